This design comes from an exercise in tuning for small area and a short achievable clock period on the open sky130 flow, not from production work. RTL that was checked went through simulation tests only; none was proved equivalent to the original. The runs stand in the order in which they began. Some may have run side by side, so a run need not build on the results above it, and the first need not be the original design. Some runs may be left out. An edit can pass the tests and still lose a function that they never use. Only the layout flow was run in runs 3 to 12, 14, 22 to 26, 29 to 31, 40, 41 and 43; the RTL was not checked for function there. In runs 31 to 55 the design's own scripts or RTL, not TritonCTS, make the clock network. The flow treats the clock pin as an ideal source. Dropping or thinning the clock tree relies on that and would not hold on a real chip. Power and IR drop assume default switching activity.

**flow/config.mk**
```make
export PLATFORM = sky130hd
export DESIGN_NAME = CPU
export DESIGN_NICKNAME = CPU
export VERILOG_FILES = /design/flow/design.v
export SDC_FILE = /design/flow/constraint.sdc
export NUM_CORES = 4
export LEC_CHECK = 0
export CAP_MARGIN = 20
export CORE_MARGIN = 2
export CORE_UTILIZATION = 40
export SLEW_MARGIN = 20
```
**flow/constraint.sdc**
```tcl
create_clock -name core_clock -period 6.0 [get_ports {clk}]
set_input_delay 1.2000 -clock core_clock [delete_from_list [all_inputs] [get_ports {clk}]]
set_output_delay 1.2000 -clock core_clock [all_outputs]
set_load 0.01 [all_outputs]
```
**flow/design.v**
```verilog
module TC_Splitter8 (in, out0, out1, out2, out3, out4, out5, out6, out7);
    parameter UUID = 0;
    parameter NAME = "";
    input [7:0] in;
    output out0;
    output out1;
    output out2;
    output out3;
    output out4;
    output out5;
    output out6;
    output out7;
    assign {out7, out6, out5, out4, out3, out2, out1, out0} = in;
endmodule
module TC_Decoder3 (dis, sel0, sel1, sel2, out0, out1, out2, out3, out4, out5, out6, out7);
    parameter UUID = 0;
    parameter NAME = "";
    input dis;
    input sel0;
    input sel1;
    input sel2;
    output reg out0;
    output reg out1;
    output reg out2;
    output reg out3;
    output reg out4;
    output reg out5;
    output reg out6;
    output reg out7;
    always @ (dis or sel2 or sel1 or sel0)
    begin
        case({dis, sel2, sel1, sel0})
        4'b0000 : {out7, out6, out5, out4, out3, out2, out1, out0} = 8'b0000_0001;
        4'b0001 : {out7, out6, out5, out4, out3, out2, out1, out0} = 8'b0000_0010;
        4'b0010 : {out7, out6, out5, out4, out3, out2, out1, out0} = 8'b0000_0100;
        4'b0011 : {out7, out6, out5, out4, out3, out2, out1, out0} = 8'b0000_1000;
        4'b0100 : {out7, out6, out5, out4, out3, out2, out1, out0} = 8'b0001_0000;
        4'b0101 : {out7, out6, out5, out4, out3, out2, out1, out0} = 8'b0010_0000;
        4'b0110 : {out7, out6, out5, out4, out3, out2, out1, out0} = 8'b0100_0000;
        4'b0111 : {out7, out6, out5, out4, out3, out2, out1, out0} = 8'b1000_0000;
        default : {out7, out6, out5, out4, out3, out2, out1, out0} = 8'b0000_0000;
        endcase
    end 
endmodule
module TC_Switch(en, in, out);
    parameter UUID = 0;
    parameter NAME = "";
    parameter BIT_WIDTH = 1;
    input en;
    input [BIT_WIDTH-1:0] in;
    output [BIT_WIDTH-1:0] out;
    reg [BIT_WIDTH-1:0] outval;
    always @ (en or in) begin
        case(en)
        1'b0 : outval = {BIT_WIDTH{1'b0}};
        1'b1 : outval = in;
        endcase
    end
    assign out = outval;
endmodule
module TC_Mux(sel, in0, in1, out);
    parameter UUID = 0;
    parameter NAME = "";
    parameter BIT_WIDTH = 1;
    input sel;
    input [BIT_WIDTH-1:0] in0;
    input [BIT_WIDTH-1:0] in1;
    output reg [BIT_WIDTH-1:0] out;
    always @ (sel or in0 or in1) begin
        case(sel)
        1'b0 : out = in0;
        1'b1 : out = in1;
        endcase
    end
endmodule
module TC_Counter (clk, rst, save, in, out);
    parameter UUID = 0;
    parameter NAME = "";
    parameter BIT_WIDTH = 8;
    parameter count = 1;
    input clk;
    input rst;
    input save;
    input [BIT_WIDTH-1:0] in;
    output reg [BIT_WIDTH-1:0] out;
    reg [BIT_WIDTH-1:0] value;
    always @ (posedge clk) begin
        if (rst) begin
            out <= {BIT_WIDTH{1'b0}};
            value <= {BIT_WIDTH{1'b0}};
        end else begin
            if (save) begin
                out <= in;
                value <= in + count;
            end else begin
                out <= value;
                value <= value + count;
            end
        end
    end
endmodule
module TC_Not(in, out);
    parameter UUID = 0;
    parameter NAME = "";
    parameter BIT_WIDTH = 1;
    input [BIT_WIDTH-1:0] in;
    output [BIT_WIDTH-1:0] out;
    assign out = ~in;
endmodule
module TC_Or(in0, in1, out);
    parameter UUID = 0;
    parameter NAME = "";
    parameter BIT_WIDTH = 1;
    input [BIT_WIDTH-1:0] in0;
    input [BIT_WIDTH-1:0] in1;
    output [BIT_WIDTH-1:0] out;
    assign out = in0 | in1;
endmodule
module TC_Or3(in0, in1, in2, out);
    parameter UUID = 0;
    parameter NAME = "";
    parameter BIT_WIDTH = 1;
    input [BIT_WIDTH-1:0] in0;
    input [BIT_WIDTH-1:0] in1;
    input [BIT_WIDTH-1:0] in2;
    output [BIT_WIDTH-1:0] out;
    assign out = in0 | in1 | in2;
endmodule
module TC_And(in0, in1, out);
    parameter UUID = 0;
    parameter NAME = "";
    parameter BIT_WIDTH = 1;
    input [BIT_WIDTH-1:0] in0;
    input [BIT_WIDTH-1:0] in1;
    output [BIT_WIDTH-1:0] out;
    assign out = in0 & in1;
endmodule
module TC_Nor(in0, in1, out);
    parameter UUID = 0;
    parameter NAME = "";
    parameter BIT_WIDTH = 1;
    input [BIT_WIDTH-1:0] in0;
    input [BIT_WIDTH-1:0] in1;
    output [BIT_WIDTH-1:0] out;
    assign out = ~(in0 | in1);
endmodule
module TC_Xor(in0, in1, out);
    parameter UUID = 0;
    parameter NAME = "";
    parameter BIT_WIDTH = 1;
    input [BIT_WIDTH-1:0] in0;
    input [BIT_WIDTH-1:0] in1;
    output [BIT_WIDTH-1:0] out;
    assign out = in0 ^ in1;
endmodule
module TC_Add (in0, in1, ci, out, co);
    parameter UUID = 0;
    parameter NAME = "";
    parameter BIT_WIDTH = 1;
    input [BIT_WIDTH-1:0] in0;
    input [BIT_WIDTH-1:0] in1;
    input ci;
    output [BIT_WIDTH-1:0] out;
    output co;
    assign {co, out} = in0 + in1 + ci;
endmodule
module TC_Neg (in, out);
    parameter UUID = 0;
    parameter NAME = "";
    parameter BIT_WIDTH = 1;
    input [BIT_WIDTH-1:0] in;
    output [BIT_WIDTH-1:0] out;
    assign out = {BIT_WIDTH{1'b0}} - in;
endmodule
module TC_Constant(out);
    parameter UUID = 0;
    parameter NAME = "";
    parameter BIT_WIDTH = 1;
    parameter value = {BIT_WIDTH{1'b0}};
    output [BIT_WIDTH-1:0] out;
    assign out = value;
endmodule
module TC_Register(clk, rst, load, save, in, out);
    parameter UUID = 0;
    parameter NAME = "";
    parameter BIT_WIDTH = 1;
    input clk;
    input rst;
    input load;
    input save;
    input [BIT_WIDTH-1:0] in;
    output [BIT_WIDTH-1:0] out;
    reg [BIT_WIDTH-1:0] value;
    always @(posedge clk) begin
        if (rst) begin
            value <= {BIT_WIDTH{1'b0}};
        end else if (save) begin
            value <= in;
        end
    end
    assign out = rst ? {BIT_WIDTH{1'b0}} : (load ? value : {BIT_WIDTH{1'b0}});
endmodule
module TC_SegmentDisplay (clk, rst, enable, value);
    parameter UUID = 0;
    parameter NAME = "";
    input clk;
    input rst;
    input enable;
    input [7:0] value;
endmodule
module DEC (clk, rst, opcode, imme, condition, cal, copy);
  parameter UUID = 0;
  parameter NAME = "";
  input wire clk;
  input wire rst;
  input  wire [7:0] opcode;
  output  wire [0:0] imme;
  output  wire [0:0] condition;
  output  wire [0:0] cal;
  output  wire [0:0] copy;
    wire [0:0] wire_0;
  wire [0:0] wire_1;
  wire [0:0] wire_2;
  assign imme = wire_2;
  wire [0:0] wire_3;
  assign condition = wire_3;
  wire [0:0] wire_4;
  wire [0:0] wire_5;
  assign cal = wire_5;
  wire [0:0] wire_6;
  assign copy = wire_6;
  wire [7:0] wire_7;
  assign wire_7 = opcode;
  wire [0:0] wire_8;
  TC_Splitter8 # (.UUID(64'd827310526666029203 ^ UUID)) Splitter8_0 (.in(wire_7), .out0(), .out1(), .out2(), .out3(), .out4(), .out5(), .out6(wire_1), .out7(wire_0));
  TC_Nor # (.UUID(64'd906105695261242525 ^ UUID), .BIT_WIDTH(64'd1)) Nor_1 (.in0(wire_1), .in1(wire_0), .out(wire_2));
  TC_And # (.UUID(64'd3789704926614815027 ^ UUID), .BIT_WIDTH(64'd1)) And_2 (.in0(wire_0), .in1(wire_1), .out(wire_3));
  TC_Xor # (.UUID(64'd856303867671499959 ^ UUID), .BIT_WIDTH(64'd1)) Xor_3 (.in0(wire_0), .in1(wire_1), .out(wire_4));
  TC_Xor # (.UUID(64'd3369899527930689728 ^ UUID), .BIT_WIDTH(64'd1)) Xor_4 (.in0(wire_0), .in1(wire_1), .out(wire_8));
  TC_And # (.UUID(64'd755252315778961311 ^ UUID), .BIT_WIDTH(64'd1)) And_5 (.in0(wire_1), .in1(wire_4), .out(wire_5));
  TC_And # (.UUID(64'd2053104498862861711 ^ UUID), .BIT_WIDTH(64'd1)) And_6 (.in0(wire_0), .in1(wire_8), .out(wire_6));
endmodule
module ALU (clk, rst, cmd, input1, input2, \output );
  parameter UUID = 0;
  parameter NAME = "";
  input wire clk;
  input wire rst;
  input  wire [7:0] cmd;
  input  wire [7:0] input1;
  input  wire [7:0] input2;
  output  wire [7:0] \output ;
    wire [0:0] wire_0;
  wire [7:0] wire_1;
  wire [7:0] wire_2;
  wire [7:0] wire_2_0;
  wire [7:0] wire_2_1;
  wire [7:0] wire_2_2;
  wire [7:0] wire_2_3;
  wire [7:0] wire_2_4;
  wire [7:0] wire_2_5;
  assign wire_2 = wire_2_0|wire_2_1|wire_2_2|wire_2_3|wire_2_4|wire_2_5;
  assign \output  = wire_2;
  wire [0:0] wire_3;
  wire [7:0] wire_4;
  assign wire_4 = input1;
  wire [0:0] wire_5;
  wire [0:0] wire_6;
  wire [0:0] wire_7;
  wire [0:0] wire_8;
  wire [7:0] wire_9;
  assign wire_9 = input2;
  wire [7:0] wire_10;
  wire [7:0] wire_11;
  wire [7:0] wire_12;
  wire [7:0] wire_13;
  wire [7:0] wire_14;
  wire [7:0] wire_15;
  wire [7:0] wire_16;
  wire [7:0] wire_17;
  wire [7:0] wire_18;
  wire [7:0] wire_19;
  wire [7:0] wire_20;
  wire [7:0] wire_21;
  wire [7:0] wire_22;
  wire [7:0] wire_23;
  wire [0:0] wire_24;
  wire [7:0] wire_25;
  wire [7:0] wire_26;
  wire [7:0] wire_27;
  wire [7:0] wire_28;
  wire [0:0] wire_29;
  wire [7:0] wire_30;
  wire [7:0] wire_31;
  wire [0:0] wire_32;
  wire [7:0] wire_33;
  wire [7:0] wire_34;
  wire [7:0] wire_35;
  assign wire_35 = cmd;
  wire [7:0] wire_36;
  wire [7:0] wire_37;
  TC_Or # (.UUID(64'd1029278905383820776 ^ UUID), .BIT_WIDTH(64'd8)) Or8_0 (.in0(wire_20), .in1(wire_31), .out(wire_16));
  TC_Not # (.UUID(64'd1855087917867058098 ^ UUID), .BIT_WIDTH(64'd8)) Not8_1 (.in(wire_18), .out(wire_20));
  TC_Not # (.UUID(64'd1120555654468192161 ^ UUID), .BIT_WIDTH(64'd8)) Not8_2 (.in(wire_14), .out(wire_31));
  TC_Or # (.UUID(64'd4087604044960771246 ^ UUID), .BIT_WIDTH(64'd8)) Or8_3 (.in0(wire_34), .in1(wire_22), .out(wire_21));
  TC_Not # (.UUID(64'd1605617921455847448 ^ UUID), .BIT_WIDTH(64'd8)) Not8_4 (.in(wire_21), .out(wire_30));
  TC_Or # (.UUID(64'd2585052386329273930 ^ UUID), .BIT_WIDTH(64'd8)) Or8_5 (.in0(wire_37), .in1(wire_17), .out(wire_36));
  TC_Not # (.UUID(64'd3425828984370853204 ^ UUID), .BIT_WIDTH(64'd8)) Not8_6 (.in(wire_36), .out(wire_25));
  TC_Not # (.UUID(64'd673144019471828146 ^ UUID), .BIT_WIDTH(64'd8)) Not8_7 (.in(wire_26), .out(wire_37));
  TC_Not # (.UUID(64'd3365265557724810005 ^ UUID), .BIT_WIDTH(64'd8)) Not8_8 (.in(wire_10), .out(wire_17));
  TC_Or # (.UUID(64'd3577820485719657908 ^ UUID), .BIT_WIDTH(64'd8)) Or8_9 (.in0(wire_19), .in1(wire_28), .out(wire_23));
  TC_Splitter8 # (.UUID(64'd2795288827045885747 ^ UUID)) Splitter8_10 (.in(wire_35), .out0(wire_32), .out1(wire_24), .out2(wire_29), .out3(), .out4(), .out5(), .out6(), .out7());
  TC_Switch # (.UUID(64'd4468983803232351222 ^ UUID), .BIT_WIDTH(64'd8)) Switch8_11 (.en(wire_0), .in(wire_4), .out(wire_18));
  TC_Switch # (.UUID(64'd395591505664693870 ^ UUID), .BIT_WIDTH(64'd8)) Switch8_12 (.en(wire_0), .in(wire_9), .out(wire_14));
  TC_Switch # (.UUID(64'd1601402203432394550 ^ UUID), .BIT_WIDTH(64'd8)) Switch8_13 (.en(wire_3), .in(wire_4), .out(wire_34));
  TC_Switch # (.UUID(64'd970195613402418433 ^ UUID), .BIT_WIDTH(64'd8)) Switch8_14 (.en(wire_3), .in(wire_9), .out(wire_22));
  TC_Switch # (.UUID(64'd1974079933648512979 ^ UUID), .BIT_WIDTH(64'd8)) Switch8_15 (.en(wire_8), .in(wire_4), .out(wire_26));
  TC_Switch # (.UUID(64'd2113715048216053677 ^ UUID), .BIT_WIDTH(64'd8)) Switch8_16 (.en(wire_8), .in(wire_9), .out(wire_10));
  TC_Switch # (.UUID(64'd1417111000291069272 ^ UUID), .BIT_WIDTH(64'd8)) Switch8_17 (.en(wire_7), .in(wire_4), .out(wire_19));
  TC_Switch # (.UUID(64'd2620733236984203592 ^ UUID), .BIT_WIDTH(64'd8)) Switch8_18 (.en(wire_7), .in(wire_9), .out(wire_28));
  TC_Decoder3 # (.UUID(64'd3431927245054413885 ^ UUID)) Decoder3_19 (.dis(1'd0), .sel0(wire_32), .sel1(wire_24), .sel2(wire_29), .out0(wire_7), .out1(wire_0), .out2(wire_3), .out3(wire_8), .out4(wire_6), .out5(wire_5), .out6(), .out7());
  TC_Switch # (.UUID(64'd888147644563154846 ^ UUID), .BIT_WIDTH(64'd8)) Switch8_20 (.en(wire_7), .in(wire_23), .out(wire_2_1));
  TC_Switch # (.UUID(64'd2228716300505859704 ^ UUID), .BIT_WIDTH(64'd8)) Switch8_21 (.en(wire_0), .in(wire_16), .out(wire_2_0));
  TC_Switch # (.UUID(64'd1607598335967245297 ^ UUID), .BIT_WIDTH(64'd8)) Switch8_22 (.en(wire_3), .in(wire_30), .out(wire_2_2));
  TC_Switch # (.UUID(64'd299260152923995108 ^ UUID), .BIT_WIDTH(64'd8)) Switch8_23 (.en(wire_8), .in(wire_25), .out(wire_2_3));
  TC_Add # (.UUID(64'd169074278508500186 ^ UUID), .BIT_WIDTH(64'd8)) Add8_24 (.in0(wire_1), .in1(wire_11), .ci(1'd0), .out(wire_15), .co());
  TC_Add # (.UUID(64'd2574134166858126510 ^ UUID), .BIT_WIDTH(64'd8)) Add8_25 (.in0(wire_27), .in1(wire_12), .ci(1'd0), .out(wire_33), .co());
  TC_Switch # (.UUID(64'd629117182162894566 ^ UUID), .BIT_WIDTH(64'd8)) Switch8_26 (.en(wire_6), .in(wire_4), .out(wire_1));
  TC_Switch # (.UUID(64'd4347130703739876119 ^ UUID), .BIT_WIDTH(64'd8)) Switch8_27 (.en(wire_6), .in(wire_9), .out(wire_11));
  TC_Switch # (.UUID(64'd2731706839471440459 ^ UUID), .BIT_WIDTH(64'd8)) Switch8_28 (.en(wire_6), .in(wire_15), .out(wire_2_4));
  TC_Neg # (.UUID(64'd1635506308924341396 ^ UUID), .BIT_WIDTH(64'd8)) Neg8_29 (.in(wire_13), .out(wire_12));
  TC_Switch # (.UUID(64'd2718341691260391934 ^ UUID), .BIT_WIDTH(64'd8)) Switch8_30 (.en(wire_5), .in(wire_4), .out(wire_27));
  TC_Switch # (.UUID(64'd1850747926098071791 ^ UUID), .BIT_WIDTH(64'd8)) Switch8_31 (.en(wire_5), .in(wire_9), .out(wire_13));
  TC_Switch # (.UUID(64'd1099209684752076663 ^ UUID), .BIT_WIDTH(64'd8)) Switch8_32 (.en(wire_5), .in(wire_33), .out(wire_2_5));
endmodule
module COND (clk, rst, condition, \input , \output );
  parameter UUID = 0;
  parameter NAME = "";
  input wire clk;
  input wire rst;
  input  wire [7:0] condition;
  input  wire [7:0] \input ;
  output  wire [0:0] \output ;
    wire [0:0] wire_0;
  wire [0:0] wire_1;
  wire [7:0] wire_2;
  assign wire_2 = \input ;
  wire [0:0] wire_3;
  wire [0:0] wire_4;
  wire [0:0] wire_5;
  wire [0:0] wire_6;
  wire [0:0] wire_7;
  wire [0:0] wire_8;
  wire [0:0] wire_8_0;
  wire [0:0] wire_8_1;
  wire [0:0] wire_8_2;
  wire [0:0] wire_8_3;
  wire [0:0] wire_8_4;
  wire [0:0] wire_8_5;
  wire [0:0] wire_8_6;
  wire [0:0] wire_8_7;
  assign wire_8 = wire_8_0|wire_8_1|wire_8_2|wire_8_3|wire_8_4|wire_8_5|wire_8_6|wire_8_7;
  assign \output  = wire_8;
  wire [0:0] wire_9;
  wire [0:0] wire_10;
  wire [0:0] wire_11;
  wire [0:0] wire_12;
  wire [0:0] wire_13;
  wire [0:0] wire_14;
  wire [0:0] wire_15;
  wire [0:0] wire_16;
  wire [0:0] wire_17;
  wire [0:0] wire_18;
  wire [0:0] wire_19;
  wire [0:0] wire_20;
  wire [0:0] wire_21;
  wire [0:0] wire_22;
  wire [0:0] wire_23;
  wire [0:0] wire_24;
  wire [0:0] wire_25;
  wire [0:0] wire_26;
  wire [0:0] wire_27;
  wire [7:0] wire_28;
  assign wire_28 = condition;
  wire [0:0] wire_29;
  wire [0:0] wire_30;
  wire [0:0] wire_31;
  wire [0:0] wire_32;
  TC_Splitter8 # (.UUID(64'd1626108248391372479 ^ UUID)) Splitter8_0 (.in(wire_28), .out0(wire_16), .out1(wire_23), .out2(wire_32), .out3(), .out4(), .out5(), .out6(), .out7());
  TC_Decoder3 # (.UUID(64'd664719945811842615 ^ UUID)) Decoder3_1 (.dis(1'd0), .sel0(wire_16), .sel1(wire_23), .sel2(wire_32), .out0(wire_5), .out1(wire_18), .out2(wire_15), .out3(wire_24), .out4(wire_17), .out5(wire_11), .out6(wire_31), .out7(wire_1));
  TC_Splitter8 # (.UUID(64'd3409271623388678653 ^ UUID)) Splitter8_2 (.in(wire_2), .out0(wire_12), .out1(wire_26), .out2(wire_9), .out3(wire_0), .out4(wire_27), .out5(wire_29), .out6(wire_14), .out7(wire_3));
  TC_Or3 # (.UUID(64'd4544219891533489094 ^ UUID), .BIT_WIDTH(64'd1)) Or3_3 (.in0(wire_12), .in1(wire_26), .in2(wire_9), .out(wire_6));
  TC_Or3 # (.UUID(64'd812029084129003057 ^ UUID), .BIT_WIDTH(64'd1)) Or3_4 (.in0(wire_0), .in1(wire_27), .in2(wire_29), .out(wire_21));
  TC_Or # (.UUID(64'd3906001498225346400 ^ UUID), .BIT_WIDTH(64'd1)) Or_5 (.in0(wire_14), .in1(wire_3), .out(wire_19));
  TC_Or3 # (.UUID(64'd2236180109743473341 ^ UUID), .BIT_WIDTH(64'd1)) Or3_6 (.in0(wire_6), .in1(wire_21), .in2(wire_19), .out(wire_7));
  TC_Not # (.UUID(64'd2732009158243364202 ^ UUID), .BIT_WIDTH(64'd1)) Not_7 (.in(wire_7), .out(wire_4));
  TC_Switch # (.UUID(64'd1355124367183916583 ^ UUID), .BIT_WIDTH(64'd1)) Switch1_8 (.en(wire_18), .in(wire_4), .out(wire_8_0));
  TC_Switch # (.UUID(64'd2343652008544335172 ^ UUID), .BIT_WIDTH(64'd1)) Switch1_9 (.en(wire_15), .in(wire_3), .out(wire_8_2));
  TC_Or # (.UUID(64'd3524322528432577362 ^ UUID), .BIT_WIDTH(64'd1)) Or_10 (.in0(wire_4), .in1(wire_3), .out(wire_20));
  TC_Switch # (.UUID(64'd1512187370760949314 ^ UUID), .BIT_WIDTH(64'd1)) Switch1_11 (.en(wire_24), .in(wire_20), .out(wire_8_1));
  TC_Switch # (.UUID(64'd1404402443833340378 ^ UUID), .BIT_WIDTH(64'd1)) Switch1_12 (.en(wire_17), .in(wire_30), .out(wire_8_6));
  TC_Constant # (.UUID(64'd4049127725879294253 ^ UUID), .BIT_WIDTH(64'd1), .value(1'd1)) On_13 (.out(wire_30));
  TC_Constant # (.UUID(64'd167062377107786211 ^ UUID), .BIT_WIDTH(64'd1), .value(1'd0)) Off_14 (.out(wire_22));
  TC_Switch # (.UUID(64'd3190015809445638485 ^ UUID), .BIT_WIDTH(64'd1)) Switch1_15 (.en(wire_5), .in(wire_22), .out(wire_8_7));
  TC_Switch # (.UUID(64'd1801256342584983417 ^ UUID), .BIT_WIDTH(64'd1)) Switch1_16 (.en(wire_11), .in(wire_7), .out(wire_8_3));
  TC_Or # (.UUID(64'd1019657907615878222 ^ UUID), .BIT_WIDTH(64'd1)) Or_17 (.in0(wire_4), .in1(wire_10), .out(wire_25));
  TC_Switch # (.UUID(64'd4479935552462623508 ^ UUID), .BIT_WIDTH(64'd1)) Switch1_18 (.en(wire_31), .in(wire_25), .out(wire_8_4));
  TC_Switch # (.UUID(64'd2638523907705458315 ^ UUID), .BIT_WIDTH(64'd1)) Switch1_19 (.en(wire_1), .in(wire_10), .out(wire_8_5));
  TC_And # (.UUID(64'd2181256102390187462 ^ UUID), .BIT_WIDTH(64'd1)) And_20 (.in0(wire_7), .in1(wire_13), .out(wire_10));
  TC_Not # (.UUID(64'd183784368915722352 ^ UUID), .BIT_WIDTH(64'd1)) Not_21 (.in(wire_3), .out(wire_13));
endmodule
module RegisterPlus (clk, rst, rd_en, \input , wr_en, output_always, Output);
  parameter UUID = 0;
  parameter NAME = "";
  input wire clk;
  input wire rst;
  input  wire [0:0] rd_en;
  input  wire [7:0] \input ;
  input  wire [0:0] wr_en;
  output  wire [7:0] output_always;
  output  wire [7:0] Output;
    wire [7:0] wire_0;
  assign wire_0 = \input ;
  wire [7:0] wire_1;
  assign output_always = wire_1;
  wire [0:0] wire_2;
  assign wire_2 = rd_en;
  wire [0:0] wire_3;
  wire [0:0] wire_4;
  assign wire_4 = wr_en;
  TC_Register # (.UUID(64'd1 ^ UUID), .BIT_WIDTH(64'd8)) Register8_0 (.clk(clk), .rst(rst), .load(wire_3), .save(wire_4), .in(wire_0), .out(wire_1));
  TC_Constant # (.UUID(64'd2 ^ UUID), .BIT_WIDTH(64'd1), .value(1'd1)) On_1 (.out(wire_3));
  TC_Switch # (.UUID(64'd3587491547824661070 ^ UUID), .BIT_WIDTH(64'd8)) Output8z_2 (.en(wire_2), .in(wire_1), .out(Output));
endmodule
module CPU (clk, input_8bit, output_8bit ,cmd_addr, cmd_8bit, rst);
  parameter UUID = 0;
  parameter NAME = "";
  input wire 		clk;
  input wire 		rst;
  input wire [7:0] 	input_8bit;
  input wire [7:0] 	cmd_8bit  ;
  output wire [7:0] output_8bit;
  output reg  [7:0] cmd_addr   ;
  wire [7:0] wire_0;
  wire [7:0] wire_0_0;
  wire [7:0] wire_0_1;
  wire [7:0] wire_0_2;
  wire [7:0] wire_0_3;
  wire [7:0] wire_0_4;
  wire [7:0] wire_0_5;
  wire [7:0] wire_0_6;
  wire [7:0] wire_0_7;
  wire [7:0] wire_0_8;
  assign wire_0 = wire_0_0|wire_0_1|wire_0_2|wire_0_3|wire_0_4|wire_0_5|wire_0_6|wire_0_7|wire_0_8;
  wire [0:0] wire_1;
  wire [0:0] wire_2;
  wire [0:0] wire_3;
  wire [0:0] wire_4;
  wire [7:0] wire_5;
  wire [7:0] wire_6;
  wire [7:0] wire_7;
  wire [0:0] wire_8;
  wire [0:0] wire_9;
  wire [0:0] wire_10;
  wire [0:0] wire_11;
  wire [7:0] wire_12;
  wire [0:0] wire_13;
  wire [0:0] wire_14;
  wire [0:0] wire_15;
  wire [7:0] wire_16;
  wire [0:0] wire_17;
  wire [0:0] wire_18;
  wire [7:0] wire_19;
  wire [0:0] wire_20;
  wire [7:0] wire_21;
  wire [7:0] wire_22;
  wire [0:0] wire_23;
  wire [0:0] wire_24;
  wire [0:0] wire_25;
  wire [7:0] wire_26;
  wire [7:0] wire_27;
  wire [0:0] wire_28;
  wire [0:0] wire_29;
  wire [0:0] wire_30;
  wire [0:0] wire_31;
  wire [0:0] wire_32;
  wire [0:0] wire_33;
  wire [0:0] wire_34;
  wire [0:0] wire_35;
  wire [0:0] wire_36;
  wire [7:0] wire_37;
  assign wire_0_4 = rst ? 8'b0 : (wire_8 ? input_8bit : 8'b0);   
  assign output_8bit = rst ? 8'b0 : (wire_25 ? wire_0 : 8'b0);   
  assign wire_16 = cmd_8bit;                                     
  TC_Splitter8 # (.UUID(64'd1740909036157118627 ^ UUID)) Splitter8_0 (.in(wire_16), .out0(wire_24), .out1(wire_10), .out2(wire_33), .out3(wire_29), .out4(wire_35), .out5(wire_2), .out6(), .out7());
  TC_Decoder3 # (.UUID(64'd3285532197686644414 ^ UUID)) Decoder3_1 (.dis(wire_20), .sel0(wire_24), .sel1(wire_10), .sel2(wire_33), .out0(wire_18), .out1(wire_9), .out2(wire_15), .out3(wire_13), .out4(wire_32), .out5(wire_31), .out6(wire_25), .out7());
  TC_Decoder3 # (.UUID(64'd2068417560946943622 ^ UUID)) Decoder3_2 (.dis(wire_20), .sel0(wire_29), .sel1(wire_35), .sel2(wire_2), .out0(wire_30), .out1(wire_36), .out2(wire_14), .out3(wire_23), .out4(wire_11), .out5(wire_34), .out6(wire_8), .out7());
  TC_Switch # (.UUID(64'd325150327384652478 ^ UUID), .BIT_WIDTH(64'd8)) Switch8_3 (.en(wire_4), .in(wire_22), .out(wire_0_7));
  TC_Mux # (.UUID(64'd723863209402855404 ^ UUID), .BIT_WIDTH(64'd8)) Mux8_4 (.sel(wire_4), .in0({{7{1'b0}}, wire_13 }), .in1({{7{1'b0}}, wire_4 }), .out(wire_37));
  TC_Counter # (.UUID(64'd2647770476147775263 ^ UUID), .BIT_WIDTH(64'd8), .count(8'd1)) Counter8_5 (.clk(clk), .rst(rst), .save(wire_1), .in(wire_5), .out(wire_6));
  TC_Mux # (.UUID(64'd4158782181600309462 ^ UUID), .BIT_WIDTH(64'd8)) Mux8_6 (.sel(wire_3), .in0({{7{1'b0}}, wire_18 }), .in1({{7{1'b0}}, wire_3 }), .out(wire_27));
  TC_Switch # (.UUID(64'd3888359016934678901 ^ UUID), .BIT_WIDTH(64'd8)) Switch8_7 (.en(wire_3), .in(wire_16), .out(wire_0_8));
  TC_Not # (.UUID(64'd3155310201563455113 ^ UUID), .BIT_WIDTH(64'd1)) Not_8 (.in(wire_17), .out(wire_20));
  TC_Switch # (.UUID(64'd347437319060339452 ^ UUID), .BIT_WIDTH(64'd8)) Switch8_9 (.en(wire_28), .in(wire_16), .out(wire_7));
  DEC # (.UUID(64'd561234129375555341 ^ UUID)) DEC_11 (.clk(clk), .rst(rst), .opcode(wire_16), .imme(wire_3), .condition(wire_28), .cal(wire_4), .copy(wire_17));
  ALU # (.UUID(64'd3203376692861713137 ^ UUID)) ALU_12 (.clk(clk), .rst(rst), .cmd(wire_16), .input1(wire_26), .input2(wire_12), .\output (wire_22));
  COND # (.UUID(64'd3319144537462594360 ^ UUID)) COND_13 (.clk(clk), .rst(rst), .condition(wire_7), .\input (wire_21), .\output (wire_1));
  RegisterPlus # (.UUID(64'd2013824320296903733 ^ UUID)) RegisterPlus_14 (.clk(clk), .rst(rst), .rd_en(wire_30), .\input (wire_0), .wr_en(wire_27[0:0]), .output_always(wire_5), .Output(wire_0_5));
  RegisterPlus # (.UUID(64'd4393917700000120423 ^ UUID)) RegisterPlus_15 (.clk(clk), .rst(rst), .rd_en(wire_36), .\input (wire_0), .wr_en(wire_9), .output_always(wire_26), .Output(wire_0_6));
  RegisterPlus # (.UUID(64'd898038243217137729 ^ UUID)) RegisterPlus_16 (.clk(clk), .rst(rst), .rd_en(wire_14), .\input (wire_0), .wr_en(wire_15), .output_always(wire_12), .Output(wire_0_3));
  RegisterPlus # (.UUID(64'd2922266585936576169 ^ UUID)) RegisterPlus_17 (.clk(clk), .rst(rst), .rd_en(wire_23), .\input (wire_0), .wr_en(wire_37[0:0]), .output_always(wire_21), .Output(wire_0_2));
  RegisterPlus # (.UUID(64'd2122138527428093258 ^ UUID)) RegisterPlus_18 (.clk(clk), .rst(rst), .rd_en(wire_11), .\input (wire_0), .wr_en(wire_32), .output_always(), .Output(wire_0_1));
  RegisterPlus # (.UUID(64'd4446153895860665334 ^ UUID)) RegisterPlus_19 (.clk(clk), .rst(rst), .rd_en(wire_34), .\input (wire_0), .wr_en(wire_31), .output_always(), .Output(wire_0_0));
  TC_SegmentDisplay # (.UUID(64'd4193781903170062915 ^ UUID)) SegmentDisplay_22 (.clk(clk), .rst(rst), .enable(wire_25), .value(wire_0));
  always@(posedge clk) begin  
	if(rst)
		cmd_addr <= 'b0;
	else
		cmd_addr <= wire_6;
  end
endmodule
```
**flow/run.sh**
```bash
#!/bin/bash
# synth_recipe.tcl (not shown) runs the flow's synth.tcl, then flattens the netlist and writes it again
# the make line also repeats each setting of config.mk as NAME=value (left out here)
make -C /OpenROAD-flow-scripts/flow DESIGN_CONFIG=/design/flow/config.mk WORK_HOME=/design/flow/orfs CLKGATE_MAP_FILE= SYNTH_SCRIPT=/design/flow/synth_recipe.tcl finish
```
==> summary.txt, run 1 <==
Synth
  • Syn Area/Cell: about 8.3 um2
  • Sequential cell area fraction in the yosys report: 30.8%
  • Multiplexer share of the synthesized area: about a tenth
  • Complex-gate fraction of the synthesized area: around 22%
  • Number of instances in the synthesized netlist: ~560
  • Count of yosys warnings during synthesis: a little under 50
  • Main combinational cell family by area after synthesis: compound AO/OA/AOI/OAI gates
  • Number of distinct library cells after synthesis: between 60 and 70
  • Netlist area before placement: roughly 0.0047 mm2
  • Total nets after synthesis: between 500 and 600
  • Flip-flop cell with the highest count after synthesis: dfxtp_1
  • Number of enable flip-flop cells after synthesis: 0
  • Post-Synth Adder-Cell Area: 4.60%
  • Area share of xor/xnor cells in the synthesized design: 4.49%
  • Post-synthesis share of cell area spent on and, or, nand and nor gates: between 20 and 25%
  • Register bit total from synthesis: between 70 and 80
  • Fraction of registers with async set or reset after synthesis: 0%

Run status
  • Outcome: timing/DRC/antenna clean

Critical path
  • Data arrival at the endpoint of the critical path: approximately 4.5 ns
  • Peak fanout along the critical path: 15
  • Crit-path max cell delay: approximately 0.50 ns
  • WP buf/inv: 3
  • Cell family with the largest share of critical-path delay: buffers and inverters
  • Slowest stage cell on the critical path: clkdlybuf4s50_1
  • Type of element launching the critical path: input port
  • Critical path data required time: about 4.8 ns
  • Setup crit end kind: output pin
  • CP cell instances: clkdlybuf4s50_1, nor2_1, and2_1, buf_4, and3_1, fa_1, a21oi_1, o211ai_1, a21oi_1, mux2i_1, o21a_1, nor2_1, clkdlybuf4s50_1
  • Start-to-end type of the worst setup path: in -> out

STA
  • Setup-failing EPs final: 0
  • Final worst clock skew: 0.00873 ns
  • Final hold vios: 0
  • Min Hold Slack: around 0.44 ns
  • RSZ-0062 raised after global routing: no
  • Final critical-path share of the clock period: 94.2%
  • Final total negative setup slack: 0 ns
  • Min cycle time layout: approximately 5.7 ns
  • Number of max-slew violations in the final report: 0
  • Fmax: between 150 and 200 MHz
  • Worst Max-Slew Pin Slew: just over 0.9 ns
  • Rel. slew slack: approximately 39%

Global routing
  • Via count of the first global-routing pass: ~4.2k
  • Global-route wire length before repair: roughly 22000 um
  • Initial antenna violation count: 0
  • Grt ovf: 0
  • Total global routing track utilization: between 20% and 30%
  • Pin count of the biggest net entering global routing: 44

Finish
  • Layout net count: 618
  • Ratio of cells with drive above 1 in the final layout: about 11%
  • Final Instance Area: approximately 0.0055 mm2
  • Diode insertion count for antenna repair: 0
  • Syn-to-layout area delta: 17.3%

Route
  • Number of antenna-violating nets in the routed design: 0
  • Via count: between 4k and 5k
  • First DRT Iteration DRCs: 335
  • Remaining DRCs: 0
  • Detailed-route wire length per cell: 18.1 um
  • Aggregate routed wire length: ~13000 um
  • Per-cell via count in the routed design: just under 6
  • DR pass1 iterations: 5

Placed design
  • Placed wire-length estimate after detailed placement: 9640 um
  • Gp weighted congestion: 0.878
  • Placement Cell Area: between 0.005 and 0.006 mm2
  • Quantity of I/O buffers inserted on ports: 33

Flow run
  • Number of maximum-capacitance constraint violations: 0

Power
  • Fraction of power consumed by combinational cells: 12.6%
  • Power density over cell area: between 200 and 250 mW/mm2
  • Leakage power summed over all cells: roughly 2 nW
  • Power share of the sequential group: between 40% and 50%
  • Highest ir drop seen on vdd: ~140 uV
  • Internal power: ~980 uW
  • Clock share of power: 47.3%
  • Sw frac: approximately a quarter
  • Psw: 318 uW

Die
  • Ports placed on the boundary: 34
  • Initial standard-cell utilization of the core: between 40% and 50%
  • Count of standard-cell rows: 39
  • Die Span Y: 112 um
  • Core ar.: between 0.01 and 0.015 mm2
  • Width of the chip: between 100 and 150 um
  • Die ar.: between 0.01 and 0.015 mm2

Clock network
  • Clock sink count: 72
  • CTS Hold Buffers Added: 0
  • Post-CTS clock slew at the launch and capture registers of the worst setup and hold paths: 0.06 ns
  • Buffer type at the clock tree root: clkbuf_16
  • Maximum buffer depth of the clock tree: 2
  • CTS tree: built
  • Post_cts resized: 0
  • Buffers inserted during post-CTS setup optimization: 0
  • Cts bufs inserted: 9
  • Maximum level of the CTS H-tree: 3
  • Latest clock arrival within the worst-skew pair: approximately 0.34 ns

Worst hold path
  • Tightest Hold Check Type: reg -> reg
cell usage after synthesis, drive strengths merged, types with 5 or more instances:
library cell	instances	share of area [%]
a21oi	19	2.0
nand2b	7	0.94
a22oi	5	0.80
and3	18	2.4
o21ba	5	1.1
o211ai	6	0.96
o22ai	8	1.1
xor2	14	2.6
ha	14	3.7
a211oi	32	6.0
xnor2	10	1.9
clkbuf	23	1.8
o21ai	22	2.4
nor3	12	1.3
nand2	37	3.0
nand3	9	0.96
inv	8	0.64
o221ai	5	0.94
mux2	5	1.2
buf	17	2.1
nor2	89	7.1
nor2b	21	2.8
mux2i	37	7.9
and2	10	1.3
dfxtp	72	31
per-layer routing:
metal	part of all wire [%]	up-vias	track usage, %
li1	-	2072	-
met1	47	2004	30.2
met2	45	155	33.7
met3	6.7	12	5.35
met4	0.96	0	4.63
met5	0	-	0
final timing paths:
path | start | end | slack (ns) | cells past startpoint
setup / recovery | cmd_8bit[0] | output_8bit[6] | 0.35 | 13
hold / removal | Counter8_5.out[0] | cmd_addr[0] | 0.44 | 1
setup reg to reg | RegisterPlus_15.Register8_0.value[0] | RegisterPlus_17.Register8_0.value[6] | 3.31 | 9
hold reg to reg | Counter8_5.out[0] | cmd_addr[0] | 0.44 | 1
cell families after synthesis:
group / Yosys count
xor+xnor: 24
simple gates: 217
flops: 72
fa+ha+maj: 16
compound gates: 139
buf+inv: 48
mux: 45
layout by cell type, fill, tap and decap left out, drive strengths merged, types with 14 or more instances in the layout:
cell type	Yosys	routed
o21ai	22	22
clkdlybuf4s50	0	32
nand2	37	37
ha	14	14
nor2b	21	21
and3	18	18
nor2	89	89
dfxtp	72	72
xor2	14	14
mux2i	37	37
a211oi	32	32
buf	17	20
a21oi	19	19
final cells by class:
class	instances	area (um2)
Tap cell	143	179
Fill cell	1110	5930
Clock inverter	7	118
Inverter	8	30.0
Multi-Input combinational cell	441	3030
Sequential cell	72	1440
Clock buffer	9	225
Timing Repair Buffer	52	468
sequential cells by signal, indices dropped and copies added, names as in the netlist:
signal,flops
Counter8_5.out,8
Counter8_5.value,8
RegisterPlus_14.Register8_0.value,8
RegisterPlus_15.Register8_0.value,8
RegisterPlus_16.Register8_0.value,8
RegisterPlus_17.Register8_0.value,8
RegisterPlus_18.Register8_0.value,8
RegisterPlus_19.Register8_0.value,8
cmd_addr,8
metrics by stage:
stage	std cells	total power [mW]	worst slack, ns	utilization, %
3_3_place_gp	716	0.685	0.518	45.0
2_1_floorplan	561	0.636	1.08	-
3_5_place_dp	716	0.689	0.450	45.0
6_report	732	1.29	0.348	48.1
5_1_grt	732	1.34	0.156	48.1
4_1_cts	732	1.30	0.420	48.0
power groups by stage:
stage,logic [mW],registers [mW],clock network [mW]
4_1_cts,0.162,0.518,0.621
2_1_floorplan,0.114,0.522,0
3_5_place_dp,0.161,0.528,0
6_report,0.164,0.518,0.613
5_1_grt,0.179,0.520,0.643
3_3_place_gp,0.158,0.527,0
==> run 2: changes to the inputs <==
==> flow/design.v (replaced) <==
module CPU (clk, input_8bit, output_8bit, cmd_addr, cmd_8bit, rst);
  input  wire       clk;
  input  wire       rst;
  input  wire [7:0] input_8bit;
  input  wire [7:0] cmd_8bit;
  output wire [7:0] output_8bit;
  output reg  [7:0] cmd_addr;
  reg [7:0] r0, r1, r2, r3, r4, r5;
  reg [7:0] f;
  reg       boot;
  wire [1:0] op = cmd_8bit[7:6];
  wire [2:0] s  = cmd_8bit[5:3];
  wire [2:0] d  = cmd_8bit[2:0];
  wire is_imm = (op == 2'b00);
  wire is_cal = (op == 2'b01);
  wire is_cpy = (op == 2'b10);
  wire is_cnd = (op == 2'b11);
  reg [7:0] src;
  always @* begin
    case (s)
      3'd0: src = r0;
      3'd1: src = r1;
      3'd2: src = r2;
      3'd3: src = r3;
      3'd4: src = r4;
      3'd5: src = r5;
      3'd6: src = input_8bit;
      default: src = 8'd0;
    endcase
  end
  assign output_8bit = (!rst && is_cpy && d == 3'd6) ? src : 8'd0;
  reg [7:0] alu;
  always @* begin
    case (d)
      3'd0: alu = r1 | r2;
      3'd1: alu = ~(r1 & r2);
      3'd2: alu = ~(r1 | r2);
      3'd3: alu = r1 & r2;
      3'd4: alu = r1 + r2;
      3'd5: alu = r1 - r2;
      default: alu = 8'd0;
    endcase
  end
  wire z = (r3 == 8'd0);
  wire n = r3[7];
  reg  t;
  always @* begin
    case (d)
      3'd0: t = 1'b0;
      3'd1: t = z;
      3'd2: t = n;
      3'd3: t = z | n;
      3'd4: t = 1'b1;
      3'd5: t = ~z;
      3'd6: t = ~n;
      default: t = ~z & ~n;
    endcase
  end
  wire jump = is_cnd & t;
  always @(posedge clk) begin
    if (rst) begin
      cmd_addr <= 8'd0;
      f        <= 8'd0;
      boot     <= 1'b1;
      r0 <= 8'd0; r1 <= 8'd0; r2 <= 8'd0;
      r3 <= 8'd0; r4 <= 8'd0; r5 <= 8'd0;
    end else begin
      cmd_addr <= f;
      f        <= jump ? r0 : f + {7'd0, ~boot};
      boot     <= 1'b0;
      if (is_imm)                  r0 <= cmd_8bit;
      else if (is_cpy && d == 3'd0) r0 <= src;
      if (is_cpy && d == 3'd1)     r1 <= src;
      if (is_cpy && d == 3'd2)     r2 <= src;
      if (is_cal)                  r3 <= alu;
      else if (is_cpy && d == 3'd3) r3 <= src;
      if (is_cpy && d == 3'd4)     r4 <= src;
      if (is_cpy && d == 3'd5)     r5 <= src;
    end
  end
endmodule
==> run 2 against run 1 <==
Effect of this change:
- still clean on timing, DRC and antenna
- critical path depth down 6
- final area down 15%
- final cell count down 10%
- critical path type unchanged
==> summary.txt, run 2 <==
Run status
  • Outcome: timing/DRC/antenna clean

STA
  • Min Hold Slack: 0.458 ns (+0.0211 ns)
  • Min cycle time layout: 5.13 ns (-0.526 ns)
  • Setup-failing EPs final: 0 (unchanged)
  • Final critical-path share of the clock period: 85.4% (-8.8 points)
  • Number of max-slew violations in the final report: 0 (unchanged)
  • Worst Max-Slew Pin Slew: 0.883 ns (-0.0295 ns)
  • Fmax: 195 MHz (+10%)
  • Final hold vios: 0 (unchanged)

Critical path
  • Start-to-end type of the worst setup path: in -> out
  • Type of element launching the critical path: input port
  • Peak fanout along the critical path: 16 (+1)
  • Critical path data required time: 4.80 ns (about the same)
  • Data arrival at the endpoint of the critical path: 3.93 ns (-0.52 ns)

Route
  • Aggregate routed wire length: 12000 um (-9.5%)
  • Via count: 3759 (-11%)
  • DR pass1 iterations: 5 (unchanged)
  • Detailed-route wire length per cell: 18.2 um (+0.85%)
  • Per-cell via count in the routed design: 5.72 (-1.3%)
  • Remaining DRCs: 0 (unchanged)
  • First DRT Iteration DRCs: 224 (-33%)
  • Number of antenna-violating nets in the routed design: 0 (unchanged)

Placed design
  • Quantity of I/O buffers inserted on ports: 33 (unchanged)
  • Placement Cell Area: 0.00446 mm2 (-13%)
  • Worst slack at placement: 0.958 ns (+0.507 ns)
  • Gp weighted congestion: 0.850 (-3.2%)
  • Placed wire-length estimate after detailed placement: 8460 um (-12%)
  • Number of instances in the placed design: 640 (-11%)

Power
  • Power density over cell area: 226 mW/mm2 (-4.2%)
  • Overall Power: 1.06 mW (-18%)
  • Highest ir drop seen on vdd: 119 uV (-14%)

Clock network
  • Maximum level of the CTS H-tree: 3 (unchanged)
  • Cts bufs inserted: 9 (unchanged)
  • Post_cts resized: 0 (unchanged)
  • Latest clock arrival within the worst-skew pair: 0.36 ns (+0.02 ns)
  • Post-CTS clock slew at the launch and capture registers of the worst setup and hold paths: 0.08 ns (+0.02 ns)

Finish
  • Core occupancy in the finished layout: 47.5% (-0.60 points)
  • Syn-to-layout area delta: 14.5%
  • Diode insertion count for antenna repair: 0 (unchanged)
  • Most frequent standard cell in the layout excluding fill and tap cells: nor2_1
  • Top library cells by usage in the layout, fill and taps aside: nor2_1 (66), dfxtp_1 (65), nand2_1 (37), a21oi_1 (33), clkdlybuf4s50_1 (32)
  • Layout net count: 550 (-11%)
  • Fill cell count: 994 (-10%)
  • Ratio of cells with drive above 1 in the final layout: 8.97% (-2.2 points)
  • Final Non-Filler Cells: 657 (-10%)

Synth
  • Area fraction of the dominant cell type after synthesis: 31.8% (+1.0 points)
  • Total nets after synthesis: 527 (-11%)
  • Number of distinct library cells after synthesis: 72 (+13%)
  • Number of instances in the synthesized netlist: 496 (-12%)
  • Top area cells in the synthesized netlist: dfxtp_1 (32%), mux2i_1 (6.1%), nor2_1 (6.1%)
  • Fraction of registers with async set or reset after synthesis: 0% (unchanged)
  • Number of enable flip-flop cells after synthesis: 0 (unchanged)
  • Sequential cell area fraction in the yosys report: 31.8% (+1.0 points)
  • Syn Area/Cell: 8.24 um2 (-1.1%)
  • Register bit total from synthesis: 65 (-9.7%)
  • Most common cell in the netlist: nor2_1
  • Top cells by instance count after synthesis: nor2_1 (66), dfxtp_1 (65), nand2_1 (37)
  • Netlist area before placement: 0.00409 mm2 (-13%)
  • Count of yosys warnings during synthesis: 1 (-98%)

Flow run
  • Number of maximum-capacitance constraint violations: 0 (unchanged)

Die
  • Width of the chip: 105 um (-6.3%)
  • Core ar.: 0.00986 mm2 (-14%)
  • Count of standard-cell rows: 36 (-7.7%)
  • Die ar.: 0.0110 mm2 (-12%)
  • Initial standard-cell utilization of the core: 41.5% (+0.48 points)
  • Ports placed on the boundary: 34 (unchanged)

Global routing
  • Global-route wire length before repair: 18900 um (-14%)
  • Grt ovf: 0 (unchanged)
  • Via count of the first global-routing pass: 3435 (-18%)
  • Total global routing track utilization: 22.0% (+0.48 points)

Worst hold path
  • Tightest Hold Check Type: reg -> reg
-- run 2: changes by cell type after synthesis, moves of 10 or more --
cell | previous run | this run
xor2_1 | 14 | 4
inv_1 | 8 | 21
and3_1 | 18 | 5
nor2_1 | 89 | 66
mux2i_1 | 37 | 25
o21ai_0 | 22 | 12
a21oi_1 | 19 | 33
-- run 2: final cells by class --
class	count	area, um2	share of cell area (%)
Clock buffer	9	124	2.64
Clock inverter	7	95.1	2.03
Inverter	21	78.8	1.68
Multi-Input combinational cell	376	2490	53.3
Sequential cell	65	1300	27.8
Tap cell	133	166	3.55
Timing Repair Buffer	46	423	9.03
-- run 2: logic make-up after synthesis --
kind of cell | synth area share [%]
compound gates | 19.2
fa+ha+maj | 4.16
flops | 31.8
simple gates | 25.0
xor+xnor | 3.64
mux | 8.97
buf+inv | 7.16
-- run 2: critical path: stages --
cell and delay [ns]:
clkdlybuf4s50_1 0.87, nor2b_1 0.20, buf_4 0.16, a22oi_1 0.09
o221ai_1 0.54, nor2b_1 0.28, clkdlybuf4s50_1 0.58
-- run 2: layer usage --
| metal | wire length, um | vias up | global-route usage (%) |
|---|---|---|---|
| li1 | - | 1821 | - |
| met5 | 0 | - | 0 |
| met3 | 663 | 14 | 4.37 |
| met1 | 5460 | 1816 | 29.6 |
| met4 | 136 | 0 | 5.81 |
| met2 | 5710 | 108 | 35.9 |
-- run 2: worst paths after layout --
check / from / end / slack [ns] / cells after the start
setup / recovery: cmd_8bit[3] / output_8bit[0] / 0.87 / 7
hold / removal: r4[7] / r4[7] / 0.46 / 2
setup reg to reg: r2[0] / r3[6] / 3.06 / 9
hold reg to reg: r4[7] / r4[7] / 0.46 / 2
-- run 2: power breakdown --
group	internal (mW)	switching, mW	total, mW
sequential	0.446	0.0156	0.462
clock	0.234	0.189	0.423
combinational	0.0743	0.0984	0.173
total	0.754	0.303	1.06
==> run 3: changes to the inputs <==
==> flow/design.v (replaced) <==
module CPU (clk, input_8bit, output_8bit, cmd_addr, cmd_8bit, rst);
  input  wire       clk;
  input  wire       rst;
  input  wire [7:0] input_8bit;
  input  wire [7:0] cmd_8bit;
  output wire [7:0] output_8bit;
  output reg  [7:0] cmd_addr;
  reg [7:0] r0, r1, r2, r3, r4, r5;
  reg [7:0] f;
  reg       boot;
  wire [1:0] op = cmd_8bit[7:6];
  wire [2:0] s  = cmd_8bit[5:3];
  wire [2:0] d  = cmd_8bit[2:0];
  wire is_imm = (op == 2'b00);
  wire is_cal = (op == 2'b01);
  wire is_cpy = (op == 2'b10);
  wire is_cnd = (op == 2'b11);
  wire cp = is_cpy & ~rst;
  wire [7:0] bus = ({8{cp & (s == 3'd0)}} & r0)
                 | ({8{cp & (s == 3'd1)}} & r1)
                 | ({8{cp & (s == 3'd2)}} & r2)
                 | ({8{cp & (s == 3'd3)}} & r3)
                 | ({8{cp & (s == 3'd4)}} & r4)
                 | ({8{cp & (s == 3'd5)}} & r5)
                 | ({8{cp & (s == 3'd6)}} & input_8bit);
  assign output_8bit = {8{d == 3'd6}} & bus;
  wire       sub = (d[2:0] == 3'd5);
  wire [7:0] b   = r2 ^ {8{sub}};
  wire [7:0] sum = r1 + b + {7'd0, sub};
  wire [7:0] g   = r1 & b;
  wire [7:0] o   = r1 | b;
  wire [7:0] lg  = (d[0] ? g : o) ^ {8{d[0] ^ d[1]}};
  wire [7:0] alu = d[2] ? (d[1] ? 8'd0 : sum) : lg;
  wire       cal = is_cal & ~rst;
  wire z = (r3 == 8'd0);
  wire n = r3[7];
  wire t = d[2] ^ (d[0] & z | d[1] & n);
  wire jump = is_cnd & t;
  wire [7:0] r0_in = bus | ({8{is_imm & ~rst}} & cmd_8bit);
  wire [7:0] r3_in = bus | ({8{cal}} & alu);
  wire we0 = rst | is_imm | (is_cpy & d == 3'd0);
  wire we1 = rst | (is_cpy & d == 3'd1);
  wire we2 = rst | (is_cpy & d == 3'd2);
  wire we3 = rst | is_cal | (is_cpy & d == 3'd3);
  wire we4 = rst | (is_cpy & d == 3'd4);
  wire we5 = rst | (is_cpy & d == 3'd5);
  always @(posedge clk) begin
    if (we0) r0 <= r0_in;
    if (we1) r1 <= bus;
    if (we2) r2 <= bus;
    if (we3) r3 <= r3_in;
    if (we4) r4 <= bus;
    if (we5) r5 <= bus;
  end
  always @(posedge clk) begin
    if (rst) begin
      cmd_addr <= 8'd0;
      f        <= 8'd0;
      boot     <= 1'b1;
    end else begin
      cmd_addr <= f;
      f        <= jump ? r0 : f + {7'd0, ~boot};
      boot     <= 1'b0;
    end
  end
endmodule
--- a/flow/config.mk
+++ b/flow/config.mk
@@ -8,4 +8,5 @@
 export CAP_MARGIN = 20
 export CORE_MARGIN = 2
 export CORE_UTILIZATION = 40
+export SETUP_SLACK_MARGIN = 3.0
 export SLEW_MARGIN = 20
==> run 3 against run 2 <==
Effect of this change:
- still clean on timing, DRC and antenna
- clock skew barely moved
- core utilization increased by 9.0 points
- clock-buffer cell count is the same
- setup slack better by 1.3 ns
- final cell count shrank 19%
- non-clock buffer count rose by 34
- maximum frequency grew 35%
- area after synthesis shrank 7.9%
- total power increased by 7.2%
- combinational power increased by 32%
- first-iteration DRC count shrank 0.45%
- die area fell by 7.6%
- critical path type unchanged
==> summary.txt, run 3 <==
Run status
  • Outcome: timing/DRC/antenna clean

Power
  • Psw: 316 uW (+4.2%)
  • Highest ir drop seen on vdd: 106 uV (-11%)
  • Power share of the sequential group: 47.5% (+3.8 points)
  • Clock share of power: 32.2% (-7.8 points)
  • Fraction of power consumed by combinational cells: 20.2% (+3.9 points)

Synth
  • Number of instances in the synthesized netlist: 343 (-31%)
  • Netlist area before placement: 0.00377 mm2 (-7.9%)
  • Syn Area/Cell: 11.0 um2 (+33%)
  • Multiplexer share of the synthesized area: 0.266% (-8.7 points)
  • Most common cell in the netlist: edfxtp_1
  • Post-Synth Adder-Cell Area: 7.17% (+3.0 points)
  • Sequential cell area fraction in the yosys report: 47.3% (+15 points)
  • Complex-gate fraction of the synthesized area: 16.6% (-2.6 points)
  • Number of enable flip-flop cells after synthesis: 48 (+48)
  • Post-synthesis share of cell area spent on and, or, nand and nor gates: 16.3% (-8.7 points)
  • Register bit total from synthesis: 65 (unchanged)
  • Number of distinct library cells after synthesis: 58 (-19%)
  • Area share of xor/xnor cells in the synthesized design: 6.71% (+3.1 points)
  • Area fraction of the dominant cell type after synthesis: 38.3% (+6.4 points)
  • Fraction of registers with async set or reset after synthesis: 0% (unchanged)
  • Top cells by instance count after synthesis: edfxtp_1 (48), inv_1 (35), nand2_1 (23)

Die
  • Initial standard-cell utilization of the core: 41.0% (-0.49 points)
  • Core ar.: 0.00920 mm2 (-6.8%)
  • Count of standard-cell rows: 35 (-2.8%)
  • Ports placed on the boundary: 34 (unchanged)
  • Die ar.: 0.0102 mm2 (-7.6%)
  • Width of the chip: 101 um (-3.9%)

Route
  • Per-cell via count in the routed design: 5.61 (-1.9%)
  • WL met1: 4380 um (-20%)
  • DR pass1 iterations: 5 (unchanged)
  • Via count: 2996 (-20%)
  • Detailed route wirelength on metal2: 5130 um (-10%)
  • Highest metal used: met4
  • Aggregate routed wire length: 10500 um (-13%)
  • Detailed-route wire length per cell: 19.6 um (+7.5%)
  • Met3 WL post-DR: 801 um (+21%)
  • Remaining DRCs: 0 (unchanged)
  • First DRT Iteration DRCs: 223 (-0.45%)

STA
  • Final critical-path share of the clock period: 63.1% (-22 points)
  • Setup-failing EPs final: 0 (unchanged)
  • Final hold vios: 0 (unchanged)
  • Number of max-slew violations in the final report: 0 (unchanged)
  • Worst Max-Slew Pin Slew: 1.11 ns (+0.229 ns)
  • Fmax: 264 MHz (+35%)

Finish
  • Total area of multi-input combinational cells: 0.00214 mm2 (-14%)
  • Fill cell count: 794 (-20%)
  • Most frequent standard cell in the layout excluding fill and tap cells: edfxtp_1
  • Diode insertion count for antenna repair: 0 (unchanged)
  • Top library cells by usage in the layout, fill and taps aside: edfxtp_1 (48), buf_4 (35), inv_1 (30), nand2_1 (20), dfxtp_1 (17)
  • Syn-to-layout area delta: 37.9%
  • Ratio of cells with drive above 1 in the final layout: 35.7% (+27 points)
  • Layout net count: 457 (-17%)
  • Register cell area after layout: 0.00178 mm2 (+37%)

Global routing
  • Total global routing track utilization: 21.5% (-0.48 points)
  • Global-route wire length before repair: 16300 um (-13%)
  • Grt ovf: 0 (unchanged)

Critical path
  • Peak fanout along the critical path: 8 (-8)
  • Cell family with the largest share of critical-path delay: simple AND/OR/NAND/NOR gates
  • Critical path data required time: 4.80 ns (about the same)
  • Start-to-end type of the worst setup path: in -> out
  • Data arrival at the endpoint of the critical path: 2.58 ns (-1.35 ns)
  • Crit-path max cell delay: 0.38 ns (-0.49 ns)

Clock network
  • Latest clock arrival within the worst-skew pair: 0.35 ns (about the same)
  • Post-CTS clock slew at the launch and capture registers of the worst setup and hold paths: 0.07 ns (about the same)
  • Cts bufs inserted: 9 (unchanged)

Placed design
  • Quantity of I/O buffers inserted on ports: 33 (unchanged)
  • Placement Cell Area: 0.00435 mm2 (-2.4%)
  • Worst slack at placement: 1.03 ns (+0.0689 ns)
  • Gp weighted congestion: 0.871 (+2.5%)
  • Placed wire-length estimate after detailed placement: 7070 um (-16%)
run 3: worst reg2reg max path: cells and delay by family (launching register included):
family	cells	cell delay [ns]
AOI/OAI and AO/OA	4	0.65
DFF	1	0.54
adders and majority gates	1	0.38
and+or+nand+nor	2	0.27
xor gates and xnor gates	1	0.20
run 3: power by group through the flow:
stage	Clock [mW]	Combinational [mW]	Sequential [mW]
after floorplan	0	0.123	0.537
after global placement	0	0.172	0.546
after detailed placement	0	0.174	0.547
after CTS	0.369	0.209	0.538
after global routing	0.392	0.250	0.541
final	0.365	0.229	0.539
run 3: kinds of logic (layout without fill, tap and decap cells):
logic type,after synthesis,after routing
adder cells (fa/ha/maj),21,21
AND/OR/NAND/NOR,95,95
XOR/XNOR,28,28
multiplexers,1,1
AO/OA/AOI/OAI,82,82
flip-flops,65,65
buffers and inverters,51,131
run 3: cell type report:
type | count | share of cell area, %
well taps | 111 | 2.67
clock buffers | 9 | 2.38
inverters | 35 | 2.91
repair buffers | 80 | 15.2
multi-input cells | 227 | 41.2
clock inverters | 7 | 1.35
flip-flops and latches | 65 | 34.3
run 3: path summary, 6_finish.rpt:
path                    endpoint  slack [ns]         from  cells after the start
hold / removal       cmd_addr[0]        0.47         f[0]                      1
hold reg to reg      cmd_addr[0]        0.47         f[0]                      1
setup / recovery  output_8bit[6]        2.22  cmd_8bit[7]                      8
setup reg to reg           r3[6]        3.71        r2[0]                      8
run 3: metrics by stage:
stage	util [%]	hold WS (ns)	total power, mW	cells
6_report	56.5	0.470	1.13	534
5_1_grt	56.5	0.495	1.18	534
4_1_cts	54.5	0.479	1.12	525
3_5_place_dp	47.3	0.464	0.720	474
3_3_place_gp	47.3	0.463	0.719	474
2_1_floorplan	-	0.445	0.661	343
run 3: layer usage:
layer  vias to the layer above  GRT usage (%)
met2                       130           34.5
li1                       1392              -
met1                      1457           29.2
met3                        17           5.27
met4                         0           5.61
met5                         -              0
run 3: what timing repair did:
action	CTS	global route
resized for setup	130	18
pin swaps	49	35
buffers inserted	35	9
endpoints found under the setup margin	87	20
==> run 4: changes to the inputs <==
--- a/flow/config.mk
+++ b/flow/config.mk
@@ -8,5 +8,5 @@
 export CAP_MARGIN = 20
 export CORE_MARGIN = 2
 export CORE_UTILIZATION = 40
-export SETUP_SLACK_MARGIN = 3.0
+export SETUP_SLACK_MARGIN = 2.0
 export SLEW_MARGIN = 20
==> run 4 against run 3 <==
Effect of this change:
- combinational power decreased by 24%
- routed wire length decreased by 4.8%
- highest routed layer unchanged
- largest cell class unchanged
- maximum frequency decreased by 3.3%
- clock power about the same
- sequential cell count unchanged
- hold slack got worse by 0.0018 ns
- via count decreased by 5.1%
- final area decreased by 11%
- sequential share of layout area increased by 4.2 points
==> summary.txt, run 4 <==
Run status
  • Outcome: timing/DRC/antenna clean

Route
  • WL met1: 4550 um (+3.7%)
  • Per-cell via count in the routed design: 5.57 (-0.80%)
  • Detailed route wirelength on metal2: 4800 um (-6.4%)
  • Via count: 2844 (-5.1%)
  • DR pass1 iterations: 5 (unchanged)
  • Aggregate routed wire length: 9960 um (-4.8%)
  • Number of antenna-violating nets in the routed design: 0
  • First DRT Iteration DRCs: 171 (-23%)
  • Met3 WL post-DR: 433 um (-46%)
  • Remaining DRCs: 0 (unchanged)
  • Highest metal used: met4
  • Detailed-route wire length per cell: 19.5 um (-0.48%)

Finish
  • Final Instance Area: roughly 0.0046 mm2
  • Most frequent standard cell in the layout excluding fill and tap cells: edfxtp_1
  • Syn-to-layout area delta: 22.7%
  • Top library cells by usage in the layout, fill and taps aside: edfxtp_1 (48), inv_1 (34), nand2_1 (21), ha_1 (19), buf_4 (18)
  • Ratio of cells with drive above 1 in the final layout: 24.5% (-11 points)
  • Diode insertion count for antenna repair: 0 (unchanged)
  • Layout net count: 434 (-5.0%)

Placed design
  • Gp weighted congestion: 0.915 (+5.0%)
  • Placed wire-length estimate after detailed placement: 7180 um (+1.6%)
  • Quantity of I/O buffers inserted on ports: 33 (unchanged)
  • Placement Cell Area: 0.00419 mm2 (-3.6%)

Synth
  • Post-synth top area cell: edfxtp_1
  • Number of instances in the synthesized netlist: 343 (unchanged)
  • Most common cell in the netlist: edfxtp_1
  • Number of distinct library cells after synthesis: 58 (unchanged)
  • Sequential cell area fraction in the yosys report: 47.3% (unchanged)
  • Top area cells in the synthesized netlist: edfxtp_1 (38%), dfxtp_1 (9.0%), ha_1 (6.6%)
  • Syn Area/Cell: 11.0 um2 (unchanged)
  • Register bit total from synthesis: 65 (unchanged)
  • Top cells by instance count after synthesis: edfxtp_1 (48), inv_1 (35), nand2_1 (23)
  • Fraction of registers with async set or reset after synthesis: 0% (unchanged)
  • Netlist area before placement: 0.00377 mm2 (unchanged)
  • Count of yosys warnings during synthesis: 1
  • Number of enable flip-flop cells after synthesis: 48 (unchanged)

Die
  • Ports placed on the boundary: 34 (unchanged)
  • Core ar.: 0.00920 mm2 (unchanged)
  • Initial standard-cell utilization of the core: 41.0% (unchanged)
  • Count of standard-cell rows: 35 (unchanged)
  • Die ar.: 0.0102 mm2 (unchanged)
  • Width of the chip: 101 um (unchanged)

Clock network
  • Cts bufs inserted: 9 (unchanged)
  • CTS Hold Buffers Added: 0
  • Post-CTS clock slew at the launch and capture registers of the worst setup and hold paths: 0.06 ns (about the same)
  • Latest clock arrival within the worst-skew pair: 0.35 ns (about the same)

STA
  • Final hold vios: 0 (unchanged)
  • Setup-failing EPs final: 0 (unchanged)
  • Worst Max-Slew Pin Slew: 1.06 ns (-0.0505 ns)
  • Fmax: 256 MHz (-3.3%)
  • Final critical-path share of the clock period: 65.2% (+2.1 points)
  • Number of max-slew violations in the final report: 0 (unchanged)

Power
  • Sequential power: 536 uW (about the same)
  • Highest ir drop seen on vdd: 109 uV (+2.1%)
  • Power share of the sequential group: 49.8% (+2.3 points)
  • Power consumed by combinational cells: 175 uW (-24%)
  • Clock share of power: 34.0% (+1.8 points)
  • Fraction of power consumed by combinational cells: 16.3% (-3.9 points)
  • Top power consumer group: registers
  • Psw: 290 uW (-8.1%)

Global routing
  • Grt ovf: 0 (unchanged)
  • Total global routing track utilization: 20.7% (-0.85 points)
  • Global-route wire length before repair: 15400 um (-5.4%)

Critical path
  • Peak fanout along the critical path: 7 (-1)
  • Cell family with the largest share of critical-path delay: simple AND/OR/NAND/NOR gates
  • Start-to-end type of the worst setup path: in -> out
  • Critical path data required time: 4.80 ns (about the same)
  • Data arrival at the endpoint of the critical path: 2.71 ns (+0.13 ns)
  • Crit-path max cell delay: 0.26 ns (-0.12 ns)
  • CP cell instances: dlygate4sd2_1, buf_6, nor3b_4, and2_4, buf_4, a22oi_1, and3_4, nor2_1, buf_2
-- run 4: cell counts after synthesis --
Identical to the previous run, type by type.
-- run 4: through the flow --
step	util [%]	total power, mW	instances	hold WS, ns	worst slack, ns
after floorplan	-	0.648	343	0.445	2.31
after global placement	45.6	0.704	476	0.448	0.965
after global routing	50.3	1.13	511	0.494	2.03
after detailed placement	45.6	0.706	476	0.462	0.937
after CTS	49.9	1.08	509	0.471	2.00
final	50.3	1.08	511	0.468	2.09
-- run 4: final timing paths --
path	startpoint	end	slack, ns	cells past startpoint
min	f[0]	cmd_addr[0]	0.47	1
max reg2reg	r2[4]	r3[7]	3.67	8
min reg2reg	f[0]	cmd_addr[0]	0.47	1
max	rst	output_8bit[5]	2.09	9
-- run 4: layout make-up --
cell class,instances,area (um2)
well taps,111,139
flip-flops and latches,65,1780
inverters,35,135
clock inverters,2,10.0
fillers,852,4570
repair buffers,57,474
clock buffers,14,184
multi-input cells,227,1900
-- run 4: repair_timing --
item | in CTS | in global routing
pin swaps | 11 | 1
setup endpoints to repair | 13 | 11
buffers inserted | 17 | 2
resized for setup | 77 | 13
endpoints found under the hold margin | 0 | 0
-- run 4: metal layers --
metal / vias to the layer above / GRT usage [%]
met4: 0 / 8.00
met5: - / 0
met3: 16 / 4.30
met1: 1397 / 27.0
li1: 1343 / -
met2: 88 / 33.6
-- run 4: worst reg2reg max path, cell delays in order, from the launching register on --
cell	delay, ns
edfxtp_1	0.47
xnor2_2	0.20
inv_1	0.06
ha_1	0.33
a21o_1	0.20
a21o_1	0.20
a221oi_2	0.30
xor2_1	0.17
o221ai_1	0.13
-- run 4: kinds of logic after synthesis --
group / share of synthesized area, %
AND/OR/NAND/NOR: 16.3
AO/OA/AOI/OAI: 16.6
flip-flops: 47.3
buffers and inverters: 5.61
XOR/XNOR: 6.71
adder cells (fa/ha/maj): 7.17
multiplexers: 0.266
==> run 5: changes to the inputs <==
==> flow/design.v (replaced) <==
module CPU (clk, input_8bit, output_8bit, cmd_addr, cmd_8bit, rst);
  input  wire       clk;
  input  wire       rst;
  input  wire [7:0] input_8bit;
  input  wire [7:0] cmd_8bit;
  output wire [7:0] output_8bit;
  output reg  [7:0] cmd_addr;
  reg [7:0] r0, r1, r2, r3, r4, r5;
  reg [7:0] f;
  reg       boot;
  wire [1:0] op = cmd_8bit[7:6];
  wire [2:0] s  = cmd_8bit[5:3];
  wire [2:0] d  = cmd_8bit[2:0];
  wire is_imm = (op == 2'b00);
  wire is_cal = (op == 2'b01);
  wire is_cpy = (op == 2'b10);
  wire is_cnd = (op == 2'b11);
  wire [7:0] bus = ({8{s == 3'd0}} & r0)
                 | ({8{s == 3'd1}} & r1)
                 | ({8{s == 3'd2}} & r2)
                 | ({8{s == 3'd3}} & r3)
                 | ({8{s == 3'd4}} & r4)
                 | ({8{s == 3'd5}} & r5)
                 | ({8{s == 3'd6}} & input_8bit);
  wire out_en = is_cpy & (d == 3'd6) & ~rst;
  assign output_8bit = {8{out_en}} & bus;
  wire [7:0] b   = r2 ^ {8{d[0]}};
  wire [7:0] sum = r1 + b + {7'd0, d[0]};
  wire [7:0] g   = r1 & r2;
  wire [7:0] o   = r1 | r2;
  wire [7:0] lg  = (d[0] ? g : o) ^ {8{d[0] ^ d[1]}};
  wire [7:0] alu = d[2] ? (d[1] ? 8'd0 : sum) : lg;
  wire z = (r3 == 8'd0);
  wire n = r3[7];
  wire t = d[2] ^ (d[0] & z | d[1] & n);
  wire jump = is_cnd & t;
  wire [7:0] r0_in = {8{~rst}} & (is_imm ? cmd_8bit : bus);
  wire [7:0] r3_in = {8{~rst}} & (is_cal ? alu : bus);
  wire [7:0] rx_in = {8{~rst}} & bus;
  wire we0 = rst | is_imm | (is_cpy & d == 3'd0);
  wire we1 = rst | (is_cpy & d == 3'd1);
  wire we2 = rst | (is_cpy & d == 3'd2);
  wire we3 = rst | is_cal | (is_cpy & d == 3'd3);
  wire we4 = rst | (is_cpy & d == 3'd4);
  wire we5 = rst | (is_cpy & d == 3'd5);
  always @(posedge clk) begin
    if (we0) r0 <= r0_in;
    if (we1) r1 <= rx_in;
    if (we2) r2 <= rx_in;
    if (we3) r3 <= r3_in;
    if (we4) r4 <= rx_in;
    if (we5) r5 <= rx_in;
  end
  always @(posedge clk) begin
    if (rst) begin
      cmd_addr <= 8'd0;
      f        <= 8'd0;
      boot     <= 1'b1;
    end else begin
      cmd_addr <= f;
      f        <= jump ? r0 : f + {7'd0, ~boot};
      boot     <= 1'b0;
    end
  end
endmodule
==> run 5 against run 4 <==
Effect of this change:
- critical endpoint is now output_8bit[7]
- non-clock buffer count is 5 lower
- sequential cell count unchanged
- combinational power grew 42%
- routed wire length down 2.4%
- sequential power rose by 5.0%
- critical path depth fell by 2
- maximum frequency is 1.2% higher
- core utilization fell by 1.7 points
- final cell count is 5.1% lower
- clock-buffer cell count is 4 lower
- synthesized cell count fell by 5.8%
- largest power group unchanged
==> summary.txt, run 5 <==
Synth
  • Register bit total from synthesis: 65 (unchanged)
  • Count of yosys warnings during synthesis: 1 (unchanged)
  • Top area cells in the synthesized netlist: edfxtp_1 (39%), dfxtp_1 (9.2%), ha_1 (4.1%)
  • Post-synth top area cell: edfxtp_1
  • Most common cell in the netlist: edfxtp_1
  • Area fraction of the dominant cell type after synthesis: 39.1%
  • Fraction of registers with async set or reset after synthesis: 0% (unchanged)
  • Top cells by instance count after synthesis: edfxtp_1 (48), nor2_1 (29), a21oi_1 (17), dfxtp_1 (17), xor2_1 (16)
  • Netlist area before placement: 0.00369 mm2 (-2.1%)
  • Sequential cell area fraction in the yosys report: 48.3% (+0.99 points)
  • Number of distinct library cells after synthesis: 56 (-3.4%)
  • Number of enable flip-flop cells after synthesis: 48 (unchanged)
  • Syn Area/Cell: 11.4 um2 (+4.0%)
  • Flip-flop cell with the highest count after synthesis: edfxtp_1
  • Number of instances in the synthesized netlist: 323 (-5.8%)

Finish
  • Total area of multi-input combinational cells: 0.00183 mm2 (-3.5%)
  • Syn-to-layout area delta: 19.9%
  • Final Instance Area: 0.00443 mm2 (-4.3%)
  • Diode insertion count for antenna repair: 0 (unchanged)
  • Ratio of cells with drive above 1 in the final layout: 19.5% (-5.0 points)
  • Layout net count: 400 (-7.8%)
  • Core occupancy in the finished layout: 48.6% (-1.7 points)
  • Fill cell count: 856 (+0.47%)
  • Top library cells by usage in the layout, fill and taps aside: edfxtp_1 (48), nor2_1 (28), clkdlybuf4s50_1 (20), a21oi_1 (17), dfxtp_1 (17)
  • Final Non-Filler Cells: 485 (-5.1%)
  • Register cell area after layout: 0.00178 mm2 (unchanged)
  • Most frequent standard cell in the layout excluding fill and tap cells: edfxtp_1

Clock network
  • Cts bufs inserted: 9 (unchanged)
  • CTS Hold Buffers Added: 0 (unchanged)
  • Latest clock arrival within the worst-skew pair: 0.35 ns (about the same)
  • Post-CTS clock slew at the launch and capture registers of the worst setup and hold paths: 0.06 ns (about the same)
  • CTS tree: built

Placed design
  • Placement Cell Area: 0.00414 mm2 (-1.4%)
  • Number of instances in the placed design: 459 (-3.6%)
  • Worst slack at placement: 0.995 ns (+0.0582 ns)
  • Gp weighted congestion: 0.907 (-0.90%)
  • Placed wire-length estimate after detailed placement: 7010 um (-2.4%)
  • Quantity of I/O buffers inserted on ports: 33 (unchanged)

Global routing
  • Global-route wire length before repair: 15200 um (-1.4%)
  • Grt ovf: 0 (unchanged)
  • Total global routing track utilization: 20.6% (-0.052 points)
  • Pin count of the biggest net entering global routing: 43

Critical path
  • Data arrival at the endpoint of the critical path: 2.67 ns (-0.04 ns)
  • Peak fanout along the critical path: 2 (-5)
  • Start-to-end type of the worst setup path: in -> out
  • Critical path data required time: 4.80 ns (about the same)

STA
  • Setup-failing EPs final: 0 (unchanged)
  • Fmax: 259 MHz (+1.2%)
  • Least setup slack across all paths after layout: 2.13 ns (+0.0461 ns)
  • Worst Max-Slew Pin Slew: 0.459 ns (-0.602 ns)
  • Min Hold Slack: 0.469 ns (+0.000940 ns)
  • Final hold vios: 0 (unchanged)
  • Number of max-slew violations in the final report: 0 (unchanged)

Route
  • First DRT Iteration DRCs: 237 (+39%)
  • Remaining DRCs: 0 (unchanged)
  • Per-cell via count in the routed design: 5.69 (+2.2%)
  • Via count: 2759 (-3.0%)
  • Aggregate routed wire length: 9720 um (-2.4%)
  • Number of antenna-violating nets in the routed design: 0 (unchanged)
  • Detailed-route wire length per cell: 20.0 um (+2.9%)
  • DR pass1 iterations: 5 (unchanged)

Die
  • Width of the chip: 100 um (-0.99%)
  • Ports placed on the boundary: 34 (unchanged)
  • Core ar.: 0.00911 mm2 (-0.95%)
  • Initial standard-cell utilization of the core: 40.5% (-0.46 points)

Power
  • Clock share of power: 31.4% (-2.6 points)
  • Psw: 351 uW (+21%)
  • Fraction of power consumed by combinational cells: 21.0% (+4.7 points)
  • Power share of the sequential group: 47.6% (-2.2 points)
  • Highest ir drop seen on vdd: 173 uV (+59%)

Run status
  • Outcome: timing/DRC/antenna clean
[run 5: cell families (layout without fill, tap and decap cells)]
group	after synthesis	in the layout	synth area share (%)
and+or+nand+nor	97	97	14.3
DFF	65	65	48.3
muxes	20	20	6.99
xor gates and xnor gates	30	30	7.83
buffers and inverters	21	72	2.85
AOI/OAI and AO/OA	69	69	12.9
adders and majority gates	21	21	6.78
[run 5: final timing paths]
kind / from / depth (start not counted) / endpoint / slack, ns
worst max register to register: r2[0] / 8 / r3[6] / 3.50
worst max-delay path: input_8bit[7] / 7 / output_8bit[7] / 2.13
worst min-delay path: f[0] / 1 / cmd_addr[0] / 0.47
worst min register to register: f[0] / 1 / cmd_addr[0] / 0.47
[run 5: timing repair]
item | 4_1_cts | 5_1_grt
buffers inserted | 10 | 0
setup endpoints to repair | 8 | 7
pin swaps | 6 | 1
gates resized for setup | 37 | 14
[run 5: cell type report]
type | count | share of cell area [%]
multi-input combinational | 237 | 41.4
clock buffer | 10 | 2.88
sequential | 65 | 40.3
clock inverter | 6 | 1.50
inverter | 4 | 0.452
timing repair buffer | 52 | 10.3
tap | 111 | 3.14
[run 5: per-layer routing]
layer / wire length [um] / vias to the layer above / track usage, % / part of all wire [%]
li1: - / 1299 / - / -
met4: 272 / 0 / 7.59 / 2.8
met5: 0 / - / 0 / 0
met2: 4660 / 120 / 33.7 / 48
met1: 4050 / 1319 / 26.7 / 42
met3: 744 / 21 / 5.01 / 7.7
[run 5: power by group through the flow]
| stage | Sequential [mW] | Clock [mW] | Combinational (mW) |
|---|---|---|---|
| after detailed placement | 0.572 | 0 | 0.232 |
| after CTS | 0.562 | 0.378 | 0.247 |
| final | 0.563 | 0.371 | 0.248 |
| after global placement | 0.572 | 0 | 0.230 |
| after floorplan | 0.556 | 0 | 0.165 |
| after global routing | 0.566 | 0.398 | 0.272 |
[run 5: critical path, stage by stage]
cell and delay, ns:
clkdlybuf4s50_1 0.42, mux2_2 0.28, a221oi_2 0.21, a21oi_1 0.08, nor2_2 0.14, nor2_1 0.05, dlygate4sd2_1 0.28
==> run 6: changes to the inputs <==
--- a/flow/config.mk
+++ b/flow/config.mk
@@ -8,5 +8,5 @@
 export CAP_MARGIN = 20
 export CORE_MARGIN = 2
 export CORE_UTILIZATION = 40
-export SETUP_SLACK_MARGIN = 2.0
+export SETUP_SLACK_MARGIN = 2.5
 export SLEW_MARGIN = 20
==> run 6 against run 5 <==
Effect of this change:
- core utilization up 3.9 points
- first-iteration DRC count grew 24%
- combinational power grew 18%
- largest cell class unchanged
- global-route usage increased by 1.7 points
- via count up 6.5%
- critical path type unchanged
- sequential power barely moved
==> summary.txt, run 6 <==
Power
  • Highest ir drop seen on vdd: 180 uV (+3.7%)

Clock network
  • CTS Hold Buffers Added: 0 (unchanged)
  • CTS tree: built
  • Cts bufs inserted: 9 (unchanged)
  • Post-CTS clock slew at the launch and capture registers of the worst setup and hold paths: 0.06 ns (about the same)
  • Latest clock arrival within the worst-skew pair: 0.35 ns (about the same)
  • Buffer type at the clock tree root: clkbuf_8

Global routing
  • Total global routing track utilization: 22.3% (+1.7 points)
  • Grt ovf: 0 (unchanged)
  • Pin count of the biggest net entering global routing: 22 (-49%)
  • Global-route wire length before repair: 16300 um (+7.0%)

Route
  • DR pass1 iterations: 5 (unchanged)
  • Detailed-route wire length per cell: 21.5 um (+7.1%)
  • Number of antenna-violating nets in the routed design: 0 (unchanged)
  • Remaining DRCs: 0 (unchanged)
  • First DRT Iteration DRCs: 294 (+24%)
  • Per-cell via count in the routed design: 5.81 (+2.1%)
  • Aggregate routed wire length: 10900 um (+12%)
  • Via count: 2939 (+6.5%)

Synth
  • Netlist area before placement: 0.00369 mm2 (unchanged)
  • Register bit total from synthesis: 65 (unchanged)
  • Sequential cell area fraction in the yosys report: 48.3% (unchanged)
  • Count of yosys warnings during synthesis: 1 (unchanged)
  • Number of instances in the synthesized netlist: 323 (unchanged)
  • Number of enable flip-flop cells after synthesis: 48 (unchanged)
  • Most common cell in the netlist: edfxtp_1
  • Post-Synth Adder-Cell Area: 6.78% (unchanged)
  • Main combinational cell family by area after synthesis: simple AND/OR/NAND/NOR gates
  • Complex-gate fraction of the synthesized area: 12.9% (unchanged)
  • Syn Area/Cell: 11.4 um2 (unchanged)
  • Area share of xor/xnor cells in the synthesized design: 7.83% (unchanged)
  • Post-synthesis share of cell area spent on and, or, nand and nor gates: 14.3% (unchanged)
  • Fraction of registers with async set or reset after synthesis: 0% (unchanged)
  • Area fraction of the dominant cell type after synthesis: 39.1% (unchanged)
  • Post-synth top area cell: edfxtp_1
  • Multiplexer share of the synthesized area: 6.99% (unchanged)

Die
  • Width of the chip: 100 um (unchanged)
  • Count of standard-cell rows: 35
  • Initial standard-cell utilization of the core: 40.5% (unchanged)
  • Ports placed on the boundary: 34 (unchanged)

Finish
  • Total area of multi-input combinational cells: 0.00194 mm2 (+5.7%)
  • Register cell area after layout: 0.00178 mm2 (unchanged)
  • Most frequent standard cell in the layout excluding fill and tap cells: edfxtp_1
  • Layout net count: 421 (+5.3%)
  • Diode insertion count for antenna repair: 0 (unchanged)
  • Ratio of cells with drive above 1 in the final layout: 31.1% (+12 points)
  • Syn-to-layout area delta: 29.6%
  • Final Instance Area: 0.00478 mm2 (+8.1%)
  • Fill cell count: 814 (-4.9%)
  • Top library cells by usage in the layout, fill and taps aside: edfxtp_1 (48), buf_4 (30), nor2_1 (25), a21oi_1 (17), dfxtp_1 (17)

Critical path
  • Critical register-to-register path startpoint: r2[0]
  • First element of the critical path: cmd_8bit[5]
  • Critical path data required time: 4.80 ns (about the same)
  • Crit Reg-Reg Endpoint: r3[6]
  • Data arrival at the endpoint of the critical path: 2.34 ns (-0.33 ns)
  • Setup slack of the most critical reg-to-reg path: 3.49 ns (about the same)
  • Peak fanout along the critical path: 7 (+5)
  • Worst R2R Path Depth: 8 (unchanged)
  • Start-to-end type of the worst setup path: in -> out
  • Type of element launching the critical path: input port

Placed design
  • Placed wire-length estimate after detailed placement: 7010 um (unchanged)
  • Placement Cell Area: 0.00414 mm2 (unchanged)
  • Gp weighted congestion: 0.907 (unchanged)
  • Quantity of I/O buffers inserted on ports: 33 (unchanged)

STA
  • Fmax: 283 MHz (+9.3%)
  • Number of max-slew violations in the final report: 0 (unchanged)
  • Setup-failing EPs final: 0 (unchanged)
  • Worst Max-Slew Pin Slew: 0.494 ns (+0.0357 ns)
  • Final critical-path share of the clock period: between 50% and 60%

Worst hold path
  • Tightest Hold Check Type: reg -> reg

Run status
  • Outcome: timing/DRC/antenna clean
-- run 6: how the worst min path moves through the flow --
stage                  end  depth (start not counted)  startpoint
2_1_floorplan  cmd_addr[0]                          1        f[0]
3_3_place_gp   cmd_addr[0]                          1        f[0]
3_5_place_dp   cmd_addr[0]                          1        f[0]
4_1_cts        cmd_addr[0]                          1        f[0]
5_1_grt        cmd_addr[0]                          1        f[0]
6_report       cmd_addr[0]                          1        f[0]
-- run 6: what timing repair did --
action                                  CTS  global route
pin swaps                                19             8
setup buffers                            24             3
gates cloned                              4             0
endpoints found under the setup margin    8             8
resized for setup                       130            22
-- run 6: cell type report --
class	instances	share of cell area (%)
Tap cell	111	2.90
Sequential cell	65	37.3
Multi-Input combinational cell	237	40.5
Timing Repair Buffer	73	14.8
Clock buffer	10	2.67
Clock inverter	6	1.39
Inverter	4	0.471
-- run 6: stage by stage --
stage | power (mW) | cells | util, % | worst slack [ns] | hold WS (ns)
after global placement | 0.802 | 459 | 45.4 | 1.07 | 0.456
after CTS | 1.22 | 503 | 52.0 | 2.47 | 0.471
after global routing | 1.28 | 506 | 52.5 | 2.42 | 0.480
final | 1.23 | 506 | 52.5 | 2.46 | 0.469
after floorplan | 0.721 | 323 | - | 2.53 | 0.445
after detailed placement | 0.804 | 459 | 45.4 | 0.995 | 0.463
-- run 6: where the power goes --
group	switching [mW]	leakage (nW)	internal (mW)	total (mW)
Clock	0.178	0.0889	0.192	0.371
Sequential	0.0372	0.638	0.528	0.566
Combinational	0.153	1.14	0.139	0.292
-- run 6: cells by family after synthesis --
group,count (synthesis)
DFF,65
and+or+nand+nor,97
buffers and inverters,21
AOI/OAI and AO/OA,69
xor gates and xnor gates,30
adders and majority gates,21
muxes,20
-- run 6: layer usage --
metal	vias to the layer above	routed length, um	global-route usage [%]
li1	1339	-	-
met1	1412	4380	27.8
met2	144	5140	36.3
met3	44	777	6.48
met4	0	565	9.80
met5	-	0	0
-- run 6: critical path: stages --
cell and delay, ns:
buf_16 0.11, mux2_2 0.34, a22oi_2 0.16, o22ai_2 0.11, a31oi_2 0.23, nor2_2 0.05, buf_2 0.14
==> run 7: changes to the inputs <==
==> flow/flow/run.sh (new file) <==
#!/bin/bash
# Own layout flow: the standard ORFS flow, with two changes:
#  - synthesis is the standard flow's synthesis script unchanged except for the abc script
#    (flow/abc.script, an area-oriented mapping); registers are mapped by the
#    same dfflibmap step before abc, so their names and cells are unchanged;
#  - port buffers are sky130_fd_sc_hd__buf_2 instead of buffer_ports' default.
# Every tool's output goes to a log file in the work folder (and ORFS's own
# per-step logs under orfs/logs).
set -euo pipefail
W=$(pwd)
sed 's#log_cmd abc {\*}\$abc_args#log_cmd abc -script '"$W"'/flow/abc.script {*}[lrange $abc_args 2 end]#' \
  "$FLOW_HOME/scripts/synth.tcl" > "$W/my_synth.tcl"
grep -q 'flow/abc.script' "$W/my_synth.tcl"
sed "s#source \$::env(SCRIPTS_DIR)/synth.tcl#source $W/my_synth.tcl#" "$W/synth_recipe.tcl" > "$W/my_synth_recipe.tcl"
grep -q 'my_synth.tcl' "$W/my_synth_recipe.tcl"
sed "s#SYNTH_SCRIPT=[^ ]*#SYNTH_SCRIPT=$W/my_synth_recipe.tcl#" "$W/standard.sh" > "$W/my_standard.sh"
grep -q 'my_synth_recipe.tcl' "$W/my_standard.sh"
bash "$W/my_standard.sh" "BUFFER_PORTS_ARGS=-buffer_cell sky130_fd_sc_hd__buf_2" finish > "$W/flow.log" 2>&1
==> flow/flow/abc.script (new file) <==
strash
&get -n
&dch
&nf -R 1000 -p
&put
==> flow/standard.sh (new file) <==
#!/bin/bash
# synth_recipe.tcl (not shown) runs the flow's synth.tcl, then flattens the netlist and writes it again
# the make line also repeats each setting of config.mk as NAME=value (left out here)
make -C /OpenROAD-flow-scripts/flow DESIGN_CONFIG=/design/flow/config.mk WORK_HOME=/design/flow/orfs CLKGATE_MAP_FILE= SYNTH_SCRIPT=/design/flow/synth_recipe.tcl "${@:-finish}"
removed: flow/run.sh
==> run 7 against run 6 <==
Effect of this change:
- largest cell class is now sequential cells
- combinational power is 26% lower
- hold slack improved by 0.0012 ns
- core utilization fell by 1.7 points
- die area fell by 11%
- sequential power fell by 2%
- final cell count shrank 7.9%
==> summary.txt, run 7 <==
Die
  • Count of standard-cell rows: 33 (-5.7%)
  • Initial standard-cell utilization of the core: 40.5% (about the same)
  • Width of the chip: 94.6 um (-5.5%)
  • Ports placed on the boundary: 34 (unchanged)

Finish
  • Total area of multi-input combinational cells: 0.00162 mm2 (-16%)
  • Top library cells by usage in the layout, fill and taps aside: edfxtp_1 (48), nor2_1 (34), buf_2 (29), nand2_1 (25), buf_4 (19)
  • Fill cell count: 756 (-7.1%)
  • Final Non-Filler Cells: 466 (-7.9%)
  • Layout net count: 387 (-8.1%)
  • Register cell area after layout: 0.00178 mm2 (unchanged)
  • Syn-to-layout area delta: 25.3%
  • Ratio of cells with drive above 1 in the final layout: 23.3% (-7.9 points)
  • Diode insertion count for antenna repair: 0 (unchanged)

Power
  • Highest ir drop seen on vdd: 144 uV (-20%)
  • Overall Power: 1.19 mW (-3.4%)

Global routing
  • Grt ovf: 0 (unchanged)
  • GR peak layer: met2
  • Total global routing track utilization: 22.3% (-0.061 points)
  • Met1 track demand over resource in global routing: 29.2% (+1.5 points)
  • Global-route track usage on met2: 35.7% (-0.62 points)
  • Routing usage on met3: 5.51% (-0.97 points)

STA
  • Number of max-slew violations in the final report: 0 (unchanged)
  • Worst Max-Slew Pin Slew: 0.760 ns (+0.266 ns)
  • Final total negative setup slack: 0 ns
  • Final critical-path share of the clock period: 62.5% (+3.5 points)
  • Fmax: 267 MHz (-5.6%)
  • Least setup slack across all paths after layout: 2.25 ns (-0.209 ns)
  • Min Hold Slack: 0.471 ns (+0.00120 ns)
  • RSZ-0062 raised after global routing: yes
  • Setup-failing EPs final: 0 (unchanged)

Synth
  • Number of enable flip-flop cells after synthesis: 48 (unchanged)
  • Netlist area before placement: 0.00328 mm2 (-11%)
  • Post-synth top area cell: edfxtp_1
  • Number of instances in the synthesized netlist: 294 (-9.0%)
  • Area fraction of the dominant cell type after synthesis: 43.9% (+4.9 points)
  • Sequential cell area fraction in the yosys report: 54.3% (+6.0 points)
  • Register bit total from synthesis: 65 (unchanged)
  • Count of yosys warnings during synthesis: 1 (unchanged)
  • Syn Area/Cell: 11.2 um2 (-2.3%)
  • Fraction of registers with async set or reset after synthesis: 0% (unchanged)
  • Most common cell in the netlist: edfxtp_1

Placed design
  • Number of instances in the placed design: 435 (-5.2%)
  • Placement Cell Area: 0.00360 mm2 (-13%)
  • Quantity of I/O buffers inserted on ports: 33 (unchanged)
  • Gp weighted congestion: 0.876 (-3.5%)
  • Worst slack at placement: 1.66 ns (+0.667 ns)

Critical path
  • CP cell instances: buf_12, nor3b_4, a222oi_1, nand3_1, a221oi_4, nor2_1, buf_2
  • Slowest stage cell on the critical path: a222oi_1
  • Worst R2R Path Depth: 10 (+2)
  • Cell family with the largest share of critical-path delay: compound AO/OA/AOI/OAI gates
  • Setup slack of the most critical reg-to-reg path: 3.59 ns (+0.10 ns)
  • Crit-path max cell delay: 0.32 ns (-0.02 ns)
  • Peak fanout along the critical path: 7 (unchanged)
  • Type of element launching the critical path: input port
  • Data arrival at the endpoint of the critical path: 2.55 ns (+0.21 ns)
  • Crit Reg-Reg Endpoint: r3[7]
  • WP buf/inv: 2 (unchanged)

Route
  • Number of antenna-violating nets in the routed design: 0 (unchanged)
  • Remaining DRCs: 0 (unchanged)
  • Aggregate routed wire length: 9410 um (-13%)
  • DR pass1 iterations: 5 (unchanged)
  • Detailed-route wire length per cell: 20.2 um (-5.9%)
  • Via count: 2716 (-7.6%)

Worst hold path
  • Tightest Hold Check Type: reg -> reg
  • Instance count along the most critical hold path: 1 (unchanged)
  • Hold wc startpoint: f[0]
  • WHS Endpoint: cmd_addr[0]

Clock network
  • CTS tree: built
  • Latest clock arrival within the worst-skew pair: 0.34 ns (about the same)
  • Buffer type at the clock tree root: clkbuf_8

Run status
  • Outcome: timing/DRC/antenna clean
## run 7: cell count changes in the layout (fill, tap and decap cells not counted), moves of 5 or more
cell             previous run  this run
buf_2                      15        29
nand2_1                    12        25
buf_4                      30        19
clkdlybuf4s50_1             9         0
nor2_1                     25        34
nor3_1                     11         2
a222oi_1                    0         8
o21ai_0                     7        15
a21o_1                      6         0
nand3_1                     8        14
nor3_2                      6         0
a211oi_1                    7        12
a31o_1                      0         5
mux2i_1                     7         2
## run 7: per-layer routing
layer | wire, um | up-vias
li1 | - | 1254
met1 | 3990 | 1291
met3 | 795 | 30
met4 | 284 | 0
met2 | 4340 | 141
met5 | 0 | -
## run 7: kinds of logic (layout without fill, tap and decap cells)
logic type / after synthesis / after routing / synth area share (%)
and+or+nand+nor: 106 / 106 / 15.2
AOI/OAI and AO/OA: 70 / 70 / 14.9
DFF: 65 / 65 / 54.3
xor gates and xnor gates: 27 / 27 / 7.21
adders and majority gates: 20 / 20 / 7.32
buffers and inverters: 4 / 71 / 0.458
muxes: 2 / 2 / 0.610
## run 7: layout make-up
class / instances / area share (%)
Inverter: 4 / 0.487
Multi-Input combinational cell: 225 / 39.4
Tap cell: 105 / 3.20
Sequential cell: 65 / 43.3
Clock inverter: 7 / 2.28
Timing Repair Buffer: 51 / 8.25
Clock buffer: 9 / 3.01
## run 7: power breakdown
group	internal (mW)	switching (mW)	total (mW)
sequential	0.528	0.0292	0.557
combinational	0.0943	0.121	0.215
clock	0.234	0.180	0.414
total	0.856	0.330	1.19
## run 7: timing repair
action | in CTS | in global routing
endpoints found under the setup margin | 8 | 8
setup buffers | 10 | 5
gates resized for setup | 39 | 1
pin swaps | 19 | 10
endpoints found under the hold margin | 0 | 0
## run 7: worst max-delay path by stage
stage / slack [ns] / end / start
2_1_floorplan: 2.50 / output_8bit[2] / cmd_8bit[3]
3_3_place_gp: 1.67 / output_8bit[5] / cmd_8bit[3]
3_5_place_dp: 1.66 / output_8bit[5] / cmd_8bit[3]
4_1_cts: 2.27 / output_8bit[3] / cmd_8bit[3]
5_1_grt: 2.18 / output_8bit[4] / cmd_8bit[3]
6_report: 2.25 / output_8bit[3] / cmd_8bit[3]
==> run 8: changes to the inputs <==
--- a/flow/flow/run.sh
+++ b/flow/flow/run.sh
@@ -3,7 +3,7 @@
 #  - synthesis is the standard flow's synthesis script unchanged except for the abc script
 #    (flow/abc.script, an area-oriented mapping); registers are mapped by the
 #    same dfflibmap step before abc, so their names and cells are unchanged;
-#  - port buffers are sky130_fd_sc_hd__buf_2 instead of buffer_ports' default.
+#  - port buffers are sky130_fd_sc_hd__buf_1 instead of buffer_ports' default.
 # Every tool's output goes to a log file in the work folder (and ORFS's own
 # per-step logs under orfs/logs).
 set -euo pipefail
--- a/flow/config.mk
+++ b/flow/config.mk
@@ -8,5 +8,6 @@
 export CAP_MARGIN = 20
 export CORE_MARGIN = 2
 export CORE_UTILIZATION = 40
+export CTS_BUF_LIST = sky130_fd_sc_hd__clkbuf_4
 export SETUP_SLACK_MARGIN = 2.5
 export SLEW_MARGIN = 20
==> run 8 against run 7 <==
Effect of this change:
- clock power is 18% lower
- combinational power is 4% higher
- final cell count is 1.5% higher
- sequential share of layout area is 0.39 points lower
- highest routed layer unchanged
- final area is 0.91% higher
- critical path depth stayed put
- critical path type unchanged
- largest power group unchanged
==> summary.txt, run 8 <==
Run status
  • Outcome: timing/DRC/antenna clean

Finish
  • Diode insertion count for antenna repair: 0 (unchanged)
  • Layout net count: 394 (+1.8%)
  • Final Non-Filler Cells: 473 (+1.5%)
  • Syn-to-layout area delta: 26.5%
  • Top library cells by usage in the layout, fill and taps aside: edfxtp_1 (48), nor2_1 (32), buf_4 (27), buf_2 (27), nand2_1 (24)
  • Ratio of cells with drive above 1 in the final layout: 25.8% (+2.5 points)

Placed design
  • Worst slack at placement: 1.66 ns (unchanged)
  • Gp weighted congestion: 0.876 (unchanged)
  • Placement Cell Area: 0.00360 mm2 (unchanged)
  • Quantity of I/O buffers inserted on ports: 33 (unchanged)
  • Number of instances in the placed design: 435 (unchanged)

Critical path
  • Setup slack of the most critical reg-to-reg path: 3.58 ns (about the same)
  • Data arrival at the endpoint of the critical path: 2.58 ns (+0.03 ns)
  • Type of element launching the critical path: input port
  • Cell family with the largest share of critical-path delay: compound AO/OA/AOI/OAI gates
  • First element of the critical path: cmd_8bit[3]
  • Worst R2R Path Depth: 10 (unchanged)
  • WP buf/inv: 2 (unchanged)
  • Crit Reg-Reg Endpoint: r3[7]
  • Worst Setup EP: output_8bit[3]
  • CP cell instances: buf_12, nor3b_4, a222oi_1, nand3_1, a221oi_4, nor2_1, buf_2
  • Peak fanout along the critical path: 8 (+1)
  • Crit-path max cell delay: 0.33 ns (about the same)
  • Slowest stage cell on the critical path: a222oi_1

Die
  • Width of the chip: 94.6 um (unchanged)
  • Count of standard-cell rows: 33 (unchanged)
  • Ports placed on the boundary: 34 (unchanged)
  • Initial standard-cell utilization of the core: 40.5% (unchanged)

Clock network
  • Buffer type at the clock tree root: clkbuf_4
  • Latest clock arrival within the worst-skew pair: 0.41 ns (+0.07 ns)
  • CTS tree: built
  • Clock sink count: 65
  • Cts bufs inserted: 9

Synth
  • Netlist area before placement: 0.00328 mm2 (unchanged)
  • Area fraction of the dominant cell type after synthesis: 43.9% (unchanged)
  • Syn Area/Cell: 11.2 um2 (unchanged)
  • Fraction of registers with async set or reset after synthesis: 0% (unchanged)
  • Sequential cell area fraction in the yosys report: 54.3% (unchanged)
  • Most common cell in the netlist: edfxtp_1
  • Number of enable flip-flop cells after synthesis: 48 (unchanged)
  • Count of yosys warnings during synthesis: 1 (unchanged)
  • Register bit total from synthesis: 65 (unchanged)
  • Post-synth top area cell: edfxtp_1
  • Number of instances in the synthesized netlist: 294 (unchanged)

STA
  • Final total negative setup slack: 0 ns (unchanged)
  • Setup-failing EPs final: 0 (unchanged)
  • Fmax: 264 MHz (-0.93%)
  • Final critical-path share of the clock period: 63.0% (+0.59 points)
  • Worst Max-Slew Pin Slew: 0.619 ns (-0.141 ns)
  • Least setup slack across all paths after layout: 2.22 ns (-0.0353 ns)
  • Min Hold Slack: 0.477 ns (+0.00599 ns)
  • Number of max-slew violations in the final report: 0 (unchanged)
  • RSZ-0062 raised after global routing: yes

Route
  • Detailed route wirelength on metal2: 4330 um (-0.25%)
  • Number of antenna-violating nets in the routed design: 0 (unchanged)
  • Via count: 2760 (+1.6%)
  • Aggregate routed wire length: 9660 um (+2.6%)
  • WL met1: 4070 um (+2.1%)
  • Met3 WL post-DR: 799 um (+0.50%)
  • Highest metal used: met4
  • DR pass1 iterations: 6 (+1)
  • Detailed-route wire length per cell: 20.4 um (+1.1%)
  • Remaining DRCs: 0 (unchanged)

Flow run
  • Number of maximum-capacitance constraint violations: 0

Power
  • Overall Power: 1.12 mW (-5.7%)
  • Highest ir drop seen on vdd: 138 uV (-4.3%)

Worst hold path
  • Tightest Hold Check Type: reg -> reg

Global routing
  • Total global routing track utilization: 22.3% (+0.030 points)
  • Global-route wire length before repair: 14400 um
  • Grt ovf: 0 (unchanged)
run 8: cell types whose count changed in the layout (fill, tap and decap cells not counted), moves of 2 or more:
cell      previous run  this run
and3b_2              2         0
and3b_4              0         2
buf_2               29        27
buf_4               19        27
clkbuf_4             0         9
clkbuf_8             9         0
nor2_1              34        32
run 8: area by class of cell:
type | instances | area, um2
clock buffers | 9 | 67.6
well taps | 105 | 131
fillers | 745 | 3940
repair buffers | 58 | 409
flip-flops and latches | 65 | 1780
multi-input cells | 225 | 1650
inverters | 4 | 20.0
clock inverters | 7 | 93.8
run 8: cell families (layout without fill, tap and decap cells):
family / after synthesis / in the layout / share of synthesized area (%)
flip-flops: 65 / 65 / 54.3
multiplexers: 2 / 2 / 0.610
AND/OR/NAND/NOR: 106 / 106 / 15.2
adder cells (fa/ha/maj): 20 / 20 / 7.32
buffers and inverters: 4 / 78 / 0.458
XOR/XNOR: 27 / 27 / 7.21
AO/OA/AOI/OAI: 70 / 70 / 14.9
run 8: power breakdown:
| group | switching, mW | total (mW) | leakage [nW] | internal [mW] |
|---|---|---|---|---|
| Combinational | 0.124 | 0.224 | 0.863 | 0.0996 |
| Sequential | 0.0299 | 0.557 | 0.639 | 0.527 |
| Clock | 0.169 | 0.338 | 0.0839 | 0.169 |
run 8: timing repair:
| action | 4_1_cts | 5_1_grt |
|---|---|---|
| setup buffers | 10 | 12 |
| endpoints found under the setup margin | 8 | 8 |
| pin swaps | 21 | 15 |
| resized for setup | 41 | 10 |
| hold endpoints to repair | 0 | 0 |
run 8: routing by layer:
metal	vias up	GRT usage [%]
met5	-	0
met2	157	34.4
met4	0	12.2
li1	1267	-
met3	35	5.43
met1	1301	28.9
run 8: worst min-delay path by stage:
stage          from     endpoint  slack [ns]  depth (start not counted)
5_1_grt        f[0]  cmd_addr[0]        0.50                          1
2_1_floorplan  f[0]  cmd_addr[0]        0.44                          1
3_5_place_dp   f[0]  cmd_addr[0]        0.47                          1
4_1_cts        f[0]  cmd_addr[0]        0.48                          1
3_3_place_gp   f[0]  cmd_addr[0]        0.45                          1
6_report       f[0]  cmd_addr[0]        0.48                          1
==> run 9: changes to the inputs <==
==> flow/design.v (replaced) <==
module CPU (clk, input_8bit, output_8bit, cmd_addr, cmd_8bit, rst);
  input  wire       clk;
  input  wire       rst;
  input  wire [7:0] input_8bit;
  input  wire [7:0] cmd_8bit;
  output wire [7:0] output_8bit;
  output reg  [7:0] cmd_addr;
  reg [7:0] r0, r1, r2, r3, r4, r5;
  reg [7:0] f;
  reg       boot;
  wire [1:0] op = cmd_8bit[7:6];
  wire [2:0] s  = cmd_8bit[5:3];
  wire [2:0] d  = cmd_8bit[2:0];
  wire is_imm = (op == 2'b00);
  wire is_cal = (op == 2'b01);
  wire is_cpy = (op == 2'b10);
  wire is_cnd = (op == 2'b11);
  wire cp = is_cpy & ~rst;
  wire [7:0] bus = ({8{cp & (s == 3'd0)}} & r0)
                 | ({8{cp & (s == 3'd1)}} & r1)
                 | ({8{cp & (s == 3'd2)}} & r2)
                 | ({8{cp & (s == 3'd3)}} & r3)
                 | ({8{cp & (s == 3'd4)}} & r4)
                 | ({8{cp & (s == 3'd5)}} & r5)
                 | ({8{cp & (s == 3'd6)}} & input_8bit);
  assign output_8bit = {8{d == 3'd6}} & bus;
  wire       ca  = is_cal & ~rst;
  wire [7:0] b   = r2 ^ {8{d[0]}};
  wire [7:0] sum = r1 + b + {7'd0, d[0]};
  wire [7:0] g   = r1 & r2;
  wire [7:0] o   = r1 | r2;
  wire [7:0] alu = ({8{ca & (d == 3'd0)}} & o)
                 | ({8{ca & (d == 3'd1)}} & ~g)
                 | ({8{ca & (d == 3'd2)}} & ~o)
                 | ({8{ca & (d == 3'd3)}} & g)
                 | ({8{ca & (d[2:1] == 2'b10)}} & sum);
  wire z = (r3 == 8'd0);
  wire n = r3[7];
  wire t = d[2] ^ (d[0] & z | d[1] & n);
  wire jump = is_cnd & t;
  wire [7:0] r0_in = bus | ({8{is_imm & ~rst}} & cmd_8bit);
  wire [7:0] r3_in = bus | alu;
  wire we0 = rst | is_imm | (is_cpy & d == 3'd0);
  wire we1 = rst | (is_cpy & d == 3'd1);
  wire we2 = rst | (is_cpy & d == 3'd2);
  wire we3 = rst | is_cal | (is_cpy & d == 3'd3);
  wire we4 = rst | (is_cpy & d == 3'd4);
  wire we5 = rst | (is_cpy & d == 3'd5);
  always @(posedge clk) begin
    if (we0) r0 <= r0_in;
    if (we1) r1 <= bus;
    if (we2) r2 <= bus;
    if (we3) r3 <= r3_in;
    if (we4) r4 <= bus;
    if (we5) r5 <= bus;
  end
  always @(posedge clk) begin
    if (rst) begin
      cmd_addr <= 8'd0;
      f        <= 8'd0;
      boot     <= 1'b1;
    end else begin
      cmd_addr <= f;
      f        <= jump ? r0 : f + {7'd0, ~boot};
      boot     <= 1'b0;
    end
  end
endmodule
--- a/flow/flow/run.sh
+++ b/flow/flow/run.sh
@@ -3,7 +3,7 @@
 #  - synthesis is the standard flow's synthesis script unchanged except for the abc script
 #    (flow/abc.script, an area-oriented mapping); registers are mapped by the
 #    same dfflibmap step before abc, so their names and cells are unchanged;
-#  - port buffers are sky130_fd_sc_hd__buf_1 instead of buffer_ports' default.
+#  - port buffers are sky130_fd_sc_hd__buf_2 instead of buffer_ports' default.
 # Every tool's output goes to a log file in the work folder (and ORFS's own
 # per-step logs under orfs/logs).
 set -euo pipefail
--- a/flow/config.mk
+++ b/flow/config.mk
@@ -8,6 +8,5 @@
 export CAP_MARGIN = 20
 export CORE_MARGIN = 2
 export CORE_UTILIZATION = 40
-export CTS_BUF_LIST = sky130_fd_sc_hd__clkbuf_4
 export SETUP_SLACK_MARGIN = 2.5
 export SLEW_MARGIN = 20
==> run 9 against run 8 <==
Effect of this change:
- still clean on timing, DRC and antenna
- final cell count grew 3.2%
- sequential power shrank 3%
- die area shrank 1.2%
- clock-buffer cell count grew 4
- global-route usage grew 0.084 points
- setup slack lost 0.26 ns
==> summary.txt, run 9 <==
STA
  • Worst Max-Slew Pin Slew: 1.08 ns (+0.461 ns)
  • Final critical-path share of the clock period: 67.3% (+4.3 points)
  • Setup-failing EPs final: 0 (unchanged)
  • Fmax: 248 MHz (-6.4%)
  • RSZ-0062 raised after global routing: yes
  • Number of max-slew violations in the final report: 0 (unchanged)
  • Final total negative setup slack: 0 ns (unchanged)
  • Min cycle time layout: ~4.0 ns

Global routing
  • Met1 track demand over resource in global routing: 26.5% (-2.4 points)
  • GR peak layer: met2
  • Total global routing track utilization: 22.4% (+0.084 points)
  • Global-route wire length before repair: 14300 um (-0.71%)
  • Global-route track usage on met2: 37.1% (+2.7 points)
  • Routing usage on met3: 7.46% (+2.0 points)
  • Grt ovf: 0 (unchanged)

Critical path
  • Crit Reg-Reg Endpoint: r3[6]
  • Worst R2R Path Depth: 9 (-1)
  • Peak fanout along the critical path: 5 (-3)
  • Type of element launching the critical path: input port
  • Data arrival at the endpoint of the critical path: 2.84 ns (+0.26 ns)
  • Setup slack of the most critical reg-to-reg path: 3.69 ns (+0.11 ns)

Placed design
  • Placement Cell Area: 0.00364 mm2 (+1.2%)
  • Number of instances in the placed design: 450 (+3.4%)
  • Gp weighted congestion: 0.851 (-2.8%)
  • Quantity of I/O buffers inserted on ports: 33 (unchanged)

Finish
  • Final Non-Filler Cells: 488 (+3.2%)
  • Ratio of cells with drive above 1 in the final layout: 24.1% (-1.7 points)
  • Top library cells by usage in the layout, fill and taps aside: nand2_1 (49), edfxtp_1 (48), buf_2 (29), nor2_1 (22), buf_4 (20)
  • Syn-to-layout area delta: 27.4%

Flow run
  • Number of maximum-capacitance constraint violations: 0 (unchanged)

Clock network
  • Cts bufs inserted: 9 (unchanged)
  • CTS Hold Buffers Added: 0
  • Latest clock arrival within the worst-skew pair: 0.34 ns (-0.07 ns)
  • Post_cts resized: 22 (-46%)
  • CTS tree: built
  • Clock sink count: 65 (unchanged)
  • Buffer type at the clock tree root: clkbuf_8

Die
  • Count of standard-cell rows: 32 (-3.0%)
  • Width of the chip: 94.0 um (-0.60%)
  • Ports placed on the boundary: 34 (unchanged)
  • Initial standard-cell utilization of the core: 41.7% (+1.2 points)

Route
  • DR pass1 iterations: 9 (+3)
  • Aggregate routed wire length: 9510 um (-1.6%)
  • Highest metal used: met4
  • Detailed route wirelength on metal2: 4700 um (+8.6%)
  • Number of antenna-violating nets in the routed design: 0 (unchanged)
  • WL met1: 3630 um (-11%)
  • Remaining DRCs: 0 (unchanged)
  • Via count: 2870 (+4.0%)
  • Met3 WL post-DR: 902 um (+13%)

Power
  • Psw: 262 uW (-19%)
  • Internal power: 730 uW (-8.3%)
  • Highest ir drop seen on vdd: 152 uV (+10%)
  • Overall Power: 992 uW (-11%)
  • Sw frac: 26.4% (-2.5 points)
  • Fraction of power consumed by combinational cells: 13.0% (-7.0 points)
  • Clock share of power: 32.4% (+2.2 points)

Synth
  • Total nets after synthesis: 341
  • Register bit total from synthesis: 65 (unchanged)
  • Sequential cell area fraction in the yosys report: 55.0% (+0.69 points)
  • Area fraction of the dominant cell type after synthesis: 44.5% (+0.56 points)
  • Fraction of registers with async set or reset after synthesis: 0% (unchanged)
  • Number of instances in the synthesized netlist: 314 (+6.8%)
  • Count of yosys warnings during synthesis: 1 (unchanged)
  • Netlist area before placement: 0.00324 mm2 (-1.3%)
  • Most common cell in the netlist: nand2_1

Worst hold path
  • Hold wc startpoint: f[0]
  • WHS Endpoint: cmd_addr[0]
  • Instance count along the most critical hold path: 1 (unchanged)
  • Tightest Hold Check Type: reg -> reg

Run status
  • Outcome: timing/DRC/antenna clean
-- run 9: changes by cell type after synthesis, sizes merged, moves of 5 or more --
cell	delta
nand4	+6
a31o	-5
a21oi	+7
nor2	-7
maj3	-7
xnor2	-8
a221oi	-5
a211oi	-5
clkinv	+8
o21ai	-6
nor3	+12
nand2	+25
-- run 9: area by class of cell --
class                           count  area (um2)
Sequential cell                    65        1780
Timing Repair Buffer               56         417
Clock inverter                      3        17.5
Clock buffer                       13         149
Fill cell                         702        3640
Tap cell                          102         128
Multi-Input combinational cell    237        1590
Inverter                           12        50.0
-- run 9: how the worst max path moves through the flow --
stage	from	endpoint	slack, ns	depth (start not counted)
floorplan	rst	output_8bit[6]	2.28	5
global placement	rst	output_8bit[4]	1.61	10
detailed placement	rst	output_8bit[1]	1.57	10
CTS	cmd_8bit[7]	output_8bit[1]	1.98	11
global route	rst	output_8bit[4]	1.88	10
finish	rst	output_8bit[1]	1.96	10
-- run 9: logic make-up after synthesis --
kind of cell / after synthesis / synth area share [%]
adders and majority gates: 9 / 3.71
DFF: 65 / 55.0
muxes: 2 / 0.618
xor gates and xnor gates: 20 / 5.41
AOI/OAI and AO/OA: 66 / 13.9
buffers and inverters: 12 / 1.39
and+or+nand+nor: 140 / 19.9
-- run 9: worst max-delay path, stage by stage --
cell      delay, ns
buf_16         0.11
or3_4          0.43
nand2b_4       0.19
nor3b_4        0.27
buf_6          0.16
nand2_2        0.04
nand4_1        0.15
a21oi_4        0.06
nor2_2         0.08
buf_2          0.15
-- run 9: metrics by stage --
| step | hold WS, ns | setup WS (ns) |
|---|---|---|
| final | 0.467 | 1.96 |
| after global placement | 0.455 | 1.61 |
| after global routing | 0.489 | 1.88 |
| after CTS | 0.468 | 1.98 |
| after floorplan | 0.445 | 2.28 |
| after detailed placement | 0.467 | 1.57 |
-- run 9: power by group through the flow --
stage / sequential, mW / combinational, mW / clock (mW)
global route: 0.544 / 0.142 / 0.355
floorplan: 0.541 / 0.0728 / 0
CTS: 0.540 / 0.122 / 0.331
global placement: 0.550 / 0.111 / 0
detailed placement: 0.550 / 0.112 / 0
finish: 0.542 / 0.129 / 0.321
==> run 10: changes to the inputs <==
==> flow/design.v (replaced) <==
module CPU (clk, input_8bit, output_8bit, cmd_addr, cmd_8bit, rst);
  input  wire       clk;
  input  wire       rst;
  input  wire [7:0] input_8bit;
  input  wire [7:0] cmd_8bit;
  output wire [7:0] output_8bit;
  output reg  [7:0] cmd_addr;
  reg [7:0] r0, r1, r2, r3, r4, r5;
  reg [7:0] f;
  reg       boot;
  wire [1:0] op = cmd_8bit[7:6];
  wire [2:0] s  = cmd_8bit[5:3];
  wire [2:0] d  = cmd_8bit[2:0];
  wire is_imm = (op == 2'b00);
  wire is_cal = (op == 2'b01);
  wire is_cpy = (op == 2'b10);
  wire is_cnd = (op == 2'b11);
  wire [7:0] bus = ({8{s == 3'd0}} & r0)
                 | ({8{s == 3'd1}} & r1)
                 | ({8{s == 3'd2}} & r2)
                 | ({8{s == 3'd3}} & r3)
                 | ({8{s == 3'd4}} & r4)
                 | ({8{s == 3'd5}} & r5)
                 | ({8{s == 3'd6}} & input_8bit);
  wire out_en = is_cpy & (d == 3'd6) & ~rst;
  assign output_8bit = {8{out_en}} & bus;
  wire [7:0] b   = r2 ^ {8{d[0]}};
  wire [7:0] sum = r1 + b + {7'd0, d[0]};
  wire [7:0] g   = r1 & r2;
  wire [7:0] o   = r1 | r2;
  wire [7:0] lg  = (d[0] ? g : o) ^ {8{d[0] ^ d[1]}};
  wire [7:0] alu = d[2] ? (d[1] ? 8'd0 : sum) : lg;
  wire z = (r3 == 8'd0);
  wire n = r3[7];
  wire t = d[2] ^ (d[0] & z | d[1] & n);
  wire jump = is_cnd & t;
  wire [7:0] r0_in = {8{~rst}} & (is_imm ? cmd_8bit : bus);
  wire [7:0] r3_in = {8{~rst}} & (is_cal ? alu : bus);
  wire [7:0] rx_in = {8{~rst}} & bus;
  wire we0 = rst | is_imm | (is_cpy & d == 3'd0);
  wire we1 = rst | (is_cpy & d == 3'd1);
  wire we2 = rst | (is_cpy & d == 3'd2);
  wire we3 = rst | is_cal | (is_cpy & d == 3'd3);
  wire we4 = rst | (is_cpy & d == 3'd4);
  wire we5 = rst | (is_cpy & d == 3'd5);
  always @(posedge clk) begin
    if (we0) r0 <= r0_in;
    if (we1) r1 <= rx_in;
    if (we2) r2 <= rx_in;
    if (we3) r3 <= r3_in;
    if (we4) r4 <= rx_in;
    if (we5) r5 <= rx_in;
  end
  always @(posedge clk) begin
    if (rst) begin
      cmd_addr <= 8'd0;
      f        <= 8'd0;
      boot     <= 1'b1;
    end else begin
      cmd_addr <= f;
      f        <= jump ? r0 : f + {7'd0, ~boot};
      boot     <= 1'b0;
    end
  end
endmodule
--- a/flow/config.mk
+++ b/flow/config.mk
@@ -7,6 +7,6 @@
 export LEC_CHECK = 0
 export CAP_MARGIN = 20
 export CORE_MARGIN = 2
-export CORE_UTILIZATION = 40
-export SETUP_SLACK_MARGIN = 2.5
+export CORE_UTILIZATION = 65
+export SETUP_SLACK_MARGIN = 2.3
 export SLEW_MARGIN = 20
==> run 10 against run 9 <==
Effect of this change:
- combinational power grew 59%
- non-clock buffer count shrank 12
- critical endpoint is now output_8bit[4]
- first-iteration DRC count grew 42%
- critical path type unchanged
- maximum frequency grew 5.0%
- final cell count shrank 14%
- synthesized cell count shrank 6.4%
- area after synthesis grew 1.3%
- sequential cell count is the same
- critical path depth shrank 3
- clock skew grew 0.0093 ns
- register-to-register slack lost 0.09 ns
- setup slack gained 0.19 ns
- largest power group unchanged
==> summary.txt, run 10 <==
Synth
  • Fraction of registers with async set or reset after synthesis: 0% (unchanged)
  • Flip-flop cell with the highest count after synthesis: edfxtp_1
  • Top cells by instance count after synthesis: edfxtp_1 (48), nor2_1 (37), nand2_1 (25)
  • Register bit total from synthesis: 65 (unchanged)
  • Count of yosys warnings during synthesis: 1 (unchanged)
  • Sequential cell area fraction in the yosys report: 54.3% (-0.69 points)
  • Most common cell in the netlist: edfxtp_1
  • Total nets after synthesis: 325 (-4.7%)
  • Area fraction of the dominant cell type after synthesis: 43.9% (-0.56 points)
  • Top area cells in the synthesized netlist: edfxtp_1 (44%), dfxtp_1 (10%), ha_1 (4.6%)
  • Number of instances in the synthesized netlist: 294 (-6.4%)
  • Netlist area before placement: 0.00328 mm2 (+1.3%)
  • Number of distinct library cells after synthesis: 36

STA
  • RSZ-0062 raised after global routing: yes
  • Min Hold Slack: 0.472 ns (+0.00483 ns)
  • Final hold vios: 0
  • Final total negative setup slack: 0 ns (unchanged)
  • Worst Max-Slew Pin Slew: 0.750 ns (-0.331 ns)
  • Final critical-path share of the clock period: 64.1% (-3.2 points)
  • Fmax: 260 MHz (+5.0%)
  • Min cycle time layout: 3.85 ns (-0.193 ns)
  • Rel. slew slack: roughly half
  • Number of max-slew violations in the final report: 0 (unchanged)
  • Setup-failing EPs final: 0 (unchanged)

Route
  • Number of antenna-violating nets in the routed design: 0 (unchanged)
  • Detailed route wirelength on metal2: 4030 um (-14%)
  • Per-cell via count in the routed design: roughly 6.5
  • Detailed-route wire length per cell: between 20 and 25 um
  • Via count: 2743 (-4.4%)
  • WL met1: 3330 um (-8.2%)
  • Aggregate routed wire length: 8600 um (-9.6%)
  • Highest metal used: met4
  • DR pass1 iterations: 8 (-1)
  • Remaining DRCs: 0 (unchanged)
  • Met3 WL post-DR: 989 um (+9.6%)

Die
  • Count of standard-cell rows: 25 (-22%)
  • Ports placed on the boundary: 34 (unchanged)
  • Initial standard-cell utilization of the core: 68.5% (+27 points)
  • Width of the chip: 75.0 um (-20%)

Critical path
  • Critical register-to-register path startpoint: r2[4]
  • Peak fanout along the critical path: 8 (+3)
  • Type of element launching the critical path: input port
  • Data arrival at the endpoint of the critical path: 2.65 ns (-0.19 ns)
  • First element of the critical path: cmd_8bit[3]

Finish
  • Fill cell count: 277 (-61%)
  • Top library cells by usage in the layout, fill and taps aside: edfxtp_1 (48), nor2_1 (36), buf_2 (29), nand2_1 (25), dfxtp_1 (17)
  • Syn-to-layout area delta: 20.7%
  • Final Non-Filler Cells: 421 (-14%)
  • Layout net count: 380
  • Ratio of cells with drive above 1 in the final layout: 20.3% (-3.8 points)

Placed design
  • Number of instances in the placed design: 394 (-12%)
  • Gp weighted congestion: 0.886 (+4.0%)
  • Quantity of I/O buffers inserted on ports: 33 (unchanged)

Clock network
  • Clock sink count: 65 (unchanged)
  • Cts bufs inserted: 9 (unchanged)
  • Maximum buffer depth of the clock tree: 2
  • Buffer type at the clock tree root: clkbuf_8
  • Latest clock arrival within the worst-skew pair: 0.34 ns (about the same)
  • CTS tree: built
  • CTS Hold Buffers Added: 0 (unchanged)

Power
  • Overall Power: 1.11 mW (+12%)
  • Highest ir drop seen on vdd: 213 uV (+41%)
  • Leakage power summed over all cells: ~1.5 nW

Global routing
  • Total global routing track utilization: 33.0% (+11 points)
  • Global-route wire length before repair: 13300 um (-7.3%)
  • Initial antenna violation count: 0
  • Grt ovf: 0 (unchanged)

Worst hold path
  • Tightest Hold Check Type: reg -> reg
  • Hold wc startpoint: f[0]

Flow run
  • Number of maximum-capacitance constraint violations: 0 (unchanged)

Run status
  • Outcome: timing/DRC/antenna clean
==> run 10: cell types whose count changed in the layout (fill, tap and decap cells not counted), sizes merged, moves of 7 or more <==
| cell | previous run | this run |
|---|---|---|
| maj3 | 0 | 7 |
| a21oi | 23 | 16 |
| xnor2 | 7 | 15 |
| nand2 | 50 | 25 |
| buf | 55 | 44 |
| nor3 | 15 | 3 |
| nor2 | 30 | 37 |
==> run 10: what timing repair did <==
item / CTS / global route
setup buffers: 5 / 6
setup endpoints to repair: 8 / 7
pin swaps: 0 / 12
resized for setup: 27 / 5
endpoints found under the hold margin: 0 / 0
==> run 10: worst paths after layout <==
path | to | cells after the start | slack [ns]
max reg2reg | r3[7] | 10 | 3.60
min | cmd_addr[0] | 1 | 0.47
min reg2reg | cmd_addr[0] | 1 | 0.47
max | output_8bit[4] | 7 | 2.15
==> run 10: kinds of logic after synthesis <==
| group | synth area share (%) |
|---|---|
| AO/OA/AOI/OAI | 14.9 |
| flip-flops | 54.3 |
| XOR/XNOR | 7.21 |
| multiplexers | 0.610 |
| AND/OR/NAND/NOR | 15.2 |
| buffers and inverters | 0.458 |
| adder cells (fa/ha/maj) | 7.32 |
==> run 10: through the flow <==
step                      utilization [%]  setup WS [ns]  instance area, um2
after global routing                 82.8           2.12                3960
after CTS                            81.4           2.31                3900
final                                82.8           2.15                3960
after floorplan                         -           2.50                3280
after detailed placement             73.8           1.88                3530
after global placement               73.8           1.79                3530
==> run 10: metal layers <==
metal	up-vias	GRT usage, %
met5	-	0
met4	0	13.7
met3	31	7.63
met2	208	52.0
met1	1264	44.3
li1	1240	-
==> run 10: worst max-delay path: stages <==
cell	delay [ns]
buf_12	0.11
nor3b_4	0.18
a222oi_1	0.45
nand3_1	0.20
a221oi_4	0.26
nor2_1	0.08
buf_2	0.15
==> run 10: area by class of cell <==
cell class	instances	area [um2]	area share (%)
inverter	4	16.3	0.411
clock buffer	13	170	4.30
tap	67	83.8	2.12
sequential	65	1780	45.0
multi-input combinational	225	1620	40.8
clock inverter	3	13.8	0.347
timing repair buffer	44	278	7.01
==> run 10: where the power goes <==
group,switching (mW),internal [mW]
registers,0.0295,0.528
clock network,0.166,0.184
logic,0.118,0.0869
==> run 11: changes to the inputs <==
--- a/flow/design.v
+++ b/flow/design.v
@@ -15,13 +15,18 @@
   wire is_cal = (op == 2'b01);
   wire is_cpy = (op == 2'b10);
   wire is_cnd = (op == 2'b11);
-  wire [7:0] bus = ({8{s == 3'd0}} & r0)
-                 | ({8{s == 3'd1}} & r1)
-                 | ({8{s == 3'd2}} & r2)
-                 | ({8{s == 3'd3}} & r3)
-                 | ({8{s == 3'd4}} & r4)
-                 | ({8{s == 3'd5}} & r5)
-                 | ({8{s == 3'd6}} & input_8bit);
+  wire [7:0] sel;
+  genvar k;
+  generate
+    for (k = 0; k < 8; k = k + 1) begin : dec
+      assign sel[k] = (s == k);
+    end
+  endgenerate
+  wire [7:0] x01 = ({8{sel[0]}} & r0) | ({8{sel[1]}} & r1);
+  wire [7:0] x23 = ({8{sel[2]}} & r2) | ({8{sel[3]}} & r3);
+  wire [7:0] x45 = ({8{sel[4]}} & r4) | ({8{sel[5]}} & r5);
+  wire [7:0] x6  = ({8{sel[6]}} & input_8bit);
+  wire [7:0] bus = x01 | x23 | x45 | x6;
   wire out_en = is_cpy & (d == 3'd6) & ~rst;
   assign output_8bit = {8{out_en}} & bus;
   wire [7:0] b   = r2 ^ {8{d[0]}};
--- a/flow/config.mk
+++ b/flow/config.mk
@@ -7,6 +7,6 @@
 export LEC_CHECK = 0
 export CAP_MARGIN = 20
 export CORE_MARGIN = 2
-export CORE_UTILIZATION = 65
-export SETUP_SLACK_MARGIN = 2.3
+export CORE_UTILIZATION = 40
+export SETUP_SLACK_MARGIN = 2.5
 export SLEW_MARGIN = 20
==> run 11 against run 10 <==
Effect of this change:
- still clean on timing, DRC and antenna
- final cell count grew 10%
- total power increased by 2.5%
- combinational power grew 4%
- final area increased by 5.3%
- sequential cell count is the same
- clock-buffer cell count down 2
- via count fell by 3.5%
- clock power rose by 6.3%
- sequential power about the same
- sequential share of layout area fell by 2.3 points
- non-clock buffer count rose by 6
- synthesized cell count down 0.68%
- critical path type unchanged
==> summary.txt, run 11 <==
Global routing
  • Via count of the first global-routing pass: roughly 2.6k
  • Initial antenna violation count: 0 (unchanged)
  • Grt ovf: 0 (unchanged)
  • Global-route wire length before repair: 13900 um (+4.4%)
  • Total global routing track utilization: 20.9% (-12 points)

Route
  • DR pass1 iterations: 6 (-2)
  • Aggregate routed wire length: 8750 um (+1.8%)
  • Via count: 2646 (-3.5%)
  • Remaining DRCs: 0 (unchanged)
  • Per-cell via count in the routed design: 5.71 (-12%)
  • Detailed-route wire length per cell: 18.9 um (-7.5%)
  • Number of antenna-violating nets in the routed design: 0 (unchanged)

Die
  • Width of the chip: 94.9 um (+26%)
  • Initial standard-cell utilization of the core: 40.8% (-28 points)
  • Count of standard-cell rows: 33 (+32%)
  • Ports placed on the boundary: 34 (unchanged)

Placed design
  • Quantity of I/O buffers inserted on ports: 33 (unchanged)
  • Gp weighted congestion: 0.869 (-1.8%)
  • Placed wire-length estimate after detailed placement: between 6000 and 7000 um

STA
  • Final hold vios: 0 (unchanged)
  • Worst Max-Slew Pin Slew: 0.652 ns (-0.0975 ns)
  • Rel. slew slack: 56.5% (+6.5 points)
  • Setup-failing EPs final: 0 (unchanged)
  • RSZ-0062 raised after global routing: yes
  • Final critical-path share of the clock period: 61.2% (-2.9 points)
  • Number of max-slew violations in the final report: 0 (unchanged)
  • Final worst clock skew: ~0.0095 ns
  • Fmax: 272 MHz (+4.8%)
  • Final total negative setup slack: 0 ns (unchanged)
  • Min cycle time layout: 3.67 ns (-0.176 ns)

Clock network
  • CTS tree: built
  • Clock sink count: 65 (unchanged)
  • Maximum buffer depth of the clock tree: 2 (unchanged)
  • Post-CTS clock slew at the launch and capture registers of the worst setup and hold paths: around 0.08 ns
  • Cts bufs inserted: 9 (unchanged)
  • Latest clock arrival within the worst-skew pair: 0.35 ns (about the same)
  • Buffer type at the clock tree root: clkbuf_8

Synth
  • Flip-flop cell with the highest count after synthesis: edfxtp_1
  • Sequential cell area fraction in the yosys report: 54.0% (-0.35 points)
  • Netlist area before placement: 0.00330 mm2 (+0.65%)
  • Fraction of registers with async set or reset after synthesis: 0% (unchanged)
  • Count of yosys warnings during synthesis: 1 (unchanged)
  • Top cells by instance count after synthesis: edfxtp_1 (48), nor2_1 (41), a211oi_1 (20)
  • Area fraction of the dominant cell type after synthesis: 43.7% (-0.28 points)
  • Top area cells in the synthesized netlist: edfxtp_1 (44%), dfxtp_1 (10%), nor2_1 (4.7%)
  • Most common cell in the netlist: edfxtp_1
  • Total nets after synthesis: 323 (-0.62%)
  • Number of distinct library cells after synthesis: 32 (-11%)
  • Register bit total from synthesis: 65 (unchanged)
  • Number of instances in the synthesized netlist: 292 (-0.68%)

Critical path
  • Peak fanout along the critical path: 8 (unchanged)
  • Type of element launching the critical path: input port
  • Data arrival at the endpoint of the critical path: 2.47 ns (-0.18 ns)
  • Critical register-to-register path startpoint: r2[4]
  • Critical path data required time: about 4.8 ns
  • First element of the critical path: cmd_8bit[3]

Power
  • Highest ir drop seen on vdd: 144 uV (-33%)
  • Power density over cell area: roughly 270 mW/mm2
  • Overall Power: 1.14 mW (+2.5%)
  • Leakage power summed over all cells: 1.58 nW (+3.7%)

Worst hold path
  • Tightest Hold Check Type: reg -> reg
  • Hold wc startpoint: f[0]

Flow run
  • Number of maximum-capacitance constraint violations: 0 (unchanged)

Finish
  • Total area of multi-input combinational cells: 0.00164 mm2 (+1.2%)
  • Layout net count: 384 (+1.1%)
  • Ratio of cells with drive above 1 in the final layout: 25.4% (+5.1 points)
  • Fill cell count: 727 (+160%)
  • Register cell area after layout: 0.00178 mm2 (unchanged)
  • Syn-to-layout area delta: 26.3%
  • Top library cells by usage in the layout, fill and taps aside: edfxtp_1 (48), nor2_1 (36), buf_2 (27), a211oi_1 (20)

Run status
  • Outcome: timing/DRC/antenna clean
## run 11: area by class of cell
| class | instances | share of cell area, % |
|---|---|---|
| clock buffers | 11 | 4.17 |
| clock inverters | 5 | 0.810 |
| inverters | 4 | 0.480 |
| multi-input cells | 223 | 39.2 |
| flip-flops and latches | 65 | 42.7 |
| well taps | 105 | 3.15 |
| repair buffers | 50 | 9.42 |
## run 11: cell families after synthesis
kind of cell	share of synthesized area, %
adders and majority gates	7.28
xor gates and xnor gates	7.43
AOI/OAI and AO/OA	16.0
and+or+nand+nor	14.3
buffers and inverters	0.455
muxes	0.606
DFF	54.0
## run 11: path summary, 6_finish.rpt
kind                                  endpoint  slack, ns  depth (start not counted)
worst max register to register           r3[7]       3.61                         10
worst min-delay path               cmd_addr[0]       0.47                          1
worst max-delay path            output_8bit[2]       2.33                          7
worst min register to register     cmd_addr[0]       0.47                          1
## run 11: stage by stage
stage	util [%]	setup WS (ns)	hold slack, ns	instances	area (um2)
after detailed placement	44.7	1.89	0.462	430	3610
final	51.5	2.33	0.469	463	4170
after floorplan	-	2.53	0.445	292	3320
after CTS	51.1	2.35	0.473	461	4130
after global placement	44.7	1.91	0.454	430	3610
after global routing	51.5	2.31	0.497	463	4170
## run 11: critical path, cell delays in order
cell      delay [ns]
buf_12          0.12
nor3b_4         0.15
buf_12          0.13
a222oi_1        0.42
and3_4          0.28
nor2_2          0.04
buf_2           0.13
## run 11: what timing repair did
item                                    4_1_cts  5_1_grt
hold buffers                                  0        0
setup buffers                                15        2
resized for setup                            45        3
pin swaps                                    20        6
endpoints found under the setup margin        8        8
## run 11: report_power, final
part | leakage (nW) | switching, mW | internal [mW]
Combinational | 0.833 | 0.117 | 0.0967
Clock | 0.110 | 0.173 | 0.200
Sequential | 0.639 | 0.0269 | 0.527
Total | 1.58 | 0.316 | 0.824
## run 11: layer usage
layer | routed length, um | part of all wire (%) | GRT usage, %
met1 | 3990 | 46 | 28.0
met2 | 4060 | 46 | 33.2
met3 | 484 | 5.5 | 4.23
met4 | 215 | 2.5 | 8.45
met5 | 0 | 0 | 0
==> run 12: changes to the inputs <==
--- a/flow/design.v
+++ b/flow/design.v
@@ -15,22 +15,14 @@
   wire is_cal = (op == 2'b01);
   wire is_cpy = (op == 2'b10);
   wire is_cnd = (op == 2'b11);
-  wire [7:0] sel;
-  genvar k;
-  generate
-    for (k = 0; k < 8; k = k + 1) begin : dec
-      assign sel[k] = (s == k);
-    end
-  endgenerate
-  wire [7:0] x01 = ({8{sel[0]}} & r0) | ({8{sel[1]}} & r1);
-  wire [7:0] x23 = ({8{sel[2]}} & r2) | ({8{sel[3]}} & r3);
-  wire [7:0] x45 = ({8{sel[4]}} & r4) | ({8{sel[5]}} & r5);
-  wire [7:0] x6  = ({8{sel[6]}} & input_8bit);
-  wire [7:0] bus = x01 | x23 | x45 | x6;
+  wire [7:0] m0  = s[1] ? (s[0] ? r3 : r2) : (s[0] ? r1 : r0);
+  wire [7:0] m1  = s[1] ? (s[0] ? 8'd0 : input_8bit) : (s[0] ? r5 : r4);
+  wire [7:0] bus = s[2] ? m1 : m0;
   wire out_en = is_cpy & (d == 3'd6) & ~rst;
   assign output_8bit = {8{out_en}} & bus;
-  wire [7:0] b   = r2 ^ {8{d[0]}};
-  wire [7:0] sum = r1 + b + {7'd0, d[0]};
+  wire [7:0] sa  = r1 + r2;
+  wire [7:0] ss  = r1 - r2;
+  wire [7:0] sum = d[0] ? ss : sa;
   wire [7:0] g   = r1 & r2;
   wire [7:0] o   = r1 | r2;
   wire [7:0] lg  = (d[0] ? g : o) ^ {8{d[0] ^ d[1]}};
==> run 12 against run 11 <==
Effect of this change:
- area after synthesis increased by 5.6%
- critical path type unchanged
- core utilization decreased by 2.2 points
- die area increased by 5.3%
- highest routed layer unchanged
- still clean
- register-to-register slack got worse by 0.64 ns
- critical path depth decreased by 2
- clock power decreased by 6.7%
- critical endpoint is now output_8bit[1]
- sequential share of layout area decreased by 0.73 points
- sequential power about the same
- clock skew decreased by 0.0053 ns
- combinational power increased by 12%
- maximum frequency increased by 5.7%
==> summary.txt, run 12 <==
Run status
  • Outcome: timing/DRC/antenna clean

Finish
  • Layout net count: 398 (+3.6%)
  • Core occupancy in the finished layout: 49.4% (-2.2 points)
  • Top library cells by usage in the layout, fill and taps aside: edfxtp_1 (48), nor2_1 (43), buf_2 (28), nand2_1 (20), xnor2_1 (19)
  • Final Non-Filler Cells: 476 (+2.8%)
  • Final Instance Area: 0.00424 mm2 (+1.7%)
  • Ratio of cells with drive above 1 in the final layout: 21.7% (-3.7 points)
  • Fill cell count: 790 (+8.7%)

Placed design
  • Gp weighted congestion: 0.859 (-1.2%)
  • Placement Cell Area: 0.00379 mm2 (+4.8%)
  • Placed wire-length estimate after detailed placement: 6160 um (+1.9%)
  • Worst slack at placement: 1.91 ns (+0.0163 ns)
  • Number of instances in the placed design: 449 (+4.4%)

Route
  • Number of antenna-violating nets in the routed design: 0 (unchanged)
  • DR pass1 iterations: 5 (-1)
  • Aggregate routed wire length: 8790 um (+0.48%)
  • Detailed-route wire length per cell: 18.5 um (-2.3%)
  • Via count: 2671 (+0.94%)
  • Per-cell via count in the routed design: 5.61 (-1.8%)

STA
  • Final total negative setup slack: 0 ns (unchanged)
  • Final critical-path share of the clock period: 57.9% (-3.3 points)
  • Worst Max-Slew Pin Slew: 0.638 ns (-0.0143 ns)
  • Final worst clock skew: 0.00428 ns (-0.00526 ns)
  • Final hold vios: 0 (unchanged)
  • Rel. slew slack: 57.5% (+0.96 points)
  • Fmax: 288 MHz (+5.7%)
  • RSZ-0062 raised after global routing: no
  • Setup-failing EPs final: 0 (unchanged)
  • Min Hold Slack: 0.468 ns (-0.000909 ns)
  • Least setup slack across all paths after layout: 2.53 ns (+0.199 ns)
  • Number of max-slew violations in the final report: 0 (unchanged)
  • Min cycle time layout: 3.47 ns (-0.199 ns)

Global routing
  • Total global routing track utilization: 19.2% (-1.7 points)
  • Global-route wire length before repair: 14000 um (+0.84%)
  • Grt ovf: 0 (unchanged)
  • Initial antenna violation count: 0 (unchanged)
  • Via count of the first global-routing pass: 2554 (-2.3%)

Synth
  • Number of distinct library cells after synthesis: 32 (unchanged)
  • Most common cell in the netlist: edfxtp_1
  • Top area cells in the synthesized netlist: edfxtp_1 (41%), dfxtp_1 (9.8%), ha_1 (5.7%)
  • Register bit total from synthesis: 65 (unchanged)
  • Top cells by instance count after synthesis: edfxtp_1 (48), nor2_1 (46), nand2_1 (20)
  • Number of instances in the synthesized netlist: 308 (+5.5%)
  • Netlist area before placement: 0.00349 mm2 (+5.6%)
  • Total nets after synthesis: 343 (+6.2%)
  • Count of yosys warnings during synthesis: 1 (unchanged)
  • Flip-flop cell with the highest count after synthesis: edfxtp_1
  • Area fraction of the dominant cell type after synthesis: 41.3% (-2.3 points)
  • Fraction of registers with async set or reset after synthesis: 0% (unchanged)
  • Sequential cell area fraction in the yosys report: 51.1% (-2.8 points)

Clock network
  • CTS Hold Buffers Added: 0 (unchanged)
  • Maximum buffer depth of the clock tree: 2 (unchanged)
  • Buffer type at the clock tree root: clkbuf_8
  • Latest clock arrival within the worst-skew pair: 0.34 ns (about the same)
  • Post-CTS clock slew at the launch and capture registers of the worst setup and hold paths: 0.07 ns (about the same)

Flow run
  • Number of maximum-capacitance constraint violations: 0 (unchanged)

Power
  • Power density over cell area: 269 mW/mm2 (-1.6%)
  • Leakage power summed over all cells: 1.62 nW (+2.7%)
  • Highest ir drop seen on vdd: 112 uV (-22%)
  • Overall Power: 1.14 mW (+0.13%)

Critical path
  • Peak fanout along the critical path: 18 (+10)
  • Data arrival at the endpoint of the critical path: 2.27 ns (-0.20 ns)
  • Critical path data required time: 4.80 ns (about the same)
  • Type of element launching the critical path: input port
  • First element of the critical path: cmd_8bit[4]

Die
  • Die ar.: 0.00948 mm2
  • Count of standard-cell rows: 34 (+3.0%)
  • Width of the chip: 97.4 um (+2.6%)
  • Initial standard-cell utilization of the core: 40.6% (-0.24 points)

Worst hold path
  • Hold wc startpoint: f[0]
  • Tightest Hold Check Type: reg -> reg
## run 12: path summary, 6_finish.rpt
path	slack [ns]	to	cells past startpoint
max	2.53	output_8bit[1]	5
min	0.47	cmd_addr[0]	1
max reg2reg	2.97	r3[7]	16
min reg2reg	0.47	cmd_addr[0]	1
## run 12: worst max-delay path: stages
cell and delay, ns:
buf_12 0.13, mux4_2 0.54, o21ai_4 0.19, nor2_1 0.07, buf_2 0.14
## run 12: logic make-up after synthesis
family          count (synthesis)  share of synthesized area, %
simple gates                   93                          11.7
compound gates                 73                          13.4
flops                          65                          51.1
xor+xnor                       27                          6.78
fa+ha+maj                      23                          8.04
mux                            18                          8.04
buf+inv                         9                         0.969
## run 12: layout make-up
cell class / instances / area (um2) / area share, %
inverter: 9 / 38.8 / 0.914
sequential: 65 / 1780 / 42.0
clock buffer: 14 / 174 / 4.10
clock inverter: 2 / 10.0 / 0.236
multi-input combinational: 234 / 1790 / 42.2
tap: 108 / 135 / 3.18
timing repair buffer: 44 / 314 / 7.40
## run 12: timing repair
action / in CTS / in global routing
pin swaps: 2 / 3
cloned: 0 / 1
gates resized for setup: 39 / 7
buffers inserted: 4 / 6
endpoints found under the setup margin: 9 / 8
## run 12: metal layers
metal  share of wire [%]  GRT usage (%)  vias up  wire length [um]
met4                 1.7           6.30        0               153
met2                  46           29.6      109              4030
met3                 8.2           4.68       20               720
met5                   0              0        -                 0
li1                    -              -     1265                 -
met1                  44           26.8     1277              3880
## run 12: power by group
part / internal, mW / switching [mW]
clock network: 0.186 / 0.163
logic: 0.107 / 0.132
registers: 0.528 / 0.0267
total: 0.821 / 0.321
==> run 13: changes to the inputs <==
--- a/flow/design.v
+++ b/flow/design.v
@@ -20,9 +20,8 @@
   wire [7:0] bus = s[2] ? m1 : m0;
   wire out_en = is_cpy & (d == 3'd6) & ~rst;
   assign output_8bit = {8{out_en}} & bus;
-  wire [7:0] sa  = r1 + r2;
-  wire [7:0] ss  = r1 - r2;
-  wire [7:0] sum = d[0] ? ss : sa;
+  wire [7:0] b   = r2 ^ {8{d[0]}};
+  wire [7:0] sum = r1 + b + {7'd0, d[0]};
   wire [7:0] g   = r1 & r2;
   wire [7:0] o   = r1 | r2;
   wire [7:0] lg  = (d[0] ? g : o) ^ {8{d[0] ^ d[1]}};
==> run 13 against run 12 <==
Effect of this change:
- maximum frequency hardly changed
- via count is 4.3% lower
- non-clock buffer count is 6 higher
- core utilization is 1.9 points higher
- largest power group unchanged
- routed wire length is 4.9% lower
- highest routed layer unchanged
- sequential share of layout area is 0.26 points higher
- area after synthesis is 2.5% lower
- largest cell class is now sequential cells
- sequential cell count stayed put
- critical path depth stayed put
- still clean on timing, DRC and antenna
- global-route usage is 0.10 points lower
==> summary.txt, run 13 <==
Route
  • Number of antenna-violating nets in the routed design: 0 (unchanged)
  • Via count: 2556 (-4.3%)
  • Per-cell via count in the routed design: 5.54 (-1.2%)

Finish
  • Fill cell count: 736 (-6.8%)
  • Core occupancy in the finished layout: 51.3% (+1.9 points)

STA
  • Min cycle time layout: 3.47 ns (+0.00190 ns)
  • Final critical-path share of the clock period: 57.9% (about the same)
  • Least setup slack across all paths after layout: 2.53 ns (-0.00190 ns)
  • Final worst clock skew: 0.00959 ns (+0.00530 ns)
  • Rel. slew slack: 55.5% (-2.0 points)
  • Final total negative setup slack: 0 ns (unchanged)
  • Fmax: 288 MHz (about the same)
  • Min Hold Slack: 0.469 ns (+0.00122 ns)

Synth
  • Complex-gate fraction of the synthesized area: 12.8% (-0.57 points)
  • Multiplexer share of the synthesized area: 8.25% (+0.21 points)
  • Most common cell in the netlist: edfxtp_1
  • Main combinational cell family by area after synthesis: compound AO/OA/AOI/OAI gates
  • Sequential cell area fraction in the yosys report: 52.4% (+1.3 points)
  • Netlist area before placement: 0.00340 mm2 (-2.5%)
  • Area share of xor/xnor cells in the synthesized design: 7.48% (+0.69 points)
  • Top cells by instance count after synthesis: edfxtp_1 (48), nor2_1 (44), a211oi_1 (19)
  • Number of instances in the synthesized netlist: 290 (-5.8%)
  • Total nets after synthesis: 321 (-6.4%)
  • Count of yosys warnings during synthesis: 1 (unchanged)
  • Register bit total from synthesis: 65 (unchanged)
  • Top area cells in the synthesized netlist: edfxtp_1 (42%), dfxtp_1 (10%), mux4_2 (5.3%)
  • Area fraction of the dominant cell type after synthesis: 42.4% (+1.1 points)

Placed design
  • Worst slack at placement: 1.81 ns (-0.0973 ns)
  • Gp weighted congestion: 0.888 (+3.4%)
  • Placement Cell Area: 0.00370 mm2 (-2.2%)

Global routing
  • Global-route wire length before repair: 12800 um (-8.7%)
  • Grt ovf: 0 (unchanged)
  • Via count of the first global-routing pass: 2363 (-7.5%)
  • Total global routing track utilization: 19.1% (-0.10 points)

Run status
  • Outcome: timing/DRC/antenna clean

Power
  • Psw: 316 uW (-1.8%)
  • Power density over cell area: 281 mW/mm2 (+4.5%)
  • Power share of the sequential group: 46.6% (-2.0 points)
  • Overall Power: 1.19 mW (+3.8%)
  • Highest ir drop seen on vdd: 152 uV (+36%)
  • Fraction of power consumed by combinational cells: 19.3% (-1.6 points)
  • Sw frac: 26.6% (-1.5 points)

Die
  • Die ar.: 0.00925 mm2 (-2.4%)
  • Initial standard-cell utilization of the core: 41.3% (+0.78 points)

Worst hold path
  • Tightest Hold Check Type: reg -> reg

Clock network
  • Post-CTS clock slew at the launch and capture registers of the worst setup and hold paths: 0.07 ns (about the same)
  • Maximum buffer depth of the clock tree: 2 (unchanged)
  • CTS Hold Buffers Added: 0 (unchanged)

Critical path
  • Data arrival at the endpoint of the critical path: 2.27 ns (about the same)
==> run 13: changes by cell type after synthesis, sizes merged, moves of 4 or more <==
| cell | delta |
|---|---|
| nand2 | -4 |
| clkinv | -5 |
| a211oi | +6 |
| xnor2 | -4 |
| ha | -4 |
| o21ai | -7 |
| xor2 | +6 |
==> run 13: critical path: stages <==
cell and delay, ns:
clkbuf_16 0.14, mux4_2 0.54, o21ai_4 0.19, nor2_1 0.06, buf_2 0.13
==> run 13: layout make-up <==
class	count	area share [%]
tap	105	3.12
timing repair buffer	50	8.66
clock buffer	12	4.18
inverter	4	0.534
multi-input combinational	221	40.1
clock inverter	4	1.10
sequential	65	42.3
==> run 13: per-layer routing <==
metal  global-route usage, %  wire length [um]  vias up
met3                    4.62               473       14
li1                        -                 -     1226
met4                    8.10               168        0
met2                    29.1              3850       81
met1                    25.9              3870     1235
met5                       0                 0        -
==> run 13: what timing repair did <==
| action | in CTS | in global routing |
|---|---|---|
| endpoints found under the setup margin | 10 | 9 |
| pin swaps | 2 | 5 |
| gates cloned | 0 | 1 |
| setup buffers | 3 | 12 |
| endpoints found under the hold margin | 0 | 0 |
| resized for setup | 35 | 9 |
==> run 13: cell families (layout without fill, tap and decap cells) <==
family,after synthesis,count (layout)
xor gates and xnor gates,29,29
DFF,65,65
AOI/OAI and AO/OA,66,66
and+or+nand+nor,88,88
muxes,18,18
adders and majority gates,20,20
buffers and inverters,4,70
==> run 13: worst max-delay path by stage <==
stage                           start  slack [ns]        endpoint  cells past startpoint
after floorplan           cmd_8bit[3]        2.71  output_8bit[6]                      3
after global routing      cmd_8bit[3]        2.49  output_8bit[4]                      5
after detailed placement  cmd_8bit[3]        1.81  output_8bit[4]                      5
after CTS                 cmd_8bit[3]        2.45  output_8bit[4]                      5
after global placement    cmd_8bit[3]        1.79  output_8bit[4]                      5
final                     cmd_8bit[3]        2.53  output_8bit[4]                      5
==> run 13: power by group through the flow <==
stage / clock network, mW / logic (mW) / registers [mW]
after detailed placement: 0 / 0.194 / 0.562
after global placement: 0 / 0.193 / 0.562
final: 0.404 / 0.229 / 0.553
after global routing: 0.434 / 0.251 / 0.557
after CTS: 0.414 / 0.211 / 0.552
after floorplan: 0 / 0.136 / 0.554
==> run 14: changes to the inputs <==
--- a/flow/design.v
+++ b/flow/design.v
@@ -15,9 +15,18 @@
   wire is_cal = (op == 2'b01);
   wire is_cpy = (op == 2'b10);
   wire is_cnd = (op == 2'b11);
-  wire [7:0] m0  = s[1] ? (s[0] ? r3 : r2) : (s[0] ? r1 : r0);
-  wire [7:0] m1  = s[1] ? (s[0] ? 8'd0 : input_8bit) : (s[0] ? r5 : r4);
-  wire [7:0] bus = s[2] ? m1 : m0;
+  wire [7:0] sel;
+  genvar k;
+  generate
+    for (k = 0; k < 8; k = k + 1) begin : dec
+      assign sel[k] = (s == k);
+    end
+  endgenerate
+  wire [7:0] x01 = ({8{sel[0]}} & r0) | ({8{sel[1]}} & r1);
+  wire [7:0] x23 = ({8{sel[2]}} & r2) | ({8{sel[3]}} & r3);
+  wire [7:0] x45 = ({8{sel[4]}} & r4) | ({8{sel[5]}} & r5);
+  wire [7:0] x6  = ({8{sel[6]}} & input_8bit);
+  wire [7:0] bus = x01 | x23 | x45 | x6;
   wire out_en = is_cpy & (d == 3'd6) & ~rst;
   assign output_8bit = {8{out_en}} & bus;
   wire [7:0] b   = r2 ^ {8{d[0]}};
==> flow/flow/run.sh (replaced) <==
#!/bin/bash
# Own layout flow: the standard ORFS flow (standard.sh), with these changes:
#  - synthesis is the standard flow's synthesis script unchanged except for the abc script
#    (flow/abc.script, an area-oriented mapping) and any extra abc options
#    in flow/abc_args (cells abc may not use); registers are mapped by the
#    same dfflibmap step before abc, so their names and cells are unchanged;
#  - extra ORFS make variables, one per line, from flow/make_args
#    (port buffer cell, clock tree options).
# Every tool's output goes to flow.log in the work folder, and ORFS writes its
# own per-step logs under orfs/logs.
set -euo pipefail
W=$(pwd)
extra=""
[[ -f "$W/flow/abc_args" ]] && extra=$(tr '\n' ' ' < "$W/flow/abc_args")
sed 's#log_cmd abc {\*}\$abc_args#log_cmd abc -script '"$W"'/flow/abc.script {*}[lrange $abc_args 2 end] '"$extra"'#' \
  "$FLOW_HOME/scripts/synth.tcl" > "$W/my_synth.tcl"
grep -q 'flow/abc.script' "$W/my_synth.tcl"
sed "s#source \$::env(SCRIPTS_DIR)/synth.tcl#source $W/my_synth.tcl#" "$W/synth_recipe.tcl" > "$W/my_synth_recipe.tcl"
grep -q 'my_synth.tcl' "$W/my_synth_recipe.tcl"
sed "s#SYNTH_SCRIPT=[^ ]*#SYNTH_SCRIPT=$W/my_synth_recipe.tcl#" "$W/standard.sh" > "$W/my_standard.sh"
grep -q 'my_synth_recipe.tcl' "$W/my_standard.sh"
args=()
if [[ -f "$W/flow/make_args" ]]; then
  while IFS= read -r line; do
    [[ -n "$line" && "$line" != \#* ]] && args+=("$line")
  done < "$W/flow/make_args"
fi
bash "$W/my_standard.sh" "${args[@]}" finish > "$W/flow.log" 2>&1
==> flow/flow/abc_args (new file) <==
-dont_use sky130_fd_sc_hd__a222oi_1
==> flow/flow/make_args (new file) <==
BUFFER_PORTS_ARGS=-buffer_cell sky130_fd_sc_hd__buf_2
==> run 14 against run 13 <==
Effect of this change:
- first-iteration DRC count is 50% higher
- clock-buffer cell count decreased by 3
- die area fell by 2.4%
- sequential power rose by 1%
- clock skew increased by 0.0022 ns
- still clean
- combinational power about the same
- sequential cell count did not move
- largest cell class unchanged
- core utilization grew 1.7 points
- clock power increased by 2%
- total power grew 1.4%
- routed wire length increased by 16%
- critical path depth rose by 2
==> summary.txt, run 14 <==
Route
  • Highest metal used: met4
  • Per-cell via count in the routed design: 5.88 (+6.1%)
  • Met3 WL post-DR: 739 um (+56%)
  • Remaining DRCs: 0
  • WL met1: 3920 um (+1.4%)
  • Via count: 2782 (+8.8%)
  • Detailed route wirelength on metal2: 4580 um (+19%)
  • Number of antenna-violating nets in the routed design: 0 (unchanged)
  • First DRT Iteration DRCs: between 300 and 400

Synth
  • Most common cell in the netlist: edfxtp_1
  • Register bit total from synthesis: 65 (unchanged)
  • Top area cells in the synthesized netlist: edfxtp_1 (44%), dfxtp_1 (10%), a22oi_1 (5.4%)
  • Area fraction of the dominant cell type after synthesis: 43.5% (+1.1 points)
  • Post-synth top area cell: edfxtp_1
  • Count of yosys warnings during synthesis: 1 (unchanged)
  • Number of instances in the synthesized netlist: 299 (+3.1%)
  • Number of enable flip-flop cells after synthesis: 48
  • Sequential cell area fraction in the yosys report: 53.8% (+1.3 points)
  • Netlist area before placement: 0.00331 mm2 (-2.5%)
  • Syn Area/Cell: 11.1 um2
  • Total nets after synthesis: 330 (+2.8%)
  • Top cells by instance count after synthesis: edfxtp_1 (48), nor2_1 (41), a22oi_1 (24)

Global routing
  • Pin count of the biggest net entering global routing: 49
  • Global-route wire length before repair: 15000 um (+17%)
  • Grt ovf: 0 (unchanged)
  • Total global routing track utilization: 23.1% (+4.0 points)
  • Via count of the first global-routing pass: 2680 (+13%)

Clock network
  • CTS tree: built
  • Maximum buffer depth of the clock tree: 2 (unchanged)
  • Maximum level of the CTS H-tree: 3
  • Clock sink count: 65
  • Buffer type at the clock tree root: clkbuf_8
  • CTS Hold Buffers Added: 0 (unchanged)
  • Post-CTS clock slew at the launch and capture registers of the worst setup and hold paths: 0.07 ns (about the same)

STA
  • Setup-failing EPs final: 0
  • Least setup slack across all paths after layout: 2.45 ns (-0.0717 ns)
  • Final worst clock skew: 0.0117 ns (+0.00216 ns)
  • Fmax: 282 MHz (-2.0%)
  • Final total negative setup slack: 0 ns (unchanged)
  • Min cycle time layout: 3.55 ns (+0.0717 ns)
  • Final hold vios: 0
  • Worst Max-Slew Pin Slew: 0.680 ns
  • Rel. slew slack: 54.7% (-0.83 points)
  • Number of max-slew violations in the final report: 0
  • Final critical-path share of the clock period: 59.1% (+1.2 points)

Die
  • Initial standard-cell utilization of the core: 40.7% (-0.63 points)
  • Ports placed on the boundary: 34
  • Count of standard-cell rows: 33
  • Die ar.: 0.00902 mm2 (-2.4%)

Worst hold path
  • Tightest Hold Check Type: reg -> reg
  • WHS Endpoint: cmd_addr[0]

Critical path
  • Peak fanout along the critical path: 8
  • First element of the critical path: cmd_8bit[5]
  • Worst Setup EP: output_8bit[5]
  • Setup slack of the most critical reg-to-reg path: between 3 and 4 ns
  • Worst R2R Path Depth: 10
  • Data arrival at the endpoint of the critical path: 2.35 ns (+0.08 ns)

Finish
  • Fill cell count: 705 (-4.2%)
  • Diode insertion count for antenna repair: 0
  • Final Instance Area: 0.00431 mm2
  • Final Non-Filler Cells: around 470
  • Top library cells by usage in the layout, fill and taps aside: edfxtp_1 (48), nor2_1 (39), buf_2 (28), a211oi_1 (20), buf_4 (19)

Placed design
  • Worst slack at placement: 1.82 ns (+0.00947 ns)
  • Gp weighted congestion: 0.927 (+4.4%)
  • Placement Cell Area: 0.00361 mm2 (-2.4%)
  • Number of instances in the placed design: between 400 and 500
  • Placed wire-length estimate after detailed placement: 6760 um

Power
  • Highest ir drop seen on vdd: 144 uV (-5.4%)
  • Overall Power: 1.20 mW (+1.4%)
  • Power density over cell area: 279 mW/mm2 (-0.82%)

Run status
  • Outcome: timing/DRC/antenna clean
==> run 14: cell count changes in the layout (fill, tap and decap cells not counted), moves of 4 or more <==
cell      delta
mux4_2       -8
o21ai_4      -4
a21oi_4      +5
buf_12       +4
a22oi_1      +6
o21ai_0      +4
nand3_2      +5
buf_4        +5
a22oi_2     +18
nand3_1      +5
o21ai_2      -4
o211ai_1     -8
mux2i_1      -7
==> run 14: what timing repair did <==
action | 4_1_cts | 5_1_grt
setup endpoints to repair | 10 | 8
buffers inserted | 16 | 4
gates resized for setup | 60 | 7
hold endpoints to repair | 0 | 0
pin swaps | 15 | 16
==> run 14: area by class of cell <==
class / count / share of cell area, %
Clock buffer: 9 / 2.87
Clock inverter: 7 / 2.20
Inverter: 4 / 0.464
Multi-Input combinational cell: 230 / 41.0
Sequential cell: 65 / 41.3
Tap cell: 105 / 3.05
Timing Repair Buffer: 53 / 9.14
==> run 14: report_power, final <==
part | internal [mW] | total (mW) | switching (mW)
logic | 0.101 | 0.231 | 0.130
registers | 0.528 | 0.560 | 0.0325
clock network | 0.233 | 0.412 | 0.179
==> run 14: worst max-delay path, cell delays in order <==
cell,delay [ns]
buf_12,0.12
and3b_2,0.29
a22oi_2,0.25
nand3_2,0.12
a21oi_4,0.17
nor2_1,0.06
buf_2,0.13
==> run 14: through the flow <==
stage          hold WS [ns]  util [%]
4_1_cts               0.473      52.1
5_1_grt               0.484      53.0
2_1_floorplan         0.445         -
3_5_place_dp          0.463      44.4
3_3_place_gp          0.453      44.4
6_report              0.471      53.0
==> run 14: layer usage <==
metal | up-vias | GRT usage (%)
li1 | 1268 | -
met1 | 1314 | 30.2
met2 | 160 | 36.8
met3 | 40 | 5.43
met4 | 0 | 10.0
met5 | - | 0
==> run 14: logic make-up (layout without fill, tap and decap cells) <==
kind of cell | after synthesis | after routing | synth area share [%]
buf+inv | 4 | 73 | 0.453
compound gates | 82 | 82 | 16.6
mux | 2 | 2 | 0.604
xor+xnor | 28 | 28 | 7.40
flops | 65 | 65 | 53.8
simple gates | 98 | 98 | 13.9
fa+ha+maj | 20 | 20 | 7.25
==> run 15: changes to the inputs <==
--- a/flow/design.v
+++ b/flow/design.v
@@ -15,18 +15,9 @@
   wire is_cal = (op == 2'b01);
   wire is_cpy = (op == 2'b10);
   wire is_cnd = (op == 2'b11);
-  wire [7:0] sel;
-  genvar k;
-  generate
-    for (k = 0; k < 8; k = k + 1) begin : dec
-      assign sel[k] = (s == k);
-    end
-  endgenerate
-  wire [7:0] x01 = ({8{sel[0]}} & r0) | ({8{sel[1]}} & r1);
-  wire [7:0] x23 = ({8{sel[2]}} & r2) | ({8{sel[3]}} & r3);
-  wire [7:0] x45 = ({8{sel[4]}} & r4) | ({8{sel[5]}} & r5);
-  wire [7:0] x6  = ({8{sel[6]}} & input_8bit);
-  wire [7:0] bus = x01 | x23 | x45 | x6;
+  wire [7:0] m0  = s[1] ? (s[0] ? r3 : r2) : (s[0] ? r1 : r0);
+  wire [7:0] m1  = s[1] ? (s[0] ? 8'd0 : input_8bit) : (s[0] ? r5 : r4);
+  wire [7:0] bus = s[2] ? m1 : m0;
   wire out_en = is_cpy & (d == 3'd6) & ~rst;
   assign output_8bit = {8{out_en}} & bus;
   wire [7:0] b   = r2 ^ {8{d[0]}};
--- a/flow/flow/run.sh
+++ b/flow/flow/run.sh
@@ -1,8 +1,7 @@
 #!/bin/bash
 # Own layout flow: the standard ORFS flow (standard.sh), with these changes:
 #  - synthesis is the standard flow's synthesis script unchanged except for the abc script
-#    (flow/abc.script, an area-oriented mapping) and any extra abc options
-#    in flow/abc_args (cells abc may not use); registers are mapped by the
+#    (flow/abc.script, an area-oriented mapping); registers are mapped by the
 #    same dfflibmap step before abc, so their names and cells are unchanged;
 #  - extra ORFS make variables, one per line, from flow/make_args
 #    (port buffer cell, clock tree options).
@@ -10,9 +9,7 @@
 # own per-step logs under orfs/logs.
 set -euo pipefail
 W=$(pwd)
-extra=""
-[[ -f "$W/flow/abc_args" ]] && extra=$(tr '\n' ' ' < "$W/flow/abc_args")
-sed 's#log_cmd abc {\*}\$abc_args#log_cmd abc -script '"$W"'/flow/abc.script {*}[lrange $abc_args 2 end] '"$extra"'#' \
+sed 's#log_cmd abc {\*}\$abc_args#log_cmd abc -script '"$W"'/flow/abc.script {*}[lrange $abc_args 2 end]#' \
   "$FLOW_HOME/scripts/synth.tcl" > "$W/my_synth.tcl"
 grep -q 'flow/abc.script' "$W/my_synth.tcl"
 sed "s#source \$::env(SCRIPTS_DIR)/synth.tcl#source $W/my_synth.tcl#" "$W/synth_recipe.tcl" > "$W/my_synth_recipe.tcl"
==> flow/flow/make_args (replaced) <==
BUFFER_PORTS_ARGS=-buffer_cell sky130_fd_sc_hd__buf_2
CTS_ARGS=-sink_clustering_enable -repair_clock_nets -dont_use_dummy_load -buf_list sky130_fd_sc_hd__clkbuf_8 -root_buf sky130_fd_sc_hd__clkbuf_8 -sink_clustering_size 65 -sink_clustering_max_diameter 400
removed: flow/flow/abc_args
==> run 15 against run 14 <==
Effect of this change:
- clock skew is 0.0064 ns higher
- clock-buffer cell count is the same
- setup slack better by 0.077 ns
- total power decreased by 12%
- largest cell class unchanged
- critical path depth shrank 2
- first-iteration DRC count decreased by 46%
- critical path type unchanged
- highest routed layer unchanged
- via count is 10% lower
- still clean on timing, DRC and antenna
==> summary.txt, run 15 <==
Run status
  • Outcome: timing/DRC/antenna clean

Placed design
  • Number of instances in the placed design: 429 (-1.8%)
  • Placement Cell Area: 0.00370 mm2 (+2.4%)
  • Quantity of I/O buffers inserted on ports: 33
  • Gp weighted congestion: 0.888 (-4.2%)
  • Placed wire-length estimate after detailed placement: 5890 um (-13%)
  • Worst slack at placement: 1.81 ns (-0.00947 ns)

Route
  • Per-cell via count in the routed design: 5.59 (-5.0%)
  • Number of antenna-violating nets in the routed design: 0 (unchanged)
  • Remaining DRCs: 0 (unchanged)
  • First DRT Iteration DRCs: 182 (-46%)
  • Via count: 2503 (-10%)

Die
  • Ports placed on the boundary: 34 (unchanged)
  • Count of standard-cell rows: 33 (unchanged)
  • Die ar.: 0.00925 mm2 (+2.5%)
  • Initial standard-cell utilization of the core: 41.3% (+0.63 points)

Clock network
  • CTS Hold Buffers Added: 0 (unchanged)
  • Post-CTS clock slew at the launch and capture registers of the worst setup and hold paths: 0.07 ns (about the same)
  • Maximum level of the CTS H-tree: 3 (unchanged)
  • Buffer type at the clock tree root: clkbuf_8
  • CTS tree: built
  • Maximum buffer depth of the clock tree: 2 (unchanged)
  • Clock sink count: 65 (unchanged)
  • Cts bufs inserted: 9

Power
  • Power density over cell area: 258 mW/mm2 (-7.4%)
  • Overall Power: 1.05 mW (-12%)
  • Highest ir drop seen on vdd: 145 uV (+0.58%)

Synth
  • Netlist area before placement: 0.00340 mm2 (+2.6%)
  • Number of instances in the synthesized netlist: 290 (-3.0%)
  • Sequential cell area fraction in the yosys report: 52.4% (-1.3 points)
  • Top area cells in the synthesized netlist: edfxtp_1 (42%), dfxtp_1 (10%), mux4_2 (5.3%)
  • Register bit total from synthesis: 65 (unchanged)
  • Post-synth top area cell: edfxtp_1
  • Top cells by instance count after synthesis: edfxtp_1 (48), nor2_1 (44), a211oi_1 (19)
  • Area fraction of the dominant cell type after synthesis: 42.4% (-1.1 points)
  • Most common cell in the netlist: edfxtp_1
  • Total nets after synthesis: 321 (-2.7%)
  • Syn Area/Cell: 11.7 um2 (+5.8%)
  • Number of enable flip-flop cells after synthesis: 48 (unchanged)

Global routing
  • Total global routing track utilization: 19.1% (-4.1 points)
  • Global-route wire length before repair: 12700 um (-15%)
  • Pin count of the biggest net entering global routing: 49 (unchanged)
  • Initial antenna violation count: 0
  • Grt ovf: 0 (unchanged)
  • Via count of the first global-routing pass: 2353 (-12%)

Finish
  • Core occupancy in the finished layout: 49.7% (-3.3 points)
  • Most frequent standard cell in the layout excluding fill and tap cells: edfxtp_1
  • Ratio of cells with drive above 1 in the final layout: 22.2%
  • Fill cell count: 748 (+6.1%)
  • Final Non-Filler Cells: 448 (-5.3%)
  • Final Instance Area: 0.00408 mm2 (-5.3%)
  • Top library cells by usage in the layout, fill and taps aside: edfxtp_1 (48), nor2_1 (41), buf_2 (30), a211oi_1 (19)
  • Diode insertion count for antenna repair: 0 (unchanged)

Critical path
  • Start-to-end type of the worst setup path: in -> out
  • Data arrival at the endpoint of the critical path: 2.27 ns (-0.08 ns)
  • Peak fanout along the critical path: 8 (unchanged)

STA
  • Worst Max-Slew Pin Slew: 0.642 ns (-0.0377 ns)
  • Fmax: 288 MHz (+2.2%)
  • Min Hold Slack: 0.469 ns (-0.00181 ns)
  • Min cycle time layout: 3.47 ns (-0.0769 ns)
  • Least setup slack across all paths after layout: 2.53 ns (+0.0769 ns)
  • Setup-failing EPs final: 0 (unchanged)
  • RSZ-0062 raised after global routing: yes
  • Final critical-path share of the clock period: 57.8% (-1.3 points)
  • Final hold vios: 0 (unchanged)
  • Rel. slew slack: 57.2% (+2.5 points)
  • Final total negative setup slack: 0 ns (unchanged)
  • Final worst clock skew: 0.0181 ns (+0.00638 ns)
  • Number of max-slew violations in the final report: 0 (unchanged)

Flow run
  • Number of maximum-capacitance constraint violations: 0

Worst hold path
  • Tightest Hold Check Type: reg -> reg
-- run 15: changes by cell type after synthesis, moves of 4 or more --
| cell | before | now |
|---|---|---|
| o211ai_1 | 0 | 8 |
| o21ai_0 | 8 | 12 |
| mux2i_1 | 2 | 10 |
| a21oi_1 | 23 | 17 |
| mux4_2 | 0 | 8 |
| nand3_1 | 18 | 8 |
| a22oi_1 | 24 | 0 |
-- run 15: logic make-up (layout without fill, tap and decap cells) --
kind of cell / after synthesis / after routing / share of synthesized area [%]
compound gates: 66 / 66 / 12.8
simple gates: 88 / 88 / 11.5
xor+xnor: 29 / 29 / 7.48
mux: 18 / 18 / 8.25
fa+ha+maj: 20 / 20 / 7.07
buf+inv: 4 / 57 / 0.442
flops: 65 / 65 / 52.4
-- run 15: worst max-delay path: stages --
cell and delay [ns]:
buf_16 0.11, mux4_2 0.51, o21ai_2 0.23, nor2_1 0.07, buf_2 0.14
-- run 15: routing by layer --
layer  track usage (%)  wire length [um]  up-vias
met5                 0                 0        -
met4              7.74               172        0
met3              4.62               405       15
met2              29.3              3800       76
met1              25.8              3790     1207
li1                  -                 -     1205
-- run 15: path summary, 6_finish.rpt --
kind	from	cells past startpoint	slack, ns	end
worst min register to register	f[0]	1	0.47	cmd_addr[0]
worst max register to register	r2[2]	10	3.17	r3[7]
worst min-delay path	f[0]	1	0.47	cmd_addr[0]
worst max-delay path	cmd_8bit[3]	5	2.53	output_8bit[3]
-- run 15: timing repair --
item	CTS	global route
hold endpoints to repair	0	0
setup endpoints to repair	10	9
gates resized for setup	37	5
cloned	0	1
pin swaps	4	3
setup buffers	5	4
-- run 15: power by group --
part           internal (mW)  switching (mW)  total, mW
Sequential             0.529          0.0248      0.553
Combinational          0.101           0.124      0.225
Clock                  0.133           0.143      0.276
-- run 15: final cells by class --
type / instances / area (um2) / area share (%)
inverters: 4 / 20.0 / 0.490
clock buffers: 9 / 124 / 3.03
flip-flops and latches: 65 / 1780 / 43.6
multi-input cells: 221 / 1700 / 41.6
well taps: 105 / 131 / 3.22
repair buffers: 44 / 329 / 8.06
==> run 16: changes to the inputs <==
==> flow/flow/make_args (replaced) <==
BUFFER_PORTS_ARGS=-buffer_cell sky130_fd_sc_hd__buf_2
CTS_ARGS=-sink_clustering_enable -repair_clock_nets -dont_use_dummy_load -sink_clustering_size 30 -sink_clustering_max_diameter 150
--- a/flow/config.mk
+++ b/flow/config.mk
@@ -7,6 +7,6 @@
 export LEC_CHECK = 0
 export CAP_MARGIN = 20
 export CORE_MARGIN = 2
-export CORE_UTILIZATION = 40
+export CORE_UTILIZATION = 55
 export SETUP_SLACK_MARGIN = 2.5
 export SLEW_MARGIN = 20
==> run 16 against run 15 <==
Effect of this change:
- critical path depth is the same
- routed wire length increased by 5.3%
- area after synthesis did not move
- setup slack worse by 0.019 ns
- total power is 0.46% higher
- via count grew 3.7%
- sequential power is essentially flat
- sequential share of layout area grew 0.36 points
- hold slack worse by 0.0050 ns
- first-iteration DRC count down 21%
==> summary.txt, run 16 <==
Die
  • Count of standard-cell rows: 28 (-15%)
  • Core ar.: around 0.0060 mm2
  • Die ar.: 0.00682 mm2 (-26%)
  • Initial standard-cell utilization of the core: 57.0% (+16 points)
  • Ports placed on the boundary: 34 (unchanged)

Route
  • Via count: 2596 (+3.7%)
  • Per-cell via count in the routed design: 6.18 (+11%)
  • First DRT Iteration DRCs: 144 (-21%)

Power
  • Fraction of power consumed by combinational cells: 21.4% (about the same)
  • Highest ir drop seen on vdd: 190 uV (+31%)
  • Power share of the sequential group: 52.4% (about the same)
  • Psw: 296 uW (+1.5%)
  • Overall Power: 1.06 mW (+0.46%)
  • Internal power: 763 uW (about the same)
  • Clock share of power: 26.2% (about the same)

STA
  • Rel. slew slack: 53.9% (-3.3 points)
  • Number of max-slew violations in the final report: 0 (unchanged)
  • Final hold vios: 0 (unchanged)
  • Setup-failing EPs final: 0 (unchanged)
  • Min cycle time layout: 3.49 ns (+0.0187 ns)
  • Worst Max-Slew Pin Slew: 0.692 ns (+0.0494 ns)
  • Final critical-path share of the clock period: 58.1% (+0.31 points)
  • RSZ-0062 raised after global routing: yes

Critical path
  • Crit Reg-Reg Endpoint: r3[7]
  • Data arrival at the endpoint of the critical path: 2.29 ns (+0.02 ns)
  • CP cell instances: clkbuf_16, mux4_2, o21ai_2, nor2_1, buf_2
  • First element of the critical path: cmd_8bit[3]
  • Logic depth of the worst path, buffers included: 5 (unchanged)
  • Worst R2R Path Depth: 10 (unchanged)
  • WP buf/inv: 2 (unchanged)
  • Worst Setup EP: output_8bit[2]
  • Crit-path max cell delay: 0.50 ns (about the same)
  • Start-to-end type of the worst setup path: in -> out
  • Setup slack of the most critical reg-to-reg path: 3.29 ns (+0.12 ns)
  • Cell family with the largest share of critical-path delay: multiplexers

Synth
  • Netlist area before placement: 0.00340 mm2 (unchanged)
  • Sequential cell area fraction in the yosys report: 52.4% (unchanged)
  • Top area cells in the synthesized netlist: edfxtp_1 (42%), dfxtp_1 (10%), mux4_2 (5.3%)
  • Most common cell in the netlist: edfxtp_1
  • Total nets after synthesis: 321 (unchanged)
  • Post-synth top area cell: edfxtp_1
  • Top cells by instance count after synthesis: edfxtp_1 (48), nor2_1 (44), a211oi_1 (19)
  • Syn Area/Cell: 11.7 um2 (unchanged)
  • Register bit total from synthesis: 65 (unchanged)
  • Number of enable flip-flop cells after synthesis: 48 (unchanged)
  • Area fraction of the dominant cell type after synthesis: 42.4% (unchanged)
  • Number of instances in the synthesized netlist: 290 (unchanged)

Clock network
  • Cts bufs inserted: 9 (unchanged)
  • Buffer type at the clock tree root: clkbuf_8
  • Post-CTS clock slew at the launch and capture registers of the worst setup and hold paths: 0.07 ns (about the same)
  • Clock sink count: 65 (unchanged)
  • CTS tree: built
  • Maximum buffer depth of the clock tree: 2 (unchanged)
  • Maximum level of the CTS H-tree: 3 (unchanged)

Flow run
  • Number of maximum-capacitance constraint violations: 0 (unchanged)

Placed design
  • Placed wire-length estimate after detailed placement: 5720 um (-2.9%)
  • Placement Cell Area: 0.00366 mm2 (-1.2%)
  • Quantity of I/O buffers inserted on ports: 33 (unchanged)
  • Gp weighted congestion: 0.827 (-6.9%)

Finish
  • Ratio of cells with drive above 1 in the final layout: 21.7% (-0.42 points)
  • Top library cells by usage in the layout, fill and taps aside: edfxtp_1 (48), nor2_1 (44), buf_2 (28), a211oi_1 (19)
  • Syn-to-layout area delta: 19.2%
  • Final Non-Filler Cells: 420 (-6.3%)
  • Diode insertion count for antenna repair: 0 (unchanged)
  • Most frequent standard cell in the layout excluding fill and tap cells: edfxtp_1

Global routing
  • Total global routing track utilization: 26.5% (+7.4 points)
  • Initial antenna violation count: 0 (unchanged)
  • Pin count of the biggest net entering global routing: 49 (unchanged)
  • Grt ovf: 0 (unchanged)

Worst hold path
  • Hold wc startpoint: f[7]

Run status
  • Outcome: timing/DRC/antenna clean
-- run 16: cell count changes in the layout (fill, tap and decap cells not counted), sizes merged --
cell    change
buf         +1
clkbuf      +1
-- run 16: timing repair --
item / 4_1_cts / 5_1_grt
gates cloned: 0 / 1
resized for setup: 33 / 11
hold buffers: 0 / 0
pin swaps: 3 / 5
setup endpoints to repair: 9 / 9
setup buffers: 9 / 3
-- run 16: per-stage QoR --
stage	utilization (%)	hold slack, ns	worst slack [ns]
detailed placement	61.4	0.466	1.74
global route	68.0	0.486	2.48
global placement	61.4	0.454	1.71
finish	68.0	0.464	2.51
CTS	66.3	0.469	2.48
floorplan	-	0.445	2.71
-- run 16: area by class of cell --
type | instances | area (um2)
Inverter | 4 | 20.0
Sequential cell | 65 | 1780
Timing Repair Buffer | 46 | 333
Tap cell | 75 | 93.8
Multi-Input combinational cell | 221 | 1700
Fill cell | 443 | 1910
Clock buffer | 9 | 124
-- run 16: cells by family after synthesis --
group	count (synthesis)	synth area share, %
buf+inv	4	0.442
mux	18	8.25
xor+xnor	29	7.48
flops	65	52.4
compound gates	66	12.8
simple gates	88	11.5
fa+ha+maj	20	7.07
-- run 16: worst min path at each step --
stage | to | slack (ns) | cells past startpoint
floorplan | cmd_addr[0] | 0.44 | 1
global placement | cmd_addr[0] | 0.45 | 1
detailed placement | cmd_addr[0] | 0.47 | 1
CTS | cmd_addr[7] | 0.47 | 1
global route | cmd_addr[7] | 0.49 | 1
finish | cmd_addr[7] | 0.46 | 1
-- run 16: power groups by stage --
| stage | logic, mW | clock network (mW) | registers (mW) |
|---|---|---|---|
| after floorplan | 0.136 | 0 | 0.554 |
| after global placement | 0.192 | 0 | 0.563 |
| after detailed placement | 0.194 | 0 | 0.563 |
| after CTS | 0.214 | 0.283 | 0.554 |
| after global routing | 0.248 | 0.299 | 0.558 |
| final | 0.227 | 0.277 | 0.555 |
-- run 16: routing by layer --
layer / part of all wire, % / GRT usage [%] / vias up / wire (um)
li1: - / - / 1210 / -
met1: 41 / 32.7 / 1254 / 3530
met2: 49 / 43.6 / 103 / 4220
met3: 6.2 / 6.74 / 29 / 535
met4: 3.7 / 12.1 / 0 / 316
met5: 0 / 0 / - / 0
==> run 17: changes to the inputs <==
--- a/flow/config.mk
+++ b/flow/config.mk
@@ -7,6 +7,6 @@
 export LEC_CHECK = 0
 export CAP_MARGIN = 20
 export CORE_MARGIN = 2
-export CORE_UTILIZATION = 55
+export CORE_UTILIZATION = 70
 export SETUP_SLACK_MARGIN = 2.5
 export SLEW_MARGIN = 20
==> run 17 against run 16 <==
Effect of this change:
- clock skew is 0.0023 ns lower
- area after synthesis stayed put
- total power up 1.3%
- final area decreased by 0.90%
- clock power about the same
- combinational power grew 6%
- critical path depth rose by 6
- critical endpoint is now r3[7]
- largest cell class unchanged
==> summary.txt, run 17 <==
STA
  • Min cycle time layout: 3.54 ns (+0.0494 ns)
  • Number of max-slew violations in the final report: 0 (unchanged)
  • Final worst clock skew: slightly above 0.02 ns
  • Final critical-path share of the clock period: 58.9% (+0.82 points)
  • Rel. slew slack: 53.7% (-0.16 points)
  • Setup-failing EPs final: 0 (unchanged)
  • Final hold vios: 0 (unchanged)
  • RSZ-0062 raised after global routing: yes
  • Worst Max-Slew Pin Slew: 0.694 ns (+0.00238 ns)

Die
  • Count of standard-cell rows: 25 (-11%)
  • Initial standard-cell utilization of the core: 72.4% (+15 points)
  • Ports placed on the boundary: 34 (unchanged)
  • Core ar.: 0.00469 mm2 (-21%)
  • Die ar.: 0.00543 mm2 (-20%)

Clock network
  • CTS tree: built
  • Cts bufs inserted: 9 (unchanged)
  • Clock sink count: 65 (unchanged)
  • Maximum buffer depth of the clock tree: 2 (unchanged)
  • CTS Hold Buffers Added: 0 (unchanged)
  • Maximum level of the CTS H-tree: 3 (unchanged)
  • Buffer type at the clock tree root: clkbuf_8
  • Post-CTS clock slew at the launch and capture registers of the worst setup and hold paths: 0.07 ns (about the same)
  • Latest clock arrival within the worst-skew pair: approximately 0.34 ns

Worst hold path
  • Instance count along the most critical hold path: 1 (unchanged)
  • Tightest Hold Check Type: reg -> reg
  • Hold wc startpoint: f[1]
  • WHS Endpoint: cmd_addr[1]

Critical path
  • Setup slack of the most critical reg-to-reg path: 3.05 ns (-0.24 ns)
  • Crit Reg-Reg Endpoint: r3[7]
  • CP cell instances: buf_6, xor2_1, ha_1, a21o_1, a31oi_1, nor3_1, a2111oi_2, xnor2_1, o21ai_0, a21oi_1, a211oi_1
  • Crit-path max cell delay: 0.46 ns (-0.04 ns)
  • Start-to-end type of the worst setup path: in -> reg
  • Data arrival at the endpoint of the critical path: 3.67 ns (+1.38 ns)
  • Worst R2R Path Depth: 10 (unchanged)

Synth
  • Post-synth top area cell: edfxtp_1
  • Netlist area before placement: 0.00340 mm2 (unchanged)
  • Top cells by instance count after synthesis: edfxtp_1 (48), nor2_1 (44), a211oi_1 (19)
  • Most common cell in the netlist: edfxtp_1
  • Syn Area/Cell: 11.7 um2 (unchanged)
  • Number of instances in the synthesized netlist: 290 (unchanged)
  • Total nets after synthesis: 321 (unchanged)
  • Number of enable flip-flop cells after synthesis: 48 (unchanged)
  • Top area cells in the synthesized netlist: edfxtp_1 (42%), dfxtp_1 (10%), mux4_2 (5.3%)
  • Register bit total from synthesis: 65 (unchanged)
  • Area fraction of the dominant cell type after synthesis: 42.4% (unchanged)

Power
  • Highest ir drop seen on vdd: 195 uV (+2.9%)
  • Leakage power summed over all cells: roughly 1.6 nW
  • Overall Power: 1.07 mW (+1.3%)

Finish
  • Final Non-Filler Cells: 398 (-5.2%)
  • Most frequent standard cell in the layout excluding fill and tap cells: edfxtp_1
  • Ratio of cells with drive above 1 in the final layout: 22.1% (+0.35 points)
  • Top library cells by usage in the layout, fill and taps aside: edfxtp_1 (48), nor2_1 (42), buf_2 (28), a211oi_1 (19)
  • Diode insertion count for antenna repair: 0 (unchanged)
  • Core occupancy in the finished layout: 85.5% (+18 points)
  • Syn-to-layout area delta: 18.1%

Route
  • Met3 WL post-DR: 1140 um (+110%)
  • Per-cell via count in the routed design: 7.20 (+17%)
  • WL met1: 3320 um (-6.1%)
  • Via count: 2867 (+10%)
  • Detailed route wirelength on metal2: 4390 um (+4.2%)
  • First DRT Iteration DRCs: 384 (+170%)
  • Highest metal used: met4

Placed design
  • Placement Cell Area: 0.00363 mm2 (-0.72%)
  • Gp weighted congestion: 0.897 (+8.5%)
  • Placed wire-length estimate after detailed placement: 5710 um (-0.22%)
  • Quantity of I/O buffers inserted on ports: 33 (unchanged)

Flow run
  • Number of maximum-capacitance constraint violations: 0 (unchanged)

Global routing
  • Pin count of the biggest net entering global routing: 49 (unchanged)
  • Grt ovf: 0 (unchanged)
  • Total global routing track utilization: 34.5% (+8.0 points)

Run status
  • Outcome: timing/DRC/antenna clean
==> run 17: worst max-delay path by stage <==
stage | start | to | slack, ns | cells after the start
2_1_floorplan | cmd_8bit[3] | output_8bit[6] | 2.71 | 3
3_3_place_gp | cmd_8bit[3] | output_8bit[5] | 1.80 | 5
3_5_place_dp | cmd_8bit[3] | output_8bit[6] | 1.83 | 5
4_1_cts | cmd_8bit[3] | output_8bit[6] | 2.47 | 5
5_1_grt | cmd_8bit[0] | r3[7] | 2.45 | 11
6_report | cmd_8bit[0] | r3[7] | 2.46 | 11
==> run 17: logic make-up after synthesis <==
family	share of synthesized area, %
compound gates	12.8
xor+xnor	7.48
fa+ha+maj	7.07
buf+inv	0.442
flops	52.4
mux	8.25
simple gates	11.5
==> run 17: layer usage <==
metal  track usage, %  vias to the layer above
li1                 -                     1205
met1             45.6                     1317
met2             52.6                      279
met3             7.96                       66
met4             19.6                        0
met5                0                        -
==> run 17: cell type report <==
cell class                      count  area [um2]
Clock buffer                        9         124
Fill cell                         249         679
Inverter                            4        20.0
Multi-Input combinational cell    221        1690
Sequential cell                    65        1780
Tap cell                           54        67.6
Timing Repair Buffer               45         325
==> run 17: critical path, delay by kind of cell <==
kind	cells	cell delay (ns)
xor+xnor	2	0.31
compound gates	6	1.54
simple gates	1	0.12
buf+inv	1	0.18
fa+ha+maj	1	0.31
==> run 17: metrics by stage <==
stage	setup slack, ns	hold slack, ns
CTS	2.47	0.484
global route	2.45	0.494
global placement	1.80	0.454
floorplan	2.71	0.445
detailed placement	1.83	0.475
finish	2.46	0.480
==> run 17: report_power, final <==
part           switching, mW  internal, mW  total [mW]  leakage [nW]
Clock                  0.141         0.133       0.274        0.0647
Combinational          0.139         0.102       0.241         0.862
Sequential            0.0286         0.529       0.557         0.635
Total                  0.308         0.764        1.07          1.56
==> run 17: timing repair <==
item	CTS	global route
hold endpoints to repair	0	0
cloned	0	1
setup endpoints to repair	10	9
pin swaps	1	8
setup buffers	6	5
gates resized for setup	32	13
==> run 18: changes to the inputs <==
==> flow/flow/make_args (replaced) <==
BUFFER_PORTS_ARGS=-buffer_cell sky130_fd_sc_hd__buf_1
CTS_ARGS=-sink_clustering_enable -repair_clock_nets -dont_use_dummy_load -sink_clustering_size 30 -sink_clustering_max_diameter 150
--- a/flow/config.mk
+++ b/flow/config.mk
@@ -7,6 +7,6 @@
 export LEC_CHECK = 0
 export CAP_MARGIN = 20
 export CORE_MARGIN = 2
-export CORE_UTILIZATION = 70
+export CORE_UTILIZATION = 40
 export SETUP_SLACK_MARGIN = 2.5
 export SLEW_MARGIN = 20
==> run 18 against run 17 <==
Effect of this change:
- maximum frequency down 0.42%
- area after synthesis unchanged
- clock-buffer cell count unchanged
- clock power about the same
- clock skew down 0.0025 ns
- synthesized cell count unchanged
- routed wire length down 9.4%
- hold slack worse by 0.018 ns
- still clean
- sequential power about the same
- sequential cell count unchanged
- non-clock buffer count up 14
- combinational power down 2%
==> summary.txt, run 18 <==
STA
  • Least setup slack across all paths after layout: 2.45 ns (-0.0150 ns)
  • Setup-failing EPs final: 0 (unchanged)
  • Final worst clock skew: 0.0183 ns (-0.00248 ns)
  • Min Hold Slack: 0.462 ns (-0.0181 ns)
  • RSZ-0062 raised after global routing: yes
  • Rel. slew slack: 54.5% (+0.74 points)
  • Worst Max-Slew Pin Slew: 0.683 ns (-0.0112 ns)
  • Min cycle time layout: 3.55 ns (+0.0150 ns)
  • Number of max-slew violations in the final report: 0 (unchanged)
  • Final critical-path share of the clock period: 59.2% (+0.25 points)
  • Final hold vios: 0 (unchanged)

Placed design
  • Placed wire-length estimate after detailed placement: 5880 um (+2.9%)
  • Placement Cell Area: 0.00369 mm2 (+1.7%)
  • Gp weighted congestion: 0.895 (-0.31%)
  • Quantity of I/O buffers inserted on ports: 33 (unchanged)

Die
  • Count of standard-cell rows: 33 (+32%)
  • Core ar.: 0.00822 mm2 (+75%)
  • Ports placed on the boundary: 34 (unchanged)
  • Initial standard-cell utilization of the core: 41.3% (-31 points)

Critical path
  • Cell family with the largest share of critical-path delay: simple AND/OR/NAND/NOR gates
  • First element of the critical path: cmd_8bit[3]
  • Crit-path max cell delay: 0.23 ns (-0.23 ns)
  • Critical register-to-register path startpoint: r2[2]
  • Crit Reg-Reg Endpoint: r3[7]
  • WP buf/inv: 3 (+2)
  • Start-to-end type of the worst setup path: in -> out
  • Setup slack of the most critical reg-to-reg path: 3.38 ns (+0.33 ns)
  • Worst R2R Path Depth: 10 (unchanged)
  • Data arrival at the endpoint of the critical path: 2.35 ns (-1.32 ns)

Power
  • Highest ir drop seen on vdd: 112 uV (-43%)
  • Psw: 297 uW (-3.7%)
  • Overall Power: 1.07 mW (-0.46%)
  • Fraction of power consumed by combinational cells: 22.2% (-0.2 points)
  • Sw frac: 27.8% (-0.95 points)
  • Internal power: 771 uW (+0.87%)
  • Leakage power summed over all cells: 1.56 nW (-0.15%)

Synth
  • Number of enable flip-flop cells after synthesis: 48 (unchanged)
  • Post-synth top area cell: edfxtp_1
  • Most common cell in the netlist: edfxtp_1
  • Register bit total from synthesis: 65 (unchanged)
  • Top area cells in the synthesized netlist: edfxtp_1 (42%), dfxtp_1 (10%), mux4_2 (5.3%)
  • Netlist area before placement: 0.00340 mm2 (unchanged)
  • Total nets after synthesis: 321 (unchanged)
  • Syn Area/Cell: 11.7 um2 (unchanged)
  • Top cells by instance count after synthesis: edfxtp_1 (48), nor2_1 (44), a211oi_1 (19)

Clock network
  • Maximum level of the CTS H-tree: 3 (unchanged)
  • Clock sink count: 65 (unchanged)
  • Post-CTS clock slew at the launch and capture registers of the worst setup and hold paths: 0.07 ns (about the same)
  • Buffer type at the clock tree root: clkbuf_8
  • Latest clock arrival within the worst-skew pair: 0.34 ns (about the same)
  • CTS tree: built

Global routing
  • Grt ovf: 0 (unchanged)
  • Pin count of the biggest net entering global routing: 49 (unchanged)
  • Global-route track usage on met2: 30.4% (-22 points)
  • Routing usage on met3: 4.54% (-3.4 points)
  • Met1 track demand over resource in global routing: 27.0% (-19 points)
  • GR peak layer: met2

Finish
  • Top library cells by usage in the layout, fill and taps aside: edfxtp_1 (48), nor2_1 (38), a211oi_1 (19), buf_1 (19), buf_4 (19)
  • Syn-to-layout area delta: 22.8%
  • Ratio of cells with drive above 1 in the final layout: 21.2% (-0.86 points)
  • Final Non-Filler Cells: 463 (+16%)
  • Most frequent standard cell in the layout excluding fill and tap cells: edfxtp_1
  • Layout net count: between 300 and 400
  • Core occupancy in the finished layout: 50.8% (-35 points)

Run status
  • Outcome: timing/DRC/antenna clean

Route
  • Per-cell via count in the routed design: 5.57 (-23%)
  • Via count: 2577 (-10%)
  • First DRT Iteration DRCs: 243 (-37%)

Worst hold path
  • Hold wc startpoint: f[0]
  • Tightest Hold Check Type: reg -> reg
  • Instance count along the most critical hold path: 1 (unchanged)
run 18: cell count changes in the layout (fill, tap and decap cells not counted), moves of 2 or more:
cell and delta:
buf_1 +19, buf_2 -19, buf_4 +8, buf_6 +2, clkbuf_2 +4, nor2_1 -4, nor2_2 +4
run 18: repair_timing:
action,CTS,global route
buffers inserted,9,11
pin swaps,7,9
hold endpoints to repair,0,0
resized for setup,46,23
cloned,1,0
endpoints found under the setup margin,9,9
hold buffers,0,0
run 18: per-layer routing:
| metal | wire, um | vias to the layer above | part of all wire, % |
|---|---|---|---|
| met1 | 3870 | 1236 | 45 |
| met2 | 3970 | 93 | 46 |
| li1 | - | 1233 | - |
| met5 | 0 | - | 0 |
| met3 | 535 | 15 | 6.3 |
| met4 | 169 | 0 | 2.0 |
run 18: final cells by class:
type | instances | area [um2]
clock buffer | 9 | 124
fill | 734 | 4050
inverter | 4 | 15.0
multi-input combinational | 221 | 1710
sequential | 65 | 1780
tap | 105 | 131
timing repair buffer | 59 | 407
run 18: power by group through the flow:
stage                     Sequential (mW)  Clock (mW)  Combinational, mW
final                               0.555       0.276              0.237
after global routing                0.559       0.301              0.261
after CTS                           0.554       0.284              0.219
after detailed placement            0.563           0              0.192
after global placement              0.562           0              0.190
after floorplan                     0.554           0              0.136
run 18: cell families (layout without fill, tap and decap cells):
logic type / Yosys count / count (layout) / share of synthesized area, %
AO/OA/AOI/OAI: 66 / 66 / 12.8
XOR/XNOR: 29 / 29 / 7.48
adder cells (fa/ha/maj): 20 / 20 / 7.07
buffers and inverters: 4 / 72 / 0.442
flip-flops: 65 / 65 / 52.4
multiplexers: 18 / 18 / 8.25
AND/OR/NAND/NOR: 88 / 88 / 11.5
run 18: how the worst max path moves through the flow:
stage	slack (ns)	endpoint	cells after the start
final	2.45	output_8bit[7]	8
after global routing	2.38	output_8bit[7]	8
after CTS	2.39	output_8bit[1]	8
after detailed placement	1.55	output_8bit[6]	6
after global placement	1.62	output_8bit[3]	6
after floorplan	2.71	output_8bit[6]	3
==> run 19: changes to the inputs <==
==> flow/flow/make_args (replaced) <==
BUFFER_PORTS_ARGS=-buffer_cell sky130_fd_sc_hd__buf_2
CTS_ARGS=-sink_clustering_enable -repair_clock_nets -dont_use_dummy_load -sink_clustering_size 30 -sink_clustering_max_diameter 150
--- a/flow/config.mk
+++ b/flow/config.mk
@@ -5,8 +5,8 @@
 export SDC_FILE = /design/flow/constraint.sdc
 export NUM_CORES = 4
 export LEC_CHECK = 0
-export CAP_MARGIN = 20
+export CAP_MARGIN = 0
 export CORE_MARGIN = 2
 export CORE_UTILIZATION = 40
 export SETUP_SLACK_MARGIN = 2.5
-export SLEW_MARGIN = 20
+export SLEW_MARGIN = 0
==> run 19 against run 18 <==
Effect of this change:
- global-route usage shrank 0.61 points
- non-clock buffer count shrank 15
- critical path type unchanged
- largest cell class unchanged
- hold slack better by 0.0068 ns
- combinational power decreased by 5%
- still clean on timing, DRC and antenna
==> summary.txt, run 19 <==
Run status
  • Outcome: timing/DRC/antenna clean

STA
  • Worst Max-Slew Pin Slew: 0.642 ns (-0.0406 ns)
  • Final hold vios: 0 (unchanged)
  • Min cycle time layout: 3.47 ns (-0.0831 ns)
  • Number of max-slew violations in the final report: 0 (unchanged)
  • RSZ-0062 raised after global routing: yes
  • Final critical-path share of the clock period: 57.8% (-1.4 points)
  • Final worst clock skew: 0.0181 ns (-0.000180 ns)
  • Setup-failing EPs final: 0 (unchanged)
  • Rel. slew slack: 57.2% (+2.7 points)
  • Least setup slack across all paths after layout: 2.53 ns (+0.0831 ns)

Clock network
  • Buffer type at the clock tree root: clkbuf_8
  • Maximum level of the CTS H-tree: 3 (unchanged)
  • Clock sink count: 65 (unchanged)
  • Buffers inserted during post-CTS setup optimization: 5 (-4)
  • Post_cts resized: 37 (-20%)
  • CTS tree: built
  • Latest clock arrival within the worst-skew pair: 0.35 ns (about the same)

Synth
  • Top cells by instance count after synthesis: edfxtp_1 (48), nor2_1 (44), a211oi_1 (19)
  • Register bit total from synthesis: 65 (unchanged)
  • Top area cells in the synthesized netlist: edfxtp_1 (42%), dfxtp_1 (10%), mux4_2 (5.3%)
  • Syn Area/Cell: 11.7 um2 (unchanged)
  • Number of instances in the synthesized netlist: between 200 and 300
  • Most common cell in the netlist: edfxtp_1
  • Post-synth top area cell: edfxtp_1
  • Netlist area before placement: 0.00340 mm2 (unchanged)
  • Number of enable flip-flop cells after synthesis: 48 (unchanged)

Power
  • Leakage power summed over all cells: 1.57 nW (+0.37%)
  • Fraction of power consumed by combinational cells: 21.4% (-0.8 points)
  • Sw frac: 27.7% (-0.14 points)
  • Psw: 292 uW (-1.7%)

Finish
  • Count of buffers not belonging to the clock network in the layout: 44 (-25%)
  • Fill cell count: 748 (+1.9%)
  • Fraction of standard cell area in multi-input logic: 41.6% (+0.50 points)
  • Layout net count: 376 (-3.8%)
  • Register fraction of the total cell area: 43.6% (+0.93 points)
  • Ratio of cells with drive above 1 in the final layout: 22.2% (+0.93 points)
  • Register cell area after layout: 0.00178 mm2 (unchanged)
  • Non-Clock Inverter Count: 4 (unchanged)
  • Most frequent standard cell in the layout excluding fill and tap cells: edfxtp_1
  • Syn-to-layout area delta: 20.2%
  • Top library cells by usage in the layout, fill and taps aside: edfxtp_1 (48), nor2_1 (41), buf_2 (30), a211oi_1 (19)
  • Clock network contribution to total cell area: 3.03% (+0.065 points)
  • Cell class ranked first by area: sequential cells
  • Count of multi-input combinational gates: 221 (unchanged)
  • Total area of multi-input combinational cells: 0.00170 mm2 (-0.95%)
  • Count of flip-flops and latches: 65 (unchanged)
  • Number of clock buffers in the layout: 9 (unchanged)

Critical path
  • Setup slack of the most critical reg-to-reg path: 3.17 ns (-0.21 ns)
  • Cell family with the largest share of critical-path delay: multiplexers
  • Critical register-to-register path startpoint: r2[2]
  • Worst R2R Path Depth: 10 (unchanged)
  • Crit-path max cell delay: 0.51 ns (+0.28 ns)
  • WP buf/inv: 2 (-1)
  • Crit Reg-Reg Endpoint: r3[7]
  • Start-to-end type of the worst setup path: in -> out
  • Data arrival at the endpoint of the critical path: 2.27 ns (-0.08 ns)

Placed design
  • Placement Cell Area: 0.00370 mm2 (+0.27%)
  • Gp weighted congestion: 0.888 (-0.72%)
  • Quantity of I/O buffers inserted on ports: 33 (unchanged)
  • Placed wire-length estimate after detailed placement: 5890 um (+0.29%)

Die
  • Tapcell Cnt: 105 (unchanged)
  • Initial standard-cell utilization of the core: 41.3% (unchanged)
  • Count of standard-cell rows: 33 (unchanged)

Worst hold path
  • Hold wc startpoint: f[0]
  • Tightest Hold Check Type: reg -> reg
  • Instance count along the most critical hold path: 1 (unchanged)

Route
  • Per-cell via count in the routed design: 5.59 (+0.38%)
  • Via count: 2503 (-2.9%)
  • First DRT Iteration DRCs: 182 (-25%)

Global routing
  • Pin count of the biggest net entering global routing: 49 (unchanged)
run 19: routing by layer:
| layer | share of wire (%) | track usage (%) | routed length, um | up-vias |
|---|---|---|---|---|
| met3 | 5.0 | 4.62 | 405 | 15 |
| li1 | - | - | - | 1205 |
| met5 | 0 | 0 | 0 | - |
| met1 | 46 | 25.8 | 3790 | 1207 |
| met2 | 46 | 29.3 | 3800 | 76 |
| met4 | 2.1 | 7.74 | 172 | 0 |
run 19: power groups by stage:
| stage | registers, mW | clock network [mW] | logic [mW] |
|---|---|---|---|
| 2_1_floorplan | 0.554 | 0 | 0.136 |
| 3_3_place_gp | 0.562 | 0 | 0.193 |
| 3_5_place_dp | 0.562 | 0 | 0.194 |
| 4_1_cts | 0.552 | 0.283 | 0.215 |
| 5_1_grt | 0.557 | 0.301 | 0.247 |
| 6_report | 0.553 | 0.276 | 0.225 |
run 19: metrics by stage:
stage / hold slack (ns) / util, % / power (mW) / cells
6_report: 0.469 / 49.7 / 1.05 / 448
3_5_place_dp: 0.463 / 45.0 / 0.756 / 429
2_1_floorplan: 0.445 / - / 0.690 / 290
4_1_cts: 0.473 / 48.6 / 1.05 / 443
3_3_place_gp: 0.450 / 45.0 / 0.754 / 429
5_1_grt: 0.491 / 49.7 / 1.11 / 448
run 19: logic make-up (layout without fill, tap and decap cells):
family          count (synthesis)  after routing  synth area share [%]
compound gates                 66             66                  12.8
xor+xnor                       29             29                  7.48
fa+ha+maj                      20             20                  7.07
buf+inv                         4             57                 0.442
flops                          65             65                  52.4
mux                            18             18                  8.25
simple gates                   88             88                  11.5
run 19: worst max-delay path by stage:
stage / from / endpoint / slack [ns] / cells past startpoint
after detailed placement: cmd_8bit[3] / output_8bit[4] / 1.81 / 5
after global placement: cmd_8bit[3] / output_8bit[4] / 1.79 / 5
after CTS: cmd_8bit[3] / output_8bit[6] / 2.48 / 5
after global routing: cmd_8bit[4] / output_8bit[1] / 2.48 / 7
final: cmd_8bit[3] / output_8bit[3] / 2.53 / 5
after floorplan: cmd_8bit[3] / output_8bit[6] / 2.71 / 3
==> run 20: changes to the inputs <==
==> flow/flow/make_args (replaced) <==
BUFFER_PORTS_ARGS=-buffer_cell sky130_fd_sc_hd__buf_2
CTS_ARGS=-sink_clustering_enable -repair_clock_nets -dont_use_dummy_load -buf_list sky130_fd_sc_hd__clkbuf_16 -sink_clustering_size 65 -sink_clustering_max_diameter 400 -sink_buffer_max_cap_derate 1.0
--- a/flow/config.mk
+++ b/flow/config.mk
@@ -5,8 +5,8 @@
 export SDC_FILE = /design/flow/constraint.sdc
 export NUM_CORES = 4
 export LEC_CHECK = 0
-export CAP_MARGIN = 0
+export CAP_MARGIN = 20
 export CORE_MARGIN = 2
 export CORE_UTILIZATION = 40
 export SETUP_SLACK_MARGIN = 2.5
-export SLEW_MARGIN = 0
+export SLEW_MARGIN = 20
==> run 20 against run 19 <==
Effect of this change:
- still clean
- synthesized cell count stayed put
- total power up 14%
- clock skew is 0.0053 ns lower
- global-route usage is essentially flat
- register-to-register slack improved by 0.16 ns
- critical path depth did not move
- hold slack got worse by 0.0027 ns
- sequential power barely moved
- core utilization grew 1.5 points
- final area rose by 3.1%
- largest power group unchanged
==> summary.txt, run 20 <==
Run status
  • Outcome: timing/DRC/antenna clean

Synth
  • Number of enable flip-flop cells after synthesis: 48 (unchanged)
  • Top cells by instance count after synthesis: edfxtp_1 (48), nor2_1 (44), a211oi_1 (19)
  • Fraction of registers with async set or reset after synthesis: 0%
  • Netlist area before placement: 0.00340 mm2 (unchanged)
  • Sequential cell area fraction in the yosys report: between 50 and 60%
  • Top area cells in the synthesized netlist: edfxtp_1 (42%), dfxtp_1 (10%), mux4_2 (5.3%)
  • Register bit total from synthesis: 65 (unchanged)
  • Post-synth top area cell: edfxtp_1
  • Count of yosys warnings during synthesis: 1
  • Number of distinct library cells after synthesis: 31
  • Number of instances in the synthesized netlist: 290 (unchanged)
  • Syn Area/Cell: 11.7 um2 (unchanged)
  • Total nets after synthesis: 321
  • Most common cell in the netlist: edfxtp_1

STA
  • Final critical-path share of the clock period: 57.5% (-0.33 points)
  • Fmax: 290 MHz
  • Number of max-slew violations in the final report: 0 (unchanged)
  • Min cycle time layout: 3.45 ns (-0.0198 ns)
  • Final hold vios: 0 (unchanged)
  • Worst Max-Slew Pin Slew: 0.653 ns (+0.0109 ns)
  • Setup-failing EPs final: 0 (unchanged)
  • Final worst clock skew: 0.0128 ns (-0.00529 ns)
  • Rel. slew slack: 56.4% (-0.73 points)
  • Final total negative setup slack: 0 ns
  • RSZ-0062 raised after global routing: yes

Critical path
  • Data arrival at the endpoint of the critical path: 2.25 ns (-0.02 ns)
  • Critical register-to-register path startpoint: r2[2]
  • Start-to-end type of the worst setup path: in -> out
  • Setup slack of the most critical reg-to-reg path: 3.33 ns (+0.16 ns)
  • First element of the critical path: cmd_8bit[3]

Worst hold path
  • Hold wc startpoint: f[0]
  • Tightest Hold Check Type: reg -> reg

Global routing
  • Met1 track demand over resource in global routing: 25.8% (-0.050 points)
  • Grt ovf: 0
  • Global-route track usage on met2: 29.3% (+0.058 points)
  • Initial antenna violation count: 0
  • Routing usage on met3: 4.62% (unchanged)
  • Pin count of the biggest net entering global routing: 49 (unchanged)
  • Global-route wire length before repair: around 13000 um
  • GR peak layer: met2

Finish
  • Layout net count: 377 (+0.27%)
  • Ratio of cells with drive above 1 in the final layout: 22.4% (+0.23 points)
  • Most frequent standard cell in the layout excluding fill and tap cells: edfxtp_1
  • Top library cells by usage in the layout, fill and taps aside: edfxtp_1 (48), nor2_1 (41), buf_2 (29), a211oi_1 (19)
  • Syn-to-layout area delta: 23.9%

Clock network
  • CTS tree: built
  • Maximum buffer depth of the clock tree: 2
  • Buffer type at the clock tree root: clkbuf_16
  • Clock sink count: 65 (unchanged)
  • Maximum level of the CTS H-tree: 3 (unchanged)
  • Latest clock arrival within the worst-skew pair: 0.32 ns (-0.03 ns)

Die
  • Width of the chip: ~96 um
  • Initial standard-cell utilization of the core: 41.3% (unchanged)
  • Count of standard-cell rows: 33 (unchanged)
  • Ports placed on the boundary: 34
  • Die Span Y: around 96 um
  • Die ar.: between 0.009 and 0.01 mm2

Power
  • Leakage power summed over all cells: 1.62 nW (+3.4%)
  • Overall Power: 1.20 mW (+14%)
  • Power density over cell area: 285 mW/mm2
  • Highest ir drop seen on vdd: ~160 uV

Route
  • Detailed-route wire length per cell: between 15 and 20 um
  • Via count: 2484 (-0.76%)
  • First DRT Iteration DRCs: 146 (-20%)
  • Per-cell via count in the routed design: 5.53 (-0.98%)
  • Number of antenna-violating nets in the routed design: 0
  • DR pass1 iterations: 4

Placed design
  • Quantity of I/O buffers inserted on ports: 33 (unchanged)
  • Gp weighted congestion: 0.888 (unchanged)
  • Placed wire-length estimate after detailed placement: 5890 um (unchanged)
==> run 20: changes by cell type in the layout (fill, tap and decap cells not counted), sizes merged <==
cell and change:
clkbuf +1
==> run 20: stage by stage <==
step / hold WS [ns] / worst slack (ns) / std cells / cell area (um2) / util [%]
after floorplan: 0.445 / 2.71 / 290 / 3400 / -
after CTS: 0.470 / 2.48 / 440 / 4060 / 49.5
after global placement: 0.450 / 1.79 / 429 / 3700 / 45.0
after global routing: 0.488 / 2.49 / 449 / 4210 / 51.2
after detailed placement: 0.463 / 1.81 / 429 / 3700 / 45.0
final: 0.466 / 2.55 / 449 / 4210 / 51.2
==> run 20: cell families after synthesis <==
logic type      share of synthesized area [%]
compound gates                           12.8
xor+xnor                                 7.48
fa+ha+maj                                7.07
buf+inv                                 0.442
flops                                    52.4
mux                                      8.25
simple gates                             11.5
==> run 20: layout make-up <==
type	count	area [um2]
Fill cell	733	4010
Sequential cell	65	1780
Tap cell	105	131
Timing Repair Buffer	45	330
Multi-Input combinational cell	221	1720
Inverter	4	20.0
Clock buffer	9	225
==> run 20: layer usage <==
layer | vias to the layer above | wire [um]
met5 | - | 0
met2 | 67 | 3880
met3 | 10 | 390
li1 | 1210 | -
met4 | 0 | 119
met1 | 1197 | 3820
==> run 20: path summary, 6_finish.rpt <==
kind / endpoint / cells past startpoint
worst min register to register: cmd_addr[0] / 1
worst max register to register: r3[7] / 10
worst max-delay path: output_8bit[3] / 5
worst min-delay path: cmd_addr[0] / 1
==> run 20: timing repair <==
item                                    4_1_cts  5_1_grt
resized for setup                            36       11
setup buffers                                 2        8
pin swaps                                     1        3
endpoints found under the setup margin       10        9
gates cloned                                  0        1
==> run 20: worst max-delay path, cell delays in order <==
cell and delay [ns]:
buf_16 0.12, mux4_2 0.54, o21ai_4 0.19, nor2_1 0.07, buf_2 0.14
==> run 20: power breakdown <==
| group | internal [mW] | switching, mW | total, mW |
|---|---|---|---|
| clock | 0.261 | 0.156 | 0.417 |
| combinational | 0.103 | 0.126 | 0.229 |
| sequential | 0.530 | 0.0248 | 0.554 |
==> run 21: changes to the inputs <==
==> flow/flow/make_args (replaced) <==
BUFFER_PORTS_ARGS=-buffer_cell sky130_fd_sc_hd__buf_2
CTS_ARGS=-repair_clock_nets -dont_use_dummy_load
==> run 21 against run 20 <==
Effect of this change:
- final cell count is 0.22% lower
- largest power group unchanged
- area after synthesis stayed put
- core utilization is 1.5 points lower
- final area is 3.0% lower
- sequential power hardly changed
- synthesized cell count stayed put
- combinational power is 2% lower
- still clean on timing, DRC and antenna
==> summary.txt, run 21 <==
Die
  • Die ar.: 0.00925 mm2 (unchanged)
  • Count of standard-cell rows: 33 (unchanged)
  • Die Span Y: 96.2 um (unchanged)

Critical path
  • Worst R2R Path Depth: 10 (unchanged)
  • Worst Setup EP: output_8bit[3]
  • Crit Reg-Reg Endpoint: r3[7]
  • Start-to-end type of the worst setup path: in -> out
  • Critical register-to-register path startpoint: r2[2]
  • Setup slack of the most critical reg-to-reg path: 3.17 ns (-0.16 ns)
  • First element of the critical path: cmd_8bit[3]

Power
  • Psw: 292 uW (-5.1%)
  • Internal power: 763 uW (-15%)
  • Clock share of power: 26.2% (-8.5 points)
  • Leakage power summed over all cells: 1.57 nW (-3.2%)
  • Power share of the sequential group: 52.5% (+6.3 points)
  • Power density over cell area: 258 mW/mm2 (-9.5%)
  • Fraction of power consumed by combinational cells: 21.4% (+2.3 points)
  • Sw frac: 27.7% (+2.1 points)

Route
  • Met3 WL post-DR: 405 um (+3.8%)
  • DR pass1 iterations: 4 (unchanged)
  • Number of antenna-violating nets in the routed design: 0 (unchanged)
  • First DRT Iteration DRCs: 182 (+25%)
  • WL met1: 3790 um (-0.84%)
  • Highest metal used: met4
  • Via count: 2503 (+0.76%)
  • Per-cell via count in the routed design: 5.59 (+0.99%)
  • Detailed-route wire length per cell: 18.2 um (-0.35%)

Synth
  • Register bit total from synthesis: 65 (unchanged)
  • Post-synth top area cell: edfxtp_1
  • Post-synthesis share of cell area spent on and, or, nand and nor gates: 11.5% (unchanged)
  • Fraction of registers with async set or reset after synthesis: 0% (unchanged)
  • Main combinational cell family by area after synthesis: compound AO/OA/AOI/OAI gates
  • Netlist area before placement: 0.00340 mm2 (unchanged)
  • Number of instances in the synthesized netlist: 290 (unchanged)
  • Total nets after synthesis: 321 (unchanged)
  • Count of yosys warnings during synthesis: 1 (unchanged)
  • Top area cells in the synthesized netlist: edfxtp_1 (42%), dfxtp_1 (10%), mux4_2 (5.3%)
  • Sequential cell area fraction in the yosys report: 52.4% (unchanged)
  • Complex-gate fraction of the synthesized area: 12.8% (unchanged)
  • Post-Synth Adder-Cell Area: 7.07% (unchanged)

Clock network
  • Latest clock arrival within the worst-skew pair: 0.35 ns (+0.03 ns)
  • Maximum buffer depth of the clock tree: 2 (unchanged)
  • Clock sink count: 65 (unchanged)
  • Buffer type at the clock tree root: clkbuf_8
  • CTS tree: built

Global routing
  • GR peak layer: met2
  • Grt ovf: 0 (unchanged)
  • Global-route wire length before repair: 12700 um (-0.16%)
  • Met1 track demand over resource in global routing: 25.8% (+0.050 points)
  • Pin count of the biggest net entering global routing: 49 (unchanged)
  • Routing usage on met3: 4.62% (unchanged)
  • Initial antenna violation count: 0 (unchanged)

STA
  • RSZ-0062 raised after global routing: yes
  • Final critical-path share of the clock period: 57.8% (+0.33 points)
  • Min Hold Slack: 0.469 ns (+0.00265 ns)
  • Final worst clock skew: 0.0181 ns (+0.00529 ns)
  • Final hold vios: 0 (unchanged)
  • Number of max-slew violations in the final report: 0 (unchanged)
  • Worst Max-Slew Pin Slew: 0.642 ns (-0.0109 ns)
  • Final total negative setup slack: 0 ns (unchanged)
  • Rel. slew slack: 57.2% (+0.73 points)
  • Fmax: 288 MHz (-0.57%)

Finish
  • Ratio of cells with drive above 1 in the final layout: 22.2% (-0.23 points)
  • Core occupancy in the finished layout: 49.7% (-1.5 points)
  • Layout net count: 376 (-0.27%)
  • Final Instance Area: 0.00408 mm2 (-3.0%)
  • Syn-to-layout area delta: 20.2%

Placed design
  • Gp weighted congestion: 0.888 (unchanged)
  • Placed wire-length estimate after detailed placement: 5890 um (unchanged)
  • Placement Cell Area: 0.00370 mm2 (unchanged)

Run status
  • Outcome: timing/DRC/antenna clean
run 21: changes by cell type in the layout (fill, tap and decap cells not counted), sizes merged:
cell	previous run	this run
clkbuf	11	10
run 21: worst min path at each step:
| stage | from | end | slack, ns | depth (start not counted) |
|---|---|---|---|---|
| 3_5_place_dp | f[0] | cmd_addr[0] | 0.46 | 1 |
| 2_1_floorplan | f[0] | cmd_addr[0] | 0.44 | 1 |
| 4_1_cts | f[0] | cmd_addr[0] | 0.47 | 1 |
| 5_1_grt | f[0] | cmd_addr[0] | 0.49 | 1 |
| 3_3_place_gp | f[0] | cmd_addr[0] | 0.45 | 1 |
| 6_report | f[0] | cmd_addr[0] | 0.47 | 1 |
run 21: final cells by class:
class	count	area, um2
Sequential cell	65	1780
Fill cell	748	4130
Timing Repair Buffer	44	329
Clock buffer	9	124
Tap cell	105	131
Multi-Input combinational cell	221	1700
Inverter	4	20.0
run 21: what timing repair did:
action	CTS	global route
setup endpoints to repair	10	9
buffers inserted	5	4
cloned	0	1
hold buffers	0	0
hold endpoints to repair	0	0
resized for setup	37	5
pin swaps	4	3
run 21: cell families (layout without fill, tap and decap cells):
kind of cell               Yosys count  count (layout)
buffers and inverters                4              57
xor gates and xnor gates            29              29
adders and majority gates           20              20
DFF                                 65              65
AOI/OAI and AO/OA                   66              66
muxes                               18              18
and+or+nand+nor                     88              88
run 21: power groups by stage:
stage                     Combinational (mW)  Sequential [mW]  Clock (mW)
after floorplan                        0.136            0.554           0
after CTS                              0.215            0.552       0.283
after global routing                   0.247            0.557       0.301
after detailed placement               0.194            0.562           0
after global placement                 0.193            0.562           0
final                                  0.225            0.553       0.276
run 21: critical path, cell delays in order:
cell,delay (ns)
buf_16,0.11
mux4_2,0.51
o21ai_2,0.23
nor2_1,0.07
buf_2,0.14
run 21: per-stage QoR:
step / instances / power [mW] / setup slack, ns
6_report: 448 / 1.05 / 2.53
5_1_grt: 448 / 1.11 / 2.48
4_1_cts: 443 / 1.05 / 2.48
3_5_place_dp: 429 / 0.756 / 1.81
3_3_place_gp: 429 / 0.754 / 1.79
2_1_floorplan: 290 / 0.690 / 2.71
==> run 22: changes to the inputs <==
--- a/flow/design.v
+++ b/flow/design.v
@@ -15,13 +15,30 @@
   wire is_cal = (op == 2'b01);
   wire is_cpy = (op == 2'b10);
   wire is_cnd = (op == 2'b11);
-  wire [7:0] m0  = s[1] ? (s[0] ? r3 : r2) : (s[0] ? r1 : r0);
-  wire [7:0] m1  = s[1] ? (s[0] ? 8'd0 : input_8bit) : (s[0] ? r5 : r4);
-  wire [7:0] bus = s[2] ? m1 : m0;
+  wire [6:0] q;
+  genvar k;
+  generate
+    for (k = 0; k < 7; k = k + 1) begin : dec
+      assign q[k] = (s == k);
+    end
+  endgenerate
   wire out_en = is_cpy & (d == 3'd6) & ~rst;
-  assign output_8bit = {8{out_en}} & bus;
-  wire [7:0] b   = r2 ^ {8{d[0]}};
-  wire [7:0] sum = r1 + b + {7'd0, d[0]};
+  wire [7:0] bus;
+  genvar i;
+  generate
+    for (i = 0; i < 8; i = i + 1) begin : src
+      wire x01, x23, x45;
+      wire x6 = ~(q[6] & input_8bit[i]);
+      OVT_AOI22 u01 (.a(q[0]), .b(r0[i]), .c(q[1]), .d(r1[i]), .y(x01));
+      OVT_AOI22 u23 (.a(q[2]), .b(r2[i]), .c(q[3]), .d(r3[i]), .y(x23));
+      OVT_AOI22 u45 (.a(q[4]), .b(r4[i]), .c(q[5]), .d(r5[i]), .y(x45));
+      OVT_NAND4 ub  (.a(x01), .b(x23), .c(x45), .d(x6), .y(bus[i]));
+      OVT_AOI41 uo  (.a(x01), .b(x23), .c(x45), .d(x6), .e(~out_en), .y(output_8bit[i]));
+    end
+  endgenerate
+  wire [7:0] sa  = r1 + r2;
+  wire [7:0] ss  = r1 - r2;
+  wire [7:0] sum = d[0] ? ss : sa;
   wire [7:0] g   = r1 & r2;
   wire [7:0] o   = r1 | r2;
   wire [7:0] lg  = (d[0] ? g : o) ^ {8{d[0] ^ d[1]}};
@@ -59,3 +76,18 @@
     end
   end
 endmodule
+module OVT_AOI22 (a, b, c, d, y);
+  input  wire a, b, c, d;
+  output wire y;
+  assign y = ~(a & b | c & d);
+endmodule
+module OVT_NAND4 (a, b, c, d, y);
+  input  wire a, b, c, d;
+  output wire y;
+  assign y = ~(a & b & c & d);
+endmodule
+module OVT_AOI41 (a, b, c, d, e, y);
+  input  wire a, b, c, d, e;
+  output wire y;
+  assign y = ~(a & b & c & d | e);
+endmodule
==> flow/flow/make_args (replaced) <==
BUFFER_PORTS_ARGS=-buffer_cell sky130_fd_sc_hd__buf_2
CTS_ARGS=-sink_clustering_enable -repair_clock_nets -dont_use_dummy_load -sink_clustering_size 30 -sink_clustering_max_diameter 150
SYNTH_KEEP_MODULES=OVT_AOI22 OVT_NAND4 OVT_AOI41
==> run 22 against run 21 <==
Effect of this change:
- sequential power grew 0.7%
- total power decreased by 1.0%
- critical path type unchanged
- clock power fell by 1%
- maximum frequency shrank 0.20%
- still clean on timing, DRC and antenna
- final cell count grew 5.1%
- critical path depth increased by 2
- non-clock buffer count up 3
- largest cell class unchanged
- routed wire length rose by 11%
==> summary.txt, run 22 <==
Placed design
  • Placed wire-length estimate after detailed placement: 6360 um (+7.9%)
  • Placement Cell Area: 0.00377 mm2 (+1.8%)
  • Gp weighted congestion: 0.909 (+2.3%)
  • Number of instances in the placed design: 449 (+4.7%)

Critical path
  • Cell family with the largest share of critical-path delay: buffers and inverters
  • Crit Reg-Reg Endpoint: r3[7]
  • Cell occurring most often along the worst timing path: buf_6
  • CP cell instances: buf_6, clkinv_8, ha_2, nand4b_1, buf_6, a41oi_1, buf_2
  • Start-to-end type of the worst setup path: in -> out
  • Worst R2R Path Depth: 16 (+6)
  • Slowest stage cell on the critical path: ha_2
  • Setup slack of the most critical reg-to-reg path: 2.95 ns (-0.22 ns)

Synth
  • Number of instances in the synthesized netlist: 310 (+6.9%)
  • Sequential cell area fraction in the yosys report: 51.5% (-0.97 points)
  • Post-synth top area cell: edfxtp_1
  • Total nets after synthesis: 345 (+7.5%)
  • Complex-gate fraction of the synthesized area: 19.0% (+6.2 points)
  • Top area cells in the synthesized netlist: edfxtp_1 (42%), dfxtp_1 (9.8%), ha_1 (5.8%)
  • Main combinational cell family by area after synthesis: compound AO/OA/AOI/OAI gates
  • Post-synthesis share of cell area spent on and, or, nand and nor gates: 13.6% (+2.0 points)
  • Area share of xor/xnor cells in the synthesized design: approximately 6.3%
  • Netlist area before placement: 0.00346 mm2 (+1.9%)
  • Register bit total from synthesis: 65 (unchanged)
  • Fraction of registers with async set or reset after synthesis: 0% (unchanged)
  • Post-Synth Adder-Cell Area: 8.10% (+1.0 points)
  • Count of yosys warnings during synthesis: 1 (unchanged)

STA
  • Worst Max-Slew Pin Slew: 0.783 ns (+0.141 ns)
  • Min Hold Slack: 0.461 ns (-0.00793 ns)
  • Fmax: 288 MHz (-0.20%)
  • Final critical-path share of the clock period: 57.9% (+0.12 points)
  • Final total negative setup slack: 0 ns (unchanged)
  • RSZ-0062 raised after global routing: yes
  • Least setup slack across all paths after layout: 2.52 ns (-0.00697 ns)

Global routing
  • Initial antenna violation count: 0 (unchanged)
  • Pin count of the biggest net entering global routing: 43 (-12%)
  • Global-route wire length before repair: 13800 um (+8.5%)
  • Grt ovf: 0 (unchanged)

Finish
  • Fill cell count: 760 (+1.6%)
  • Final Instance Area: 0.00423 mm2 (+3.7%)
  • Final Non-Filler Cells: 471 (+5.1%)
  • Ratio of cells with drive above 1 in the final layout: 20.8% (-1.4 points)
  • Core occupancy in the finished layout: 51.0% (+1.3 points)
  • Layout net count: 403 (+7.2%)
  • Syn-to-layout area delta: 22.3%

Route
  • Via count: 2752 (+9.9%)
  • First DRT Iteration DRCs: 238 (+31%)
  • Number of antenna-violating nets in the routed design: 0 (unchanged)
  • DR pass1 iterations: 5 (+1)
  • Detailed-route wire length per cell: 19.2 um (+5.4%)
  • Per-cell via count in the routed design: 5.84 (+4.6%)

Clock network
  • Maximum buffer depth of the clock tree: 2 (unchanged)
  • Latest clock arrival within the worst-skew pair: 0.34 ns (about the same)
  • CTS Hold Buffers Added: 0 (unchanged)
  • Clock sink count: 65 (unchanged)
  • CTS tree: built
  • Buffer type at the clock tree root: clkbuf_8

Power
  • Power share of the sequential group: 53.4% (+0.9 points)
  • Overall Power: 1.04 mW (-1.0%)
  • Clock share of power: 26.0% (-0.2 points)
  • Sw frac: 27.7% (+0.087 points)
  • Power density over cell area: 246 mW/mm2 (-4.6%)
  • Leakage power summed over all cells: 1.57 nW (+0.17%)
  • Internal power: 754 uW (-1.1%)
  • Psw: 289 uW (-0.71%)
  • Fraction of power consumed by combinational cells: 20.6% (-0.8 points)

Worst hold path
  • WHS Endpoint: cmd_addr[0]
  • Hold wc startpoint: f[0]
  • Instance count along the most critical hold path: 1 (unchanged)

Run status
  • Outcome: timing/DRC/antenna clean

Die
  • Count of standard-cell rows: 33 (unchanged)
  • Die ar.: 0.00941 mm2 (+1.8%)
==> run 22: timing repair <==
action,4_1_cts,5_1_grt
pin swaps,2,4
endpoints found under the setup margin,9,8
gates cloned,0,1
gates resized for setup,20,23
buffers inserted,6,6
==> run 22: power groups by stage <==
stage | clock [mW] | sequential [mW] | combinational [mW]
floorplan | 0 | 0.555 | 0.135
global placement | 0 | 0.565 | 0.189
detailed placement | 0 | 0.564 | 0.191
CTS | 0.282 | 0.555 | 0.203
global route | 0.301 | 0.560 | 0.236
finish | 0.272 | 0.557 | 0.215
==> run 22: worst max path at each step <==
stage | from | to | slack (ns) | cells after the start
finish | cmd_8bit[0] | output_8bit[0] | 2.52 | 7
global route | cmd_8bit[0] | output_8bit[3] | 2.47 | 7
CTS | cmd_8bit[4] | output_8bit[5] | 2.50 | 5
detailed placement | cmd_8bit[5] | output_8bit[5] | 1.81 | 5
global placement | cmd_8bit[5] | output_8bit[3] | 1.83 | 5
floorplan | cmd_8bit[4] | output_8bit[0] | 2.52 | 3
==> run 22: cells by family after synthesis <==
| kind of cell | count (synthesis) |
|---|---|
| AO/OA/AOI/OAI | 93 |
| AND/OR/NAND/NOR | 93 |
| flip-flops | 65 |
| XOR/XNOR | 25 |
| adder cells (fa/ha/maj) | 23 |
| buffers and inverters | 9 |
| multiplexers | 2 |
==> run 22: routing by layer <==
metal  vias to the layer above  GRT usage [%]  part of all wire, %
li1                       1318              -                    -
met1                      1330           25.9                   44
met2                        97           30.7                   48
met3                         7           4.26                  6.9
met4                         0           5.31                 0.91
met5                         -              0                    0
==> run 22: per-module statistics from Yosys, one instance, submodules excluded <==
| module | times used | flops+latches |
|---|---|---|
| CPU | 1 | 65 |
| OVT_AOI22 | 24 | 0 |
| OVT_NAND4 | 8 | 0 |
| OVT_AOI41 | 8 | 0 |
==> run 22: final cells by class <==
cell class | count | area [um2] | area share [%]
flip-flops and latches | 65 | 1780 | 42.1
clock buffers | 9 | 124 | 2.93
well taps | 105 | 131 | 3.10
multi-input cells | 236 | 1770 | 41.8
repair buffers | 47 | 380 | 8.98
inverters | 9 | 46.3 | 1.09
==> run 23: changes to the inputs <==
--- a/flow/config.mk
+++ b/flow/config.mk
@@ -8,5 +8,5 @@
 export CAP_MARGIN = 20
 export CORE_MARGIN = 2
 export CORE_UTILIZATION = 40
-export SETUP_SLACK_MARGIN = 2.5
+export SETUP_SLACK_MARGIN = 2.9
 export SLEW_MARGIN = 20
==> run 23 against run 22 <==
Effect of this change:
- clock-buffer cell count unchanged
- maximum frequency increased by 1.9%
- combinational power increased by 12%
- clock skew decreased by 0.0047 ns
- total power increased by 2.9%
- setup slack improved by 0.066 ns
- sequential power about the same
- final cell count increased by 2.1%
- area after synthesis unchanged
- still clean
- critical endpoint is now output_8bit[3]
==> summary.txt, run 23 <==
Critical path
  • Type of element launching the critical path: input port
  • Crit Reg-Reg Endpoint: r3[6]
  • Logic depth of the worst path, buffers included: 5 (-2)
  • Slowest stage cell on the critical path: and3b_4
  • First element of the critical path: cmd_8bit[4]
  • Peak fanout along the critical path: 8
  • Worst R2R Path Depth: 11 (-5)
  • Start-to-end type of the worst setup path: in -> out
  • Worst Setup EP: output_8bit[3]
  • Cell family with the largest share of critical-path delay: simple AND/OR/NAND/NOR gates
  • WP buf/inv: 2
  • Setup slack of the most critical reg-to-reg path: 3.05 ns (+0.10 ns)
  • CP cell instances: buf_12, and3b_4, a22oi_2, a41oi_2, buf_2

Synth
  • Fraction of registers with async set or reset after synthesis: 0% (unchanged)
  • Post-synth top area cell: edfxtp_1
  • Complex-gate fraction of the synthesized area: 19.0% (unchanged)
  • Area fraction of the dominant cell type after synthesis: 41.6%
  • Post-synthesis share of cell area spent on and, or, nand and nor gates: 13.6% (unchanged)
  • Number of instances in the synthesized netlist: 310 (unchanged)
  • Area share of xor/xnor cells in the synthesized design: 6.33% (unchanged)
  • Top area cells in the synthesized netlist: edfxtp_1 (42%), dfxtp_1 (9.8%), ha_1 (5.8%)
  • Main combinational cell family by area after synthesis: compound AO/OA/AOI/OAI gates
  • Register bit total from synthesis: 65 (unchanged)
  • Total nets after synthesis: 345 (unchanged)
  • Sequential cell area fraction in the yosys report: 51.5% (unchanged)
  • Netlist area before placement: 0.00346 mm2 (unchanged)
  • Post-Synth Adder-Cell Area: 8.10% (unchanged)
  • Count of yosys warnings during synthesis: 1 (unchanged)
  • Syn Area/Cell: roughly 11 um2

STA
  • Min cycle time layout: approximately 3.4 ns
  • RSZ-0062 raised after global routing: yes
  • Final total negative setup slack: 0 ns (unchanged)
  • Rel. slew slack: between 50% and 60%
  • Final critical-path share of the clock period: 56.8% (-1.1 points)
  • Worst Max-Slew Pin Slew: 0.733 ns (-0.0505 ns)
  • Fmax: 293 MHz (+1.9%)

Route
  • First DRT Iteration DRCs: 184 (-23%)
  • Via count: 2824 (+2.6%)
  • Number of antenna-violating nets in the routed design: 0 (unchanged)
  • Detailed-route wire length per cell: 19.6 um (+1.9%)
  • Per-cell via count in the routed design: 5.87 (+0.48%)

Placed design
  • Gp weighted congestion: 0.962 (+5.9%)
  • Placement Cell Area: 0.00387 mm2 (+2.7%)
  • Placed wire-length estimate after detailed placement: 6600 um (+3.9%)

Global routing
  • Pin count of the biggest net entering global routing: 43 (unchanged)
  • Grt ovf: 0 (unchanged)
  • Initial antenna violation count: 0 (unchanged)
  • Global-route wire length before repair: 14900 um (+8.3%)
  • Met1 track demand over resource in global routing: 26.4% (+0.55 points)
  • Global-route track usage on met2: 34.5% (+3.8 points)
  • Routing usage on met3: 5.56% (+1.3 points)
  • GR peak layer: met2

Clock network
  • Latest clock arrival within the worst-skew pair: 0.34 ns (about the same)
  • CTS tree: built
  • Buffer type at the clock tree root: clkbuf_8
  • Maximum buffer depth of the clock tree: 2 (unchanged)

Power
  • Power density over cell area: 238 mW/mm2 (-3.4%)
  • Leakage power summed over all cells: 1.64 nW (+4.7%)
  • Overall Power: 1.07 mW (+2.9%)

Finish
  • Final Instance Area: 0.00451 mm2 (+6.5%)
  • Ratio of cells with drive above 1 in the final layout: 31.1% (+10 points)
  • Syn-to-layout area delta: 30.3%
  • Layout net count: 413 (+2.5%)

Worst hold path
  • WHS Endpoint: cmd_addr[1]
  • Tightest Hold Check Type: reg -> reg
  • Instance count along the most critical hold path: 1 (unchanged)
  • Hold wc startpoint: f[1]

Die
  • Ports placed on the boundary: 34
  • Die ar.: 0.00941 mm2 (unchanged)
  • Count of standard-cell rows: 33 (unchanged)

Run status
  • Outcome: timing/DRC/antenna clean
-- run 23: changes by cell type in the layout (fill, tap and decap cells not counted), moves of 3 or more --
cell / change
a21oi_1: -3
a21oi_2: +3
a22oi_1: -17
a22oi_2: +17
a41oi_1: -3
a41oi_2: +3
buf_4: +10
nand2_1: -4
nand2_2: +4
o21ai_0: -5
o21ai_1: +3
-- run 23: cell type report --
| class | count | area [um2] |
|---|---|---|
| Clock buffer | 9 | 124 |
| Fill cell | 730 | 3790 |
| Inverter | 9 | 46.3 |
| Multi-Input combinational cell | 236 | 1940 |
| Sequential cell | 65 | 1780 |
| Tap cell | 105 | 131 |
| Timing Repair Buffer | 57 | 492 |
-- run 23: repair_timing --
item,in CTS,in global routing
gates resized for setup,46,29
setup buffers,14,9
endpoints found under the setup margin,11,10
hold buffers,0,0
pin swaps,13,25
-- run 23: where the power goes --
part / total, mW / switching [mW] / internal [mW]
Combinational: 0.241 / 0.133 / 0.108
Sequential: 0.560 / 0.0319 / 0.528
Clock: 0.272 / 0.139 / 0.133
-- run 23: cells by family (layout without fill, tap and decap cells) --
logic type | count (synthesis) | in the layout
buffers and inverters | 9 | 75
muxes | 2 | 2
DFF | 65 | 65
and+or+nand+nor | 93 | 93
adders and majority gates | 23 | 23
xor gates and xnor gates | 25 | 25
AOI/OAI and AO/OA | 93 | 93
-- run 23: per-layer routing --
metal | routed length, um | part of all wire [%]
met5 | 0 | 0
met4 | 95 | 1.0
met3 | 528 | 5.6
met2 | 4790 | 51
met1 | 4000 | 42
-- run 23: stage by stage --
| step | worst slack (ns) | utilization, % | hold WS (ns) | instances |
|---|---|---|---|---|
| 2_1_floorplan | 2.71 | - | 0.445 | 310 |
| 3_3_place_gp | 1.87 | 46.6 | 0.455 | 449 |
| 5_1_grt | 2.54 | 54.3 | 0.479 | 481 |
| 4_1_cts | 2.59 | 52.2 | 0.461 | 472 |
| 3_5_place_dp | 1.84 | 46.6 | 0.468 | 449 |
| 6_report | 2.59 | 54.3 | 0.462 | 481 |
-- run 23: modules after synthesis, one instance, submodules excluded --
module / area [um2] / copies in the design
OVT_AOI22: 7.51 / 24
OVT_NAND4: 6.26 / 8
CPU: 3160 / 1
OVT_AOI41: 8.76 / 8
==> run 24: changes to the inputs <==
--- a/flow/design.v
+++ b/flow/design.v
@@ -22,7 +22,8 @@
       assign q[k] = (s == k);
     end
   endgenerate
-  wire out_en = is_cpy & (d == 3'd6) & ~rst;
+  wire out_en_n;
+  OVT_NEN uen (.op(op), .rst(rst), .d(d), .y(out_en_n));
   wire [7:0] bus;
   genvar i;
   generate
@@ -33,7 +34,7 @@
       OVT_AOI22 u23 (.a(q[2]), .b(r2[i]), .c(q[3]), .d(r3[i]), .y(x23));
       OVT_AOI22 u45 (.a(q[4]), .b(r4[i]), .c(q[5]), .d(r5[i]), .y(x45));
       OVT_NAND4 ub  (.a(x01), .b(x23), .c(x45), .d(x6), .y(bus[i]));
-      OVT_AOI41 uo  (.a(x01), .b(x23), .c(x45), .d(x6), .e(~out_en), .y(output_8bit[i]));
+      OVT_AOI41 uo  (.a(x01), .b(x23), .c(x45), .d(x6), .e(out_en_n), .y(output_8bit[i]));
     end
   endgenerate
   wire [7:0] sa  = r1 + r2;
@@ -91,3 +92,10 @@
   output wire y;
   assign y = ~(a & b & c & d | e);
 endmodule
+module OVT_NEN (op, rst, d, y);
+  input  wire [1:0] op;
+  input  wire       rst;
+  input  wire [2:0] d;
+  output wire       y;
+  assign y = ~(op[1] & ~op[0] & ~rst & d[2] & d[1] & ~d[0]);
+endmodule
==> flow/flow/make_args (replaced) <==
BUFFER_PORTS_ARGS=-buffer_cell sky130_fd_sc_hd__buf_2
CTS_ARGS=-sink_clustering_enable -repair_clock_nets -dont_use_dummy_load -sink_clustering_size 30 -sink_clustering_max_diameter 150
SYNTH_KEEP_MODULES=OVT_AOI22 OVT_NAND4 OVT_AOI41 OVT_NEN
==> run 24 against run 23 <==
Effect of this change:
- largest cell class unchanged
- area after synthesis increased by 0.51%
- still clean
- final area increased by 0.42%
- sequential share of layout area down 0.16 points
- critical path depth increased by 1
==> summary.txt, run 24 <==
Run status
  • Outcome: timing/DRC/antenna clean

Global routing
  • Global-route wire length before repair: 14200 um (-4.9%)
  • Grt ovf: 0 (unchanged)
  • Total global routing track utilization: approximately 20%
  • Initial antenna violation count: 0 (unchanged)
  • Pin count of the biggest net entering global routing: 46 (+7.0%)

Synth
  • Netlist area before placement: 0.00348 mm2 (+0.51%)
  • Number of instances in the synthesized netlist: 321 (+3.5%)
  • Top area cells in the synthesized netlist: edfxtp_1 (41%), dfxtp_1 (9.8%), ha_1 (5.8%)
  • Sequential cell area fraction in the yosys report: 51.2% (-0.26 points)
  • Register bit total from synthesis: 65 (unchanged)
  • Area share of xor/xnor cells in the synthesized design: 5.54% (-0.79 points)
  • Main combinational cell family by area after synthesis: compound AO/OA/AOI/OAI gates
  • Syn Area/Cell: 10.8 um2 (-2.9%)
  • Fraction of registers with async set or reset after synthesis: 0% (unchanged)
  • Total nets after synthesis: 356 (+3.2%)
  • Post-Synth Adder-Cell Area: 8.06% (-0.041 points)
  • Post-synth top area cell: edfxtp_1
  • Count of yosys warnings during synthesis: 1 (unchanged)
  • Number of distinct library cells after synthesis: 36
  • Post-synthesis share of cell area spent on and, or, nand and nor gates: 15.6% (+2.1 points)
  • Complex-gate fraction of the synthesized area: 18.0% (-0.99 points)
  • Area fraction of the dominant cell type after synthesis: 41.4% (-0.21 points)

Die
  • Count of standard-cell rows: 34 (+3.0%)
  • Die ar.: 0.00946 mm2 (+0.49%)
  • Ports placed on the boundary: 34 (unchanged)

Power
  • Leakage power summed over all cells: 1.64 nW (+0.16%)
  • Sw frac: 28.1% (-0.27 points)
  • Psw: 298 uW (-2.0%)
  • Overall Power: 1.06 mW (-1.1%)
  • Power share of the sequential group: 52.7% (+0.5 points)
  • Fraction of power consumed by combinational cells: 21.7% (-0.8 points)
  • Internal power: 764 uW (-0.74%)
  • Power density over cell area: 234 mW/mm2 (-1.5%)
  • Clock share of power: 25.6% (+0.3 points)

Route
  • Per-cell via count in the routed design: 5.77 (-1.6%)
  • Detailed-route wire length per cell: 18.5 um (-5.3%)
  • First DRT Iteration DRCs: 187 (+1.6%)
  • Number of antenna-violating nets in the routed design: 0 (unchanged)
  • Via count: 2847 (+0.81%)

Critical path
  • CP cell instances: buf_12, and3b_2, buf_12, a22oi_2, a41oi_2, buf_2
  • Slowest stage cell on the critical path: and3b_2
  • First element of the critical path: cmd_8bit[3]
  • Start-to-end type of the worst setup path: in -> out
  • Type of element launching the critical path: input port
  • Cell family with the largest share of critical-path delay: buffers and inverters
  • Peak fanout along the critical path: 8 (unchanged)
  • WP buf/inv: 3 (+1)

Worst hold path
  • Tightest Hold Check Type: reg -> reg
  • Hold wc startpoint: f[7]

Placed design
  • Placed wire-length estimate after detailed placement: 6430 um (-2.6%)
  • Gp weighted congestion: 0.934 (-2.9%)

Finish
  • Syn-to-layout area delta: 30.2% (about the same)
  • Ratio of cells with drive above 1 in the final layout: 30.1% (-0.99 points)
  • Top library cells by usage in the layout, fill and taps aside: edfxtp_1 (48), nor2_1 (35), buf_2 (27), a22oi_2 (24), nor2b_1 (18)
  • Fill cell count: 758 (+3.8%)
  • Layout net count: 422 (+2.2%)

STA
  • Final total negative setup slack: 0 ns (unchanged)
  • Min cycle time layout: 3.35 ns (-0.0578 ns)
  • Final critical-path share of the clock period: 55.9% (-0.96 points)
  • Worst Max-Slew Pin Slew: 0.649 ns (-0.0833 ns)
  • RSZ-0062 raised after global routing: yes
  • Fmax: 298 MHz (+1.7%)
  • Rel. slew slack: 56.5% (+5.7 points)
  • Min Hold Slack: 0.474 ns (+0.0118 ns)

Clock network
  • Maximum buffer depth of the clock tree: 2 (unchanged)
  • Buffer type at the clock tree root: clkbuf_8
  • Clock sink count: 65
  • CTS tree: built
  • Latest clock arrival within the worst-skew pair: 0.33 ns (about the same)
  • Cts bufs inserted: 9
## run 24: cell count changes in the layout (fill, tap and decap cells not counted), sizes merged, moves of 2 or more
cell / before / now
nand2: 18 / 21
a211oi: 13 / 15
a22o: 3 / 0
o32a: 3 / 0
xnor2: 15 / 13
nor3: 3 / 6
nor2: 27 / 36
## run 24: per-stage QoR
stage                     cell area, um2  worst slack (ns)  utilization [%]  cells
final                               4530              2.65             52.7    493
after global routing                4530              2.60             52.7    493
after CTS                           4400              2.66             51.2    484
after detailed placement            3900              2.04             45.3    463
after global placement              3900              2.13             45.3    463
after floorplan                     3590              2.85                -    321
## run 24: final cells by class
type | count | area [um2] | area share (%)
multi-input cells | 247 | 1950 | 43.0
flip-flops and latches | 65 | 1780 | 39.3
repair buffers | 55 | 503 | 11.1
well taps | 108 | 135 | 2.98
clock buffers | 9 | 124 | 2.73
inverters | 9 | 38.8 | 0.856
## run 24: final timing paths
| kind | end | slack [ns] | cells after the start |
|---|---|---|---|
| max reg2reg | r3[7] | 3.15 | 16 |
| max | output_8bit[5] | 2.65 | 6 |
| min | cmd_addr[7] | 0.47 | 1 |
| min reg2reg | cmd_addr[7] | 0.47 | 1 |
## run 24: power by group through the flow
| stage | clock (mW) | sequential, mW | combinational, mW |
|---|---|---|---|
| floorplan | 0 | 0.554 | 0.136 |
| global placement | 0 | 0.563 | 0.192 |
| detailed placement | 0 | 0.564 | 0.194 |
| CTS | 0.282 | 0.559 | 0.216 |
| global route | 0.300 | 0.563 | 0.253 |
| finish | 0.271 | 0.560 | 0.230 |
## run 24: what timing repair did
item,4_1_cts,5_1_grt
pin swaps,20,7
endpoints found under the setup margin,11,9
hold buffers,0,0
setup buffers,12,9
gates cloned,0,0
resized for setup,53,17
## run 24: per-layer routing
| layer | track usage (%) | up-vias | share of wire [%] | wire length (um) |
|---|---|---|---|---|
| met4 | 5.88 | 0 | 0.85 | 78 |
| met1 | 24.9 | 1387 | 43 | 3970 |
| met3 | 4.39 | 8 | 6.5 | 598 |
| met5 | 0 | - | 0 | 0 |
| li1 | - | 1365 | - | - |
| met2 | 33.6 | 87 | 49 | 4490 |
==> run 25: changes to the inputs <==
--- a/flow/config.mk
+++ b/flow/config.mk
@@ -8,5 +8,5 @@
 export CAP_MARGIN = 20
 export CORE_MARGIN = 2
 export CORE_UTILIZATION = 40
-export SETUP_SLACK_MARGIN = 2.9
+export SETUP_SLACK_MARGIN = 2.3
 export SLEW_MARGIN = 20
==> run 25 against run 24 <==
Effect of this change:
- non-clock buffer count shrank 12
- maximum frequency down 6.6%
- die area unchanged
- clock skew grew 0.0013 ns
- total power fell by 2.9%
- critical endpoint is now output_8bit[1]
- largest power group unchanged
==> summary.txt, run 25 <==
Clock network
  • CTS tree: built
  • Clock sink count: 65 (unchanged)
  • Latest clock arrival within the worst-skew pair: 0.35 ns (+0.02 ns)
  • Cts bufs inserted: 9 (unchanged)
  • Buffer type at the clock tree root: clkbuf_8
  • Maximum buffer depth of the clock tree: 2 (unchanged)
  • CTS Hold Buffers Added: 0 (unchanged)

Placed design
  • Quantity of I/O buffers inserted on ports: 33
  • Placed wire-length estimate after detailed placement: 6420 um (-0.20%)
  • Gp weighted congestion: 0.867 (-7.1%)
  • Worst slack at placement: 2.03 ns (-0.0138 ns)

Critical path
  • Crit Reg-Reg Endpoint: r3[7]
  • Setup slack of the most critical reg-to-reg path: 3.06 ns (-0.09 ns)
  • Worst R2R Path Depth: 16 (unchanged)
  • Worst Setup EP: output_8bit[1]
  • Peak fanout along the critical path: 8 (unchanged)
  • Type of element launching the critical path: input port

Finish
  • Syn-to-layout area delta: 16.1%
  • Register cell area after layout: 0.00178 mm2 (unchanged)
  • Core occupancy in the finished layout: 47.0% (-5.7 points)
  • Ratio of cells with drive above 1 in the final layout: 16.1% (-14 points)
  • Layout net count: 410 (-2.8%)
  • Total area of multi-input combinational cells: 0.00170 mm2 (-13%)

Synth
  • Sequential cell area fraction in the yosys report: 51.2% (unchanged)
  • Register bit total from synthesis: 65 (unchanged)
  • Syn Area/Cell: 10.8 um2 (unchanged)
  • Post-synthesis share of cell area spent on and, or, nand and nor gates: 15.6% (unchanged)
  • Number of distinct library cells after synthesis: 36 (unchanged)
  • Complex-gate fraction of the synthesized area: 18.0% (unchanged)
  • Post-Synth Adder-Cell Area: 8.06% (unchanged)
  • Netlist area before placement: 0.00348 mm2 (unchanged)
  • Area fraction of the dominant cell type after synthesis: 41.4% (unchanged)
  • Main combinational cell family by area after synthesis: compound AO/OA/AOI/OAI gates
  • Top area cells in the synthesized netlist: edfxtp_1 (41%), dfxtp_1 (9.8%), ha_1 (5.8%)
  • Total nets after synthesis: 356 (unchanged)
  • Post-synth top area cell: edfxtp_1
  • Area share of xor/xnor cells in the synthesized design: 5.54% (unchanged)
  • Fraction of registers with async set or reset after synthesis: 0% (unchanged)

STA
  • RSZ-0062 raised after global routing: no
  • Least setup slack across all paths after layout: 2.41 ns (-0.236 ns)
  • Fmax: 279 MHz (-6.6%)
  • Final hold vios: 0
  • Final critical-path share of the clock period: 59.8% (+3.9 points)
  • Rel. slew slack: 57.1% (+0.61 points)
  • Worst Max-Slew Pin Slew: 0.643 ns (-0.00619 ns)
  • Min cycle time layout: 3.59 ns (+0.236 ns)
  • Final total negative setup slack: 0 ns (unchanged)

Route
  • Per-cell via count in the routed design: 5.84 (+1.2%)
  • Number of antenna-violating nets in the routed design: 0 (unchanged)
  • Via count: 2810 (-1.3%)
  • Detailed-route wire length per cell: 19.2 um (+3.3%)
  • First DRT Iteration DRCs: 266 (+42%)

Power
  • Sw frac: 28.1% (about the same)
  • Psw: 289 uW (-2.8%)
  • Overall Power: 1.03 mW (-2.9%)
  • Clock share of power: 26.9% (+1.3 points)
  • Internal power: 742 uW (-2.9%)
  • Power density over cell area: 255 mW/mm2 (+9.0%)
  • Leakage power summed over all cells: 1.50 nW (-8.7%)
  • Fraction of power consumed by combinational cells: 19.2% (-2.5 points)
  • Power share of the sequential group: 53.8% (+1.1 points)

Global routing
  • Initial antenna violation count: 0 (unchanged)
  • Global-route wire length before repair: 14400 um (+1.6%)
  • Grt ovf: 0 (unchanged)
  • Pin count of the biggest net entering global routing: 46 (unchanged)
  • Total global routing track utilization: 20.3% (+0.64 points)

Worst hold path
  • Hold wc startpoint: f[0]
  • Tightest Hold Check Type: reg -> reg

Die
  • Count of standard-cell rows: 34 (unchanged)
  • Die ar.: 0.00946 mm2 (unchanged)

Run status
  • Outcome: timing/DRC/antenna clean
[run 25: metal layers]
metal	global-route usage [%]	wire length [um]	vias to the layer above
met5	0	0	-
met4	7.16	249	0
met3	6.19	657	17
met2	32.0	4270	96
met1	26.5	4030	1352
li1	-	-	1345
[run 25: logic make-up (layout without fill, tap and decap cells)]
| family | Yosys count | in the layout |
|---|---|---|
| AOI/OAI and AO/OA | 90 | 90 |
| xor gates and xnor gates | 22 | 22 |
| adders and majority gates | 23 | 23 |
| buffers and inverters | 9 | 61 |
| DFF | 65 | 65 |
| muxes | 2 | 2 |
| and+or+nand+nor | 110 | 110 |
[run 25: final cells by class]
class | instances | share of cell area [%]
well taps | 108 | 3.35
flip-flops and latches | 65 | 44.1
inverters | 9 | 0.930
clock buffers | 9 | 3.07
multi-input cells | 247 | 42.1
repair buffers | 43 | 6.38
[run 25: how the worst min path moves through the flow]
| stage | end | cells after the start |
|---|---|---|
| 2_1_floorplan | cmd_addr[0] | 1 |
| 3_3_place_gp | cmd_addr[0] | 1 |
| 3_5_place_dp | cmd_addr[0] | 1 |
| 4_1_cts | cmd_addr[0] | 1 |
| 5_1_grt | cmd_addr[0] | 1 |
| 6_report | cmd_addr[0] | 1 |
[run 25: worst max-delay path, cell delays in order]
cell and delay (ns):
buf_2 0.16, nor3_4 0.45, a22oi_1 0.19, a41oi_1 0.21, buf_2 0.16
[run 25: power groups by stage]
stage	logic, mW	registers, mW	clock network [mW]
detailed placement	0.190	0.564	0
floorplan	0.133	0.554	0
global route	0.223	0.559	0.304
finish	0.198	0.555	0.278
CTS	0.192	0.555	0.286
global placement	0.186	0.563	0
[run 25: repair_timing]
action | CTS | global route
setup buffers | 1 | 5
pin swaps | 1 | 0
endpoints found under the setup margin | 8 | 10
resized for setup | 4 | 5
gates cloned | 0 | 0
[run 25: through the flow]
stage / cells / hold WS [ns] / instance area, um2
floorplan: 321 / 0.445 / 3480
finish: 481 / 0.453 / 4040
CTS: 476 / 0.453 / 3970
global placement: 466 / 0.454 / 3810
global route: 481 / 0.461 / 4040
detailed placement: 466 / 0.464 / 3820
==> run 26: changes to the inputs <==
--- a/flow/config.mk
+++ b/flow/config.mk
@@ -8,5 +8,5 @@
 export CAP_MARGIN = 20
 export CORE_MARGIN = 2
 export CORE_UTILIZATION = 40
-export SETUP_SLACK_MARGIN = 2.3
+export SETUP_SLACK_MARGIN = 2.55
 export SLEW_MARGIN = 20
==> run 26 against run 25 <==
Effect of this change:
- still clean
- maximum frequency rose by 3.7%
- clock-buffer cell count stayed put
- sequential share of layout area shrank 2.9 points
==> summary.txt, run 26 <==
Run status
  • Outcome: timing/DRC/antenna clean

Critical path
  • Type of element launching the critical path: input port
  • CP cell instances: buf_8, nor3b_4, buf_12, a22oi_1, a41oi_2, buf_2
  • Slowest stage cell on the critical path: a22oi_1
  • Peak fanout along the critical path: 8 (unchanged)
  • Cell family with the largest share of critical-path delay: compound AO/OA/AOI/OAI gates
  • Crit-path max cell delay: 0.30 ns (-0.15 ns)
  • Critical path data required time: 4.80 ns
  • WP buf/inv: 3 (+1)

Power
  • Power density over cell area: 242 mW/mm2 (-5.2%)
  • Overall Power: 1.05 mW (+1.5%)
  • Leakage power summed over all cells: 1.56 nW (+3.8%)

STA
  • Final total negative setup slack: 0 ns (unchanged)
  • Final critical-path share of the clock period: 57.6% (-2.2 points)
  • Final hold vios: 0 (unchanged)
  • Worst Max-Slew Pin Slew: 0.693 ns (+0.0500 ns)
  • Setup-failing EPs final: 0
  • Min cycle time layout: 3.46 ns (-0.129 ns)
  • RSZ-0062 raised after global routing: yes
  • Rel. slew slack: 53.8% (-3.3 points)
  • Fmax: 289 MHz (+3.7%)

Clock network
  • Post-CTS clock slew at the launch and capture registers of the worst setup and hold paths: approximately 0.070 ns
  • Clock sink count: 65 (unchanged)
  • Maximum level of the CTS H-tree: 3
  • Cts bufs inserted: 9 (unchanged)
  • CTS tree: built
  • Buffer type at the clock tree root: clkbuf_8
  • Latest clock arrival within the worst-skew pair: 0.34 ns (about the same)
  • Maximum buffer depth of the clock tree: 2 (unchanged)

Synth
  • Register bit total from synthesis: 65 (unchanged)
  • Number of distinct library cells after synthesis: 36 (unchanged)
  • Top area cells in the synthesized netlist: edfxtp_1 (41%), dfxtp_1 (9.8%), ha_1 (5.8%)
  • Syn Area/Cell: 10.8 um2 (unchanged)
  • Number of enable flip-flop cells after synthesis: 48
  • Area fraction of the dominant cell type after synthesis: 41.4% (unchanged)
  • Netlist area before placement: 0.00348 mm2 (unchanged)
  • Fraction of registers with async set or reset after synthesis: 0% (unchanged)
  • Sequential cell area fraction in the yosys report: 51.2% (unchanged)
  • Post-synth top area cell: edfxtp_1
  • Total nets after synthesis: 356 (unchanged)
  • Flip-flop cell with the highest count after synthesis: edfxtp_1

Finish
  • Most frequent standard cell in the layout excluding fill and tap cells: edfxtp_1
  • Syn-to-layout area delta: 24.3%
  • Layout net count: 410 (unchanged)
  • Ratio of cells with drive above 1 in the final layout: 23.6% (+7.5 points)

Die
  • Core ar.: around 0.0086 mm2
  • Die ar.: 0.00946 mm2 (unchanged)
  • Count of standard-cell rows: 34 (unchanged)
  • Die Span Y: roughly 100 um

Route
  • Detailed-route wire length per cell: 19.5 um (+1.6%)
  • Via count: 2802 (-0.28%)
  • Highest metal used: met4
  • Number of antenna-violating nets in the routed design: 0 (unchanged)
  • First DRT Iteration DRCs: 269 (+1.1%)
  • WL met1: 4140 um (+2.7%)
  • Met3 WL post-DR: 585 um (-11%)
  • Per-cell via count in the routed design: 5.83 (-0.28%)
  • Detailed route wirelength on metal2: 4550 um (+6.4%)

Global routing
  • Global-route wire length before repair: 14200 um (-1.4%)
  • Initial antenna violation count: 0 (unchanged)
  • GR peak layer: met2
  • Routing usage on met3: 4.60% (-1.6 points)
  • Grt ovf: 0 (unchanged)
  • Met1 track demand over resource in global routing: 27.1% (+0.53 points)
  • Total global routing track utilization: 19.5% (-0.73 points)
  • Global-route track usage on met2: 29.8% (-2.2 points)
  • Pin count of the biggest net entering global routing: 47 (+2.2%)

Placed design
  • Quantity of I/O buffers inserted on ports: 33 (unchanged)
  • Placed wire-length estimate after detailed placement: 6300 um (-1.9%)
  • Gp weighted congestion: 0.872 (+0.61%)

Worst hold path
  • Tightest Hold Check Type: reg -> reg
[run 26: cell counts after synthesis]
Identical to the previous run, type by type.
[run 26: area by class of cell]
type | instances | area, um2
Fill cell | 789 | 4270
Sequential cell | 65 | 1780
Tap cell | 108 | 135
Multi-Input combinational cell | 247 | 1870
Clock buffer | 9 | 124
Timing Repair Buffer | 43 | 370
Inverter | 9 | 38.8
[run 26: what timing repair did]
| action | CTS | global route |
|---|---|---|
| endpoints found under the hold margin | 0 | 0 |
| cloned | 0 | 0 |
| setup buffers | 7 | 1 |
| pin swaps | 4 | 13 |
| hold buffers | 0 | 0 |
| gates resized for setup | 23 | 38 |
| setup endpoints to repair | 9 | 8 |
[run 26: kinds of logic after synthesis]
logic type               share of synthesized area, %
adder cells (fa/ha/maj)                          8.06
XOR/XNOR                                         5.54
AND/OR/NAND/NOR                                  15.6
multiplexers                                    0.576
flip-flops                                       51.2
buffers and inverters                           0.971
AO/OA/AOI/OAI                                    18.0
[run 26: per-stage QoR]
step | instance area [um2] | worst slack, ns | cells | utilization, % | hold slack, ns
floorplan | 3480 | 2.58 | 321 | - | 0.445
global placement | 3800 | 1.76 | 464 | 44.2 | 0.453
detailed placement | 3800 | 1.86 | 464 | 44.3 | 0.468
CTS | 4130 | 2.56 | 480 | 48.0 | 0.477
global route | 4320 | 2.50 | 481 | 50.3 | 0.496
finish | 4320 | 2.54 | 481 | 50.3 | 0.472
[run 26: per-module statistics from Yosys (local to each module, per instance)]
module / flip-flops and latches / area, um2
CPU: 65 / 3160
OVT_NAND4: 0 / 6.26
OVT_NEN: 0 / 16.3
OVT_AOI41: 0 / 8.76
OVT_AOI22: 0 / 7.51
[run 26: path summary, 6_finish.rpt]
| path | slack (ns) | from | endpoint | depth (start not counted) |
|---|---|---|---|---|
| setup / recovery | 2.54 | cmd_8bit[4] | output_8bit[2] | 6 |
| hold / removal | 0.47 | f[0] | cmd_addr[0] | 1 |
| setup reg to reg | 2.88 | r2[0] | r3[7] | 16 |
| hold reg to reg | 0.47 | f[0] | cmd_addr[0] | 1 |
[run 26: report_power, final]
part,internal [mW],total (mW),switching [mW]
sequential,0.528,0.558,0.0305
clock,0.133,0.276,0.143
combinational,0.0908,0.213,0.122
==> run 27: changes to the inputs <==
==> flow/design.v (replaced) <==
module CPU (clk, input_8bit, output_8bit, cmd_addr, cmd_8bit, rst);
  input  wire       clk;
  input  wire       rst;
  input  wire [7:0] input_8bit;
  input  wire [7:0] cmd_8bit;
  output wire [7:0] output_8bit;
  output reg  [7:0] cmd_addr;
  reg [7:0] r0, r1, r2, r3, r4, r5;
  reg [7:0] f;
  reg       boot;
  wire [1:0] op = cmd_8bit[7:6];
  wire [2:0] s  = cmd_8bit[5:3];
  wire [2:0] d  = cmd_8bit[2:0];
  wire is_imm = (op == 2'b00);
  wire is_cal = (op == 2'b01);
  wire is_cpy = (op == 2'b10);
  wire is_cnd = (op == 2'b11);
  wire [7:0] m0  = s[1] ? (s[0] ? r3 : r2) : (s[0] ? r1 : r0);
  wire [7:0] m1  = s[1] ? (s[0] ? 8'd0 : input_8bit) : (s[0] ? r5 : r4);
  wire [7:0] bus = s[2] ? m1 : m0;
  wire out_en = is_cpy & (d == 3'd6) & ~rst;
  assign output_8bit = {8{out_en}} & bus;
  wire [7:0] b   = r2 ^ {8{d[0]}};
  wire [7:0] sum = r1 + b + {7'd0, d[0]};
  wire [7:0] g   = r1 & r2;
  wire [7:0] o   = r1 | r2;
  wire [7:0] lg  = (d[0] ? g : o) ^ {8{d[0] ^ d[1]}};
  wire [7:0] alu = d[2] ? (d[1] ? 8'd0 : sum) : lg;
  wire z = (r3 == 8'd0);
  wire n = r3[7];
  wire t = d[2] ^ (d[0] & z | d[1] & n);
  wire jump = is_cnd & t;
  wire [7:0] r0_in = {8{~rst}} & (is_imm ? cmd_8bit : bus);
  wire [7:0] r3_in = {8{~rst}} & (is_cal ? alu : bus);
  wire [7:0] rx_in = {8{~rst}} & bus;
  wire we0 = rst | is_imm | (is_cpy & d == 3'd0);
  wire we1 = rst | (is_cpy & d == 3'd1);
  wire we2 = rst | (is_cpy & d == 3'd2);
  wire we3 = rst | is_cal | (is_cpy & d == 3'd3);
  wire we4 = rst | (is_cpy & d == 3'd4);
  wire we5 = rst | (is_cpy & d == 3'd5);
  always @(posedge clk) begin
    if (we0) r0 <= r0_in;
    if (we1) r1 <= rx_in;
    if (we2) r2 <= rx_in;
    if (we3) r3 <= r3_in;
    if (we4) r4 <= rx_in;
    if (we5) r5 <= rx_in;
  end
  always @(posedge clk) begin
    if (rst) begin
      cmd_addr <= 8'd0;
      f        <= 8'd0;
      boot     <= 1'b1;
    end else begin
      cmd_addr <= f;
      f        <= jump ? r0 : f + {7'd0, ~boot};
      boot     <= 1'b0;
    end
  end
endmodule
==> flow/flow/make_args (replaced) <==
BUFFER_PORTS_ARGS=-buffer_cell sky130_fd_sc_hd__buf_2
CTS_ARGS=-sink_clustering_enable -repair_clock_nets -dont_use_dummy_load -sink_clustering_size 30 -sink_clustering_max_diameter 150
REMOVE_ABC_BUFFERS=1
RECOVER_POWER=100
--- a/flow/config.mk
+++ b/flow/config.mk
@@ -8,5 +8,5 @@
 export CAP_MARGIN = 20
 export CORE_MARGIN = 2
 export CORE_UTILIZATION = 40
-export SETUP_SLACK_MARGIN = 2.55
+export SETUP_SLACK_MARGIN = 2.5
 export SLEW_MARGIN = 20
==> run 27 against run 26 <==
Effect of this change:
- the layout now fails its checks (capacitance limit, slew limit)
- final cell count decreased by 6.9%
- sequential power fell by 0.9%
- area after synthesis down 2.3%
- maximum frequency decreased by 24%
- synthesized cell count fell by 9.7%
- hold slack got worse by 0.0031 ns
- register-to-register slack is essentially flat
- sequential cell count stayed put
- final area shrank 6.5%
- highest routed layer unchanged
==> summary.txt, run 27 <==
Critical path
  • Cell family with the largest share of critical-path delay: buffers and inverters
  • Setup crit end kind: output pin
  • Type of element launching the critical path: input port
  • Slowest stage cell on the critical path: clkbuf_1
  • Setup slack of the most critical reg-to-reg path: 2.87 ns (about the same)
  • Peak fanout along the critical path: 48 (+40)
  • Critical path data required time: 4.80 ns (about the same)
  • Crit-path max cell delay: 1.42 ns (+1.12 ns)
  • WP buf/inv: 4 (+1)

Clock network
  • Buffer type at the clock tree root: clkbuf_8
  • CTS Hold Buffers Added: 0 (unchanged)
  • Latest clock arrival within the worst-skew pair: 0.35 ns (about the same)
  • Maximum buffer depth of the clock tree: 2 (unchanged)
  • Cts bufs inserted: 9 (unchanged)
  • Clock sink count: 65 (unchanged)
  • Post-CTS clock slew at the launch and capture registers of the worst setup and hold paths: 0.07 ns (about the same)
  • Maximum level of the CTS H-tree: 3 (unchanged)
  • CTS tree: built

Synth
  • Fraction of registers with async set or reset after synthesis: 0% (unchanged)
  • Top area cells in the synthesized netlist: edfxtp_1 (42%), dfxtp_1 (10%), mux4_2 (5.3%)
  • Sequential cell area fraction in the yosys report: 52.4% (+1.2 points)
  • Netlist area before placement: 0.00340 mm2 (-2.3%)
  • Area fraction of the dominant cell type after synthesis: 42.4% (+0.99 points)
  • Syn Area/Cell: 11.7 um2 (+8.1%)
  • Flip-flop cell with the highest count after synthesis: edfxtp_1
  • Number of enable flip-flop cells after synthesis: 48 (unchanged)
  • Post-synth top area cell: edfxtp_1

Route
  • First DRT Iteration DRCs: 180 (-33%)
  • DR pass1 iterations: 4
  • Detailed-route wire length per cell: 18.2 um (-6.4%)
  • Per-cell via count in the routed design: 5.61 (-3.7%)

STA
  • Min Hold Slack: 0.469 ns (-0.00311 ns)
  • Final hold vios: 0 (unchanged)
  • Final total negative setup slack: 0 ns (unchanged)
  • Number of max-slew violations in the final report: between 40 and 50
  • Final critical-path share of the clock period: 75.5% (+18 points)
  • Setup-failing EPs final: 0 (unchanged)
  • Min cycle time layout: 4.53 ns (+1.07 ns)
  • RSZ-0062 raised after global routing: yes
  • Worst Max-Slew Pin Slew: 1.99 ns (+1.30 ns)
  • Fmax: 221 MHz (-24%)

Finish
  • Syn-to-layout area delta: 19.0%
  • Final Instance Area: 0.00404 mm2 (-6.5%)
  • Ratio of cells with drive above 1 in the final layout: 16.9% (-6.7 points)
  • Final Non-Filler Cells: 448 (-6.9%)
  • Fill cell count: 761 (-3.5%)
  • Layout net count: 376 (-8.3%)

Global routing
  • Grt ovf: 0 (unchanged)
  • Global-route wire length before repair: 12700 um (-11%)
  • Initial antenna violation count: 0 (unchanged)
  • Total global routing track utilization: 19.1% (-0.46 points)
  • Pin count of the biggest net entering global routing: 49 (+4.3%)

Placed design
  • Quantity of I/O buffers inserted on ports: 33 (unchanged)
  • Placed wire-length estimate after detailed placement: 5890 um (-6.4%)
  • Gp weighted congestion: 0.888 (+1.8%)
  • Number of instances in the placed design: 429 (-7.5%)
  • Placement Cell Area: 0.00370 mm2 (-2.7%)

Worst hold path
  • Tightest Hold Check Type: reg -> reg

Power
  • Power density over cell area: 260 mW/mm2 (+7.2%)
  • Power share of the sequential group: 52.7% (-0.6 points)
  • Internal power: 760 uW (+1.1%)
  • Clock share of power: 26.2% (-0.2 points)
  • Psw: 290 uW (-1.9%)
  • Leakage power summed over all cells: 1.49 nW (-4.3%)

Die
  • Count of standard-cell rows: 33 (-2.9%)
  • Core ar.: 0.00822 mm2 (-4.4%)
  • Die ar.: 0.00925 mm2 (-2.2%)
  • Die Span Y: 96.2 um (-1.1%)

Run status
  • Outcome: finished with violations
  • Blocking Checks: capacitance limit, slew limit

Flow run
  • Number of maximum-capacitance constraint violations: 1
[run 27: timing repair]
item | 4_1_cts | 5_1_grt
cloned | 0 | 1
pin swaps | 4 | 3
resized for setup | 37 | 5
setup endpoints to repair | 10 | 9
buffers inserted | 5 | 4
[run 27: logic make-up (layout without fill, tap and decap cells)]
logic type                 after synthesis  after routing  synth area share [%]
and+or+nand+nor                         88             88                  11.5
AOI/OAI and AO/OA                       66             66                  12.8
DFF                                     65             65                  52.4
xor gates and xnor gates                29             29                  7.48
adders and majority gates               20             20                  7.07
muxes                                   18             18                  8.25
buffers and inverters                    4             57                 0.442
[run 27: path summary, 6_finish.rpt]
path,to,depth (start not counted),startpoint
max reg2reg,r3[7],10,r2[2]
min,cmd_addr[0],1,f[0]
max,output_8bit[4],6,rst
min reg2reg,cmd_addr[0],1,f[0]
[run 27: stage by stage]
stage               setup slack (ns)  util [%]  power [mW]
floorplan                       2.71         -       0.690
global placement                1.79      45.0       0.754
detailed placement              1.81      45.0       0.756
CTS                             2.48      48.6        1.05
global route                    1.27      49.2        1.10
finish                          1.47      49.2        1.05
[run 27: worst reg2reg max path, cell delays in order (launching register included)]
cell	delay, ns
edfxtp_1	0.44
xor2_1	0.19
ha_1	0.38
a21o_1	0.19
a31oi_1	0.31
nor3_1	0.10
a2111oi_0	0.65
xnor2_1	0.17
o21ai_0	0.17
a21oi_1	0.08
a211oi_1	0.23
[run 27: layout make-up]
cell class | count | area, um2 | area share [%]
flip-flops and latches | 65 | 1780 | 44.1
multi-input cells | 221 | 1690 | 41.8
repair buffers | 44 | 295 | 7.30
well taps | 105 | 131 | 3.25
clock buffers | 9 | 124 | 3.06
inverters | 4 | 20.0 | 0.495
[run 27: power groups by stage]
stage / combinational (mW) / sequential, mW / clock (mW)
global placement: 0.193 / 0.562 / 0
detailed placement: 0.194 / 0.562 / 0
CTS: 0.215 / 0.552 / 0.283
floorplan: 0.136 / 0.554 / 0
global route: 0.244 / 0.558 / 0.301
finish: 0.222 / 0.553 / 0.275
[run 27: layer usage]
layer | share of wire (%) | track usage, %
met5 | 0 | 0
met4 | 1.7 | 7.74
met3 | 5.2 | 4.62
met2 | 47 | 29.3
met1 | 47 | 25.8
==> run 28: changes to the inputs <==
==> flow/flow/make_args (replaced) <==
BUFFER_PORTS_ARGS=-buffer_cell sky130_fd_sc_hd__buf_2
CTS_ARGS=-sink_clustering_enable -repair_clock_nets -dont_use_dummy_load -sink_clustering_size 30 -sink_clustering_max_diameter 150
==> run 28 against run 27 <==
Effect of this change:
- the run now finishes clean
- global-route usage unchanged
- die area unchanged
- sequential power barely moved
- final area increased by 0.99%
- via count shrank 0.44%
- total power increased by 0.41%
- register-to-register slack improved by 0.30 ns
- routed wire length is essentially flat
- sequential cell count is the same
- clock power about the same
- area after synthesis unchanged
- clock skew fell by 0.00077 ns
- critical endpoint is now output_8bit[3]
==> summary.txt, run 28 <==
Global routing
  • Grt ovf: 0 (unchanged)
  • Global-route wire length before repair: 12700 um (unchanged)
  • Total global routing track utilization: 19.1% (unchanged)
  • Initial antenna violation count: 0 (unchanged)
  • Pin count of the biggest net entering global routing: 49 (unchanged)

Synth
  • Top area cells in the synthesized netlist: edfxtp_1 (42%), dfxtp_1 (10%), mux4_2 (5.3%)
  • Number of enable flip-flop cells after synthesis: 48 (unchanged)
  • Netlist area before placement: 0.00340 mm2 (unchanged)
  • Post-Synth Adder-Cell Area: 7.07% (unchanged)
  • Fraction of registers with async set or reset after synthesis: 0% (unchanged)
  • Complex-gate fraction of the synthesized area: 12.8% (unchanged)
  • Area fraction of the dominant cell type after synthesis: 42.4% (unchanged)
  • Post-synthesis share of cell area spent on and, or, nand and nor gates: 11.5% (unchanged)
  • Sequential cell area fraction in the yosys report: 52.4% (unchanged)
  • Syn Area/Cell: 11.7 um2 (unchanged)
  • Number of distinct library cells after synthesis: 31
  • Flip-flop cell with the highest count after synthesis: edfxtp_1
  • Area share of xor/xnor cells in the synthesized design: 7.48% (unchanged)
  • Number of instances in the synthesized netlist: slightly below 300
  • Multiplexer share of the synthesized area: 8.25% (unchanged)
  • Register bit total from synthesis: 65
  • Post-synth top area cell: edfxtp_1
  • Main combinational cell family by area after synthesis: compound AO/OA/AOI/OAI gates

Clock network
  • Cts bufs inserted: 9 (unchanged)
  • Clock sink count: 65 (unchanged)
  • Maximum level of the CTS H-tree: 3 (unchanged)
  • Latest clock arrival within the worst-skew pair: 0.35 ns (about the same)
  • Post-CTS clock slew at the launch and capture registers of the worst setup and hold paths: 0.07 ns (about the same)
  • Buffer type at the clock tree root: clkbuf_8
  • Maximum buffer depth of the clock tree: 2 (unchanged)
  • CTS Hold Buffers Added: 0 (unchanged)
  • CTS tree: built

STA
  • Number of max-slew violations in the final report: 0 (-100%)
  • Fmax: 288 MHz (+31%)
  • Worst Max-Slew Pin Slew: 0.642 ns (-1.35 ns)
  • Final total negative setup slack: 0 ns (unchanged)
  • Final critical-path share of the clock period: 57.8% (-18 points)
  • Min cycle time layout: 3.47 ns (-1.06 ns)
  • RSZ-0062 raised after global routing: yes
  • Final hold vios: 0 (unchanged)

Power
  • Leakage power summed over all cells: 1.57 nW (+5.1%)
  • Power density over cell area: 258 mW/mm2 (-0.57%)
  • Highest ir drop seen on vdd: roughly 140 uV
  • Overall Power: 1.05 mW (+0.41%)

Critical path
  • Type of element launching the critical path: input port
  • Peak fanout along the critical path: 8 (-83%)
  • Critical path data required time: 4.80 ns (about the same)
  • Setup crit end kind: output pin

Route
  • Per-cell via count in the routed design: 5.59 (-0.44%)
  • First DRT Iteration DRCs: 182 (+1.1%)
  • Detailed-route wire length per cell: 18.2 um (about the same)
  • DR pass1 iterations: 4 (unchanged)

Finish
  • Fill cell count: 748 (-1.7%)
  • Top library cells by usage in the layout, fill and taps aside: edfxtp_1 (48), nor2_1 (41), buf_2 (30), a211oi_1 (19)
  • Ratio of cells with drive above 1 in the final layout: 22.2% (+5.2 points)
  • Most frequent standard cell in the layout excluding fill and tap cells: edfxtp_1
  • Core occupancy in the finished layout: 49.7% (+0.49 points)
  • Syn-to-layout area delta: 20.2%
  • Layout net count: 376 (unchanged)
  • Final Non-Filler Cells: 448 (unchanged)

Placed design
  • Placed wire-length estimate after detailed placement: 5890 um (unchanged)
  • Number of instances in the placed design: 429 (unchanged)
  • Quantity of I/O buffers inserted on ports: 33 (unchanged)
  • Gp weighted congestion: 0.888 (unchanged)

Die
  • Core ar.: 0.00822 mm2 (unchanged)
  • Die ar.: 0.00925 mm2 (unchanged)
  • Count of standard-cell rows: 33 (unchanged)
  • Die Span Y: 96.2 um (unchanged)

Flow run
  • Number of maximum-capacitance constraint violations: 0 (-1)

Run status
  • Outcome: timing/DRC/antenna clean

Worst hold path
  • Tightest Hold Check Type: reg -> reg
-- run 28: changes by cell type in the layout (fill, tap and decap cells not counted) --
cell,previous run,this run
a2111oi_0,1,0
buf_6,1,3
a2111oi_2,0,1
buf_2,15,30
clkbuf_1,17,0
-- run 28: path summary, 6_finish.rpt --
| check | startpoint | to | slack, ns | depth (start not counted) |
|---|---|---|---|---|
| worst min register to register | f[0] | cmd_addr[0] | 0.47 | 1 |
| worst min-delay path | f[0] | cmd_addr[0] | 0.47 | 1 |
| worst max-delay path | cmd_8bit[3] | output_8bit[3] | 2.53 | 5 |
| worst max register to register | r2[2] | r3[7] | 3.17 | 10 |
-- run 28: cells by family after synthesis --
family | Yosys count
DFF | 65
xor gates and xnor gates | 29
and+or+nand+nor | 88
buffers and inverters | 4
muxes | 18
AOI/OAI and AO/OA | 66
adders and majority gates | 20
-- run 28: power breakdown --
| part | switching (mW) | internal, mW |
|---|---|---|
| logic | 0.124 | 0.101 |
| clock network | 0.143 | 0.133 |
| registers | 0.0248 | 0.529 |
| total | 0.292 | 0.763 |
-- run 28: worst max-delay path, cell delays in order --
cell	delay [ns]
buf_16	0.11
mux4_2	0.51
o21ai_2	0.23
nor2_1	0.07
buf_2	0.14
-- run 28: what timing repair did --
action | in CTS | in global routing
gates resized for setup | 37 | 5
setup endpoints to repair | 10 | 9
gates cloned | 0 | 1
pin swaps | 4 | 3
buffers inserted | 5 | 4
-- run 28: final cells by class --
cell class	instances	area (um2)	area share, %
Tap cell	105	131	3.22
Timing Repair Buffer	44	329	8.06
Inverter	4	20.0	0.490
Clock buffer	9	124	3.03
Sequential cell	65	1780	43.6
Multi-Input combinational cell	221	1700	41.6
-- run 28: metal layers --
metal	up-vias	GRT usage, %	wire [um]
li1	1205	-	-
met5	-	0	0
met3	15	4.62	405
met4	0	7.74	172
met1	1207	25.8	3790
met2	76	29.3	3800
-- run 28: through the flow --
step,worst slack [ns],area (um2),hold slack [ns]
floorplan,2.71,3400,0.445
global placement,1.79,3700,0.450
detailed placement,1.81,3700,0.463
CTS,2.48,4000,0.473
global route,2.48,4080,0.491
finish,2.53,4080,0.469
==> run 29: changes to the inputs <==
--- a/flow/design.v
+++ b/flow/design.v
@@ -15,13 +15,31 @@
   wire is_cal = (op == 2'b01);
   wire is_cpy = (op == 2'b10);
   wire is_cnd = (op == 2'b11);
-  wire [7:0] m0  = s[1] ? (s[0] ? r3 : r2) : (s[0] ? r1 : r0);
-  wire [7:0] m1  = s[1] ? (s[0] ? 8'd0 : input_8bit) : (s[0] ? r5 : r4);
-  wire [7:0] bus = s[2] ? m1 : m0;
-  wire out_en = is_cpy & (d == 3'd6) & ~rst;
-  assign output_8bit = {8{out_en}} & bus;
-  wire [7:0] b   = r2 ^ {8{d[0]}};
-  wire [7:0] sum = r1 + b + {7'd0, d[0]};
+  wire [6:0] q;
+  genvar k;
+  generate
+    for (k = 0; k < 7; k = k + 1) begin : dec
+      assign q[k] = (s == k);
+    end
+  endgenerate
+  wire out_en_n;
+  OVT_NEN uen (.op(op), .rst(rst), .d(d), .y(out_en_n));
+  wire [7:0] bus;
+  genvar i;
+  generate
+    for (i = 0; i < 8; i = i + 1) begin : src
+      wire x01, x23, x45;
+      wire x6 = ~(q[6] & input_8bit[i]);
+      OVT_AOI22 u01 (.a(q[0]), .b(r0[i]), .c(q[1]), .d(r1[i]), .y(x01));
+      OVT_AOI22 u23 (.a(q[2]), .b(r2[i]), .c(q[3]), .d(r3[i]), .y(x23));
+      OVT_AOI22 u45 (.a(q[4]), .b(r4[i]), .c(q[5]), .d(r5[i]), .y(x45));
+      OVT_NAND4 ub  (.a(x01), .b(x23), .c(x45), .d(x6), .y(bus[i]));
+      OVT_AOI41 uo  (.a(x01), .b(x23), .c(x45), .d(x6), .e(out_en_n), .y(output_8bit[i]));
+    end
+  endgenerate
+  wire [7:0] sa  = r1 + r2;
+  wire [7:0] ss  = r1 - r2;
+  wire [7:0] sum = d[0] ? ss : sa;
   wire [7:0] g   = r1 & r2;
   wire [7:0] o   = r1 | r2;
   wire [7:0] lg  = (d[0] ? g : o) ^ {8{d[0] ^ d[1]}};
@@ -59,3 +77,25 @@
     end
   end
 endmodule
+module OVT_AOI22 (a, b, c, d, y);
+  input  wire a, b, c, d;
+  output wire y;
+  assign y = ~(a & b | c & d);
+endmodule
+module OVT_NAND4 (a, b, c, d, y);
+  input  wire a, b, c, d;
+  output wire y;
+  assign y = ~(a & b & c & d);
+endmodule
+module OVT_AOI41 (a, b, c, d, e, y);
+  input  wire a, b, c, d, e;
+  output wire y;
+  assign y = ~(a & b & c & d | e);
+endmodule
+module OVT_NEN (op, rst, d, y);
+  input  wire [1:0] op;
+  input  wire       rst;
+  input  wire [2:0] d;
+  output wire       y;
+  assign y = ~(op[1] & ~op[0] & ~rst & d[2] & d[1] & ~d[0]);
+endmodule
==> flow/flow/make_args (replaced) <==
BUFFER_PORTS_ARGS=-buffer_cell sky130_fd_sc_hd__buf_2
CTS_ARGS=-sink_clustering_enable -repair_clock_nets -dont_use_dummy_load -sink_clustering_size 30 -sink_clustering_max_diameter 150
SYNTH_KEEP_MODULES=OVT_AOI22 OVT_NAND4 OVT_AOI41 OVT_NEN
REMOVE_ABC_BUFFERS=1
--- a/flow/config.mk
+++ b/flow/config.mk
@@ -8,5 +8,5 @@
 export CAP_MARGIN = 20
 export CORE_MARGIN = 2
 export CORE_UTILIZATION = 40
-export SETUP_SLACK_MARGIN = 2.5
+export SETUP_SLACK_MARGIN = 2.4
 export SLEW_MARGIN = 20
==> run 29 against run 28 <==
Effect of this change:
- core utilization decreased by 2.2 points
- sequential cell count unchanged
- sequential power about the same
- clock power about the same
- sequential share of layout area about the same
- setup slack got worse by 0.034 ns
- via count increased by 11%
- die area increased by 2.3%
- total power decreased by 1.9%
- global-route usage increased by 1.2 points
==> summary.txt, run 29 <==
Run status
  • Outcome: timing/DRC/antenna clean

Critical path
  • WP buf/inv: 2 (unchanged)
  • Critical path data required time: 4.80 ns (about the same)
  • Logic depth of the worst path, buffers included: 5 (unchanged)
  • Worst R2R Path Depth: 16 (+6)
  • Crit-path max cell delay: 0.41 ns (-0.10 ns)
  • Peak fanout along the critical path: 8 (unchanged)
  • Cell occurring most often along the worst timing path: buf_2
  • Type of element launching the critical path: input port
  • Slowest stage cell on the critical path: and3b_4
  • Cell family with the largest share of critical-path delay: simple AND/OR/NAND/NOR gates

Synth
  • Post-synthesis share of cell area spent on and, or, nand and nor gates: 15.6% (+4.1 points)
  • Post-Synth Adder-Cell Area: 8.06% (+0.99 points)
  • Post-synth top area cell: edfxtp_1
  • Number of distinct library cells after synthesis: 36 (+16%)
  • Sequential cell area fraction in the yosys report: 51.2% (-1.2 points)
  • Number of enable flip-flop cells after synthesis: 48 (unchanged)
  • Flip-flop cell with the highest count after synthesis: edfxtp_1
  • Top area cells in the synthesized netlist: edfxtp_1 (41%), dfxtp_1 (9.8%), ha_1 (5.8%)
  • Syn Area/Cell: 10.8 um2 (-7.5%)
  • Netlist area before placement: 0.00348 mm2 (+2.4%)
  • Area fraction of the dominant cell type after synthesis: 41.4% (-0.99 points)
  • Multiplexer share of the synthesized area: 0.576% (-7.7 points)
  • Fraction of registers with async set or reset after synthesis: 0% (unchanged)
  • Complex-gate fraction of the synthesized area: 18.0% (+5.2 points)
  • Main combinational cell family by area after synthesis: compound AO/OA/AOI/OAI gates
  • Area share of xor/xnor cells in the synthesized design: 5.54% (-1.9 points)
  • Number of instances in the synthesized netlist: 321 (+11%)

Placed design
  • Gp weighted congestion: 0.867 (-2.4%)
  • Quantity of I/O buffers inserted on ports: 33 (unchanged)
  • Placement Cell Area: 0.00382 mm2 (+3.2%)
  • Worst slack at placement: 2.03 ns (+0.217 ns)
  • Number of instances in the placed design: 466 (+8.6%)

Power
  • Overall Power: 1.03 mW (-1.9%)
  • Power density over cell area: 253 mW/mm2 (-1.8%)
  • Highest ir drop seen on vdd: 137 uV (-5.4%)
  • Leakage power summed over all cells: 1.51 nW (-3.5%)

Clock network
  • Buffer type at the clock tree root: clkbuf_8
  • Post-CTS clock slew at the launch and capture registers of the worst setup and hold paths: 0.07 ns (about the same)
  • Maximum level of the CTS H-tree: 3 (unchanged)
  • Cts bufs inserted: 9 (unchanged)
  • Latest clock arrival within the worst-skew pair: 0.35 ns (about the same)
  • Maximum buffer depth of the clock tree: 2 (unchanged)

Worst hold path
  • Tightest Hold Check Type: reg -> reg

Finish
  • Core occupancy in the finished layout: 47.5% (-2.2 points)
  • Final Instance Area: 0.00408 mm2 (about the same)
  • Most frequent standard cell in the layout excluding fill and tap cells: edfxtp_1
  • Top library cells by usage in the layout, fill and taps aside: edfxtp_1 (48), nor2_1 (35), buf_2 (28), a22oi_1 (24), nand2_1 (21)
  • Ratio of cells with drive above 1 in the final layout: 16.6% (-5.6 points)
  • Final Non-Filler Cells: 482 (+7.6%)
  • Layout net count: 411 (+9.3%)

STA
  • Fmax: 286 MHz (-0.98%)
  • Final total negative setup slack: 0 ns (unchanged)
  • Min cycle time layout: 3.50 ns (+0.0342 ns)
  • Number of max-slew violations in the final report: 0 (unchanged)
  • RSZ-0062 raised after global routing: no
  • Final hold vios: 0 (unchanged)
  • Worst Max-Slew Pin Slew: 0.637 ns (-0.00583 ns)
  • Least setup slack across all paths after layout: 2.50 ns (-0.0342 ns)
  • Min Hold Slack: 0.454 ns (-0.0156 ns)

Flow run
  • Number of maximum-capacitance constraint violations: 0 (unchanged)

Route
  • DR pass1 iterations: 4 (unchanged)
  • Detailed-route wire length per cell: 19.1 um (+4.7%)
  • First DRT Iteration DRCs: 314 (+73%)
  • Per-cell via count in the routed design: 5.78 (+3.4%)

Global routing
  • Global-route wire length before repair: 14400 um (+14%)
  • Total global routing track utilization: 20.3% (+1.2 points)
  • Pin count of the biggest net entering global routing: 46 (-6.1%)

Die
  • Die ar.: 0.00946 mm2 (+2.3%)
  • Die Span Y: 97.3 um (+1.1%)
  • Count of standard-cell rows: 34 (+3.0%)
[run 29: cell count changes in the layout (fill, tap and decap cells not counted), sizes merged, moves of 5 or more]
cell and delta:
a22oi +24, nand4 +9, nor2b +9, a41oi +8, mux2i -8, mux4 -8
nor2 -8, o211ai -8, nand2 +5, xor2 -5
[run 29: layout make-up]
cell class	count	area, um2
clock buffer	9	124
fill	829	4510
inverter	9	37.5
multi-input combinational	247	1710
sequential	65	1780
tap	108	135
timing repair buffer	44	289
[run 29: worst paths after layout]
check | slack, ns | to | start
setup / recovery | 2.50 | output_8bit[1] | cmd_8bit[4]
hold / removal | 0.45 | cmd_addr[0] | f[0]
setup reg to reg | 3.16 | r3[7] | r2[0]
hold reg to reg | 0.45 | cmd_addr[0] | f[0]
[run 29: logic make-up (layout without fill, tap and decap cells)]
kind of cell	after synthesis	count (layout)
xor gates and xnor gates	22	22
buffers and inverters	9	62
and+or+nand+nor	110	110
DFF	65	65
muxes	2	2
adders and majority gates	23	23
AOI/OAI and AO/OA	90	90
[run 29: routing by layer]
layer	vias to the layer above	global-route usage [%]	part of all wire [%]
met2	87	32.0	46
li1	1348	-	-
met5	-	0	0
met4	0	7.16	1.4
met1	1340	26.5	45
met3	10	6.19	7.5
[run 29: report_power, final]
group	total [mW]	internal, mW	switching [mW]
Sequential	0.555	0.528	0.0278
Clock	0.278	0.133	0.145
Combinational	0.201	0.0833	0.118
[run 29: worst reg2reg max path: cells and delay by family, from the launching register on]
kind	cells	cell delay [ns]
compound gates	5	0.72
xor+xnor	2	0.23
fa+ha+maj	2	0.64
buf+inv	1	0.12
flops	1	0.43
simple gates	6	0.53
[run 29: Yosys stat by module (local to each module, per instance)]
module,cells,area (um2),copies in the design,flops+latches
OVT_AOI22,1,7.51,24,0
OVT_NEN,3,16.3,1,0
CPU,278,3160,1,65
OVT_NAND4,1,6.26,8,0
OVT_AOI41,1,8.76,8,0
[run 29: repair_timing]
item | 4_1_cts | 5_1_grt
resized for setup | 6 | 11
hold buffers | 0 | 0
endpoints found under the setup margin | 8 | 10
pin swaps | 1 | 2
buffers inserted | 1 | 6
==> run 30: changes to the inputs <==
--- a/flow/config.mk
+++ b/flow/config.mk
@@ -8,5 +8,5 @@
 export CAP_MARGIN = 20
 export CORE_MARGIN = 2
 export CORE_UTILIZATION = 40
-export SETUP_SLACK_MARGIN = 2.4
+export SETUP_SLACK_MARGIN = 2.5
 export SLEW_MARGIN = 20
==> run 30 against run 29 <==
Effect of this change:
- hold slack gained 0.0024 ns
- largest power group unchanged
- clock power is essentially flat
- register-to-register slack about the same
- critical endpoint is now output_8bit[7]
- die area unchanged
- combinational power about the same
- total power increased by 0.23%
- routed wire length increased by 1.4%
==> summary.txt, run 30 <==
Route
  • Aggregate routed wire length: around 9300 um
  • Per-cell via count in the routed design: 5.85 (+1.3%)
  • First DRT Iteration DRCs: 250 (-20%)
  • Number of antenna-violating nets in the routed design: 0
  • DR pass1 iterations: 5 (+1)
  • Detailed-route wire length per cell: 19.4 um (+1.6%)
  • Remaining DRCs: 0
  • Via count: between 2k and 3k

Run status
  • Outcome: timing/DRC/antenna clean

Critical path
  • Start-to-end type of the worst setup path: in -> out
  • Cell family with the largest share of critical-path delay: buffers and inverters
  • WP buf/inv: 3 (+1)
  • Peak fanout along the critical path: 8 (unchanged)
  • Data arrival at the endpoint of the critical path: around 2.3 ns
  • Crit-path max cell delay: 0.25 ns (-0.16 ns)
  • Type of element launching the critical path: input port
  • Slowest stage cell on the critical path: a41oi_1
  • Setup slack of the most critical reg-to-reg path: 3.17 ns (about the same)
  • Critical path data required time: 4.80 ns (about the same)

Finish
  • Syn-to-layout area delta: 19.1%
  • Layout net count: 410 (-0.24%)
  • Ratio of cells with drive above 1 in the final layout: 18.8% (+2.2 points)
  • Top library cells by usage in the layout, fill and taps aside: edfxtp_1 (48), nor2_1 (35), buf_2 (27), nand2_1 (21), nor2b_1 (19)
  • Most frequent standard cell in the layout excluding fill and tap cells: edfxtp_1

Clock network
  • Cts bufs inserted: 9 (unchanged)
  • Maximum buffer depth of the clock tree: 2 (unchanged)
  • Maximum level of the CTS H-tree: 3 (unchanged)
  • Buffer type at the clock tree root: clkbuf_8
  • CTS Hold Buffers Added: 0 (unchanged)
  • Post-CTS clock slew at the launch and capture registers of the worst setup and hold paths: 0.07 ns (about the same)
  • Latest clock arrival within the worst-skew pair: 0.35 ns (about the same)
  • CTS tree: built

Flow run
  • Number of maximum-capacitance constraint violations: 0 (unchanged)

Die
  • Ports placed on the boundary: 34
  • Die ar.: 0.00946 mm2 (unchanged)
  • Die Span Y: 97.3 um (unchanged)
  • Count of standard-cell rows: 34 (unchanged)
  • Width of the chip: ~100 um

Placed design
  • Quantity of I/O buffers inserted on ports: 33 (unchanged)
  • Gp weighted congestion: 0.867 (unchanged)

Synth
  • Top cells by instance count after synthesis: edfxtp_1 (48), nor2_1 (36), a22oi_1 (24)
  • Area fraction of the dominant cell type after synthesis: 41.4% (unchanged)
  • Post-synth top area cell: edfxtp_1
  • Number of enable flip-flop cells after synthesis: 48 (unchanged)
  • Sequential cell area fraction in the yosys report: 51.2% (unchanged)
  • Flip-flop cell with the highest count after synthesis: edfxtp_1
  • Number of instances in the synthesized netlist: 321 (unchanged)
  • Fraction of registers with async set or reset after synthesis: 0% (unchanged)
  • Netlist area before placement: 0.00348 mm2 (unchanged)
  • Most common cell in the netlist: edfxtp_1
  • Top area cells in the synthesized netlist: edfxtp_1 (41%), dfxtp_1 (9.8%), ha_1 (5.8%)
  • Number of distinct library cells after synthesis: 36 (unchanged)
  • Syn Area/Cell: 10.8 um2 (unchanged)

Global routing
  • Global-route wire length before repair: 14600 um (+1.3%)
  • Via count of the first global-routing pass: between 2k and 3k
  • Total global routing track utilization: 20.5% (+0.22 points)
  • Pin count of the biggest net entering global routing: 46 (unchanged)

STA
  • Min Hold Slack: 0.456 ns (+0.00243 ns)
  • Number of max-slew violations in the final report: 0 (unchanged)
  • Final worst clock skew: 0.0206 ns
  • Min cycle time layout: 3.53 ns (+0.0226 ns)
  • Fmax: 284 MHz (-0.64%)
  • RSZ-0062 raised after global routing: yes
  • Worst Max-Slew Pin Slew: 0.642 ns (+0.00538 ns)
  • Final hold vios: 0 (unchanged)
  • Final total negative setup slack: 0 ns (unchanged)
  • Final critical-path share of the clock period: roughly three fifths

Power
  • Leakage power summed over all cells: 1.53 nW (+1.0%)
  • Power density over cell area: 250 mW/mm2 (-1.2%)
  • Highest ir drop seen on vdd: 137 uV (+0.39%)

Worst hold path
  • Tightest Hold Check Type: reg -> reg
-- run 30: cell counts after synthesis --
Identical to the previous run, type by type.
-- run 30: path summary, 6_finish.rpt --
check | endpoint | depth (start not counted) | start
setup / recovery | output_8bit[7] | 6 | cmd_8bit[5]
hold / removal | cmd_addr[0] | 1 | f[0]
setup reg to reg | r3[7] | 16 | r2[0]
hold reg to reg | cmd_addr[0] | 1 | f[0]
-- run 30: layer usage --
metal  track usage (%)  vias up  routed length [um]
met5                 0        -                   0
met3              6.19       14                 698
met4              6.73        0                 259
li1                  -     1349                   -
met2              32.6      101                4400
met1              26.9     1351                3970
-- run 30: modules after synthesis (local to each module, per instance) --
module | area (um2) | cells
OVT_NEN | 16.3 | 3
OVT_AOI41 | 8.76 | 1
OVT_AOI22 | 7.51 | 1
OVT_NAND4 | 6.26 | 1
CPU | 3160 | 278
-- run 30: cells by family (layout without fill, tap and decap cells) --
group	count (synthesis)	in the layout	share of synthesized area (%)
XOR/XNOR	22	22	5.54
flip-flops	65	65	51.2
buffers and inverters	9	61	0.971
AND/OR/NAND/NOR	110	110	15.6
multiplexers	2	2	0.576
adder cells (fa/ha/maj)	23	23	8.06
AO/OA/AOI/OAI	90	90	18.0
-- run 30: area by class of cell --
class | instances | area, um2
fill | 824 | 4450
inverter | 9 | 36.3
tap | 108 | 135
sequential | 65 | 1780
multi-input combinational | 247 | 1770
clock buffer | 9 | 124
timing repair buffer | 43 | 299
-- run 30: power by group --
part	switching, mW	internal (mW)	leakage (nW)
clock network	0.144	0.133	0.0647
registers	0.0288	0.528	0.639
logic	0.119	0.0847	0.822
-- run 30: what timing repair did --
action,4_1_cts,5_1_grt
buffers inserted,5,1
gates resized for setup,14,19
endpoints found under the setup margin,9,10
pin swaps,3,1
-- run 30: metrics by stage --
step           worst slack, ns  instances  utilization (%)  cell area, um2  power, mW
2_1_floorplan             2.52        321                -            3480      0.687
3_3_place_gp              1.81        466             44.3            3810      0.750
3_5_place_dp              2.03        466             44.4            3820      0.754
4_1_cts                   2.50        480             47.2            4060       1.04
5_1_grt                   2.45        481             48.2            4140       1.09
6_report                  2.47        481             48.2            4140       1.04
==> run 31: changes to the inputs <==
==> flow/flow/run.sh (replaced) <==
#!/bin/bash
# Own layout flow: the standard ORFS flow (standard.sh), with these changes:
#  - synthesis is the standard flow's synthesis script unchanged except for the abc script
#    (flow/abc.script, an area-oriented mapping) and any extra abc options
#    in flow/abc_args (cells abc may not use); registers are mapped by the
#    same dfflibmap step before abc, so their names and cells are unchanged;
#  - extra ORFS make variables, one per line, from flow/make_args
#    (port buffer cell, clock tree options, kept modules); @W@ in a line
#    stands for the work folder.
# Every tool's output goes to flow.log in the work folder, and ORFS writes its
# own per-step logs under orfs/logs.
set -euo pipefail
W=$(pwd)
extra=""
[[ -f "$W/flow/abc_args" ]] && extra=$(tr '\n' ' ' < "$W/flow/abc_args")
sed 's#log_cmd abc {\*}\$abc_args#log_cmd abc -script '"$W"'/flow/abc.script {*}[lrange $abc_args 2 end] '"$extra"'#' \
  "$FLOW_HOME/scripts/synth.tcl" > "$W/my_synth.tcl"
grep -q 'flow/abc.script' "$W/my_synth.tcl"
sed "s#source \$::env(SCRIPTS_DIR)/synth.tcl#source $W/my_synth.tcl#" "$W/synth_recipe.tcl" > "$W/my_synth_recipe.tcl"
grep -q 'my_synth.tcl' "$W/my_synth_recipe.tcl"
sed "s#SYNTH_SCRIPT=[^ ]*#SYNTH_SCRIPT=$W/my_synth_recipe.tcl#" "$W/standard.sh" > "$W/my_standard.sh"
grep -q 'my_synth_recipe.tcl' "$W/my_standard.sh"
args=()
if [[ -f "$W/flow/make_args" ]]; then
  while IFS= read -r line; do
    [[ -n "$line" && "$line" != \#* ]] && args+=("${line//@W@/$W}")
  done < "$W/flow/make_args"
fi
bash "$W/my_standard.sh" "${args[@]}" finish > "$W/flow.log" 2>&1
==> flow/flow/make_args (replaced) <==
BUFFER_PORTS_ARGS=-buffer_cell sky130_fd_sc_hd__buf_2
PRE_CTS_TCL=@W@/flow/pre_cts.tcl
SYNTH_KEEP_MODULES=OVT_AOI22 OVT_NAND4 OVT_AOI41 OVT_NEN
REMOVE_ABC_BUFFERS=1
==> flow/flow/pre_cts.tcl (new file) <==
# Sourced by ORFS's cts.tcl before clock_tree_synthesis (PRE_CTS_TCL).
# The design has 65 flip-flops close together.  Instead of TritonCTS's
# H-tree, the flip-flops are split into four groups by location (halves in
# x, then halves in y) and the clock port drives one clock buffer per group,
# placed at the group's centroid; clock_tree_synthesis is then a no-op.
set pre_cts_buf [expr {[info exists ::env(PRE_CTS_BUF)] ? $::env(PRE_CTS_BUF) : "sky130_fd_sc_hd__clkbuf_8"}]
set block [ord::get_db_block]
set clk_master [[ord::get_db] findMaster $pre_cts_buf]
set clk_net [$block findNet clk]
set sinks {}
foreach it [$clk_net getITerms] {
  set box [[$it getInst] getBBox]
  lappend sinks [list $it [expr {([$box xMin] + [$box xMax]) / 2}] [expr {([$box yMin] + [$box yMax]) / 2}]]
}
proc pre_cts_halves { items idx } {
  set s [lsort -integer -index $idx $items]
  set h [expr {[llength $s] / 2}]
  return [list [lrange $s 0 [expr {$h - 1}]] [lrange $s $h end]]
}
set groups {}
foreach half [pre_cts_halves $sinks 1] {
  foreach quarter [pre_cts_halves $half 2] { lappend groups $quarter }
}
set g 0
foreach group $groups {
  set sx 0
  set sy 0
  foreach s $group {
    set sx [expr {$sx + [lindex $s 1]}]
    set sy [expr {$sy + [lindex $s 2]}]
  }
  set n [llength $group]
  set buf [odb::dbInst_create $block $clk_master clkbuf_g$g]
  set net [odb::dbNet_create $block clk_g$g]
  $net setSigType CLOCK
  foreach s $group {
    set it [lindex $s 0]
    $it disconnect
    $it connect $net
  }
  [$buf findITerm A] connect $clk_net
  [$buf findITerm X] connect $net
  $buf setLocation [expr {$sx / $n}] [expr {$sy / $n}]
  $buf setPlacementStatus PLACED
  puts "pre_cts.tcl: clkbuf_g$g ($pre_cts_buf) drives $n clock pins"
  incr g
}
proc clock_tree_synthesis { args } {
  puts "pre_cts.tcl: clock_tree_synthesis skipped (one clock buffer per flip-flop group)"
}
--- a/flow/config.mk
+++ b/flow/config.mk
@@ -8,5 +8,5 @@
 export CAP_MARGIN = 20
 export CORE_MARGIN = 2
 export CORE_UTILIZATION = 40
-export SETUP_SLACK_MARGIN = 2.5
+export SETUP_SLACK_MARGIN = 2.4
 export SLEW_MARGIN = 20
==> run 31 against run 30 <==
Effect of this change:
- final area is 3.8% lower
- synthesized cell count stayed put
- clock skew is 0.0034 ns lower
- setup slack worse by 0.0056 ns
- global-route usage is 1.5 points lower
- hold slack better by 0.020 ns
- die area stayed put
- clock power is 37% lower
- highest routed layer unchanged
==> summary.txt, run 31 <==
Run status
  • Outcome: timing/DRC/antenna clean

Critical path
  • Peak fanout along the critical path: 8 (unchanged)
  • Critical path data required time: 4.80 ns (about the same)
  • Crit-path max cell delay: 0.43 ns (+0.18 ns)
  • Start-to-end type of the worst setup path: in -> out
  • Cell family with the largest share of critical-path delay: simple AND/OR/NAND/NOR gates
  • Type of element launching the critical path: input port
  • Slowest stage cell on the critical path: and3b_4
  • Data arrival at the endpoint of the critical path: 2.33 ns (about the same)
  • WP buf/inv: 2 (-1)

Flow run
  • Number of maximum-capacitance constraint violations: 0 (unchanged)

Die
  • Die Span Y: 97.3 um (unchanged)
  • Count of standard-cell rows: 34 (unchanged)
  • Width of the chip: 97.3 um (unchanged)
  • Die ar.: 0.00946 mm2 (unchanged)

Finish
  • Final Instance Area: 0.00398 mm2 (-3.8%)
  • Top library cells by usage in the layout, fill and taps aside: edfxtp_1 (48), nor2_1 (35), buf_2 (28), a22oi_1 (24), nand2_1 (21)
  • Most frequent standard cell in the layout excluding fill and tap cells: edfxtp_1
  • Syn-to-layout area delta: 14.5%
  • Layout net count: 402 (-2.0%)
  • Ratio of cells with drive above 1 in the final layout: 14.5% (-4.2 points)

Synth
  • Fraction of registers with async set or reset after synthesis: 0% (unchanged)
  • Sequential cell area fraction in the yosys report: 51.2% (unchanged)
  • Most common cell in the netlist: edfxtp_1
  • Number of instances in the synthesized netlist: 321 (unchanged)
  • Top cells by instance count after synthesis: edfxtp_1 (48), nor2_1 (36), a22oi_1 (24)
  • Netlist area before placement: 0.00348 mm2 (unchanged)
  • Syn Area/Cell: 10.8 um2 (unchanged)
  • Number of distinct library cells after synthesis: 36 (unchanged)
  • Area fraction of the dominant cell type after synthesis: 41.4% (unchanged)
  • Flip-flop cell with the highest count after synthesis: edfxtp_1
  • Top area cells in the synthesized netlist: edfxtp_1 (41%), dfxtp_1 (9.8%), ha_1 (5.8%)
  • Post-synth top area cell: edfxtp_1

Route
  • First DRT Iteration DRCs: 188 (-25%)
  • Remaining DRCs: 0 (unchanged)
  • Aggregate routed wire length: 9110 um (-2.3%)
  • Via count: 2786 (-1.0%)
  • Number of antenna-violating nets in the routed design: 0 (unchanged)
  • Detailed-route wire length per cell: 19.3 um (-0.64%)
  • DR pass1 iterations: 5 (unchanged)
  • Per-cell via count in the routed design: 5.89 (+0.64%)

Power
  • Leakage power summed over all cells: 1.46 nW (-4.4%)
  • Power density over cell area: 233 mW/mm2 (-6.9%)
  • Highest ir drop seen on vdd: 120 uV (-12%)

Global routing
  • Global-route wire length before repair: 14300 um (-2.4%)
  • GR peak layer: met2
  • Pin count of the biggest net entering global routing: 46 (unchanged)
  • Met1 track demand over resource in global routing: 26.8% (-0.071 points)
  • Routing usage on met3: 1.58% (-4.6 points)
  • Total global routing track utilization: 19.0% (-1.5 points)
  • Via count of the first global-routing pass: 2709 (-2.9%)
  • Global-route track usage on met2: 31.1% (-1.5 points)

Placed design
  • Worst slack at placement: 2.03 ns (unchanged)
  • Quantity of I/O buffers inserted on ports: 33 (unchanged)
  • Gp weighted congestion: 0.867 (unchanged)
  • Placement Cell Area: 0.00382 mm2 (unchanged)

STA
  • Worst Max-Slew Pin Slew: 0.642 ns (-0.000338 ns)
  • Final critical-path share of the clock period: 58.8% (+0.093 points)
  • Min cycle time layout: 3.53 ns (+0.00560 ns)
  • Number of max-slew violations in the final report: 0 (unchanged)
  • Least setup slack across all paths after layout: 2.47 ns (-0.00560 ns)
  • Final worst clock skew: 0.0171 ns (-0.00345 ns)
  • Final hold vios: 0 (unchanged)
  • Final total negative setup slack: 0 ns (unchanged)
  • Fmax: 283 MHz (-0.16%)
  • Setup-failing EPs final: 0

Clock network
  • CTS Hold Buffers Added: 0 (unchanged)
  • Post_cts resized: 9 (-5)
  • Post-CTS clock slew at the launch and capture registers of the worst setup and hold paths: 0.10 ns (+0.03 ns)
  • Buffers inserted during post-CTS setup optimization: 1 (-4)

Worst hold path
  • Tightest Hold Check Type: reg -> reg
[run 31: stage by stage]
step | power (mW) | std cells | util [%] | hold slack (ns)
5_1_grt | 0.977 | 473 | 46.4 | 0.492
2_1_floorplan | 0.687 | 321 | - | 0.445
3_5_place_dp | 0.754 | 466 | 44.4 | 0.464
3_3_place_gp | 0.750 | 466 | 44.3 | 0.454
4_1_cts | 0.883 | 471 | 45.5 | 0.464
6_report | 0.929 | 473 | 46.4 | 0.476
[run 31: cells by family (layout without fill, tap and decap cells)]
logic type / after synthesis / after routing / synth area share, %
adder cells (fa/ha/maj): 23 / 23 / 8.06
flip-flops: 65 / 65 / 51.2
AO/OA/AOI/OAI: 90 / 90 / 18.0
multiplexers: 2 / 2 / 0.576
buffers and inverters: 9 / 53 / 0.971
XOR/XNOR: 22 / 22 / 5.54
AND/OR/NAND/NOR: 110 / 110 / 15.6
[run 31: per-module statistics from Yosys, one instance, submodules excluded]
module     cells inside  flip-flops and latches
CPU                 278                      65
OVT_NEN               3                       0
OVT_AOI41             1                       0
OVT_AOI22             1                       0
OVT_NAND4             1                       0
[run 31: path summary, 6_finish.rpt]
| kind | from | to | slack (ns) | depth (start not counted) |
|---|---|---|---|---|
| min | f[0] | cmd_addr[0] | 0.48 | 1 |
| max | cmd_8bit[4] | output_8bit[1] | 2.47 | 5 |
| min reg2reg | f[0] | cmd_addr[0] | 0.48 | 1 |
| max reg2reg | r2[0] | r3[7] | 3.17 | 16 |
[run 31: per-layer routing]
layer,vias to the layer above,share of wire [%]
li1,1329,-
met1,1334,43
met2,104,46
met3,19,7.3
met4,0,4.1
met5,-,0
[run 31: power by group]
group / total (mW) / internal (mW) / switching (mW)
combinational: 0.199 / 0.0818 / 0.117
clock: 0.175 / 0.0620 / 0.113
sequential: 0.555 / 0.527 / 0.0284
[run 31: cell type report]
class	count	area [um2]	share of cell area, %
Tap cell	108	135	3.39
Inverter	9	38.8	0.974
Multi-Input combinational cell	247	1710	43.0
Buffer	4	55.1	1.38
Sequential cell	65	1780	44.7
Timing Repair Buffer	40	259	6.50
==> run 32: changes to the inputs <==
==> flow/design.v (replaced) <==
module CPU (clk, input_8bit, output_8bit, cmd_addr, cmd_8bit, rst);
  input  wire       clk;
  input  wire       rst;
  input  wire [7:0] input_8bit;
  input  wire [7:0] cmd_8bit;
  output wire [7:0] output_8bit;
  output reg  [7:0] cmd_addr;
  reg [7:0] r0, r1, r2, r3, r4, r5;
  reg [7:0] f;
  reg       boot;
  wire [1:0] op = cmd_8bit[7:6];
  wire [2:0] s  = cmd_8bit[5:3];
  wire [2:0] d  = cmd_8bit[2:0];
  wire is_imm = (op == 2'b00);
  wire is_cal = (op == 2'b01);
  wire is_cpy = (op == 2'b10);
  wire is_cnd = (op == 2'b11);
  wire [7:0] m0  = s[1] ? (s[0] ? r3 : r2) : (s[0] ? r1 : r0);
  wire [7:0] m1  = s[1] ? (s[0] ? 8'd0 : input_8bit) : (s[0] ? r5 : r4);
  wire [7:0] bus = s[2] ? m1 : m0;
  wire out_en = is_cpy & (d == 3'd6) & ~rst;
  assign output_8bit = {8{out_en}} & bus;
  wire [7:0] b   = r2 ^ {8{d[0]}};
  wire [7:0] sum = r1 + b + {7'd0, d[0]};
  wire [7:0] g   = r1 & r2;
  wire [7:0] o   = r1 | r2;
  wire [7:0] lg  = (d[0] ? g : o) ^ {8{d[0] ^ d[1]}};
  wire [7:0] alu = d[2] ? (d[1] ? 8'd0 : sum) : lg;
  wire z = (r3 == 8'd0);
  wire n = r3[7];
  wire t = d[2] ^ (d[0] & z | d[1] & n);
  wire jump = is_cnd & t;
  wire [7:0] r0_in = {8{~rst}} & (is_imm ? cmd_8bit : bus);
  wire [7:0] r3_in = {8{~rst}} & (is_cal ? alu : bus);
  wire [7:0] rx_in = {8{~rst}} & bus;
  wire we0 = rst | is_imm | (is_cpy & d == 3'd0);
  wire we1 = rst | (is_cpy & d == 3'd1);
  wire we2 = rst | (is_cpy & d == 3'd2);
  wire we3 = rst | is_cal | (is_cpy & d == 3'd3);
  wire we4 = rst | (is_cpy & d == 3'd4);
  wire we5 = rst | (is_cpy & d == 3'd5);
  always @(posedge clk) begin
    if (we0) r0 <= r0_in;
    if (we1) r1 <= rx_in;
    if (we2) r2 <= rx_in;
    if (we3) r3 <= r3_in;
    if (we4) r4 <= rx_in;
    if (we5) r5 <= rx_in;
  end
  always @(posedge clk) begin
    if (rst) begin
      cmd_addr <= 8'd0;
      f        <= 8'd0;
      boot     <= 1'b1;
    end else begin
      cmd_addr <= f;
      f        <= jump ? r0 : f + {7'd0, ~boot};
      boot     <= 1'b0;
    end
  end
endmodule
==> flow/flow/make_args (replaced) <==
BUFFER_PORTS_ARGS=-buffer_cell sky130_fd_sc_hd__buf_2
PRE_CTS_TCL=@W@/flow/pre_cts.tcl
--- a/flow/config.mk
+++ b/flow/config.mk
@@ -8,5 +8,5 @@
 export CAP_MARGIN = 20
 export CORE_MARGIN = 2
 export CORE_UTILIZATION = 40
-export SETUP_SLACK_MARGIN = 2.4
+export SETUP_SLACK_MARGIN = 2.5
 export SLEW_MARGIN = 20
==> run 32 against run 31 <==
Effect of this change:
- maximum frequency grew 2.2%
- register-to-register slack improved by 0.24 ns
- clock skew down 0.0015 ns
- highest routed layer unchanged
- sequential cell count is the same
- total power grew 2.5%
- final area grew 1.5%
- still clean
- largest cell class unchanged
- hold slack worse by 0.0023 ns
- sequential share of layout area is 0.66 points lower
- first-iteration DRC count grew 12%
- setup slack better by 0.078 ns
- area after synthesis fell by 2.3%
==> summary.txt, run 32 <==
Route
  • Via count: 2459 (-12%)
  • Detailed-route wire length per cell: 18.3 um (-5.1%)
  • First DRT Iteration DRCs: 211 (+12%)
  • Aggregate routed wire length: 8120 um (-11%)
  • DR pass1 iterations: 4 (-1)
  • Remaining DRCs: 0 (unchanged)
  • Per-cell via count in the routed design: 5.54 (-6.0%)
  • Number of antenna-violating nets in the routed design: 0 (unchanged)

Power
  • Power share of the sequential group: 58.0% (-1.8 points)
  • Sw frac: 27.1% (-0.66 points)
  • Overall Power: 952 uW (+2.5%)
  • Leakage power summed over all cells: 1.54 nW (+5.2%)
  • Power density over cell area: 235 mW/mm2 (+0.95%)
  • Psw: 258 uW (about the same)
  • Internal power: 693 uW (+3.4%)
  • Fraction of power consumed by combinational cells: 24.3% (+2.9 points)
  • Highest ir drop seen on vdd: 134 uV (+11%)
  • Clock share of power: 17.7% (-1.1 points)

Critical path
  • Start-to-end type of the worst setup path: in -> out
  • Cell family with the largest share of critical-path delay: multiplexers
  • Slowest stage cell on the critical path: mux4_2
  • WP buf/inv: 2 (unchanged)
  • Crit-path max cell delay: 0.54 ns (+0.11 ns)
  • Peak fanout along the critical path: 9 (+1)
  • Critical path data required time: 4.80 ns (about the same)
  • Data arrival at the endpoint of the critical path: 2.25 ns (-0.08 ns)
  • Type of element launching the critical path: input port

Die
  • Die Span Y: 96.2 um (-1.1%)
  • Count of standard-cell rows: 33 (-2.9%)
  • Die ar.: 0.00925 mm2 (-2.2%)
  • Width of the chip: 96.2 um (-1.1%)

Placed design
  • Quantity of I/O buffers inserted on ports: 33 (unchanged)
  • Placement Cell Area: 0.00370 mm2 (-3.1%)
  • Gp weighted congestion: 0.888 (+2.5%)

STA
  • Number of max-slew violations in the final report: 0 (unchanged)
  • Worst Max-Slew Pin Slew: 0.669 ns (+0.0275 ns)
  • Setup-failing EPs final: 0 (unchanged)
  • Fmax: 290 MHz (+2.2%)
  • Final worst clock skew: 0.0156 ns (-0.00152 ns)
  • Final total negative setup slack: 0 ns (unchanged)
  • Final critical-path share of the clock period: 57.6% (-1.3 points)
  • Min Hold Slack: 0.473 ns (-0.00230 ns)
  • Final hold vios: 0 (unchanged)

Global routing
  • Via count of the first global-routing pass: 2276 (-16%)
  • Global-route wire length before repair: 12400 um (-13%)
  • Total global routing track utilization: 17.5% (-1.4 points)
  • Pin count of the biggest net entering global routing: 49 (+6.5%)

Worst hold path
  • Tightest Hold Check Type: reg -> reg

Synth
  • Top area cells in the synthesized netlist: edfxtp_1 (42%), dfxtp_1 (10%), mux4_2 (5.3%)
  • Most common cell in the netlist: edfxtp_1
  • Netlist area before placement: 0.00340 mm2 (-2.3%)
  • Area fraction of the dominant cell type after synthesis: 42.4% (+0.99 points)
  • Total nets after synthesis: between 300 and 400
  • Syn Area/Cell: 11.7 um2 (+8.1%)
  • Fraction of registers with async set or reset after synthesis: 0% (unchanged)
  • Flip-flop cell with the highest count after synthesis: edfxtp_1
  • Number of instances in the synthesized netlist: 290 (-9.7%)
  • Post-synth top area cell: edfxtp_1
  • Number of distinct library cells after synthesis: 31 (-14%)
  • Top cells by instance count after synthesis: edfxtp_1 (48), nor2_1 (44), a211oi_1 (19)
  • Sequential cell area fraction in the yosys report: 52.4% (+1.2 points)

Clock network
  • CTS Hold Buffers Added: 0 (unchanged)
  • Post-CTS clock slew at the launch and capture registers of the worst setup and hold paths: 0.10 ns (about the same)

Run status
  • Outcome: timing/DRC/antenna clean

Finish
  • Layout net count: 372 (-7.5%)
  • Ratio of cells with drive above 1 in the final layout: 21.5% (+7.0 points)
  • Syn-to-layout area delta: 19.0%
  • Most frequent standard cell in the layout excluding fill and tap cells: edfxtp_1
  • Top library cells by usage in the layout, fill and taps aside: edfxtp_1 (48), nor2_1 (41), buf_2 (29), a211oi_1 (19)
  • Final Instance Area: 0.00404 mm2 (+1.5%)

Flow run
  • Number of maximum-capacitance constraint violations: 0 (unchanged)
## run 32: changes by cell type after synthesis, sizes merged, moves of 5 or more
cell    change
o211ai      +8
a41oi       -8
a22oi      -24
nor2        +8
nand4       -9
mux4        +8
nor2b       -9
nand2       -5
mux2i       +8
xor2        +5
clkinv      -5
## run 32: power groups by stage
stage          combinational, mW  sequential [mW]  clock, mW
5_1_grt                    0.253            0.557      0.191
6_report                   0.231            0.552      0.169
3_3_place_gp               0.193            0.562          0
2_1_floorplan              0.136            0.554          0
3_5_place_dp               0.194            0.562          0
4_1_cts                    0.212            0.562      0.126
## run 32: area by class of cell
class                           instances  area (um2)
Inverter                                4        20.0
Buffer                                  4        55.1
Multi-Input combinational cell        221        1730
Tap cell                              105         131
Fill cell                             750        4170
Timing Repair Buffer                   45         330
Sequential cell                        65        1780
## run 32: metal layers
metal,track usage (%),wire (um),share of wire (%),up-vias
li1,-,-,-,1194
met1,26.1,3810,47,1201
met2,28.6,3790,47,57
met3,1.02,382,4.7,7
met4,2.86,136,1.7,0
met5,0,0,0,-
## run 32: stage by stage
| stage | std cells | worst slack [ns] |
|---|---|---|
| 3_5_place_dp | 429 | 1.81 |
| 2_1_floorplan | 290 | 2.71 |
| 4_1_cts | 435 | 2.48 |
| 6_report | 444 | 2.55 |
| 5_1_grt | 444 | 2.49 |
| 3_3_place_gp | 429 | 1.79 |
## run 32: what timing repair did
action,4_1_cts,5_1_grt
pin swaps,2,2
setup buffers,2,8
gates cloned,0,1
resized for setup,37,11
endpoints found under the setup margin,15,8
## run 32: path summary, 6_finish.rpt
| kind | startpoint | to | slack (ns) | cells past startpoint |
|---|---|---|---|---|
| worst max-delay path | cmd_8bit[3] | output_8bit[4] | 2.55 | 5 |
| worst min-delay path | f[0] | cmd_addr[0] | 0.47 | 1 |
| worst max register to register | r2[2] | r3[7] | 3.41 | 10 |
| worst min register to register | f[0] | cmd_addr[0] | 0.47 | 1 |
## run 32: kinds of logic after synthesis
kind of cell | count (synthesis) | synth area share, %
compound gates | 66 | 12.8
flops | 65 | 52.4
buf+inv | 4 | 0.442
fa+ha+maj | 20 | 7.07
mux | 18 | 8.25
simple gates | 88 | 11.5
xor+xnor | 29 | 7.48
==> run 33: changes to the inputs <==
--- a/flow/design.v
+++ b/flow/design.v
@@ -6,8 +6,8 @@
   output wire [7:0] output_8bit;
   output reg  [7:0] cmd_addr;
   reg [7:0] r0, r1, r2, r3, r4, r5;
-  reg [7:0] f;
-  reg       boot;
+  reg       j;
+  reg       b1, b2;
   wire [1:0] op = cmd_8bit[7:6];
   wire [2:0] s  = cmd_8bit[5:3];
   wire [2:0] d  = cmd_8bit[2:0];
@@ -47,15 +47,18 @@
     if (we4) r4 <= rx_in;
     if (we5) r5 <= rx_in;
   end
+  wire [7:0] f = j ? r0 : cmd_addr + {7'd0, ~(b1 | b2)};
   always @(posedge clk) begin
     if (rst) begin
       cmd_addr <= 8'd0;
-      f        <= 8'd0;
-      boot     <= 1'b1;
+      j        <= 1'b0;
+      b1       <= 1'b1;
+      b2       <= 1'b0;
     end else begin
       cmd_addr <= f;
-      f        <= jump ? r0 : f + {7'd0, ~boot};
-      boot     <= 1'b0;
+      j        <= jump;
+      b1       <= 1'b0;
+      b2       <= b1;
     end
   end
 endmodule
==> run 33 against run 32 <==
Effect of this change:
- hold slack got worse by 0.0069 ns
- die area shrank 4.2%
- total power decreased by 6.5%
- final cell count down 0.45%
- first-iteration DRC count shrank 23%
- via count up 0.94%
- sequential share of layout area down 1.7 points
==> summary.txt, run 33 <==
Run status
  • Outcome: timing/DRC/antenna clean

Die
  • Ports placed on the boundary: 34
  • Count of standard-cell rows: 32 (-3.0%)
  • Core ar.: between 0.007 and 0.008 mm2
  • Die Span Y: 94.1 um (-2.1%)
  • Die ar.: 0.00886 mm2 (-4.2%)
  • Initial standard-cell utilization of the core: a little over two fifths
  • Width of the chip: 94.1 um (-2.1%)

Placed design
  • Placed wire-length estimate after detailed placement: between 5000 and 6000 um
  • Gp weighted congestion: 0.867 (-2.4%)
  • Quantity of I/O buffers inserted on ports: 33 (unchanged)

STA
  • Min cycle time layout: around 3.5 ns
  • Rel. slew slack: 60.5%
  • Worst Max-Slew Pin Slew: 0.592 ns (-0.0768 ns)
  • Final worst clock skew: 0.0130 ns (-0.00256 ns)
  • Setup-failing EPs final: 0 (unchanged)
  • Final total negative setup slack: 0 ns (unchanged)
  • Number of max-slew violations in the final report: 0 (unchanged)
  • Fmax: 289 MHz (-0.20%)
  • Final hold vios: 0 (unchanged)
  • Final critical-path share of the clock period: 57.7% (+0.12 points)
  • RSZ-0062 raised after global routing: no

Synth
  • Flip-flop cell with the highest count after synthesis: edfxtp_1
  • Total nets after synthesis: 315 (-1.9%)
  • Syn Area/Cell: 11.4 um2 (-2.3%)
  • Number of instances in the synthesized netlist: 284 (-2.1%)
  • Top cells by instance count after synthesis: edfxtp_1 (48), nor2_1 (48), a21oi_1 (23)
  • Fraction of registers with async set or reset after synthesis: 0% (unchanged)
  • Post-synth top area cell: edfxtp_1
  • Register bit total from synthesis: 59
  • Number of enable flip-flop cells after synthesis: 48
  • Top area cells in the synthesized netlist: edfxtp_1 (44%), dfxtp_1 (6.8%), mux4_2 (5.5%)
  • Sequential cell area fraction in the yosys report: 51.1% (-1.3 points)
  • Netlist area before placement: 0.00325 mm2 (-4.3%)
  • Area fraction of the dominant cell type after synthesis: 44.4% (+1.9 points)
  • Number of distinct library cells after synthesis: 33 (+6.5%)
  • Count of yosys warnings during synthesis: 1

Global routing
  • Grt ovf: 0
  • Pin count of the biggest net entering global routing: 43 (-12%)
  • Total global routing track utilization: 18.5% (+1.0 points)
  • Via count of the first global-routing pass: 2379 (+4.5%)
  • Global-route wire length before repair: 12800 um (+2.4%)
  • Initial antenna violation count: 0

Power
  • Leakage power summed over all cells: 1.51 nW (-1.4%)
  • Power density over cell area: 227 mW/mm2 (-3.5%)
  • Overall Power: 890 uW (-6.5%)
  • Highest ir drop seen on vdd: 99.3 uV (-26%)

Clock network
  • Latest clock arrival within the worst-skew pair: around 0.15 ns
  • Post-CTS clock slew at the launch and capture registers of the worst setup and hold paths: 0.09 ns (about the same)
  • CTS Hold Buffers Added: 0 (unchanged)

Route
  • Remaining DRCs: 0 (unchanged)
  • Detailed-route wire length per cell: 18.8 um (+2.9%)
  • Per-cell via count in the routed design: 5.62 (+1.4%)
  • Via count: 2482 (+0.94%)
  • Number of antenna-violating nets in the routed design: 0 (unchanged)
  • DR pass1 iterations: 4 (unchanged)
  • Aggregate routed wire length: 8320 um (+2.4%)
  • First DRT Iteration DRCs: 162 (-23%)

Critical path
  • Setup crit end kind: output pin
  • Peak fanout along the critical path: 8 (-1)
  • Critical path data required time: 4.80 ns (about the same)
  • Type of element launching the critical path: input port
  • Start-to-end type of the worst setup path: in -> out
  • Data arrival at the endpoint of the critical path: 2.26 ns (about the same)

Finish
  • Most frequent standard cell in the layout excluding fill and tap cells: edfxtp_1
  • Syn-to-layout area delta: 20.6%
  • Layout net count: 373 (+0.27%)
  • Diode insertion count for antenna repair: 0
  • Top library cells by usage in the layout, fill and taps aside: edfxtp_1 (48), nor2_1 (47), buf_2 (29), a21oi_1 (23)
  • Ratio of cells with drive above 1 in the final layout: 22.6% (+1.1 points)

Flow run
  • Number of maximum-capacitance constraint violations: 0 (unchanged)

Worst hold path
  • Tightest Hold Check Type: reg -> reg
## run 33: what timing repair did
item,in CTS,in global routing
resized for setup,36,7
buffers inserted,13,5
pin swaps,5,1
cloned,0,1
endpoints found under the setup margin,14,8
## run 33: per-layer routing
layer  GRT usage (%)  up-vias  share of wire [%]
met5               0        -                  0
met4            5.31        0                3.8
met3            1.44       18                4.9
met2            28.9       67                 44
met1            27.7     1198                 47
li1                -     1199                  -
## run 33: logic make-up after synthesis
logic type / after synthesis / synth area share, %
AOI/OAI and AO/OA: 65 / 12.7
xor gates and xnor gates: 26 / 7.01
adders and majority gates: 20 / 7.39
buffers and inverters: 3 / 0.347
DFF: 59 / 51.1
muxes: 18 / 8.63
and+or+nand+nor: 93 / 12.8
## run 33: path summary, 6_finish.rpt
kind | startpoint | to | slack (ns) | depth (start not counted)
setup / recovery | cmd_8bit[3] | output_8bit[3] | 2.54 | 7
hold / removal | b1 | b2 | 0.47 | 1
setup reg to reg | r2[0] | r3[6] | 3.66 | 12
hold reg to reg | b1 | b2 | 0.47 | 1
## run 33: worst max-delay path: stages
cell	delay, ns
clkbuf_16	0.15
buf_4	0.14
mux2i_1	0.13
o211ai_1	0.23
o21ai_2	0.11
nor2_2	0.15
buf_2	0.15
## run 33: stage by stage
step	setup WS (ns)	instances	cell area [um2]	utilization [%]	hold WS, ns
CTS	2.52	436	3830	49.0	0.457
detailed placement	1.81	419	3540	45.4	0.457
global route	2.50	442	3920	50.2	0.501
global placement	1.81	419	3540	45.4	0.448
finish	2.54	442	3920	50.2	0.467
floorplan	2.71	284	3250	-	0.439
## run 33: power breakdown
part / internal, mW / switching [mW]
registers: 0.484 / 0.0242
clock network: 0.0615 / 0.0948
logic: 0.102 / 0.124
## run 33: area by class of cell
| cell class | instances | area [um2] |
|---|---|---|
| Sequential cell | 59 | 1660 |
| Tap cell | 102 | 128 |
| Buffer | 4 | 55.1 |
| Inverter | 3 | 18.8 |
| Timing Repair Buffer | 52 | 384 |
| Fill cell | 729 | 3890 |
| Multi-Input combinational cell | 222 | 1670 |
==> run 34: changes to the inputs <==
--- a/flow/design.v
+++ b/flow/design.v
@@ -15,11 +15,28 @@
   wire is_cal = (op == 2'b01);
   wire is_cpy = (op == 2'b10);
   wire is_cnd = (op == 2'b11);
-  wire [7:0] m0  = s[1] ? (s[0] ? r3 : r2) : (s[0] ? r1 : r0);
-  wire [7:0] m1  = s[1] ? (s[0] ? 8'd0 : input_8bit) : (s[0] ? r5 : r4);
-  wire [7:0] bus = s[2] ? m1 : m0;
-  wire out_en = is_cpy & (d == 3'd6) & ~rst;
-  assign output_8bit = {8{out_en}} & bus;
+  wire [6:0] q;
+  genvar k;
+  generate
+    for (k = 0; k < 7; k = k + 1) begin : dec
+      assign q[k] = (s == k);
+    end
+  endgenerate
+  wire out_en_n;
+  OVT_NEN uen (.op(op), .rst(rst), .d(d), .y(out_en_n));
+  wire [7:0] bus;
+  genvar i;
+  generate
+    for (i = 0; i < 8; i = i + 1) begin : src
+      wire x01, x23, x45;
+      wire x6 = ~(q[6] & input_8bit[i]);
+      OVT_AOI22 u01 (.a(q[0]), .b(r0[i]), .c(q[1]), .d(r1[i]), .y(x01));
+      OVT_AOI22 u23 (.a(q[2]), .b(r2[i]), .c(q[3]), .d(r3[i]), .y(x23));
+      OVT_AOI22 u45 (.a(q[4]), .b(r4[i]), .c(q[5]), .d(r5[i]), .y(x45));
+      OVT_NAND4 ub  (.a(x01), .b(x23), .c(x45), .d(x6), .y(bus[i]));
+      OVT_AOI41 uo  (.a(x01), .b(x23), .c(x45), .d(x6), .e(out_en_n), .y(output_8bit[i]));
+    end
+  endgenerate
   wire [7:0] b   = r2 ^ {8{d[0]}};
   wire [7:0] sum = r1 + b + {7'd0, d[0]};
   wire [7:0] g   = r1 & r2;
@@ -62,3 +79,25 @@
     end
   end
 endmodule
+module OVT_AOI22 (a, b, c, d, y);
+  input  wire a, b, c, d;
+  output wire y;
+  assign y = ~(a & b | c & d);
+endmodule
+module OVT_NAND4 (a, b, c, d, y);
+  input  wire a, b, c, d;
+  output wire y;
+  assign y = ~(a & b & c & d);
+endmodule
+module OVT_AOI41 (a, b, c, d, e, y);
+  input  wire a, b, c, d, e;
+  output wire y;
+  assign y = ~(a & b & c & d | e);
+endmodule
+module OVT_NEN (op, rst, d, y);
+  input  wire [1:0] op;
+  input  wire       rst;
+  input  wire [2:0] d;
+  output wire       y;
+  assign y = ~(op[1] & ~op[0] & ~rst & d[2] & d[1] & ~d[0]);
+endmodule
==> flow/flow/make_args (replaced) <==
BUFFER_PORTS_ARGS=-buffer_cell sky130_fd_sc_hd__buf_2
PRE_CTS_TCL=@W@/flow/pre_cts.tcl
SYNTH_KEEP_MODULES=OVT_AOI22 OVT_NAND4 OVT_AOI41 OVT_NEN
REMOVE_ABC_BUFFERS=1
==> run 34 against run 33 <==
Effect of this change:
- still clean
- via count rose by 8.3%
- synthesized cell count rose by 3.5%
- hold slack improved by 0.0019 ns
- largest cell class unchanged
==> summary.txt, run 34 <==
Critical path
  • Crit Reg-Reg Endpoint: r3[7]
  • Setup slack of the most critical reg-to-reg path: 3.59 ns (-0.07 ns)
  • Critical register-to-register path startpoint: r2[2]
  • Type of element launching the critical path: input port
  • Critical path data required time: 4.80 ns (about the same)

Clock network
  • Latest clock arrival within the worst-skew pair: 0.16 ns (about the same)

Power
  • Highest ir drop seen on vdd: 168 uV (+70%)
  • Top power consumer group: registers
  • Clk pwr: 162 uW (+4%)
  • Internal power: 626 uW (-3.3%)
  • Sw frac: 27.8% (+0.51 points)
  • Sequential power: 510 uW (about the same)
  • Power share of the sequential group: 58.9% (+1.8 points)
  • Power consumed by combinational cells: 195 uW (-14%)
  • Power density over cell area: 224 mW/mm2 (-1.2%)

Synth
  • Post-synth top area cell: edfxtp_1
  • Complex-gate fraction of the synthesized area: 18.4% (+5.7 points)
  • Register bit total from synthesis: 59 (unchanged)
  • Netlist area before placement: 0.00322 mm2 (-1.0%)
  • Count of yosys warnings during synthesis: 1 (unchanged)
  • Number of distinct library cells after synthesis: 36 (+9.1%)
  • Area fraction of the dominant cell type after synthesis: 44.8% (+0.45 points)
  • Top cells by instance count after synthesis: edfxtp_1 (48), nor2_1 (34), a22oi_1 (24)
  • Sequential cell area fraction in the yosys report: 51.7% (+0.52 points)
  • Flip-flop cell with the highest count after synthesis: edfxtp_1
  • Area share of xor/xnor cells in the synthesized design: 6.26% (-0.75 points)

Finish
  • Non-Clock Inverter Count: 3 (unchanged)
  • Ratio of cells with drive above 1 in the final layout: 21.7% (-0.97 points)
  • Register fraction of the total cell area: 43.0% (+0.62 points)
  • Layout net count: 379 (+1.6%)
  • Register cell area after layout: 0.00166 mm2 (unchanged)
  • Cell class ranked first by area: multi-input gates
  • Final Non-Filler Cells: 448 (+1.4%)
  • Most frequent standard cell in the layout excluding fill and tap cells: edfxtp_1
  • Diode insertion count for antenna repair: 0 (unchanged)
  • Fill cell count: 723 (-0.82%)
  • Count of multi-input combinational gates: 232 (+4.5%)

STA
  • Final total negative setup slack: 0 ns (unchanged)
  • Final hold vios: 0 (unchanged)
  • Min cycle time layout: 3.48 ns (+0.0152 ns)
  • Final worst clock skew: 0.00902 ns (-0.00402 ns)
  • Min Hold Slack: 0.468 ns (+0.00194 ns)
  • Rel. slew slack: 58.3% (-2.2 points)
  • Fmax: 288 MHz (-0.44%)
  • Number of max-slew violations in the final report: 0 (unchanged)
  • RSZ-0062 raised after global routing: yes
  • Final critical-path share of the clock period: 57.9% (+0.25 points)

Global routing
  • Pin count of the biggest net entering global routing: 41 (-4.7%)
  • Global-route wire length before repair: 13900 um (+8.7%)
  • Via count of the first global-routing pass: 2495 (+4.9%)
  • Total global routing track utilization: 20.7% (+2.2 points)
  • Grt ovf: 0 (unchanged)

Worst hold path
  • Hold wc startpoint: b1
  • Tightest Hold Check Type: reg -> reg
  • Instance count along the most critical hold path: 1 (unchanged)

Flow run
  • Number of maximum-capacitance constraint violations: 0 (unchanged)

Placed design
  • Number of instances in the placed design: 433 (+3.3%)
  • Gp weighted congestion: 0.882 (+1.7%)
  • Placed wire-length estimate after detailed placement: 6040 um (+3.5%)
  • Quantity of I/O buffers inserted on ports: 33 (unchanged)

Route
  • Remaining DRCs: 0 (unchanged)
  • Number of antenna-violating nets in the routed design: 0 (unchanged)
  • First DRT Iteration DRCs: 187 (+15%)
  • Detailed-route wire length per cell: 20.5 um (+8.9%)
  • DR pass1 iterations: 4 (unchanged)

Run status
  • Outcome: timing/DRC/antenna clean

Die
  • Tapcell Cnt: 102 (unchanged)
  • Core ar.: 0.00777 mm2 (-0.51%)
  • Width of the chip: 93.7 um (-0.48%)
  • Ports placed on the boundary: 34 (unchanged)
  • Initial standard-cell utilization of the core: 41.4% (-0.20 points)
-- run 34: cell count changes after synthesis, moves of 8 or more --
cell and delta:
mux2i_1 -8, mux4_2 -8, o211ai_1 -8, nor2b_1 +8
a22oi_1 +24, a41oi_1 +8, nor2_1 -14, nand4_1 +8
-- run 34: critical path, cell delays in order --
cell	delay, ns
buf_4	0.15
nor3_1	0.19
buf_4	0.24
a22oi_1	0.14
a41oi_1	0.20
buf_2	0.16
-- run 34: repair_timing --
action / 4_1_cts / 5_1_grt
endpoints found under the setup margin: 13 / 10
pin swaps: 2 / 8
hold buffers: 0 / 0
buffers inserted: 4 / 7
resized for setup: 12 / 32
-- run 34: logic make-up (layout without fill, tap and decap cells) --
kind of cell             Yosys count  count (layout)
AO/OA/AOI/OAI                     86              86
XOR/XNOR                          23              23
adder cells (fa/ha/maj)           20              20
AND/OR/NAND/NOR                  101             101
multiplexers                       2               2
flip-flops                        59              59
buffers and inverters              3              55
-- run 34: through the flow --
stage	power [mW]	setup slack, ns	util (%)	instance area (um2)
final	0.866	2.52	49.7	3860
after detailed placement	0.688	1.98	45.6	3540
after global placement	0.684	2.06	45.6	3540
after global routing	0.906	2.45	49.7	3860
after CTS	0.815	2.50	47.2	3670
after floorplan	0.625	2.52	-	3220
-- run 34: per-layer routing --
metal / up-vias / track usage (%) / share of wire (%)
met3: 21 / 1.36 / 5.8
met1: 1321 / 30.5 / 45
li1: 1253 / - / -
met4: 0 / 6.52 / 4.5
met5: - / 0 / 0
met2: 93 / 32.8 / 45
-- run 34: worst max-delay path by stage --
stage,from,end,slack (ns),cells after the start
2_1_floorplan,cmd_8bit[4],output_8bit[0],2.52,3
3_3_place_gp,cmd_8bit[5],output_8bit[4],2.06,5
3_5_place_dp,rst,output_8bit[6],1.98,5
4_1_cts,cmd_8bit[4],output_8bit[6],2.50,5
5_1_grt,cmd_8bit[4],output_8bit[6],2.45,6
6_report,cmd_8bit[4],output_8bit[1],2.52,6
==> run 35: changes to the inputs <==
--- a/flow/flow/run.sh
+++ b/flow/flow/run.sh
@@ -7,7 +7,9 @@
 #  - extra ORFS make variables, one per line, from flow/make_args
 #    (port buffer cell, clock tree options, kept modules); @W@ in a line
 #    stands for the work folder.
-# Every tool's output goes to flow.log in the work folder, and ORFS writes its
+#  - optionally (flow/late_margin) a different setup slack margin for the
+#    steps after clock tree synthesis.
+# Every tool's output goes to flow.log (and flow_finish.log) in the work folder, and ORFS writes its
 # own per-step logs under orfs/logs.
 set -euo pipefail
 W=$(pwd)
@@ -26,4 +28,11 @@
     [[ -n "$line" && "$line" != \#* ]] && args+=("${line//@W@/$W}")
   done < "$W/flow/make_args"
 fi
-bash "$W/my_standard.sh" "${args[@]}" finish > "$W/flow.log" 2>&1
+if [[ -f "$W/flow/late_margin" ]]; then
+  # up to clock tree synthesis with config.mk's SETUP_SLACK_MARGIN, the rest
+  # (global route's repair) with the margin in flow/late_margin
+  bash "$W/my_standard.sh" "${args[@]}" cts > "$W/flow.log" 2>&1
+  bash "$W/my_standard.sh" "${args[@]}" "SETUP_SLACK_MARGIN=$(tr -d ' \n' < "$W/flow/late_margin")" finish > "$W/flow_finish.log" 2>&1
+else
+  bash "$W/my_standard.sh" "${args[@]}" finish > "$W/flow.log" 2>&1
+fi
==> flow/flow/late_margin (new file) <==
2.3
==> run 35 against run 34 <==
Effect of this change:
- combinational power is 7% lower
- core utilization decreased by 2.5 points
- final cell count shrank 1.6%
- first-iteration DRC count increased by 1.6%
==> summary.txt, run 35 <==
Run status
  • Outcome: timing/DRC/antenna clean

Route
  • DR pass1 iterations: 5 (+1)
  • Per-cell via count in the routed design: between 6 and 7
  • Detailed-route wire length per cell: 20.4 um (-0.39%)
  • Number of antenna-violating nets in the routed design: 0 (unchanged)
  • Remaining DRCs: 0 (unchanged)
  • First DRT Iteration DRCs: 190 (+1.6%)

Die
  • Width of the chip: 93.7 um (unchanged)
  • Ports placed on the boundary: 34 (unchanged)
  • Initial standard-cell utilization of the core: 41.4% (unchanged)
  • Core ar.: 0.00777 mm2 (unchanged)

Finish
  • Ratio of cells with drive above 1 in the final layout: 15.3% (-6.3 points)
  • Final Instance Area: 0.00367 mm2 (-5.1%)
  • Diode insertion count for antenna repair: 0 (unchanged)
  • Core occupancy in the finished layout: 47.2% (-2.5 points)
  • Top library cells by usage in the layout, fill and taps aside: edfxtp_1 (48), nor2_1 (33), buf_2 (30), a22oi_1 (24), nand2_1 (20)
  • Layout net count: 372 (-1.8%)
  • Most frequent standard cell in the layout excluding fill and tap cells: edfxtp_1
  • Fill cell count: 745 (+3.0%)

Global routing
  • Via count of the first global-routing pass: 2495 (unchanged)
  • Grt ovf: 0 (unchanged)
  • Pin count of the biggest net entering global routing: 41 (unchanged)
  • Global-route track usage on met2: 32.8% (unchanged)
  • Routing usage on met3: 1.36% (unchanged)
  • Met1 track demand over resource in global routing: 30.5% (unchanged)
  • Global-route wire length before repair: 13900 um (unchanged)
  • GR peak layer: met2
  • Total global routing track utilization: 20.7% (unchanged)

Placed design
  • Placement Cell Area: 0.00354 mm2 (unchanged)
  • Placed wire-length estimate after detailed placement: 6040 um (unchanged)
  • Gp weighted congestion: 0.882 (unchanged)
  • Quantity of I/O buffers inserted on ports: 33 (unchanged)

STA
  • RSZ-0062 raised after global routing: no
  • Final worst clock skew: 0.0111 ns (+0.00207 ns)
  • Min cycle time layout: 3.54 ns (+0.0604 ns)
  • Number of max-slew violations in the final report: 0 (unchanged)
  • Final hold vios: 0 (unchanged)
  • Rel. slew slack: 60.1% (+1.8 points)
  • Min Hold Slack: 0.468 ns (-0.0000570 ns)
  • Fmax: 283 MHz (-1.7%)
  • Worst Max-Slew Pin Slew: 0.599 ns
  • Final critical-path share of the clock period: 58.9% (+1.0 points)
  • Final total negative setup slack: 0 ns (unchanged)

Critical path
  • Critical path data required time: 4.80 ns (about the same)
  • Type of element launching the critical path: input port
  • Setup crit end kind: output pin
  • Peak fanout along the critical path: 8

Synth
  • Number of instances in the synthesized netlist: 294
  • Post-synth top area cell: edfxtp_1
  • Most common cell in the netlist: edfxtp_1
  • Sequential cell area fraction in the yosys report: 51.7% (unchanged)
  • Count of yosys warnings during synthesis: 1 (unchanged)
  • Number of enable flip-flop cells after synthesis: 48
  • Top cells by instance count after synthesis: edfxtp_1 (48), nor2_1 (34), a22oi_1 (24)
  • Number of distinct library cells after synthesis: 36 (unchanged)
  • Netlist area before placement: 0.00322 mm2 (unchanged)
  • Flip-flop cell with the highest count after synthesis: edfxtp_1
  • Area fraction of the dominant cell type after synthesis: 44.8% (unchanged)
  • Register bit total from synthesis: 59 (unchanged)
  • Complex-gate fraction of the synthesized area: 18.4% (unchanged)
  • Area share of xor/xnor cells in the synthesized design: 6.26% (unchanged)

Power
  • Power density over cell area: 232 mW/mm2 (+3.2%)
  • Highest ir drop seen on vdd: 170 uV (+0.98%)
  • Sw frac: 27.5% (-0.28 points)
  • Internal power: 616 uW (-1.6%)
  • Clock share of power: 18.9%
  • Power share of the sequential group: 59.8% (+0.9 points)
  • Overall Power: 849 uW (-2.0%)

Clock network
  • Latest clock arrival within the worst-skew pair: 0.15 ns (about the same)

Flow run
  • Number of maximum-capacitance constraint violations: 0 (unchanged)

Worst hold path
  • Tightest Hold Check Type: reg -> reg
[run 35: cell count changes in the layout (fill, tap and decap cells not counted), moves of 2 or more]
cell     delta
a41oi_2     -3
a22oi_2    -10
buf_6       -7
nor3b_1     +2
a41oi_1     +3
buf_2       +4
a22oi_1    +10
buf_4       -2
[run 35: cell families (layout without fill, tap and decap cells)]
logic type,count (synthesis),count (layout)
compound gates,86,86
flops,59,59
mux,2,2
xor+xnor,23,23
fa+ha+maj,20,20
buf+inv,3,48
simple gates,101,101
[run 35: power by group through the flow]
stage / logic [mW] / clock network [mW] / registers (mW)
floorplan: 0.117 / 0 / 0.508
global placement: 0.169 / 0 / 0.515
detailed placement: 0.172 / 0 / 0.516
CTS: 0.179 / 0.119 / 0.516
global route: 0.202 / 0.176 / 0.511
finish: 0.181 / 0.160 / 0.508
[run 35: routing by layer]
layer | up-vias | wire length, um
met1 | 1290 | 3960
met3 | 24 | 659
met2 | 117 | 4040
met5 | - | 0
li1 | 1238 | -
met4 | 0 | 344
[run 35: through the flow]
| stage | cells | setup WS [ns] |
|---|---|---|
| final | 441 | 2.46 |
| after global routing | 441 | 2.33 |
| after CTS | 441 | 2.50 |
| after detailed placement | 433 | 1.98 |
| after global placement | 433 | 2.06 |
| after floorplan | 294 | 2.52 |
[run 35: path summary, 6_finish.rpt]
path,from,endpoint,slack (ns),cells after the start
hold reg to reg,b1,b2,0.47,1
setup reg to reg,r2[2],r3[7],3.52,10
setup / recovery,cmd_8bit[5],output_8bit[3],2.46,6
hold / removal,b1,b2,0.47,1
[run 35: layout make-up]
cell class	instances	area (um2)	share of cell area [%]
timing repair buffer	41	233	6.35
inverter	3	12.5	0.341
tap	102	128	3.48
buffer	4	55.1	1.50
sequential	59	1660	45.3
multi-input combinational	232	1580	43.0
[run 35: timing repair]
item                       CTS  global route
setup buffers                4             0
hold buffers                 0             0
gates resized for setup     12             0
hold endpoints to repair     0             0
setup endpoints to repair   13             0
[run 35: worst max-delay path, stage by stage]
cell and delay, ns:
buf_2 0.19, nor3b_4 0.25, buf_4 0.21, a22oi_1 0.11, a41oi_1 0.22, buf_2 0.16
==> run 36: changes to the inputs <==
--- a/flow/config.mk
+++ b/flow/config.mk
@@ -8,5 +8,5 @@
 export CAP_MARGIN = 20
 export CORE_MARGIN = 2
 export CORE_UTILIZATION = 40
-export SETUP_SLACK_MARGIN = 2.5
+export SETUP_SLACK_MARGIN = 2.3
 export SLEW_MARGIN = 20
removed: flow/flow/late_margin
==> run 36 against run 35 <==
Effect of this change:
- routed wire length is 0.88% lower
- first-iteration DRC count rose by 7.4%
- still clean
- final area fell by 0.17%
- critical path type unchanged
- largest power group unchanged
- clock skew fell by 0.0047 ns
- total power is 0.27% lower
==> summary.txt, run 36 <==
STA
  • Rel. slew slack: 58.4% (-1.7 points)
  • Min cycle time layout: 3.55 ns (+0.0114 ns)
  • Final critical-path share of the clock period: 59.1% (+0.19 points)
  • RSZ-0062 raised after global routing: no
  • Fmax: 282 MHz (-0.32%)
  • Final worst clock skew: 0.00644 ns (-0.00466 ns)
  • Final hold vios: 0 (unchanged)
  • Min Hold Slack: 0.469 ns (+0.000304 ns)
  • Worst Max-Slew Pin Slew: 0.624 ns (+0.0253 ns)

Finish
  • Fill cell count: 743 (-0.27%)
  • Diode insertion count for antenna repair: 0 (unchanged)
  • Layout net count: 372 (unchanged)
  • Most frequent standard cell in the layout excluding fill and tap cells: edfxtp_1
  • Ratio of cells with drive above 1 in the final layout: 15.0% (-0.29 points)
  • Top library cells by usage in the layout, fill and taps aside: edfxtp_1 (48), nor2_1 (33), buf_2 (30), a22oi_1 (24), nand2_1 (20)

Global routing
  • GR peak layer: met2
  • Via count of the first global-routing pass: 2498 (+0.12%)
  • Global-route track usage on met2: 32.0% (-0.84 points)
  • Pin count of the biggest net entering global routing: 41 (unchanged)
  • Total global routing track utilization: 20.6% (-0.14 points)
  • Grt ovf: 0 (unchanged)
  • Met1 track demand over resource in global routing: 30.2% (-0.31 points)
  • Routing usage on met3: 1.44% (+0.080 points)
  • Global-route wire length before repair: 13800 um (-0.80%)

Power
  • Internal power: 615 uW (-0.15%)
  • Power density over cell area: 231 mW/mm2 (about the same)
  • Power share of the sequential group: 60.0% (+0.2 points)
  • Highest ir drop seen on vdd: 168 uV (-1.2%)
  • Clock share of power: 19.0% (about the same)

Critical path
  • Logic depth of the worst path, buffers included: 6 (unchanged)
  • Peak fanout along the critical path: 8 (unchanged)
  • Slowest stage cell on the critical path: nor3b_4
  • Type of element launching the critical path: input port
  • CP cell instances: buf_2, nor3b_4, buf_4, a22oi_1, a41oi_1, buf_2
  • Setup crit end kind: output pin
  • Critical register-to-register path startpoint: r2[2]
  • Cell occurring most often along the worst timing path: buf_2
  • Setup slack of the most critical reg-to-reg path: 3.35 ns (-0.17 ns)
  • Crit-path max cell delay: 0.25 ns (about the same)
  • First element of the critical path: cmd_8bit[5]
  • WP buf/inv: 3 (unchanged)
  • Cell family with the largest share of critical-path delay: buffers and inverters
  • Crit Reg-Reg Endpoint: r3[7]
  • Worst R2R Path Depth: 10 (unchanged)

Clock network
  • Latest clock arrival within the worst-skew pair: 0.15 ns (about the same)

Synth
  • Number of instances in the synthesized netlist: 294 (unchanged)
  • Most common cell in the netlist: edfxtp_1
  • Netlist area before placement: 0.00322 mm2 (unchanged)
  • Number of enable flip-flop cells after synthesis: 48 (unchanged)
  • Number of distinct library cells after synthesis: 36 (unchanged)
  • Count of yosys warnings during synthesis: 1 (unchanged)
  • Area fraction of the dominant cell type after synthesis: 44.8% (unchanged)
  • Flip-flop cell with the highest count after synthesis: edfxtp_1
  • Top cells by instance count after synthesis: edfxtp_1 (48), nor2_1 (34), a22oi_1 (24)
  • Register bit total from synthesis: 59 (unchanged)

Flow run
  • Number of maximum-capacitance constraint violations: 0 (unchanged)

Die
  • Initial standard-cell utilization of the core: 41.4% (unchanged)
  • Width of the chip: 93.7 um (unchanged)
  • Ports placed on the boundary: 34 (unchanged)
  • Core ar.: 0.00777 mm2 (unchanged)

Placed design
  • Placed wire-length estimate after detailed placement: 6040 um (unchanged)
  • Quantity of I/O buffers inserted on ports: 33 (unchanged)
  • Gp weighted congestion: 0.882 (unchanged)

Route
  • Per-cell via count in the routed design: 5.98 (-1.1%)
  • Detailed-route wire length per cell: 20.2 um (-0.88%)
  • DR pass1 iterations: 4 (-1)
  • Remaining DRCs: 0 (unchanged)
  • Number of antenna-violating nets in the routed design: 0 (unchanged)
  • First DRT Iteration DRCs: 204 (+7.4%)

Worst hold path
  • Tightest Hold Check Type: reg -> reg

Run status
  • Outcome: timing/DRC/antenna clean
## run 36: routing by layer
metal | up-vias | routed length [um]
met5 | - | 0
met4 | 0 | 414
met3 | 24 | 762
met2 | 109 | 3880
met1 | 1264 | 3860
li1 | 1242 | -
## run 36: layout make-up
cell class	instances	area, um2	share of cell area, %
Sequential cell	59	1660	45.4
Timing Repair Buffer	41	233	6.36
Inverter	3	12.5	0.342
Multi-Input combinational cell	232	1570	42.9
Tap cell	102	128	3.49
Buffer	4	55.1	1.50
## run 36: worst min-delay path by stage
stage | depth (start not counted) | endpoint | from
floorplan | 1 | b2 | b1
global placement | 1 | b2 | b1
detailed placement | 1 | b2 | b1
CTS | 1 | b2 | b1
global route | 1 | b2 | b1
finish | 1 | b2 | b1
## run 36: Yosys stat by module (local to each module, per instance)
module	copies in the design	flops+latches
CPU	1	59
OVT_AOI22	24	0
OVT_AOI41	8	0
OVT_NAND4	8	0
OVT_NEN	1	0
## run 36: power by group through the flow
stage	sequential [mW]	combinational, mW	clock [mW]
final	0.508	0.179	0.161
after global routing	0.511	0.200	0.176
after CTS	0.516	0.177	0.119
after detailed placement	0.516	0.172	0
after global placement	0.515	0.169	0
after floorplan	0.508	0.117	0
## run 36: timing repair
action                                  CTS  global route
pin swaps                                 1             0
resized for setup                         6             6
endpoints found under the setup margin   10             9
hold endpoints to repair                  0             0
setup buffers                             4             0
hold buffers                              0             0
## run 36: cells by family (layout without fill, tap and decap cells)
family          Yosys count  count (layout)  share of synthesized area, %
flops                    59              59                          51.7
buf+inv                   3              48                         0.350
xor+xnor                 23              23                          6.26
fa+ha+maj                20              20                          7.47
simple gates            101             101                          15.3
mux                       2               2                         0.622
compound gates           86              86                          18.4
## run 36: metrics by stage
step	util [%]	area [um2]	instances	power, mW	setup WS, ns
4_1_cts	47.0	3650	441	0.813	2.32
3_5_place_dp	45.6	3540	433	0.688	1.98
5_1_grt	47.1	3660	441	0.887	2.30
6_report	47.1	3660	441	0.847	2.45
3_3_place_gp	45.6	3540	433	0.684	2.06
2_1_floorplan	-	3220	294	0.625	2.52
==> run 37: changes to the inputs <==
--- a/flow/flow/run.sh
+++ b/flow/flow/run.sh
@@ -7,9 +7,7 @@
 #  - extra ORFS make variables, one per line, from flow/make_args
 #    (port buffer cell, clock tree options, kept modules); @W@ in a line
 #    stands for the work folder.
-#  - optionally (flow/late_margin) a different setup slack margin for the
-#    steps after clock tree synthesis.
-# Every tool's output goes to flow.log (and flow_finish.log) in the work folder, and ORFS writes its
+# Every tool's output goes to flow.log in the work folder, and ORFS writes its
 # own per-step logs under orfs/logs.
 set -euo pipefail
 W=$(pwd)
@@ -28,11 +26,4 @@
     [[ -n "$line" && "$line" != \#* ]] && args+=("${line//@W@/$W}")
   done < "$W/flow/make_args"
 fi
-if [[ -f "$W/flow/late_margin" ]]; then
-  # up to clock tree synthesis with config.mk's SETUP_SLACK_MARGIN, the rest
-  # (global route's repair) with the margin in flow/late_margin
-  bash "$W/my_standard.sh" "${args[@]}" cts > "$W/flow.log" 2>&1
-  bash "$W/my_standard.sh" "${args[@]}" "SETUP_SLACK_MARGIN=$(tr -d ' \n' < "$W/flow/late_margin")" finish > "$W/flow_finish.log" 2>&1
-else
-  bash "$W/my_standard.sh" "${args[@]}" finish > "$W/flow.log" 2>&1
-fi
+bash "$W/my_standard.sh" "${args[@]}" finish > "$W/flow.log" 2>&1
--- a/flow/config.mk
+++ b/flow/config.mk
@@ -8,5 +8,5 @@
 export CAP_MARGIN = 20
 export CORE_MARGIN = 2
 export CORE_UTILIZATION = 40
-export SETUP_SLACK_MARGIN = 2.3
+export SETUP_SLACK_MARGIN = 2.4
 export SLEW_MARGIN = 20
==> run 37 against run 36 <==
Effect of this change:
- clock power hardly changed
- critical endpoint unchanged
- setup slack improved by 0.015 ns
- largest cell class unchanged
- hold slack is essentially flat
- final area is 1.5% higher
- largest power group unchanged
- synthesized cell count unchanged
- still clean
- first-iteration DRC count up 1.5%
==> summary.txt, run 37 <==
STA
  • Final total negative setup slack: 0 ns
  • Least setup slack across all paths after layout: 2.47 ns (+0.0147 ns)
  • Fmax: 283 MHz (+0.42%)
  • Final hold vios: 0 (unchanged)
  • Min cycle time layout: 3.53 ns (-0.0147 ns)
  • Final critical-path share of the clock period: 58.9% (-0.24 points)
  • Final worst clock skew: 0.00886 ns (+0.00242 ns)
  • Worst Max-Slew Pin Slew: 0.618 ns (-0.00618 ns)
  • RSZ-0062 raised after global routing: no
  • Rel. slew slack: 58.8% (+0.41 points)

Finish
  • Top library cells by usage in the layout, fill and taps aside: edfxtp_1 (48), nor2_1 (33), buf_2 (27), a22oi_1 (24), nand2_1 (20)
  • Ratio of cells with drive above 1 in the final layout: 16.4% (+1.4 points)
  • Layout net count: 374 (+0.54%)
  • Final Instance Area: 0.00372 mm2 (+1.5%)
  • Register cell area after layout: 0.00166 mm2 (unchanged)
  • Diode insertion count for antenna repair: 0 (unchanged)
  • Total area of multi-input combinational cells: 0.00159 mm2 (+1.0%)
  • Most frequent standard cell in the layout excluding fill and tap cells: edfxtp_1
  • Fill cell count: 738 (-0.67%)

Global routing
  • Global-route wire length before repair: 13800 um (+0.50%)
  • Grt ovf: 0 (unchanged)
  • Via count of the first global-routing pass: 2502 (+0.16%)
  • Total global routing track utilization: 20.7% (+0.10 points)

Worst hold path
  • Tightest Hold Check Type: reg -> reg
  • Instance count along the most critical hold path: 1 (unchanged)
  • Hold wc startpoint: b1

Critical path
  • Critical register-to-register path startpoint: r2[2]
  • Setup crit end kind: output pin
  • Peak fanout along the critical path: 8 (unchanged)
  • First element of the critical path: cmd_8bit[5]
  • WP buf/inv: 3 (unchanged)
  • CP cell instances: clkbuf_4, nor3b_4, buf_4, a22oi_1, a41oi_1, buf_2
  • Type of element launching the critical path: input port
  • Crit-path max cell delay: 0.24 ns (about the same)
  • Logic depth of the worst path, buffers included: 6 (unchanged)

Placed design
  • Placement Cell Area: 0.00354 mm2 (unchanged)
  • Quantity of I/O buffers inserted on ports: 33 (unchanged)
  • Gp weighted congestion: 0.882 (unchanged)
  • Worst slack at placement: 1.98 ns (unchanged)
  • Placed wire-length estimate after detailed placement: 6040 um (unchanged)
  • Number of instances in the placed design: 433 (unchanged)

Synth
  • Flip-flop cell with the highest count after synthesis: edfxtp_1
  • Netlist area before placement: 0.00322 mm2 (unchanged)
  • Count of yosys warnings during synthesis: 1 (unchanged)
  • Most common cell in the netlist: edfxtp_1
  • Top cells by instance count after synthesis: edfxtp_1 (48), nor2_1 (34), a22oi_1 (24)
  • Number of distinct library cells after synthesis: 36 (unchanged)
  • Number of instances in the synthesized netlist: 294 (unchanged)
  • Fraction of registers with async set or reset after synthesis: 0%
  • Number of enable flip-flop cells after synthesis: 48 (unchanged)
  • Area fraction of the dominant cell type after synthesis: 44.8% (unchanged)
  • Register bit total from synthesis: 59 (unchanged)

Power
  • Highest ir drop seen on vdd: 169 uV (+0.34%)
  • Power density over cell area: 230 mW/mm2 (-0.65%)

Die
  • Ports placed on the boundary: 34 (unchanged)
  • Width of the chip: 93.7 um (unchanged)
  • Die ar.: 0.00878 mm2
  • Core ar.: 0.00777 mm2 (unchanged)
  • Initial standard-cell utilization of the core: 41.4% (unchanged)

Run status
  • Outcome: timing/DRC/antenna clean

Flow run
  • Number of maximum-capacitance constraint violations: 0 (unchanged)

Route
  • DR pass1 iterations: 4 (unchanged)
  • Number of antenna-violating nets in the routed design: 0 (unchanged)
  • WL met1: 4070 um (+5.2%)
  • Met3 WL post-DR: 577 um (-24%)
  • Remaining DRCs: 0 (unchanged)
  • First DRT Iteration DRCs: 207 (+1.5%)
  • Detailed route wirelength on metal2: 4200 um (+8.1%)
  • Per-cell via count in the routed design: 5.93 (-0.90%)
  • Highest metal used: met4

Clock network
  • Latest clock arrival within the worst-skew pair: 0.16 ns (about the same)
run 37: cell families after synthesis:
group                    count (synthesis)  synth area share (%)
adder cells (fa/ha/maj)                 20                  7.47
AO/OA/AOI/OAI                           86                  18.4
XOR/XNOR                                23                  6.26
buffers and inverters                    3                 0.350
AND/OR/NAND/NOR                        101                  15.3
flip-flops                              59                  51.7
multiplexers                             2                 0.622
run 37: routing by layer:
layer  global-route usage (%)  up-vias
met4                     7.85        0
met1                     30.3     1287
met5                        0        -
li1                         -     1245
met3                     1.44       11
met2                     32.2       84
run 37: repair_timing:
action / 4_1_cts / 5_1_grt
pin swaps: 1 / 2
buffers inserted: 4 / 2
hold buffers: 0 / 0
gates resized for setup: 10 / 9
endpoints found under the setup margin: 12 / 9
endpoints found under the hold margin: 0 / 0
run 37: stage by stage:
| stage | hold slack [ns] | util [%] | power (mW) |
|---|---|---|---|
| global route | 0.499 | 47.8 | 0.893 |
| finish | 0.469 | 47.8 | 0.854 |
| global placement | 0.448 | 45.6 | 0.684 |
| floorplan | 0.439 | - | 0.625 |
| CTS | 0.458 | 47.1 | 0.814 |
| detailed placement | 0.456 | 45.6 | 0.688 |
run 37: layout make-up:
cell class                      count  area share [%]
Inverter                            3           0.337
Timing Repair Buffer               43            7.31
Buffer                              4            1.48
Tap cell                          102            3.43
Multi-Input combinational cell    232            42.7
Sequential cell                    59            44.7
run 37: power by group:
| group | switching, mW | internal [mW] |
|---|---|---|
| registers | 0.0253 | 0.483 |
| logic | 0.111 | 0.0736 |
| clock network | 0.100 | 0.0617 |
| total | 0.236 | 0.618 |
run 37: modules after synthesis (local to each module, per instance):
module | flops+latches | cells | copies in the design | area [um2]
CPU | 59 | 251 | 1 | 2900
OVT_AOI22 | 0 | 1 | 24 | 7.51
OVT_AOI41 | 0 | 1 | 8 | 8.76
OVT_NAND4 | 0 | 1 | 8 | 6.26
OVT_NEN | 0 | 3 | 1 | 16.3
run 37: worst paths after layout:
check	end	slack [ns]
hold / removal	b2	0.47
hold reg to reg	b2	0.47
setup reg to reg	r3[7]	3.53
setup / recovery	output_8bit[1]	2.47
==> run 38: changes to the inputs <==
--- a/flow/flow/run.sh
+++ b/flow/flow/run.sh
@@ -7,7 +7,9 @@
 #  - extra ORFS make variables, one per line, from flow/make_args
 #    (port buffer cell, clock tree options, kept modules); @W@ in a line
 #    stands for the work folder.
-# Every tool's output goes to flow.log in the work folder, and ORFS writes its
+#  - optionally (flow/late_margin) a different setup slack margin for the
+#    steps after clock tree synthesis.
+# Every tool's output goes to flow.log (and flow_finish.log) in the work folder, and ORFS writes its
 # own per-step logs under orfs/logs.
 set -euo pipefail
 W=$(pwd)
@@ -26,4 +28,11 @@
     [[ -n "$line" && "$line" != \#* ]] && args+=("${line//@W@/$W}")
   done < "$W/flow/make_args"
 fi
-bash "$W/my_standard.sh" "${args[@]}" finish > "$W/flow.log" 2>&1
+if [[ -f "$W/flow/late_margin" ]]; then
+  # up to clock tree synthesis with config.mk's SETUP_SLACK_MARGIN, the rest
+  # (global route's repair) with the margin in flow/late_margin
+  bash "$W/my_standard.sh" "${args[@]}" cts > "$W/flow.log" 2>&1
+  bash "$W/my_standard.sh" "${args[@]}" "SETUP_SLACK_MARGIN=$(tr -d ' \n' < "$W/flow/late_margin")" finish > "$W/flow_finish.log" 2>&1
+else
+  bash "$W/my_standard.sh" "${args[@]}" finish > "$W/flow.log" 2>&1
+fi
==> flow/flow/late_margin (new file) <==
2.1
==> run 38 against run 37 <==
Effect of this change:
- die area is the same
- clock power is essentially flat
- sequential share of layout area is 0.69 points higher
- critical path depth stayed put
- first-iteration DRC count decreased by 0.97%
- critical path type unchanged
- final cell count fell by 0.45%
- area after synthesis unchanged
- global-route usage unchanged
- maximum frequency down 1.4%
==> summary.txt, run 38 <==
Run status
  • Outcome: timing/DRC/antenna clean

Synth
  • Number of enable flip-flop cells after synthesis: 48 (unchanged)
  • Number of distinct library cells after synthesis: 36 (unchanged)
  • Top cells by instance count after synthesis: edfxtp_1 (48), nor2_1 (34), a22oi_1 (24)
  • Area fraction of the dominant cell type after synthesis: 44.8% (unchanged)
  • Post-synth top area cell: edfxtp_1
  • Fraction of registers with async set or reset after synthesis: 0% (unchanged)
  • Count of yosys warnings during synthesis: 1 (unchanged)
  • Flip-flop cell with the highest count after synthesis: edfxtp_1
  • Register bit total from synthesis: 59 (unchanged)
  • Number of instances in the synthesized netlist: 294 (unchanged)
  • Netlist area before placement: 0.00322 mm2 (unchanged)
  • Most common cell in the netlist: edfxtp_1

Route
  • DR pass1 iterations: 4 (unchanged)
  • Detailed route wirelength on metal2: 3940 um (-6.1%)
  • WL met1: 3970 um (-2.3%)
  • Highest metal used: met4
  • Number of antenna-violating nets in the routed design: 0 (unchanged)
  • Per-cell via count in the routed design: 6.03 (+1.7%)
  • Remaining DRCs: 0 (unchanged)
  • First DRT Iteration DRCs: 205 (-0.97%)

Flow run
  • Number of maximum-capacitance constraint violations: 0 (unchanged)

Critical path
  • Crit-path max cell delay: 0.38 ns (+0.14 ns)
  • Type of element launching the critical path: input port
  • Setup slack of the most critical reg-to-reg path: 3.40 ns (-0.13 ns)
  • Setup crit end kind: output pin
  • CP cell instances: buf_2, nand2_1, nor2_2, a22oi_1, a41oi_1, buf_2
  • Start-to-end type of the worst setup path: in -> out
  • Crit Reg-Reg Endpoint: r3[7]
  • Critical register-to-register path startpoint: r2[2]
  • Peak fanout along the critical path: 8 (unchanged)

Power
  • Highest ir drop seen on vdd: 170 uV (+0.82%)
  • Top power consumer group: registers
  • Sequential power: 508 uW (about the same)
  • Power consumed by combinational cells: 180 uW (-2%)
  • Clk pwr: 162 uW (about the same)
  • Internal power: 615 uW (-0.43%)
  • Sw frac: 27.7% (about the same)
  • Psw: 235 uW (-0.30%)
  • Clock share of power: 19.1% (+0.2 points)
  • Power share of the sequential group: 59.7% (+0.2 points)
  • Fraction of power consumed by combinational cells: 21.2% (-0.4 points)
  • Power density over cell area: 232 mW/mm2 (+1.1%)

Die
  • Width of the chip: 93.7 um (unchanged)
  • Die ar.: 0.00878 mm2 (unchanged)
  • Ports placed on the boundary: 34 (unchanged)
  • Initial standard-cell utilization of the core: 41.4% (unchanged)
  • Core ar.: 0.00777 mm2 (unchanged)

Clock network
  • Latest clock arrival within the worst-skew pair: 0.15 ns (about the same)

Global routing
  • Global-route wire length before repair: 13800 um (unchanged)
  • Grt ovf: 0 (unchanged)
  • Total global routing track utilization: 20.7% (unchanged)
  • Via count of the first global-routing pass: 2502 (unchanged)
  • Initial antenna violation count: 0

Placed design
  • Worst slack at placement: 1.98 ns (unchanged)
  • Gp weighted congestion: 0.882 (unchanged)
  • Placed wire-length estimate after detailed placement: 6040 um (unchanged)

STA
  • RSZ-0062 raised after global routing: no
  • Final total negative setup slack: 0 ns (unchanged)
  • Fmax: 279 MHz (-1.4%)
  • Rel. slew slack: 58.9% (+0.064 points)
  • Final worst clock skew: 0.00680 ns (-0.00206 ns)
  • Min cycle time layout: 3.58 ns (+0.0492 ns)
  • Final critical-path share of the clock period: 59.7% (+0.82 points)
  • Final hold vios: 0 (unchanged)

Worst hold path
  • WHS Endpoint: b2
  • Hold wc startpoint: b1

Finish
  • Top library cells by usage in the layout, fill and taps aside: edfxtp_1 (48), nor2_1 (33), buf_2 (31), a22oi_1 (24), nand2_1 (20)
  • Diode insertion count for antenna repair: 0 (unchanged)
  • Most frequent standard cell in the layout excluding fill and tap cells: edfxtp_1
  • Layout net count: 372 (-0.53%)
## run 38: cell count changes in the layout (fill, tap and decap cells not counted), sizes merged
cell / change
buf: +1
clkbuf: -3
## run 38: cells by family (layout without fill, tap and decap cells)
family | after synthesis | in the layout | synth area share [%]
AO/OA/AOI/OAI | 86 | 86 | 18.4
buffers and inverters | 3 | 48 | 0.350
adder cells (fa/ha/maj) | 20 | 20 | 7.47
AND/OR/NAND/NOR | 101 | 101 | 15.3
XOR/XNOR | 23 | 23 | 6.26
multiplexers | 2 | 2 | 0.622
flip-flops | 59 | 59 | 51.7
## run 38: per-module statistics from Yosys (local to each module, per instance)
module	flops+latches	times used	cells	cell area, um2
OVT_AOI41	0	8	1	8.76
OVT_AOI22	0	24	1	7.51
OVT_NEN	0	1	3	16.3
CPU	59	1	251	2900
OVT_NAND4	0	8	1	6.26
## run 38: through the flow
step	cells	hold slack (ns)	power (mW)	utilization, %	cell area, um2
after floorplan	294	0.439	0.625	-	3220
after global placement	433	0.448	0.684	45.6	3540
after detailed placement	433	0.456	0.688	45.6	3540
after CTS	441	0.458	0.814	47.1	3660
after global routing	441	0.499	0.889	47.1	3660
final	441	0.469	0.851	47.1	3660
## run 38: worst max path at each step
stage,from,to,slack [ns],cells past startpoint
finish,cmd_8bit[4],output_8bit[6],2.42,6
global route,cmd_8bit[3],output_8bit[3],2.21,6
CTS,cmd_8bit[0],r3[7],2.43,11
detailed placement,rst,output_8bit[6],1.98,5
global placement,cmd_8bit[5],output_8bit[4],2.06,5
floorplan,cmd_8bit[4],output_8bit[0],2.52,3
## run 38: area by class of cell
class                   instances  area [um2]
flip-flops and latches         59        1660
plain buffers                   4        55.1
inverters                       3        12.5
multi-input cells             232        1570
repair buffers                 41         230
well taps                     102         128
fillers                       748        4110
## run 38: repair_timing
action                     4_1_cts  5_1_grt
setup buffers                    4        0
gates resized for setup         10        0
hold buffers                     0        0
setup endpoints to repair       12        0
hold endpoints to repair         0        0
## run 38: routing by layer
| metal | vias up | track usage [%] |
|---|---|---|
| li1 | 1240 | - |
| met1 | 1290 | 30.3 |
| met2 | 103 | 32.2 |
| met3 | 26 | 1.44 |
| met4 | 0 | 7.85 |
| met5 | - | 0 |
==> run 39: changes to the inputs <==
==> flow/flow/late_margin (replaced) <==
2.2
--- a/flow/config.mk
+++ b/flow/config.mk
@@ -8,5 +8,5 @@
 export CAP_MARGIN = 20
 export CORE_MARGIN = 2
 export CORE_UTILIZATION = 40
-export SETUP_SLACK_MARGIN = 2.4
+export SETUP_SLACK_MARGIN = 2.6
 export SLEW_MARGIN = 20
==> run 39 against run 38 <==
Effect of this change:
- hold slack is essentially flat
- still clean on timing, DRC and antenna
- highest routed layer unchanged
- routed wire length rose by 0.83%
- sequential cell count unchanged
- largest power group unchanged
==> summary.txt, run 39 <==
Run status
  • Outcome: timing/DRC/antenna clean

Finish
  • Ratio of cells with drive above 1 in the final layout: about 20%
  • Register cell area after layout: 0.00166 mm2 (unchanged)
  • Core occupancy in the finished layout: 49.1% (+1.9 points)
  • Most frequent standard cell in the layout excluding fill and tap cells: edfxtp_1
  • Syn-to-layout area delta: 18.5%
  • Fill cell count: 728 (-2.7%)
  • Total area of multi-input combinational cells: 0.00164 mm2 (+4.1%)
  • Layout net count: 377 (+1.3%)
  • Diode insertion count for antenna repair: 0 (unchanged)
  • Top library cells by usage in the layout, fill and taps aside: edfxtp_1 (48), nor2_1 (33), buf_2 (26), nand2_1 (20)

Die
  • Core ar.: 0.00777 mm2 (unchanged)
  • Width of the chip: 93.7 um (unchanged)
  • Die ar.: 0.00878 mm2 (unchanged)
  • Initial standard-cell utilization of the core: 41.4% (unchanged)
  • Ports placed on the boundary: 34 (unchanged)
  • Count of standard-cell rows: 32

Route
  • Remaining DRCs: 0 (unchanged)
  • Per-cell via count in the routed design: 6.01 (-0.34%)
  • DR pass1 iterations: 5 (+1)
  • First DRT Iteration DRCs: 248 (+21%)
  • Number of antenna-violating nets in the routed design: 0 (unchanged)

Synth
  • Number of enable flip-flop cells after synthesis: 48 (unchanged)
  • Post-synthesis share of cell area spent on and, or, nand and nor gates: 15.3% (unchanged)
  • Main combinational cell family by area after synthesis: compound AO/OA/AOI/OAI gates
  • Most common cell in the netlist: edfxtp_1
  • Syn Area/Cell: around 11 um2
  • Fraction of registers with async set or reset after synthesis: 0% (unchanged)
  • Number of instances in the synthesized netlist: 294 (unchanged)
  • Register bit total from synthesis: 59 (unchanged)
  • Number of distinct library cells after synthesis: 36 (unchanged)
  • Count of yosys warnings during synthesis: 1 (unchanged)
  • Top area cells in the synthesized netlist: edfxtp_1 (45%), dfxtp_1 (6.8%), a22oi_1 (5.6%)
  • Area fraction of the dominant cell type after synthesis: 44.8% (unchanged)
  • Netlist area before placement: 0.00322 mm2 (unchanged)
  • Post-synth top area cell: edfxtp_1
  • Post-Synth Adder-Cell Area: 7.47% (unchanged)
  • Area share of xor/xnor cells in the synthesized design: 6.26% (unchanged)
  • Sequential cell area fraction in the yosys report: 51.7%
  • Complex-gate fraction of the synthesized area: 18.4% (unchanged)
  • Top cells by instance count after synthesis: edfxtp_1 (48), nor2_1 (34), a22oi_1 (24)
  • Multiplexer share of the synthesized area: 0.622% (unchanged)
  • Flip-flop cell with the highest count after synthesis: edfxtp_1

Critical path
  • Peak fanout along the critical path: 8 (unchanged)
  • Start-to-end type of the worst setup path: in -> out
  • Setup crit end kind: output pin
  • Type of element launching the critical path: input port
  • Critical path data required time: approximately 4.8 ns

Flow run
  • Number of maximum-capacitance constraint violations: 0 (unchanged)

Power
  • Power density over cell area: 226 mW/mm2 (-2.9%)
  • Highest ir drop seen on vdd: 168 uV (-1.1%)
  • Overall Power: 860 uW (+1.1%)

Clock network
  • Latest clock arrival within the worst-skew pair: 0.15 ns (about the same)
  • CTS Hold Buffers Added: 0 (unchanged)

Placed design
  • Quantity of I/O buffers inserted on ports: 33
  • Placed wire-length estimate after detailed placement: 6040 um (unchanged)
  • Gp weighted congestion: 0.882 (unchanged)

Global routing
  • Global-route wire length before repair: 13900 um (+0.90%)
  • Total global routing track utilization: 20.8% (+0.15 points)
  • Grt ovf: 0 (unchanged)
  • Via count of the first global-routing pass: 2536 (+1.4%)
  • Initial antenna violation count: 0 (unchanged)

STA
  • RSZ-0062 raised after global routing: no
  • Final worst clock skew: 0.00898 ns (+0.00217 ns)
  • Rel. slew slack: 58.2% (-0.66 points)
  • Min Hold Slack: 0.468 ns (-0.000389 ns)
  • Min cycle time layout: 3.52 ns (-0.0619 ns)
  • Fmax: 284 MHz (+1.8%)
  • Final critical-path share of the clock period: 58.7% (-1.0 points)
  • Final hold vios: 0 (unchanged)
  • Final total negative setup slack: 0 ns (unchanged)
## run 39: changes by cell type in the layout (fill, tap and decap cells not counted), sizes merged
| cell | delta |
|---|---|
| buf | +5 |
## run 39: worst max-delay path: stages
cell and delay [ns]:
buf_4 0.15, nor3b_1 0.24, buf_4 0.24, a22oi_1 0.12, a41oi_1 0.19, buf_2 0.16
## run 39: per-layer routing
metal	vias to the layer above	share of wire [%]	track usage [%]
li1	1252	-	-
met1	1298	44	30.2
met2	104	44	33.0
met3	26	7.0	1.36
met4	0	5.0	7.61
met5	-	0	0
## run 39: path summary, 6_finish.rpt
kind	start	to	slack, ns	cells past startpoint
worst max-delay path	cmd_8bit[5]	output_8bit[6]	2.48	6
worst min-delay path	b1	b2	0.47	1
worst max register to register	r2[2]	r3[7]	3.58	10
worst min register to register	b1	b2	0.47	1
## run 39: stage by stage
| step | cells | area [um2] | setup slack (ns) |
|---|---|---|---|
| 2_1_floorplan | 294 | 3220 | 2.52 |
| 3_3_place_gp | 433 | 3540 | 2.06 |
| 3_5_place_dp | 433 | 3540 | 1.98 |
| 4_1_cts | 446 | 3810 | 2.56 |
| 5_1_grt | 446 | 3810 | 2.40 |
| 6_report | 446 | 3810 | 2.48 |
## run 39: per-module statistics from Yosys, one instance, submodules excluded
module	flip-flops and latches	area, um2	cells
OVT_AOI22	0	7.51	1
OVT_NAND4	0	6.26	1
CPU	59	2900	251
OVT_NEN	0	16.3	3
OVT_AOI41	0	8.76	1
## run 39: layout make-up
class,count,share of cell area [%]
plain buffers,4,1.44
inverters,3,0.328
multi-input cells,232,43.0
flip-flops and latches,59,43.6
well taps,102,3.35
repair buffers,46,8.31
## run 39: power breakdown
part,leakage (nW),switching (mW),internal [mW]
combinational,0.792,0.112,0.0787
sequential,0.589,0.0266,0.483
clock,0.0288,0.0982,0.0616
## run 39: cell families (layout without fill, tap and decap cells)
group                      count (synthesis)  count (layout)
and+or+nand+nor                          101             101
AOI/OAI and AO/OA                         86              86
DFF                                       59              59
xor gates and xnor gates                  23              23
adders and majority gates                 20              20
buffers and inverters                      3              53
muxes                                      2               2
## run 39: what timing repair did
item                       4_1_cts  5_1_grt
gates resized for setup         32        0
buffers inserted                 9        0
setup endpoints to repair       15        0
==> run 40: changes to the inputs <==
--- a/flow/design.v
+++ b/flow/design.v
@@ -39,16 +39,29 @@
   endgenerate
   wire [7:0] b   = r2 ^ {8{d[0]}};
   wire [7:0] sum = r1 + b + {7'd0, d[0]};
-  wire [7:0] g   = r1 & r2;
-  wire [7:0] o   = r1 | r2;
-  wire [7:0] lg  = (d[0] ? g : o) ^ {8{d[0] ^ d[1]}};
-  wire [7:0] alu = d[2] ? (d[1] ? 8'd0 : sum) : lg;
+  wire       nd0 = ~d[0];
+  wire       inv = d[0] ^ d[1];
+  wire [7:0] lg;
+  genvar m;
+  generate
+    for (m = 0; m < 8; m = m + 1) begin : logic_op
+      OVT_LOGIC ul (.a(r1[m]), .b(r2[m]), .c(nd0), .x(inv), .y(lg[m]));
+    end
+  endgenerate
   wire z = (r3 == 8'd0);
   wire n = r3[7];
   wire t = d[2] ^ (d[0] & z | d[1] & n);
   wire jump = is_cnd & t;
   wire [7:0] r0_in = {8{~rst}} & (is_imm ? cmd_8bit : bus);
-  wire [7:0] r3_in = {8{~rst}} & (is_cal ? alu : bus);
+  wire k_sum = ~rst & is_cal & d[2] & ~d[1];
+  wire k_lg  = ~rst & is_cal & ~d[2];
+  wire k_bus = ~rst & ~is_cal;
+  wire [7:0] r3_in;
+  generate
+    for (m = 0; m < 8; m = m + 1) begin : r3_sel
+      OVT_AO222 us (.a(k_sum), .b(sum[m]), .c(k_lg), .d(lg[m]), .e(k_bus), .f(bus[m]), .y(r3_in[m]));
+    end
+  endgenerate
   wire [7:0] rx_in = {8{~rst}} & bus;
   wire we0 = rst | is_imm | (is_cpy & d == 3'd0);
   wire we1 = rst | (is_cpy & d == 3'd1);
@@ -101,3 +114,13 @@
   output wire       y;
   assign y = ~(op[1] & ~op[0] & ~rst & d[2] & d[1] & ~d[0]);
 endmodule
+module OVT_LOGIC (a, b, c, x, y);
+  input  wire a, b, c, x;
+  output wire y;
+  assign y = (a & b | a & c | b & c) ^ x;
+endmodule
+module OVT_AO222 (a, b, c, d, e, f, y);
+  input  wire a, b, c, d, e, f;
+  output wire y;
+  assign y = a & b | c & d | e & f;
+endmodule
==> flow/flow/make_args (replaced) <==
BUFFER_PORTS_ARGS=-buffer_cell sky130_fd_sc_hd__buf_2
PRE_CTS_TCL=@W@/flow/pre_cts.tcl
SYNTH_KEEP_MODULES=OVT_AOI22 OVT_NAND4 OVT_AOI41 OVT_NEN OVT_LOGIC OVT_AO222
REMOVE_ABC_BUFFERS=1
--- a/flow/config.mk
+++ b/flow/config.mk
@@ -8,5 +8,5 @@
 export CAP_MARGIN = 20
 export CORE_MARGIN = 2
 export CORE_UTILIZATION = 40
-export SETUP_SLACK_MARGIN = 2.6
+export SETUP_SLACK_MARGIN = 2.4
 export SLEW_MARGIN = 20
removed: flow/flow/late_margin
==> run 40 against run 39 <==
Effect of this change:
- combinational power decreased by 9%
- maximum frequency shrank 0.21%
- highest routed layer unchanged
- final cell count down 4.9%
- total power decreased by 2.4%
==> summary.txt, run 40 <==
Power
  • Highest ir drop seen on vdd: 111 uV (-34%)
  • Power density over cell area: 228 mW/mm2 (+1.0%)
  • Overall Power: 840 uW (-2.4%)

Critical path
  • Start-to-end type of the worst setup path: in -> out
  • Peak fanout along the critical path: 8 (unchanged)
  • First element of the critical path: cmd_8bit[4]
  • Crit Reg-Reg Endpoint: r3[6]
  • Worst R2R Path Depth: 9 (-1)
  • Crit-path max cell delay: 0.33 ns (+0.09 ns)
  • Slowest stage cell on the critical path: and3b_2
  • CP cell instances: buf_2, and3b_2, a22oi_1, a41oi_1, buf_2
  • Setup crit end kind: output pin
  • Critical register-to-register path startpoint: r2[0]
  • Cell occurring most often along the worst timing path: buf_2
  • Type of element launching the critical path: input port
  • Worst Setup EP: output_8bit[0]
  • Critical path data required time: 4.80 ns (about the same)

Synth
  • Number of enable flip-flop cells after synthesis: 48 (unchanged)
  • Syn Area/Cell: 11.4 um2 (+3.9%)
  • Top area cells in the synthesized netlist: edfxtp_1 (45%), dfxtp_1 (6.9%), xor2_1 (6.6%)
  • Number of instances in the synthesized netlist: 280 (-4.8%)
  • Area fraction of the dominant cell type after synthesis: 45.3% (+0.48 points)
  • Number of distinct library cells after synthesis: 32 (-11%)
  • Sequential cell area fraction in the yosys report: 52.2% (+0.55 points)
  • Top cells by instance count after synthesis: edfxtp_1 (48), nor2_1 (30), a22oi_1 (24), xor2_1 (24), nand2_1 (17)
  • Flip-flop cell with the highest count after synthesis: edfxtp_1
  • Count of yosys warnings during synthesis: 1 (unchanged)
  • Register bit total from synthesis: 59 (unchanged)
  • Most common cell in the netlist: edfxtp_1

Route
  • First DRT Iteration DRCs: 331 (+33%)
  • Detailed-route wire length per cell: approximately 19 um
  • Remaining DRCs: 0 (unchanged)
  • Via count: ~2.4k
  • Number of antenna-violating nets in the routed design: 0 (unchanged)
  • DR pass1 iterations: 5 (unchanged)
  • Per-cell via count in the routed design: 5.75 (-4.4%)

Placed design
  • Placed wire-length estimate after detailed placement: 6090 um (+0.74%)
  • Quantity of I/O buffers inserted on ports: 33 (unchanged)
  • Gp weighted congestion: 0.917 (+4.1%)

STA
  • Final critical-path share of the clock period: 58.8% (+0.12 points)
  • Rel. slew slack: 30.3% (-28 points)
  • RSZ-0062 raised after global routing: no
  • Min cycle time layout: 3.53 ns (+0.00732 ns)
  • Final hold vios: 0 (unchanged)
  • Final worst clock skew: 0.0122 ns (+0.00327 ns)
  • Final total negative setup slack: 0 ns (unchanged)
  • Fmax: 284 MHz (-0.21%)

Die
  • Initial standard-cell utilization of the core: 41.2% (-0.22 points)
  • Width of the chip: 93.2 um (-0.50%)
  • Die ar.: 0.00869 mm2 (-1.0%)
  • Ports placed on the boundary: 34 (unchanged)
  • Count of standard-cell rows: 32 (unchanged)

Clock network
  • Latest clock arrival within the worst-skew pair: 0.15 ns (about the same)
  • CTS Hold Buffers Added: 0 (unchanged)
  • Post_cts resized: 14 (-56%)
  • Buffers inserted during post-CTS setup optimization: 1 (-8)

Finish
  • Layout net count: 355 (-5.8%)
  • Top library cells by usage in the layout, fill and taps aside: edfxtp_1 (48), buf_2 (30), nor2_1 (29), xor2_1 (24), a22oi_1 (24)
  • Fill cell count: 713 (-2.1%)
  • Syn-to-layout area delta: 15.7%
  • Most frequent standard cell in the layout excluding fill and tap cells: edfxtp_1
  • Ratio of cells with drive above 1 in the final layout: 15.8% (-4.2 points)

Global routing
  • Initial antenna violation count: 0 (unchanged)
  • Total global routing track utilization: 19.3% (-1.5 points)
  • Via count of the first global-routing pass: 2409 (-5.0%)
  • Global-route wire length before repair: 13000 um (-7.0%)
  • Grt ovf: 0 (unchanged)

Run status
  • Outcome: timing/DRC/antenna clean

Worst hold path
  • Instance count along the most critical hold path: 1 (unchanged)
  • Hold wc startpoint: b1
  • WHS Endpoint: b2
[run 40: cell count changes in the layout (fill, tap and decap cells not counted), sizes merged, moves of 3 or more]
cell / before / now
o21ai: 15 / 3
buf: 46 / 37
clkinv: 3 / 12
a222oi: 0 / 8
xor2: 16 / 24
a211oi: 9 / 4
a21oi: 16 / 11
nor2: 34 / 30
nand2: 20 / 17
nand3b: 1 / 4
[run 40: power by group]
part / internal, mW / switching, mW / leakage, nW
clock network: 0.0615 / 0.0955 / 0.0288
registers: 0.483 / 0.0265 / 0.590
logic: 0.0704 / 0.102 / 0.773
total: 0.615 / 0.224 / 1.39
[run 40: logic make-up (layout without fill, tap and decap cells)]
kind of cell               after synthesis  after routing  share of synthesized area (%)
adders and majority gates               21             21                           7.86
and+or+nand+nor                         91             91                           14.2
xor gates and xnor gates                30             30                           8.25
buffers and inverters                   12             54                           1.41
DFF                                     59             59                           52.2
AOI/OAI and AO/OA                       65             65                           15.4
muxes                                    2              2                          0.629
[run 40: per-stage QoR]
step                      setup slack [ns]  hold WS (ns)  instances  cell area, um2  utilization, %
after global placement                1.90         0.451        416            3480            45.1
final                                 2.47         0.468        424            3680            47.7
after detailed placement              1.89         0.456        416            3480            45.1
after global routing                  2.40         0.492        424            3680            47.7
after CTS                             2.39         0.460        421            3600            46.6
after floorplan                       2.52         0.439        280            3180               -
[run 40: area by class of cell]
cell class / count / area (um2) / area share (%)
inverter: 12 / 50.0 / 1.36
multi-input combinational: 209 / 1540 / 41.7
sequential: 59 / 1660 / 45.1
timing repair buffer: 38 / 251 / 6.83
tap: 102 / 128 / 3.47
buffer: 4 / 55.1 / 1.50
[run 40: metal layers]
| metal | part of all wire [%] | vias to the layer above | global-route usage (%) |
|---|---|---|---|
| li1 | - | 1167 | - |
| met1 | 45 | 1175 | 28.4 |
| met2 | 45 | 80 | 30.4 |
| met3 | 7.1 | 14 | 2.01 |
| met4 | 3.1 | 0 | 5.15 |
| met5 | 0 | - | 0 |
[run 40: worst max-delay path, delay by kind of cell]
kind                   cells  cell delay, ns
AOI/OAI and AO/OA          2            0.42
buffers and inverters      2            0.38
and+or+nand+nor            1            0.33
==> run 41: changes to the inputs <==
==> flow/flow/late_margin (new file) <==
2.3
--- a/flow/config.mk
+++ b/flow/config.mk
@@ -8,5 +8,5 @@
 export CAP_MARGIN = 20
 export CORE_MARGIN = 2
 export CORE_UTILIZATION = 40
-export SETUP_SLACK_MARGIN = 2.4
+export SETUP_SLACK_MARGIN = 2.5
 export SLEW_MARGIN = 20
==> run 41 against run 40 <==
Effect of this change:
- still clean on timing, DRC and antenna
- final cell count unchanged
- sequential cell count did not move
- hold slack about the same
- synthesized cell count unchanged
- register-to-register slack barely moved
- highest routed layer unchanged
==> summary.txt, run 41 <==
Power
  • Power density over cell area: 229 mW/mm2 (+0.35%)
  • Highest ir drop seen on vdd: 111 uV (about the same)
  • Overall Power: 840 uW (about the same)

Finish
  • Layout net count: 355 (unchanged)
  • Most frequent standard cell in the layout excluding fill and tap cells: edfxtp_1
  • Fill cell count: 720 (+0.98%)
  • Ratio of cells with drive above 1 in the final layout: 15.8% (unchanged)
  • Core occupancy in the finished layout: 47.5% (-0.15 points)
  • Final Instance Area: 0.00367 mm2 (-0.31%)
  • Register cell area after layout: 0.00166 mm2 (unchanged)
  • Top library cells by usage in the layout, fill and taps aside: edfxtp_1 (48), buf_2 (30), nor2_1 (29), xor2_1 (24), a22oi_1 (24)
  • Syn-to-layout area delta: 15.3%
  • Total area of multi-input combinational cells: 0.00153 mm2 (-0.49%)

Route
  • Remaining DRCs: 0 (unchanged)
  • Via count: 2455 (+0.78%)
  • Met3 WL post-DR: 675 um (+15%)
  • WL met1: 3570 um (-2.7%)
  • Per-cell via count in the routed design: 5.79 (+0.78%)
  • DR pass1 iterations: 5 (unchanged)
  • Detailed-route wire length per cell: 19.4 um (+0.71%)
  • Number of antenna-violating nets in the routed design: 0 (unchanged)
  • First DRT Iteration DRCs: 252 (-24%)
  • Detailed route wirelength on metal2: 3720 um (+0.90%)
  • Highest metal used: met4

Synth
  • Sequential cell area fraction in the yosys report: 52.2% (unchanged)
  • Area fraction of the dominant cell type after synthesis: 45.3% (unchanged)
  • Top cells by instance count after synthesis: edfxtp_1 (48), nor2_1 (30), a22oi_1 (24), xor2_1 (24), nand2_1 (17)
  • Top area cells in the synthesized netlist: edfxtp_1 (45%), dfxtp_1 (6.9%), xor2_1 (6.6%)
  • Post-Synth Adder-Cell Area: 7.86% (unchanged)
  • Register bit total from synthesis: 59 (unchanged)
  • Syn Area/Cell: 11.4 um2 (unchanged)
  • Number of instances in the synthesized netlist: 280 (unchanged)
  • Count of yosys warnings during synthesis: 1 (unchanged)
  • Main combinational cell family by area after synthesis: compound AO/OA/AOI/OAI gates
  • Area share of xor/xnor cells in the synthesized design: 8.25% (unchanged)
  • Number of enable flip-flop cells after synthesis: 48 (unchanged)
  • Flip-flop cell with the highest count after synthesis: edfxtp_1
  • Number of distinct library cells after synthesis: 32 (unchanged)
  • Complex-gate fraction of the synthesized area: 15.4% (unchanged)
  • Most common cell in the netlist: edfxtp_1
  • Multiplexer share of the synthesized area: 0.629% (unchanged)
  • Post-synthesis share of cell area spent on and, or, nand and nor gates: 14.2% (unchanged)

Critical path
  • Start-to-end type of the worst setup path: in -> out
  • Peak fanout along the critical path: 8 (unchanged)
  • Type of element launching the critical path: input port
  • Critical path data required time: 4.80 ns (about the same)
  • Setup crit end kind: output pin

Run status
  • Outcome: timing/DRC/antenna clean

STA
  • Final critical-path share of the clock period: 58.4% (-0.35 points)
  • Final total negative setup slack: 0 ns (unchanged)
  • Final worst clock skew: 0.0119 ns (-0.000398 ns)
  • Final hold vios: 0 (unchanged)
  • Min cycle time layout: 3.51 ns (-0.0210 ns)
  • RSZ-0062 raised after global routing: no
  • Fmax: 285 MHz (+0.60%)
  • Rel. slew slack: 33.4% (+3.0 points)

Global routing
  • Global-route wire length before repair: 13100 um (+0.74%)
  • Grt ovf: 0 (unchanged)
  • Total global routing track utilization: 19.5% (+0.17 points)
  • Via count of the first global-routing pass: 2433 (+1.0%)
  • Initial antenna violation count: 0 (unchanged)

Die
  • Die ar.: 0.00869 mm2 (unchanged)
  • Count of standard-cell rows: 32 (unchanged)
  • Ports placed on the boundary: 34 (unchanged)
  • Width of the chip: 93.2 um (unchanged)

Clock network
  • CTS Hold Buffers Added: 0 (unchanged)
  • Latest clock arrival within the worst-skew pair: 0.15 ns (about the same)

Placed design
  • Placed wire-length estimate after detailed placement: 6090 um (unchanged)
  • Placement Cell Area: 0.00348 mm2 (unchanged)
  • Gp weighted congestion: 0.917 (unchanged)
  • Quantity of I/O buffers inserted on ports: 33 (unchanged)
-- run 41: cell families after synthesis --
group	after synthesis
and+or+nand+nor	91
AOI/OAI and AO/OA	65
DFF	59
xor gates and xnor gates	30
adders and majority gates	21
buffers and inverters	12
muxes	2
-- run 41: routing by layer --
metal	up-vias	global-route usage, %
met5	-	0
met4	0	5.51
met3	16	2.01
met2	105	30.9
met1	1168	28.4
li1	1166	-
-- run 41: stage by stage --
stage                     setup WS [ns]  hold WS (ns)  instances
after floorplan                    2.52         0.439        280
after global placement             1.90         0.451        416
after detailed placement           1.89         0.456        416
after CTS                          2.48         0.460        424
after global routing               2.37         0.492        424
final                              2.49         0.468        424
-- run 41: worst max-delay path: stages --
cell and delay, ns:
buf_2 0.16, nor3b_2 0.20, buf_4 0.20, a22oi_1 0.13
a41oi_1 0.24, buf_2 0.16
-- run 41: per-module statistics from Yosys (local to each module, per instance) --
module	flip-flops and latches	cells
CPU	59	205
OVT_AO222	0	2
OVT_AOI22	0	1
OVT_AOI41	0	1
OVT_LOGIC	0	2
OVT_NAND4	0	1
OVT_NEN	0	3
-- run 41: path summary, 6_finish.rpt --
path	endpoint	depth (start not counted)	slack, ns	from
hold / removal	b2	1	0.47	b1
hold reg to reg	b2	1	0.47	b1
setup / recovery	output_8bit[0]	6	2.49	cmd_8bit[4]
setup reg to reg	r3[7]	9	3.47	r2[1]
-- run 41: final cells by class --
class | count | share of cell area, %
flip-flops and latches | 59 | 45.3
multi-input cells | 209 | 41.6
repair buffers | 38 | 6.75
well taps | 102 | 3.48
plain buffers | 4 | 1.50
inverters | 12 | 1.36
-- run 41: repair_timing --
action                     CTS  global route
setup endpoints to repair   15             0
gates resized for setup     18             0
setup buffers                4             0
-- run 41: power by group --
group / total, mW / switching, mW / leakage (nW) / internal [mW]
Sequential: 0.510 / 0.0264 / 0.590 / 0.483
Combinational: 0.173 / 0.103 / 0.769 / 0.0705
Clock: 0.157 / 0.0957 / 0.0288 / 0.0615
==> run 42: changes to the inputs <==
==> flow/design.v (replaced) <==
module CPU (clk, input_8bit, output_8bit, cmd_addr, cmd_8bit, rst);
  input  wire       clk;
  input  wire       rst;
  input  wire [7:0] input_8bit;
  input  wire [7:0] cmd_8bit;
  output wire [7:0] output_8bit;
  output reg  [7:0] cmd_addr;
  reg [7:0] r0, r1, r2, r3, r4, r5;
  reg       j;
  reg       b1, b2;
  wire [1:0] op = cmd_8bit[7:6];
  wire [2:0] s  = cmd_8bit[5:3];
  wire [2:0] d  = cmd_8bit[2:0];
  wire is_imm = (op == 2'b00);
  wire is_cal = (op == 2'b01);
  wire is_cpy = (op == 2'b10);
  wire is_cnd = (op == 2'b11);
  wire [7:0] m0  = s[1] ? (s[0] ? r3 : r2) : (s[0] ? r1 : r0);
  wire [7:0] m1  = s[1] ? (s[0] ? 8'd0 : input_8bit) : (s[0] ? r5 : r4);
  wire [7:0] bus = s[2] ? m1 : m0;
  wire out_en = is_cpy & (d == 3'd6) & ~rst;
  assign output_8bit = {8{out_en}} & bus;
  wire [7:0] b   = r2 ^ {8{d[0]}};
  wire [7:0] sum = r1 + b + {7'd0, d[0]};
  wire [7:0] g   = r1 & r2;
  wire [7:0] o   = r1 | r2;
  wire [7:0] lg  = (d[0] ? g : o) ^ {8{d[0] ^ d[1]}};
  wire [7:0] alu = d[2] ? (d[1] ? 8'd0 : sum) : lg;
  wire z = (r3 == 8'd0);
  wire n = r3[7];
  wire t = d[2] ^ (d[0] & z | d[1] & n);
  wire jump = is_cnd & t;
  wire [7:0] r0_in = {8{~rst}} & (is_imm ? cmd_8bit : bus);
  wire [7:0] r3_in = {8{~rst}} & (is_cal ? alu : bus);
  wire [7:0] rx_in = {8{~rst}} & bus;
  wire we0 = rst | is_imm | (is_cpy & d == 3'd0);
  wire we1 = rst | (is_cpy & d == 3'd1);
  wire we2 = rst | (is_cpy & d == 3'd2);
  wire we3 = rst | is_cal | (is_cpy & d == 3'd3);
  wire we4 = rst | (is_cpy & d == 3'd4);
  wire we5 = rst | (is_cpy & d == 3'd5);
  always @(posedge clk) begin
    if (we0) r0 <= r0_in;
    if (we1) r1 <= rx_in;
    if (we2) r2 <= rx_in;
    if (we3) r3 <= r3_in;
    if (we4) r4 <= rx_in;
    if (we5) r5 <= rx_in;
  end
  wire [7:0] f = j ? r0 : cmd_addr + {7'd0, ~(b1 | b2)};
  always @(posedge clk) begin
    if (rst) begin
      cmd_addr <= 8'd0;
      j        <= 1'b0;
      b1       <= 1'b1;
      b2       <= 1'b0;
    end else begin
      cmd_addr <= f;
      j        <= jump;
      b1       <= 1'b0;
      b2       <= b1;
    end
  end
endmodule
==> flow/flow/make_args (replaced) <==
BUFFER_PORTS_ARGS=-buffer_cell sky130_fd_sc_hd__buf_2
PRE_CTS_TCL=@W@/flow/pre_cts.tcl
==> run 42 against run 41 <==
Effect of this change:
- area after synthesis up 2.1%
- largest cell class unchanged
- synthesized cell count up 1.4%
- total power up 4.4%
- combinational power up 24%
- global-route usage down 0.92 points
- largest power group unchanged
- highest routed layer unchanged
- core utilization up 1.5 points
- final area up 4.3%
- clock power about the same
- sequential cell count unchanged
- setup slack better by 0.021 ns
- critical endpoint is now output_8bit[7]
==> summary.txt, run 42 <==
Finish
  • Layout net count: 367 (+3.4%)
  • Top library cells by usage in the layout, fill and taps aside: nor2_1 (48), edfxtp_1 (48), buf_2 (29), a21oi_1 (23), nand2_1 (18)
  • Syn-to-layout area delta: 17.8%
  • Ratio of cells with drive above 1 in the final layout: 20.7% (+4.8 points)
  • Fill cell count: 735 (+2.1%)

Power
  • Power density over cell area: 229 mW/mm2 (+0.17%)
  • Overall Power: 878 uW (+4.4%)
  • Highest ir drop seen on vdd: 96.5 uV (-13%)

Critical path
  • Setup crit end kind: output pin
  • Crit-path max cell delay: 0.52 ns (+0.28 ns)
  • Slowest stage cell on the critical path: mux4_2
  • CP cell instances: buf_16, mux4_2, o21ai_2, nor2_1, buf_2
  • Crit Reg-Reg Endpoint: r3[6]
  • Critical register-to-register path startpoint: r2[0]
  • Peak fanout along the critical path: 16 (+8)
  • Start-to-end type of the worst setup path: in -> out
  • WP buf/inv: 2 (-1)
  • Setup slack of the most critical reg-to-reg path: 3.67 ns (+0.20 ns)
  • Worst R2R Path Depth: 12 (+3)
  • Type of element launching the critical path: input port
  • Cell family with the largest share of critical-path delay: multiplexers
  • Critical path data required time: 4.80 ns (about the same)

Route
  • Per-cell via count in the routed design: 5.59 (-3.4%)
  • Remaining DRCs: 0 (unchanged)
  • First DRT Iteration DRCs: 142 (-44%)
  • DR pass1 iterations: 4 (-1)
  • Number of antenna-violating nets in the routed design: 0 (unchanged)
  • Via count: 2438 (-0.69%)
  • Detailed-route wire length per cell: 18.6 um (-4.5%)

Synth
  • Post-synth top area cell: edfxtp_1
  • Flip-flop cell with the highest count after synthesis: edfxtp_1
  • Top cells by instance count after synthesis: edfxtp_1 (48), nor2_1 (48), a21oi_1 (23)
  • Area fraction of the dominant cell type after synthesis: 44.4% (-0.92 points)
  • Number of distinct library cells after synthesis: 33 (+3.1%)
  • Top area cells in the synthesized netlist: edfxtp_1 (44%), dfxtp_1 (6.8%), mux4_2 (5.5%)
  • Count of yosys warnings during synthesis: 1 (unchanged)
  • Syn Area/Cell: 11.4 um2 (+0.65%)
  • Number of instances in the synthesized netlist: 284 (+1.4%)
  • Sequential cell area fraction in the yosys report: 51.1% (-1.1 points)
  • Number of enable flip-flop cells after synthesis: 48 (unchanged)
  • Register bit total from synthesis: 59 (unchanged)

STA
  • Final total negative setup slack: 0 ns (unchanged)
  • Fmax: 287 MHz (+0.60%)
  • Rel. slew slack: 60.5% (+27 points)
  • Final critical-path share of the clock period: 58.1% (-0.35 points)
  • Final worst clock skew: 0.0121 ns (+0.000275 ns)
  • RSZ-0062 raised after global routing: no
  • Final hold vios: 0 (unchanged)
  • Min cycle time layout: 3.49 ns (-0.0210 ns)

Die
  • Die ar.: 0.00886 mm2 (+2.0%)
  • Core ar.: roughly 0.0078 mm2
  • Width of the chip: 94.1 um (+0.99%)
  • Count of standard-cell rows: 32 (unchanged)
  • Die Span Y: about 94 um
  • Ports placed on the boundary: 34 (unchanged)

Run status
  • Outcome: timing/DRC/antenna clean

Global routing
  • Via count of the first global-routing pass: 2379 (-2.2%)
  • Global-route wire length before repair: 12800 um (-2.4%)
  • Grt ovf: 0 (unchanged)
  • Initial antenna violation count: 0 (unchanged)
  • Total global routing track utilization: 18.5% (-0.92 points)

Placed design
  • Placed wire-length estimate after detailed placement: 5830 um (-4.1%)
  • Gp weighted congestion: 0.867 (-5.5%)
  • Quantity of I/O buffers inserted on ports: 33 (unchanged)

Clock network
  • CTS Hold Buffers Added: 0 (unchanged)
  • Post-CTS clock slew at the launch and capture registers of the worst setup and hold paths: around 0.090 ns
  • Latest clock arrival within the worst-skew pair: 0.15 ns (about the same)

Worst hold path
  • Hold wc startpoint: b1
  • Tightest Hold Check Type: reg -> reg
  • WHS Endpoint: b2
  • Instance count along the most critical hold path: 1 (unchanged)
==> run 42: how the worst max path moves through the flow <==
stage | start | endpoint | cells past startpoint
floorplan | cmd_8bit[3] | output_8bit[6] | 3
global placement | cmd_8bit[3] | output_8bit[5] | 5
detailed placement | cmd_8bit[3] | output_8bit[5] | 5
CTS | cmd_8bit[3] | output_8bit[4] | 5
global route | cmd_8bit[4] | output_8bit[3] | 8
finish | cmd_8bit[3] | output_8bit[7] | 5
==> run 42: what timing repair did <==
action,4_1_cts,5_1_grt
buffers inserted,13,0
resized for setup,36,0
endpoints found under the setup margin,14,0
==> run 42: cell families after synthesis <==
group / Yosys count / share of synthesized area [%]
mux: 18 / 8.63
flops: 59 / 51.1
xor+xnor: 26 / 7.01
buf+inv: 3 / 0.347
fa+ha+maj: 20 / 7.39
simple gates: 93 / 12.8
compound gates: 65 / 12.7
==> run 42: cell type report <==
| type | instances | area, um2 | area share (%) |
|---|---|---|---|
| multi-input combinational | 222 | 1650 | 43.2 |
| inverter | 3 | 16.3 | 0.425 |
| sequential | 59 | 1660 | 43.4 |
| timing repair buffer | 46 | 313 | 8.17 |
| buffer | 4 | 55.1 | 1.44 |
| tap | 102 | 128 | 3.33 |
==> run 42: per-layer routing <==
layer	global-route usage [%]	wire length, um	vias up
met4	5.31	287	0
met5	0	0	-
met1	27.7	3770	1167
met2	28.9	3610	68
li1	-	-	1187
met3	1.44	435	16
==> run 42: metrics by stage <==
stage          utilization, %  hold slack [ns]  setup WS, ns  cell area, um2  cells
6_report                 49.0            0.466          2.51            3830    436
5_1_grt                  49.0            0.501          2.40            3830    436
4_1_cts                  49.0            0.457          2.52            3830    436
3_5_place_dp             45.4            0.457          1.81            3540    419
3_3_place_gp             45.4            0.448          1.81            3540    419
2_1_floorplan               -            0.439          2.71            3250    284
==> run 42: where the power goes <==
part / total [mW] / internal, mW / switching [mW]
clock: 0.155 / 0.0614 / 0.0931
sequential: 0.508 / 0.484 / 0.0242
combinational: 0.215 / 0.0953 / 0.120
total: 0.878 / 0.640 / 0.237
==> run 43: changes to the inputs <==
--- a/flow/design.v
+++ b/flow/design.v
@@ -22,16 +22,36 @@
   assign output_8bit = {8{out_en}} & bus;
   wire [7:0] b   = r2 ^ {8{d[0]}};
   wire [7:0] sum = r1 + b + {7'd0, d[0]};
-  wire [7:0] g   = r1 & r2;
-  wire [7:0] o   = r1 | r2;
-  wire [7:0] lg  = (d[0] ? g : o) ^ {8{d[0] ^ d[1]}};
-  wire [7:0] alu = d[2] ? (d[1] ? 8'd0 : sum) : lg;
+  wire       nd0 = ~d[0];
+  wire       inv = d[0] ^ d[1];
+  wire [7:0] lg;
+  genvar m;
+  generate
+    for (m = 0; m < 8; m = m + 1) begin : logic_op
+      OVT_LOGIC ul (.a(r1[m]), .b(r2[m]), .c(nd0), .x(inv), .y(lg[m]));
+    end
+  endgenerate
   wire z = (r3 == 8'd0);
   wire n = r3[7];
   wire t = d[2] ^ (d[0] & z | d[1] & n);
   wire jump = is_cnd & t;
-  wire [7:0] r0_in = {8{~rst}} & (is_imm ? cmd_8bit : bus);
-  wire [7:0] r3_in = {8{~rst}} & (is_cal ? alu : bus);
+  wire k_imm = ~rst & is_imm;
+  wire k_cp0 = ~rst & ~is_imm;
+  wire [7:0] r0_in;
+  generate
+    for (m = 0; m < 8; m = m + 1) begin : r0_sel
+      OVT_AO22 u0 (.a(k_imm), .b(cmd_8bit[m]), .c(k_cp0), .d(bus[m]), .y(r0_in[m]));
+    end
+  endgenerate
+  wire k_sum = ~rst & is_cal & d[2] & ~d[1];
+  wire k_lg  = ~rst & is_cal & ~d[2];
+  wire k_bus = ~rst & ~is_cal;
+  wire [7:0] r3_in;
+  generate
+    for (m = 0; m < 8; m = m + 1) begin : r3_sel
+      OVT_AO222 us (.a(k_sum), .b(sum[m]), .c(k_lg), .d(lg[m]), .e(k_bus), .f(bus[m]), .y(r3_in[m]));
+    end
+  endgenerate
   wire [7:0] rx_in = {8{~rst}} & bus;
   wire we0 = rst | is_imm | (is_cpy & d == 3'd0);
   wire we1 = rst | (is_cpy & d == 3'd1);
@@ -47,18 +67,40 @@
     if (we4) r4 <= rx_in;
     if (we5) r5 <= rx_in;
   end
-  wire [7:0] f = j ? r0 : cmd_addr + {7'd0, ~(b1 | b2)};
+  wire [7:0] a_inc = cmd_addr + {7'd0, ~(b1 | b2)};
+  wire k_j   = ~rst & j;
+  wire k_inc = ~rst & ~j;
+  wire [7:0] a_next;
+  generate
+    for (m = 0; m < 8; m = m + 1) begin : a_sel
+      OVT_AO22 ua (.a(k_j), .b(r0[m]), .c(k_inc), .d(a_inc[m]), .y(a_next[m]));
+    end
+  endgenerate
   always @(posedge clk) begin
+    cmd_addr <= a_next;
     if (rst) begin
-      cmd_addr <= 8'd0;
       j        <= 1'b0;
       b1       <= 1'b1;
       b2       <= 1'b0;
     end else begin
-      cmd_addr <= f;
       j        <= jump;
       b1       <= 1'b0;
       b2       <= b1;
     end
   end
 endmodule
+module OVT_LOGIC (a, b, c, x, y);
+  input  wire a, b, c, x;
+  output wire y;
+  assign y = (a & b | a & c | b & c) ^ x;
+endmodule
+module OVT_AO222 (a, b, c, d, e, f, y);
+  input  wire a, b, c, d, e, f;
+  output wire y;
+  assign y = a & b | c & d | e & f;
+endmodule
+module OVT_AO22 (a, b, c, d, y);
+  input  wire a, b, c, d;
+  output wire y;
+  assign y = a & b | c & d;
+endmodule
==> flow/flow/make_args (replaced) <==
BUFFER_PORTS_ARGS=-buffer_cell sky130_fd_sc_hd__buf_2
PRE_CTS_TCL=@W@/flow/pre_cts.tcl
SYNTH_KEEP_MODULES=OVT_LOGIC OVT_AO222 OVT_AO22
REMOVE_ABC_BUFFERS=1
==> run 43 against run 42 <==
Effect of this change:
- total power shrank 2.3%
- final area decreased by 3.8%
- critical path depth is 2 higher
- first-iteration DRC count up 23%
- setup slack worse by 0.042 ns
==> summary.txt, run 43 <==
STA
  • Final critical-path share of the clock period: 58.8% (+0.69 points)
  • RSZ-0062 raised after global routing: no
  • Final hold vios: 0 (unchanged)
  • Fmax: 284 MHz (-1.2%)
  • Rel. slew slack: 26.9% (-34 points)
  • Final worst clock skew: 0.0131 ns (+0.000994 ns)
  • Final total negative setup slack: 0 ns (unchanged)
  • Min cycle time layout: 3.53 ns (+0.0416 ns)

Synth
  • Post-synth top area cell: edfxtp_1
  • Number of distinct library cells after synthesis: 30 (-9.1%)
  • Count of yosys warnings during synthesis: 1 (unchanged)
  • Sequential cell area fraction in the yosys report: 52.0% (+0.84 points)
  • Flip-flop cell with the highest count after synthesis: edfxtp_1
  • Top cells by instance count after synthesis: edfxtp_1 (48), nor2_1 (24), xor2_1 (22)
  • Register bit total from synthesis: 59 (unchanged)
  • Number of instances in the synthesized netlist: 260 (-8.5%)
  • Top area cells in the synthesized netlist: edfxtp_1 (45%), dfxtp_1 (6.9%), xor2_1 (6.0%)
  • Syn Area/Cell: 12.3 um2 (+7.5%)

Power
  • Fraction of power consumed by combinational cells: 22.4% (-2.1 points)
  • Top power consumer group: registers
  • Internal power: 630 uW (-1.7%)
  • Power consumed by combinational cells: 192 uW (-11%)
  • Sw frac: 26.5% (-0.47 points)
  • Psw: 228 uW (-4.0%)
  • Sequential power: 508 uW (about the same)
  • Highest ir drop seen on vdd: 127 uV (+31%)
  • Power density over cell area: 233 mW/mm2 (+1.6%)
  • Power share of the sequential group: 59.3% (+1.4 points)

Placed design
  • Quantity of I/O buffers inserted on ports: 33 (unchanged)
  • Placed wire-length estimate after detailed placement: 5390 um (-7.6%)
  • Gp weighted congestion: 0.859 (-0.96%)

Route
  • DR pass1 iterations: 5 (+1)
  • Per-cell via count in the routed design: 5.57 (-0.40%)
  • Number of antenna-violating nets in the routed design: 0 (unchanged)
  • First DRT Iteration DRCs: 175 (+23%)
  • Remaining DRCs: 0 (unchanged)
  • Detailed-route wire length per cell: 19.3 um (+3.7%)

Die
  • Die Span Y: 93.4 um (-0.78%)
  • Ports placed on the boundary: 34 (unchanged)
  • Core ar.: 0.00773 mm2 (-1.0%)
  • Width of the chip: 93.4 um (-0.78%)
  • Count of standard-cell rows: 32 (unchanged)
  • Die ar.: 0.00872 mm2 (-1.5%)

Finish
  • Layout net count: 335 (-8.7%)
  • Syn-to-layout area delta: 15.1%
  • Fill cell count: 713 (-3.0%)
  • Core occupancy in the finished layout: 47.6% (-1.4 points)
  • Ratio of cells with drive above 1 in the final layout: 20.9% (+0.20 points)
  • Diode insertion count for antenna repair: 0
  • Top library cells by usage in the layout, fill and taps aside: edfxtp_1 (48), buf_2 (30), nor2_1 (23), xor2_1 (21), clkinv_1 (19)

Critical path
  • Start-to-end type of the worst setup path: in -> out
  • Setup slack of the most critical reg-to-reg path: 3.49 ns (-0.18 ns)
  • Critical path data required time: 4.80 ns (about the same)
  • Type of element launching the critical path: input port
  • Crit Reg-Reg Endpoint: r3[6]
  • First element of the critical path: cmd_8bit[7]
  • Worst R2R Path Depth: 9 (-3)
  • Peak fanout along the critical path: 7 (-9)
  • Critical register-to-register path startpoint: r2[0]
  • Worst Setup EP: output_8bit[7]
  • Setup crit end kind: output pin

Worst hold path
  • Tightest Hold Check Type: reg -> reg
  • Hold wc startpoint: b1

Run status
  • Outcome: timing/DRC/antenna clean

Clock network
  • Latest clock arrival within the worst-skew pair: 0.15 ns (about the same)
  • Post-CTS clock slew at the launch and capture registers of the worst setup and hold paths: 0.09 ns (about the same)

Global routing
  • Total global routing track utilization: 18.3% (-0.22 points)
  • Initial antenna violation count: 0 (unchanged)
  • Pin count of the biggest net entering global routing: 24
  • Grt ovf: 0 (unchanged)
  • Via count of the first global-routing pass: 2289 (-3.8%)
## run 43: through the flow
stage	hold WS, ns	cells	total power, mW	instance area, um2	worst slack (ns)
after detailed placement	0.460	395	0.694	3490	1.74
final	0.469	404	0.857	3680	2.47
after global placement	0.451	395	0.690	3490	1.76
after global routing	0.493	404	0.906	3680	2.37
after CTS	0.460	404	0.827	3680	2.50
after floorplan	0.439	260	0.633	3200	2.73
## run 43: repair_timing
action | 4_1_cts | 5_1_grt
hold buffers | 0 | 0
buffers inserted | 5 | 0
gates resized for setup | 33 | 0
setup endpoints to repair | 15 | 0
## run 43: cell families (layout without fill, tap and decap cells)
| kind of cell | Yosys count | count (layout) | synth area share [%] |
|---|---|---|---|
| buf+inv | 20 | 62 | 2.35 |
| compound gates | 56 | 56 | 13.4 |
| fa+ha+maj | 21 | 21 | 7.83 |
| xor+xnor | 30 | 30 | 8.22 |
| mux | 16 | 16 | 8.14 |
| simple gates | 58 | 58 | 8.06 |
| flops | 59 | 59 | 52.0 |
## run 43: Yosys stat by module (local to each module, per instance)
module     area, um2  cells  times used
CPU             2800    212           1
OVT_LOGIC       18.8      2           8
OVT_AO222       13.8      2           8
OVT_AO22        8.76      1          16
## run 43: worst max-delay path, cell delays in order
cell and delay, ns:
buf_2 0.14, clkinv_1 0.12, nor2_2 0.26, nand4b_1 0.20, buf_4 0.20, nor2_1 0.09, buf_2 0.13
## run 43: layer usage
layer	global-route usage, %	vias to the layer above	share of wire, %
li1	-	1086	-
met1	26.5	1074	45
met2	30.5	77	46
met3	1.37	13	5.9
met4	3.43	0	2.4
met5	0	-	0
## run 43: how the worst min path moves through the flow
stage,endpoint,slack (ns),cells past startpoint
CTS,b2,0.46,1
global route,b2,0.49,1
finish,b2,0.47,1
detailed placement,b2,0.46,1
floorplan,b2,0.44,1
global placement,b2,0.45,1
## run 43: cell type report
type	count	area, um2	area share (%)
flip-flops and latches	59	1660	45.1
repair buffers	38	246	6.70
inverters	20	80.1	2.18
well taps	102	128	3.47
plain buffers	4	55.1	1.50
multi-input cells	181	1510	41.0
==> run 44: changes to the inputs <==
--- a/flow/design.v
+++ b/flow/design.v
@@ -15,11 +15,28 @@
   wire is_cal = (op == 2'b01);
   wire is_cpy = (op == 2'b10);
   wire is_cnd = (op == 2'b11);
-  wire [7:0] m0  = s[1] ? (s[0] ? r3 : r2) : (s[0] ? r1 : r0);
-  wire [7:0] m1  = s[1] ? (s[0] ? 8'd0 : input_8bit) : (s[0] ? r5 : r4);
-  wire [7:0] bus = s[2] ? m1 : m0;
-  wire out_en = is_cpy & (d == 3'd6) & ~rst;
-  assign output_8bit = {8{out_en}} & bus;
+  wire [6:0] q;
+  genvar k;
+  generate
+    for (k = 0; k < 7; k = k + 1) begin : dec
+      assign q[k] = (s == k);
+    end
+  endgenerate
+  wire out_en_n;
+  OVT_NEN uen (.op(op), .rst(rst), .d(d), .y(out_en_n));
+  wire [7:0] bus;
+  genvar i;
+  generate
+    for (i = 0; i < 8; i = i + 1) begin : src
+      wire x01, x23, x45;
+      wire x6 = ~(q[6] & input_8bit[i]);
+      OVT_AOI22 u01 (.a(q[0]), .b(r0[i]), .c(q[1]), .d(r1[i]), .y(x01));
+      OVT_AOI22 u23 (.a(q[2]), .b(r2[i]), .c(q[3]), .d(r3[i]), .y(x23));
+      OVT_AOI22 u45 (.a(q[4]), .b(r4[i]), .c(q[5]), .d(r5[i]), .y(x45));
+      OVT_NAND4 ub  (.a(x01), .b(x23), .c(x45), .d(x6), .y(bus[i]));
+      OVT_AOI41 uo  (.a(x01), .b(x23), .c(x45), .d(x6), .e(out_en_n), .y(output_8bit[i]));
+    end
+  endgenerate
   wire [7:0] b   = r2 ^ {8{d[0]}};
   wire [7:0] sum = r1 + b + {7'd0, d[0]};
   wire       nd0 = ~d[0];
@@ -89,6 +106,28 @@
     end
   end
 endmodule
+module OVT_AOI22 (a, b, c, d, y);
+  input  wire a, b, c, d;
+  output wire y;
+  assign y = ~(a & b | c & d);
+endmodule
+module OVT_NAND4 (a, b, c, d, y);
+  input  wire a, b, c, d;
+  output wire y;
+  assign y = ~(a & b & c & d);
+endmodule
+module OVT_AOI41 (a, b, c, d, e, y);
+  input  wire a, b, c, d, e;
+  output wire y;
+  assign y = ~(a & b & c & d | e);
+endmodule
+module OVT_NEN (op, rst, d, y);
+  input  wire [1:0] op;
+  input  wire       rst;
+  input  wire [2:0] d;
+  output wire       y;
+  assign y = ~(op[1] & ~op[0] & ~rst & d[2] & d[1] & ~d[0]);
+endmodule
 module OVT_LOGIC (a, b, c, x, y);
   input  wire a, b, c, x;
   output wire y;
==> flow/flow/make_args (replaced) <==
BUFFER_PORTS_ARGS=-buffer_cell sky130_fd_sc_hd__buf_2
PRE_CTS_TCL=@W@/flow/pre_cts.tcl
SYNTH_KEEP_MODULES=OVT_AOI22 OVT_NAND4 OVT_AOI41 OVT_NEN OVT_LOGIC OVT_AO222 OVT_AO22
REMOVE_ABC_BUFFERS=1
==> run 44 against run 43 <==
Effect of this change:
- setup slack lost 0.0031 ns
- global-route usage grew 0.18 points
- core utilization is 0.18 points lower
- die area down 1.5%
- via count grew 2.4%
- sequential power barely moved
- area after synthesis fell by 1.5%
- first-iteration DRC count grew 13%
- register-to-register slack improved by 0.02 ns
- final cell count rose by 0.25%
- critical path type unchanged
==> summary.txt, run 44 <==
Run status
  • Outcome: timing/DRC/antenna clean

Finish
  • Final Non-Filler Cells: 405 (+0.25%)
  • Syn-to-layout area delta: 15.9%
  • Most frequent standard cell in the layout excluding fill and tap cells: edfxtp_1
  • Top library cells by usage in the layout, fill and taps aside: edfxtp_1 (48), buf_2 (30), a22oi_1 (23), xor2_1 (22), nand2_1 (18)
  • Ratio of cells with drive above 1 in the final layout: 17.5% (-3.4 points)
  • Layout net count: 336 (+0.30%)
  • Diode insertion count for antenna repair: 0 (unchanged)
  • Core occupancy in the finished layout: 47.5% (-0.18 points)

Critical path
  • Critical register-to-register path startpoint: r2[2]
  • Crit Reg-Reg Endpoint: r3[5]
  • Critical path data required time: 4.80 ns (about the same)
  • Setup crit end kind: output pin
  • Type of element launching the critical path: input port
  • Worst R2R Path Depth: 9 (unchanged)
  • Setup slack of the most critical reg-to-reg path: 3.51 ns (+0.02 ns)
  • Peak fanout along the critical path: 8 (+1)

Worst hold path
  • Tightest Hold Check Type: reg -> reg
  • WHS Endpoint: b2
  • Hold wc startpoint: b1
  • Instance count along the most critical hold path: 1 (unchanged)

Global routing
  • Pin count of the biggest net entering global routing: 24 (unchanged)
  • Via count of the first global-routing pass: 2235 (-2.4%)
  • Grt ovf: 0 (unchanged)
  • Total global routing track utilization: 18.5% (+0.18 points)
  • Initial antenna violation count: 0 (unchanged)

Synth
  • Number of distinct library cells after synthesis: 30 (unchanged)
  • Number of instances in the synthesized netlist: 261 (+0.38%)
  • Flip-flop cell with the highest count after synthesis: edfxtp_1
  • Post-synth top area cell: edfxtp_1
  • Top area cells in the synthesized netlist: edfxtp_1 (46%), dfxtp_1 (7.0%), xor2_1 (6.4%)
  • Syn Area/Cell: 12.1 um2 (-1.9%)
  • Top cells by instance count after synthesis: edfxtp_1 (48), a22oi_1 (24), xor2_1 (23)
  • Count of yosys warnings during synthesis: 1 (unchanged)
  • Register bit total from synthesis: 59 (unchanged)

Clock network
  • Post-CTS clock slew at the launch and capture registers of the worst setup and hold paths: 0.10 ns (about the same)
  • Latest clock arrival within the worst-skew pair: 0.16 ns (about the same)
  • CTS Hold Buffers Added: 0 (unchanged)
  • Buffers inserted during post-CTS setup optimization: 4 (-1)
  • Post_cts resized: 19 (-42%)

Route
  • First DRT Iteration DRCs: 198 (+13%)
  • WL met1: 3610 um (+2.5%)
  • Number of antenna-violating nets in the routed design: 0 (unchanged)
  • Met3 WL post-DR: 584 um (+27%)
  • Highest metal used: met4
  • Per-cell via count in the routed design: 5.69 (+2.1%)
  • Remaining DRCs: 0 (unchanged)
  • Detailed-route wire length per cell: 19.5 um (+1.2%)
  • Detailed route wirelength on metal2: 3620 um (+0.22%)
  • DR pass1 iterations: 5 (unchanged)

STA
  • Final worst clock skew: 0.0167 ns (+0.00355 ns)
  • Fmax: 283 MHz (about the same)
  • Min cycle time layout: 3.53 ns (+0.00310 ns)
  • RSZ-0062 raised after global routing: no
  • Final critical-path share of the clock period: 58.8% (about the same)
  • Rel. slew slack: 26.5% (-0.36 points)
  • Final hold vios: 0 (unchanged)
  • Final total negative setup slack: 0 ns (unchanged)

Placed design
  • Gp weighted congestion: 0.963 (+12%)
  • Placed wire-length estimate after detailed placement: 5880 um (+8.9%)
  • Quantity of I/O buffers inserted on ports: 33 (unchanged)
  • Number of instances in the placed design: 397 (+0.51%)

Die
  • Count of standard-cell rows: 32 (unchanged)
  • Ports placed on the boundary: 34 (unchanged)
  • Die ar.: 0.00860 mm2 (-1.5%)
  • Core ar.: 0.00769 mm2 (-0.52%)
  • Die Span Y: 92.7 um (-0.73%)
  • Width of the chip: 92.7 um (-0.73%)

Power
  • Overall Power: 840 uW (-2.0%)
  • Highest ir drop seen on vdd: 152 uV (+20%)
  • Power density over cell area: 230 mW/mm2 (-1.1%)
==> run 44: area by class of cell <==
type	count	area, um2
plain buffers	4	55.1
well taps	102	128
flip-flops and latches	59	1660
multi-input cells	190	1510
fillers	718	4040
repair buffers	38	248
inverters	12	50.0
==> run 44: where the power goes <==
part	internal [mW]	leakage (nW)	switching, mW	total [mW]
Clock	0.0616	0.0288	0.0996	0.161
Sequential	0.483	0.590	0.0244	0.508
Combinational	0.0712	0.787	0.100	0.171
==> run 44: per-layer routing <==
metal  up-vias  global-route usage [%]
met5         -                       0
met4         0                    2.21
met3         5                    1.06
met2        75                    29.9
met1      1096                    28.5
li1       1128                       -
==> run 44: modules after synthesis, one instance, submodules excluded <==
module / area [um2] / flip-flops and latches
CPU: 2430 / 59
OVT_LOGIC: 18.8 / 0
OVT_NEN: 16.3 / 0
OVT_AO222: 13.8 / 0
OVT_AO22: 8.76 / 0
OVT_AOI41: 8.76 / 0
OVT_AOI22: 7.51 / 0
OVT_NAND4: 6.26 / 0
==> run 44: logic make-up after synthesis <==
kind of cell	synth area share, %
simple gates	11.1
flops	52.8
fa+ha+maj	7.95
xor+xnor	8.35
compound gates	18.4
buf+inv	1.43
==> run 44: worst max-delay path by stage <==
stage / endpoint / slack (ns) / start / cells past startpoint
CTS: output_8bit[1] / 2.50 / cmd_8bit[4] / 5
finish: output_8bit[0] / 2.47 / cmd_8bit[3] / 6
detailed placement: output_8bit[0] / 1.89 / cmd_8bit[5] / 5
floorplan: output_8bit[0] / 2.52 / cmd_8bit[4] / 3
global placement: output_8bit[0] / 1.87 / cmd_8bit[3] / 5
global route: output_8bit[0] / 2.40 / cmd_8bit[3] / 6
==> run 44: metrics by stage <==
step                      cell area [um2]  hold WS (ns)  worst slack, ns
after floorplan                      3150         0.439             2.52
after global routing                 3650         0.489             2.40
after global placement               3450         0.452             1.87
final                                3650         0.471             2.47
after CTS                            3650         0.459             2.50
after detailed placement             3450         0.454             1.89
==> run 44: worst max-delay path, cell delays in order <==
cell and delay [ns]:
buf_2 0.21, nor3b_4 0.28, buf_12 0.16, a22oi_1 0.08, a41oi_1 0.23, buf_2 0.17
==> run 45: changes to the inputs <==
--- a/flow/design.v
+++ b/flow/design.v
@@ -33,7 +33,7 @@
       OVT_AOI22 u01 (.a(q[0]), .b(r0[i]), .c(q[1]), .d(r1[i]), .y(x01));
       OVT_AOI22 u23 (.a(q[2]), .b(r2[i]), .c(q[3]), .d(r3[i]), .y(x23));
       OVT_AOI22 u45 (.a(q[4]), .b(r4[i]), .c(q[5]), .d(r5[i]), .y(x45));
-      OVT_NAND4 ub  (.a(x01), .b(x23), .c(x45), .d(x6), .y(bus[i]));
+      OVT_AOI41 ub  (.a(x01), .b(x23), .c(x45), .d(x6), .e(rst), .y(bus[i]));
       OVT_AOI41 uo  (.a(x01), .b(x23), .c(x45), .d(x6), .e(out_en_n), .y(output_8bit[i]));
     end
   endgenerate
@@ -53,7 +53,7 @@
   wire t = d[2] ^ (d[0] & z | d[1] & n);
   wire jump = is_cnd & t;
   wire k_imm = ~rst & is_imm;
-  wire k_cp0 = ~rst & ~is_imm;
+  wire k_cp0 = ~is_imm;
   wire [7:0] r0_in;
   generate
     for (m = 0; m < 8; m = m + 1) begin : r0_sel
@@ -62,14 +62,13 @@
   endgenerate
   wire k_sum = ~rst & is_cal & d[2] & ~d[1];
   wire k_lg  = ~rst & is_cal & ~d[2];
-  wire k_bus = ~rst & ~is_cal;
+  wire k_bus = ~is_cal;
   wire [7:0] r3_in;
   generate
     for (m = 0; m < 8; m = m + 1) begin : r3_sel
       OVT_AO222 us (.a(k_sum), .b(sum[m]), .c(k_lg), .d(lg[m]), .e(k_bus), .f(bus[m]), .y(r3_in[m]));
     end
   endgenerate
-  wire [7:0] rx_in = {8{~rst}} & bus;
   wire we0 = rst | is_imm | (is_cpy & d == 3'd0);
   wire we1 = rst | (is_cpy & d == 3'd1);
   wire we2 = rst | (is_cpy & d == 3'd2);
@@ -78,11 +77,11 @@
   wire we5 = rst | (is_cpy & d == 3'd5);
   always @(posedge clk) begin
     if (we0) r0 <= r0_in;
-    if (we1) r1 <= rx_in;
-    if (we2) r2 <= rx_in;
+    if (we1) r1 <= bus;
+    if (we2) r2 <= bus;
     if (we3) r3 <= r3_in;
-    if (we4) r4 <= rx_in;
-    if (we5) r5 <= rx_in;
+    if (we4) r4 <= bus;
+    if (we5) r5 <= bus;
   end
   wire [7:0] a_inc = cmd_addr + {7'd0, ~(b1 | b2)};
   wire k_j   = ~rst & j;
@@ -111,11 +110,6 @@
   output wire y;
   assign y = ~(a & b | c & d);
 endmodule
-module OVT_NAND4 (a, b, c, d, y);
-  input  wire a, b, c, d;
-  output wire y;
-  assign y = ~(a & b & c & d);
-endmodule
 module OVT_AOI41 (a, b, c, d, e, y);
   input  wire a, b, c, d, e;
   output wire y;
==> flow/flow/make_args (replaced) <==
BUFFER_PORTS_ARGS=-buffer_cell sky130_fd_sc_hd__buf_2
PRE_CTS_TCL=@W@/flow/pre_cts.tcl
SYNTH_KEEP_MODULES=OVT_AOI22 OVT_AOI41 OVT_NEN OVT_LOGIC OVT_AO222 OVT_AO22
REMOVE_ABC_BUFFERS=1
==> run 45 against run 44 <==
Effect of this change:
- still clean on timing, DRC and antenna
- sequential cell count unchanged
- routed wire length increased by 1.6%
- critical path depth decreased by 1
- clock skew decreased by 0.0096 ns
- largest cell class unchanged
- largest power group unchanged
==> summary.txt, run 45 <==
Run status
  • Outcome: timing/DRC/antenna clean

STA
  • Min cycle time layout: 3.54 ns (+0.0114 ns)
  • Rel. slew slack: 34.4% (+7.9 points)
  • Final total negative setup slack: 0 ns (unchanged)
  • Fmax: 282 MHz (-0.32%)
  • Final worst clock skew: 0.00712 ns (-0.00955 ns)
  • Final hold vios: 0 (unchanged)
  • Least setup slack across all paths after layout: 2.46 ns (-0.0114 ns)
  • RSZ-0062 raised after global routing: no
  • Setup-failing EPs final: 0
  • Min Hold Slack: 0.473 ns (+0.00199 ns)
  • Final critical-path share of the clock period: 59.0% (+0.19 points)

Finish
  • Top library cells by usage in the layout, fill and taps aside: edfxtp_1 (48), buf_2 (30), a22oi_1 (23), xor2_1 (22), nand2_1 (17)
  • Core occupancy in the finished layout: 47.5% (about the same)
  • Syn-to-layout area delta: 16.6%
  • Final Non-Filler Cells: 401 (-0.99%)
  • Fill cell count: 713 (-0.70%)
  • Most frequent standard cell in the layout excluding fill and tap cells: edfxtp_1
  • Final Instance Area: 0.00363 mm2 (-0.48%)
  • Diode insertion count for antenna repair: 0 (unchanged)
  • Ratio of cells with drive above 1 in the final layout: 19.7% (+2.2 points)

Placed design
  • Placement Cell Area: 0.00341 mm2 (-1.0%)
  • Gp weighted congestion: 0.816 (-15%)
  • Quantity of I/O buffers inserted on ports: 33 (unchanged)
  • Number of instances in the placed design: 386 (-2.8%)
  • Placed wire-length estimate after detailed placement: 5830 um (-0.74%)

Global routing
  • Grt ovf: 0 (unchanged)
  • Via count of the first global-routing pass: 2300 (+2.9%)
  • Initial antenna violation count: 0 (unchanged)
  • Total global routing track utilization: 18.7% (+0.17 points)
  • Pin count of the biggest net entering global routing: 24 (unchanged)

Worst hold path
  • Tightest Hold Check Type: reg -> reg
  • Hold wc startpoint: b1
  • WHS Endpoint: b2
  • Instance count along the most critical hold path: 1 (unchanged)

Critical path
  • Type of element launching the critical path: input port
  • Peak fanout along the critical path: 8 (unchanged)
  • Setup slack of the most critical reg-to-reg path: 3.46 ns (-0.05 ns)
  • Critical register-to-register path startpoint: r2[2]
  • First element of the critical path: cmd_8bit[4]
  • Setup crit end kind: output pin
  • Critical path data required time: 4.80 ns (about the same)
  • Worst R2R Path Depth: 9 (unchanged)

Synth
  • Area fraction of the dominant cell type after synthesis: a little under half
  • Syn Area/Cell: 12.5 um2 (+3.2%)
  • Flip-flop cell with the highest count after synthesis: edfxtp_1
  • Post-synth top area cell: edfxtp_1
  • Top cells by instance count after synthesis: edfxtp_1 (48), a22oi_1 (24), xor2_1 (23)
  • Count of yosys warnings during synthesis: 1 (unchanged)
  • Number of distinct library cells after synthesis: 31 (+3.3%)
  • Register bit total from synthesis: 59 (unchanged)
  • Fraction of registers with async set or reset after synthesis: 0%
  • Number of instances in the synthesized netlist: 250 (-4.2%)
  • Top area cells in the synthesized netlist: edfxtp_1 (46%), dfxtp_1 (7.1%), xor2_1 (6.5%)

Clock network
  • Post-CTS clock slew at the launch and capture registers of the worst setup and hold paths: 0.09 ns (about the same)
  • Buffers inserted during post-CTS setup optimization: 11 (+7)
  • Post_cts resized: 20 (+1)
  • CTS Hold Buffers Added: 0 (unchanged)
  • Latest clock arrival within the worst-skew pair: 0.15 ns (about the same)

Die
  • Core ar.: 0.00765 mm2 (-0.52%)
  • Ports placed on the boundary: 34 (unchanged)
  • Count of standard-cell rows: 32 (unchanged)
  • Die ar.: 0.00850 mm2 (-1.1%)

Power
  • Overall Power: 833 uW (-0.82%)
  • Power density over cell area: 230 mW/mm2 (-0.34%)
  • Highest ir drop seen on vdd: 135 uV (-11%)

Route
  • Number of antenna-violating nets in the routed design: 0 (unchanged)
  • First DRT Iteration DRCs: 168 (-15%)
  • Per-cell via count in the routed design: 5.98 (+5.0%)
  • DR pass1 iterations: 5 (unchanged)
  • Detailed-route wire length per cell: 20.0 um (+2.6%)
## run 45: cell types whose count changed after synthesis, sizes merged
cell	before	now
a21oi	5	3
a32oi	0	1
a41oi	8	16
and3	3	2
nand2	18	17
nand2b	0	1
nand4	8	0
nor2	10	8
nor2b	10	3
nor3	5	4
nor4	2	3
## run 45: cells by family (layout without fill, tap and decap cells)
family	after synthesis	after routing	synth area share, %
buffers and inverters	12	61	1.45
xor gates and xnor gates	30	30	8.44
AOI/OAI and AO/OA	79	79	20.8
adders and majority gates	21	21	8.04
and+or+nand+nor	49	49	7.88
DFF	59	59	53.4
## run 45: where the power goes
part | internal, mW | leakage [nW] | switching [mW]
Sequential | 0.484 | 0.590 | 0.0265
Clock | 0.0616 | 0.0288 | 0.0986
Combinational | 0.0680 | 0.761 | 0.0948
Total | 0.613 | 1.38 | 0.220
## run 45: layer usage
layer,global-route usage (%),share of wire (%),vias to the layer above
met4,2.86,1.6,0
met1,25.7,44,1191
met2,33.1,50,68
li1,-,-,1126
met3,1.15,4.5,11
met5,0,0,-
## run 45: area by class of cell
cell class / count / area [um2] / area share, %
Sequential cell: 59 / 1660 / 45.8
Timing Repair Buffer: 45 / 263 / 7.24
Inverter: 12 / 50.0 / 1.38
Multi-Input combinational cell: 179 / 1470 / 40.6
Tap cell: 102 / 128 / 3.51
Buffer: 4 / 55.1 / 1.52
## run 45: worst max-delay path, cell delays in order
cell	delay [ns]
buf_2	0.22
and3b_2	0.32
a22oi_1	0.26
a41oi_1	0.17
buf_2	0.17
## run 45: how the worst max path moves through the flow
| stage | to | slack, ns | cells after the start |
|---|---|---|---|
| final | output_8bit[2] | 2.46 | 5 |
| after global routing | output_8bit[7] | 2.39 | 6 |
| after CTS | output_8bit[7] | 2.49 | 5 |
| after detailed placement | output_8bit[7] | 1.80 | 5 |
| after global placement | output_8bit[7] | 1.85 | 5 |
| after floorplan | output_8bit[0] | 2.52 | 3 |
## run 45: modules after synthesis, one instance, submodules excluded
module	copies in the design	cell area [um2]
CPU	1	2380
OVT_LOGIC	8	18.8
OVT_AOI41	16	8.76
OVT_AOI22	24	7.51
OVT_AO22	16	8.76
OVT_AO222	8	13.8
OVT_NEN	1	16.3
==> run 46: changes to the inputs <==
==> flow/flow/late_margin (replaced) <==
2.4
--- a/flow/config.mk
+++ b/flow/config.mk
@@ -8,5 +8,5 @@
 export CAP_MARGIN = 20
 export CORE_MARGIN = 2
 export CORE_UTILIZATION = 40
-export SETUP_SLACK_MARGIN = 2.5
+export SETUP_SLACK_MARGIN = 2.6
 export SLEW_MARGIN = 20
==> run 46 against run 45 <==
Effect of this change:
- sequential share of layout area down 1.6 points
- clock skew down 0.0012 ns
- highest routed layer unchanged
- still clean
- setup slack better by 0.11 ns
- area after synthesis unchanged
- core utilization up 1.7 points
- total power up 1.7%
- global-route usage up 0.21 points
==> summary.txt, run 46 <==
Power
  • Sw frac: 26.6% (+0.26 points)
  • Overall Power: 847 uW (+1.7%)
  • Highest ir drop seen on vdd: 122 uV (-9.3%)
  • Power density over cell area: 225 mW/mm2 (-1.9%)
  • Power share of the sequential group: 60.4% (-0.8 points)
  • Psw: 226 uW (+2.6%)
  • Clock share of power: 19.0% (-0.2 points)

Global routing
  • Via count of the first global-routing pass: 2338 (+1.7%)
  • Global-route wire length before repair: 12600 um
  • Met1 track demand over resource in global routing: 26.1% (+0.42 points)
  • Global-route track usage on met2: 33.5% (+0.37 points)
  • Routing usage on met3: 1.31% (+0.16 points)
  • GR peak layer: met2
  • Grt ovf: 0 (unchanged)

Finish
  • Syn-to-layout area delta: 20.8%
  • Register cell area after layout: 0.00166 mm2 (unchanged)
  • Fill cell count: 696 (-2.4%)
  • Final Instance Area: 0.00376 mm2 (+3.6%)
  • Total area of multi-input combinational cells: 0.00154 mm2 (+4.7%)
  • Top library cells by usage in the layout, fill and taps aside: edfxtp_1 (48), buf_2 (27), xor2_1 (22), nand2_1 (16), a22o_1 (16)
  • Diode insertion count for antenna repair: 0 (unchanged)

STA
  • Fmax: 291 MHz (+3.2%)
  • Final total negative setup slack: 0 ns (unchanged)
  • Min Hold Slack: 0.473 ns (+0.00000500 ns)
  • Final critical-path share of the clock period: 57.2% (-1.8 points)
  • Setup-failing EPs final: 0 (unchanged)
  • Least setup slack across all paths after layout: 2.57 ns (+0.109 ns)
  • Final hold vios: 0 (unchanged)
  • Min cycle time layout: 3.43 ns (-0.109 ns)
  • Rel. slew slack: 38.1% (+3.7 points)
  • Final worst clock skew: 0.00593 ns (-0.00119 ns)
  • RSZ-0062 raised after global routing: no

Critical path
  • WP buf/inv: 3 (+1)
  • Cell family with the largest share of critical-path delay: buffers and inverters
  • Type of element launching the critical path: input port
  • Crit-path max cell delay: 0.27 ns (-0.05 ns)
  • Setup crit end kind: output pin
  • Slowest stage cell on the critical path: a22oi_1
  • Peak fanout along the critical path: 8 (unchanged)
  • CP cell instances: buf_6, nor3b_4, buf_4, a22oi_1, a41oi_2, buf_2

Die
  • Core ar.: 0.00765 mm2 (unchanged)
  • Die ar.: 0.00850 mm2 (unchanged)
  • Ports placed on the boundary: 34 (unchanged)
  • Count of standard-cell rows: 32 (unchanged)
  • Width of the chip: roughly 90 um

Synth
  • Top area cells in the synthesized netlist: edfxtp_1 (46%), dfxtp_1 (7.1%), xor2_1 (6.5%)
  • Top cells by instance count after synthesis: edfxtp_1 (48), a22oi_1 (24), xor2_1 (23)
  • Count of yosys warnings during synthesis: 1 (unchanged)
  • Register bit total from synthesis: 59 (unchanged)
  • Netlist area before placement: roughly 0.0031 mm2
  • Post-synth top area cell: edfxtp_1
  • Number of instances in the synthesized netlist: 250 (unchanged)
  • Area fraction of the dominant cell type after synthesis: 46.3% (unchanged)
  • Number of distinct library cells after synthesis: 31 (unchanged)
  • Syn Area/Cell: 12.5 um2 (unchanged)
  • Fraction of registers with async set or reset after synthesis: 0% (unchanged)

Placed design
  • Placement Cell Area: 0.00341 mm2 (unchanged)
  • Placed wire-length estimate after detailed placement: 5830 um (unchanged)
  • Quantity of I/O buffers inserted on ports: 33 (unchanged)

Route
  • First DRT Iteration DRCs: 170 (+1.2%)
  • Detailed route wirelength on metal2: 4050 um (+1.6%)
  • DR pass1 iterations: 5 (unchanged)
  • Highest metal used: met4
  • Number of antenna-violating nets in the routed design: 0 (unchanged)
  • Detailed-route wire length per cell: 20.0 um (+0.15%)
  • Per-cell via count in the routed design: 6.05 (+1.3%)
  • Met3 WL post-DR: 444 um (+23%)

Worst hold path
  • Tightest Hold Check Type: reg -> reg

Clock network
  • Post-CTS clock slew at the launch and capture registers of the worst setup and hold paths: 0.09 ns (about the same)
  • Latest clock arrival within the worst-skew pair: 0.15 ns (about the same)

Run status
  • Outcome: timing/DRC/antenna clean
==> run 46: cell types whose count changed in the layout (fill, tap and decap cells not counted), sizes merged <==
cell and delta:
buf +3
==> run 46: layout make-up <==
class / instances / share of cell area, %
buffer: 4 / 1.46
timing repair buffer: 48 / 8.62
multi-input combinational: 179 / 41.0
sequential: 59 / 44.2
tap: 102 / 3.39
inverter: 12 / 1.33
==> run 46: final timing paths <==
kind / start / endpoint / slack (ns) / cells past startpoint
min reg2reg: b1 / b2 / 0.47 / 1
max reg2reg: r2[2] / r3[7] / 3.49 / 9
max: cmd_8bit[4] / output_8bit[5] / 2.57 / 6
min: b1 / b2 / 0.47 / 1
==> run 46: per-module statistics from Yosys, one instance, submodules excluded <==
module,area (um2),times used
CPU,2380,1
OVT_AO22,8.76,16
OVT_AO222,13.8,8
OVT_AOI22,7.51,24
OVT_AOI41,8.76,16
OVT_LOGIC,18.8,8
OVT_NEN,16.3,1
==> run 46: power by group through the flow <==
stage | combinational (mW) | sequential (mW) | clock, mW
after global routing | 0.191 | 0.515 | 0.177
after global placement | 0.150 | 0.520 | 0
final | 0.174 | 0.512 | 0.161
after detailed placement | 0.153 | 0.519 | 0
after floorplan | 0.107 | 0.508 | 0
after CTS | 0.173 | 0.521 | 0.119
==> run 46: repair_timing <==
| item | 4_1_cts | 5_1_grt |
|---|---|---|
| gates resized for setup | 42 | 0 |
| setup endpoints to repair | 47 | 0 |
| setup buffers | 14 | 0 |
| hold buffers | 0 | 0 |
==> run 46: through the flow <==
stage,cells,util (%)
after floorplan,250,-
after global placement,386,44.6
after detailed placement,386,44.6
after CTS,404,49.2
after global routing,404,49.2
final,404,49.2
==> run 46: kinds of logic (layout without fill, tap and decap cells) <==
kind of cell | count (synthesis) | in the layout | share of synthesized area (%)
buffers and inverters | 12 | 64 | 1.45
adder cells (fa/ha/maj) | 21 | 21 | 8.04
AND/OR/NAND/NOR | 49 | 49 | 7.88
flip-flops | 59 | 59 | 53.4
XOR/XNOR | 30 | 30 | 8.44
AO/OA/AOI/OAI | 79 | 79 | 20.8
==> run 47: changes to the inputs <==
==> flow/flow/late_margin (replaced) <==
2.3
--- a/flow/config.mk
+++ b/flow/config.mk
@@ -8,5 +8,5 @@
 export CAP_MARGIN = 20
 export CORE_MARGIN = 2
 export CORE_UTILIZATION = 40
-export SETUP_SLACK_MARGIN = 2.6
+export SETUP_SLACK_MARGIN = 2.45
 export SLEW_MARGIN = 20
==> run 47 against run 46 <==
Effect of this change:
- critical path depth unchanged
- first-iteration DRC count up 0.59%
- synthesized cell count unchanged
- sequential cell count unchanged
- clock power about the same
- setup slack worse by 0.16 ns
- largest power group unchanged
==> summary.txt, run 47 <==
Placed design
  • Placement Cell Area: 0.00341 mm2 (unchanged)
  • Quantity of I/O buffers inserted on ports: 33 (unchanged)
  • Placed wire-length estimate after detailed placement: 5830 um (unchanged)
  • Number of instances in the placed design: 386 (unchanged)

Critical path
  • Peak fanout along the critical path: 8 (unchanged)
  • Setup slack of the most critical reg-to-reg path: 3.45 ns (-0.04 ns)
  • Critical register-to-register path startpoint: r2[2]
  • Data arrival at the endpoint of the critical path: roughly 2.4 ns
  • Worst R2R Path Depth: 9 (unchanged)
  • Crit Reg-Reg Endpoint: r3[7]
  • Type of element launching the critical path: input port
  • Setup crit end kind: output pin

Power
  • Overall Power: 831 uW (-1.9%)
  • Highest ir drop seen on vdd: 134 uV (+10%)
  • Clock share of power: 19.2% (+0.2 points)
  • Power density over cell area: 230 mW/mm2 (+2.1%)
  • Sw frac: 26.3% (-0.37 points)
  • Power share of the sequential group: 61.3% (+0.9 points)
  • Psw: 218 uW (-3.3%)

STA
  • Min cycle time layout: 3.59 ns (+0.161 ns)
  • Least setup slack across all paths after layout: 2.41 ns (-0.161 ns)
  • Final hold vios: 0 (unchanged)
  • Min Hold Slack: 0.473 ns (-0.000155 ns)
  • Setup-failing EPs final: 0 (unchanged)
  • Final worst clock skew: 0.00684 ns (+0.000911 ns)
  • Final critical-path share of the clock period: 59.9% (+2.7 points)
  • Fmax: 278 MHz (-4.5%)
  • Rel. slew slack: 33.7% (-4.4 points)
  • RSZ-0062 raised after global routing: no
  • Final total negative setup slack: 0 ns (unchanged)

Route
  • Detailed-route wire length per cell: 19.9 um (-0.57%)
  • Per-cell via count in the routed design: 5.99 (-1.1%)
  • Number of antenna-violating nets in the routed design: 0 (unchanged)
  • First DRT Iteration DRCs: 171 (+0.59%)
  • Highest metal used: met4
  • Met3 WL post-DR: 341 um (-23%)
  • DR pass1 iterations: 5 (unchanged)
  • Detailed route wirelength on metal2: 3970 um (-2.1%)

Worst hold path
  • Instance count along the most critical hold path: 1 (unchanged)
  • WHS Endpoint: b2
  • Tightest Hold Check Type: reg -> reg
  • Hold wc startpoint: b1

Synth
  • Netlist area before placement: 0.00311 mm2 (unchanged)
  • Fraction of registers with async set or reset after synthesis: 0% (unchanged)
  • Post-synth top area cell: edfxtp_1
  • Area fraction of the dominant cell type after synthesis: 46.3% (unchanged)
  • Count of yosys warnings during synthesis: 1 (unchanged)
  • Number of instances in the synthesized netlist: 250 (unchanged)
  • Register bit total from synthesis: 59 (unchanged)
  • Top cells by instance count after synthesis: edfxtp_1 (48), a22oi_1 (24), xor2_1 (23)
  • Syn Area/Cell: 12.5 um2 (unchanged)
  • Top area cells in the synthesized netlist: edfxtp_1 (46%), dfxtp_1 (7.1%), xor2_1 (6.5%)
  • Number of distinct library cells after synthesis: 31 (unchanged)

Finish
  • Core occupancy in the finished layout: 47.3% (-1.9 points)
  • Final Non-Filler Cells: 401 (-0.74%)
  • Diode insertion count for antenna repair: 0 (unchanged)
  • Layout net count: about 330
  • Syn-to-layout area delta: 16.1%
  • Final Instance Area: 0.00361 mm2 (-3.9%)
  • Top library cells by usage in the layout, fill and taps aside: edfxtp_1 (48), buf_2 (32), a22oi_1 (24), xor2_1 (23), nand2_1 (17)

Die
  • Count of standard-cell rows: 32 (unchanged)
  • Die ar.: 0.00850 mm2 (unchanged)
  • Ports placed on the boundary: 34 (unchanged)
  • Core ar.: 0.00765 mm2 (unchanged)

Clock network
  • Latest clock arrival within the worst-skew pair: 0.15 ns (about the same)
  • CTS Hold Buffers Added: 0 (unchanged)
  • Post-CTS clock slew at the launch and capture registers of the worst setup and hold paths: 0.09 ns (about the same)

Global routing
  • Global-route wire length before repair: 12400 um (-1.4%)
  • Total global routing track utilization: a little under a fifth
  • Via count of the first global-routing pass: 2290 (-2.1%)

Run status
  • Outcome: timing/DRC/antenna clean
-- run 47: power groups by stage --
stage | Clock (mW) | Combinational, mW | Sequential, mW
4_1_cts | 0.119 | 0.161 | 0.519
2_1_floorplan | 0 | 0.107 | 0.508
3_5_place_dp | 0 | 0.153 | 0.519
6_report | 0.159 | 0.162 | 0.510
5_1_grt | 0.177 | 0.178 | 0.514
3_3_place_gp | 0 | 0.150 | 0.520
-- run 47: logic make-up after synthesis --
kind of cell / count (synthesis) / synth area share (%)
adder cells (fa/ha/maj): 21 / 8.04
AND/OR/NAND/NOR: 49 / 7.88
flip-flops: 59 / 53.4
buffers and inverters: 12 / 1.45
XOR/XNOR: 30 / 8.44
AO/OA/AOI/OAI: 79 / 20.8
-- run 47: cell type report --
type	instances	area, um2
buffer	4	55.1
multi-input combinational	179	1460
timing repair buffer	45	258
sequential	59	1660
tap	102	128
fill	718	4030
inverter	12	50.0
-- run 47: worst max path at each step --
stage	end	from	slack (ns)
finish	output_8bit[2]	cmd_8bit[5]	2.41
global route	output_8bit[2]	cmd_8bit[5]	2.33
CTS	output_8bit[7]	cmd_8bit[5]	2.43
detailed placement	output_8bit[7]	cmd_8bit[5]	1.80
global placement	output_8bit[7]	cmd_8bit[5]	1.85
floorplan	output_8bit[0]	cmd_8bit[4]	2.52
-- run 47: timing repair --
action | CTS | global route
buffers inserted | 11 | 0
setup endpoints to repair | 16 | 0
resized for setup | 16 | 0
-- run 47: per-module statistics from Yosys, one instance, submodules excluded --
module,times used,flops+latches,cell area [um2]
OVT_LOGIC,8,0,18.8
OVT_NEN,1,0,16.3
OVT_AO222,8,0,13.8
OVT_AOI22,24,0,7.51
OVT_AO22,16,0,8.76
CPU,1,59,2380
OVT_AOI41,16,0,8.76
-- run 47: metal layers --
layer	vias to the layer above	track usage (%)
met1	1191	25.6
met2	63	33.1
li1	1131	-
met5	-	0
met4	0	2.86
met3	15	1.15
-- run 47: critical path: stages --
cell and delay, ns:
buf_2 0.25, nor3b_4 0.24, buf_4 0.16, a22oi_1 0.11, a41oi_1 0.26, buf_2 0.17
==> run 48: changes to the inputs <==
--- a/flow/config.mk
+++ b/flow/config.mk
@@ -7,6 +7,6 @@
 export LEC_CHECK = 0
 export CAP_MARGIN = 20
 export CORE_MARGIN = 2
-export CORE_UTILIZATION = 40
-export SETUP_SLACK_MARGIN = 2.45
+export CORE_UTILIZATION = 65
+export SETUP_SLACK_MARGIN = 2.5
 export SLEW_MARGIN = 20
==> run 48 against run 47 <==
Effect of this change:
- final area fell by 2.3%
- die area decreased by 37%
- register-to-register slack about the same
- final cell count fell by 13%
- hold slack improved by 0.0041 ns
- critical path depth did not move
- largest power group unchanged
- highest routed layer unchanged
==> summary.txt, run 48 <==
Run status
  • Outcome: timing/DRC/antenna clean

Global routing
  • Total global routing track utilization: 29.0% (+10 points)
  • Grt ovf: 0
  • Via count of the first global-routing pass: 2268 (-0.96%)
  • Global-route wire length before repair: 11700 um (-5.6%)

Critical path
  • Logic depth of the worst path, buffers included: 6 (unchanged)
  • First element of the critical path: cmd_8bit[4]
  • Setup crit end kind: output pin
  • Crit-path max cell delay: 0.23 ns (-0.03 ns)
  • Setup slack of the most critical reg-to-reg path: 3.44 ns (about the same)
  • Worst Setup EP: output_8bit[7]
  • Critical register-to-register path startpoint: r2[2]
  • Crit Reg-Reg Endpoint: r3[7]
  • Cell family with the largest share of critical-path delay: buffers and inverters
  • Worst R2R Path Depth: 9 (unchanged)
  • Type of element launching the critical path: input port
  • Peak fanout along the critical path: 8 (unchanged)
  • WP buf/inv: 3 (unchanged)
  • Slowest stage cell on the critical path: buf_2
  • Data arrival at the endpoint of the critical path: 2.36 ns (-0.03 ns)
  • CP cell instances: buf_2, nor3b_4, buf_4, a22oi_1, a41oi_1, buf_2
  • Cell occurring most often along the worst timing path: buf_2

STA
  • Final hold vios: 0 (unchanged)
  • RSZ-0062 raised after global routing: no
  • Min cycle time layout: 3.56 ns (-0.0291 ns)
  • Final worst clock skew: 0.0124 ns (+0.00556 ns)
  • Fmax: 281 MHz (+0.82%)
  • Final critical-path share of the clock period: 59.4% (-0.48 points)
  • Setup-failing EPs final: 0 (unchanged)
  • Rel. slew slack: 31.3% (-2.5 points)
  • Min Hold Slack: 0.477 ns (+0.00410 ns)
  • Worst Max-Slew Pin Slew: 1.02 ns
  • Final total negative setup slack: 0 ns (unchanged)

Synth
  • Fraction of registers with async set or reset after synthesis: 0% (unchanged)
  • Syn Area/Cell: 12.5 um2 (unchanged)
  • Top area cells in the synthesized netlist: edfxtp_1 (46%), dfxtp_1 (7.1%), xor2_1 (6.5%)
  • Count of yosys warnings during synthesis: 1 (unchanged)
  • Netlist area before placement: 0.00311 mm2 (unchanged)
  • Number of distinct library cells after synthesis: 31 (unchanged)
  • Area fraction of the dominant cell type after synthesis: 46.3% (unchanged)
  • Flip-flop cell with the highest count after synthesis: edfxtp_1
  • Post-synth top area cell: edfxtp_1
  • Number of instances in the synthesized netlist: 250 (unchanged)
  • Top cells by instance count after synthesis: edfxtp_1 (48), a22oi_1 (24), xor2_1 (23)
  • Register bit total from synthesis: 59 (unchanged)

Route
  • Per-cell via count in the routed design: 6.99 (+17%)
  • First DRT Iteration DRCs: 232 (+36%)
  • DR pass1 iterations: 5 (unchanged)
  • Number of antenna-violating nets in the routed design: 0 (unchanged)
  • Detailed-route wire length per cell: 22.1 um (+11%)

Clock network
  • Latest clock arrival within the worst-skew pair: 0.15 ns (about the same)
  • Post-CTS clock slew at the launch and capture registers of the worst setup and hold paths: 0.10 ns (about the same)

Power
  • Power density over cell area: 235 mW/mm2 (+2.3%)
  • Leakage power summed over all cells: between 1 and 1.5 nW
  • Highest ir drop seen on vdd: 195 uV (+45%)

Worst hold path
  • Tightest Hold Check Type: reg -> reg
  • Instance count along the most critical hold path: 1 (unchanged)
  • Hold wc startpoint: b1
  • WHS Endpoint: b2

Finish
  • Core occupancy in the finished layout: 75.7% (+28 points)
  • Top library cells by usage in the layout, fill and taps aside: edfxtp_1 (48), buf_2 (31), xor2_1 (23), a22oi_1 (21), nand2_1 (17)
  • Layout net count: 326 (-1.8%)
  • Syn-to-layout area delta: 13.4%
  • Diode insertion count for antenna repair: 0 (unchanged)

Die
  • Count of standard-cell rows: 25 (-22%)
  • Die Span Y: about 73 um
  • Ports placed on the boundary: 34 (unchanged)
  • Die ar.: 0.00536 mm2 (-37%)
  • Core ar.: 0.00466 mm2 (-39%)

Placed design
  • Placed wire-length estimate after detailed placement: 5560 um (-4.6%)
  • Quantity of I/O buffers inserted on ports: 33 (unchanged)
==> run 48: cell counts after synthesis <==
No cell type changed its count.
==> run 48: area by class of cell <==
cell class | instances | area, um2
Sequential cell | 59 | 1660
Multi-Input combinational cell | 179 | 1480
Buffer | 4 | 55.1
Fill cell | 329 | 1130
Tap cell | 54 | 67.6
Inverter | 12 | 50.0
Timing Repair Buffer | 39 | 219
==> run 48: what timing repair did <==
item                                   CTS  global route
setup endpoints to repair               15             0
endpoints found under the hold margin    0             0
buffers inserted                         5             0
hold buffers                             0             0
gates resized for setup                 20             0
==> run 48: metal layers <==
| layer | share of wire, % | track usage [%] | vias up |
|---|---|---|---|
| li1 | - | - | 1113 |
| met1 | 42 | 42.0 | 1167 |
| met2 | 46 | 46.5 | 128 |
| met3 | 8.4 | 2.49 | 17 |
| met4 | 3.3 | 9.26 | 0 |
| met5 | 0 | 0 | - |
==> run 48: through the flow <==
step | cell area [um2] | power (mW) | setup slack, ns | cells
2_1_floorplan | 3110 | 0.615 | 2.52 | 250
3_3_place_gp | 3350 | 0.666 | 1.93 | 338
5_1_grt | 3530 | 0.856 | 2.39 | 347
6_report | 3530 | 0.830 | 2.44 | 347
3_5_place_dp | 3350 | 0.669 | 1.93 | 338
4_1_cts | 3530 | 0.798 | 2.48 | 347
==> run 48: power breakdown <==
| part | switching (mW) | internal, mW | leakage [nW] |
|---|---|---|---|
| clock | 0.0957 | 0.0615 | 0.0288 |
| combinational | 0.0965 | 0.0667 | 0.731 |
| sequential | 0.0260 | 0.484 | 0.590 |
==> run 48: per-module statistics from Yosys, one instance, submodules excluded <==
module / cell area [um2] / cells / times used
CPU: 2380 / 159 / 1
OVT_AO22: 8.76 / 1 / 16
OVT_AO222: 13.8 / 2 / 8
OVT_AOI22: 7.51 / 1 / 24
OVT_AOI41: 8.76 / 1 / 16
OVT_LOGIC: 18.8 / 2 / 8
OVT_NEN: 16.3 / 3 / 1
==> run 48: cell families after synthesis <==
group / share of synthesized area (%)
AO/OA/AOI/OAI: 20.8
flip-flops: 53.4
AND/OR/NAND/NOR: 7.88
XOR/XNOR: 8.44
adder cells (fa/ha/maj): 8.04
buffers and inverters: 1.45
==> run 49: changes to the inputs <==
==> flow/flow/make_args (replaced) <==
BUFFER_PORTS_ARGS=-buffer_cell sky130_fd_sc_hd__buf_4
PRE_CTS_TCL=@W@/flow/pre_cts.tcl
SYNTH_KEEP_MODULES=OVT_AOI22 OVT_AOI41 OVT_NEN OVT_LOGIC OVT_AO222 OVT_AO22
REMOVE_ABC_BUFFERS=1
--- a/flow/config.mk
+++ b/flow/config.mk
@@ -7,6 +7,6 @@
 export LEC_CHECK = 0
 export CAP_MARGIN = 20
 export CORE_MARGIN = 2
-export CORE_UTILIZATION = 65
+export CORE_UTILIZATION = 55
 export SETUP_SLACK_MARGIN = 2.5
 export SLEW_MARGIN = 20
==> run 49 against run 48 <==
Effect of this change:
- largest cell class unchanged
- final area increased by 2.3%
- global-route usage shrank 3.4 points
- setup slack worse by 0.022 ns
- critical path depth fell by 1
- clock skew grew 0.0013 ns
- via count grew 0.74%
- still clean
- synthesized cell count stayed put
- maximum frequency down 0.62%
- final cell count rose by 4.9%
==> summary.txt, run 49 <==
STA
  • Rel. slew slack: 36.4% (+5.2 points)
  • Final hold vios: 0 (unchanged)
  • Worst Max-Slew Pin Slew: 0.946 ns (-0.0768 ns)
  • Setup-failing EPs final: 0 (unchanged)
  • Final critical-path share of the clock period: 59.8% (+0.37 points)
  • Fmax: 279 MHz (-0.62%)

Power
  • Fraction of power consumed by combinational cells: 20.1% (+0.4 points)
  • Leakage power summed over all cells: 1.35 nW (+0.33%)
  • Highest ir drop seen on vdd: 190 uV (-2.7%)
  • Internal power: 618 uW (+1.0%)
  • Power density over cell area: 233 mW/mm2 (-1.1%)
  • Sw frac: 26.4% (+0.12 points)
  • Clock share of power: 19.1% (+0.2 points)
  • Psw: 222 uW (+1.6%)

Die
  • Die Span Y: 79.2 um (+8.2%)
  • Tapcell Cnt: 72 (+33%)
  • Ports placed on the boundary: 34 (unchanged)
  • Core ar.: 0.00547 mm2 (+17%)
  • Count of standard-cell rows: 27 (+8.0%)

Critical path
  • Setup crit end kind: output pin
  • Data arrival at the endpoint of the critical path: 2.39 ns (+0.03 ns)
  • Slowest stage cell on the critical path: nor3b_4
  • CP cell instances: buf_4, nor3b_4, a22oi_1, a41oi_1, buf_4
  • Peak fanout along the critical path: 8 (unchanged)
  • Crit-path max cell delay: 0.41 ns (+0.18 ns)
  • Cell occurring most often along the worst timing path: buf_4

Synth
  • Post-synth top area cell: edfxtp_1
  • Post-Synth Adder-Cell Area: 8.04% (unchanged)
  • Top area cells in the synthesized netlist: edfxtp_1 (46%), dfxtp_1 (7.1%), xor2_1 (6.5%)
  • Area share of xor/xnor cells in the synthesized design: 8.44% (unchanged)
  • Multiplexer share of the synthesized area: 0% (unchanged)
  • Fraction of registers with async set or reset after synthesis: 0% (unchanged)
  • Area fraction of the dominant cell type after synthesis: 46.3% (unchanged)
  • Flip-flop cell with the highest count after synthesis: edfxtp_1
  • Main combinational cell family by area after synthesis: compound AO/OA/AOI/OAI gates
  • Top cells by instance count after synthesis: edfxtp_1 (48), a22oi_1 (24), xor2_1 (23)
  • Count of yosys warnings during synthesis: 1 (unchanged)
  • Syn Area/Cell: 12.5 um2 (unchanged)
  • Complex-gate fraction of the synthesized area: 20.8% (unchanged)
  • Netlist area before placement: 0.00311 mm2 (unchanged)
  • Number of instances in the synthesized netlist: 250 (unchanged)

Route
  • Per-cell via count in the routed design: 6.71 (-4.0%)
  • Detailed-route wire length per cell: 21.6 um (-2.3%)
  • DR pass1 iterations: 5 (unchanged)
  • Number of antenna-violating nets in the routed design: 0 (unchanged)
  • First DRT Iteration DRCs: 282 (+22%)

Clock network
  • Latest clock arrival within the worst-skew pair: 0.16 ns (about the same)
  • Post-CTS clock slew at the launch and capture registers of the worst setup and hold paths: 0.10 ns (about the same)

Placed design
  • Quantity of I/O buffers inserted on ports: 33 (unchanged)
  • Placement Cell Area: 0.00346 mm2 (+3.1%)
  • Number of instances in the placed design: 356 (+5.3%)

Finish
  • Layout net count: 325 (-0.31%)
  • Final Non-Filler Cells: 364 (+4.9%)
  • Register fraction of the total cell area: 46.0% (-1.0 points)
  • Register cell area after layout: 0.00166 mm2 (unchanged)
  • Final Instance Area: 0.00361 mm2 (+2.3%)
  • Diode insertion count for antenna repair: 0 (unchanged)
  • Syn-to-layout area delta: 16.0%
  • Count of multi-input combinational gates: 179 (unchanged)
  • Core occupancy in the finished layout: 66.0% (-9.8 points)
  • Fill cell count: 444 (+35%)
  • Fraction of standard cell area in multi-input logic: 40.7% (-1.2 points)
  • Non-Clock Inverter Count: 12 (unchanged)
  • Total area of multi-input combinational cells: 0.00147 mm2 (-0.59%)
  • Count of flip-flops and latches: 59 (unchanged)

Run status
  • Outcome: timing/DRC/antenna clean

Global routing
  • Global-route wire length before repair: 12200 um (+4.2%)
  • Via count of the first global-routing pass: 2234 (-1.5%)
  • Grt ovf: 0 (unchanged)
  • Total global routing track utilization: 25.6% (-3.4 points)

Worst hold path
  • Tightest Hold Check Type: reg -> reg
-- run 49: changes by cell type in the layout (fill, tap and decap cells not counted), moves of 2 or more --
cell,before,now
buf_4,7,38
buf_2,31,0
o21ai_1,0,2
a22oi_1,21,24
a22oi_2,3,0
o21ai_0,3,1
-- run 49: final timing paths --
path                from        endpoint  slack, ns  cells after the start
max          cmd_8bit[4]  output_8bit[6]       2.41                      5
min                   b1              b2       0.49                      1
max reg2reg        r2[1]           r3[6]       3.48                      8
min reg2reg           b1              b2       0.49                      1
-- run 49: kinds of logic (layout without fill, tap and decap cells) --
group | after synthesis | in the layout
xor gates and xnor gates | 30 | 30
adders and majority gates | 21 | 21
buffers and inverters | 12 | 54
DFF | 59 | 59
AOI/OAI and AO/OA | 79 | 79
and+or+nand+nor | 49 | 49
-- run 49: routing by layer --
metal  vias up  global-route usage, %  part of all wire [%]
met5         -                      0                     0
li1       1110                      -                     -
met4         0                   6.21                   3.2
met2       125                   40.5                    46
met1      1192                   38.9                    43
met3        16                   1.36                   7.2
-- run 49: critical path: cells and delay by family --
kind	cells	cell delay (ns)
AO/OA/AOI/OAI	2	0.45
buffers and inverters	2	0.33
AND/OR/NAND/NOR	1	0.41
-- run 49: Yosys stat by module (local to each module, per instance) --
module	cells	copies in the design	area, um2
CPU	159	1	2380
OVT_AOI41	1	16	8.76
OVT_AO222	2	8	13.8
OVT_NEN	3	1	16.3
OVT_AO22	1	16	8.76
OVT_AOI22	1	24	7.51
OVT_LOGIC	2	8	18.8
-- run 49: metrics by stage --
stage               power (mW)  hold slack, ns  setup slack (ns)
floorplan                0.615           0.439              2.52
global placement         0.673           0.451              1.94
detailed placement       0.676           0.471              1.95
CTS                      0.806           0.472              2.46
global route             0.879           0.497              2.35
finish                   0.840           0.488              2.41
-- run 49: power groups by stage --
stage / logic, mW / clock network [mW] / registers [mW]
after detailed placement: 0.157 / 0 / 0.519
after floorplan: 0.107 / 0 / 0.508
after global routing: 0.186 / 0.180 / 0.513
after CTS: 0.167 / 0.119 / 0.519
after global placement: 0.154 / 0 / 0.519
final: 0.169 / 0.160 / 0.511
-- run 49: timing repair --
action	CTS	global route
setup buffers	4	0
endpoints found under the setup margin	14	0
resized for setup	17	0
==> run 50: changes to the inputs <==
==> flow/flow/make_args (replaced) <==
BUFFER_PORTS_ARGS=-buffer_cell sky130_fd_sc_hd__buf_2
PRE_CTS_TCL=@W@/flow/pre_cts.tcl
SYNTH_KEEP_MODULES=OVT_AOI22 OVT_AOI41 OVT_NEN OVT_LOGIC OVT_AO222 OVT_AO22
REMOVE_ABC_BUFFERS=1
MATCH_CELL_FOOTPRINT=0
==> run 50 against run 49 <==
Effect of this change:
- final cell count increased by 0.55%
- clock power about the same
- via count decreased by 0.49%
- core utilization unchanged
- synthesized cell count unchanged
- final area unchanged
- combinational power about the same
==> summary.txt, run 50 <==
Finish
  • Layout net count: 327 (+0.62%)
  • Final Instance Area: 0.00361 mm2 (unchanged)
  • Diode insertion count for antenna repair: 0 (unchanged)
  • Fill cell count: 442 (-0.45%)
  • Core occupancy in the finished layout: 66.0% (unchanged)
  • Syn-to-layout area delta: 16.0% (unchanged)

Critical path
  • Peak fanout along the critical path: 8 (unchanged)
  • CP cell instances: clkbuf_4, nand2_1, nor2_4, a22oi_1, a41oi_1, buf_2
  • Setup slack of the most critical reg-to-reg path: 3.45 ns (-0.03 ns)
  • First element of the critical path: cmd_8bit[4]
  • Crit-path max cell delay: 0.28 ns (-0.13 ns)
  • Worst R2R Path Depth: 9 (+1)
  • Critical register-to-register path startpoint: r2[0]
  • Worst Setup EP: output_8bit[7]
  • Data arrival at the endpoint of the critical path: 2.34 ns (-0.05 ns)
  • Setup crit end kind: output pin
  • Slowest stage cell on the critical path: nor2_4
  • Crit Reg-Reg Endpoint: r3[6]

Synth
  • Top cells by instance count after synthesis: edfxtp_1 (48), a22oi_1 (24), xor2_1 (23)
  • Flip-flop cell with the highest count after synthesis: edfxtp_1
  • Fraction of registers with async set or reset after synthesis: 0% (unchanged)
  • Number of instances in the synthesized netlist: 250 (unchanged)
  • Top area cells in the synthesized netlist: edfxtp_1 (46%), dfxtp_1 (7.1%), xor2_1 (6.5%)
  • Netlist area before placement: 0.00311 mm2 (unchanged)
  • Syn Area/Cell: 12.5 um2 (unchanged)
  • Number of enable flip-flop cells after synthesis: 48
  • Post-synth top area cell: edfxtp_1
  • Area fraction of the dominant cell type after synthesis: 46.3% (unchanged)
  • Count of yosys warnings during synthesis: 1 (unchanged)
  • Sequential cell area fraction in the yosys report: 53.4%

Run status
  • Outcome: timing/DRC/antenna clean

Clock network
  • CTS Hold Buffers Added: 0
  • Latest clock arrival within the worst-skew pair: 0.15 ns (about the same)

Global routing
  • Via count of the first global-routing pass: 2306 (+3.2%)
  • Grt ovf: 0 (unchanged)
  • Total global routing track utilization: 26.3% (+0.69 points)
  • Global-route wire length before repair: 12600 um (+3.2%)

Die
  • Die Span Y: 79.2 um (unchanged)
  • Count of standard-cell rows: 27 (unchanged)
  • Ports placed on the boundary: 34 (unchanged)
  • Core ar.: 0.00547 mm2 (unchanged)

Worst hold path
  • Instance count along the most critical hold path: 1 (unchanged)
  • Tightest Hold Check Type: reg -> reg
  • WHS Endpoint: b2
  • Hold wc startpoint: b1

Power
  • Overall Power: 835 uW (-0.58%)
  • Top power consumer group: registers
  • Psw: 220 uW (-0.67%)
  • Leakage power summed over all cells: 1.36 nW (+0.51%)
  • Highest ir drop seen on vdd: 209 uV (+10%)
  • Sequential power: 510 uW (about the same)
  • Internal power: 615 uW (-0.55%)
  • Sw frac: 26.4% (about the same)
  • Clock share of power: 18.8% (-0.3 points)
  • Clk pwr: 157 uW (about the same)
  • Power consumed by combinational cells: 167 uW (about the same)
  • Fraction of power consumed by combinational cells: 20.0% (about the same)
  • Power density over cell area: 231 mW/mm2 (-0.58%)

Route
  • Number of antenna-violating nets in the routed design: 0 (unchanged)
  • First DRT Iteration DRCs: 236 (-16%)
  • Per-cell via count in the routed design: 6.64 (-1.0%)
  • Detailed-route wire length per cell: 21.9 um (+1.5%)
  • DR pass1 iterations: 7 (+2)

STA
  • Rel. slew slack: 30.0% (-6.4 points)
  • Worst Max-Slew Pin Slew: 1.04 ns (+0.0954 ns)
  • Fmax: 282 MHz (+1.3%)
  • Final critical-path share of the clock period: 59.0% (-0.74 points)
  • Final hold vios: 0 (unchanged)
  • Setup-failing EPs final: 0 (unchanged)

Placed design
  • Quantity of I/O buffers inserted on ports: 33 (unchanged)
  • Placement Cell Area: 0.00338 mm2 (-2.4%)
-- run 50: cell counts after synthesis --
No cell type changed its count.
-- run 50: critical path, delay by kind of cell --
kind / cells / cell delay [ns]
buf+inv: 2 / 0.38
simple gates: 2 / 0.39
compound gates: 2 / 0.37
-- run 50: cell families after synthesis --
logic type | Yosys count | share of synthesized area, %
AO/OA/AOI/OAI | 79 | 20.8
flip-flops | 59 | 53.4
AND/OR/NAND/NOR | 49 | 7.88
XOR/XNOR | 30 | 8.44
adder cells (fa/ha/maj) | 21 | 8.04
buffers and inverters | 12 | 1.45
-- run 50: repair_timing --
item / CTS / global route
resized for setup: 25 / 0
setup endpoints to repair: 24 / 0
setup buffers: 6 / 0
-- run 50: Yosys stat by module, one instance, submodules excluded --
module / area, um2 / times used / flops+latches
OVT_AO22: 8.76 / 16 / 0
CPU: 2380 / 1 / 59
OVT_NEN: 16.3 / 1 / 0
OVT_AO222: 13.8 / 8 / 0
OVT_AOI41: 8.76 / 16 / 0
OVT_LOGIC: 18.8 / 8 / 0
OVT_AOI22: 7.51 / 24 / 0
-- run 50: routing by layer --
| metal | part of all wire (%) | GRT usage (%) | vias to the layer above |
|---|---|---|---|
| li1 | - | - | 1112 |
| met1 | 44 | 38.8 | 1182 |
| met2 | 46 | 41.8 | 118 |
| met3 | 7.0 | 2.27 | 19 |
| met4 | 3.6 | 7.24 | 0 |
| met5 | 0 | 0 | - |
-- run 50: cell type report --
| class | instances | area (um2) | share of cell area [%] |
|---|---|---|---|
| Buffer | 4 | 55.1 | 1.53 |
| Inverter | 12 | 48.8 | 1.35 |
| Multi-Input combinational cell | 179 | 1490 | 41.2 |
| Sequential cell | 59 | 1660 | 46.0 |
| Tap cell | 72 | 90.1 | 2.50 |
| Timing Repair Buffer | 40 | 265 | 7.35 |
-- run 50: per-stage QoR --
stage / instances / hold slack, ns / setup WS, ns
2_1_floorplan: 250 / 0.439 / 2.52
4_1_cts: 366 / 0.463 / 2.51
6_report: 366 / 0.475 / 2.46
5_1_grt: 366 / 0.484 / 2.39
3_5_place_dp: 356 / 0.463 / 1.88
3_3_place_gp: 356 / 0.457 / 1.82
==> run 51: changes to the inputs <==
==> flow/flow/make_args (replaced) <==
BUFFER_PORTS_ARGS=-buffer_cell sky130_fd_sc_hd__buf_2
PRE_CTS_TCL=@W@/flow/pre_cts.tcl
SYNTH_KEEP_MODULES=OVT_AOI22 OVT_AOI41 OVT_NEN OVT_LOGIC OVT_AO222 OVT_AO22
REMOVE_ABC_BUFFERS=1
==> run 51 against run 50 <==
Effect of this change:
- clock power hardly changed
- sequential power hardly changed
- final area is 0.28% lower
- hold slack better by 0.00087 ns
- routed wire length is 0.39% lower
- via count is 0.16% higher
- core utilization is 0.18 points lower
- sequential share of layout area is 0.13 points higher
- sequential cell count stayed put
- largest cell class unchanged
- highest routed layer unchanged
==> summary.txt, run 51 <==
Run status
  • Outcome: timing/DRC/antenna clean

Placed design
  • Quantity of I/O buffers inserted on ports: 33 (unchanged)
  • Number of instances in the placed design: 356 (unchanged)
  • Worst slack at placement: 1.88 ns (unchanged)
  • Gp weighted congestion: roughly 0.85

Global routing
  • Via count of the first global-routing pass: 2254 (-2.3%)
  • Global-route wire length before repair: 12600 um (-0.28%)
  • Total global routing track utilization: 26.2% (-0.055 points)
  • Grt ovf: 0 (unchanged)
  • Pin count of the biggest net entering global routing: 24

Critical path
  • Crit Reg-Reg Endpoint: r3[7]
  • Data arrival at the endpoint of the critical path: 2.31 ns (-0.03 ns)
  • First element of the critical path: cmd_8bit[5]
  • Worst Setup EP: output_8bit[7]
  • Critical path data required time: around 4.8 ns
  • Worst R2R Path Depth: 9 (unchanged)
  • Setup slack of the most critical reg-to-reg path: 3.46 ns (about the same)
  • Peak fanout along the critical path: 8 (unchanged)
  • Setup crit end kind: output pin
  • Critical register-to-register path startpoint: r2[2]
  • Type of element launching the critical path: input port

Die
  • Ports placed on the boundary: 34 (unchanged)
  • Count of standard-cell rows: 27 (unchanged)
  • Core ar.: 0.00547 mm2 (unchanged)
  • Die ar.: 0.00628 mm2
  • Die Span Y: 79.2 um (unchanged)

STA
  • Final hold vios: 0 (unchanged)
  • RSZ-0062 raised after global routing: no
  • Final worst clock skew: around 0.012 ns
  • Worst Max-Slew Pin Slew: 1.07 ns (+0.0244 ns)
  • Rel. slew slack: 28.4% (-1.6 points)
  • Fmax: 285 MHz (+0.80%)
  • Setup-failing EPs final: 0 (unchanged)
  • Final total negative setup slack: 0 ns
  • Final critical-path share of the clock period: 58.6% (-0.47 points)
  • Least setup slack across all paths after layout: 2.49 ns (+0.0280 ns)

Synth
  • Fraction of registers with async set or reset after synthesis: 0% (unchanged)
  • Most common cell in the netlist: edfxtp_1
  • Top cells by instance count after synthesis: edfxtp_1 (48), a22oi_1 (24), xor2_1 (23)
  • Area fraction of the dominant cell type after synthesis: 46.3% (unchanged)
  • Flip-flop cell with the highest count after synthesis: edfxtp_1
  • Number of instances in the synthesized netlist: 250 (unchanged)
  • Number of enable flip-flop cells after synthesis: 48 (unchanged)
  • Register bit total from synthesis: 59
  • Post-synth top area cell: edfxtp_1
  • Count of yosys warnings during synthesis: 1 (unchanged)
  • Sequential cell area fraction in the yosys report: 53.4% (unchanged)
  • Syn Area/Cell: 12.5 um2 (unchanged)
  • Netlist area before placement: 0.00311 mm2 (unchanged)
  • Top area cells in the synthesized netlist: edfxtp_1 (46%), dfxtp_1 (7.1%), xor2_1 (6.5%)

Finish
  • Syn-to-layout area delta: 15.6%
  • Diode insertion count for antenna repair: 0 (unchanged)
  • Layout net count: 326 (-0.31%)
  • Most frequent standard cell in the layout excluding fill and tap cells: edfxtp_1
  • Final Non-Filler Cells: 365 (-0.27%)

Power
  • Power density over cell area: 232 mW/mm2 (+0.23%)
  • Highest ir drop seen on vdd: 220 uV (+5.1%)
  • Leakage power summed over all cells: 1.36 nW (about the same)
  • Overall Power: 835 uW (about the same)

Route
  • DR pass1 iterations: 5 (-2)
  • Per-cell via count in the routed design: 6.67 (+0.44%)
  • Detailed-route wire length per cell: 21.9 um (-0.11%)
  • Number of antenna-violating nets in the routed design: 0 (unchanged)
  • First DRT Iteration DRCs: 279 (+18%)
  • Aggregate routed wire length: around 8000 um

Clock network
  • CTS Hold Buffers Added: 0 (unchanged)
  • Latest clock arrival within the worst-skew pair: 0.15 ns (about the same)

Worst hold path
  • Instance count along the most critical hold path: 1 (unchanged)
  • WHS Endpoint: b2
  • Hold wc startpoint: b1
  • Tightest Hold Check Type: reg -> reg
[run 51: cell counts after synthesis]
No cell type changed its count.
[run 51: power by group]
| part | internal, mW | leakage, nW | switching (mW) | total, mW |
|---|---|---|---|---|
| clock network | 0.0615 | 0.0288 | 0.0960 | 0.158 |
| registers | 0.484 | 0.590 | 0.0267 | 0.511 |
| logic | 0.0694 | 0.741 | 0.0973 | 0.167 |
| total | 0.615 | 1.36 | 0.220 | 0.835 |
[run 51: worst max-delay path, stage by stage]
cell     delay, ns
buf_4         0.18
nor3b_4       0.25
buf_12        0.15
a22oi_1       0.10
a41oi_1       0.25
buf_2         0.17
[run 51: Yosys stat by module (local to each module, per instance), a selection]
module     flops+latches  cells inside
OVT_AOI41              0             1
OVT_AOI22              0             1
OVT_LOGIC              0             2
OVT_AO22               0             1
OVT_AO222              0             2
OVT_NEN                0             3
[run 51: cell type report]
class,count,area (um2)
Inverter,12,50.0
Buffer,4,55.1
Multi-Input combinational cell,179,1490
Timing Repair Buffer,39,258
Tap cell,72,90.1
Sequential cell,59,1660
Fill cell,444,1870
[run 51: kinds of logic after synthesis]
logic type	synth area share, %
compound gates	20.8
xor+xnor	8.44
fa+ha+maj	8.04
buf+inv	1.45
flops	53.4
simple gates	7.88
[run 51: layer usage]
| metal | GRT usage (%) | vias to the layer above | wire, um |
|---|---|---|---|
| li1 | - | 1109 | - |
| met1 | 38.7 | 1182 | 3480 |
| met2 | 41.8 | 122 | 3660 |
| met3 | 2.39 | 22 | 536 |
| met4 | 6.90 | 0 | 303 |
| met5 | 0 | - | 0 |
[run 51: per-stage QoR]
step	util [%]	area, um2	hold slack, ns
after floorplan	-	3110	0.439
after global placement	61.7	3380	0.457
after detailed placement	61.7	3380	0.463
after CTS	65.8	3600	0.463
after global routing	65.8	3600	0.484
final	65.8	3600	0.476
[run 51: timing repair]
| item | CTS | global route |
|---|---|---|
| endpoints found under the setup margin | 24 | 0 |
| buffers inserted | 5 | 0 |
| resized for setup | 23 | 0 |
==> run 52: changes to the inputs <==
==> flow/flow/make_args (replaced) <==
BUFFER_PORTS_ARGS=-buffer_cell sky130_fd_sc_hd__buf_1
PRE_CTS_TCL=@W@/flow/pre_cts.tcl
SYNTH_KEEP_MODULES=OVT_AOI22 OVT_AOI41 OVT_NEN OVT_LOGIC OVT_AO222 OVT_AO22
REMOVE_ABC_BUFFERS=1
MATCH_CELL_FOOTPRINT=0
==> run 52 against run 51 <==
Effect of this change:
- still clean on timing, DRC and antenna
- register-to-register slack better by 0.03 ns
- combinational power about the same
- routed wire length up 1.1%
- via count down 2.1%
- total power about the same
- die area unchanged
- critical endpoint is now output_8bit[6]
- largest cell class unchanged
==> summary.txt, run 52 <==
Run status
  • Outcome: timing/DRC/antenna clean

Global routing
  • GR peak layer: met2
  • Grt ovf: 0 (unchanged)
  • Global-route track usage on met2: 40.7% (-1.1 points)
  • Total global routing track utilization: 26.2% (about the same)
  • Routing usage on met3: 2.16% (-0.23 points)
  • Global-route wire length before repair: 12400 um (-1.1%)
  • Met1 track demand over resource in global routing: 39.0% (+0.33 points)
  • Pin count of the biggest net entering global routing: 24 (unchanged)
  • Via count of the first global-routing pass: 2246 (-0.35%)

Finish
  • Most frequent standard cell in the layout excluding fill and tap cells: edfxtp_1
  • Syn-to-layout area delta: 15.1%
  • Fill cell count: 454 (+2.3%)
  • Final Non-Filler Cells: 366 (+0.27%)
  • Layout net count: 327 (+0.31%)

Route
  • Highest metal used: met4
  • Met3 WL post-DR: 520 um (-3.0%)
  • WL met1: 3670 um (+5.3%)
  • Per-cell via count in the routed design: 6.51 (-2.4%)
  • Detailed route wirelength on metal2: 3540 um (-3.2%)
  • Number of antenna-violating nets in the routed design: 0 (unchanged)
  • First DRT Iteration DRCs: 223 (-20%)
  • Detailed-route wire length per cell: 22.0 um (+0.78%)
  • Aggregate routed wire length: 8070 um (+1.1%)
  • DR pass1 iterations: 6 (+1)

Power
  • Power share of the sequential group: 61.3% (about the same)
  • Sw frac: 26.5% (+0.12 points)
  • Power density over cell area: 233 mW/mm2 (+0.36%)
  • Fraction of power consumed by combinational cells: 19.8% (-0.2 points)
  • Highest ir drop seen on vdd: 154 uV (-30%)
  • Internal power: 613 uW (-0.26%)
  • Leakage power summed over all cells: 1.27 nW (-6.7%)

Synth
  • Register bit total from synthesis: 59 (unchanged)
  • Syn Area/Cell: 12.5 um2 (unchanged)
  • Flip-flop cell with the highest count after synthesis: edfxtp_1
  • Fraction of registers with async set or reset after synthesis: 0% (unchanged)
  • Most common cell in the netlist: edfxtp_1
  • Sequential cell area fraction in the yosys report: 53.4% (unchanged)
  • Top cells by instance count after synthesis: edfxtp_1 (48), a22oi_1 (24), xor2_1 (23)
  • Netlist area before placement: 0.00311 mm2 (unchanged)
  • Post-synth top area cell: edfxtp_1
  • Number of enable flip-flop cells after synthesis: 48 (unchanged)
  • Number of instances in the synthesized netlist: 250 (unchanged)

Critical path
  • Peak fanout along the critical path: 23 (+15)
  • Critical register-to-register path startpoint: r2[0]
  • Setup crit end kind: output pin
  • Critical path data required time: 4.80 ns (about the same)
  • Type of element launching the critical path: input port
  • Worst R2R Path Depth: 9 (unchanged)
  • First element of the critical path: rst
  • Setup slack of the most critical reg-to-reg path: 3.49 ns (+0.03 ns)
  • Data arrival at the endpoint of the critical path: 2.34 ns (+0.03 ns)
  • Worst Setup EP: output_8bit[6]

Die
  • Die ar.: 0.00628 mm2 (unchanged)
  • Die Span Y: 79.2 um (unchanged)
  • Count of standard-cell rows: 27 (unchanged)
  • Ports placed on the boundary: 34 (unchanged)
  • Core ar.: 0.00547 mm2 (unchanged)

Worst hold path
  • Hold wc startpoint: b1
  • WHS Endpoint: b2
  • Instance count along the most critical hold path: 1 (unchanged)
  • Tightest Hold Check Type: reg -> reg

Placed design
  • Quantity of I/O buffers inserted on ports: 33 (unchanged)
  • Number of instances in the placed design: 356 (unchanged)
  • Gp weighted congestion: 0.894 (+5.8%)

STA
  • Rel. slew slack: 34.7% (+6.4 points)
  • Final worst clock skew: 0.0221 ns (+0.00990 ns)
  • Final critical-path share of the clock period: 59.0% (+0.47 points)
  • Setup-failing EPs final: 0 (unchanged)
  • Final hold vios: 0 (unchanged)

Clock network
  • CTS Hold Buffers Added: 0 (unchanged)
## run 52: layout make-up
type / count / area [um2] / area share, %
plain buffers: 4 / 55.1 / 1.54
inverters: 12 / 48.8 / 1.36
multi-input cells: 179 / 1490 / 41.7
flip-flops and latches: 59 / 1660 / 46.4
well taps: 72 / 90.1 / 2.51
repair buffers: 40 / 234 / 6.53
## run 52: worst max-delay path, stage by stage
cell	delay (ns)
buf_2	0.24
nor3_1	0.22
nand3b_1	0.10
buf_4	0.18
a41oi_1	0.21
buf_1	0.18
## run 52: repair_timing
item | 4_1_cts | 5_1_grt
endpoints found under the setup margin | 52 | 0
setup buffers | 6 | 0
resized for setup | 39 | 0
## run 52: power groups by stage
| stage | Combinational [mW] | Sequential, mW | Clock [mW] |
|---|---|---|---|
| after global routing | 0.180 | 0.514 | 0.175 |
| final | 0.165 | 0.511 | 0.158 |
| after floorplan | 0.107 | 0.508 | 0 |
| after CTS | 0.164 | 0.520 | 0.119 |
| after global placement | 0.150 | 0.519 | 0 |
| after detailed placement | 0.151 | 0.518 | 0 |
## run 52: per-module statistics from Yosys (local to each module, per instance), excerpt
| module | flip-flops and latches | cells | cell area (um2) | times used |
|---|---|---|---|---|
| CPU | 59 | 159 | 2380 | 1 |
| OVT_LOGIC | 0 | 2 | 18.8 | 8 |
| OVT_NEN | 0 | 3 | 16.3 | 1 |
| OVT_AO222 | 0 | 2 | 13.8 | 8 |
| OVT_AOI41 | 0 | 1 | 8.76 | 16 |
| OVT_AO22 | 0 | 1 | 8.76 | 16 |
## run 52: per-stage QoR
stage / cell area (um2) / hold WS [ns] / power (mW) / setup WS, ns / utilization (%)
floorplan: 3110 / 0.439 / 0.615 / 2.52 / -
global placement: 3330 / 0.450 / 0.668 / 1.72 / 60.9
detailed placement: 3330 / 0.454 / 0.670 / 1.70 / 60.9
CTS: 3580 / 0.459 / 0.803 / 2.50 / 65.5
global route: 3580 / 0.506 / 0.870 / 2.32 / 65.5
finish: 3580 / 0.470 / 0.834 / 2.46 / 65.5
## run 52: cells by family after synthesis
logic type	share of synthesized area, %
compound gates	20.8
xor+xnor	8.44
fa+ha+maj	8.04
buf+inv	1.45
flops	53.4
simple gates	7.88
==> run 53: changes to the inputs <==
==> flow/flow/abc.script (replaced) <==
strash
&get -n
&fraig -x
&put
scorr
dc2
dretime
strash
&get -n
&dch -f
&nf -R 1000 -p
&put
==> flow/flow/make_args (replaced) <==
BUFFER_PORTS_ARGS=-buffer_cell sky130_fd_sc_hd__buf_2
PRE_CTS_TCL=@W@/flow/pre_cts.tcl
SYNTH_KEEP_MODULES=OVT_AOI22 OVT_AOI41 OVT_NEN OVT_LOGIC OVT_AO222 OVT_AO22
REMOVE_ABC_BUFFERS=1
==> run 53 against run 52 <==
Effect of this change:
- final cell count up 2.5%
- register-to-register slack got worse by 0.23 ns
- core utilization rose by 1.1 points
- final area up 2.4%
- maximum frequency down 0.19%
- sequential share of layout area is 1.1 points lower
- sequential cell count unchanged
- still clean
- setup slack got worse by 0.0068 ns
- clock power about the same
- critical path type unchanged
- clock skew decreased by 0.015 ns
==> summary.txt, run 53 <==
Run status
  • Outcome: timing/DRC/antenna clean

Critical path
  • Data arrival at the endpoint of the critical path: 2.35 ns (about the same)
  • Setup crit end kind: output pin
  • Critical path data required time: 4.80 ns (about the same)
  • Logic depth of the worst path, buffers included: 5 (-1)
  • Worst R2R Path Depth: 12 (+3)
  • WP buf/inv: 2 (-1)
  • Slowest stage cell on the critical path: and3b_1
  • Peak fanout along the critical path: 8 (-65%)
  • CP cell instances: buf_2, and3b_1, a22oi_1, a41oi_1, buf_2
  • Crit-path max cell delay: 0.40 ns (+0.16 ns)
  • Cell family with the largest share of critical-path delay: buffers and inverters
  • Type of element launching the critical path: input port

Power
  • Fraction of power consumed by combinational cells: 20.8% (+1.0 points)
  • Sw frac: 26.1% (-0.34 points)
  • Power consumed by combinational cells: 175 uW (+6%)
  • Leakage power summed over all cells: 1.37 nW (+8.1%)
  • Top power consumer group: registers
  • Power density over cell area: 230 mW/mm2 (-1.3%)
  • Sequential power: 512 uW (about the same)
  • Clk pwr: 155 uW (about the same)
  • Clock share of power: a little under a fifth
  • Internal power: 622 uW (+1.5%)

Synth
  • Most common cell in the netlist: edfxtp_1
  • Top cells by instance count after synthesis: edfxtp_1 (48), a22oi_1 (24), xor2_1 (18)
  • Number of enable flip-flop cells after synthesis: 48 (unchanged)
  • Netlist area before placement: 0.00312 mm2 (+0.24%)
  • Syn Area/Cell: 12.4 um2 (-0.16%)
  • Post-synth top area cell: edfxtp_1
  • Flip-flop cell with the highest count after synthesis: edfxtp_1
  • Sequential cell area fraction in the yosys report: 53.2% (-0.13 points)
  • Fraction of registers with async set or reset after synthesis: 0% (unchanged)
  • Register bit total from synthesis: 59 (unchanged)
  • Number of instances in the synthesized netlist: 251 (+0.40%)
  • Count of yosys warnings during synthesis: 1

STA
  • Final hold vios: 0 (unchanged)
  • Final critical-path share of the clock period: 59.1% (+0.11 points)
  • Setup-failing EPs final: 0 (unchanged)
  • Rel. slew slack: 37.1% (+2.3 points)
  • Final worst clock skew: 0.00687 ns (-0.0153 ns)

Finish
  • Syn-to-layout area delta: 17.6%
  • Final Instance Area: 0.00367 mm2 (+2.4%)
  • Layout net count: 336 (+2.8%)
  • Most frequent standard cell in the layout excluding fill and tap cells: edfxtp_1

Clock network
  • CTS Hold Buffers Added: 0 (unchanged)
  • Latest clock arrival within the worst-skew pair: roughly 0.15 ns

Route
  • Number of antenna-violating nets in the routed design: 0 (unchanged)
  • Highest metal used: met4
  • Detailed-route wire length per cell: 21.3 um (-3.6%)
  • WL met1: 3400 um (-7.3%)
  • Per-cell via count in the routed design: 6.42 (-1.3%)
  • DR pass1 iterations: 5 (-1)
  • Remaining DRCs: 0
  • Detailed route wirelength on metal2: 3930 um (+11%)
  • Met3 WL post-DR: 473 um (-9.0%)
  • Aggregate routed wire length: 7970 um (-1.2%)

Global routing
  • Pin count of the biggest net entering global routing: 24 (unchanged)
  • Via count of the first global-routing pass: 2276 (+1.3%)
  • Total global routing track utilization: 26.5% (+0.30 points)
  • Grt ovf: 0 (unchanged)
  • Global-route wire length before repair: 12600 um (+1.3%)

Worst hold path
  • Instance count along the most critical hold path: 1 (unchanged)
  • Tightest Hold Check Type: reg -> reg

Die
  • Count of standard-cell rows: 27 (unchanged)
  • Die Span Y: 79.3 um (+0.12%)
  • Die ar.: 0.00629 mm2 (+0.24%)
  • Ports placed on the boundary: 34 (unchanged)
  • Core ar.: 0.00551 mm2 (+0.62%)

Placed design
  • Placement Cell Area: 0.00338 mm2 (+1.5%)
  • Quantity of I/O buffers inserted on ports: 33 (unchanged)
  • Number of instances in the placed design: 357 (+0.28%)
==> run 53: changes by cell type after synthesis, moves of 3 or more <==
cell / previous run / this run
nand2_1: 17 / 13
xor2_1: 23 / 18
nor2b_1: 3 / 6
a21oi_1: 3 / 6
==> run 53: layout make-up <==
class	instances	area, um2
Buffer	4	55.1
Fill cell	421	1840
Inverter	14	52.6
Multi-Input combinational cell	178	1510
Sequential cell	59	1660
Tap cell	72	90.1
Timing Repair Buffer	48	300
==> run 53: logic make-up (layout without fill, tap and decap cells) <==
| logic type | Yosys count | after routing | share of synthesized area, % |
|---|---|---|---|
| AOI/OAI and AO/OA | 80 | 80 | 20.7 |
| xor gates and xnor gates | 27 | 27 | 7.58 |
| adders and majority gates | 21 | 21 | 8.02 |
| buffers and inverters | 14 | 66 | 1.68 |
| DFF | 59 | 59 | 53.2 |
| muxes | 1 | 1 | 0.361 |
| and+or+nand+nor | 49 | 49 | 8.38 |
==> run 53: per-stage QoR <==
stage               setup WS (ns)  hold WS, ns  utilization, %  power, mW
global route                 2.34        0.478            66.6      0.881
detailed placement           1.84        0.459            61.4      0.672
finish                       2.45        0.470            66.6      0.842
CTS                          2.46        0.461            66.6      0.813
global placement             1.86        0.448            61.4      0.668
floorplan                    2.52        0.439               -      0.614
==> run 53: final timing paths <==
kind,startpoint,end,slack [ns]
max,cmd_8bit[3],output_8bit[7],2.45
min reg2reg,b1,b2,0.47
max reg2reg,r2[1],r3[7],3.26
min,b1,b2,0.47
==> run 53: Yosys stat by module (local to each module, per instance) <==
module     cells inside  flip-flops and latches  times used  cell area, um2
CPU                 160                      59           1            2380
OVT_AO22              1                       0          16            8.76
OVT_AO222             2                       0           8            13.8
OVT_AOI22             1                       0          24            7.51
OVT_AOI41             1                       0          16            8.76
OVT_LOGIC             2                       0           8            18.8
OVT_NEN               3                       0           1            16.3
==> run 53: what timing repair did <==
item,CTS,global route
endpoints found under the setup margin,16,0
resized for setup,26,0
buffers inserted,14,0
==> run 53: per-layer routing <==
metal  up-vias  global-route usage (%)
met1      1151                    36.6
met5         -                       0
met3        14                    1.93
met4         0                    4.48
met2       108                    46.9
li1       1136                       -
==> run 54: changes to the inputs <==
==> flow/flow/abc.script (replaced) <==
strash
&get -n
&st
&dch -f
&nf -R 1000 -p
&put
strash
&get -n
&st
&dch -f
&nf -R 1000 -p
&put
strash
&get -n
&dch -f
&nf -R 1000 -p
&put
==> run 54 against run 53 <==
Effect of this change:
- clock skew grew 0.00058 ns
- area after synthesis fell by 0.36%
- synthesized cell count down 0.40%
- core utilization fell by 0.89 points
- setup slack lost 0.040 ns
- hold slack improved by 0.0031 ns
- sequential cell count did not move
- critical endpoint unchanged
- highest routed layer unchanged
==> summary.txt, run 54 <==
Run status
  • Outcome: timing/DRC/antenna clean

Synth
  • Sequential cell area fraction in the yosys report: 53.4% (+0.19 points)
  • Syn Area/Cell: 12.4 um2 (about the same)
  • Flip-flop cell with the highest count after synthesis: edfxtp_1
  • Most common cell in the netlist: edfxtp_1
  • Post-synth top area cell: edfxtp_1
  • Netlist area before placement: 0.00311 mm2 (-0.36%)
  • Fraction of registers with async set or reset after synthesis: 0% (unchanged)
  • Count of yosys warnings during synthesis: 1 (unchanged)
  • Top area cells in the synthesized netlist: edfxtp_1 (46%), dfxtp_1 (7.1%), xor2_1 (7.0%)
  • Number of enable flip-flop cells after synthesis: 48 (unchanged)
  • Top cells by instance count after synthesis: edfxtp_1 (48), xor2_1 (25), a22oi_1 (24)
  • Register bit total from synthesis: 59 (unchanged)
  • Number of instances in the synthesized netlist: 250 (-0.40%)

Global routing
  • Routing usage on met3: 3.52% (+1.6 points)
  • Grt ovf: 0 (unchanged)
  • Total global routing track utilization: 26.7% (+0.22 points)
  • Pin count of the biggest net entering global routing: 24 (unchanged)
  • Via count of the first global-routing pass: 2402 (+5.5%)
  • Global-route track usage on met2: 42.7% (-4.2 points)
  • Global-route wire length before repair: 12800 um (+1.3%)
  • GR peak layer: met2
  • Met1 track demand over resource in global routing: 37.3% (+0.71 points)

Finish
  • Syn-to-layout area delta: 15.7%
  • Fill cell count: 441 (+4.8%)
  • Final Non-Filler Cells: approximately 370
  • Ratio of cells with drive above 1 in the final layout: between 15 and 20%
  • Most frequent standard cell in the layout excluding fill and tap cells: edfxtp_1
  • Diode insertion count for antenna repair: 0
  • Layout net count: 332 (-1.2%)
  • Top library cells by usage in the layout, fill and taps aside: edfxtp_1 (48), buf_2 (29), xor2_1 (24), a22oi_1 (24), nand2_1 (18)

Placed design
  • Number of instances in the placed design: 356 (-0.28%)
  • Placed wire-length estimate after detailed placement: 5940 um
  • Quantity of I/O buffers inserted on ports: 33 (unchanged)
  • Gp weighted congestion: 0.883

Die
  • Ports placed on the boundary: 34 (unchanged)
  • Core ar.: 0.00547 mm2 (-0.61%)
  • Count of standard-cell rows: 27 (unchanged)
  • Die Span Y: 79.2 um (-0.18%)

Route
  • Number of antenna-violating nets in the routed design: 0 (unchanged)
  • DR pass1 iterations: 6 (+1)
  • Aggregate routed wire length: 8130 um (+2.0%)
  • Remaining DRCs: 0 (unchanged)
  • Per-cell via count in the routed design: 6.63 (+3.2%)
  • Detailed-route wire length per cell: 21.9 um (+3.1%)

STA
  • Final critical-path share of the clock period: 59.8% (+0.66 points)
  • Final worst clock skew: 0.00745 ns (+0.000577 ns)
  • Rel. slew slack: 31.6% (-5.5 points)
  • Min Hold Slack: 0.473 ns (+0.00313 ns)
  • Setup-failing EPs final: 0 (unchanged)
  • Min cycle time layout: around 3.6 ns
  • Final hold vios: 0 (unchanged)

Critical path
  • Type of element launching the critical path: input port
  • Crit-path max cell delay: 0.29 ns (-0.11 ns)
  • Setup crit end kind: output pin
  • Logic depth of the worst path, buffers included: 6 (+1)
  • Slowest stage cell on the critical path: a41oi_1
  • Cell family with the largest share of critical-path delay: buffers and inverters
  • Peak fanout along the critical path: 8 (unchanged)
  • CP cell instances: buf_4, nor3b_4, buf_4, a22oi_1, a41oi_1, buf_2
  • Data arrival at the endpoint of the critical path: 2.39 ns (+0.04 ns)
  • Critical path data required time: 4.80 ns (about the same)
  • WP buf/inv: 3 (+1)
  • Worst R2R Path Depth: 9 (-3)

Power
  • Leakage power summed over all cells: 1.43 nW (+4.0%)
  • Power density over cell area: 234 mW/mm2 (+1.8%)

Clock network
  • Latest clock arrival within the worst-skew pair: 0.15 ns (about the same)
  • CTS Hold Buffers Added: 0 (unchanged)
  • Post-CTS clock slew at the launch and capture registers of the worst setup and hold paths: ~0.09 ns

Worst hold path
  • Tightest Hold Check Type: reg -> reg
  • Instance count along the most critical hold path: 1 (unchanged)
run 54: per-stage QoR:
stage / worst slack (ns) / utilization, % / power (mW) / area [um2]
floorplan: 2.52 / - / 0.614 / 3110
global placement: 1.79 / 61.6 / 0.669 / 3370
detailed placement: 1.79 / 61.6 / 0.672 / 3370
CTS: 2.49 / 65.7 / 0.806 / 3600
global route: 2.34 / 65.7 / 0.878 / 3600
finish: 2.41 / 65.7 / 0.841 / 3600
run 54: area by class of cell:
cell class | instances | area [um2] | area share [%]
well taps | 72 | 90.1 | 2.50
multi-input cells | 181 | 1480 | 41.1
inverters | 10 | 42.5 | 1.18
repair buffers | 45 | 269 | 7.48
plain buffers | 4 | 55.1 | 1.53
flip-flops and latches | 59 | 1660 | 46.2
run 54: path summary, 6_finish.rpt:
kind / slack, ns / start / to
max: 2.41 / cmd_8bit[5] / output_8bit[7]
min: 0.47 / b1 / b2
max reg2reg: 3.44 / r2[2] / r3[7]
min reg2reg: 0.47 / b1 / b2
run 54: layer usage:
layer | share of wire (%) | wire length, um
met4 | 4.2 | 339
met3 | 8.3 | 675
met5 | 0 | 0
met2 | 46 | 3730
met1 | 42 | 3380
run 54: logic make-up after synthesis:
logic type / share of synthesized area [%]
adder cells (fa/ha/maj): 8.05
AO/OA/AOI/OAI: 20.6
flip-flops: 53.4
XOR/XNOR: 8.45
buffers and inverters: 1.21
AND/OR/NAND/NOR: 8.29
run 54: timing repair:
| item | 4_1_cts | 5_1_grt |
|---|---|---|
| setup buffers | 11 | 0 |
| gates resized for setup | 22 | 0 |
| setup endpoints to repair | 48 | 0 |
| hold endpoints to repair | 0 | 0 |
run 54: report_power, final:
group          total, mW  switching, mW  internal, mW
logic              0.169         0.0976        0.0716
registers          0.512         0.0286         0.484
clock network      0.159         0.0975        0.0616
==> run 55: changes to the inputs <==
==> flow/flow/abc.script (replaced) <==
strash
&get -n
&dch
&nf -R 1000 -p
&put
==> flow/flow/late_margin (replaced) <==
2.4
==> run 55 against run 54 <==
Effect of this change:
- register-to-register slack is essentially flat
- clock power is essentially flat
- synthesized cell count is the same
- maximum frequency grew 1.5%
- die area grew 0.11%
- core utilization grew 0.18 points
- first-iteration DRC count shrank 11%
- final area grew 0.28%
- sequential share of layout area shrank 0.13 points
- critical endpoint unchanged
- largest cell class unchanged
==> summary.txt, run 55 <==
Route
  • First DRT Iteration DRCs: around 280
  • Number of antenna-violating nets in the routed design: 0 (unchanged)
  • Detailed-route wire length per cell: 22.1 um (+0.86%)
  • DR pass1 iterations: 5 (-1)
  • Per-cell via count in the routed design: 6.59 (-0.51%)
  • Remaining DRCs: 0 (unchanged)
  • Aggregate routed wire length: 8060 um (-0.78%)

Critical path
  • Data arrival at the endpoint of the critical path: 2.33 ns (-0.06 ns)
  • Setup crit end kind: output pin
  • Critical path data required time: 4.80 ns (about the same)
  • Peak fanout along the critical path: 8 (unchanged)
  • Type of element launching the critical path: input port

Die
  • Count of standard-cell rows: 27 (unchanged)
  • Die Span Y: 79.2 um (about the same)
  • Ports placed on the boundary: 34 (unchanged)
  • Core ar.: 0.00547 mm2 (unchanged)

Global routing
  • Grt ovf: 0 (unchanged)
  • Via count of the first global-routing pass: 2254 (-6.2%)
  • Pin count of the biggest net entering global routing: 24 (unchanged)
  • Total global routing track utilization: 26.2% (-0.54 points)
  • Global-route wire length before repair: 12600 um (-1.4%)

Finish
  • Top library cells by usage in the layout, fill and taps aside: edfxtp_1 (48), buf_2 (29), xor2_1 (23), a22oi_1 (20), nand2_1 (17)
  • Most frequent standard cell in the layout excluding fill and tap cells: edfxtp_1
  • Syn-to-layout area delta: 15.9%
  • Diode insertion count for antenna repair: 0 (unchanged)
  • Layout net count: 326 (-1.8%)
  • Final Non-Filler Cells: 365 (-1.6%)
  • Ratio of cells with drive above 1 in the final layout: 19.5% (+0.056 points)
  • Fill cell count: 444 (+0.68%)

Power
  • Overall Power: 835 uW (-0.70%)
  • Power density over cell area: 231 mW/mm2 (-0.97%)
  • Power share of the sequential group: 61.1% (about the same)
  • Leakage power summed over all cells: 1.36 nW (-4.7%)
  • Fraction of power consumed by combinational cells: 20.0% (about the same)
  • Clock share of power: 18.8% (about the same)
  • Internal power: 615 uW (-0.36%)
  • Sw frac: 26.4% (-0.25 points)
  • Psw: 220 uW (-1.6%)

Clock network
  • Latest clock arrival within the worst-skew pair: 0.15 ns (about the same)
  • CTS Hold Buffers Added: 0 (unchanged)
  • Buffers inserted during post-CTS setup optimization: 5 (-6)
  • Post_cts resized: 23 (+4.5%)
  • Post-CTS clock slew at the launch and capture registers of the worst setup and hold paths: 0.10 ns (about the same)

Synth
  • Fraction of registers with async set or reset after synthesis: 0% (unchanged)
  • Syn Area/Cell: 12.5 um2 (+0.12%)
  • Most common cell in the netlist: edfxtp_1
  • Post-synth top area cell: edfxtp_1
  • Number of enable flip-flop cells after synthesis: 48 (unchanged)
  • Netlist area before placement: 0.00311 mm2 (+0.12%)
  • Sequential cell area fraction in the yosys report: 53.4% (-0.064 points)
  • Register bit total from synthesis: 59 (unchanged)
  • Flip-flop cell with the highest count after synthesis: edfxtp_1
  • Count of yosys warnings during synthesis: 1 (unchanged)
  • Top area cells in the synthesized netlist: edfxtp_1 (46%), dfxtp_1 (7.1%), xor2_1 (6.5%)
  • Top cells by instance count after synthesis: edfxtp_1 (48), a22oi_1 (24), xor2_1 (23)
  • Number of instances in the synthesized netlist: 250 (unchanged)

STA
  • Final worst clock skew: 0.0129 ns (+0.00546 ns)
  • Final critical-path share of the clock period: 58.9% (-0.90 points)
  • Worst Max-Slew Pin Slew: ~1.0 ns
  • Final hold vios: 0 (unchanged)
  • Min Hold Slack: 0.475 ns (+0.00185 ns)
  • Setup-failing EPs final: 0 (unchanged)
  • Rel. slew slack: 29.6% (-1.9 points)
  • Min cycle time layout: 3.53 ns (-0.0541 ns)
  • RSZ-0062 raised after global routing: no

Placed design
  • Placed wire-length estimate after detailed placement: 5800 um (-2.4%)
  • Gp weighted congestion: 0.845 (-4.3%)
  • Number of instances in the placed design: 356 (unchanged)
  • Quantity of I/O buffers inserted on ports: 33 (unchanged)

Run status
  • Outcome: timing/DRC/antenna clean

Worst hold path
  • Tightest Hold Check Type: reg -> reg
## run 55: cells by family (layout without fill, tap and decap cells)
kind of cell	count (synthesis)	count (layout)	share of synthesized area, %
AOI/OAI and AO/OA	79	79	20.8
xor gates and xnor gates	30	30	8.44
adders and majority gates	21	21	8.04
buffers and inverters	12	55	1.45
DFF	59	59	53.4
and+or+nand+nor	49	49	7.88
## run 55: stage by stage
step / utilization (%) / worst slack (ns) / cell area [um2]
global placement: 61.7 / 1.82 / 3380
global route: 65.9 / 2.41 / 3610
floorplan: - / 2.52 / 3110
CTS: 65.8 / 2.47 / 3600
finish: 65.9 / 2.47 / 3610
detailed placement: 61.7 / 1.88 / 3380
## run 55: worst paths after layout
kind              cells past startpoint             end  slack (ns)         from
hold / removal                        1              b2        0.48           b1
setup / recovery                      6  output_8bit[7]        2.47  cmd_8bit[5]
hold reg to reg                       1              b2        0.48           b1
setup reg to reg                      9           r3[7]        3.45        r2[2]
## run 55: critical path: stages
cell     delay (ns)
buf_4          0.17
nor3b_4        0.25
buf_12         0.15
a22oi_1        0.10
a41oi_1        0.27
buf_2          0.18
## run 55: power groups by stage
stage | Combinational (mW) | Sequential (mW) | Clock, mW
finish | 0.167 | 0.510 | 0.157
global route | 0.184 | 0.514 | 0.175
CTS | 0.164 | 0.519 | 0.119
detailed placement | 0.152 | 0.518 | 0
global placement | 0.150 | 0.518 | 0
floorplan | 0.107 | 0.508 | 0
## run 55: cell type report
class,count,area [um2],share of cell area (%)
buffer,4,55.1,1.53
inverter,12,50.0,1.39
multi-input combinational,179,1490,41.4
sequential,59,1660,46.1
tap,72,90.1,2.50
timing repair buffer,39,258,7.15
## run 55: modules after synthesis (local to each module, per instance)
module | area [um2] | copies in the design
OVT_NEN | 16.3 | 1
CPU | 2380 | 1
OVT_AO222 | 13.8 | 8
OVT_LOGIC | 18.8 | 8
OVT_AOI22 | 7.51 | 24
OVT_AO22 | 8.76 | 16
OVT_AOI41 | 8.76 | 16
## run 55: per-layer routing
metal  up-vias  GRT usage [%]  wire length (um)
li1       1107              -                 -
met1      1174           38.7              3570
met2       112           41.8              3710
met3        14           2.39               534
met4         0           6.90               243
met5         -              0                 0

## port drivers added, routing unchanged
The results above use ideal ports. As a check the final layouts listed here were re-extracted and re-timed, cells and wires unchanged.
Step 1 (the two cells are an assumption about what drives the block):
set clk [get_ports {clk}]
set_driving_cell -lib_cell sky130_fd_sc_hd__clkbuf_16 $clk
set_driving_cell -lib_cell sky130_fd_sc_hd__buf_2 [delete_from_list [all_inputs] $clk]
Step 2 times the ports against the registers' clock, not the clock port: input delays grow and output delays shrink by t, the midpoint of the rising clock arrivals with the driver on.
Three values: ideal ports, drivers, drivers and shift; two values: the first two.
run | t, ns | setup WS [ns] | hold WS [ns]
run 1 | 0.365 | 0.348 / 0.325 / 0.325 | 0.437 / 0.437 / 0.437
run 2 | 0.384 | 0.874 / 0.846 / 0.846 | 0.458 / 0.458 / 0.458
run 3 | 0.378 | 2.215 / 2.174 / 2.174 | 0.470 / 0.470 / 0.470
run 4 | 0.376 | 2.087 / 2.069 / 1.976 | 0.468 / 0.468 / 0.468
run 5 | 0.378 | 2.133 / 2.112 / 2.036 | 0.469 / 0.469 / 0.469
run 6 | 0.375 | 2.462 / 2.287 / 2.287 | 0.469 / 0.469 / 0.469
run 7 | 0.369 | 2.253 / 2.207 / 2.207 | 0.471 / 0.471 / 0.471
run 8 | 0.431 | 2.218 / 2.165 / 2.165 | 0.477 / 0.477 / 0.477
run 9 | 0.368 | 1.961 / 1.869 / 1.869 | 0.467 / 0.467 / 0.467
run 10 | 0.359 | 2.153 / 2.102 / 2.102 | 0.472 / 0.472 / 0.472
run 11 | 0.373 | 2.329 / 2.278 / 2.278 | 0.469 / 0.469 / 0.469
run 12 | 0.369 | 2.528 / 2.376 / 2.376 | 0.468 / 0.468 / 0.468
run 13 | 0.373 | 2.526 / 2.358 / 2.264 | 0.469 / 0.469 / 0.469
run 14 | 0.370 | 2.455 / 2.398 / 2.398 | 0.471 / 0.471 / 0.471
run 15 | 0.369 | 2.532 / 2.390 / 2.266 | 0.469 / 0.469 / 0.469
run 16 | 0.363 | 2.513 / 2.361 / 2.351 | 0.464 / 0.464 / 0.464
run 17 | 0.354 | 2.464 / 2.336 / 2.096 | 0.480 / 0.480 / 0.480
run 18 | 0.362 | 2.449 / 2.400 / 2.333 | 0.462 / 0.462 / 0.462
run 19 | 0.369 | 2.532 / 2.390 / 2.266 | 0.469 / 0.469 / 0.469
run 20 | 0.353 | 2.551 / 2.408 / 2.408 | 0.466 / 0.466 / 0.466
run 21 | 0.369 | 2.532 / 2.390 / 2.266 | 0.469 / 0.469 / 0.469
run 22 | 0.361 | 2.525 / 2.494 / 2.293 | 0.461 / 0.461 / 0.461
run 23 | 0.354 | 2.590 / 2.538 / 2.538 | 0.462 / 0.462 / 0.462
run 24 | 0.353 | 2.648 / 2.597 / 2.585 | 0.474 / 0.474 / 0.474
run 25 | 0.369 | 2.412 / 2.387 / 2.304 | 0.453 / 0.453 / 0.453
run 26 | 0.358 | 2.542 / 2.494 / 2.339 | 0.472 / 0.472 / 0.472
run 27 | 0.367 | 1.469 / 1.443 / 1.392 | 0.469 / 0.469 / 0.469
run 28 | 0.369 | 2.532 / 2.390 / 2.266 | 0.469 / 0.469 / 0.469
run 29 | 0.369 | 2.498 / 2.464 / 2.404 | 0.454 / 0.454 / 0.454
run 30 | 0.367 | 2.475 / 2.441 / 2.441 | 0.456 / 0.456 / 0.456
run 31 | 0.224 | 2.469 / 2.436 / 2.436 | 0.476 / 0.476 / 0.476
run 32 | 0.216 | 2.547 / 2.397 / 2.397 | 0.473 / 0.473 / 0.473
run 33 | 0.213 | 2.540 / 2.394 / 2.394 | 0.467 / 0.467 / 0.467
run 34 | 0.218 | 2.525 / 2.496 / 2.496 | 0.468 / 0.468 / 0.468
run 35 | 0.216 | 2.464 / 2.442 / 2.442 | 0.468 / 0.468 / 0.468
run 36 | 0.216 | 2.453 / 2.430 / 2.359 | 0.469 / 0.469 / 0.469
run 37 | 0.218 | 2.467 / 2.443 / 2.443 | 0.469 / 0.469 / 0.469
run 38 | 0.217 | 2.418 / 2.392 / 2.392 | 0.469 / 0.469 / 0.469
run 39 | 0.218 | 2.480 / 2.451 / 2.451 | 0.468 / 0.468 / 0.468
run 40 | 0.207 | 2.473 / 2.440 / 2.438 | 0.468 / 0.468 / 0.468
run 41 | 0.208 | 2.494 / 2.466 / 2.466 | 0.468 / 0.468 / 0.468
run 42 | 0.211 | 2.515 / 2.431 / 2.431 | 0.466 / 0.466 / 0.466
run 43 | 0.209 | 2.473 / 2.438 / 2.438 | 0.469 / 0.469 / 0.469
run 44 | 0.213 | 2.470 / 2.447 / 2.447 | 0.471 / 0.471 / 0.471
run 45 | 0.207 | 2.459 / 2.429 / 2.429 | 0.473 / 0.473 / 0.473
run 46 | 0.208 | 2.568 / 2.533 / 2.533 | 0.473 / 0.473 / 0.473
run 47 | 0.207 | 2.407 / 2.385 / 2.385 | 0.473 / 0.473 / 0.473
run 48 | 0.202 | 2.436 / 2.413 / 2.413 | 0.477 / 0.477 / 0.477
run 49 | 0.211 | 2.414 / 2.382 / 2.382 | 0.488 / 0.488 / 0.488
run 50 | 0.211 | 2.459 / 2.401 / 2.401 | 0.475 / 0.475 / 0.475
run 51 | 0.209 | 2.487 / 2.449 / 2.449 | 0.476 / 0.476 / 0.476
run 52 | 0.205 | 2.458 / 2.437 / 2.437 | 0.470 / 0.470 / 0.470
run 53 | 0.209 | 2.452 / 2.431 / 2.405 | 0.470 / 0.470 / 0.470
run 54 | 0.210 | 2.412 / 2.385 / 2.385 | 0.473 / 0.473 / 0.473
run 55 | 0.209 | 2.466 / 2.435 / 2.435 | 0.475 / 0.475 / 0.475
The setup slack of run 17, which loses most, moves by -0.128 ns with the drivers and by -0.368 ns with both steps.
